This design comes from an exercise in tuning for small area, a short achievable clock period and few clock cycles on the open sky130 flow, not from production work. Where RTL was checked, it was by simulation tests only, not by an equivalence proof against the original. The runs stand in the order in which they began. Some may have run side by side, so a run need not build on the results above it, and the first need not be the original design. Not every run is shown, and edits may drop behaviour that the tests do not exercise. Only the layout flow was run in runs 2 to 6, 10, 12 to 15, 18, 19, 27 and 28; the RTL was not checked for function there.

$ cat design.v
`timescale 1ns/1ns
module full_adder #(parameter n = 8)
					(input [n-1:0] a, b,
					input c,
					output reg carry,
					output reg [n-1:0] sum);
  always@(*)
	{carry, sum} = a+b+c;
endmodule
`timescale 1ns/1ns
module register #(parameter n = 8)
						(input clk, rst, enable,
						input [n-1:0] reg_in,
						output reg [n-1:0] reg_out);
	always @(posedge clk) begin
		if (rst)
			reg_out <= 0;
		else if (enable)
			reg_out <= reg_in;	
	end
endmodule
`timescale 1ns/1ns
module shift_register #(parameter n = 8)
						(input clk, rst, enable, load,
						input  ser_in,
						input [n-1:0] par_in,
						output reg [n-1:0] par_out);
	always @(posedge clk) begin
		if (rst)
			par_out <= 0;
		else if (load)
			par_out <= par_in;	
		else if (enable) begin
			par_out <= {ser_in, par_out[n-1:1]};
		end	
	end
endmodule
`timescale 1ns/1ns
module mux2to1 #(parameter width = 8) 
				(input [width-1:0] a,b,
				 input sel,
				 output reg [width-1:0] out);
	always @(*) begin
		case (sel)
			0: out = a;
			1: out = b;
			default: out = {width{1'b0}};
		endcase	
	end
endmodule
`timescale 1ns/1ns
module datapath #(parameter n = 8)
				(input rst, clk,
				input reg_b_enable, reg_a_enable, reg_p_enable, reg_a_load, sel_mux_reg_b_zero,
				input sel_p_reg,
				input [n-1:0] a, b,
				output a_lsb,
				output [2*n-1:0] mul_out);
	wire [n-1:0] b_to_mux, mux_to_adder, adder_sum, mux_to_p_out, reg_p_out;
	wire adder_cout;
	register #(n) reg_partial_out (.clk(clk), .enable(reg_p_enable), .rst (rst), .reg_in(mux_to_p_out), .reg_out(reg_p_out));
	shift_register #(n) reg_a (.clk(clk), .rst (rst), .enable(reg_a_enable), .load (reg_a_load), .ser_in (adder_sum[0]), .par_in (a), .par_out(mul_out[n-1:0]));
	register #(n) reg_b (.clk(clk), .rst (rst), .enable(reg_b_enable), .reg_in(b), .reg_out(b_to_mux));			
	full_adder #(n) fa (.a(reg_p_out), .b(mux_to_adder), .c(1'b0), .carry(adder_cout), .sum(adder_sum));
	mux2to1 #(n) mux_to_reg_p (.a({n{1'b0}}), .b({adder_cout,adder_sum[n-1:1]}), .sel(sel_p_reg), .out(mux_to_p_out));  
	mux2to1 #(n) mux_reg_b_zero (.a({n{1'b0}}), .b(b_to_mux), .sel(sel_mux_reg_b_zero), .out(mux_to_adder));  
	assign a_lsb = (mul_out[0] == 1);  
	assign mul_out[2*n-1:n] = reg_p_out;
endmodule				
`timescale 1ns/1ns
module controller #(parameter m = 3)  
					(input start, clk, rst, a_lsb,
					output reg reg_b_enable, reg_a_enable, reg_p_enable, sel_p_reg, reg_a_load, sel_mux_reg_b_zero,
					output reg valid);
	parameter [1:0] reset = 0, load = 1, addshift = 2, done = 3;
	reg [1:0] current_state, next_state;
	reg count_en;
	reg [m-1:0] count;
	always @(current_state, start, count) begin :combinational
		case (current_state) 
			reset: begin
				if (start == 1) next_state = load;
				else next_state = reset;
			end	
			load: begin
				if (start == 0) next_state = addshift;
				else next_state = load;
			end				
			addshift: begin
				if ( count == {m{1'b1}}) next_state = done;
				else next_state = addshift;
			end	
			done: begin
				next_state = reset;
			end	
			default: next_state = reset;
		endcase
	end
	always @(current_state, a_lsb) begin :combinational_controlling_signals
		count_en = 0;
		reg_b_enable = 0;
		reg_a_enable = 0;
		reg_p_enable = 0;
		sel_p_reg = 0;
		reg_a_load = 0;
		sel_mux_reg_b_zero = 0;
		valid = 0;
		case (current_state) 
			reset: begin
				count_en = 0;
				reg_b_enable = 0;
				reg_a_enable = 0;
				reg_p_enable = 1;
				sel_p_reg = 0;
				reg_a_load = 0;
				sel_mux_reg_b_zero = 0;
				valid = 0;
			end	
			load: begin
				reg_a_load = 1;
				reg_b_enable =1;
			end				
			addshift: begin
				if (a_lsb == 0) begin
					reg_a_enable = 1;
					sel_mux_reg_b_zero = 0;  
					reg_p_enable = 1;
				end	
				else begin
					reg_a_enable = 1;
					sel_mux_reg_b_zero = 1;  
					reg_p_enable = 1;
				end	
				count_en = 1;
				sel_p_reg = 1;
			end	
			done: begin
				valid = 1;
			end	
			default: begin
				count_en = 0;
				reg_b_enable = 0;
				reg_a_enable = 0;
				reg_p_enable = 0;
				sel_p_reg = 0;
				reg_a_load = 0;
				sel_mux_reg_b_zero = 0;
				valid = 0;
			end
		endcase
	end
	always @(posedge clk) begin :sequential
		if (rst)
			current_state <= reset;
		else
			current_state <= next_state;
	end	
	always @(posedge clk) begin :counter_seq
		if (rst) begin
			count <= 0;
		end	
		else if (count_en == 1)
			count <= count + 1;
	end
endmodule
`timescale 1ns/1ns
module seq_mult #(parameter n = 32)
				(input start, rst, clk,
				input [n-1:0] a, b,
				output valid,
				output [2*n-1:0] result);
	wire reg_b_enable, reg_a_enable, reg_p_enable, reg_a_load, sel_mux_reg_b_zero, sel_p_reg;
	datapath #(n) dpth (.rst (rst), .clk (clk),
					.reg_b_enable (reg_b_enable), .reg_a_enable (reg_a_enable), .reg_p_enable(reg_p_enable), .reg_a_load(reg_a_load),
					.sel_mux_reg_b_zero(sel_mux_reg_b_zero), .sel_p_reg(sel_p_reg),
					.a (a), .b (b),
					.a_lsb (a_lsb),
					.mul_out(result));
	controller #($clog2(n)) ctl (.start (start), .clk (clk), .rst (rst), .a_lsb (a_lsb),
				    .reg_b_enable (reg_b_enable), .reg_a_enable (reg_a_enable), .reg_p_enable(reg_p_enable), .sel_p_reg (sel_p_reg),
					.reg_a_load (reg_a_load), .sel_mux_reg_b_zero (sel_mux_reg_b_zero),
					.valid (valid));				
endmodule	
$ cat run.sh
#!/bin/bash
# synth_recipe.tcl (not shown) runs the flow's synth.tcl, then flattens the netlist and writes it again
# the make line also repeats each setting of config.mk as NAME=value (left out here)
make -C /OpenROAD-flow-scripts/flow DESIGN_CONFIG=/design/flow/config.mk WORK_HOME=/design/flow/orfs CLKGATE_MAP_FILE= SYNTH_SCRIPT=/design/flow/synth_recipe.tcl finish
$ cat config.mk
export PLATFORM = sky130hd
export DESIGN_NAME = seq_mult
export DESIGN_NICKNAME = seq_mult
export VERILOG_FILES = /design/flow/design.v
export SDC_FILE = /design/flow/constraint.sdc
export NUM_CORES = 4
export LEC_CHECK = 0
export CAP_MARGIN = 20
export CORE_MARGIN = 2
export CORE_UTILIZATION = 40
export SLEW_MARGIN = 20
$ cat constraint.sdc
create_clock -name core_clock -period 5.0 [get_ports {clk}]
set_input_delay 1.0000 -clock core_clock [delete_from_list [all_inputs] [get_ports {clk}]]
set_output_delay 1.0000 -clock core_clock [all_outputs]
set_load 0.01 [all_outputs]
==> results of run 1 <==
routing by layer:
metal,track usage,share of wire,up-vias
li1,-,-,2700
met1,0.2537,0.45,2515
met2,0.3375,0.49,122
met3,0.04639,0.051,14
met4,0.06076,0.013,0
met5,0,0,-
registers in the layout (all words and copies together), names as in the netlist, named ones only:
name / flops
ctl.current_state: 1
dpth.reg_partial_out.reg_out: 32
dpth.reg_b.reg_out: 32
dpth.reg_a.par_out: 32
ctl.count: 5
synthesized netlist by cell type (3+ instances only):
library cell / n / area (sq um)
and3_1: 37 / 231.5
a21oi_1: 37 / 185.2
nor2_1: 93 / 349.1
buf_2: 5 / 25.02
a31oi_1: 4 / 25.02
dfxtp_1: 103 / 2062
nand3_1: 12 / 60.06
a21o_1: 17 / 127.6
nor2b_1: 5 / 31.28
xnor2_1: 13 / 113.9
clkbuf_1: 39 / 146.4
a211oi_1: 36 / 270.3
xor2_1: 14 / 122.6
nand2_1: 44 / 165.2
o21ai_0: 34 / 170.2
buf_1: 7 / 26.28
o31ai_1: 4 / 30.03
nand4_1: 7 / 43.79
inv_1: 10 / 37.54
o21bai_1: 4 / 30.03
ha_1: 39 / 488.0
o21ai_1: 5 / 25.02
or3_1: 3 / 18.77
a22oi_1: 7 / 52.55
nor3_1: 3 / 15.01
mux2i_1: 68 / 680.7
nand2b_1: 12 / 75.07
nand3b_1: 3 / 22.52
kinds of logic after synthesis:
logic type	count (synthesis)
adder cells (fa/ha/maj)	40
multiplexers	68
AND/OR/NAND/NOR	227
AO/OA/AOI/OAI	175
buffers and inverters	63
flip-flops	103
XOR/XNOR	27
area by class of cell:
class	count	area, sq um	share of cell area
flip-flops and latches	103	2062	0.2683
clock inverters	6	73.82	0.009604
clock buffers	10	239.0	0.03109
well taps	184	230.2	0.02995
repair buffers	135	1340	0.1743
inverters	10	37.54	0.004884
multi-input cells	537	3704	0.4818
critical path: stages (launching register included):
cell       delay (ns)
dfxtp_1          0.37
inv_1            0.18
ha_1             0.69
and3_1           0.28
ha_1             0.16
inv_1            0.06
fa_1             0.40
nand2b_1         0.18
a21oi_1          0.28
o2111ai_2        0.22
o21ai_2          0.33
o211ai_2         0.13
a21oi_1          0.17
o21ai_0          0.09
a32o_1           0.27
worst max path at each step:
stage | startpoint | end | slack, ns | depth (start not counted)
finish | ctl.current_state[0] | dpth.reg_partial_out.reg_out[25] | 1.07 | 14
global route | ctl.current_state[0] | dpth.reg_partial_out.reg_out[31] | 0.71 | 14
CTS | ctl.current_state[0] | dpth.reg_partial_out.reg_out[25] | 1.14 | 14
detailed placement | ctl.current_state[0] | dpth.reg_partial_out.reg_out[25] | 1.18 | 14
global placement | ctl.current_state[0] | dpth.reg_partial_out.reg_out[25] | 1.32 | 14
floorplan | ctl.current_state[0] | dpth.reg_partial_out.reg_out[25] | 1.89 | 15
stage by stage:
stage	cell area, sq um	hold slack, ns
2_1_floorplan	5988	0.4516
3_3_place_gp	7360	0.4691
3_5_place_dp	7360	0.4795
4_1_cts	7672	0.4905
5_1_grt	7686	0.4975
6_report	7686	0.4848
==> results.tsv, run 1 <==
metric	value	unit
start_util	0.4105	
ys_ff_latch	103	
min_from	dpth.reg_partial_out.reg_out[14]	
clock_path_buffers	2	
maxCapViolations	0	
r2r_slack	1.07	ns
dp.cells	969	
viasPerCell	5.432	
r2r-end	dpth.reg_partial_out.reg_out[25]	
r2r-start	ctl.current_state[0]	
synth-edff-count	0	
dp_hpwl	11.43	mm
yosys.area_share.simple	0.1797	
status	no timing/DRC/antenna violations	
ios	132	
core_region_area	14590	sq um
route.detailed.wl_per_inst	16.17	microns
mostFrequentLayoutCells	clkdlybuf4s50_1 (130), dfxtp_1 (103), nor2_1 (92), mux2i_1 (68), nand2_1 (44)	
post-route-period-util	0.7859	
setup_viol_count_final	0	
rsz0062_at_grt	false	
reg2reg_depth	14	
root_buffer	clkbuf_16	
hold_end	dpth.reg_partial_out.reg_out[14]	
port_buffers	131	
synth_area_per_cell	8.518	sq um
area_growth	28.35	%
fmaxAchievable	254.5	MHz
cts_buffers	9	
cts.clk_slew.worst_paths	0.07	ns
place.gp.congestion	0.8813	
grt.overflow.total	0	
wirelength	15.93	mm
clk_latency	0.36	ns
endpoint_kind	flop	
drc	0	
grt_pass1_vias	5356	
drt_pass1_iterations	4	
chipWidth	126.4	microns
final_max_slew_viol_count	0	
fin_util	0.5268	
fin_tns_setup	0	ns
worstSetupStartpointType	flop	
place_ws	1.184	ns
cts_num_sinks	103	
grt_pass1_wl	26.28	mm
stdcell_count	985	
synth_xor_area_frac	0.03949	
antenna_cells	0	
netlist_area	5988	sq um
synthAdderAreaFrac	0.08483	
setup_ws	1.071	ns
dieArea	15970	sq um
synthMuxAreaShare	0.1137	
post_cts_buffers	0	
cts_tree	done	
ys_seq_area_frac	0.3443	
fp.dieH	126.4	microns
final_common_cell	clkdlybuf4s50_1	
vias	5351	
required	5.25	ns
ys_warn_count	6	
arrival	4.18	ns
antenna_found_initial	0	
grt_use_total	0.1997	
worst_hold_path_type	flop to flop	
fillers	1343	
hold_viol	0	
final_nets	903	
ctsResizeCount	0	
ctsHoldBuffers	0	
grt_max_degree	85	
drt-initial-drc-count	272	
dominantRegCellSynth	dfxtp_1	
fin_skew	0.007062	ns
synthArstFlopShare	0	
synth-compound-area-share	0.1962	
rows	44	
synth_top_family_by_area	compound AO/OA/AOI/OAI gates	
postRouteAntennaNets	0	
tightest_slew	1.086	ns
final_layout_size_suffix_gt1_frac	0.04869	
synth_cell_type_count	57	
min_path_cells	2	
path_max_fanout	26	
path_class	flop to flop	
slew_headroom	0.2751	
synthCells	703	
final.min_clock_period	3.929	ns
htreeDepth	3	
Testbench counts, summed over its fixed seeds: cycles 56,000.
Power of run 1 is not shown: the default activity estimate is doubtful for this run.
==> inputs of run 2 (changes only) <==
--- a/design.v
+++ b/design.v
@@ -171,13 +171,69 @@
 				output [2*n-1:0] result);
-	wire reg_b_enable, reg_a_enable, reg_p_enable, reg_a_load, sel_mux_reg_b_zero, sel_p_reg;
-	datapath #(n) dpth (.rst (rst), .clk (clk),
-					.reg_b_enable (reg_b_enable), .reg_a_enable (reg_a_enable), .reg_p_enable(reg_p_enable), .reg_a_load(reg_a_load),
-					.sel_mux_reg_b_zero(sel_mux_reg_b_zero), .sel_p_reg(sel_p_reg),
-					.a (a), .b (b),
-					.a_lsb (a_lsb),
-					.mul_out(result));
-	controller #($clog2(n)) ctl (.start (start), .clk (clk), .rst (rst), .a_lsb (a_lsb),
-				    .reg_b_enable (reg_b_enable), .reg_a_enable (reg_a_enable), .reg_p_enable(reg_p_enable), .sel_p_reg (sel_p_reg),
-					.reg_a_load (reg_a_load), .sel_mux_reg_b_zero (sel_mux_reg_b_zero),
-					.valid (valid));				
-endmodule	
+	localparam D  = 2;           
+	localparam SB = 2*D;         
+	localparam NS = 32/SB;       
+	localparam W  = 32 + SB;     
+	localparam CW = $clog2(NS);
+	reg [31:0] breg;
+	reg [31:0] h;                
+	reg [32:0] l;                
+	reg        pb;               
+	reg [CW-1:0] cnt;
+	reg        run, vld;
+	wire [W-1:0] rows [0:D-1];
+	wire [D-1:0] negs;
+	genvar j;
+	generate
+		for (j = 0; j < D; j = j + 1) begin : g_row
+			wire p  = (j == 0) ? pb : l[2*j-1];
+			wire x0 = l[2*j];
+			wire x1 = l[2*j+1];
+			wire one = x0 ^ p;
+			wire two = (x1 & ~x0 & ~p) | (~x1 & x0 & p);
+			wire [32:0] m = ({33{one}} & {1'b0, breg}) | ({33{two}} & {breg, 1'b0});
+			wire [W-1:0] me = {{(W-33){1'b0}}, m};
+			assign rows[j] = (me << (2*j)) ^ {W{x1}};
+			assign negs[j] = x1;
+		end
+	endgenerate
+	reg [W-1:0] v;
+	integer k;
+	always @(*) begin
+		v = {{(W-32){h[31]}}, h};
+		for (k = 0; k < D; k = k + 1)
+			v = v + rows[k] + {{(W-1){1'b0}}, negs[k]};
+	end
+	always @(posedge clk) begin
+		if (start) begin
+			breg <= b;
+			h    <= {1'b0, (b & {32{a[0]}}) >> 1};
+			l    <= {b[0] & a[0], 1'b0, a[31:1]};
+			pb   <= 1'b0;
+		end else begin
+			h    <= v[W-1:SB];
+			l    <= {v[SB-1:0], l[32:SB]};
+			pb   <= l[SB-1];
+		end
+	end
+	always @(posedge clk) begin
+		if (rst) begin
+			run <= 1'b0;
+			vld <= 1'b0;
+			cnt <= {CW{1'b0}};
+		end else begin
+			vld <= 1'b0;
+			if (start) begin
+				run <= 1'b1;
+				cnt <= {CW{1'b0}};
+			end else if (run) begin
+				cnt <= cnt + 1'b1;
+				if (cnt == NS-1) begin
+					run <= 1'b0;
+					vld <= 1'b1;
+				end
+			end
+		end
+	end
+	assign valid  = vld;
+	assign result = {h[30:0], l};
+endmodule
==> results.tsv, run 2 <==
metric	value	unit
grt_use_total	0.2291	
viasPerCell	5.877	
netlist_area	9199	sq um
wirelength	27.54	mm
cts.clk_slew.worst_paths	0.09	ns
r2r-start	l[0]	
synthTopCellsByCount	a21oi_1 (125), nand2_1 (114), clkbuf_1 (85)	
yosys.area.top_type	dfxtp_1	
start_util	0.4063	
met1_usage	0.3203	
synth_area_per_cell	8.272	sq um
mostFrequentLayoutCells	clkdlybuf4s50_1 (130), a21oi_1 (125), nand2_1 (113), nor2_1 (81), ha_1 (70)	
post-route-period-util	0.9248	
synthCells	1112	
endpoint_kind	flop	
ys_ff_latch	103	
path_class	flop to flop	
root_buffer	clkbuf_16	
place.gp.congestion	0.9801	
grt_use_met2	0.3563	
path_depth	16	
use_met3	0.04417	
yosysTopAreaCellShare	0.1545	
arrival	4.88	ns
core_region_area	22640	sq um
path_max_fanout	32	
grt_max_degree	94	
synth-edff-count	32	
largest_reg_flops	33	
worst-path-buf-inv	4	
critPathSlowestCell	fa_1	
ys_warn_count	1	
final.min_clock_period	4.624	ns
maxCapViolations	0	
clock_path_buffers	2	
fin_tns_setup	0	ns
r2r_slack	0.38	ns
ctsResizeCount	0	
ys_seq_area_frac	0.2590	
grt.overflow.total	0	
slew_headroom	0.3622	
hold_viol	0	
status	no timing/DRC/antenna violations	
rows	55	
drt-initial-drc-count	675	
drt_pass1_iterations	5	
min_path_cells	1	
final_common_cell	clkdlybuf4s50_1	
port_buffers	131	
route.detailed.wl_per_inst	19.32	microns
grt_pass1_vias	8068	
crit_family	compound AO/OA/AOI/OAI gates	
synthTopCellsByArea	dfxtp_1 (15%), edfxtp_1 (10%), ha_1 (9.5%)	
startpoint	l[0]	
worst_hold_path_type	flop to flop	
cts_tree	done	
regMostFlops	l	
fillers	2199	
dominantRegCellSynth	dfxtp_1	
grt_pass1_wl	44.02	mm
fmaxAchievable	216.3	MHz
tightest_slew	0.9568	ns
clk_latency	0.37	ns
rsz0062_at_grt	false	
cp_slowest_stage_delay	0.49	ns
crit_top_cell	buf_4	
final_layout_size_suffix_gt1_frac	0.07719	
cts_buffers	9	
reg2reg_depth	16	
dieArea	24230	sq um
setup_viol_count_final	0	
dp_hpwl	20.81	mm
ios	132	
synth_cell_type_count	69	
cts_num_sinks	103	
synthArstFlopShare	0	
required	5.26	ns
final_nets	1307	
largestRegisters	l (33), breg (32), h (32)	
busiest_layer	met2	
path_cells	buf_4 > nor2_2 > buf_4 > a221oi_1 > fa_1 > ha_1 > ha_1 > a21oi_1 > a32oi_1 > o31ai_1 > buf_4 > a221o_1 > a2111oi_0 > buf_4 > o21ai_0 > o311ai_0	
post_cts_buffers	0	
yosysMostFrequentCell	a21oi_1	
chipWidth	155.6	microns
area_growth	16.35	%
final_max_slew_viol_count	0	
antenna_found_initial	0	
vias	8375	
fin_skew	0.01201	ns
htreeDepth	3	
postRouteAntennaNets	0	
drc	0	
worstSetupStartpointType	flop	
fp.dieH	155.6	microns
min_from	l[20]	
antenna_cells	0	
ctsHoldBuffers	0	
-- run 2: cell count changes after synthesis, sizes merged, moves of 36 or more --
| cell | delta |
|---|---|
| clkbuf | +47 |
| o22ai | +50 |
| and3 | -37 |
| nand2 | +71 |
| buf | +42 |
| a211oi | -36 |
| a21oi | +87 |
| mux2i | -65 |
-- run 2: cell families after synthesis --
family                     share of synthesized area
AOI/OAI and AO/OA                             0.2497
muxes                                        0.04121
adders and majority gates                     0.2018
and+or+nand+nor                               0.1405
buffers and inverters                        0.08202
DFF                                           0.2590
xor gates and xnor gates                     0.02571
-- run 2: stage by stage --
stage,setup slack [ns],instance area (sq um),utilization,cells,hold WS (ns)
4_1_cts,0.2517,10700,0.4726,1425,0.4901
3_3_place_gp,0.2896,10390,0.4590,1409,0.4650
6_report,0.3759,10700,0.4727,1425,0.4848
3_5_place_dp,0.2628,10390,0.4590,1409,0.4748
2_1_floorplan,0.4165,9199,-,1112,0.4892
5_1_grt,0.02617,10700,0.4727,1425,0.5132
-- run 2: final timing paths --
check	end
setup reg to reg	h[27]
hold / removal	l[16]
setup / recovery	h[27]
hold reg to reg	l[16]
-- run 2: layout make-up --
cell class                 count  area (sq um)  share of cell area
timing repair buffer         154          1494              0.1396
multi-input combinational    844          6070              0.5671
clock buffer                   9         225.2             0.02104
clock inverter                 7         81.33            0.007599
tap                          285         356.6             0.03332
sequential                   103          2390              0.2233
inverter                      23         86.33            0.008066
-- run 2: worst reg2reg max path: stages (launching register included) --
cell and delay [ns]:
dfxtp_2 0.37, buf_4 0.36, nor2_2 0.10, buf_4 0.24, a221oi_1 0.48, fa_1 0.49
ha_1 0.31, ha_1 0.39, a21oi_1 0.14, a32oi_1 0.19, o31ai_1 0.10, buf_4 0.15
a221o_1 0.37, a2111oi_0 0.45, buf_4 0.19, o21ai_0 0.07, o311ai_0 0.11
-- run 2: per-layer routing --
metal	vias to the layer above	share of wire
met3	41	0.088
met5	-	0
met1	3921	0.44
met2	364	0.45
met4	0	0.026
li1	4049	-
Power of run 2 is not shown: the default activity estimate is doubtful for this run.
==> inputs of run 3 (changes only) <==
--- a/design.v
+++ b/design.v
@@ -171,3 +171,3 @@
 				output [2*n-1:0] result);
-	localparam D  = 2;           
+	localparam D  = 4;           
 	localparam SB = 2*D;         
==> results.tsv, run 3 <==
metric	value	unit
final_common_cell	nand2_1	
rows	69	
slew_headroom	0.4303	
fillers	3375	
port_buffers	131	
grt.overflow.total	0	
critPathSlowestCell	fa_1	
cts.clk_slew.worst_paths	0.09	ns
min_from	l[19]	
path_max_fanout	11	
crit_family	adder cells	
tightest_slew	0.8545	ns
hold_end	l[11]	
ys_ff_latch	102	
wirelength	47.31	mm
grt_use_total	0.2478	
synth-edff-count	32	
root_buffer	clkbuf_16	
cts_buffers	9	
required	5.32	ns
vias	14280	
worstSetupStartpointType	flop	
cts_tree	done	
synthTopCellsByCount	nand2_1 (207), a21oi_1 (185), inv_1 (179)	
arrival	5.23	ns
dominantRegCellSynth	dfxtp_1	
fin_util	0.5126	
startpoint	l[1]	
place_ws	-0.1552	ns
setup_viol_count_final	0	
cts_num_sinks	102	
largestRegisters	l (33), breg (32), h (32)	
mostFrequentLayoutCells	nand2_1 (205), buf_4 (190), inv_1 (175), nor2_1 (173), a21oi_1 (170)	
core_region_area	35310	sq um
place.gp.congestion	0.9306	
ys_warn_count	1	
viasPerCell	5.742	
drt_pass1_iterations	6	
fin_skew	0.01852	ns
dieArea	37050	sq um
yosysTopAreaCellShare	0.1479	
final_nets	2271	
hold_viol	0	
regMostFlops	l	
largest_reg_flops	33	
min_path_cells	1	
rsz0062_at_grt	true	
grt_max_degree	68	
area_growth	27.37	%
antenna_cells	0	
synthTopCellsByArea	fa_1 (15%), dfxtp_1 (9.9%), ha_1 (6.9%)	
chipWidth	192.5	microns
synth_area_per_cell	7.499	sq um
r2r-end	h[30]	
yosys.area.top_type	fa_1	
multiInputGateArea	10700	sq um
final_max_slew_viol_count	0	
worst_hold_path_type	flop to flop	
hold_ws	0.4890	ns
route.detailed.wl_per_inst	19.02	microns
r2r_slack	0.09	ns
ys_seq_area_frac	0.1662	
start_util	0.4024	
netlist_area	14210	sq um
post-route-period-util	0.9820	
final.min_clock_period	4.910	ns
final_layout_size_suffix_gt1_frac	0.1945	
postRouteAntennaNets	0	
clk_latency	0.40	ns
path_class	flop to flop	
drt-initial-drc-count	1280	
fmaxAchievable	203.7	MHz
clock_path_buffers	2	
grt_pass1_wl	72.51	mm
setup_ws	0.09000	ns
htreeDepth	3	
synth_cell_type_count	79	
cp_slowest_stage_delay	0.57	ns
ios	132	
drc	0	
synthCells	1895	
grt_pass1_vias	13330	
dp_hpwl	34.47	mm
r2r-start	l[1]	
yosysMostFrequentCell	nand2_1	
register_area	2385	sq um
reg2reg_depth	20	
worst-path-buf-inv	5	
path_cells	buf_12 > maj3_2 > o22ai_2 > a21oi_2 > fa_1 > inv_1 > fa_1 > inv_1 > fa_1 > ha_4 > buf_4 > o211ai_4 > o21ai_4 > o21ai_4 > nand4b_4 > a311oi_4 > buf_4 > o21ai_4 > mux2_4 > a211oi_2	
antenna_found_initial	0	
maxCapViolations	0	
fp.dieH	192.5	microns
synthArstFlopShare	0	
endpoint_kind	flop	
status	no timing/DRC/antenna violations	
-- run 3: final cells by class --
| cell class | instances | area share |
|---|---|---|
| clock buffers | 9 | 0.01244 |
| repair buffers | 359 | 0.1901 |
| flip-flops and latches | 102 | 0.1318 |
| inverters | 179 | 0.03712 |
| multi-input cells | 1370 | 0.5912 |
| clock inverters | 7 | 0.005461 |
| well taps | 461 | 0.03187 |
-- run 3: cell families (layout without fill, tap and decap cells) --
logic type / Yosys count / count (layout) / share of synthesized area
buf+inv: 423 / 554 / 0.1241
simple gates: 471 / 471 / 0.1393
mux: 33 / 33 / 0.02624
xor+xnor: 42 / 42 / 0.02589
flops: 102 / 102 / 0.1662
compound gates: 582 / 582 / 0.2601
fa+ha+maj: 242 / 242 / 0.2582
-- run 3: how the worst max path moves through the flow --
stage / to / slack [ns] / cells past startpoint
4_1_cts: h[31] / 0.002 / 20
3_5_place_dp: h[9] / -0.16 / 18
3_3_place_gp: h[9] / -0.09 / 18
6_report: h[30] / 0.09 / 20
2_1_floorplan: h[31] / -0.008 / 21
5_1_grt: h[20] / -0.08 / 23
-- run 3: metrics by stage --
| stage | instance area, sq um | TNS (ns) | instances |
|---|---|---|---|
| after floorplan | 14220 | -0.007998 | 1895 |
| after global placement | 16680 | -0.3066 | 2440 |
| after global routing | 18100 | -0.5348 | 2487 |
| after CTS | 17170 | 0 | 2460 |
| final | 18100 | 0 | 2487 |
| after detailed placement | 16680 | -0.5848 | 2440 |
-- run 3: metal layers --
layer,share of wire,GRT usage
met5,0,0
met4,0.018,0.05960
met3,0.069,0.03601
met2,0.47,0.4135
met1,0.44,0.3371
-- run 3: what timing repair did --
action / in CTS / in global routing
gates cloned: 0 / 6
hold buffers: 0 / 0
setup buffers: 4 / 21
endpoints found under the setup margin: 13 / 22
gates resized for setup: 16 / 122
hold endpoints to repair: 0 / 0
pin swaps: 8 / 38
Power of run 3 is left out: the tool's default activity adds up to more than one toggle a clock period on the data nets, which glitch-free logic cannot reach.
==> inputs of run 4 (changes only) <==
--- a/design.v
+++ b/design.v
@@ -171,36 +171,594 @@
 				output [2*n-1:0] result);
-	localparam D  = 4;           
-	localparam SB = 2*D;         
-	localparam NS = 32/SB;       
-	localparam W  = 32 + SB;     
-	localparam CW = $clog2(NS);
 	reg [31:0] breg;
-	reg [31:0] h;                
-	reg [32:0] l;                
-	reg        pb;               
-	reg [CW-1:0] cnt;
-	reg        run, vld;
-	wire [W-1:0] rows [0:D-1];
-	wire [D-1:0] negs;
-	genvar j;
-	generate
-		for (j = 0; j < D; j = j + 1) begin : g_row
-			wire p  = (j == 0) ? pb : l[2*j-1];
-			wire x0 = l[2*j];
-			wire x1 = l[2*j+1];
-			wire one = x0 ^ p;
-			wire two = (x1 & ~x0 & ~p) | (~x1 & x0 & p);
-			wire [32:0] m = ({33{one}} & {1'b0, breg}) | ({33{two}} & {breg, 1'b0});
-			wire [W-1:0] me = {{(W-33){1'b0}}, m};
-			assign rows[j] = (me << (2*j)) ^ {W{x1}};
-			assign negs[j] = x1;
-		end
-	endgenerate
-	reg [W-1:0] v;
-	integer k;
-	always @(*) begin
-		v = {{(W-32){h[31]}}, h};
-		for (k = 0; k < D; k = k + 1)
-			v = v + rows[k] + {{(W-1){1'b0}}, negs[k]};
-	end
+	reg [33:0] hs, hc;
+	reg [29:0] l;
+	reg        cy;
+	reg [2:0]  cnt;
+	reg        run, fin, vld;
+	wire [31:0] pp0 = breg & {32{l[0]}};
+	wire [31:0] pp1 = breg & {32{l[1]}};
+	wire [31:0] pp2 = breg & {32{l[2]}};
+	wire [31:0] pp3 = breg & {32{l[3]}};
+	wire [31:0] pp4 = breg & {32{l[4]}};
+	wire [31:0] pp5 = breg & {32{l[5]}};
+	wire s1, c2;
+	wire s3, c4;
+	wire s5, c6;
+	wire s7, c8;
+	wire s9, c10;
+	wire s11, c12;
+	wire s13, c14;
+	wire s15, c16;
+	wire s17, c18;
+	wire s19, c20;
+	wire s21, c22;
+	wire s23, c24;
+	wire s25, c26;
+	wire s27, c28;
+	wire s29, c30;
+	wire s31, c32;
+	wire s33, c34;
+	wire s35, c36;
+	wire s37, c38;
+	wire s39, c40;
+	wire s41, c42;
+	wire s43, c44;
+	wire s45, c46;
+	wire s47, c48;
+	wire s49, c50;
+	wire s51, c52;
+	wire s53, c54;
+	wire s55, c56;
+	wire s57, c58;
+	wire s59, c60;
+	wire s61, c62;
+	wire s63, c64;
+	wire s65, c66;
+	wire s67, c68;
+	wire s69, c70;
+	wire s71, c72;
+	wire s73, c74;
+	wire s75, c76;
+	wire s77, c78;
+	wire s79, c80;
+	wire s81, c82;
+	wire s83, c84;
+	wire s85, c86;
+	wire s87, c88;
+	wire s89, c90;
+	wire s91, c92;
+	wire s93, c94;
+	wire s95, c96;
+	wire s97, c98;
+	wire s99, c100;
+	wire s101, c102;
+	wire s103, c104;
+	wire s105, c106;
+	wire s107, c108;
+	wire s109, c110;
+	wire s111, c112;
+	wire s113, c114;
+	wire s115, c116;
+	wire s117, c118;
+	wire s119, c120;
+	wire s121, c122;
+	wire s123, c124;
+	wire s125, c126;
+	wire s127, c128;
+	wire s129, c130;
+	wire s131, c132;
+	wire s133, c134;
+	wire s135, c136;
+	wire s137, c138;
+	wire s139, c140;
+	wire s141, c142;
+	wire s143, c144;
+	wire s145, c146;
+	wire s147, c148;
+	wire s149, c150;
+	wire s151, c152;
+	wire s153, c154;
+	wire s155, c156;
+	wire s157, c158;
+	wire s159, c160;
+	wire s161, c162;
+	wire s163, c164;
+	wire s165, c166;
+	wire s167, c168;
+	wire s169, c170;
+	wire s171, c172;
+	wire s173, c174;
+	wire s175, c176;
+	wire s177, c178;
+	wire s179, c180;
+	wire s181, c182;
+	wire s183, c184;
+	wire s185, c186;
+	wire s187, c188;
+	wire s189, c190;
+	wire s191, c192;
+	wire s193, c194;
+	wire s195, c196;
+	wire s197, c198;
+	wire s199, c200;
+	wire s201, c202;
+	wire s203, c204;
+	wire s205, c206;
+	wire s207, c208;
+	wire s209, c210;
+	wire s211, c212;
+	wire s213, c214;
+	wire s215, c216;
+	wire s217, c218;
+	wire s219, c220;
+	wire s221, c222;
+	wire s223, c224;
+	wire s225, c226;
+	wire s227, c228;
+	wire s229, c230;
+	wire s231, c232;
+	wire s233, c234;
+	wire s235, c236;
+	wire s237, c238;
+	wire s239, c240;
+	wire s241, c242;
+	wire s243, c244;
+	wire s245, c246;
+	wire s247, c248;
+	wire s249, c250;
+	wire s251, c252;
+	wire s253, c254;
+	wire s255, c256;
+	wire s257, c258;
+	wire s259, c260;
+	wire s261, c262;
+	wire s263, c264;
+	wire s265, c266;
+	wire s267, c268;
+	wire s269, c270;
+	wire s271, c272;
+	wire s273, c274;
+	wire s275, c276;
+	wire s277, c278;
+	wire s279, c280;
+	wire s281, c282;
+	wire s283, c284;
+	wire s285, c286;
+	wire s287, c288;
+	wire s289, c290;
+	wire s291, c292;
+	wire s293, c294;
+	wire s295, c296;
+	wire s297, c298;
+	wire s299, c300;
+	wire s301, c302;
+	wire s303, c304;
+	wire s305, c306;
+	wire s307, c308;
+	wire s309, c310;
+	wire s311, c312;
+	wire s313, c314;
+	wire s315, c316;
+	wire s317, c318;
+	wire s319, c320;
+	wire s321, c322;
+	wire s323, c324;
+	wire s325, c326;
+	wire s327, c328;
+	wire s329, c330;
+	wire s331, c332;
+	wire s333, c334;
+	wire s335, c336;
+	wire s337, c338;
+	wire s339, c340;
+	wire s341, c342;
+	wire s343, c344;
+	wire s345, c346;
+	wire s347, c348;
+	wire s349, c350;
+	wire s351, c352;
+	wire s353, c354;
+	wire s355, c356;
+	wire s357, c358;
+	wire s359, c360;
+	wire s361, c362;
+	wire s363, c364;
+	wire s365, c366;
+	wire s367, c368;
+	wire s369, c370;
+	wire s371, c372;
+	wire s373, c374;
+	wire s375, c376;
+	wire s377, c378;
+	wire s379, c380;
+	wire s381, c382;
+	wire s383, c384;
+	assign s1 = hs[6] ^ hc[6];
+	assign c2 = hs[6] & hc[6];
+	assign s3 = hs[7] ^ hc[7] ^ pp0[5];
+	assign c4 = (hs[7] & hc[7]) | (hs[7] & pp0[5]) | (hc[7] & pp0[5]);
+	assign s5 = pp1[4] ^ pp2[3];
+	assign c6 = pp1[4] & pp2[3];
+	assign s7 = hs[8] ^ hc[8] ^ pp0[6];
+	assign c8 = (hs[8] & hc[8]) | (hs[8] & pp0[6]) | (hc[8] & pp0[6]);
+	assign s9 = pp1[5] ^ pp2[4] ^ pp3[3];
+	assign c10 = (pp1[5] & pp2[4]) | (pp1[5] & pp3[3]) | (pp2[4] & pp3[3]);
+	assign s11 = hs[9] ^ hc[9] ^ pp0[7];
+	assign c12 = (hs[9] & hc[9]) | (hs[9] & pp0[7]) | (hc[9] & pp0[7]);
+	assign s13 = pp1[6] ^ pp2[5] ^ pp3[4];
+	assign c14 = (pp1[6] & pp2[5]) | (pp1[6] & pp3[4]) | (pp2[5] & pp3[4]);
+	assign s15 = hs[10] ^ hc[10] ^ pp0[8];
+	assign c16 = (hs[10] & hc[10]) | (hs[10] & pp0[8]) | (hc[10] & pp0[8]);
+	assign s17 = pp1[7] ^ pp2[6] ^ pp3[5];
+	assign c18 = (pp1[7] & pp2[6]) | (pp1[7] & pp3[5]) | (pp2[6] & pp3[5]);
+	assign s19 = hs[11] ^ hc[11] ^ pp0[9];
+	assign c20 = (hs[11] & hc[11]) | (hs[11] & pp0[9]) | (hc[11] & pp0[9]);
+	assign s21 = pp1[8] ^ pp2[7] ^ pp3[6];
+	assign c22 = (pp1[8] & pp2[7]) | (pp1[8] & pp3[6]) | (pp2[7] & pp3[6]);
+	assign s23 = hs[12] ^ hc[12] ^ pp0[10];
+	assign c24 = (hs[12] & hc[12]) | (hs[12] & pp0[10]) | (hc[12] & pp0[10]);
+	assign s25 = pp1[9] ^ pp2[8] ^ pp3[7];
+	assign c26 = (pp1[9] & pp2[8]) | (pp1[9] & pp3[7]) | (pp2[8] & pp3[7]);
+	assign s27 = hs[13] ^ hc[13] ^ pp0[11];
+	assign c28 = (hs[13] & hc[13]) | (hs[13] & pp0[11]) | (hc[13] & pp0[11]);
+	assign s29 = pp1[10] ^ pp2[9] ^ pp3[8];
+	assign c30 = (pp1[10] & pp2[9]) | (pp1[10] & pp3[8]) | (pp2[9] & pp3[8]);
+	assign s31 = hs[14] ^ hc[14] ^ pp0[12];
+	assign c32 = (hs[14] & hc[14]) | (hs[14] & pp0[12]) | (hc[14] & pp0[12]);
+	assign s33 = pp1[11] ^ pp2[10] ^ pp3[9];
+	assign c34 = (pp1[11] & pp2[10]) | (pp1[11] & pp3[9]) | (pp2[10] & pp3[9]);
+	assign s35 = hs[15] ^ hc[15] ^ pp0[13];
+	assign c36 = (hs[15] & hc[15]) | (hs[15] & pp0[13]) | (hc[15] & pp0[13]);
+	assign s37 = pp1[12] ^ pp2[11] ^ pp3[10];
+	assign c38 = (pp1[12] & pp2[11]) | (pp1[12] & pp3[10]) | (pp2[11] & pp3[10]);
+	assign s39 = hs[16] ^ hc[16] ^ pp0[14];
+	assign c40 = (hs[16] & hc[16]) | (hs[16] & pp0[14]) | (hc[16] & pp0[14]);
+	assign s41 = pp1[13] ^ pp2[12] ^ pp3[11];
+	assign c42 = (pp1[13] & pp2[12]) | (pp1[13] & pp3[11]) | (pp2[12] & pp3[11]);
+	assign s43 = hs[17] ^ hc[17] ^ pp0[15];
+	assign c44 = (hs[17] & hc[17]) | (hs[17] & pp0[15]) | (hc[17] & pp0[15]);
+	assign s45 = pp1[14] ^ pp2[13] ^ pp3[12];
+	assign c46 = (pp1[14] & pp2[13]) | (pp1[14] & pp3[12]) | (pp2[13] & pp3[12]);
+	assign s47 = hs[18] ^ hc[18] ^ pp0[16];
+	assign c48 = (hs[18] & hc[18]) | (hs[18] & pp0[16]) | (hc[18] & pp0[16]);
+	assign s49 = pp1[15] ^ pp2[14] ^ pp3[13];
+	assign c50 = (pp1[15] & pp2[14]) | (pp1[15] & pp3[13]) | (pp2[14] & pp3[13]);
+	assign s51 = hs[19] ^ hc[19] ^ pp0[17];
+	assign c52 = (hs[19] & hc[19]) | (hs[19] & pp0[17]) | (hc[19] & pp0[17]);
+	assign s53 = pp1[16] ^ pp2[15] ^ pp3[14];
+	assign c54 = (pp1[16] & pp2[15]) | (pp1[16] & pp3[14]) | (pp2[15] & pp3[14]);
+	assign s55 = hs[20] ^ hc[20] ^ pp0[18];
+	assign c56 = (hs[20] & hc[20]) | (hs[20] & pp0[18]) | (hc[20] & pp0[18]);
+	assign s57 = pp1[17] ^ pp2[16] ^ pp3[15];
+	assign c58 = (pp1[17] & pp2[16]) | (pp1[17] & pp3[15]) | (pp2[16] & pp3[15]);
+	assign s59 = hs[21] ^ hc[21] ^ pp0[19];
+	assign c60 = (hs[21] & hc[21]) | (hs[21] & pp0[19]) | (hc[21] & pp0[19]);
+	assign s61 = pp1[18] ^ pp2[17] ^ pp3[16];
+	assign c62 = (pp1[18] & pp2[17]) | (pp1[18] & pp3[16]) | (pp2[17] & pp3[16]);
+	assign s63 = hs[22] ^ hc[22] ^ pp0[20];
+	assign c64 = (hs[22] & hc[22]) | (hs[22] & pp0[20]) | (hc[22] & pp0[20]);
+	assign s65 = pp1[19] ^ pp2[18] ^ pp3[17];
+	assign c66 = (pp1[19] & pp2[18]) | (pp1[19] & pp3[17]) | (pp2[18] & pp3[17]);
+	assign s67 = hs[23] ^ hc[23] ^ pp0[21];
+	assign c68 = (hs[23] & hc[23]) | (hs[23] & pp0[21]) | (hc[23] & pp0[21]);
+	assign s69 = pp1[20] ^ pp2[19] ^ pp3[18];
+	assign c70 = (pp1[20] & pp2[19]) | (pp1[20] & pp3[18]) | (pp2[19] & pp3[18]);
+	assign s71 = hs[24] ^ hc[24] ^ pp0[22];
+	assign c72 = (hs[24] & hc[24]) | (hs[24] & pp0[22]) | (hc[24] & pp0[22]);
+	assign s73 = pp1[21] ^ pp2[20] ^ pp3[19];
+	assign c74 = (pp1[21] & pp2[20]) | (pp1[21] & pp3[19]) | (pp2[20] & pp3[19]);
+	assign s75 = hs[25] ^ hc[25] ^ pp0[23];
+	assign c76 = (hs[25] & hc[25]) | (hs[25] & pp0[23]) | (hc[25] & pp0[23]);
+	assign s77 = pp1[22] ^ pp2[21] ^ pp3[20];
+	assign c78 = (pp1[22] & pp2[21]) | (pp1[22] & pp3[20]) | (pp2[21] & pp3[20]);
+	assign s79 = hs[26] ^ hc[26] ^ pp0[24];
+	assign c80 = (hs[26] & hc[26]) | (hs[26] & pp0[24]) | (hc[26] & pp0[24]);
+	assign s81 = pp1[23] ^ pp2[22] ^ pp3[21];
+	assign c82 = (pp1[23] & pp2[22]) | (pp1[23] & pp3[21]) | (pp2[22] & pp3[21]);
+	assign s83 = hs[27] ^ hc[27] ^ pp0[25];
+	assign c84 = (hs[27] & hc[27]) | (hs[27] & pp0[25]) | (hc[27] & pp0[25]);
+	assign s85 = pp1[24] ^ pp2[23] ^ pp3[22];
+	assign c86 = (pp1[24] & pp2[23]) | (pp1[24] & pp3[22]) | (pp2[23] & pp3[22]);
+	assign s87 = hs[28] ^ hc[28] ^ pp0[26];
+	assign c88 = (hs[28] & hc[28]) | (hs[28] & pp0[26]) | (hc[28] & pp0[26]);
+	assign s89 = pp1[25] ^ pp2[24] ^ pp3[23];
+	assign c90 = (pp1[25] & pp2[24]) | (pp1[25] & pp3[23]) | (pp2[24] & pp3[23]);
+	assign s91 = hs[29] ^ hc[29] ^ pp0[27];
+	assign c92 = (hs[29] & hc[29]) | (hs[29] & pp0[27]) | (hc[29] & pp0[27]);
+	assign s93 = pp1[26] ^ pp2[25] ^ pp3[24];
+	assign c94 = (pp1[26] & pp2[25]) | (pp1[26] & pp3[24]) | (pp2[25] & pp3[24]);
+	assign s95 = hs[30] ^ hc[30] ^ pp0[28];
+	assign c96 = (hs[30] & hc[30]) | (hs[30] & pp0[28]) | (hc[30] & pp0[28]);
+	assign s97 = pp1[27] ^ pp2[26] ^ pp3[25];
+	assign c98 = (pp1[27] & pp2[26]) | (pp1[27] & pp3[25]) | (pp2[26] & pp3[25]);
+	assign s99 = hs[31] ^ hc[31] ^ pp0[29];
+	assign c100 = (hs[31] & hc[31]) | (hs[31] & pp0[29]) | (hc[31] & pp0[29]);
+	assign s101 = pp1[28] ^ pp2[27] ^ pp3[26];
+	assign c102 = (pp1[28] & pp2[27]) | (pp1[28] & pp3[26]) | (pp2[27] & pp3[26]);
+	assign s103 = hs[32] ^ hc[32] ^ pp0[30];
+	assign c104 = (hs[32] & hc[32]) | (hs[32] & pp0[30]) | (hc[32] & pp0[30]);
+	assign s105 = pp1[29] ^ pp2[28] ^ pp3[27];
+	assign c106 = (pp1[29] & pp2[28]) | (pp1[29] & pp3[27]) | (pp2[28] & pp3[27]);
+	assign s107 = hs[33] ^ hc[33] ^ pp0[31];
+	assign c108 = (hs[33] & hc[33]) | (hs[33] & pp0[31]) | (hc[33] & pp0[31]);
+	assign s109 = pp1[30] ^ pp2[29] ^ pp3[28];
+	assign c110 = (pp1[30] & pp2[29]) | (pp1[30] & pp3[28]) | (pp2[29] & pp3[28]);
+	assign s111 = pp1[31] ^ pp2[30];
+	assign c112 = pp1[31] & pp2[30];
+	assign s113 = hs[4] ^ hc[4];
+	assign c114 = hs[4] & hc[4];
+	assign s115 = hs[5] ^ hc[5] ^ pp0[3];
+	assign c116 = (hs[5] & hc[5]) | (hs[5] & pp0[3]) | (hc[5] & pp0[3]);
+	assign s117 = pp1[2] ^ pp2[1];
+	assign c118 = pp1[2] & pp2[1];
+	assign s119 = pp0[4] ^ pp1[3] ^ pp2[2];
+	assign c120 = (pp0[4] & pp1[3]) | (pp0[4] & pp2[2]) | (pp1[3] & pp2[2]);
+	assign s121 = pp3[1] ^ pp4[0] ^ s1;
+	assign c122 = (pp3[1] & pp4[0]) | (pp3[1] & s1) | (pp4[0] & s1);
+	assign s123 = c2 ^ pp3[2] ^ pp4[1];
+	assign c124 = (c2 & pp3[2]) | (c2 & pp4[1]) | (pp3[2] & pp4[1]);
+	assign s125 = pp5[0] ^ s3 ^ s5;
+	assign c126 = (pp5[0] & s3) | (pp5[0] & s5) | (s3 & s5);
+	assign s127 = c4 ^ c6 ^ pp4[2];
+	assign c128 = (c4 & c6) | (c4 & pp4[2]) | (c6 & pp4[2]);
+	assign s129 = pp5[1] ^ s7 ^ s9;
+	assign c130 = (pp5[1] & s7) | (pp5[1] & s9) | (s7 & s9);
+	assign s131 = c8 ^ c10 ^ pp4[3];
+	assign c132 = (c8 & c10) | (c8 & pp4[3]) | (c10 & pp4[3]);
+	assign s133 = pp5[2] ^ s11 ^ s13;
+	assign c134 = (pp5[2] & s11) | (pp5[2] & s13) | (s11 & s13);
+	assign s135 = c12 ^ c14 ^ pp4[4];
+	assign c136 = (c12 & c14) | (c12 & pp4[4]) | (c14 & pp4[4]);
+	assign s137 = pp5[3] ^ s15 ^ s17;
+	assign c138 = (pp5[3] & s15) | (pp5[3] & s17) | (s15 & s17);
+	assign s139 = c16 ^ c18 ^ pp4[5];
+	assign c140 = (c16 & c18) | (c16 & pp4[5]) | (c18 & pp4[5]);
+	assign s141 = pp5[4] ^ s19 ^ s21;
+	assign c142 = (pp5[4] & s19) | (pp5[4] & s21) | (s19 & s21);
+	assign s143 = c20 ^ c22 ^ pp4[6];
+	assign c144 = (c20 & c22) | (c20 & pp4[6]) | (c22 & pp4[6]);
+	assign s145 = pp5[5] ^ s23 ^ s25;
+	assign c146 = (pp5[5] & s23) | (pp5[5] & s25) | (s23 & s25);
+	assign s147 = c24 ^ c26 ^ pp4[7];
+	assign c148 = (c24 & c26) | (c24 & pp4[7]) | (c26 & pp4[7]);
+	assign s149 = pp5[6] ^ s27 ^ s29;
+	assign c150 = (pp5[6] & s27) | (pp5[6] & s29) | (s27 & s29);
+	assign s151 = c28 ^ c30 ^ pp4[8];
+	assign c152 = (c28 & c30) | (c28 & pp4[8]) | (c30 & pp4[8]);
+	assign s153 = pp5[7] ^ s31 ^ s33;
+	assign c154 = (pp5[7] & s31) | (pp5[7] & s33) | (s31 & s33);
+	assign s155 = c32 ^ c34 ^ pp4[9];
+	assign c156 = (c32 & c34) | (c32 & pp4[9]) | (c34 & pp4[9]);
+	assign s157 = pp5[8] ^ s35 ^ s37;
+	assign c158 = (pp5[8] & s35) | (pp5[8] & s37) | (s35 & s37);
+	assign s159 = c36 ^ c38 ^ pp4[10];
+	assign c160 = (c36 & c38) | (c36 & pp4[10]) | (c38 & pp4[10]);
+	assign s161 = pp5[9] ^ s39 ^ s41;
+	assign c162 = (pp5[9] & s39) | (pp5[9] & s41) | (s39 & s41);
+	assign s163 = c40 ^ c42 ^ pp4[11];
+	assign c164 = (c40 & c42) | (c40 & pp4[11]) | (c42 & pp4[11]);
+	assign s165 = pp5[10] ^ s43 ^ s45;
+	assign c166 = (pp5[10] & s43) | (pp5[10] & s45) | (s43 & s45);
+	assign s167 = c44 ^ c46 ^ pp4[12];
+	assign c168 = (c44 & c46) | (c44 & pp4[12]) | (c46 & pp4[12]);
+	assign s169 = pp5[11] ^ s47 ^ s49;
+	assign c170 = (pp5[11] & s47) | (pp5[11] & s49) | (s47 & s49);
+	assign s171 = c48 ^ c50 ^ pp4[13];
+	assign c172 = (c48 & c50) | (c48 & pp4[13]) | (c50 & pp4[13]);
+	assign s173 = pp5[12] ^ s51 ^ s53;
+	assign c174 = (pp5[12] & s51) | (pp5[12] & s53) | (s51 & s53);
+	assign s175 = c52 ^ c54 ^ pp4[14];
+	assign c176 = (c52 & c54) | (c52 & pp4[14]) | (c54 & pp4[14]);
+	assign s177 = pp5[13] ^ s55 ^ s57;
+	assign c178 = (pp5[13] & s55) | (pp5[13] & s57) | (s55 & s57);
+	assign s179 = c56 ^ c58 ^ pp4[15];
+	assign c180 = (c56 & c58) | (c56 & pp4[15]) | (c58 & pp4[15]);
+	assign s181 = pp5[14] ^ s59 ^ s61;
+	assign c182 = (pp5[14] & s59) | (pp5[14] & s61) | (s59 & s61);
+	assign s183 = c60 ^ c62 ^ pp4[16];
+	assign c184 = (c60 & c62) | (c60 & pp4[16]) | (c62 & pp4[16]);
+	assign s185 = pp5[15] ^ s63 ^ s65;
+	assign c186 = (pp5[15] & s63) | (pp5[15] & s65) | (s63 & s65);
+	assign s187 = c64 ^ c66 ^ pp4[17];
+	assign c188 = (c64 & c66) | (c64 & pp4[17]) | (c66 & pp4[17]);
+	assign s189 = pp5[16] ^ s67 ^ s69;
+	assign c190 = (pp5[16] & s67) | (pp5[16] & s69) | (s67 & s69);
+	assign s191 = c68 ^ c70 ^ pp4[18];
+	assign c192 = (c68 & c70) | (c68 & pp4[18]) | (c70 & pp4[18]);
+	assign s193 = pp5[17] ^ s71 ^ s73;
+	assign c194 = (pp5[17] & s71) | (pp5[17] & s73) | (s71 & s73);
+	assign s195 = c72 ^ c74 ^ pp4[19];
+	assign c196 = (c72 & c74) | (c72 & pp4[19]) | (c74 & pp4[19]);
+	assign s197 = pp5[18] ^ s75 ^ s77;
+	assign c198 = (pp5[18] & s75) | (pp5[18] & s77) | (s75 & s77);
+	assign s199 = c76 ^ c78 ^ pp4[20];
+	assign c200 = (c76 & c78) | (c76 & pp4[20]) | (c78 & pp4[20]);
+	assign s201 = pp5[19] ^ s79 ^ s81;
+	assign c202 = (pp5[19] & s79) | (pp5[19] & s81) | (s79 & s81);
+	assign s203 = c80 ^ c82 ^ pp4[21];
+	assign c204 = (c80 & c82) | (c80 & pp4[21]) | (c82 & pp4[21]);
+	assign s205 = pp5[20] ^ s83 ^ s85;
+	assign c206 = (pp5[20] & s83) | (pp5[20] & s85) | (s83 & s85);
+	assign s207 = c84 ^ c86 ^ pp4[22];
+	assign c208 = (c84 & c86) | (c84 & pp4[22]) | (c86 & pp4[22]);
+	assign s209 = pp5[21] ^ s87 ^ s89;
+	assign c210 = (pp5[21] & s87) | (pp5[21] & s89) | (s87 & s89);
+	assign s211 = c88 ^ c90 ^ pp4[23];
+	assign c212 = (c88 & c90) | (c88 & pp4[23]) | (c90 & pp4[23]);
+	assign s213 = pp5[22] ^ s91 ^ s93;
+	assign c214 = (pp5[22] & s91) | (pp5[22] & s93) | (s91 & s93);
+	assign s215 = c92 ^ c94 ^ pp4[24];
+	assign c216 = (c92 & c94) | (c92 & pp4[24]) | (c94 & pp4[24]);
+	assign s217 = pp5[23] ^ s95 ^ s97;
+	assign c218 = (pp5[23] & s95) | (pp5[23] & s97) | (s95 & s97);
+	assign s219 = c96 ^ c98 ^ pp4[25];
+	assign c220 = (c96 & c98) | (c96 & pp4[25]) | (c98 & pp4[25]);
+	assign s221 = pp5[24] ^ s99 ^ s101;
+	assign c222 = (pp5[24] & s99) | (pp5[24] & s101) | (s99 & s101);
+	assign s223 = c100 ^ c102 ^ pp4[26];
+	assign c224 = (c100 & c102) | (c100 & pp4[26]) | (c102 & pp4[26]);
+	assign s225 = pp5[25] ^ s103 ^ s105;
+	assign c226 = (pp5[25] & s103) | (pp5[25] & s105) | (s103 & s105);
+	assign s227 = c104 ^ c106 ^ pp4[27];
+	assign c228 = (c104 & c106) | (c104 & pp4[27]) | (c106 & pp4[27]);
+	assign s229 = pp5[26] ^ s107 ^ s109;
+	assign c230 = (pp5[26] & s107) | (pp5[26] & s109) | (s107 & s109);
+	assign s231 = c108 ^ c110 ^ pp3[29];
+	assign c232 = (c108 & c110) | (c108 & pp3[29]) | (c110 & pp3[29]);
+	assign s233 = pp4[28] ^ pp5[27] ^ s111;
+	assign c234 = (pp4[28] & pp5[27]) | (pp4[28] & s111) | (pp5[27] & s111);
+	assign s235 = c112 ^ pp2[31] ^ pp3[30];
+	assign c236 = (c112 & pp2[31]) | (c112 & pp3[30]) | (pp2[31] & pp3[30]);
+	assign s237 = pp4[29] ^ pp5[28];
+	assign c238 = pp4[29] & pp5[28];
+	assign s239 = pp3[31] ^ pp4[30];
+	assign c240 = pp3[31] & pp4[30];
+	assign s241 = hs[3] ^ hc[3];
+	assign c242 = hs[3] & hc[3];
+	assign s243 = pp0[2] ^ pp1[1] ^ pp2[0];
+	assign c244 = (pp0[2] & pp1[1]) | (pp0[2] & pp2[0]) | (pp1[1] & pp2[0]);
+	assign s245 = c114 ^ pp3[0] ^ s115;
+	assign c246 = (c114 & pp3[0]) | (c114 & s115) | (pp3[0] & s115);
+	assign s247 = c116 ^ c118 ^ s119;
+	assign c248 = (c116 & c118) | (c116 & s119) | (c118 & s119);
+	assign s249 = c120 ^ c122 ^ s123;
+	assign c250 = (c120 & c122) | (c120 & s123) | (c122 & s123);
+	assign s251 = c124 ^ c126 ^ s127;
+	assign c252 = (c124 & c126) | (c124 & s127) | (c126 & s127);
+	assign s253 = c128 ^ c130 ^ s131;
+	assign c254 = (c128 & c130) | (c128 & s131) | (c130 & s131);
+	assign s255 = c132 ^ c134 ^ s135;
+	assign c256 = (c132 & c134) | (c132 & s135) | (c134 & s135);
+	assign s257 = c136 ^ c138 ^ s139;
+	assign c258 = (c136 & c138) | (c136 & s139) | (c138 & s139);
+	assign s259 = c140 ^ c142 ^ s143;
+	assign c260 = (c140 & c142) | (c140 & s143) | (c142 & s143);
+	assign s261 = c144 ^ c146 ^ s147;
+	assign c262 = (c144 & c146) | (c144 & s147) | (c146 & s147);
+	assign s263 = c148 ^ c150 ^ s151;
+	assign c264 = (c148 & c150) | (c148 & s151) | (c150 & s151);
+	assign s265 = c152 ^ c154 ^ s155;
+	assign c266 = (c152 & c154) | (c152 & s155) | (c154 & s155);
+	assign s267 = c156 ^ c158 ^ s159;
+	assign c268 = (c156 & c158) | (c156 & s159) | (c158 & s159);
+	assign s269 = c160 ^ c162 ^ s163;
+	assign c270 = (c160 & c162) | (c160 & s163) | (c162 & s163);
+	assign s271 = c164 ^ c166 ^ s167;
+	assign c272 = (c164 & c166) | (c164 & s167) | (c166 & s167);
+	assign s273 = c168 ^ c170 ^ s171;
+	assign c274 = (c168 & c170) | (c168 & s171) | (c170 & s171);
+	assign s275 = c172 ^ c174 ^ s175;
+	assign c276 = (c172 & c174) | (c172 & s175) | (c174 & s175);
+	assign s277 = c176 ^ c178 ^ s179;
+	assign c278 = (c176 & c178) | (c176 & s179) | (c178 & s179);
+	assign s279 = c180 ^ c182 ^ s183;
+	assign c280 = (c180 & c182) | (c180 & s183) | (c182 & s183);
+	assign s281 = c184 ^ c186 ^ s187;
+	assign c282 = (c184 & c186) | (c184 & s187) | (c186 & s187);
+	assign s283 = c188 ^ c190 ^ s191;
+	assign c284 = (c188 & c190) | (c188 & s191) | (c190 & s191);
+	assign s285 = c192 ^ c194 ^ s195;
+	assign c286 = (c192 & c194) | (c192 & s195) | (c194 & s195);
+	assign s287 = c196 ^ c198 ^ s199;
+	assign c288 = (c196 & c198) | (c196 & s199) | (c198 & s199);
+	assign s289 = c200 ^ c202 ^ s203;
+	assign c290 = (c200 & c202) | (c200 & s203) | (c202 & s203);
+	assign s291 = c204 ^ c206 ^ s207;
+	assign c292 = (c204 & c206) | (c204 & s207) | (c206 & s207);
+	assign s293 = c208 ^ c210 ^ s211;
+	assign c294 = (c208 & c210) | (c208 & s211) | (c210 & s211);
+	assign s295 = c212 ^ c214 ^ s215;
+	assign c296 = (c212 & c214) | (c212 & s215) | (c214 & s215);
+	assign s297 = c216 ^ c218 ^ s219;
+	assign c298 = (c216 & c218) | (c216 & s219) | (c218 & s219);
+	assign s299 = c220 ^ c222 ^ s223;
+	assign c300 = (c220 & c222) | (c220 & s223) | (c222 & s223);
+	assign s301 = c224 ^ c226 ^ s227;
+	assign c302 = (c224 & c226) | (c224 & s227) | (c226 & s227);
+	assign s303 = c228 ^ c230 ^ s231;
+	assign c304 = (c228 & c230) | (c228 & s231) | (c230 & s231);
+	assign s305 = c232 ^ c234 ^ s235;
+	assign c306 = (c232 & c234) | (c232 & s235) | (c234 & s235);
+	assign s307 = c236 ^ c238 ^ pp5[29];
+	assign c308 = (c236 & c238) | (c236 & pp5[29]) | (c238 & pp5[29]);
+	assign s309 = c240 ^ pp4[31];
+	assign c310 = c240 & pp4[31];
+	assign s311 = hs[2] ^ hc[2];
+	assign c312 = hs[2] & hc[2];
+	assign s313 = pp0[1] ^ pp1[0] ^ s241;
+	assign c314 = (pp0[1] & pp1[0]) | (pp0[1] & s241) | (pp1[0] & s241);
+	assign s315 = c242 ^ s113 ^ s243;
+	assign c316 = (c242 & s113) | (c242 & s243) | (s113 & s243);
+	assign s317 = c244 ^ s117 ^ s245;
+	assign c318 = (c244 & s117) | (c244 & s245) | (s117 & s245);
+	assign s319 = c246 ^ s121 ^ s247;
+	assign c320 = (c246 & s121) | (c246 & s247) | (s121 & s247);
+	assign s321 = c248 ^ s125 ^ s249;
+	assign c322 = (c248 & s125) | (c248 & s249) | (s125 & s249);
+	assign s323 = c250 ^ s129 ^ s251;
+	assign c324 = (c250 & s129) | (c250 & s251) | (s129 & s251);
+	assign s325 = c252 ^ s133 ^ s253;
+	assign c326 = (c252 & s133) | (c252 & s253) | (s133 & s253);
+	assign s327 = c254 ^ s137 ^ s255;
+	assign c328 = (c254 & s137) | (c254 & s255) | (s137 & s255);
+	assign s329 = c256 ^ s141 ^ s257;
+	assign c330 = (c256 & s141) | (c256 & s257) | (s141 & s257);
+	assign s331 = c258 ^ s145 ^ s259;
+	assign c332 = (c258 & s145) | (c258 & s259) | (s145 & s259);
+	assign s333 = c260 ^ s149 ^ s261;
+	assign c334 = (c260 & s149) | (c260 & s261) | (s149 & s261);
+	assign s335 = c262 ^ s153 ^ s263;
+	assign c336 = (c262 & s153) | (c262 & s263) | (s153 & s263);
+	assign s337 = c264 ^ s157 ^ s265;
+	assign c338 = (c264 & s157) | (c264 & s265) | (s157 & s265);
+	assign s339 = c266 ^ s161 ^ s267;
+	assign c340 = (c266 & s161) | (c266 & s267) | (s161 & s267);
+	assign s341 = c268 ^ s165 ^ s269;
+	assign c342 = (c268 & s165) | (c268 & s269) | (s165 & s269);
+	assign s343 = c270 ^ s169 ^ s271;
+	assign c344 = (c270 & s169) | (c270 & s271) | (s169 & s271);
+	assign s345 = c272 ^ s173 ^ s273;
+	assign c346 = (c272 & s173) | (c272 & s273) | (s173 & s273);
+	assign s347 = c274 ^ s177 ^ s275;
+	assign c348 = (c274 & s177) | (c274 & s275) | (s177 & s275);
+	assign s349 = c276 ^ s181 ^ s277;
+	assign c350 = (c276 & s181) | (c276 & s277) | (s181 & s277);
+	assign s351 = c278 ^ s185 ^ s279;
+	assign c352 = (c278 & s185) | (c278 & s279) | (s185 & s279);
+	assign s353 = c280 ^ s189 ^ s281;
+	assign c354 = (c280 & s189) | (c280 & s281) | (s189 & s281);
+	assign s355 = c282 ^ s193 ^ s283;
+	assign c356 = (c282 & s193) | (c282 & s283) | (s193 & s283);
+	assign s357 = c284 ^ s197 ^ s285;
+	assign c358 = (c284 & s197) | (c284 & s285) | (s197 & s285);
+	assign s359 = c286 ^ s201 ^ s287;
+	assign c360 = (c286 & s201) | (c286 & s287) | (s201 & s287);
+	assign s361 = c288 ^ s205 ^ s289;
+	assign c362 = (c288 & s205) | (c288 & s289) | (s205 & s289);
+	assign s363 = c290 ^ s209 ^ s291;
+	assign c364 = (c290 & s209) | (c290 & s291) | (s209 & s291);
+	assign s365 = c292 ^ s213 ^ s293;
+	assign c366 = (c292 & s213) | (c292 & s293) | (s213 & s293);
+	assign s367 = c294 ^ s217 ^ s295;
+	assign c368 = (c294 & s217) | (c294 & s295) | (s217 & s295);
+	assign s369 = c296 ^ s221 ^ s297;
+	assign c370 = (c296 & s221) | (c296 & s297) | (s221 & s297);
+	assign s371 = c298 ^ s225 ^ s299;
+	assign c372 = (c298 & s225) | (c298 & s299) | (s225 & s299);
+	assign s373 = c300 ^ s229 ^ s301;
+	assign c374 = (c300 & s229) | (c300 & s301) | (s229 & s301);
+	assign s375 = c302 ^ s233 ^ s303;
+	assign c376 = (c302 & s233) | (c302 & s303) | (s233 & s303);
+	assign s377 = c304 ^ s237 ^ s305;
+	assign c378 = (c304 & s237) | (c304 & s305) | (s237 & s305);
+	assign s379 = c306 ^ s239 ^ s307;
+	assign c380 = (c306 & s239) | (c306 & s307) | (s239 & s307);
+	assign s381 = c308 ^ pp5[30] ^ s309;
+	assign c382 = (c308 & pp5[30]) | (c308 & s309) | (pp5[30] & s309);
+	assign s383 = c310 ^ pp5[31];
+	assign c384 = c310 & pp5[31];
+	wire [39:0] sv = {c384, c382, c380, c378, c376, c374, c372, c370, c368, c366, c364, c362, c360, c358, c356, c354, c352, c350, c348, c346, c344, c342, c340, c338, c336, c334, c332, c330, c328, c326, c324, c322, c320, c318, c316, c314, c312, pp0[0], hs[1], hs[0]};
+	wire [39:0] cv = {1'b0, s383, s381, s379, s377, s375, s373, s371, s369, s367, s365, s363, s361, s359, s357, s355, s353, s351, s349, s347, s345, s343, s341, s339, s337, s335, s333, s331, s329, s327, s325, s323, s321, s319, s317, s315, s313, s311, hc[1], hc[0]};
+	wire [6:0] low = sv[5:0] + cv[5:0] + cy;
+	wire [33:0] hsum = hs + hc + cy;
 	always @(posedge clk) begin
@@ -208,9 +766,13 @@
 			breg <= b;
-			h    <= {1'b0, (b & {32{a[0]}}) >> 1};
-			l    <= {b[0] & a[0], 1'b0, a[31:1]};
-			pb   <= 1'b0;
+			hs   <= {2'b00, b & {32{a[0]}}};
+			hc   <= {1'b0, b & {32{a[1]}}, 1'b0};
+			l    <= a[31:2];
+			cy   <= 1'b0;
+		end else if (fin) begin
+			hs   <= hsum;
 		end else begin
-			h    <= v[W-1:SB];
-			l    <= {v[SB-1:0], l[32:SB]};
-			pb   <= l[SB-1];
+			hs   <= sv[39:6];
+			hc   <= cv[39:6];
+			l    <= {low[5:0], l[29:6]};
+			cy   <= low[6];
 		end
@@ -220,14 +782,15 @@
 			run <= 1'b0;
+			fin <= 1'b0;
 			vld <= 1'b0;
-			cnt <= {CW{1'b0}};
 		end else begin
-			vld <= 1'b0;
+			fin <= 1'b0;
+			vld <= fin;
 			if (start) begin
 				run <= 1'b1;
-				cnt <= {CW{1'b0}};
+				cnt <= 3'd0;
 			end else if (run) begin
 				cnt <= cnt + 1'b1;
-				if (cnt == NS-1) begin
+				if (cnt == 3'd4) begin
 					run <= 1'b0;
-					vld <= 1'b1;
+					fin <= 1'b1;
 				end
@@ -237,3 +800,3 @@
 	assign valid  = vld;
-	assign result = {h[30:0], l};
+	assign result = {hs, l};
 endmodule
==> results.tsv, run 4 <==
metric	value	unit
status	no timing/DRC/antenna violations	
cts_buffers	17	
vias	8959	
drc	0	
ys_warn_count	1	
dp_hpwl	25.90	mm
fin_tns_setup	0	ns
fin_skew	0.01788	ns
fmaxAchievable	271.5	MHz
fp.dieH	179.0	microns
cts.clk_slew.worst_paths	0.07	ns
ctsHoldBuffers	0	
postRouteAntennaNets	0	
grt_max_degree	57	
register_area	3694	sq um
cts_num_sinks	136	
synth_area_per_cell	10.37	sq um
regMostFlops	hs	
antenna_cells	0	
drt_pass1_iterations	5	
ios	132	
core_region_area	30350	sq um
grt.overflow.total	0	
area_growth	18.67	%
worst_hold_path_type	flop to flop	
root_buffer	clkbuf_16	
grt_use_total	0.2281	
fillers	2822	
final_common_cell	fa_1	
largest_reg_flops	34	
hold_viol	0	
wirelength	34.40	mm
setup_viol_count_final	0	
synthTopCellsByCount	fa_1 (183), nand2_1 (177), inv_1 (154)	
min_path_cells	1	
ys_ff_latch	136	
chipWidth	179.0	microns
worst-path-buf-inv	1	
grt_pass1_vias	9497	
final_layout_size_suffix_gt1_frac	0.06284	
arrival	3.85	ns
netlist_area	12250	sq um
mostFrequentLayoutCells	fa_1 (183), nand2_1 (177), inv_1 (153), clkdlybuf4s50_1 (130), and2_1 (105)	
viasPerCell	5.267	
grt_pass1_wl	54.29	mm
final_nets	1588	
htreeDepth	4	
dominantRegCellSynth	edfxtp_1	
critPathSlowestCell	edfxtp_1	
cts_tree	done	
endpoint_kind	flop	
path_class	flop to flop	
drt-initial-drc-count	579	
path_cells	and2_1 > fa_1 > inv_1 > fa_1 > fa_1 > fa_1 > o21ai_0	
tightest_slew	1.135	ns
dieArea	32040	sq um
slew_headroom	0.2435	
final.min_clock_period	3.683	ns
yosys.area.top_type	fa_1	
worstSetupStartpointType	flop	
rsz0062_at_grt	false	
ys_seq_area_frac	0.3015	
stdcell_count	1701	
yosysTopAreaCellShare	0.2991	
post-route-period-util	0.7367	
place.gp.congestion	0.8891	
crit_family	adder cells	
clock_path_buffers	2	
route.detailed.wl_per_inst	20.22	microns
multiInputGateArea	7754	sq um
synthArstFlopShare	0	
antenna_found_initial	0	
final_max_slew_viol_count	0	
synthTopCellsByArea	fa_1 (30%), edfxtp_1 (24%), dfxtp_1 (6.4%)	
synth-edff-count	97	
synthCells	1181	
largestRegisters	hs (34), breg (32), hc (31)	
synth_cell_type_count	51	
clk_latency	0.45	ns
required	5.16	ns
reg2reg_depth	7	
yosysMostFrequentCell	fa_1	
crit_top_cell	fa_1	
post_cts_buffers	0	
path_depth	7	
path_max_fanout	33	
port_buffers	131	
maxCapViolations	0	
rows	64	
dp.cells	1669	
start_util	0.4037	
cp_slowest_stage_delay	0.85	ns
ctsResizeCount	0	
[run 4: cell families after synthesis]
kind of cell             after synthesis  synth area share
adder cells (fa/ha/maj)              229            0.3460
AND/OR/NAND/NOR                      361            0.1407
flip-flops                           136            0.3015
XOR/XNOR                              34           0.02431
AO/OA/AOI/OAI                        187           0.09540
multiplexers                          29           0.02645
buffers and inverters                205           0.06557
[run 4: worst register-to-register path: stages (launching register included)]
cell,delay [ns]
edfxtp_1,0.85
and2_1,0.42
fa_1,0.50
inv_1,0.07
fa_1,0.45
fa_1,0.50
fa_1,0.54
o21ai_0,0.07
[run 4: cell type report]
class                      count  share of cell area
clock buffer                  17             0.02926
tap                          396             0.03408
timing repair buffer         143             0.09708
sequential                   136              0.2541
clock inverter                15             0.01231
inverter                     154             0.03985
multi-input combinational    840              0.5334
[run 4: through the flow]
step | util | setup slack [ns] | hold WS [ns] | area [sq um]
after floorplan | - | 1.363 | 0.4532 | 12250
after global placement | 0.4591 | 1.315 | 0.4720 | 13930
after detailed placement | 0.4591 | 1.327 | 0.4751 | 13930
after CTS | 0.4790 | 1.314 | 0.4827 | 14540
after global routing | 0.4790 | 1.196 | 0.5089 | 14540
final | 0.4790 | 1.317 | 0.4746 | 14540
[run 4: per-layer routing]
metal  wire length, microns  global-route usage
met1                  14530              0.2977
met2                  17080              0.3835
met3                   1740             0.03774
met4                   1048             0.08130
met5                      0                   0
[run 4: worst paths after layout]
path,start,to,slack (ns)
min,run,fin,0.47
min reg2reg,run,fin,0.47
max reg2reg,l[1],hc[24],1.32
max,l[1],hc[24],1.32
Power of run 4 is not shown: the default activity estimate is doubtful for this run.
==> inputs of run 5 (changes only) <==
==> design.v (replaced) <==
`timescale 1ns/1ns
module full_adder #(parameter n = 8)
					(input [n-1:0] a, b,
					input c,
					output reg carry,
					output reg [n-1:0] sum);
  always@(*)
	{carry, sum} = a+b+c;
endmodule
`timescale 1ns/1ns
module register #(parameter n = 8)
						(input clk, rst, enable,
						input [n-1:0] reg_in,
						output reg [n-1:0] reg_out);
	always @(posedge clk) begin
		if (rst)
			reg_out <= 0;
		else if (enable)
			reg_out <= reg_in;	
	end
endmodule
`timescale 1ns/1ns
module shift_register #(parameter n = 8)
						(input clk, rst, enable, load,
						input  ser_in,
						input [n-1:0] par_in,
						output reg [n-1:0] par_out);
	always @(posedge clk) begin
		if (rst)
			par_out <= 0;
		else if (load)
			par_out <= par_in;	
		else if (enable) begin
			par_out <= {ser_in, par_out[n-1:1]};
		end	
	end
endmodule
`timescale 1ns/1ns
module mux2to1 #(parameter width = 8) 
				(input [width-1:0] a,b,
				 input sel,
				 output reg [width-1:0] out);
	always @(*) begin
		case (sel)
			0: out = a;
			1: out = b;
			default: out = {width{1'b0}};
		endcase	
	end
endmodule
`timescale 1ns/1ns
module datapath #(parameter n = 8)
				(input rst, clk,
				input reg_b_enable, reg_a_enable, reg_p_enable, reg_a_load, sel_mux_reg_b_zero,
				input sel_p_reg,
				input [n-1:0] a, b,
				output a_lsb,
				output [2*n-1:0] mul_out);
	wire [n-1:0] b_to_mux, mux_to_adder, adder_sum, mux_to_p_out, reg_p_out;
	wire adder_cout;
	register #(n) reg_partial_out (.clk(clk), .enable(reg_p_enable), .rst (rst), .reg_in(mux_to_p_out), .reg_out(reg_p_out));
	shift_register #(n) reg_a (.clk(clk), .rst (rst), .enable(reg_a_enable), .load (reg_a_load), .ser_in (adder_sum[0]), .par_in (a), .par_out(mul_out[n-1:0]));
	register #(n) reg_b (.clk(clk), .rst (rst), .enable(reg_b_enable), .reg_in(b), .reg_out(b_to_mux));			
	full_adder #(n) fa (.a(reg_p_out), .b(mux_to_adder), .c(1'b0), .carry(adder_cout), .sum(adder_sum));
	mux2to1 #(n) mux_to_reg_p (.a({n{1'b0}}), .b({adder_cout,adder_sum[n-1:1]}), .sel(sel_p_reg), .out(mux_to_p_out));  
	mux2to1 #(n) mux_reg_b_zero (.a({n{1'b0}}), .b(b_to_mux), .sel(sel_mux_reg_b_zero), .out(mux_to_adder));  
	assign a_lsb = (mul_out[0] == 1);  
	assign mul_out[2*n-1:n] = reg_p_out;
endmodule				
`timescale 1ns/1ns
module controller #(parameter m = 3)  
					(input start, clk, rst, a_lsb,
					output reg reg_b_enable, reg_a_enable, reg_p_enable, sel_p_reg, reg_a_load, sel_mux_reg_b_zero,
					output reg valid);
	parameter [1:0] reset = 0, load = 1, addshift = 2, done = 3;
	reg [1:0] current_state, next_state;
	reg count_en;
	reg [m-1:0] count;
	always @(current_state, start, count) begin :combinational
		case (current_state) 
			reset: begin
				if (start == 1) next_state = load;
				else next_state = reset;
			end	
			load: begin
				if (start == 0) next_state = addshift;
				else next_state = load;
			end				
			addshift: begin
				if ( count == {m{1'b1}}) next_state = done;
				else next_state = addshift;
			end	
			done: begin
				next_state = reset;
			end	
			default: next_state = reset;
		endcase
	end
	always @(current_state, a_lsb) begin :combinational_controlling_signals
		count_en = 0;
		reg_b_enable = 0;
		reg_a_enable = 0;
		reg_p_enable = 0;
		sel_p_reg = 0;
		reg_a_load = 0;
		sel_mux_reg_b_zero = 0;
		valid = 0;
		case (current_state) 
			reset: begin
				count_en = 0;
				reg_b_enable = 0;
				reg_a_enable = 0;
				reg_p_enable = 1;
				sel_p_reg = 0;
				reg_a_load = 0;
				sel_mux_reg_b_zero = 0;
				valid = 0;
			end	
			load: begin
				reg_a_load = 1;
				reg_b_enable =1;
			end				
			addshift: begin
				if (a_lsb == 0) begin
					reg_a_enable = 1;
					sel_mux_reg_b_zero = 0;  
					reg_p_enable = 1;
				end	
				else begin
					reg_a_enable = 1;
					sel_mux_reg_b_zero = 1;  
					reg_p_enable = 1;
				end	
				count_en = 1;
				sel_p_reg = 1;
			end	
			done: begin
				valid = 1;
			end	
			default: begin
				count_en = 0;
				reg_b_enable = 0;
				reg_a_enable = 0;
				reg_p_enable = 0;
				sel_p_reg = 0;
				reg_a_load = 0;
				sel_mux_reg_b_zero = 0;
				valid = 0;
			end
		endcase
	end
	always @(posedge clk) begin :sequential
		if (rst)
			current_state <= reset;
		else
			current_state <= next_state;
	end	
	always @(posedge clk) begin :counter_seq
		if (rst) begin
			count <= 0;
		end	
		else if (count_en == 1)
			count <= count + 1;
	end
endmodule
`timescale 1ns/1ns
module seq_mult #(parameter n = 32)
				(input start, rst, clk,
				input [n-1:0] a, b,
				output valid,
				output [2*n-1:0] result);
	reg [31:0] breg;
	reg [34:0] hs, hc;
	reg [3:0] sl, cl;
	reg [27:0] l;
	reg        cy, lb;
	reg [1:0] p1, p2, n1, n2;    
	reg [2:0]  cnt;
	reg        run, vld;
	wire [1:0] ng = n1 | n2;
	wire [33:0] pp0 = {~ng[0], ({33{p1[0]}} & {1'b0, breg}) | ({33{p2[0]}} & {breg, 1'b0}) | ({33{n1[0]}} & ~{1'b0, breg}) | ({33{n2[0]}} & ~{breg, 1'b0})};
	wire [33:0] pp1 = {~ng[1], ({33{p1[1]}} & {1'b0, breg}) | ({33{p2[1]}} & {breg, 1'b0}) | ({33{n1[1]}} & ~{1'b0, breg}) | ({33{n2[1]}} & ~{breg, 1'b0})};
	wire s1, c2;
	wire s3, c4;
	wire s5, c6;
	wire s7, c8;
	wire s9, c10;
	wire s11, c12;
	wire s13, c14;
	wire s15, c16;
	wire s17, c18;
	wire s19, c20;
	wire s21, c22;
	wire s23, c24;
	wire s25, c26;
	wire s27, c28;
	wire s29, c30;
	wire s31, c32;
	wire s33, c34;
	wire s35, c36;
	wire s37, c38;
	wire s39, c40;
	wire s41, c42;
	wire s43, c44;
	wire s45, c46;
	wire s47, c48;
	wire s49, c50;
	wire s51, c52;
	wire s53, c54;
	wire s55, c56;
	wire s57, c58;
	wire s59, c60;
	wire s61, c62;
	wire s63, c64;
	wire s65, c66;
	wire s67, c68;
	wire s69, c70;
	wire s71, c72;
	wire s73, c74;
	wire s75, c76;
	wire s77, c78;
	wire s79, c80;
	wire s81, c82;
	wire s83, c84;
	wire s85, c86;
	wire s87, c88;
	wire s89, c90;
	wire s91, c92;
	wire s93, c94;
	wire s95, c96;
	wire s97, c98;
	wire s99, c100;
	wire s101, c102;
	wire s103, c104;
	wire s105, c106;
	wire s107, c108;
	wire s109, c110;
	wire s111, c112;
	wire s113, c114;
	wire s115, c116;
	wire s117, c118;
	wire s119, c120;
	wire s121, c122;
	wire s123, c124;
	wire s125, c126;
	wire s127, c128;
	wire s129, c130;
	wire s131, c132;
	wire s133, c134;
	wire s135, c136;
	wire s137, c138;
	wire s139, c140;
	wire s141, c142;
	wire s143, c144;
	wire s145, c146;
	wire s147, c148;
	wire s149, c150;
	wire s151, c152;
	wire s153, c154;
	wire s155, c156;
	wire s157, c158;
	wire s159, c160;
	wire s161, c162;
	wire s163, c164;
	wire s165, c166;
	wire s167, c168;
	wire s169, c170;
	wire s171, c172;
	wire s173, c174;
	wire s175, c176;
	wire s177, c178;
	wire s179, c180;
	wire s181, c182;
	wire s183, c184;
	wire s185, c186;
	wire s187, c188;
	wire s189, c190;
	wire s191, c192;
	wire s193, c194;
	wire s195, c196;
	wire s197, c198;
	wire s199, c200;
	assign s1 = hs[4] ^ hc[4];
	assign c2 = hs[4] & hc[4];
	assign s3 = hs[5] ^ hc[5];
	assign c4 = hs[5] & hc[5];
	assign s5 = hs[6] ^ hc[6];
	assign c6 = hs[6] & hc[6];
	assign s7 = hs[7] ^ hc[7];
	assign c8 = hs[7] & hc[7];
	assign s9 = hs[8] ^ hc[8];
	assign c10 = hs[8] & hc[8];
	assign s11 = hs[9] ^ hc[9];
	assign c12 = hs[9] & hc[9];
	assign s13 = hs[10] ^ hc[10];
	assign c14 = hs[10] & hc[10];
	assign s15 = hs[11] ^ hc[11];
	assign c16 = hs[11] & hc[11];
	assign s17 = hs[12] ^ hc[12];
	assign c18 = hs[12] & hc[12];
	assign s19 = hs[13] ^ hc[13];
	assign c20 = hs[13] & hc[13];
	assign s21 = hs[14] ^ hc[14];
	assign c22 = hs[14] & hc[14];
	assign s23 = hs[15] ^ hc[15];
	assign c24 = hs[15] & hc[15];
	assign s25 = hs[16] ^ hc[16];
	assign c26 = hs[16] & hc[16];
	assign s27 = hs[17] ^ hc[17];
	assign c28 = hs[17] & hc[17];
	assign s29 = hs[18] ^ hc[18];
	assign c30 = hs[18] & hc[18];
	assign s31 = hs[19] ^ hc[19];
	assign c32 = hs[19] & hc[19];
	assign s33 = hs[20] ^ hc[20];
	assign c34 = hs[20] & hc[20];
	assign s35 = hs[21] ^ hc[21];
	assign c36 = hs[21] & hc[21];
	assign s37 = hs[22] ^ hc[22];
	assign c38 = hs[22] & hc[22];
	assign s39 = hs[23] ^ hc[23];
	assign c40 = hs[23] & hc[23];
	assign s41 = hs[24] ^ hc[24];
	assign c42 = hs[24] & hc[24];
	assign s43 = hs[25] ^ hc[25];
	assign c44 = hs[25] & hc[25];
	assign s45 = hs[26] ^ hc[26];
	assign c46 = hs[26] & hc[26];
	assign s47 = hs[27] ^ hc[27];
	assign c48 = hs[27] & hc[27];
	assign s49 = hs[28] ^ hc[28];
	assign c50 = hs[28] & hc[28];
	assign s51 = hs[29] ^ hc[29];
	assign c52 = hs[29] & hc[29];
	assign s53 = hs[30] ^ hc[30];
	assign c54 = hs[30] & hc[30];
	assign s55 = hs[31] ^ hc[31];
	assign c56 = hs[31] & hc[31];
	assign s57 = hs[32] ^ hc[32];
	assign c58 = hs[32] & hc[32];
	assign s59 = hs[33] ^ hc[33];
	assign c60 = hs[33] & hc[33];
	assign s61 = hs[34] ^ hc[34] ^ pp0[32];
	assign c62 = (hs[34] & hc[34]) | (hs[34] & pp0[32]) | (hc[34] & pp0[32]);
	assign s63 = hs[2] ^ hc[2];
	assign c64 = hs[2] & hc[2];
	assign s65 = hs[3] ^ hc[3];
	assign c66 = hs[3] & hc[3];
	assign s67 = pp0[2] ^ pp1[0] ^ ng[1];
	assign c68 = (pp0[2] & pp1[0]) | (pp0[2] & ng[1]) | (pp1[0] & ng[1]);
	assign s69 = c2 ^ pp0[3] ^ pp1[1];
	assign c70 = (c2 & pp0[3]) | (c2 & pp1[1]) | (pp0[3] & pp1[1]);
	assign s71 = c4 ^ pp0[4] ^ pp1[2];
	assign c72 = (c4 & pp0[4]) | (c4 & pp1[2]) | (pp0[4] & pp1[2]);
	assign s73 = c6 ^ pp0[5] ^ pp1[3];
	assign c74 = (c6 & pp0[5]) | (c6 & pp1[3]) | (pp0[5] & pp1[3]);
	assign s75 = c8 ^ pp0[6] ^ pp1[4];
	assign c76 = (c8 & pp0[6]) | (c8 & pp1[4]) | (pp0[6] & pp1[4]);
	assign s77 = c10 ^ pp0[7] ^ pp1[5];
	assign c78 = (c10 & pp0[7]) | (c10 & pp1[5]) | (pp0[7] & pp1[5]);
	assign s79 = c12 ^ pp0[8] ^ pp1[6];
	assign c80 = (c12 & pp0[8]) | (c12 & pp1[6]) | (pp0[8] & pp1[6]);
	assign s81 = c14 ^ pp0[9] ^ pp1[7];
	assign c82 = (c14 & pp0[9]) | (c14 & pp1[7]) | (pp0[9] & pp1[7]);
	assign s83 = c16 ^ pp0[10] ^ pp1[8];
	assign c84 = (c16 & pp0[10]) | (c16 & pp1[8]) | (pp0[10] & pp1[8]);
	assign s85 = c18 ^ pp0[11] ^ pp1[9];
	assign c86 = (c18 & pp0[11]) | (c18 & pp1[9]) | (pp0[11] & pp1[9]);
	assign s87 = c20 ^ pp0[12] ^ pp1[10];
	assign c88 = (c20 & pp0[12]) | (c20 & pp1[10]) | (pp0[12] & pp1[10]);
	assign s89 = c22 ^ pp0[13] ^ pp1[11];
	assign c90 = (c22 & pp0[13]) | (c22 & pp1[11]) | (pp0[13] & pp1[11]);
	assign s91 = c24 ^ pp0[14] ^ pp1[12];
	assign c92 = (c24 & pp0[14]) | (c24 & pp1[12]) | (pp0[14] & pp1[12]);
	assign s93 = c26 ^ pp0[15] ^ pp1[13];
	assign c94 = (c26 & pp0[15]) | (c26 & pp1[13]) | (pp0[15] & pp1[13]);
	assign s95 = c28 ^ pp0[16] ^ pp1[14];
	assign c96 = (c28 & pp0[16]) | (c28 & pp1[14]) | (pp0[16] & pp1[14]);
	assign s97 = c30 ^ pp0[17] ^ pp1[15];
	assign c98 = (c30 & pp0[17]) | (c30 & pp1[15]) | (pp0[17] & pp1[15]);
	assign s99 = c32 ^ pp0[18] ^ pp1[16];
	assign c100 = (c32 & pp0[18]) | (c32 & pp1[16]) | (pp0[18] & pp1[16]);
	assign s101 = c34 ^ pp0[19] ^ pp1[17];
	assign c102 = (c34 & pp0[19]) | (c34 & pp1[17]) | (pp0[19] & pp1[17]);
	assign s103 = c36 ^ pp0[20] ^ pp1[18];
	assign c104 = (c36 & pp0[20]) | (c36 & pp1[18]) | (pp0[20] & pp1[18]);
	assign s105 = c38 ^ pp0[21] ^ pp1[19];
	assign c106 = (c38 & pp0[21]) | (c38 & pp1[19]) | (pp0[21] & pp1[19]);
	assign s107 = c40 ^ pp0[22] ^ pp1[20];
	assign c108 = (c40 & pp0[22]) | (c40 & pp1[20]) | (pp0[22] & pp1[20]);
	assign s109 = c42 ^ pp0[23] ^ pp1[21];
	assign c110 = (c42 & pp0[23]) | (c42 & pp1[21]) | (pp0[23] & pp1[21]);
	assign s111 = c44 ^ pp0[24] ^ pp1[22];
	assign c112 = (c44 & pp0[24]) | (c44 & pp1[22]) | (pp0[24] & pp1[22]);
	assign s113 = c46 ^ pp0[25] ^ pp1[23];
	assign c114 = (c46 & pp0[25]) | (c46 & pp1[23]) | (pp0[25] & pp1[23]);
	assign s115 = c48 ^ pp0[26] ^ pp1[24];
	assign c116 = (c48 & pp0[26]) | (c48 & pp1[24]) | (pp0[26] & pp1[24]);
	assign s117 = c50 ^ pp0[27] ^ pp1[25];
	assign c118 = (c50 & pp0[27]) | (c50 & pp1[25]) | (pp0[27] & pp1[25]);
	assign s119 = c52 ^ pp0[28] ^ pp1[26];
	assign c120 = (c52 & pp0[28]) | (c52 & pp1[26]) | (pp0[28] & pp1[26]);
	assign s121 = c54 ^ pp0[29] ^ pp1[27];
	assign c122 = (c54 & pp0[29]) | (c54 & pp1[27]) | (pp0[29] & pp1[27]);
	assign s123 = c56 ^ pp0[30] ^ pp1[28];
	assign c124 = (c56 & pp0[30]) | (c56 & pp1[28]) | (pp0[30] & pp1[28]);
	assign s125 = c58 ^ pp0[31] ^ pp1[29];
	assign c126 = (c58 & pp0[31]) | (c58 & pp1[29]) | (pp0[31] & pp1[29]);
	assign s127 = c60 ^ pp1[30] ^ 1'b1;
	assign c128 = (c60 & pp1[30]) | (c60 & 1'b1) | (pp1[30] & 1'b1);
	assign s129 = c62 ^ pp0[33];
	assign c130 = c62 & pp0[33];
	assign s131 = pp0[0] ^ ng[0];
	assign c132 = pp0[0] & ng[0];
	assign s133 = c64 ^ pp0[1] ^ s65;
	assign c134 = (c64 & pp0[1]) | (c64 & s65) | (pp0[1] & s65);
	assign s135 = c66 ^ s1 ^ s67;
	assign c136 = (c66 & s1) | (c66 & s67) | (s1 & s67);
	assign s137 = c68 ^ s3 ^ s69;
	assign c138 = (c68 & s3) | (c68 & s69) | (s3 & s69);
	assign s139 = c70 ^ s5 ^ s71;
	assign c140 = (c70 & s5) | (c70 & s71) | (s5 & s71);
	assign s141 = c72 ^ s7 ^ s73;
	assign c142 = (c72 & s7) | (c72 & s73) | (s7 & s73);
	assign s143 = c74 ^ s9 ^ s75;
	assign c144 = (c74 & s9) | (c74 & s75) | (s9 & s75);
	assign s145 = c76 ^ s11 ^ s77;
	assign c146 = (c76 & s11) | (c76 & s77) | (s11 & s77);
	assign s147 = c78 ^ s13 ^ s79;
	assign c148 = (c78 & s13) | (c78 & s79) | (s13 & s79);
	assign s149 = c80 ^ s15 ^ s81;
	assign c150 = (c80 & s15) | (c80 & s81) | (s15 & s81);
	assign s151 = c82 ^ s17 ^ s83;
	assign c152 = (c82 & s17) | (c82 & s83) | (s17 & s83);
	assign s153 = c84 ^ s19 ^ s85;
	assign c154 = (c84 & s19) | (c84 & s85) | (s19 & s85);
	assign s155 = c86 ^ s21 ^ s87;
	assign c156 = (c86 & s21) | (c86 & s87) | (s21 & s87);
	assign s157 = c88 ^ s23 ^ s89;
	assign c158 = (c88 & s23) | (c88 & s89) | (s23 & s89);
	assign s159 = c90 ^ s25 ^ s91;
	assign c160 = (c90 & s25) | (c90 & s91) | (s25 & s91);
	assign s161 = c92 ^ s27 ^ s93;
	assign c162 = (c92 & s27) | (c92 & s93) | (s27 & s93);
	assign s163 = c94 ^ s29 ^ s95;
	assign c164 = (c94 & s29) | (c94 & s95) | (s29 & s95);
	assign s165 = c96 ^ s31 ^ s97;
	assign c166 = (c96 & s31) | (c96 & s97) | (s31 & s97);
	assign s167 = c98 ^ s33 ^ s99;
	assign c168 = (c98 & s33) | (c98 & s99) | (s33 & s99);
	assign s169 = c100 ^ s35 ^ s101;
	assign c170 = (c100 & s35) | (c100 & s101) | (s35 & s101);
	assign s171 = c102 ^ s37 ^ s103;
	assign c172 = (c102 & s37) | (c102 & s103) | (s37 & s103);
	assign s173 = c104 ^ s39 ^ s105;
	assign c174 = (c104 & s39) | (c104 & s105) | (s39 & s105);
	assign s175 = c106 ^ s41 ^ s107;
	assign c176 = (c106 & s41) | (c106 & s107) | (s41 & s107);
	assign s177 = c108 ^ s43 ^ s109;
	assign c178 = (c108 & s43) | (c108 & s109) | (s43 & s109);
	assign s179 = c110 ^ s45 ^ s111;
	assign c180 = (c110 & s45) | (c110 & s111) | (s45 & s111);
	assign s181 = c112 ^ s47 ^ s113;
	assign c182 = (c112 & s47) | (c112 & s113) | (s47 & s113);
	assign s183 = c114 ^ s49 ^ s115;
	assign c184 = (c114 & s49) | (c114 & s115) | (s49 & s115);
	assign s185 = c116 ^ s51 ^ s117;
	assign c186 = (c116 & s51) | (c116 & s117) | (s51 & s117);
	assign s187 = c118 ^ s53 ^ s119;
	assign c188 = (c118 & s53) | (c118 & s119) | (s53 & s119);
	assign s189 = c120 ^ s55 ^ s121;
	assign c190 = (c120 & s55) | (c120 & s121) | (s55 & s121);
	assign s191 = c122 ^ s57 ^ s123;
	assign c192 = (c122 & s57) | (c122 & s123) | (s57 & s123);
	assign s193 = c124 ^ s59 ^ s125;
	assign c194 = (c124 & s59) | (c124 & s125) | (s59 & s125);
	assign s195 = c126 ^ s61 ^ s127;
	assign c196 = (c126 & s61) | (c126 & s127) | (s61 & s127);
	assign s197 = c128 ^ pp1[31] ^ s129;
	assign c198 = (c128 & pp1[31]) | (c128 & s129) | (pp1[31] & s129);
	assign s199 = c130 ^ pp1[32] ^ 1'b1;
	assign c200 = (c130 & pp1[32]) | (c130 & 1'b1) | (pp1[32] & 1'b1);
	wire [38:0] sv = {1'b0, c200, c198, c196, c194, c192, c190, c188, c186, c184, c182, c180, c178, c176, c174, c172, c170, c168, c166, c164, c162, c160, c158, c156, c154, c152, c150, c148, c146, c144, c142, c140, c138, c136, c134, c132, s63, hs[1], hs[0]};
	wire [38:0] cv = {1'b0, pp1[33], s199, s197, s195, s193, s191, s189, s187, s185, s183, s181, s179, s177, s175, s173, s171, s169, s167, s165, s163, s161, s159, s157, s155, s153, s151, s149, s147, s145, s143, s141, s139, s137, s135, s133, s131, hc[1], hc[0]};
	wire [4:0] low = sl + cl + cy;
	function [7:0] sel;
		input [3:0] x;
		input y;
		integer k;
		reg [4:0] xy;
		reg x1, x0, p;
		begin
			xy = {x, y};
			for (k = 0; k < 2; k = k + 1) begin
				x1 = xy[2*k+2];
				x0 = xy[2*k+1];
				p  = xy[2*k];
				sel[k]       = ~x1 & (x0 ^ p);
				sel[2+k]   = ~x1 & x0 & p;
				sel[4+k] = x1 & (x0 ^ p);
				sel[6+k] = x1 & ~x0 & ~p;
			end
		end
	endfunction
	always @(posedge clk) begin
		if (start) begin
			breg <= b;
			hs   <= {1'b1, 2'b00, b & {32{a[0]}}};
			hc   <= {2'b00, b & {32{a[1]}}, 1'b0};
			sl   <= 4'd0;
			cl   <= 4'd0;
			cy   <= 1'b0;
			{n2, n1, p2, p1} <= sel(a[5:2], 1'b0);
			lb   <= a[5];
			l    <= {6'd0, a[31:6]};
		end else begin
			hs   <= sv[38:4];
			hc   <= cv[38:4];
			sl   <= sv[3:0];
			cl   <= cv[3:0];
			cy   <= low[4];
			{n2, n1, p2, p1} <= sel(l[3:0], lb);
			lb   <= l[3];
			l    <= {low[3:0], l[27:4]};
		end
	end
	always @(posedge clk) begin
		if (rst) begin
			run <= 1'b0;
			vld <= 1'b0;
		end else begin
			vld <= 1'b0;
			if (start) begin
				run <= 1'b1;
				cnt <= 3'd0;
			end else if (run) begin
				cnt <= cnt + 1'b1;
				if (cnt == 3'd7) begin
					run <= 1'b0;
					vld <= 1'b1;
				end
			end
		end
	end
	wire [35:0] hsum = {hs[31:0], sl} + {hc[31:0], cl} + cy;
	assign valid  = vld;
	assign result = {hsum, l};
endmodule
==> results.tsv, run 5 <==
metric	value	unit
status	no timing/DRC/antenna violations	
postRouteAntennaNets	0	
worst-path-buf-inv	1	
synth_area_per_cell	9.459	sq um
cts.clk_slew.worst_paths	0.07	ns
tightest_slew	0.9147	ns
cts_buffers	17	
start_util	0.4083	
root_buffer	clkbuf_16	
critPathSlowestCell	clkdlybuf4s50_1	
largestRegisters	hs (35), hc (34), breg (32)	
maxCapViolations	0	
rsz0062_at_grt	false	
regMostFlops	hs	
final_max_slew_viol_count	0	
path_depth	11	
reg2reg_depth	8	
dominantRegCellSynth	dfxtp_1	
synth_cell_type_count	72	
min_path_cells	1	
synthCells	1087	
grt_pass1_vias	7963	
grt_max_degree	119	
fillers	2319	
yosysMostFrequentCell	inv_1	
slew_headroom	0.3902	
cp_slowest_stage_delay	0.55	ns
setup_viol_count_final	0	
wirelength	26.93	mm
dp.cells	1503	
grt_pass1_wl	43.37	mm
fmaxAchievable	206.0	MHz
path_max_fanout	4	
cts_num_sinks	152	
post-route-period-util	0.9711	
synthTopCellsByCount	inv_1 (167), dfxtp_1 (117), mux2_2 (86), o21ai_0 (86), nor2b_1 (80)	
ys_warn_count	1	
path_class	flop to primary output	
crit_family	compound AO/OA/AOI/OAI gates	
htreeDepth	4	
vias	7936	
hold_viol	0	
fp.dieH	164.3	microns
ys_seq_area_frac	0.3300	
rows	58	
port_buffers	131	
final.min_clock_period	4.855	ns
drt-initial-drc-count	444	
r2r_slack	2.24	ns
path_cells	fa_1 > fa_1 > a21oi_2 > o211ai_1 > nand4b_1 > nand4_1 > a41oi_2 > o211ai_1 > a31oi_1 > xnor2_1 > clkdlybuf4s50_1	
synthArstFlopShare	0	
grt.overflow.total	0	
worstSetupStartpointType	flop	
final_common_cell	inv_1	
route.detailed.wl_per_inst	17.53	microns
synth-edff-count	35	
drc	0	
synthTopCellsByArea	dfxtp_1 (23%), fa_1 (13%), edfxtp_1 (10%)	
antenna_found_initial	0	
ys_ff_latch	152	
antenna_cells	0	
clk_latency	0.44	ns
chipWidth	164.3	microns
fin_tns_setup	0	ns
viasPerCell	5.167	
endpoint_kind	primary output	
dp_hpwl	19.30	mm
final_layout_size_suffix_gt1_frac	0.1335	
mostFrequentLayoutCells	inv_1 (167), clkdlybuf4s50_1 (129), dfxtp_1 (115), o21ai_0 (86), mux2_2 (86)	
clock_path_buffers	2	
cts_tree	done	
ios	132	
yosysTopAreaCellShare	0.2278	
worst_hold_path_type	flop to flop	
arrival	3.86	ns
netlist_area	10280	sq um
fin_skew	0.01355	ns
core_region_area	25180	sq um
fin_util	0.4953	
drt_pass1_iterations	5	
hold_ws	0.4801	ns
yosys.area.top_type	dfxtp_1	
largest_reg_flops	35	
stdcell_count	1536	
area_growth	21.30	%
final_nets	1370	
required	4.00	ns
dieArea	27000	sq um
place.gp.congestion	0.8552	
grt_use_total	0.2078	
run 5: cell types whose count changed in the layout (fill, tap and decap cells not counted), sizes merged, moves of 16 or more:
cell / delta
edfxtp: -62
o21ai: +25
mux2: +59
a21oi: -30
nor2b: +75
inv: +16
o221ai: -19
nand2: -114
a211oi: +60
and2: -100
fa: -117
dfxtp: +78
nand3: +28
run 5: worst reg2reg max path, delay by kind of cell (launching register included):
| family | cells | cell delay (ns) |
|---|---|---|
| adders and majority gates | 2 | 1.07 |
| buffers and inverters | 3 | 0.44 |
| AOI/OAI and AO/OA | 2 | 0.18 |
| muxes | 1 | 0.19 |
| DFF | 1 | 0.81 |
run 5: area by class of cell:
type / instances / area [sq um] / share of cell area
inverters: 168 / 630.6 / 0.05056
multi-input cells: 712 / 6038 / 0.4841
flip-flops and latches: 152 / 3396 / 0.2723
clock inverters: 15 / 178.9 / 0.01435
well taps: 330 / 412.9 / 0.03311
clock buffers: 17 / 425.4 / 0.03411
repair buffers: 142 / 1390 / 0.1115
run 5: cells by family after synthesis:
| family | after synthesis | synth area share |
|---|---|---|
| simple gates | 243 | 0.1245 |
| buf+inv | 223 | 0.08323 |
| flops | 152 | 0.3300 |
| compound gates | 235 | 0.1525 |
| mux | 90 | 0.09808 |
| fa+ha+maj | 110 | 0.1820 |
| xor+xnor | 34 | 0.02969 |
run 5: worst paths after layout:
kind,startpoint,endpoint
hold reg to reg,hc[1],cl[1]
hold / removal,hc[1],cl[1]
setup reg to reg,p2[0],hc[19]
setup / recovery,sl[0],result[60]
run 5: timing repair:
| item | CTS | global route |
|---|---|---|
| buffers inserted | 0 | 1 |
| setup endpoints to repair | 0 | 4 |
| resized for setup | 0 | 1 |
| hold buffers | 0 | 0 |
run 5: metal layers:
| metal | track usage | share of wire | wire length (microns) | up-vias |
|---|---|---|---|---|
| li1 | - | - | - | 3881 |
| met1 | 0.2847 | 0.47 | 12560 | 3869 |
| met2 | 0.3450 | 0.48 | 13020 | 168 |
| met3 | 0.03485 | 0.041 | 1110 | 18 |
| met4 | 0.04466 | 0.0092 | 247 | 0 |
| met5 | 0 | 0 | 0 | - |
run 5: metrics by stage:
| stage | instance area, sq um | worst slack [ns] |
|---|---|---|
| 6_report | 12470 | 0.1445 |
| 5_1_grt | 12470 | 0.01440 |
| 4_1_cts | 12460 | 0.04405 |
| 3_5_place_dp | 11850 | 0.5144 |
| 3_3_place_gp | 11850 | 0.5724 |
| 2_1_floorplan | 10280 | 1.420 |
Power of run 5 is not shown: the default activity estimate is doubtful for this run.
==> inputs of run 6 (changes only) <==
==> design.v (replaced) <==
`timescale 1ns/1ns
module full_adder #(parameter n = 8)
					(input [n-1:0] a, b,
					input c,
					output reg carry,
					output reg [n-1:0] sum);
  always@(*)
	{carry, sum} = a+b+c;
endmodule
`timescale 1ns/1ns
module register #(parameter n = 8)
						(input clk, rst, enable,
						input [n-1:0] reg_in,
						output reg [n-1:0] reg_out);
	always @(posedge clk) begin
		if (rst)
			reg_out <= 0;
		else if (enable)
			reg_out <= reg_in;	
	end
endmodule
`timescale 1ns/1ns
module shift_register #(parameter n = 8)
						(input clk, rst, enable, load,
						input  ser_in,
						input [n-1:0] par_in,
						output reg [n-1:0] par_out);
	always @(posedge clk) begin
		if (rst)
			par_out <= 0;
		else if (load)
			par_out <= par_in;	
		else if (enable) begin
			par_out <= {ser_in, par_out[n-1:1]};
		end	
	end
endmodule
`timescale 1ns/1ns
module mux2to1 #(parameter width = 8) 
				(input [width-1:0] a,b,
				 input sel,
				 output reg [width-1:0] out);
	always @(*) begin
		case (sel)
			0: out = a;
			1: out = b;
			default: out = {width{1'b0}};
		endcase	
	end
endmodule
`timescale 1ns/1ns
module datapath #(parameter n = 8)
				(input rst, clk,
				input reg_b_enable, reg_a_enable, reg_p_enable, reg_a_load, sel_mux_reg_b_zero,
				input sel_p_reg,
				input [n-1:0] a, b,
				output a_lsb,
				output [2*n-1:0] mul_out);
	wire [n-1:0] b_to_mux, mux_to_adder, adder_sum, mux_to_p_out, reg_p_out;
	wire adder_cout;
	register #(n) reg_partial_out (.clk(clk), .enable(reg_p_enable), .rst (rst), .reg_in(mux_to_p_out), .reg_out(reg_p_out));
	shift_register #(n) reg_a (.clk(clk), .rst (rst), .enable(reg_a_enable), .load (reg_a_load), .ser_in (adder_sum[0]), .par_in (a), .par_out(mul_out[n-1:0]));
	register #(n) reg_b (.clk(clk), .rst (rst), .enable(reg_b_enable), .reg_in(b), .reg_out(b_to_mux));			
	full_adder #(n) fa (.a(reg_p_out), .b(mux_to_adder), .c(1'b0), .carry(adder_cout), .sum(adder_sum));
	mux2to1 #(n) mux_to_reg_p (.a({n{1'b0}}), .b({adder_cout,adder_sum[n-1:1]}), .sel(sel_p_reg), .out(mux_to_p_out));  
	mux2to1 #(n) mux_reg_b_zero (.a({n{1'b0}}), .b(b_to_mux), .sel(sel_mux_reg_b_zero), .out(mux_to_adder));  
	assign a_lsb = (mul_out[0] == 1);  
	assign mul_out[2*n-1:n] = reg_p_out;
endmodule				
`timescale 1ns/1ns
module controller #(parameter m = 3)  
					(input start, clk, rst, a_lsb,
					output reg reg_b_enable, reg_a_enable, reg_p_enable, sel_p_reg, reg_a_load, sel_mux_reg_b_zero,
					output reg valid);
	parameter [1:0] reset = 0, load = 1, addshift = 2, done = 3;
	reg [1:0] current_state, next_state;
	reg count_en;
	reg [m-1:0] count;
	always @(current_state, start, count) begin :combinational
		case (current_state) 
			reset: begin
				if (start == 1) next_state = load;
				else next_state = reset;
			end	
			load: begin
				if (start == 0) next_state = addshift;
				else next_state = load;
			end				
			addshift: begin
				if ( count == {m{1'b1}}) next_state = done;
				else next_state = addshift;
			end	
			done: begin
				next_state = reset;
			end	
			default: next_state = reset;
		endcase
	end
	always @(current_state, a_lsb) begin :combinational_controlling_signals
		count_en = 0;
		reg_b_enable = 0;
		reg_a_enable = 0;
		reg_p_enable = 0;
		sel_p_reg = 0;
		reg_a_load = 0;
		sel_mux_reg_b_zero = 0;
		valid = 0;
		case (current_state) 
			reset: begin
				count_en = 0;
				reg_b_enable = 0;
				reg_a_enable = 0;
				reg_p_enable = 1;
				sel_p_reg = 0;
				reg_a_load = 0;
				sel_mux_reg_b_zero = 0;
				valid = 0;
			end	
			load: begin
				reg_a_load = 1;
				reg_b_enable =1;
			end				
			addshift: begin
				if (a_lsb == 0) begin
					reg_a_enable = 1;
					sel_mux_reg_b_zero = 0;  
					reg_p_enable = 1;
				end	
				else begin
					reg_a_enable = 1;
					sel_mux_reg_b_zero = 1;  
					reg_p_enable = 1;
				end	
				count_en = 1;
				sel_p_reg = 1;
			end	
			done: begin
				valid = 1;
			end	
			default: begin
				count_en = 0;
				reg_b_enable = 0;
				reg_a_enable = 0;
				reg_p_enable = 0;
				sel_p_reg = 0;
				reg_a_load = 0;
				sel_mux_reg_b_zero = 0;
				valid = 0;
			end
		endcase
	end
	always @(posedge clk) begin :sequential
		if (rst)
			current_state <= reset;
		else
			current_state <= next_state;
	end	
	always @(posedge clk) begin :counter_seq
		if (rst) begin
			count <= 0;
		end	
		else if (count_en == 1)
			count <= count + 1;
	end
endmodule
`timescale 1ns/1ns
module seq_mult #(parameter n = 32)
				(input start, rst, clk,
				input [n-1:0] a, b,
				output valid,
				output [2*n-1:0] result);
	reg [31:0] breg;
	reg [34:0] hs, hc;
	reg [7:0] sl, cl;
	reg [23:0] l;
	reg        cy, lb;
	reg [3:0] p1, p2, n1, n2;    
	reg [1:0]  cnt;
	reg        run, vld;
	wire [3:0] ng = n1 | n2;
	wire [33:0] pp0 = {~ng[0], ({33{p1[0]}} & {1'b0, breg}) | ({33{p2[0]}} & {breg, 1'b0}) | ({33{n1[0]}} & ~{1'b0, breg}) | ({33{n2[0]}} & ~{breg, 1'b0})};
	wire [33:0] pp1 = {~ng[1], ({33{p1[1]}} & {1'b0, breg}) | ({33{p2[1]}} & {breg, 1'b0}) | ({33{n1[1]}} & ~{1'b0, breg}) | ({33{n2[1]}} & ~{breg, 1'b0})};
	wire [33:0] pp2 = {~ng[2], ({33{p1[2]}} & {1'b0, breg}) | ({33{p2[2]}} & {breg, 1'b0}) | ({33{n1[2]}} & ~{1'b0, breg}) | ({33{n2[2]}} & ~{breg, 1'b0})};
	wire [33:0] pp3 = {~ng[3], ({33{p1[3]}} & {1'b0, breg}) | ({33{p2[3]}} & {breg, 1'b0}) | ({33{n1[3]}} & ~{1'b0, breg}) | ({33{n2[3]}} & ~{breg, 1'b0})};
	wire s1, c2;
	wire s3, c4;
	wire s5, c6;
	wire s7, c8;
	wire s9, c10;
	wire s11, c12;
	wire s13, c14;
	wire s15, c16;
	wire s17, c18;
	wire s19, c20;
	wire s21, c22;
	wire s23, c24;
	wire s25, c26;
	wire s27, c28;
	wire s29, c30;
	wire s31, c32;
	wire s33, c34;
	wire s35, c36;
	wire s37, c38;
	wire s39, c40;
	wire s41, c42;
	wire s43, c44;
	wire s45, c46;
	wire s47, c48;
	wire s49, c50;
	wire s51, c52;
	wire s53, c54;
	wire s55, c56;
	wire s57, c58;
	wire s59, c60;
	wire s61, c62;
	wire s63, c64;
	wire s65, c66;
	wire s67, c68;
	wire s69, c70;
	wire s71, c72;
	wire s73, c74;
	wire s75, c76;
	wire s77, c78;
	wire s79, c80;
	wire s81, c82;
	wire s83, c84;
	wire s85, c86;
	wire s87, c88;
	wire s89, c90;
	wire s91, c92;
	wire s93, c94;
	wire s95, c96;
	wire s97, c98;
	wire s99, c100;
	wire s101, c102;
	wire s103, c104;
	wire s105, c106;
	wire s107, c108;
	wire s109, c110;
	wire s111, c112;
	wire s113, c114;
	wire s115, c116;
	wire s117, c118;
	wire s119, c120;
	wire s121, c122;
	wire s123, c124;
	wire s125, c126;
	wire s127, c128;
	wire s129, c130;
	wire s131, c132;
	wire s133, c134;
	wire s135, c136;
	wire s137, c138;
	wire s139, c140;
	wire s141, c142;
	wire s143, c144;
	wire s145, c146;
	wire s147, c148;
	wire s149, c150;
	wire s151, c152;
	wire s153, c154;
	wire s155, c156;
	wire s157, c158;
	wire s159, c160;
	wire s161, c162;
	wire s163, c164;
	wire s165, c166;
	wire s167, c168;
	wire s169, c170;
	wire s171, c172;
	wire s173, c174;
	wire s175, c176;
	wire s177, c178;
	wire s179, c180;
	wire s181, c182;
	wire s183, c184;
	wire s185, c186;
	wire s187, c188;
	wire s189, c190;
	wire s191, c192;
	wire s193, c194;
	wire s195, c196;
	wire s197, c198;
	wire s199, c200;
	wire s201, c202;
	wire s203, c204;
	wire s205, c206;
	wire s207, c208;
	wire s209, c210;
	wire s211, c212;
	wire s213, c214;
	wire s215, c216;
	wire s217, c218;
	wire s219, c220;
	wire s221, c222;
	wire s223, c224;
	wire s225, c226;
	wire s227, c228;
	wire s229, c230;
	wire s231, c232;
	wire s233, c234;
	wire s235, c236;
	wire s237, c238;
	wire s239, c240;
	wire s241, c242;
	wire s243, c244;
	wire s245, c246;
	wire s247, c248;
	wire s249, c250;
	wire s251, c252;
	wire s253, c254;
	wire s255, c256;
	wire s257, c258;
	wire s259, c260;
	wire s261, c262;
	wire s263, c264;
	wire s265, c266;
	wire s267, c268;
	wire s269, c270;
	wire s271, c272;
	wire s273, c274;
	wire s275, c276;
	wire s277, c278;
	wire s279, c280;
	wire s281, c282;
	wire s283, c284;
	wire s285, c286;
	wire s287, c288;
	wire s289, c290;
	wire s291, c292;
	wire s293, c294;
	wire s295, c296;
	wire s297, c298;
	wire s299, c300;
	wire s301, c302;
	wire s303, c304;
	wire s305, c306;
	wire s307, c308;
	wire s309, c310;
	wire s311, c312;
	wire s313, c314;
	wire s315, c316;
	wire s317, c318;
	wire s319, c320;
	wire s321, c322;
	wire s323, c324;
	wire s325, c326;
	wire s327, c328;
	wire s329, c330;
	wire s331, c332;
	assign s1 = hs[8] ^ hc[8];
	assign c2 = hs[8] & hc[8];
	assign s3 = hs[9] ^ hc[9];
	assign c4 = hs[9] & hc[9];
	assign s5 = hs[10] ^ hc[10];
	assign c6 = hs[10] & hc[10];
	assign s7 = hs[11] ^ hc[11];
	assign c8 = hs[11] & hc[11];
	assign s9 = hs[12] ^ hc[12];
	assign c10 = hs[12] & hc[12];
	assign s11 = hs[13] ^ hc[13];
	assign c12 = hs[13] & hc[13];
	assign s13 = hs[14] ^ hc[14];
	assign c14 = hs[14] & hc[14];
	assign s15 = hs[15] ^ hc[15];
	assign c16 = hs[15] & hc[15];
	assign s17 = hs[16] ^ hc[16];
	assign c18 = hs[16] & hc[16];
	assign s19 = hs[17] ^ hc[17];
	assign c20 = hs[17] & hc[17];
	assign s21 = hs[18] ^ hc[18];
	assign c22 = hs[18] & hc[18];
	assign s23 = hs[19] ^ hc[19];
	assign c24 = hs[19] & hc[19];
	assign s25 = hs[20] ^ hc[20];
	assign c26 = hs[20] & hc[20];
	assign s27 = hs[21] ^ hc[21];
	assign c28 = hs[21] & hc[21];
	assign s29 = hs[22] ^ hc[22];
	assign c30 = hs[22] & hc[22];
	assign s31 = hs[23] ^ hc[23];
	assign c32 = hs[23] & hc[23];
	assign s33 = hs[24] ^ hc[24];
	assign c34 = hs[24] & hc[24];
	assign s35 = hs[25] ^ hc[25];
	assign c36 = hs[25] & hc[25];
	assign s37 = hs[26] ^ hc[26];
	assign c38 = hs[26] & hc[26];
	assign s39 = hs[27] ^ hc[27];
	assign c40 = hs[27] & hc[27];
	assign s41 = hs[28] ^ hc[28];
	assign c42 = hs[28] & hc[28];
	assign s43 = hs[29] ^ hc[29];
	assign c44 = hs[29] & hc[29];
	assign s45 = hs[30] ^ hc[30];
	assign c46 = hs[30] & hc[30];
	assign s47 = hs[31] ^ hc[31];
	assign c48 = hs[31] & hc[31];
	assign s49 = hs[32] ^ hc[32];
	assign c50 = hs[32] & hc[32];
	assign s51 = hs[33] ^ hc[33];
	assign c52 = hs[33] & hc[33];
	assign s53 = hs[34] ^ hc[34] ^ pp0[32];
	assign c54 = (hs[34] & hc[34]) | (hs[34] & pp0[32]) | (hc[34] & pp0[32]);
	assign s55 = hs[4] ^ hc[4];
	assign c56 = hs[4] & hc[4];
	assign s57 = hs[5] ^ hc[5];
	assign c58 = hs[5] & hc[5];
	assign s59 = hs[6] ^ hc[6] ^ pp0[4];
	assign c60 = (hs[6] & hc[6]) | (hs[6] & pp0[4]) | (hc[6] & pp0[4]);
	assign s61 = pp1[2] ^ pp2[0];
	assign c62 = pp1[2] & pp2[0];
	assign s63 = hs[7] ^ hc[7] ^ pp0[5];
	assign c64 = (hs[7] & hc[7]) | (hs[7] & pp0[5]) | (hc[7] & pp0[5]);
	assign s65 = pp1[3] ^ pp2[1];
	assign c66 = pp1[3] & pp2[1];
	assign s67 = pp0[6] ^ pp1[4] ^ pp2[2];
	assign c68 = (pp0[6] & pp1[4]) | (pp0[6] & pp2[2]) | (pp1[4] & pp2[2]);
	assign s69 = pp3[0] ^ ng[3] ^ s1;
	assign c70 = (pp3[0] & ng[3]) | (pp3[0] & s1) | (ng[3] & s1);
	assign s71 = c2 ^ pp0[7] ^ pp1[5];
	assign c72 = (c2 & pp0[7]) | (c2 & pp1[5]) | (pp0[7] & pp1[5]);
	assign s73 = pp2[3] ^ pp3[1] ^ s3;
	assign c74 = (pp2[3] & pp3[1]) | (pp2[3] & s3) | (pp3[1] & s3);
	assign s75 = c4 ^ pp0[8] ^ pp1[6];
	assign c76 = (c4 & pp0[8]) | (c4 & pp1[6]) | (pp0[8] & pp1[6]);
	assign s77 = pp2[4] ^ pp3[2] ^ s5;
	assign c78 = (pp2[4] & pp3[2]) | (pp2[4] & s5) | (pp3[2] & s5);
	assign s79 = c6 ^ pp0[9] ^ pp1[7];
	assign c80 = (c6 & pp0[9]) | (c6 & pp1[7]) | (pp0[9] & pp1[7]);
	assign s81 = pp2[5] ^ pp3[3] ^ s7;
	assign c82 = (pp2[5] & pp3[3]) | (pp2[5] & s7) | (pp3[3] & s7);
	assign s83 = c8 ^ pp0[10] ^ pp1[8];
	assign c84 = (c8 & pp0[10]) | (c8 & pp1[8]) | (pp0[10] & pp1[8]);
	assign s85 = pp2[6] ^ pp3[4] ^ s9;
	assign c86 = (pp2[6] & pp3[4]) | (pp2[6] & s9) | (pp3[4] & s9);
	assign s87 = c10 ^ pp0[11] ^ pp1[9];
	assign c88 = (c10 & pp0[11]) | (c10 & pp1[9]) | (pp0[11] & pp1[9]);
	assign s89 = pp2[7] ^ pp3[5] ^ s11;
	assign c90 = (pp2[7] & pp3[5]) | (pp2[7] & s11) | (pp3[5] & s11);
	assign s91 = c12 ^ pp0[12] ^ pp1[10];
	assign c92 = (c12 & pp0[12]) | (c12 & pp1[10]) | (pp0[12] & pp1[10]);
	assign s93 = pp2[8] ^ pp3[6] ^ s13;
	assign c94 = (pp2[8] & pp3[6]) | (pp2[8] & s13) | (pp3[6] & s13);
	assign s95 = c14 ^ pp0[13] ^ pp1[11];
	assign c96 = (c14 & pp0[13]) | (c14 & pp1[11]) | (pp0[13] & pp1[11]);
	assign s97 = pp2[9] ^ pp3[7] ^ s15;
	assign c98 = (pp2[9] & pp3[7]) | (pp2[9] & s15) | (pp3[7] & s15);
	assign s99 = c16 ^ pp0[14] ^ pp1[12];
	assign c100 = (c16 & pp0[14]) | (c16 & pp1[12]) | (pp0[14] & pp1[12]);
	assign s101 = pp2[10] ^ pp3[8] ^ s17;
	assign c102 = (pp2[10] & pp3[8]) | (pp2[10] & s17) | (pp3[8] & s17);
	assign s103 = c18 ^ pp0[15] ^ pp1[13];
	assign c104 = (c18 & pp0[15]) | (c18 & pp1[13]) | (pp0[15] & pp1[13]);
	assign s105 = pp2[11] ^ pp3[9] ^ s19;
	assign c106 = (pp2[11] & pp3[9]) | (pp2[11] & s19) | (pp3[9] & s19);
	assign s107 = c20 ^ pp0[16] ^ pp1[14];
	assign c108 = (c20 & pp0[16]) | (c20 & pp1[14]) | (pp0[16] & pp1[14]);
	assign s109 = pp2[12] ^ pp3[10] ^ s21;
	assign c110 = (pp2[12] & pp3[10]) | (pp2[12] & s21) | (pp3[10] & s21);
	assign s111 = c22 ^ pp0[17] ^ pp1[15];
	assign c112 = (c22 & pp0[17]) | (c22 & pp1[15]) | (pp0[17] & pp1[15]);
	assign s113 = pp2[13] ^ pp3[11] ^ s23;
	assign c114 = (pp2[13] & pp3[11]) | (pp2[13] & s23) | (pp3[11] & s23);
	assign s115 = c24 ^ pp0[18] ^ pp1[16];
	assign c116 = (c24 & pp0[18]) | (c24 & pp1[16]) | (pp0[18] & pp1[16]);
	assign s117 = pp2[14] ^ pp3[12] ^ s25;
	assign c118 = (pp2[14] & pp3[12]) | (pp2[14] & s25) | (pp3[12] & s25);
	assign s119 = c26 ^ pp0[19] ^ pp1[17];
	assign c120 = (c26 & pp0[19]) | (c26 & pp1[17]) | (pp0[19] & pp1[17]);
	assign s121 = pp2[15] ^ pp3[13] ^ s27;
	assign c122 = (pp2[15] & pp3[13]) | (pp2[15] & s27) | (pp3[13] & s27);
	assign s123 = c28 ^ pp0[20] ^ pp1[18];
	assign c124 = (c28 & pp0[20]) | (c28 & pp1[18]) | (pp0[20] & pp1[18]);
	assign s125 = pp2[16] ^ pp3[14] ^ s29;
	assign c126 = (pp2[16] & pp3[14]) | (pp2[16] & s29) | (pp3[14] & s29);
	assign s127 = c30 ^ pp0[21] ^ pp1[19];
	assign c128 = (c30 & pp0[21]) | (c30 & pp1[19]) | (pp0[21] & pp1[19]);
	assign s129 = pp2[17] ^ pp3[15] ^ s31;
	assign c130 = (pp2[17] & pp3[15]) | (pp2[17] & s31) | (pp3[15] & s31);
	assign s131 = c32 ^ pp0[22] ^ pp1[20];
	assign c132 = (c32 & pp0[22]) | (c32 & pp1[20]) | (pp0[22] & pp1[20]);
	assign s133 = pp2[18] ^ pp3[16] ^ s33;
	assign c134 = (pp2[18] & pp3[16]) | (pp2[18] & s33) | (pp3[16] & s33);
	assign s135 = c34 ^ pp0[23] ^ pp1[21];
	assign c136 = (c34 & pp0[23]) | (c34 & pp1[21]) | (pp0[23] & pp1[21]);
	assign s137 = pp2[19] ^ pp3[17] ^ s35;
	assign c138 = (pp2[19] & pp3[17]) | (pp2[19] & s35) | (pp3[17] & s35);
	assign s139 = c36 ^ pp0[24] ^ pp1[22];
	assign c140 = (c36 & pp0[24]) | (c36 & pp1[22]) | (pp0[24] & pp1[22]);
	assign s141 = pp2[20] ^ pp3[18] ^ s37;
	assign c142 = (pp2[20] & pp3[18]) | (pp2[20] & s37) | (pp3[18] & s37);
	assign s143 = c38 ^ pp0[25] ^ pp1[23];
	assign c144 = (c38 & pp0[25]) | (c38 & pp1[23]) | (pp0[25] & pp1[23]);
	assign s145 = pp2[21] ^ pp3[19] ^ s39;
	assign c146 = (pp2[21] & pp3[19]) | (pp2[21] & s39) | (pp3[19] & s39);
	assign s147 = c40 ^ pp0[26] ^ pp1[24];
	assign c148 = (c40 & pp0[26]) | (c40 & pp1[24]) | (pp0[26] & pp1[24]);
	assign s149 = pp2[22] ^ pp3[20] ^ s41;
	assign c150 = (pp2[22] & pp3[20]) | (pp2[22] & s41) | (pp3[20] & s41);
	assign s151 = c42 ^ pp0[27] ^ pp1[25];
	assign c152 = (c42 & pp0[27]) | (c42 & pp1[25]) | (pp0[27] & pp1[25]);
	assign s153 = pp2[23] ^ pp3[21] ^ s43;
	assign c154 = (pp2[23] & pp3[21]) | (pp2[23] & s43) | (pp3[21] & s43);
	assign s155 = c44 ^ pp0[28] ^ pp1[26];
	assign c156 = (c44 & pp0[28]) | (c44 & pp1[26]) | (pp0[28] & pp1[26]);
	assign s157 = pp2[24] ^ pp3[22] ^ s45;
	assign c158 = (pp2[24] & pp3[22]) | (pp2[24] & s45) | (pp3[22] & s45);
	assign s159 = c46 ^ pp0[29] ^ pp1[27];
	assign c160 = (c46 & pp0[29]) | (c46 & pp1[27]) | (pp0[29] & pp1[27]);
	assign s161 = pp2[25] ^ pp3[23] ^ s47;
	assign c162 = (pp2[25] & pp3[23]) | (pp2[25] & s47) | (pp3[23] & s47);
	assign s163 = c48 ^ pp0[30] ^ pp1[28];
	assign c164 = (c48 & pp0[30]) | (c48 & pp1[28]) | (pp0[30] & pp1[28]);
	assign s165 = pp2[26] ^ pp3[24] ^ s49;
	assign c166 = (pp2[26] & pp3[24]) | (pp2[26] & s49) | (pp3[24] & s49);
	assign s167 = c50 ^ pp0[31] ^ pp1[29];
	assign c168 = (c50 & pp0[31]) | (c50 & pp1[29]) | (pp0[31] & pp1[29]);
	assign s169 = pp2[27] ^ pp3[25] ^ s51;
	assign c170 = (pp2[27] & pp3[25]) | (pp2[27] & s51) | (pp3[25] & s51);
	assign s171 = c52 ^ pp1[30] ^ pp2[28];
	assign c172 = (c52 & pp1[30]) | (c52 & pp2[28]) | (pp1[30] & pp2[28]);
	assign s173 = pp3[26] ^ 1'b1 ^ s53;
	assign c174 = (pp3[26] & 1'b1) | (pp3[26] & s53) | (1'b1 & s53);
	assign s175 = c54 ^ pp0[33] ^ pp1[31];
	assign c176 = (c54 & pp0[33]) | (c54 & pp1[31]) | (pp0[33] & pp1[31]);
	assign s177 = pp2[29] ^ pp3[27];
	assign c178 = pp2[29] & pp3[27];
	assign s179 = pp1[32] ^ pp2[30] ^ pp3[28];
	assign c180 = (pp1[32] & pp2[30]) | (pp1[32] & pp3[28]) | (pp2[30] & pp3[28]);
	assign s181 = hs[2] ^ hc[2];
	assign c182 = hs[2] & hc[2];
	assign s183 = hs[3] ^ hc[3];
	assign c184 = hs[3] & hc[3];
	assign s185 = pp0[2] ^ pp1[0] ^ ng[1];
	assign c186 = (pp0[2] & pp1[0]) | (pp0[2] & ng[1]) | (pp1[0] & ng[1]);
	assign s187 = c56 ^ pp0[3] ^ pp1[1];
	assign c188 = (c56 & pp0[3]) | (c56 & pp1[1]) | (pp0[3] & pp1[1]);
	assign s189 = c58 ^ ng[2] ^ s59;
	assign c190 = (c58 & ng[2]) | (c58 & s59) | (ng[2] & s59);
	assign s191 = c60 ^ c62 ^ s63;
	assign c192 = (c60 & c62) | (c60 & s63) | (c62 & s63);
	assign s193 = c64 ^ c66 ^ s67;
	assign c194 = (c64 & c66) | (c64 & s67) | (c66 & s67);
	assign s195 = c68 ^ c70 ^ s71;
	assign c196 = (c68 & c70) | (c68 & s71) | (c70 & s71);
	assign s197 = c72 ^ c74 ^ s75;
	assign c198 = (c72 & c74) | (c72 & s75) | (c74 & s75);
	assign s199 = c76 ^ c78 ^ s79;
	assign c200 = (c76 & c78) | (c76 & s79) | (c78 & s79);
	assign s201 = c80 ^ c82 ^ s83;
	assign c202 = (c80 & c82) | (c80 & s83) | (c82 & s83);
	assign s203 = c84 ^ c86 ^ s87;
	assign c204 = (c84 & c86) | (c84 & s87) | (c86 & s87);
	assign s205 = c88 ^ c90 ^ s91;
	assign c206 = (c88 & c90) | (c88 & s91) | (c90 & s91);
	assign s207 = c92 ^ c94 ^ s95;
	assign c208 = (c92 & c94) | (c92 & s95) | (c94 & s95);
	assign s209 = c96 ^ c98 ^ s99;
	assign c210 = (c96 & c98) | (c96 & s99) | (c98 & s99);
	assign s211 = c100 ^ c102 ^ s103;
	assign c212 = (c100 & c102) | (c100 & s103) | (c102 & s103);
	assign s213 = c104 ^ c106 ^ s107;
	assign c214 = (c104 & c106) | (c104 & s107) | (c106 & s107);
	assign s215 = c108 ^ c110 ^ s111;
	assign c216 = (c108 & c110) | (c108 & s111) | (c110 & s111);
	assign s217 = c112 ^ c114 ^ s115;
	assign c218 = (c112 & c114) | (c112 & s115) | (c114 & s115);
	assign s219 = c116 ^ c118 ^ s119;
	assign c220 = (c116 & c118) | (c116 & s119) | (c118 & s119);
	assign s221 = c120 ^ c122 ^ s123;
	assign c222 = (c120 & c122) | (c120 & s123) | (c122 & s123);
	assign s223 = c124 ^ c126 ^ s127;
	assign c224 = (c124 & c126) | (c124 & s127) | (c126 & s127);
	assign s225 = c128 ^ c130 ^ s131;
	assign c226 = (c128 & c130) | (c128 & s131) | (c130 & s131);
	assign s227 = c132 ^ c134 ^ s135;
	assign c228 = (c132 & c134) | (c132 & s135) | (c134 & s135);
	assign s229 = c136 ^ c138 ^ s139;
	assign c230 = (c136 & c138) | (c136 & s139) | (c138 & s139);
	assign s231 = c140 ^ c142 ^ s143;
	assign c232 = (c140 & c142) | (c140 & s143) | (c142 & s143);
	assign s233 = c144 ^ c146 ^ s147;
	assign c234 = (c144 & c146) | (c144 & s147) | (c146 & s147);
	assign s235 = c148 ^ c150 ^ s151;
	assign c236 = (c148 & c150) | (c148 & s151) | (c150 & s151);
	assign s237 = c152 ^ c154 ^ s155;
	assign c238 = (c152 & c154) | (c152 & s155) | (c154 & s155);
	assign s239 = c156 ^ c158 ^ s159;
	assign c240 = (c156 & c158) | (c156 & s159) | (c158 & s159);
	assign s241 = c160 ^ c162 ^ s163;
	assign c242 = (c160 & c162) | (c160 & s163) | (c162 & s163);
	assign s243 = c164 ^ c166 ^ s167;
	assign c244 = (c164 & c166) | (c164 & s167) | (c166 & s167);
	assign s245 = c168 ^ c170 ^ s171;
	assign c246 = (c168 & c170) | (c168 & s171) | (c170 & s171);
	assign s247 = c172 ^ c174 ^ s175;
	assign c248 = (c172 & c174) | (c172 & s175) | (c174 & s175);
	assign s249 = c176 ^ c178 ^ 1'b1;
	assign c250 = (c176 & c178) | (c176 & 1'b1) | (c178 & 1'b1);
	assign s251 = c180 ^ pp1[33] ^ pp2[31];
	assign c252 = (c180 & pp1[33]) | (c180 & pp2[31]) | (pp1[33] & pp2[31]);
	assign s253 = pp2[32] ^ pp3[30];
	assign c254 = pp2[32] & pp3[30];
	assign s255 = pp0[0] ^ ng[0];
	assign c256 = pp0[0] & ng[0];
	assign s257 = c182 ^ pp0[1] ^ s183;
	assign c258 = (c182 & pp0[1]) | (c182 & s183) | (pp0[1] & s183);
	assign s259 = c184 ^ s55 ^ s185;
	assign c260 = (c184 & s55) | (c184 & s185) | (s55 & s185);
	assign s261 = c186 ^ s57 ^ s187;
	assign c262 = (c186 & s57) | (c186 & s187) | (s57 & s187);
	assign s263 = c188 ^ s61 ^ s189;
	assign c264 = (c188 & s61) | (c188 & s189) | (s61 & s189);
	assign s265 = c190 ^ s65 ^ s191;
	assign c266 = (c190 & s65) | (c190 & s191) | (s65 & s191);
	assign s267 = c192 ^ s69 ^ s193;
	assign c268 = (c192 & s69) | (c192 & s193) | (s69 & s193);
	assign s269 = c194 ^ s73 ^ s195;
	assign c270 = (c194 & s73) | (c194 & s195) | (s73 & s195);
	assign s271 = c196 ^ s77 ^ s197;
	assign c272 = (c196 & s77) | (c196 & s197) | (s77 & s197);
	assign s273 = c198 ^ s81 ^ s199;
	assign c274 = (c198 & s81) | (c198 & s199) | (s81 & s199);
	assign s275 = c200 ^ s85 ^ s201;
	assign c276 = (c200 & s85) | (c200 & s201) | (s85 & s201);
	assign s277 = c202 ^ s89 ^ s203;
	assign c278 = (c202 & s89) | (c202 & s203) | (s89 & s203);
	assign s279 = c204 ^ s93 ^ s205;
	assign c280 = (c204 & s93) | (c204 & s205) | (s93 & s205);
	assign s281 = c206 ^ s97 ^ s207;
	assign c282 = (c206 & s97) | (c206 & s207) | (s97 & s207);
	assign s283 = c208 ^ s101 ^ s209;
	assign c284 = (c208 & s101) | (c208 & s209) | (s101 & s209);
	assign s285 = c210 ^ s105 ^ s211;
	assign c286 = (c210 & s105) | (c210 & s211) | (s105 & s211);
	assign s287 = c212 ^ s109 ^ s213;
	assign c288 = (c212 & s109) | (c212 & s213) | (s109 & s213);
	assign s289 = c214 ^ s113 ^ s215;
	assign c290 = (c214 & s113) | (c214 & s215) | (s113 & s215);
	assign s291 = c216 ^ s117 ^ s217;
	assign c292 = (c216 & s117) | (c216 & s217) | (s117 & s217);
	assign s293 = c218 ^ s121 ^ s219;
	assign c294 = (c218 & s121) | (c218 & s219) | (s121 & s219);
	assign s295 = c220 ^ s125 ^ s221;
	assign c296 = (c220 & s125) | (c220 & s221) | (s125 & s221);
	assign s297 = c222 ^ s129 ^ s223;
	assign c298 = (c222 & s129) | (c222 & s223) | (s129 & s223);
	assign s299 = c224 ^ s133 ^ s225;
	assign c300 = (c224 & s133) | (c224 & s225) | (s133 & s225);
	assign s301 = c226 ^ s137 ^ s227;
	assign c302 = (c226 & s137) | (c226 & s227) | (s137 & s227);
	assign s303 = c228 ^ s141 ^ s229;
	assign c304 = (c228 & s141) | (c228 & s229) | (s141 & s229);
	assign s305 = c230 ^ s145 ^ s231;
	assign c306 = (c230 & s145) | (c230 & s231) | (s145 & s231);
	assign s307 = c232 ^ s149 ^ s233;
	assign c308 = (c232 & s149) | (c232 & s233) | (s149 & s233);
	assign s309 = c234 ^ s153 ^ s235;
	assign c310 = (c234 & s153) | (c234 & s235) | (s153 & s235);
	assign s311 = c236 ^ s157 ^ s237;
	assign c312 = (c236 & s157) | (c236 & s237) | (s157 & s237);
	assign s313 = c238 ^ s161 ^ s239;
	assign c314 = (c238 & s161) | (c238 & s239) | (s161 & s239);
	assign s315 = c240 ^ s165 ^ s241;
	assign c316 = (c240 & s165) | (c240 & s241) | (s165 & s241);
	assign s317 = c242 ^ s169 ^ s243;
	assign c318 = (c242 & s169) | (c242 & s243) | (s169 & s243);
	assign s319 = c244 ^ s173 ^ s245;
	assign c320 = (c244 & s173) | (c244 & s245) | (s173 & s245);
	assign s321 = c246 ^ s177 ^ s247;
	assign c322 = (c246 & s177) | (c246 & s247) | (s177 & s247);
	assign s323 = c248 ^ s179 ^ s249;
	assign c324 = (c248 & s179) | (c248 & s249) | (s179 & s249);
	assign s325 = c250 ^ pp3[29] ^ s251;
	assign c326 = (c250 & pp3[29]) | (c250 & s251) | (pp3[29] & s251);
	assign s327 = c252 ^ 1'b1 ^ s253;
	assign c328 = (c252 & 1'b1) | (c252 & s253) | (1'b1 & s253);
	assign s329 = c254 ^ pp2[33] ^ pp3[31];
	assign c330 = (c254 & pp2[33]) | (c254 & pp3[31]) | (pp2[33] & pp3[31]);
	assign s331 = pp3[32] ^ 1'b1;
	assign c332 = pp3[32] & 1'b1;
	wire [42:0] sv = {1'b0, c332, c330, c328, c326, c324, c322, c320, c318, c316, c314, c312, c310, c308, c306, c304, c302, c300, c298, c296, c294, c292, c290, c288, c286, c284, c282, c280, c278, c276, c274, c272, c270, c268, c266, c264, c262, c260, c258, c256, s181, hs[1], hs[0]};
	wire [42:0] cv = {1'b0, pp3[33], s331, s329, s327, s325, s323, s321, s319, s317, s315, s313, s311, s309, s307, s305, s303, s301, s299, s297, s295, s293, s291, s289, s287, s285, s283, s281, s279, s277, s275, s273, s271, s269, s267, s265, s263, s261, s259, s257, s255, hc[1], hc[0]};
	wire [8:0] low = sl + cl + cy;
	function [15:0] sel;
		input [7:0] x;
		input y;
		integer k;
		reg [8:0] xy;
		reg x1, x0, p;
		begin
			xy = {x, y};
			for (k = 0; k < 4; k = k + 1) begin
				x1 = xy[2*k+2];
				x0 = xy[2*k+1];
				p  = xy[2*k];
				sel[k]       = ~x1 & (x0 ^ p);
				sel[4+k]   = ~x1 & x0 & p;
				sel[8+k] = x1 & (x0 ^ p);
				sel[12+k] = x1 & ~x0 & ~p;
			end
		end
	endfunction
	always @(posedge clk) begin
		if (start) begin
			breg <= b;
			hs   <= {1'b1, 2'b00, b & {32{a[0]}}};
			hc   <= {2'b00, b & {32{a[1]}}, 1'b0};
			sl   <= 8'd0;
			cl   <= 8'd0;
			cy   <= 1'b0;
			{n2, n1, p2, p1} <= sel(a[9:2], 1'b0);
			lb   <= a[9];
			l    <= {10'd0, a[31:10]};
		end else begin
			hs   <= sv[42:8];
			hc   <= cv[42:8];
			sl   <= sv[7:0];
			cl   <= cv[7:0];
			cy   <= low[8];
			{n2, n1, p2, p1} <= sel(l[7:0], lb);
			lb   <= l[7];
			l    <= {low[7:0], l[23:8]};
		end
	end
	always @(posedge clk) begin
		if (rst) begin
			run <= 1'b0;
			vld <= 1'b0;
		end else begin
			vld <= 1'b0;
			if (start) begin
				run <= 1'b1;
				cnt <= 2'd0;
			end else if (run) begin
				cnt <= cnt + 1'b1;
				if (cnt == 2'd3) begin
					run <= 1'b0;
					vld <= 1'b1;
				end
			end
		end
	end
	wire [39:0] hsum = {hs[31:0], sl} + {hc[31:0], cl} + cy;
	assign valid  = vld;
	assign result = {hsum, l};
endmodule
==> results.tsv, run 6 <==
metric	value	unit
yosysTopAreaCellShare	0.1829	
cp_slowest_stage_delay	0.55	ns
vias	11200	
antenna_found_initial	0	
final_layout_size_suffix_gt1_frac	0.1172	
r2r-end	hc[4]	
fp.dieH	191.9	microns
dieArea	36820	sq um
antenna_cells	0	
port_buffers	131	
grt.overflow.total	0	
fmaxAchievable	208.1	MHz
final.min_clock_period	4.805	ns
drt_pass1_iterations	6	
grt_pass1_vias	11140	
rsz0062_at_grt	false	
ys_warn_count	1	
maxCapViolations	0	
clk_latency	0.46	ns
yosysMostFrequentCell	inv_1	
post-route-period-util	0.9611	
worst_hold_path_type	flop to flop	
fin_skew	0.02045	ns
cts_num_sinks	163	
cts_tree	done	
reg2reg_depth	8	
ys_seq_area_frac	0.2552	
largest_reg_flops	35	
grt_max_degree	125	
tightest_slew	1.137	ns
final_common_cell	inv_1	
path_class	flop to primary output	
synthCells	1546	
place.gp.congestion	0.9602	
chipWidth	191.9	microns
synthTopCellsByCount	inv_1 (219), dfxtp_1 (129), fa_1 (129)	
start_util	0.4078	
core_region_area	34630	sq um
clock_path_buffers	2	
stdcell_count	2068	
root_buffer	clkbuf_16	
synth_area_per_cell	9.134	sq um
regMostFlops	hs	
netlist_area	14120	sq um
cts.clk_slew.worst_paths	0.08	ns
min_path_cells	1	
route.detailed.wl_per_inst	19.91	microns
required	4.00	ns
grt_pass1_wl	64.67	mm
setup_viol_count_final	0	
dp_hpwl	30.56	mm
arrival	3.81	ns
area_growth	15.91	%
slew_headroom	0.2408	
crit_top_cell	fa_1	
mostFrequentLayoutCells	inv_1 (219), fa_1 (129), clkdlybuf4s50_1 (128), dfxtp_1 (126), nor2b_1 (115)	
wirelength	41.17	mm
fin_tns_setup	0	ns
hold_viol	0	
r2r-start	p2[1]	
fin_util	0.4727	
yosys.area.top_type	dfxtp_1	
hold_ws	0.4927	ns
hold_end	l[4]	
min_from	l[12]	
drt-initial-drc-count	826	
endpoint_kind	primary output	
largestRegisters	hs (35), hc (34), breg (32)	
synth-edff-count	34	
htreeDepth	4	
final_max_slew_viol_count	0	
critPathSlowestCell	clkdlybuf4s50_1	
status	no timing/DRC/antenna violations	
drc	0	
ios	132	
synthTopCellsByArea	dfxtp_1 (18%), fa_1 (18%), mux2_2 (9.1%)	
rows	68	
synthArstFlopShare	0	
worstSetupStartpointType	flop	
path_cells	fa_1 > fa_1 > a21oi_2 > o21ai_1 > a221oi_2 > o311ai_1 > a21boi_2 > buf_4 > o21ai_4 > a41oi_2 > xnor2_1 > clkdlybuf4s50_1	
postRouteAntennaNets	0	
path_max_fanout	3	
r2r_slack	1.49	ns
synth_cell_type_count	57	
final_nets	1847	
ys_ff_latch	163	
dp.cells	2033	
cts_buffers	17	
grt_use_total	0.2320	
ctsHoldBuffers	0	
viasPerCell	5.415	
dominantRegCellSynth	dfxtp_1	
## run 6: changes by cell type after synthesis, moves of 20 or more
cell / change
fa_1: +63
a21oi_1: +20
nand2_1: +43
clkbuf_1: +60
mux2_2: +28
nor2b_1: +35
a211oi_1: +33
mux2i_1: +63
inv_1: +52
## run 6: worst max-delay path: cells and delay by family, from the launching register on
kind / cells / cell delay (ns)
AOI/OAI and AO/OA: 7 / 1.30
adders and majority gates: 2 / 0.89
buffers and inverters: 2 / 0.70
DFF: 1 / 0.32
xor gates and xnor gates: 1 / 0.14
## run 6: kinds of logic (layout without fill, tap and decap cells)
kind of cell / Yosys count / count (layout) / synth area share
xor gates and xnor gates: 44 / 44 / 0.02729
buffers and inverters: 340 / 407 / 0.09250
and+or+nand+nor: 334 / 334 / 0.1195
muxes: 181 / 181 / 0.1384
adders and majority gates: 180 / 180 / 0.2281
DFF: 163 / 163 / 0.2552
AOI/OAI and AO/OA: 304 / 304 / 0.1390
## run 6: layer usage
| layer | part of all wire | wire, microns | GRT usage | vias up |
|---|---|---|---|---|
| met1 | 0.46 | 18930 | 0.3261 | 5485 |
| met4 | 0.016 | 652 | 0.05976 | 2 |
| met3 | 0.068 | 2790 | 0.05079 | 54 |
| met2 | 0.46 | 18740 | 0.3600 | 395 |
| li1 | - | - | - | 5262 |
| met5 | 0.0014 | 59 | 0.01236 | - |
## run 6: through the flow
stage               setup WS (ns)  area (sq um)
finish                     0.1945         16370
detailed placement         0.3648         15700
global placement           0.4001         15700
floorplan                   1.300         14120
CTS                       0.04263         16330
global route              0.01653         16370
## run 6: area by class of cell
cell class | instances | area, sq um
clock buffer | 17 | 425.4
clock inverter | 15 | 185.2
fill | 3303 | 18260
inverter | 219 | 822.0
multi-input combinational | 1043 | 9241
sequential | 163 | 3607
tap | 455 | 569.3
timing repair buffer | 156 | 1518
## run 6: worst max-delay path by stage
stage	startpoint	endpoint	slack [ns]	depth (start not counted)
floorplan	sl[0]	result[60]	1.30	10
global placement	sl[0]	result[60]	0.40	11
detailed placement	sl[0]	result[60]	0.36	11
CTS	sl[0]	result[62]	0.04	13
global route	sl[0]	result[48]	0.02	12
finish	sl[0]	result[60]	0.19	12
## run 6: what timing repair did
action                                  in CTS  in global routing
endpoints found under the setup margin       2                  7
hold endpoints to repair                     0                  0
setup buffers                                1                  2
resized for setup                            2                  6
pin swaps                                    2                  2
Power of run 6 is not shown: the default activity estimate is doubtful for this run.
==> inputs of run 7 (changes only) <==
--- a/design.v
+++ b/design.v
@@ -175,3 +175,3 @@
 	reg [23:0] l;
-	reg        cy, lb;
+	reg        lb;
 	reg [3:0] p1, p2, n1, n2;    
@@ -350,2 +350,4 @@
 	wire s331, c332;
+	wire s333, c334;
+	wire s335, c336;
 	assign s1 = hs[8] ^ hc[8];
@@ -604,83 +606,88 @@
 	assign c254 = pp2[32] & pp3[30];
-	assign s255 = pp0[0] ^ ng[0];
-	assign c256 = pp0[0] & ng[0];
-	assign s257 = c182 ^ pp0[1] ^ s183;
-	assign c258 = (c182 & pp0[1]) | (c182 & s183) | (pp0[1] & s183);
-	assign s259 = c184 ^ s55 ^ s185;
-	assign c260 = (c184 & s55) | (c184 & s185) | (s55 & s185);
-	assign s261 = c186 ^ s57 ^ s187;
-	assign c262 = (c186 & s57) | (c186 & s187) | (s57 & s187);
-	assign s263 = c188 ^ s61 ^ s189;
-	assign c264 = (c188 & s61) | (c188 & s189) | (s61 & s189);
-	assign s265 = c190 ^ s65 ^ s191;
-	assign c266 = (c190 & s65) | (c190 & s191) | (s65 & s191);
-	assign s267 = c192 ^ s69 ^ s193;
-	assign c268 = (c192 & s69) | (c192 & s193) | (s69 & s193);
-	assign s269 = c194 ^ s73 ^ s195;
-	assign c270 = (c194 & s73) | (c194 & s195) | (s73 & s195);
-	assign s271 = c196 ^ s77 ^ s197;
-	assign c272 = (c196 & s77) | (c196 & s197) | (s77 & s197);
-	assign s273 = c198 ^ s81 ^ s199;
-	assign c274 = (c198 & s81) | (c198 & s199) | (s81 & s199);
-	assign s275 = c200 ^ s85 ^ s201;
-	assign c276 = (c200 & s85) | (c200 & s201) | (s85 & s201);
-	assign s277 = c202 ^ s89 ^ s203;
-	assign c278 = (c202 & s89) | (c202 & s203) | (s89 & s203);
-	assign s279 = c204 ^ s93 ^ s205;
-	assign c280 = (c204 & s93) | (c204 & s205) | (s93 & s205);
-	assign s281 = c206 ^ s97 ^ s207;
-	assign c282 = (c206 & s97) | (c206 & s207) | (s97 & s207);
-	assign s283 = c208 ^ s101 ^ s209;
-	assign c284 = (c208 & s101) | (c208 & s209) | (s101 & s209);
-	assign s285 = c210 ^ s105 ^ s211;
-	assign c286 = (c210 & s105) | (c210 & s211) | (s105 & s211);
-	assign s287 = c212 ^ s109 ^ s213;
-	assign c288 = (c212 & s109) | (c212 & s213) | (s109 & s213);
-	assign s289 = c214 ^ s113 ^ s215;
-	assign c290 = (c214 & s113) | (c214 & s215) | (s113 & s215);
-	assign s291 = c216 ^ s117 ^ s217;
-	assign c292 = (c216 & s117) | (c216 & s217) | (s117 & s217);
-	assign s293 = c218 ^ s121 ^ s219;
-	assign c294 = (c218 & s121) | (c218 & s219) | (s121 & s219);
-	assign s295 = c220 ^ s125 ^ s221;
-	assign c296 = (c220 & s125) | (c220 & s221) | (s125 & s221);
-	assign s297 = c222 ^ s129 ^ s223;
-	assign c298 = (c222 & s129) | (c222 & s223) | (s129 & s223);
-	assign s299 = c224 ^ s133 ^ s225;
-	assign c300 = (c224 & s133) | (c224 & s225) | (s133 & s225);
-	assign s301 = c226 ^ s137 ^ s227;
-	assign c302 = (c226 & s137) | (c226 & s227) | (s137 & s227);
-	assign s303 = c228 ^ s141 ^ s229;
-	assign c304 = (c228 & s141) | (c228 & s229) | (s141 & s229);
-	assign s305 = c230 ^ s145 ^ s231;
-	assign c306 = (c230 & s145) | (c230 & s231) | (s145 & s231);
-	assign s307 = c232 ^ s149 ^ s233;
-	assign c308 = (c232 & s149) | (c232 & s233) | (s149 & s233);
-	assign s309 = c234 ^ s153 ^ s235;
-	assign c310 = (c234 & s153) | (c234 & s235) | (s153 & s235);
-	assign s311 = c236 ^ s157 ^ s237;
-	assign c312 = (c236 & s157) | (c236 & s237) | (s157 & s237);
-	assign s313 = c238 ^ s161 ^ s239;
-	assign c314 = (c238 & s161) | (c238 & s239) | (s161 & s239);
-	assign s315 = c240 ^ s165 ^ s241;
-	assign c316 = (c240 & s165) | (c240 & s241) | (s165 & s241);
-	assign s317 = c242 ^ s169 ^ s243;
-	assign c318 = (c242 & s169) | (c242 & s243) | (s169 & s243);
-	assign s319 = c244 ^ s173 ^ s245;
-	assign c320 = (c244 & s173) | (c244 & s245) | (s173 & s245);
-	assign s321 = c246 ^ s177 ^ s247;
-	assign c322 = (c246 & s177) | (c246 & s247) | (s177 & s247);
-	assign s323 = c248 ^ s179 ^ s249;
-	assign c324 = (c248 & s179) | (c248 & s249) | (s179 & s249);
-	assign s325 = c250 ^ pp3[29] ^ s251;
-	assign c326 = (c250 & pp3[29]) | (c250 & s251) | (pp3[29] & s251);
-	assign s327 = c252 ^ 1'b1 ^ s253;
-	assign c328 = (c252 & 1'b1) | (c252 & s253) | (1'b1 & s253);
-	assign s329 = c254 ^ pp2[33] ^ pp3[31];
-	assign c330 = (c254 & pp2[33]) | (c254 & pp3[31]) | (pp2[33] & pp3[31]);
-	assign s331 = pp3[32] ^ 1'b1;
-	assign c332 = pp3[32] & 1'b1;
-	wire [42:0] sv = {1'b0, c332, c330, c328, c326, c324, c322, c320, c318, c316, c314, c312, c310, c308, c306, c304, c302, c300, c298, c296, c294, c292, c290, c288, c286, c284, c282, c280, c278, c276, c274, c272, c270, c268, c266, c264, c262, c260, c258, c256, s181, hs[1], hs[0]};
-	wire [42:0] cv = {1'b0, pp3[33], s331, s329, s327, s325, s323, s321, s319, s317, s315, s313, s311, s309, s307, s305, s303, s301, s299, s297, s295, s293, s291, s289, s287, s285, s283, s281, s279, s277, s275, s273, s271, s269, s267, s265, s263, s261, s259, s257, s255, hc[1], hc[0]};
-	wire [8:0] low = sl + cl + cy;
+	assign s255 = hs[0] ^ hc[0];
+	assign c256 = hs[0] & hc[0];
+	assign s257 = hs[1] ^ hc[1];
+	assign c258 = hs[1] & hc[1];
+	assign s259 = pp0[0] ^ ng[0] ^ s181;
+	assign c260 = (pp0[0] & ng[0]) | (pp0[0] & s181) | (ng[0] & s181);
+	assign s261 = c182 ^ pp0[1] ^ s183;
+	assign c262 = (c182 & pp0[1]) | (c182 & s183) | (pp0[1] & s183);
+	assign s263 = c184 ^ s55 ^ s185;
+	assign c264 = (c184 & s55) | (c184 & s185) | (s55 & s185);
+	assign s265 = c186 ^ s57 ^ s187;
+	assign c266 = (c186 & s57) | (c186 & s187) | (s57 & s187);
+	assign s267 = c188 ^ s61 ^ s189;
+	assign c268 = (c188 & s61) | (c188 & s189) | (s61 & s189);
+	assign s269 = c190 ^ s65 ^ s191;
+	assign c270 = (c190 & s65) | (c190 & s191) | (s65 & s191);
+	assign s271 = c192 ^ s69 ^ s193;
+	assign c272 = (c192 & s69) | (c192 & s193) | (s69 & s193);
+	assign s273 = c194 ^ s73 ^ s195;
+	assign c274 = (c194 & s73) | (c194 & s195) | (s73 & s195);
+	assign s275 = c196 ^ s77 ^ s197;
+	assign c276 = (c196 & s77) | (c196 & s197) | (s77 & s197);
+	assign s277 = c198 ^ s81 ^ s199;
+	assign c278 = (c198 & s81) | (c198 & s199) | (s81 & s199);
+	assign s279 = c200 ^ s85 ^ s201;
+	assign c280 = (c200 & s85) | (c200 & s201) | (s85 & s201);
+	assign s281 = c202 ^ s89 ^ s203;
+	assign c282 = (c202 & s89) | (c202 & s203) | (s89 & s203);
+	assign s283 = c204 ^ s93 ^ s205;
+	assign c284 = (c204 & s93) | (c204 & s205) | (s93 & s205);
+	assign s285 = c206 ^ s97 ^ s207;
+	assign c286 = (c206 & s97) | (c206 & s207) | (s97 & s207);
+	assign s287 = c208 ^ s101 ^ s209;
+	assign c288 = (c208 & s101) | (c208 & s209) | (s101 & s209);
+	assign s289 = c210 ^ s105 ^ s211;
+	assign c290 = (c210 & s105) | (c210 & s211) | (s105 & s211);
+	assign s291 = c212 ^ s109 ^ s213;
+	assign c292 = (c212 & s109) | (c212 & s213) | (s109 & s213);
+	assign s293 = c214 ^ s113 ^ s215;
+	assign c294 = (c214 & s113) | (c214 & s215) | (s113 & s215);
+	assign s295 = c216 ^ s117 ^ s217;
+	assign c296 = (c216 & s117) | (c216 & s217) | (s117 & s217);
+	assign s297 = c218 ^ s121 ^ s219;
+	assign c298 = (c218 & s121) | (c218 & s219) | (s121 & s219);
+	assign s299 = c220 ^ s125 ^ s221;
+	assign c300 = (c220 & s125) | (c220 & s221) | (s125 & s221);
+	assign s301 = c222 ^ s129 ^ s223;
+	assign c302 = (c222 & s129) | (c222 & s223) | (s129 & s223);
+	assign s303 = c224 ^ s133 ^ s225;
+	assign c304 = (c224 & s133) | (c224 & s225) | (s133 & s225);
+	assign s305 = c226 ^ s137 ^ s227;
+	assign c306 = (c226 & s137) | (c226 & s227) | (s137 & s227);
+	assign s307 = c228 ^ s141 ^ s229;
+	assign c308 = (c228 & s141) | (c228 & s229) | (s141 & s229);
+	assign s309 = c230 ^ s145 ^ s231;
+	assign c310 = (c230 & s145) | (c230 & s231) | (s145 & s231);
+	assign s311 = c232 ^ s149 ^ s233;
+	assign c312 = (c232 & s149) | (c232 & s233) | (s149 & s233);
+	assign s313 = c234 ^ s153 ^ s235;
+	assign c314 = (c234 & s153) | (c234 & s235) | (s153 & s235);
+	assign s315 = c236 ^ s157 ^ s237;
+	assign c316 = (c236 & s157) | (c236 & s237) | (s157 & s237);
+	assign s317 = c238 ^ s161 ^ s239;
+	assign c318 = (c238 & s161) | (c238 & s239) | (s161 & s239);
+	assign s319 = c240 ^ s165 ^ s241;
+	assign c320 = (c240 & s165) | (c240 & s241) | (s165 & s241);
+	assign s321 = c242 ^ s169 ^ s243;
+	assign c322 = (c242 & s169) | (c242 & s243) | (s169 & s243);
+	assign s323 = c244 ^ s173 ^ s245;
+	assign c324 = (c244 & s173) | (c244 & s245) | (s173 & s245);
+	assign s325 = c246 ^ s177 ^ s247;
+	assign c326 = (c246 & s177) | (c246 & s247) | (s177 & s247);
+	assign s327 = c248 ^ s179 ^ s249;
+	assign c328 = (c248 & s179) | (c248 & s249) | (s179 & s249);
+	assign s329 = c250 ^ pp3[29] ^ s251;
+	assign c330 = (c250 & pp3[29]) | (c250 & s251) | (pp3[29] & s251);
+	assign s331 = c252 ^ 1'b1 ^ s253;
+	assign c332 = (c252 & 1'b1) | (c252 & s253) | (1'b1 & s253);
+	assign s333 = c254 ^ pp2[33] ^ pp3[31];
+	assign c334 = (c254 & pp2[33]) | (c254 & pp3[31]) | (pp2[33] & pp3[31]);
+	assign s335 = pp3[32] ^ 1'b1;
+	assign c336 = pp3[32] & 1'b1;
+	wire [42:0] sv = {1'b0, c336, c334, c332, c330, c328, c326, c324, c322, c320, c318, c316, c314, c312, c310, c308, c306, c304, c302, c300, c298, c296, c294, c292, c290, c288, c286, c284, c282, c280, c278, c276, c274, c272, c270, c268, c266, c264, c262, c260, c258, c256, cyn};
+	wire [42:0] cv = {1'b0, pp3[33], s335, s333, s331, s329, s327, s325, s323, s321, s319, s317, s315, s313, s311, s309, s307, s305, s303, s301, s299, s297, s295, s293, s291, s289, s287, s285, s283, s281, s279, s277, s275, s273, s271, s269, s267, s265, s263, s261, s259, s257, s255};
+	wire [8:0] low = sl + cl;
+	wire       cyn = low[8];
 	function [15:0] sel;
@@ -711,3 +718,2 @@
 			cl   <= 8'd0;
-			cy   <= 1'b0;
 			{n2, n1, p2, p1} <= sel(a[9:2], 1'b0);
@@ -720,3 +726,2 @@
 			cl   <= cv[7:0];
-			cy   <= low[8];
 			{n2, n1, p2, p1} <= sel(l[7:0], lb);
@@ -744,3 +749,3 @@
 	end
-	wire [39:0] hsum = {hs[31:0], sl} + {hc[31:0], cl} + cy;
+	wire [39:0] hsum = {hs[31:0], sl} + {hc[31:0], cl};
 	assign valid  = vld;
==> flow/run.sh (new file) <==
#!/bin/bash
# The standard layout, with the port buffers made of buf_1 cells
# instead of the default clkdlybuf4s50_1. The make output goes to make.log.
set -euo pipefail
bash standard.sh "BUFFER_PORTS_ARGS=-buffer_cell sky130_fd_sc_hd__buf_1" finish > make.log 2>&1
==> standard.sh (new file) <==
#!/bin/bash
# synth_recipe.tcl (not shown) runs the flow's synth.tcl, then flattens the netlist and writes it again
# the make line also repeats each setting of config.mk as NAME=value (left out here)
make -C /OpenROAD-flow-scripts/flow DESIGN_CONFIG=/design/flow/config.mk WORK_HOME=/design/flow/orfs CLKGATE_MAP_FILE= SYNTH_SCRIPT=/design/flow/synth_recipe.tcl "${@:-finish}"
removed: run.sh
==> results.tsv, run 7 <==
metric	value	unit
antenna_found_initial	0	
drt_pass1_iterations	5	
yosysTopAreaCellShare	0.1840	
synthCells	1545	
clock_path_buffers	2	
area_growth	9.966	%
core_region_area	34540	sq um
rows	68	
yosys.area.top_type	fa_1	
dp.cells	2035	
cts_num_sinks	162	
critPathSlowestCell	o31ai_1	
vias	11150	
grt_use_met2	0.3742	
postRouteAntennaNets	0	
place.gp.congestion	0.8786	
largestRegisters	hs (35), hc (34), breg (32)	
grt_use_total	0.2304	
crit_family	compound AO/OA/AOI/OAI gates	
largest_reg_flops	35	
post_cts_buffers	0	
final.min_clock_period	4.461	ns
wirelength	41.09	mm
grt_pass1_vias	11180	
antenna_cells	0	
ys_ff_latch	162	
busiest_layer	met2	
rsz0062_at_grt	false	
met1_usage	0.3160	
drc	0	
route.detailed.wl_per_inst	19.88	microns
final_layout_size_suffix_gt1_frac	0.09491	
dp_hpwl	30.90	mm
synth-edff-count	34	
path_max_fanout	4	
cp_slowest_stage_delay	0.40	ns
post-route-period-util	0.8923	
maxCapViolations	0	
status	no timing/DRC/antenna violations	
worstSetupStartpointType	flop	
endpoint_kind	primary output	
chipWidth	191.3	microns
ctsHoldBuffers	0	
synthArstFlopShare	0	
root_buffer	clkbuf_16	
htreeDepth	4	
hold_ws	0.4900	ns
fin_tns_setup	0	ns
tightest_slew	0.9564	ns
path_cells	ha_1 > inv_1 > fa_1 > nor2b_1 > o21ai_0 > a21oi_1 > o31ai_1 > nand3_2 > a21oi_2 > nor2_1 > o311ai_0 > buf_1	
arrival	3.46	ns
synth_area_per_cell	9.085	sq um
fp.dieH	191.3	microns
start_util	0.4063	
synth_cell_type_count	59	
regMostFlops	hs	
drt-initial-drc-count	869	
ys_warn_count	1	
final_nets	1846	
clk_latency	0.47	ns
synthTopCellsByCount	inv_1 (213), nand2_1 (137), mux2i_1 (131)	
fin_skew	0.02404	ns
grt.overflow.total	0	
place_area	14830	sq um
viasPerCell	5.394	
register_area	3583	sq um
use_met3	0.03617	
slew_headroom	0.3624	
final_common_cell	inv_1	
netlist_area	14040	sq um
hold_viol	0	
final_cell_area	15430	sq um
worst-path-buf-inv	2	
ys_seq_area_frac	0.2553	
ctsResizeCount	0	
cts.clk_slew.worst_paths	0.08	ns
dieArea	36600	sq um
path_class	flop to primary output	
final_max_slew_viol_count	0	
dominantRegCellSynth	dfxtp_1	
fillers	3473	
ios	132	
synthTopCellsByArea	fa_1 (18%), dfxtp_1 (18%), mux2i_1 (9.3%)	
worst_hold_path_type	flop to flop	
grt_pass1_wl	64.25	mm
yosysMostFrequentCell	inv_1	
mostFrequentLayoutCells	inv_1 (213), nand2_1 (137), mux2i_1 (131), fa_1 (129), buf_1 (129)	
cts_tree	done	
required	4.00	ns
cts_buffers	17	
multiInputGateArea	9216	sq um
stdcell_count	2067	
grt_max_degree	125	
fmaxAchievable	224.1	MHz
setup_viol_count_final	0	
port_buffers	131	
==> run 7: changes by cell type after synthesis, moves of 13 or more <==
cell	previous run	this run
mux2_2	114	81
nor2_1	35	48
a211oi_1	96	67
nand2_1	104	137
mux2i_1	67	131
nor2b_1	115	81
==> run 7: tightest hold or removal path, stage by stage (launching register included) <==
cell	delay, ns
dfxtp_1	0.34
nand2_1	0.07
nor3_1	0.04
==> run 7: layout make-up <==
class,count,share of cell area
repair buffers,151,0.04272
inverters,213,0.05180
clock buffers,17,0.02756
flip-flops and latches,162,0.2322
well taps,455,0.03688
clock inverters,15,0.01175
multi-input cells,1054,0.5971
==> run 7: final timing paths <==
| path | from | end | slack (ns) | cells after the start |
|---|---|---|---|---|
| max reg2reg | n2[0] | hc[5] | 1.48 | 9 |
| max | hs[3] | result[61] | 0.54 | 12 |
| min reg2reg | lb | p2[0] | 0.49 | 2 |
| min | lb | p2[0] | 0.49 | 2 |
==> run 7: kinds of logic after synthesis <==
kind of cell / Yosys count / share of synthesized area
fa+ha+maj: 180 / 0.2295
xor+xnor: 38 / 0.02371
flops: 162 / 0.2553
mux: 212 / 0.1584
buf+inv: 329 / 0.08807
compound gates: 262 / 0.1195
simple gates: 362 / 0.1256
==> run 7: through the flow <==
stage | setup slack (ns) | util
2_1_floorplan | 1.617 | -
3_3_place_gp | 1.126 | 0.4293
3_5_place_dp | 1.056 | 0.4293
4_1_cts | 0.5440 | 0.4468
5_1_grt | 0.3556 | 0.4468
6_report | 0.5385 | 0.4468
==> run 7: routing by layer <==
| layer | share of wire | routed length (microns) |
|---|---|---|
| met5 | 0 | 0 |
| met4 | 0.018 | 741 |
| met3 | 0.048 | 1965 |
| met2 | 0.48 | 19550 |
| met1 | 0.46 | 18830 |
Testbench counts for the RTL of run 7, summed over its fixed seeds: cycles 9,600.
Power of run 7 is not shown: the default activity estimate is doubtful for this run.
==> inputs of run 8 (changes only) <==
--- a/config.mk
+++ b/config.mk
@@ -10,2 +10,3 @@
 export CORE_UTILIZATION = 40
+export SETUP_SLACK_MARGIN = 1.5
 export SLEW_MARGIN = 20
==> results.tsv, run 8 <==
metric	value	unit
synth_area_per_cell	9.085	sq um
cts.clk_slew.worst_paths	0.07	ns
core_region_area	34540	sq um
place_area	14830	sq um
grt_use_total	0.2400	
synth_xor_area_frac	0.02371	
yosysMostFrequentCell	inv_1	
final.min_clock_period	4.170	ns
slew_headroom	0.3615	
postRouteAntennaNets	0	
rsz0062_at_grt	true	
grt_max_degree	125	
cts_num_sinks	162	
wirelength	43.64	mm
ctsHoldBuffers	0	
reg2reg_depth	8	
path_depth	11	
synthCells	1545	
synthMuxAreaShare	0.1584	
cts_buffers	17	
place.gp.congestion	0.8786	
place_ws	1.056	ns
dominantRegCellSynth	dfxtp_1	
worst-path-buf-inv	1	
ios	132	
cts_tree	done	
area_growth	21.50	%
synthTopCellsByCount	inv_1 (213), nand2_1 (137), mux2i_1 (131)	
fin_tns_setup	0	ns
dp_hpwl	30.90	mm
antenna_found_initial	0	
worstSetupStartpointType	flop	
grt.overflow.total	0	
viasPerCell	5.405	
required	4.00	ns
critPathSlowestCell	fa_2	
path_max_fanout	3	
crit_family	compound AO/OA/AOI/OAI gates	
netlist_area	14040	sq um
rows	68	
r2r_slack	1.63	ns
setup_viol_count_final	0	
yosys.area_share.simple	0.1256	
path_class	flop to primary output	
final_layout_size_suffix_gt1_frac	0.2258	
route.detailed.wl_per_inst	20.41	microns
r2r-start	breg[11]	
drt-met1-wl	19.55	mm
hold_viol	0	
route.met2.wl	20.94	mm
synth_cell_type_count	59	
clock_path_buffers	2	
setup_ws	0.8295	ns
root_buffer	clkbuf_16	
vias	11560	
synth-compound-area-share	0.1195	
drt_pass1_iterations	5	
yosys.area.top_type	fa_1	
port_buffers	131	
crit_path_end	result[62]	
yosysTopAreaCellShare	0.1840	
ys_warn_count	1	
tightest_slew	0.9577	ns
grt_pass1_vias	11640	
chipWidth	191.3	microns
r2r-end	hc[8]	
regMostFlops	hs	
post-route-period-util	0.8341	
synth-edff-count	34	
arrival	3.17	ns
synth_top_family_by_area	adder cells	
final_common_cell	inv_1	
fp.dieH	191.3	microns
mostFrequentLayoutCells	inv_1 (210), nand2_1 (132), mux2i_1 (131), fa_1 (127), dfxtp_1 (102)	
dieArea	36600	sq um
dr.max_layer_used	met4	
fmaxAchievable	239.8	MHz
largestRegisters	hs (35), hc (34), breg (32)	
fin_skew	0.02306	ns
antenna_cells	0	
htreeDepth	4	
maxCapViolations	0	
grt_pass1_wl	66.96	mm
worst_hold_path_type	flop to flop	
fillers	3292	
routed-wl-met3	2.048	mm
ys_seq_area_frac	0.2553	
drc	0	
clk_latency	0.47	ns
synthTopCellsByArea	fa_1 (18%), dfxtp_1 (18%), mux2i_1 (9.3%)	
synthAdderAreaFrac	0.2295	
final_max_slew_viol_count	0	
path_cells	ha_4 > fa_2 > a211oi_4 > nor4_4 > o21ai_2 > a2111o_1 > a22oi_2 > a31o_4 > a31oi_4 > xnor2_1 > buf_2	
startpoint	sl[0]	
synthArstFlopShare	0	
final_nets	1917	
endpoint_kind	primary output	
cp_slowest_stage_delay	0.39	ns
largest_reg_flops	35	
drt-initial-drc-count	893	
status	no timing/DRC/antenna violations	
ys_ff_latch	162	
final_cell_area	17050	sq um
start_util	0.4063	
## run 8: logic make-up (layout without fill, tap and decap cells)
logic type	Yosys count	count (layout)
multiplexers	212	212
flip-flops	162	162
XOR/XNOR	38	38
adder cells (fa/ha/maj)	180	180
AO/OA/AOI/OAI	262	262
AND/OR/NAND/NOR	362	362
buffers and inverters	329	467
## run 8: final cells by class
class                   instances  area, sq um  area share
inverters                     213        804.5     0.04718
clock inverters                15        181.4     0.01064
clock buffers                  17        425.4     0.02494
repair buffers                222         1320     0.07740
multi-input cells            1054        10140      0.5944
well taps                     455        569.3     0.03338
flip-flops and latches        162         3616      0.2120
## run 8: worst min-delay path by stage
stage          start     to  slack (ns)  depth (start not counted)
6_report          lb  p2[0]        0.48                          2
3_3_place_gp   l[19]  l[11]        0.47                          1
3_5_place_dp    l[8]   l[0]        0.47                          1
4_1_cts           lb  p2[0]        0.49                          2
2_1_floorplan     lb  p2[0]        0.45                          2
5_1_grt         l[8]   l[0]        0.51                          1
## run 8: layer usage
layer | global-route usage | vias to the layer above
met5 | 0 | -
li1 | - | 5394
met1 | 0.3249 | 5774
met3 | 0.03562 | 58
met2 | 0.3911 | 329
met4 | 0.08254 | 0
## run 8: per-stage QoR
stage               hold slack, ns    util  cells
finish                      0.4826  0.4937   2138
detailed placement          0.4718  0.4293   2035
global placement            0.4670  0.4293   2035
floorplan                   0.4503       -   1545
CTS                         0.4912  0.4764   2098
global route                0.5051  0.4937   2138
## run 8: worst reg2reg max path: cells and delay by family (launching register included)
family          cells  cell delay [ns]
compound gates      2             0.53
fa+ha+maj           3             1.60
buf+inv             2             0.09
flops               1             0.66
mux                 1             0.40
## run 8: repair_timing
item,4_1_cts,5_1_grt
pin swaps,56,55
setup endpoints to repair,32,46
resized for setup,173,73
buffers inserted,31,40
endpoints found under the hold margin,0,0
Power of run 8 is not shown: the default activity estimate is doubtful for this run.
==> inputs of run 9 (changes only) <==
--- a/config.mk
+++ b/config.mk
@@ -9,4 +9,3 @@
 export CORE_MARGIN = 2
-export CORE_UTILIZATION = 40
-export SETUP_SLACK_MARGIN = 1.5
+export CORE_UTILIZATION = 65
 export SLEW_MARGIN = 20
==> results.tsv, run 9 <==
metric	value	unit
status	no timing/DRC/antenna violations	
wirelength	39.09	mm
hold_viol	0	
final.min_clock_period	4.560	ns
synthTopCellsByCount	inv_1 (213), nand2_1 (137), mux2i_1 (131)	
worstSetupStartpointType	flop	
path_max_fanout	4	
yosysMostFrequentCell	inv_1	
mostFrequentLayoutCells	inv_1 (213), nand2_1 (137), mux2i_1 (131), fa_1 (129), buf_1 (129)	
rsz0062_at_grt	false	
dominantRegCellSynth	dfxtp_1	
drt_pass1_iterations	6	
tightest_slew	1.140	ns
endpoint_kind	primary output	
grt_use_total	0.3556	
antenna_cells	0	
synth_area_per_cell	9.085	sq um
cts_tree	done	
route.detailed.wl_per_inst	20.69	microns
start_util	0.6656	
viasPerCell	6.005	
grt_pass1_wl	61.40	mm
ys_seq_area_frac	0.2553	
final_common_cell	inv_1	
ys_ff_latch	162	
cts_buffers	17	
synthCells	1545	
clock_path_buffers	2	
ctsHoldBuffers	0	
yosys.area.top_type	fa_1	
hold_ws	0.4857	ns
rows	53	
chipWidth	151.0	microns
final_max_slew_viol_count	0	
ctsResizeCount	0	
htreeDepth	4	
synth-edff-count	34	
regMostFlops	hs	
antenna_found_initial	0	
setup_viol_count_final	0	
cts.clk_slew.worst_paths	0.09	ns
reg2reg_depth	9	
core_region_area	21090	sq um
ys_warn_count	1	
area_growth	8.736	%
slew_headroom	0.2386	
root_buffer	clkbuf_16	
netlist_area	14040	sq um
yosysTopAreaCellShare	0.1840	
fin_tns_setup	0	ns
worst_hold_path_type	flop to flop	
final_nets	1848	
cts_num_sinks	162	
post_cts_buffers	0	
ios	132	
dieArea	22790	sq um
path_class	flop to primary output	
dp.cells	1857	
fp.dieH	151.0	microns
required	4.00	ns
dp_hpwl	28.46	mm
largestRegisters	hs (35), hc (34), breg (32)	
drc	0	
stdcell_count	1889	
place.gp.congestion	0.9185	
fin_skew	0.01879	ns
largest_reg_flops	35	
min_path_cells	1	
arrival	3.56	ns
synth_cell_type_count	59	
port_buffers	131	
synthArstFlopShare	0	
grt_max_degree	81	
maxCapViolations	0	
postRouteAntennaNets	0	
drt-initial-drc-count	1016	
synthTopCellsByArea	fa_1 (18%), dfxtp_1 (18%), mux2i_1 (9.3%)	
vias	11340	
grt_pass1_vias	11250	
final_layout_size_suffix_gt1_frac	0.09727	
fmaxAchievable	219.3	MHz
clk_latency	0.46	ns
post-route-period-util	0.9120	
grt.overflow.total	0	
==> run 9: cell types whose count changed in the layout (fill, tap and decap cells not counted), moves of 8 or more <==
cell	change
buf_2	-30
ha_4	-23
ha_1	+27
buf_1	+32
dfxtp_2	-24
buf_6	-22
a21oi_1	+10
o21ai_0	+10
buf_4	-49
xnor2_1	+13
xnor2_2	-8
dfxtp_1	+24
==> run 9: logic make-up after synthesis <==
group / count (synthesis) / share of synthesized area
AND/OR/NAND/NOR: 362 / 0.1256
buffers and inverters: 329 / 0.08807
AO/OA/AOI/OAI: 262 / 0.1195
adder cells (fa/ha/maj): 180 / 0.2295
XOR/XNOR: 38 / 0.02371
flip-flops: 162 / 0.2553
multiplexers: 212 / 0.1584
==> run 9: path summary, 6_finish.rpt <==
kind         start         end  slack [ns]
max reg2reg  n2[0]       hc[6]        1.30
min reg2reg   l[8]        l[0]        0.49
max          hs[3]  result[61]        0.44
min           l[8]        l[0]        0.49
==> run 9: worst max-delay path, stage by stage (launching register included) <==
cell,delay (ns)
dfxtp_1,0.31
ha_1,0.22
inv_1,0.12
fa_1,0.22
nor2b_1,0.05
o21ai_0,0.24
a21oi_1,0.16
o31ai_1,0.56
nand3_2,0.22
a21oi_2,0.36
nor2_1,0.13
o311ai_0,0.33
buf_1,0.19
==> run 9: area by class of cell <==
class | count | area [sq um]
multi-input cells | 1054 | 9216
fillers | 1673 | 5826
flip-flops and latches | 162 | 3586
inverters | 213 | 799.5
repair buffers | 153 | 674.4
clock buffers | 17 | 425.4
well taps | 275 | 344.1
clock inverters | 15 | 216.5
==> run 9: routing by layer <==
metal / share of wire / track usage / wire (microns) / vias to the layer above
li1: - / - / - / 5270
met1: 0.42 / 0.4820 / 16480 / 5516
met2: 0.47 / 0.5759 / 18400 / 476
met3: 0.077 / 0.06657 / 3025 / 81
met4: 0.030 / 0.1224 / 1182 / 0
met5: 0 / 0 / 0 / -
==> run 9: stage by stage <==
step	util	cell area (sq um)	setup WS, ns
finish	0.7237	15260	0.4400
global route	0.7237	15260	0.2570
CTS	0.7236	15260	0.5504
detailed placement	0.6932	14620	1.044
global placement	0.6932	14620	1.074
floorplan	-	14040	1.617
Power of run 9 is not shown: the default activity estimate is doubtful for this run.
==> inputs of run 10 (changes only) <==
==> design.v (replaced) <==
`timescale 1ns/1ns
module full_adder #(parameter n = 8)
					(input [n-1:0] a, b,
					input c,
					output reg carry,
					output reg [n-1:0] sum);
  always@(*)
	{carry, sum} = a+b+c;
endmodule
`timescale 1ns/1ns
module register #(parameter n = 8)
						(input clk, rst, enable,
						input [n-1:0] reg_in,
						output reg [n-1:0] reg_out);
	always @(posedge clk) begin
		if (rst)
			reg_out <= 0;
		else if (enable)
			reg_out <= reg_in;	
	end
endmodule
`timescale 1ns/1ns
module shift_register #(parameter n = 8)
						(input clk, rst, enable, load,
						input  ser_in,
						input [n-1:0] par_in,
						output reg [n-1:0] par_out);
	always @(posedge clk) begin
		if (rst)
			par_out <= 0;
		else if (load)
			par_out <= par_in;	
		else if (enable) begin
			par_out <= {ser_in, par_out[n-1:1]};
		end	
	end
endmodule
`timescale 1ns/1ns
module mux2to1 #(parameter width = 8) 
				(input [width-1:0] a,b,
				 input sel,
				 output reg [width-1:0] out);
	always @(*) begin
		case (sel)
			0: out = a;
			1: out = b;
			default: out = {width{1'b0}};
		endcase	
	end
endmodule
`timescale 1ns/1ns
module datapath #(parameter n = 8)
				(input rst, clk,
				input reg_b_enable, reg_a_enable, reg_p_enable, reg_a_load, sel_mux_reg_b_zero,
				input sel_p_reg,
				input [n-1:0] a, b,
				output a_lsb,
				output [2*n-1:0] mul_out);
	wire [n-1:0] b_to_mux, mux_to_adder, adder_sum, mux_to_p_out, reg_p_out;
	wire adder_cout;
	register #(n) reg_partial_out (.clk(clk), .enable(reg_p_enable), .rst (rst), .reg_in(mux_to_p_out), .reg_out(reg_p_out));
	shift_register #(n) reg_a (.clk(clk), .rst (rst), .enable(reg_a_enable), .load (reg_a_load), .ser_in (adder_sum[0]), .par_in (a), .par_out(mul_out[n-1:0]));
	register #(n) reg_b (.clk(clk), .rst (rst), .enable(reg_b_enable), .reg_in(b), .reg_out(b_to_mux));			
	full_adder #(n) fa (.a(reg_p_out), .b(mux_to_adder), .c(1'b0), .carry(adder_cout), .sum(adder_sum));
	mux2to1 #(n) mux_to_reg_p (.a({n{1'b0}}), .b({adder_cout,adder_sum[n-1:1]}), .sel(sel_p_reg), .out(mux_to_p_out));  
	mux2to1 #(n) mux_reg_b_zero (.a({n{1'b0}}), .b(b_to_mux), .sel(sel_mux_reg_b_zero), .out(mux_to_adder));  
	assign a_lsb = (mul_out[0] == 1);  
	assign mul_out[2*n-1:n] = reg_p_out;
endmodule				
`timescale 1ns/1ns
module controller #(parameter m = 3)  
					(input start, clk, rst, a_lsb,
					output reg reg_b_enable, reg_a_enable, reg_p_enable, sel_p_reg, reg_a_load, sel_mux_reg_b_zero,
					output reg valid);
	parameter [1:0] reset = 0, load = 1, addshift = 2, done = 3;
	reg [1:0] current_state, next_state;
	reg count_en;
	reg [m-1:0] count;
	always @(current_state, start, count) begin :combinational
		case (current_state) 
			reset: begin
				if (start == 1) next_state = load;
				else next_state = reset;
			end	
			load: begin
				if (start == 0) next_state = addshift;
				else next_state = load;
			end				
			addshift: begin
				if ( count == {m{1'b1}}) next_state = done;
				else next_state = addshift;
			end	
			done: begin
				next_state = reset;
			end	
			default: next_state = reset;
		endcase
	end
	always @(current_state, a_lsb) begin :combinational_controlling_signals
		count_en = 0;
		reg_b_enable = 0;
		reg_a_enable = 0;
		reg_p_enable = 0;
		sel_p_reg = 0;
		reg_a_load = 0;
		sel_mux_reg_b_zero = 0;
		valid = 0;
		case (current_state) 
			reset: begin
				count_en = 0;
				reg_b_enable = 0;
				reg_a_enable = 0;
				reg_p_enable = 1;
				sel_p_reg = 0;
				reg_a_load = 0;
				sel_mux_reg_b_zero = 0;
				valid = 0;
			end	
			load: begin
				reg_a_load = 1;
				reg_b_enable =1;
			end				
			addshift: begin
				if (a_lsb == 0) begin
					reg_a_enable = 1;
					sel_mux_reg_b_zero = 0;  
					reg_p_enable = 1;
				end	
				else begin
					reg_a_enable = 1;
					sel_mux_reg_b_zero = 1;  
					reg_p_enable = 1;
				end	
				count_en = 1;
				sel_p_reg = 1;
			end	
			done: begin
				valid = 1;
			end	
			default: begin
				count_en = 0;
				reg_b_enable = 0;
				reg_a_enable = 0;
				reg_p_enable = 0;
				sel_p_reg = 0;
				reg_a_load = 0;
				sel_mux_reg_b_zero = 0;
				valid = 0;
			end
		endcase
	end
	always @(posedge clk) begin :sequential
		if (rst)
			current_state <= reset;
		else
			current_state <= next_state;
	end	
	always @(posedge clk) begin :counter_seq
		if (rst) begin
			count <= 0;
		end	
		else if (count_en == 1)
			count <= count + 1;
	end
endmodule
`timescale 1ns/1ns
module seq_mult #(parameter n = 32)
				(input start, rst, clk,
				input [n-1:0] a, b,
				output valid,
				output [2*n-1:0] result);
	reg [31:0] breg;
	reg [34:0] hs, hc;
	reg [7:0] sl, cl;
	reg [23:0] l;
	reg        lb, ngd;
	reg [3:0] p1, p2, n1, n2;    
	reg [1:0]  cnt;
	reg        run, vld;
	wire [3:0] ng = n1 | n2;
	wire [33:0] pp0 = {~ng[0], ({33{p1[0]}} & {1'b0, breg}) | ({33{p2[0]}} & {breg, 1'b0}) | ({33{n1[0]}} & ~{1'b0, breg}) | ({33{n2[0]}} & ~{breg, 1'b0})};
	wire [33:0] pp1 = {~ng[1], ({33{p1[1]}} & {1'b0, breg}) | ({33{p2[1]}} & {breg, 1'b0}) | ({33{n1[1]}} & ~{1'b0, breg}) | ({33{n2[1]}} & ~{breg, 1'b0})};
	wire [33:0] pp2 = {~ng[2], ({33{p1[2]}} & {1'b0, breg}) | ({33{p2[2]}} & {breg, 1'b0}) | ({33{n1[2]}} & ~{1'b0, breg}) | ({33{n2[2]}} & ~{breg, 1'b0})};
	wire [33:0] pp3 = {~ng[3], ({33{p1[3]}} & {1'b0, breg}) | ({33{p2[3]}} & {breg, 1'b0}) | ({33{n1[3]}} & ~{1'b0, breg}) | ({33{n2[3]}} & ~{breg, 1'b0})};
	wire s1, c2;
	wire s3, c4;
	wire s5, c6;
	wire s7, c8;
	wire s9, c10;
	wire s11, c12;
	wire s13, c14;
	wire s15, c16;
	wire s17, c18;
	wire s19, c20;
	wire s21, c22;
	wire s23, c24;
	wire s25, c26;
	wire s27, c28;
	wire s29, c30;
	wire s31, c32;
	wire s33, c34;
	wire s35, c36;
	wire s37, c38;
	wire s39, c40;
	wire s41, c42;
	wire s43, c44;
	wire s45, c46;
	wire s47, c48;
	wire s49, c50;
	wire s51, c52;
	wire s53, c54;
	wire s55, c56;
	wire s57, c58;
	wire s59, c60;
	wire s61, c62;
	wire s63, c64;
	wire s65, c66;
	wire s67, c68;
	wire s69, c70;
	wire s71, c72;
	wire s73, c74;
	wire s75, c76;
	wire s77, c78;
	wire s79, c80;
	wire s81, c82;
	wire s83, c84;
	wire s85, c86;
	wire s87, c88;
	wire s89, c90;
	wire s91, c92;
	wire s93, c94;
	wire s95, c96;
	wire s97, c98;
	wire s99, c100;
	wire s101, c102;
	wire s103, c104;
	wire s105, c106;
	wire s107, c108;
	wire s109, c110;
	wire s111, c112;
	wire s113, c114;
	wire s115, c116;
	wire s117, c118;
	wire s119, c120;
	wire s121, c122;
	wire s123, c124;
	wire s125, c126;
	wire s127, c128;
	wire s129, c130;
	wire s131, c132;
	wire s133, c134;
	wire s135, c136;
	wire s137, c138;
	wire s139, c140;
	wire s141, c142;
	wire s143, c144;
	wire s145, c146;
	wire s147, c148;
	wire s149, c150;
	wire s151, c152;
	wire s153, c154;
	wire s155, c156;
	wire s157, c158;
	wire s159, c160;
	wire s161, c162;
	wire s163, c164;
	wire s165, c166;
	wire s167, c168;
	wire s169, c170;
	wire s171, c172;
	wire s173, c174;
	wire s175, c176;
	wire s177, c178;
	wire s179, c180;
	wire s181, c182;
	wire s183, c184;
	wire s185, c186;
	wire s187, c188;
	wire s189, c190;
	wire s191, c192;
	wire s193, c194;
	wire s195, c196;
	wire s197, c198;
	wire s199, c200;
	wire s201, c202;
	wire s203, c204;
	wire s205, c206;
	wire s207, c208;
	wire s209, c210;
	wire s211, c212;
	wire s213, c214;
	wire s215, c216;
	wire s217, c218;
	wire s219, c220;
	wire s221, c222;
	wire s223, c224;
	wire s225, c226;
	wire s227, c228;
	wire s229, c230;
	wire s231, c232;
	wire s233, c234;
	wire s235, c236;
	wire s237, c238;
	wire s239, c240;
	wire s241, c242;
	wire s243, c244;
	wire s245, c246;
	wire s247, c248;
	wire s249, c250;
	wire s251, c252;
	wire s253, c254;
	wire s255, c256;
	wire s257, c258;
	wire s259, c260;
	wire s261, c262;
	wire s263, c264;
	wire s265, c266;
	wire s267, c268;
	wire s269, c270;
	wire s271, c272;
	wire s273, c274;
	wire s275, c276;
	wire s277, c278;
	wire s279, c280;
	wire s281, c282;
	wire s283, c284;
	assign s1 = hs[4] ^ hc[4];
	assign c2 = hs[4] & hc[4];
	assign s3 = hs[5] ^ hc[5];
	assign c4 = hs[5] & hc[5];
	assign s5 = hs[6] ^ hc[6] ^ pp0[4];
	assign c6 = (hs[6] & hc[6]) | (hs[6] & pp0[4]) | (hc[6] & pp0[4]);
	assign s7 = pp1[2] ^ pp2[0];
	assign c8 = pp1[2] & pp2[0];
	assign s9 = hs[7] ^ hc[7] ^ pp0[5];
	assign c10 = (hs[7] & hc[7]) | (hs[7] & pp0[5]) | (hc[7] & pp0[5]);
	assign s11 = pp1[3] ^ pp2[1];
	assign c12 = pp1[3] & pp2[1];
	assign s13 = hs[8] ^ hc[8] ^ pp0[6];
	assign c14 = (hs[8] & hc[8]) | (hs[8] & pp0[6]) | (hc[8] & pp0[6]);
	assign s15 = pp1[4] ^ pp2[2] ^ pp3[0];
	assign c16 = (pp1[4] & pp2[2]) | (pp1[4] & pp3[0]) | (pp2[2] & pp3[0]);
	assign s17 = hs[9] ^ hc[9] ^ pp0[7];
	assign c18 = (hs[9] & hc[9]) | (hs[9] & pp0[7]) | (hc[9] & pp0[7]);
	assign s19 = pp1[5] ^ pp2[3] ^ pp3[1];
	assign c20 = (pp1[5] & pp2[3]) | (pp1[5] & pp3[1]) | (pp2[3] & pp3[1]);
	assign s21 = hs[10] ^ hc[10] ^ pp0[8];
	assign c22 = (hs[10] & hc[10]) | (hs[10] & pp0[8]) | (hc[10] & pp0[8]);
	assign s23 = pp1[6] ^ pp2[4] ^ pp3[2];
	assign c24 = (pp1[6] & pp2[4]) | (pp1[6] & pp3[2]) | (pp2[4] & pp3[2]);
	assign s25 = hs[11] ^ hc[11] ^ pp0[9];
	assign c26 = (hs[11] & hc[11]) | (hs[11] & pp0[9]) | (hc[11] & pp0[9]);
	assign s27 = pp1[7] ^ pp2[5] ^ pp3[3];
	assign c28 = (pp1[7] & pp2[5]) | (pp1[7] & pp3[3]) | (pp2[5] & pp3[3]);
	assign s29 = hs[12] ^ hc[12] ^ pp0[10];
	assign c30 = (hs[12] & hc[12]) | (hs[12] & pp0[10]) | (hc[12] & pp0[10]);
	assign s31 = pp1[8] ^ pp2[6] ^ pp3[4];
	assign c32 = (pp1[8] & pp2[6]) | (pp1[8] & pp3[4]) | (pp2[6] & pp3[4]);
	assign s33 = hs[13] ^ hc[13] ^ pp0[11];
	assign c34 = (hs[13] & hc[13]) | (hs[13] & pp0[11]) | (hc[13] & pp0[11]);
	assign s35 = pp1[9] ^ pp2[7] ^ pp3[5];
	assign c36 = (pp1[9] & pp2[7]) | (pp1[9] & pp3[5]) | (pp2[7] & pp3[5]);
	assign s37 = hs[14] ^ hc[14] ^ pp0[12];
	assign c38 = (hs[14] & hc[14]) | (hs[14] & pp0[12]) | (hc[14] & pp0[12]);
	assign s39 = pp1[10] ^ pp2[8] ^ pp3[6];
	assign c40 = (pp1[10] & pp2[8]) | (pp1[10] & pp3[6]) | (pp2[8] & pp3[6]);
	assign s41 = hs[15] ^ hc[15] ^ pp0[13];
	assign c42 = (hs[15] & hc[15]) | (hs[15] & pp0[13]) | (hc[15] & pp0[13]);
	assign s43 = pp1[11] ^ pp2[9] ^ pp3[7];
	assign c44 = (pp1[11] & pp2[9]) | (pp1[11] & pp3[7]) | (pp2[9] & pp3[7]);
	assign s45 = hs[16] ^ hc[16] ^ pp0[14];
	assign c46 = (hs[16] & hc[16]) | (hs[16] & pp0[14]) | (hc[16] & pp0[14]);
	assign s47 = pp1[12] ^ pp2[10] ^ pp3[8];
	assign c48 = (pp1[12] & pp2[10]) | (pp1[12] & pp3[8]) | (pp2[10] & pp3[8]);
	assign s49 = hs[17] ^ hc[17] ^ pp0[15];
	assign c50 = (hs[17] & hc[17]) | (hs[17] & pp0[15]) | (hc[17] & pp0[15]);
	assign s51 = pp1[13] ^ pp2[11] ^ pp3[9];
	assign c52 = (pp1[13] & pp2[11]) | (pp1[13] & pp3[9]) | (pp2[11] & pp3[9]);
	assign s53 = hs[18] ^ hc[18] ^ pp0[16];
	assign c54 = (hs[18] & hc[18]) | (hs[18] & pp0[16]) | (hc[18] & pp0[16]);
	assign s55 = pp1[14] ^ pp2[12] ^ pp3[10];
	assign c56 = (pp1[14] & pp2[12]) | (pp1[14] & pp3[10]) | (pp2[12] & pp3[10]);
	assign s57 = hs[19] ^ hc[19] ^ pp0[17];
	assign c58 = (hs[19] & hc[19]) | (hs[19] & pp0[17]) | (hc[19] & pp0[17]);
	assign s59 = pp1[15] ^ pp2[13] ^ pp3[11];
	assign c60 = (pp1[15] & pp2[13]) | (pp1[15] & pp3[11]) | (pp2[13] & pp3[11]);
	assign s61 = hs[20] ^ hc[20] ^ pp0[18];
	assign c62 = (hs[20] & hc[20]) | (hs[20] & pp0[18]) | (hc[20] & pp0[18]);
	assign s63 = pp1[16] ^ pp2[14] ^ pp3[12];
	assign c64 = (pp1[16] & pp2[14]) | (pp1[16] & pp3[12]) | (pp2[14] & pp3[12]);
	assign s65 = hs[21] ^ hc[21] ^ pp0[19];
	assign c66 = (hs[21] & hc[21]) | (hs[21] & pp0[19]) | (hc[21] & pp0[19]);
	assign s67 = pp1[17] ^ pp2[15] ^ pp3[13];
	assign c68 = (pp1[17] & pp2[15]) | (pp1[17] & pp3[13]) | (pp2[15] & pp3[13]);
	assign s69 = hs[22] ^ hc[22] ^ pp0[20];
	assign c70 = (hs[22] & hc[22]) | (hs[22] & pp0[20]) | (hc[22] & pp0[20]);
	assign s71 = pp1[18] ^ pp2[16] ^ pp3[14];
	assign c72 = (pp1[18] & pp2[16]) | (pp1[18] & pp3[14]) | (pp2[16] & pp3[14]);
	assign s73 = hs[23] ^ hc[23] ^ pp0[21];
	assign c74 = (hs[23] & hc[23]) | (hs[23] & pp0[21]) | (hc[23] & pp0[21]);
	assign s75 = pp1[19] ^ pp2[17] ^ pp3[15];
	assign c76 = (pp1[19] & pp2[17]) | (pp1[19] & pp3[15]) | (pp2[17] & pp3[15]);
	assign s77 = hs[24] ^ hc[24] ^ pp0[22];
	assign c78 = (hs[24] & hc[24]) | (hs[24] & pp0[22]) | (hc[24] & pp0[22]);
	assign s79 = pp1[20] ^ pp2[18] ^ pp3[16];
	assign c80 = (pp1[20] & pp2[18]) | (pp1[20] & pp3[16]) | (pp2[18] & pp3[16]);
	assign s81 = hs[25] ^ hc[25] ^ pp0[23];
	assign c82 = (hs[25] & hc[25]) | (hs[25] & pp0[23]) | (hc[25] & pp0[23]);
	assign s83 = pp1[21] ^ pp2[19] ^ pp3[17];
	assign c84 = (pp1[21] & pp2[19]) | (pp1[21] & pp3[17]) | (pp2[19] & pp3[17]);
	assign s85 = hs[26] ^ hc[26] ^ pp0[24];
	assign c86 = (hs[26] & hc[26]) | (hs[26] & pp0[24]) | (hc[26] & pp0[24]);
	assign s87 = pp1[22] ^ pp2[20] ^ pp3[18];
	assign c88 = (pp1[22] & pp2[20]) | (pp1[22] & pp3[18]) | (pp2[20] & pp3[18]);
	assign s89 = hs[27] ^ hc[27] ^ pp0[25];
	assign c90 = (hs[27] & hc[27]) | (hs[27] & pp0[25]) | (hc[27] & pp0[25]);
	assign s91 = pp1[23] ^ pp2[21] ^ pp3[19];
	assign c92 = (pp1[23] & pp2[21]) | (pp1[23] & pp3[19]) | (pp2[21] & pp3[19]);
	assign s93 = hs[28] ^ hc[28] ^ pp0[26];
	assign c94 = (hs[28] & hc[28]) | (hs[28] & pp0[26]) | (hc[28] & pp0[26]);
	assign s95 = pp1[24] ^ pp2[22] ^ pp3[20];
	assign c96 = (pp1[24] & pp2[22]) | (pp1[24] & pp3[20]) | (pp2[22] & pp3[20]);
	assign s97 = hs[29] ^ hc[29] ^ pp0[27];
	assign c98 = (hs[29] & hc[29]) | (hs[29] & pp0[27]) | (hc[29] & pp0[27]);
	assign s99 = pp1[25] ^ pp2[23] ^ pp3[21];
	assign c100 = (pp1[25] & pp2[23]) | (pp1[25] & pp3[21]) | (pp2[23] & pp3[21]);
	assign s101 = hs[30] ^ hc[30] ^ pp0[28];
	assign c102 = (hs[30] & hc[30]) | (hs[30] & pp0[28]) | (hc[30] & pp0[28]);
	assign s103 = pp1[26] ^ pp2[24] ^ pp3[22];
	assign c104 = (pp1[26] & pp2[24]) | (pp1[26] & pp3[22]) | (pp2[24] & pp3[22]);
	assign s105 = hs[31] ^ hc[31] ^ pp0[29];
	assign c106 = (hs[31] & hc[31]) | (hs[31] & pp0[29]) | (hc[31] & pp0[29]);
	assign s107 = pp1[27] ^ pp2[25] ^ pp3[23];
	assign c108 = (pp1[27] & pp2[25]) | (pp1[27] & pp3[23]) | (pp2[25] & pp3[23]);
	assign s109 = hs[32] ^ hc[32] ^ pp0[30];
	assign c110 = (hs[32] & hc[32]) | (hs[32] & pp0[30]) | (hc[32] & pp0[30]);
	assign s111 = pp1[28] ^ pp2[26] ^ pp3[24];
	assign c112 = (pp1[28] & pp2[26]) | (pp1[28] & pp3[24]) | (pp2[26] & pp3[24]);
	assign s113 = hs[33] ^ hc[33] ^ pp0[31];
	assign c114 = (hs[33] & hc[33]) | (hs[33] & pp0[31]) | (hc[33] & pp0[31]);
	assign s115 = pp1[29] ^ pp2[27] ^ pp3[25];
	assign c116 = (pp1[29] & pp2[27]) | (pp1[29] & pp3[25]) | (pp2[27] & pp3[25]);
	assign s117 = ~hs[34] ^ hc[34] ^ pp0[32];
	assign c118 = (~hs[34] & hc[34]) | (~hs[34] & pp0[32]) | (hc[34] & pp0[32]);
	assign s119 = pp1[30] ^ pp2[28] ^ pp3[26];
	assign c120 = (pp1[30] & pp2[28]) | (pp1[30] & pp3[26]) | (pp2[28] & pp3[26]);
	assign s121 = hs[34] ^ pp0[33] ^ pp1[31];
	assign c122 = (hs[34] & pp0[33]) | (hs[34] & pp1[31]) | (pp0[33] & pp1[31]);
	assign s123 = pp2[29] ^ pp3[27];
	assign c124 = pp2[29] & pp3[27];
	assign s125 = pp1[32] ^ pp2[30] ^ pp3[28];
	assign c126 = (pp1[32] & pp2[30]) | (pp1[32] & pp3[28]) | (pp2[30] & pp3[28]);
	assign s127 = hs[0] ^ hc[0];
	assign c128 = hs[0] & hc[0];
	assign s129 = hs[2] ^ hc[2];
	assign c130 = hs[2] & hc[2];
	assign s131 = hs[3] ^ hc[3];
	assign c132 = hs[3] & hc[3];
	assign s133 = pp0[2] ^ pp1[0] ^ ng[1];
	assign c134 = (pp0[2] & pp1[0]) | (pp0[2] & ng[1]) | (pp1[0] & ng[1]);
	assign s135 = c2 ^ pp0[3] ^ pp1[1];
	assign c136 = (c2 & pp0[3]) | (c2 & pp1[1]) | (pp0[3] & pp1[1]);
	assign s137 = c4 ^ ng[2] ^ s5;
	assign c138 = (c4 & ng[2]) | (c4 & s5) | (ng[2] & s5);
	assign s139 = c6 ^ c8 ^ s9;
	assign c140 = (c6 & c8) | (c6 & s9) | (c8 & s9);
	assign s141 = c10 ^ c12 ^ s13;
	assign c142 = (c10 & c12) | (c10 & s13) | (c12 & s13);
	assign s143 = c14 ^ c16 ^ s17;
	assign c144 = (c14 & c16) | (c14 & s17) | (c16 & s17);
	assign s145 = c18 ^ c20 ^ s21;
	assign c146 = (c18 & c20) | (c18 & s21) | (c20 & s21);
	assign s147 = c22 ^ c24 ^ s25;
	assign c148 = (c22 & c24) | (c22 & s25) | (c24 & s25);
	assign s149 = c26 ^ c28 ^ s29;
	assign c150 = (c26 & c28) | (c26 & s29) | (c28 & s29);
	assign s151 = c30 ^ c32 ^ s33;
	assign c152 = (c30 & c32) | (c30 & s33) | (c32 & s33);
	assign s153 = c34 ^ c36 ^ s37;
	assign c154 = (c34 & c36) | (c34 & s37) | (c36 & s37);
	assign s155 = c38 ^ c40 ^ s41;
	assign c156 = (c38 & c40) | (c38 & s41) | (c40 & s41);
	assign s157 = c42 ^ c44 ^ s45;
	assign c158 = (c42 & c44) | (c42 & s45) | (c44 & s45);
	assign s159 = c46 ^ c48 ^ s49;
	assign c160 = (c46 & c48) | (c46 & s49) | (c48 & s49);
	assign s161 = c50 ^ c52 ^ s53;
	assign c162 = (c50 & c52) | (c50 & s53) | (c52 & s53);
	assign s163 = c54 ^ c56 ^ s57;
	assign c164 = (c54 & c56) | (c54 & s57) | (c56 & s57);
	assign s165 = c58 ^ c60 ^ s61;
	assign c166 = (c58 & c60) | (c58 & s61) | (c60 & s61);
	assign s167 = c62 ^ c64 ^ s65;
	assign c168 = (c62 & c64) | (c62 & s65) | (c64 & s65);
	assign s169 = c66 ^ c68 ^ s69;
	assign c170 = (c66 & c68) | (c66 & s69) | (c68 & s69);
	assign s171 = c70 ^ c72 ^ s73;
	assign c172 = (c70 & c72) | (c70 & s73) | (c72 & s73);
	assign s173 = c74 ^ c76 ^ s77;
	assign c174 = (c74 & c76) | (c74 & s77) | (c76 & s77);
	assign s175 = c78 ^ c80 ^ s81;
	assign c176 = (c78 & c80) | (c78 & s81) | (c80 & s81);
	assign s177 = c82 ^ c84 ^ s85;
	assign c178 = (c82 & c84) | (c82 & s85) | (c84 & s85);
	assign s179 = c86 ^ c88 ^ s89;
	assign c180 = (c86 & c88) | (c86 & s89) | (c88 & s89);
	assign s181 = c90 ^ c92 ^ s93;
	assign c182 = (c90 & c92) | (c90 & s93) | (c92 & s93);
	assign s183 = c94 ^ c96 ^ s97;
	assign c184 = (c94 & c96) | (c94 & s97) | (c96 & s97);
	assign s185 = c98 ^ c100 ^ s101;
	assign c186 = (c98 & c100) | (c98 & s101) | (c100 & s101);
	assign s187 = c102 ^ c104 ^ s105;
	assign c188 = (c102 & c104) | (c102 & s105) | (c104 & s105);
	assign s189 = c106 ^ c108 ^ s109;
	assign c190 = (c106 & c108) | (c106 & s109) | (c108 & s109);
	assign s191 = c110 ^ c112 ^ s113;
	assign c192 = (c110 & c112) | (c110 & s113) | (c112 & s113);
	assign s193 = c114 ^ c116 ^ s117;
	assign c194 = (c114 & c116) | (c114 & s117) | (c116 & s117);
	assign s195 = c118 ^ c120 ^ s121;
	assign c196 = (c118 & c120) | (c118 & s121) | (c120 & s121);
	assign s197 = c122 ^ c124 ^ 1'b1;
	assign c198 = (c122 & c124) | (c122 & 1'b1) | (c124 & 1'b1);
	assign s199 = c126 ^ pp1[33] ^ pp2[31];
	assign c200 = (c126 & pp1[33]) | (c126 & pp2[31]) | (pp1[33] & pp2[31]);
	assign s201 = pp2[32] ^ pp3[30];
	assign c202 = pp2[32] & pp3[30];
	assign s203 = ngd ^ cyn;
	assign c204 = ngd & cyn;
	assign s205 = c128 ^ hs[1] ^ hc[1];
	assign c206 = (c128 & hs[1]) | (c128 & hc[1]) | (hs[1] & hc[1]);
	assign s207 = pp0[0] ^ ng[0] ^ s129;
	assign c208 = (pp0[0] & ng[0]) | (pp0[0] & s129) | (ng[0] & s129);
	assign s209 = c130 ^ pp0[1] ^ s131;
	assign c210 = (c130 & pp0[1]) | (c130 & s131) | (pp0[1] & s131);
	assign s211 = c132 ^ s1 ^ s133;
	assign c212 = (c132 & s1) | (c132 & s133) | (s1 & s133);
	assign s213 = c134 ^ s3 ^ s135;
	assign c214 = (c134 & s3) | (c134 & s135) | (s3 & s135);
	assign s215 = c136 ^ s7 ^ s137;
	assign c216 = (c136 & s7) | (c136 & s137) | (s7 & s137);
	assign s217 = c138 ^ s11 ^ s139;
	assign c218 = (c138 & s11) | (c138 & s139) | (s11 & s139);
	assign s219 = c140 ^ s15 ^ s141;
	assign c220 = (c140 & s15) | (c140 & s141) | (s15 & s141);
	assign s221 = c142 ^ s19 ^ s143;
	assign c222 = (c142 & s19) | (c142 & s143) | (s19 & s143);
	assign s223 = c144 ^ s23 ^ s145;
	assign c224 = (c144 & s23) | (c144 & s145) | (s23 & s145);
	assign s225 = c146 ^ s27 ^ s147;
	assign c226 = (c146 & s27) | (c146 & s147) | (s27 & s147);
	assign s227 = c148 ^ s31 ^ s149;
	assign c228 = (c148 & s31) | (c148 & s149) | (s31 & s149);
	assign s229 = c150 ^ s35 ^ s151;
	assign c230 = (c150 & s35) | (c150 & s151) | (s35 & s151);
	assign s231 = c152 ^ s39 ^ s153;
	assign c232 = (c152 & s39) | (c152 & s153) | (s39 & s153);
	assign s233 = c154 ^ s43 ^ s155;
	assign c234 = (c154 & s43) | (c154 & s155) | (s43 & s155);
	assign s235 = c156 ^ s47 ^ s157;
	assign c236 = (c156 & s47) | (c156 & s157) | (s47 & s157);
	assign s237 = c158 ^ s51 ^ s159;
	assign c238 = (c158 & s51) | (c158 & s159) | (s51 & s159);
	assign s239 = c160 ^ s55 ^ s161;
	assign c240 = (c160 & s55) | (c160 & s161) | (s55 & s161);
	assign s241 = c162 ^ s59 ^ s163;
	assign c242 = (c162 & s59) | (c162 & s163) | (s59 & s163);
	assign s243 = c164 ^ s63 ^ s165;
	assign c244 = (c164 & s63) | (c164 & s165) | (s63 & s165);
	assign s245 = c166 ^ s67 ^ s167;
	assign c246 = (c166 & s67) | (c166 & s167) | (s67 & s167);
	assign s247 = c168 ^ s71 ^ s169;
	assign c248 = (c168 & s71) | (c168 & s169) | (s71 & s169);
	assign s249 = c170 ^ s75 ^ s171;
	assign c250 = (c170 & s75) | (c170 & s171) | (s75 & s171);
	assign s251 = c172 ^ s79 ^ s173;
	assign c252 = (c172 & s79) | (c172 & s173) | (s79 & s173);
	assign s253 = c174 ^ s83 ^ s175;
	assign c254 = (c174 & s83) | (c174 & s175) | (s83 & s175);
	assign s255 = c176 ^ s87 ^ s177;
	assign c256 = (c176 & s87) | (c176 & s177) | (s87 & s177);
	assign s257 = c178 ^ s91 ^ s179;
	assign c258 = (c178 & s91) | (c178 & s179) | (s91 & s179);
	assign s259 = c180 ^ s95 ^ s181;
	assign c260 = (c180 & s95) | (c180 & s181) | (s95 & s181);
	assign s261 = c182 ^ s99 ^ s183;
	assign c262 = (c182 & s99) | (c182 & s183) | (s99 & s183);
	assign s263 = c184 ^ s103 ^ s185;
	assign c264 = (c184 & s103) | (c184 & s185) | (s103 & s185);
	assign s265 = c186 ^ s107 ^ s187;
	assign c266 = (c186 & s107) | (c186 & s187) | (s107 & s187);
	assign s267 = c188 ^ s111 ^ s189;
	assign c268 = (c188 & s111) | (c188 & s189) | (s111 & s189);
	assign s269 = c190 ^ s115 ^ s191;
	assign c270 = (c190 & s115) | (c190 & s191) | (s115 & s191);
	assign s271 = c192 ^ s119 ^ s193;
	assign c272 = (c192 & s119) | (c192 & s193) | (s119 & s193);
	assign s273 = c194 ^ s123 ^ s195;
	assign c274 = (c194 & s123) | (c194 & s195) | (s123 & s195);
	assign s275 = c196 ^ s125 ^ s197;
	assign c276 = (c196 & s125) | (c196 & s197) | (s125 & s197);
	assign s277 = c198 ^ pp3[29] ^ s199;
	assign c278 = (c198 & pp3[29]) | (c198 & s199) | (pp3[29] & s199);
	assign s279 = c200 ^ 1'b1 ^ s201;
	assign c280 = (c200 & 1'b1) | (c200 & s201) | (1'b1 & s201);
	assign s281 = c202 ^ pp2[33] ^ pp3[31];
	assign c282 = (c202 & pp2[33]) | (c202 & pp3[31]) | (pp2[33] & pp3[31]);
	assign s283 = pp3[32] ^ 1'b1;
	assign c284 = pp3[32] & 1'b1;
	wire [42:0] sv = {1'b0, c284, c282, c280, c278, c276, c274, c272, c270, c268, c266, c264, c262, c260, c258, c256, c254, c252, c250, c248, c246, c244, c242, c240, c238, c236, c234, c232, c230, c228, c226, c224, c222, c220, c218, c216, c214, c212, c210, c208, c206, c204, s127};
	wire [42:0] cv = {1'b0, pp3[33], s283, s281, s279, s277, s275, s273, s271, s269, s267, s265, s263, s261, s259, s257, s255, s253, s251, s249, s247, s245, s243, s241, s239, s237, s235, s233, s231, s229, s227, s225, s223, s221, s219, s217, s215, s213, s211, s209, s207, s205, s203};
	wire [8:0] low = sl + cl;
	wire       cyn = low[8];
	function [15:0] sel;
		input [7:0] x;
		input y;
		integer k;
		reg [8:0] xy;
		reg x1, x0, p;
		begin
			xy = {x, y};
			for (k = 0; k < 4; k = k + 1) begin
				x1 = xy[2*k+2];
				x0 = xy[2*k+1];
				p  = xy[2*k];
				sel[k]       = ~x1 & (x0 ^ p);
				sel[4+k]   = ~x1 & x0 & p;
				sel[8+k] = x1 & (x0 ^ p);
				sel[12+k] = x1 & ~x0 & ~p;
			end
		end
	endfunction
	always @(posedge clk) begin
		if (start) begin
			breg <= b;
			hs   <= {1'b1, 2'b00, b & {32{a[0]}}};
			hc   <= {2'b00, b & {32{a[1]}}, 1'b0};
			sl   <= 8'd0;
			ngd  <= 1'b0;
			cl   <= 8'd0;
			{n2, n1, p2, p1} <= sel(a[9:2], 1'b0);
			lb   <= a[9];
			l    <= {10'd0, a[31:10]};
		end else begin
			hs   <= sv[42:8];
			hc   <= cv[42:8];
			sl   <= sv[7:0];
			ngd  <= ng[3];
			cl   <= cv[7:0];
			{n2, n1, p2, p1} <= sel(l[7:0], lb);
			lb   <= l[7];
			l    <= {low[7:0], l[23:8]};
		end
	end
	always @(posedge clk) begin
		if (rst) begin
			run <= 1'b0;
			vld <= 1'b0;
		end else begin
			vld <= 1'b0;
			if (start) begin
				run <= 1'b1;
				cnt <= 2'd0;
			end else if (run) begin
				cnt <= cnt + 1'b1;
				if (cnt == 2'd3) begin
					run <= 1'b0;
					vld <= 1'b1;
				end
			end
		end
	end
	wire [39:0] hsum = {hs[31:0], sl} + {hc[31:0], cl};
	assign valid  = vld;
	assign result = {hsum, l};
endmodule
--- a/config.mk
+++ b/config.mk
@@ -9,3 +9,3 @@
 export CORE_MARGIN = 2
-export CORE_UTILIZATION = 65
+export CORE_UTILIZATION = 40
 export SLEW_MARGIN = 20
==> results.tsv, run 10 <==
metric	value	unit
dieArea	37240	sq um
mostFrequentLayoutCells	inv_1 (235), mux2i_1 (232), nand2_1 (190), fa_1 (130), buf_1 (130)	
clk_latency	0.45	ns
worstSetupStartpointType	flop	
path_class	flop to primary output	
ctsResizeCount	0	
grt_max_degree	102	
fillers	3559	
use_met3	0.03439	
crit_top_cell	a31oi_1	
post-route-period-util	0.9014	
wirelength	40.51	mm
route.detailed.wl_per_inst	19.26	microns
final_nets	1875	
synth_cell_type_count	69	
cts_tree	done	
grt.overflow.total	0	
final_common_cell	inv_1	
area_growth	9.407	%
drt_pass1_iterations	5	
cts.clk_slew.worst_paths	0.07	ns
busiest_layer	met2	
start_util	0.4036	
path_max_fanout	3	
yosys.area.top_type	fa_1	
fmaxAchievable	221.9	MHz
core_region_area	35400	sq um
largestRegisters	hs (35), hc (34), breg (32)	
fin_tns_setup	0	ns
grt_use_total	0.2221	
drc	0	
critPathSlowestCell	a31oi_1	
final_max_slew_viol_count	0	
rsz0062_at_grt	false	
path_cells	ha_1 > fa_1 > a21o_2 > a221oi_2 > o211ai_1 > a31oi_1 > nand2_1 > a31oi_1 > xnor2_1 > buf_1	
r2r_slack	1.59	ns
hold_end	l[5]	
met1_usage	0.2961	
post_cts_buffers	0	
drt-initial-drc-count	689	
port_buffers	131	
place.gp.congestion	0.8964	
synthCells	1585	
dominantRegCellSynth	dfxtp_1	
ys_warn_count	1	
netlist_area	14280	sq um
status	no timing/DRC/antenna violations	
clock_path_buffers	2	
fin_skew	0.01033	ns
worst_hold_path_type	flop to flop	
synthTopCellsByCount	inv_1 (235), mux2i_1 (232), nand2_1 (190)	
antenna_found_initial	0	
antenna_cells	0	
fp.dieH	193.0	microns
arrival	3.51	ns
root_buffer	clkbuf_16	
grt_pass1_wl	63.03	mm
rows	69	
min_path_cells	1	
final.min_clock_period	4.507	ns
yosysTopAreaCellShare	0.1822	
setup_viol_count_final	0	
dp_hpwl	30.94	mm
synthTopCellsByArea	fa_1 (18%), dfxtp_1 (18%), mux2i_1 (16%)	
cts_num_sinks	163	
min_from	l[13]	
viasPerCell	5.280	
grt_use_met2	0.3668	
tightest_slew	1.025	ns
postRouteAntennaNets	0	
r2r-end	hc[21]	
ys_ff_latch	163	
final_layout_size_suffix_gt1_frac	0.06273	
vias	11100	
endpoint_kind	primary output	
cts_buffers	17	
synthArstFlopShare	0	
chipWidth	193.0	microns
reg2reg_depth	10	
htreeDepth	4	
cp_slowest_stage_delay	0.51	ns
slew_headroom	0.3154	
ys_seq_area_frac	0.2523	
grt_pass1_vias	11210	
yosysMostFrequentCell	inv_1	
synth-edff-count	34	
synth_area_per_cell	9.013	sq um
ctsHoldBuffers	0	
hold_viol	0	
ios	132	
maxCapViolations	0	
regMostFlops	hs	
r2r-start	p2[0]	
largest_reg_flops	35	
required	4.00	ns
[run 10: cell types whose count changed after synthesis, sizes merged, moves of 6 or more]
cell    previous run  this run
clkbuf           100       113
a211oi            69        16
nor2b             81        29
mux2              81        31
inv              213       235
o21bai             3        10
mux2i            131       232
nand2            137       190
nand3             51        44
a21oi             40        46
nor2              48        36
[run 10: logic make-up after synthesis]
logic type                 count (synthesis)  share of synthesized area
muxes                                    263                     0.1870
xor gates and xnor gates                  42                    0.02575
buffers and inverters                    359                    0.09468
adders and majority gates                179                     0.2251
AOI/OAI and AO/OA                        233                     0.1059
DFF                                      163                     0.2523
and+or+nand+nor                          346                     0.1093
[run 10: critical path, delay by kind of cell (launching register included)]
kind / cells / cell delay [ns]
xor gates and xnor gates: 1 / 0.14
buffers and inverters: 1 / 0.17
and+or+nand+nor: 1 / 0.21
adders and majority gates: 2 / 0.65
AOI/OAI and AO/OA: 5 / 1.57
DFF: 1 / 0.31
[run 10: area by class of cell]
class / count / area, sq um / share of cell area
clock buffers: 19 / 454.2 / 0.02906
multi-input cells: 1063 / 9329 / 0.5969
repair buffers: 149 / 643.1 / 0.04115
clock inverters: 13 / 137.6 / 0.008806
well taps: 461 / 576.8 / 0.03691
inverters: 235 / 882.1 / 0.05644
flip-flops and latches: 163 / 3606 / 0.2307
[run 10: how the worst max path moves through the flow]
stage	from	end	slack, ns
finish	sl[0]	result[46]	0.49
global route	sl[0]	result[46]	0.29
CTS	sl[0]	result[46]	0.50
detailed placement	sl[0]	result[46]	1.02
global placement	sl[0]	result[46]	1.08
floorplan	sl[0]	result[46]	1.77
[run 10: through the flow]
step                      instances  worst slack, ns  hold slack (ns)  instance area, sq um  utilization
after floorplan                1585            1.774           0.4503                 14290            -
final                          2103           0.4928           0.4868                 15630       0.4415
after global routing           2103           0.2925           0.5027                 15630       0.4415
after detailed placement       2071            1.017           0.4688                 15040       0.4248
after global placement         2071            1.080           0.4636                 15040       0.4248
after CTS                      2103           0.4954           0.4868                 15630       0.4415
[run 10: metal layers]
metal / up-vias / part of all wire
li1: 5289 / -
met1: 5453 / 0.45
met2: 308 / 0.48
met3: 54 / 0.047
met4: 0 / 0.028
met5: - / 0
Power of run 10 is not shown: the default activity estimate is doubtful for this run.
==> inputs of run 11 (changes only) <==
==> design.v: back to that of run 7 <==
--- a/config.mk
+++ b/config.mk
@@ -10,2 +10,3 @@
 export CORE_UTILIZATION = 40
+export SETUP_SLACK_MARGIN = 1.0
 export SLEW_MARGIN = 20
==> results.tsv, run 11 <==
metric	value	unit
min_path_cells	2	
yosys.area.top_type	fa_1	
dp_hpwl	30.90	mm
largest_reg_flops	35	
grt_use_total	0.2369	
antenna_found_initial	0	
port_buffers	131	
ys_warn_count	1	
required	4.00	ns
cts.clk_slew.worst_paths	0.08	ns
final_layout_size_suffix_gt1_frac	0.1654	
ys_ff_latch	162	
final_max_slew_viol_count	0	
r2r-start	n2[0]	
drt-initial-drc-count	828	
place.gp.congestion	0.8786	
wirelength	42.40	mm
ios	132	
grt_max_degree	125	
arrival	3.04	ns
dieArea	36600	sq um
hold_viol	0	
cts_buffers	17	
worstSetupStartpointType	flop	
start_util	0.4063	
yosysMostFrequentCell	inv_1	
ys_seq_area_frac	0.2553	
reg2reg_depth	9	
clk_latency	0.47	ns
path_max_fanout	4	
path_class	flop to primary output	
drc	0	
post-route-period-util	0.8076	
grt_pass1_vias	11490	
largestRegisters	hs (35), hc (34), breg (32)	
min_from	lb	
drt_pass1_iterations	7	
synth-edff-count	34	
postRouteAntennaNets	0	
rows	68	
vias	11290	
final.min_clock_period	4.038	ns
synthTopCellsByArea	fa_1 (18%), dfxtp_1 (18%), mux2i_1 (9.3%)	
chipWidth	191.3	microns
fp.dieH	191.3	microns
slew_headroom	0.3675	
route.detailed.wl_per_inst	20.26	microns
endpoint_kind	primary output	
viasPerCell	5.396	
netlist_area	14040	sq um
ctsHoldBuffers	0	
grt_pass1_wl	66.05	mm
final_nets	1872	
mostFrequentLayoutCells	inv_1 (211), nand2_1 (133), mux2i_1 (131), fa_1 (127), buf_1 (116)	
fin_tns_setup	0	ns
root_buffer	clkbuf_16	
dominantRegCellSynth	dfxtp_1	
hold_end	p2[0]	
worst_hold_path_type	flop to flop	
clock_path_buffers	2	
fmaxAchievable	247.7	MHz
core_region_area	34540	sq um
grt.overflow.total	0	
cts_num_sinks	162	
regMostFlops	hs	
synthArstFlopShare	0	
tightest_slew	0.9488	ns
r2r-end	hc[5]	
area_growth	15.62	%
yosysTopAreaCellShare	0.1840	
maxCapViolations	0	
status	no timing/DRC/antenna violations	
setup_viol_count_final	0	
rsz0062_at_grt	true	
synthTopCellsByCount	inv_1 (213), nand2_1 (137), mux2i_1 (131)	
synthCells	1545	
r2r_slack	1.49	ns
antenna_cells	0	
htreeDepth	4	
final_common_cell	inv_1	
synth_area_per_cell	9.085	sq um
fin_skew	0.02359	ns
cts_tree	done	
synth_cell_type_count	59	
## run 11: changes by cell type in the layout (fill, tap and decap cells not counted), sizes merged, moves of 21 or more
cell | previous run | this run
mux2 | 31 | 81
mux2i | 232 | 131
nor2b | 29 | 81
a211oi | 16 | 69
nand2 | 190 | 137
buf | 148 | 172
inv | 243 | 222
## run 11: through the flow
step / util / hold WS [ns] / instance area [sq um] / worst slack (ns) / cells
after floorplan: - / 0.4503 / 14040 / 1.617 / 1545
after global placement: 0.4293 / 0.4670 / 14830 / 1.126 / 2035
after detailed placement: 0.4293 / 0.4718 / 14830 / 1.056 / 2035
final: 0.4698 / 0.4895 / 16230 / 0.9621 / 2093
after global routing: 0.4698 / 0.5050 / 16230 / 0.8112 / 2093
after CTS: 0.4656 / 0.4912 / 16080 / 0.8657 / 2086
## run 11: routing by layer
metal,global-route usage,vias up,part of all wire
met5,0,-,0
met4,0.08047,0,0.023
met3,0.03470,62,0.045
met2,0.3850,305,0.48
met1,0.3222,5622,0.45
li1,-,5305,-
## run 11: worst max-delay path: stages, from the launching register on
cell and delay [ns]:
dfxtp_1 0.34, ha_4 0.29, inv_1 0.12, nor3_2 0.24
o21ai_2 0.11, a2111o_1 0.54, a22oi_2 0.25, a31o_4 0.25
a31oi_4 0.10, xnor2_1 0.18, buf_2 0.15
## run 11: final cells by class
type                       count  area (sq um)
sequential                   162          3600
clock buffer                  17         425.4
multi-input combinational   1054          9772
fill                        3396         18320
tap                          455         569.3
inverter                     213         802.0
clock inverter                15         181.4
timing repair buffer         177         878.3
## run 11: worst max path at each step
| stage | startpoint | endpoint | slack, ns | cells past startpoint |
|---|---|---|---|---|
| CTS | sl[0] | result[62] | 0.87 | 11 |
| global placement | sl[0] | result[62] | 1.13 | 11 |
| detailed placement | sl[0] | result[62] | 1.06 | 11 |
| finish | hs[2] | result[62] | 0.96 | 10 |
| global route | hs[2] | result[62] | 0.81 | 10 |
| floorplan | hs[16] | result[61] | 1.62 | 9 |
## run 11: timing repair
item,in CTS,in global routing
pin swaps,33,19
setup buffers,19,7
resized for setup,103,29
endpoints found under the setup margin,20,18
## run 11: logic make-up after synthesis
logic type,count (synthesis),synth area share
flops,162,0.2553
simple gates,362,0.1256
mux,212,0.1584
xor+xnor,38,0.02371
compound gates,262,0.1195
fa+ha+maj,180,0.2295
buf+inv,329,0.08807
Testbench counts for the RTL of run 11, summed over its fixed seeds: cycles 9,600.
Power of run 11 is not shown: the default activity estimate is doubtful for this run.
==> inputs of run 12 (changes only) <==
==> design.v (replaced) <==
`timescale 1ns/1ns
module full_adder #(parameter n = 8)
					(input [n-1:0] a, b,
					input c,
					output reg carry,
					output reg [n-1:0] sum);
  always@(*)
	{carry, sum} = a+b+c;
endmodule
`timescale 1ns/1ns
module register #(parameter n = 8)
						(input clk, rst, enable,
						input [n-1:0] reg_in,
						output reg [n-1:0] reg_out);
	always @(posedge clk) begin
		if (rst)
			reg_out <= 0;
		else if (enable)
			reg_out <= reg_in;	
	end
endmodule
`timescale 1ns/1ns
module shift_register #(parameter n = 8)
						(input clk, rst, enable, load,
						input  ser_in,
						input [n-1:0] par_in,
						output reg [n-1:0] par_out);
	always @(posedge clk) begin
		if (rst)
			par_out <= 0;
		else if (load)
			par_out <= par_in;	
		else if (enable) begin
			par_out <= {ser_in, par_out[n-1:1]};
		end	
	end
endmodule
`timescale 1ns/1ns
module mux2to1 #(parameter width = 8) 
				(input [width-1:0] a,b,
				 input sel,
				 output reg [width-1:0] out);
	always @(*) begin
		case (sel)
			0: out = a;
			1: out = b;
			default: out = {width{1'b0}};
		endcase	
	end
endmodule
`timescale 1ns/1ns
module datapath #(parameter n = 8)
				(input rst, clk,
				input reg_b_enable, reg_a_enable, reg_p_enable, reg_a_load, sel_mux_reg_b_zero,
				input sel_p_reg,
				input [n-1:0] a, b,
				output a_lsb,
				output [2*n-1:0] mul_out);
	wire [n-1:0] b_to_mux, mux_to_adder, adder_sum, mux_to_p_out, reg_p_out;
	wire adder_cout;
	register #(n) reg_partial_out (.clk(clk), .enable(reg_p_enable), .rst (rst), .reg_in(mux_to_p_out), .reg_out(reg_p_out));
	shift_register #(n) reg_a (.clk(clk), .rst (rst), .enable(reg_a_enable), .load (reg_a_load), .ser_in (adder_sum[0]), .par_in (a), .par_out(mul_out[n-1:0]));
	register #(n) reg_b (.clk(clk), .rst (rst), .enable(reg_b_enable), .reg_in(b), .reg_out(b_to_mux));			
	full_adder #(n) fa (.a(reg_p_out), .b(mux_to_adder), .c(1'b0), .carry(adder_cout), .sum(adder_sum));
	mux2to1 #(n) mux_to_reg_p (.a({n{1'b0}}), .b({adder_cout,adder_sum[n-1:1]}), .sel(sel_p_reg), .out(mux_to_p_out));  
	mux2to1 #(n) mux_reg_b_zero (.a({n{1'b0}}), .b(b_to_mux), .sel(sel_mux_reg_b_zero), .out(mux_to_adder));  
	assign a_lsb = (mul_out[0] == 1);  
	assign mul_out[2*n-1:n] = reg_p_out;
endmodule				
`timescale 1ns/1ns
module controller #(parameter m = 3)  
					(input start, clk, rst, a_lsb,
					output reg reg_b_enable, reg_a_enable, reg_p_enable, sel_p_reg, reg_a_load, sel_mux_reg_b_zero,
					output reg valid);
	parameter [1:0] reset = 0, load = 1, addshift = 2, done = 3;
	reg [1:0] current_state, next_state;
	reg count_en;
	reg [m-1:0] count;
	always @(current_state, start, count) begin :combinational
		case (current_state) 
			reset: begin
				if (start == 1) next_state = load;
				else next_state = reset;
			end	
			load: begin
				if (start == 0) next_state = addshift;
				else next_state = load;
			end				
			addshift: begin
				if ( count == {m{1'b1}}) next_state = done;
				else next_state = addshift;
			end	
			done: begin
				next_state = reset;
			end	
			default: next_state = reset;
		endcase
	end
	always @(current_state, a_lsb) begin :combinational_controlling_signals
		count_en = 0;
		reg_b_enable = 0;
		reg_a_enable = 0;
		reg_p_enable = 0;
		sel_p_reg = 0;
		reg_a_load = 0;
		sel_mux_reg_b_zero = 0;
		valid = 0;
		case (current_state) 
			reset: begin
				count_en = 0;
				reg_b_enable = 0;
				reg_a_enable = 0;
				reg_p_enable = 1;
				sel_p_reg = 0;
				reg_a_load = 0;
				sel_mux_reg_b_zero = 0;
				valid = 0;
			end	
			load: begin
				reg_a_load = 1;
				reg_b_enable =1;
			end				
			addshift: begin
				if (a_lsb == 0) begin
					reg_a_enable = 1;
					sel_mux_reg_b_zero = 0;  
					reg_p_enable = 1;
				end	
				else begin
					reg_a_enable = 1;
					sel_mux_reg_b_zero = 1;  
					reg_p_enable = 1;
				end	
				count_en = 1;
				sel_p_reg = 1;
			end	
			done: begin
				valid = 1;
			end	
			default: begin
				count_en = 0;
				reg_b_enable = 0;
				reg_a_enable = 0;
				reg_p_enable = 0;
				sel_p_reg = 0;
				reg_a_load = 0;
				sel_mux_reg_b_zero = 0;
				valid = 0;
			end
		endcase
	end
	always @(posedge clk) begin :sequential
		if (rst)
			current_state <= reset;
		else
			current_state <= next_state;
	end	
	always @(posedge clk) begin :counter_seq
		if (rst) begin
			count <= 0;
		end	
		else if (count_en == 1)
			count <= count + 1;
	end
endmodule
`timescale 1ns/1ns
module seq_mult #(parameter n = 32)
				(input start, rst, clk,
				input [n-1:0] a, b,
				output valid,
				output [2*n-1:0] result);
	reg [31:0] breg;
	reg [34:0] hs, hc;
	reg [7:0] sl, cl;
	reg [23:0] l;
	reg        lb, ngd;
	reg [15:0] selr;            
	reg [1:0]  cnt;
	reg        run, vld;
	function [15:0] sel;
		input [7:0] x;
		input y;
		integer k;
		reg [8:0] xy;
		reg x1, x0, p;
		begin
			xy = {x, y};
			for (k = 0; k < 4; k = k + 1) begin
				x1 = xy[2*k+2];
				x0 = xy[2*k+1];
				p  = xy[2*k];
				sel[k]       = ~x1 & (x0 ^ p);
				sel[4+k]   = ~x1 & x0 & p;
				sel[8+k] = x1 & (x0 ^ p);
				sel[12+k] = x1 & ~x0 & ~p;
			end
		end
	endfunction
	wire [31:0] bm = start ? b : breg;
	wire [15:0] seli = start ? sel(a[9:2], 1'b0) : selr;
	wire [34:0] hsi = start ? {1'b1, 2'b00, b & {32{a[0]}}} : hs;
	wire [34:0] hci = start ? {2'b00, b & {32{a[1]}}, 1'b0} : hc;
	wire [7:0] sli = sl & {8{~start}};
	wire [7:0] cli = cl & {8{~start}};
	wire       ngdi = ngd & ~start;
	wire [3:0] p1 = seli[3:0];
	wire [3:0] p2 = seli[7:4];
	wire [3:0] n1 = seli[11:8];
	wire [3:0] n2 = seli[15:12];
	wire [3:0] ng = n1 | n2;
	wire [33:0] pp0 = {~ng[0], ({33{p1[0]}} & {1'b0, bm}) | ({33{p2[0]}} & {bm, 1'b0}) | ({33{n1[0]}} & ~{1'b0, bm}) | ({33{n2[0]}} & ~{bm, 1'b0})};
	wire [33:0] pp1 = {~ng[1], ({33{p1[1]}} & {1'b0, bm}) | ({33{p2[1]}} & {bm, 1'b0}) | ({33{n1[1]}} & ~{1'b0, bm}) | ({33{n2[1]}} & ~{bm, 1'b0})};
	wire [33:0] pp2 = {~ng[2], ({33{p1[2]}} & {1'b0, bm}) | ({33{p2[2]}} & {bm, 1'b0}) | ({33{n1[2]}} & ~{1'b0, bm}) | ({33{n2[2]}} & ~{bm, 1'b0})};
	wire [33:0] pp3 = {~ng[3], ({33{p1[3]}} & {1'b0, bm}) | ({33{p2[3]}} & {bm, 1'b0}) | ({33{n1[3]}} & ~{1'b0, bm}) | ({33{n2[3]}} & ~{bm, 1'b0})};
	wire s1, c2;
	wire s3, c4;
	wire s5, c6;
	wire s7, c8;
	wire s9, c10;
	wire s11, c12;
	wire s13, c14;
	wire s15, c16;
	wire s17, c18;
	wire s19, c20;
	wire s21, c22;
	wire s23, c24;
	wire s25, c26;
	wire s27, c28;
	wire s29, c30;
	wire s31, c32;
	wire s33, c34;
	wire s35, c36;
	wire s37, c38;
	wire s39, c40;
	wire s41, c42;
	wire s43, c44;
	wire s45, c46;
	wire s47, c48;
	wire s49, c50;
	wire s51, c52;
	wire s53, c54;
	wire s55, c56;
	wire s57, c58;
	wire s59, c60;
	wire s61, c62;
	wire s63, c64;
	wire s65, c66;
	wire s67, c68;
	wire s69, c70;
	wire s71, c72;
	wire s73, c74;
	wire s75, c76;
	wire s77, c78;
	wire s79, c80;
	wire s81, c82;
	wire s83, c84;
	wire s85, c86;
	wire s87, c88;
	wire s89, c90;
	wire s91, c92;
	wire s93, c94;
	wire s95, c96;
	wire s97, c98;
	wire s99, c100;
	wire s101, c102;
	wire s103, c104;
	wire s105, c106;
	wire s107, c108;
	wire s109, c110;
	wire s111, c112;
	wire s113, c114;
	wire s115, c116;
	wire s117, c118;
	wire s119, c120;
	wire s121, c122;
	wire s123, c124;
	wire s125, c126;
	wire s127, c128;
	wire s129, c130;
	wire s131, c132;
	wire s133, c134;
	wire s135, c136;
	wire s137, c138;
	wire s139, c140;
	wire s141, c142;
	wire s143, c144;
	wire s145, c146;
	wire s147, c148;
	wire s149, c150;
	wire s151, c152;
	wire s153, c154;
	wire s155, c156;
	wire s157, c158;
	wire s159, c160;
	wire s161, c162;
	wire s163, c164;
	wire s165, c166;
	wire s167, c168;
	wire s169, c170;
	wire s171, c172;
	wire s173, c174;
	wire s175, c176;
	wire s177, c178;
	wire s179, c180;
	wire s181, c182;
	wire s183, c184;
	wire s185, c186;
	wire s187, c188;
	wire s189, c190;
	wire s191, c192;
	wire s193, c194;
	wire s195, c196;
	wire s197, c198;
	wire s199, c200;
	wire s201, c202;
	wire s203, c204;
	wire s205, c206;
	wire s207, c208;
	wire s209, c210;
	wire s211, c212;
	wire s213, c214;
	wire s215, c216;
	wire s217, c218;
	wire s219, c220;
	wire s221, c222;
	wire s223, c224;
	wire s225, c226;
	wire s227, c228;
	wire s229, c230;
	wire s231, c232;
	wire s233, c234;
	wire s235, c236;
	wire s237, c238;
	wire s239, c240;
	wire s241, c242;
	wire s243, c244;
	wire s245, c246;
	wire s247, c248;
	wire s249, c250;
	wire s251, c252;
	wire s253, c254;
	wire s255, c256;
	wire s257, c258;
	wire s259, c260;
	wire s261, c262;
	wire s263, c264;
	wire s265, c266;
	wire s267, c268;
	wire s269, c270;
	wire s271, c272;
	wire s273, c274;
	wire s275, c276;
	wire s277, c278;
	wire s279, c280;
	wire s281, c282;
	wire s283, c284;
	assign s1 = hsi[4] ^ hci[4];
	assign c2 = hsi[4] & hci[4];
	assign s3 = hsi[5] ^ hci[5];
	assign c4 = hsi[5] & hci[5];
	assign s5 = hsi[6] ^ hci[6] ^ pp0[4];
	assign c6 = (hsi[6] & hci[6]) | (hsi[6] & pp0[4]) | (hci[6] & pp0[4]);
	assign s7 = pp1[2] ^ pp2[0];
	assign c8 = pp1[2] & pp2[0];
	assign s9 = hsi[7] ^ hci[7] ^ pp0[5];
	assign c10 = (hsi[7] & hci[7]) | (hsi[7] & pp0[5]) | (hci[7] & pp0[5]);
	assign s11 = pp1[3] ^ pp2[1];
	assign c12 = pp1[3] & pp2[1];
	assign s13 = hsi[8] ^ hci[8] ^ pp0[6];
	assign c14 = (hsi[8] & hci[8]) | (hsi[8] & pp0[6]) | (hci[8] & pp0[6]);
	assign s15 = pp1[4] ^ pp2[2] ^ pp3[0];
	assign c16 = (pp1[4] & pp2[2]) | (pp1[4] & pp3[0]) | (pp2[2] & pp3[0]);
	assign s17 = hsi[9] ^ hci[9] ^ pp0[7];
	assign c18 = (hsi[9] & hci[9]) | (hsi[9] & pp0[7]) | (hci[9] & pp0[7]);
	assign s19 = pp1[5] ^ pp2[3] ^ pp3[1];
	assign c20 = (pp1[5] & pp2[3]) | (pp1[5] & pp3[1]) | (pp2[3] & pp3[1]);
	assign s21 = hsi[10] ^ hci[10] ^ pp0[8];
	assign c22 = (hsi[10] & hci[10]) | (hsi[10] & pp0[8]) | (hci[10] & pp0[8]);
	assign s23 = pp1[6] ^ pp2[4] ^ pp3[2];
	assign c24 = (pp1[6] & pp2[4]) | (pp1[6] & pp3[2]) | (pp2[4] & pp3[2]);
	assign s25 = hsi[11] ^ hci[11] ^ pp0[9];
	assign c26 = (hsi[11] & hci[11]) | (hsi[11] & pp0[9]) | (hci[11] & pp0[9]);
	assign s27 = pp1[7] ^ pp2[5] ^ pp3[3];
	assign c28 = (pp1[7] & pp2[5]) | (pp1[7] & pp3[3]) | (pp2[5] & pp3[3]);
	assign s29 = hsi[12] ^ hci[12] ^ pp0[10];
	assign c30 = (hsi[12] & hci[12]) | (hsi[12] & pp0[10]) | (hci[12] & pp0[10]);
	assign s31 = pp1[8] ^ pp2[6] ^ pp3[4];
	assign c32 = (pp1[8] & pp2[6]) | (pp1[8] & pp3[4]) | (pp2[6] & pp3[4]);
	assign s33 = hsi[13] ^ hci[13] ^ pp0[11];
	assign c34 = (hsi[13] & hci[13]) | (hsi[13] & pp0[11]) | (hci[13] & pp0[11]);
	assign s35 = pp1[9] ^ pp2[7] ^ pp3[5];
	assign c36 = (pp1[9] & pp2[7]) | (pp1[9] & pp3[5]) | (pp2[7] & pp3[5]);
	assign s37 = hsi[14] ^ hci[14] ^ pp0[12];
	assign c38 = (hsi[14] & hci[14]) | (hsi[14] & pp0[12]) | (hci[14] & pp0[12]);
	assign s39 = pp1[10] ^ pp2[8] ^ pp3[6];
	assign c40 = (pp1[10] & pp2[8]) | (pp1[10] & pp3[6]) | (pp2[8] & pp3[6]);
	assign s41 = hsi[15] ^ hci[15] ^ pp0[13];
	assign c42 = (hsi[15] & hci[15]) | (hsi[15] & pp0[13]) | (hci[15] & pp0[13]);
	assign s43 = pp1[11] ^ pp2[9] ^ pp3[7];
	assign c44 = (pp1[11] & pp2[9]) | (pp1[11] & pp3[7]) | (pp2[9] & pp3[7]);
	assign s45 = hsi[16] ^ hci[16] ^ pp0[14];
	assign c46 = (hsi[16] & hci[16]) | (hsi[16] & pp0[14]) | (hci[16] & pp0[14]);
	assign s47 = pp1[12] ^ pp2[10] ^ pp3[8];
	assign c48 = (pp1[12] & pp2[10]) | (pp1[12] & pp3[8]) | (pp2[10] & pp3[8]);
	assign s49 = hsi[17] ^ hci[17] ^ pp0[15];
	assign c50 = (hsi[17] & hci[17]) | (hsi[17] & pp0[15]) | (hci[17] & pp0[15]);
	assign s51 = pp1[13] ^ pp2[11] ^ pp3[9];
	assign c52 = (pp1[13] & pp2[11]) | (pp1[13] & pp3[9]) | (pp2[11] & pp3[9]);
	assign s53 = hsi[18] ^ hci[18] ^ pp0[16];
	assign c54 = (hsi[18] & hci[18]) | (hsi[18] & pp0[16]) | (hci[18] & pp0[16]);
	assign s55 = pp1[14] ^ pp2[12] ^ pp3[10];
	assign c56 = (pp1[14] & pp2[12]) | (pp1[14] & pp3[10]) | (pp2[12] & pp3[10]);
	assign s57 = hsi[19] ^ hci[19] ^ pp0[17];
	assign c58 = (hsi[19] & hci[19]) | (hsi[19] & pp0[17]) | (hci[19] & pp0[17]);
	assign s59 = pp1[15] ^ pp2[13] ^ pp3[11];
	assign c60 = (pp1[15] & pp2[13]) | (pp1[15] & pp3[11]) | (pp2[13] & pp3[11]);
	assign s61 = hsi[20] ^ hci[20] ^ pp0[18];
	assign c62 = (hsi[20] & hci[20]) | (hsi[20] & pp0[18]) | (hci[20] & pp0[18]);
	assign s63 = pp1[16] ^ pp2[14] ^ pp3[12];
	assign c64 = (pp1[16] & pp2[14]) | (pp1[16] & pp3[12]) | (pp2[14] & pp3[12]);
	assign s65 = hsi[21] ^ hci[21] ^ pp0[19];
	assign c66 = (hsi[21] & hci[21]) | (hsi[21] & pp0[19]) | (hci[21] & pp0[19]);
	assign s67 = pp1[17] ^ pp2[15] ^ pp3[13];
	assign c68 = (pp1[17] & pp2[15]) | (pp1[17] & pp3[13]) | (pp2[15] & pp3[13]);
	assign s69 = hsi[22] ^ hci[22] ^ pp0[20];
	assign c70 = (hsi[22] & hci[22]) | (hsi[22] & pp0[20]) | (hci[22] & pp0[20]);
	assign s71 = pp1[18] ^ pp2[16] ^ pp3[14];
	assign c72 = (pp1[18] & pp2[16]) | (pp1[18] & pp3[14]) | (pp2[16] & pp3[14]);
	assign s73 = hsi[23] ^ hci[23] ^ pp0[21];
	assign c74 = (hsi[23] & hci[23]) | (hsi[23] & pp0[21]) | (hci[23] & pp0[21]);
	assign s75 = pp1[19] ^ pp2[17] ^ pp3[15];
	assign c76 = (pp1[19] & pp2[17]) | (pp1[19] & pp3[15]) | (pp2[17] & pp3[15]);
	assign s77 = hsi[24] ^ hci[24] ^ pp0[22];
	assign c78 = (hsi[24] & hci[24]) | (hsi[24] & pp0[22]) | (hci[24] & pp0[22]);
	assign s79 = pp1[20] ^ pp2[18] ^ pp3[16];
	assign c80 = (pp1[20] & pp2[18]) | (pp1[20] & pp3[16]) | (pp2[18] & pp3[16]);
	assign s81 = hsi[25] ^ hci[25] ^ pp0[23];
	assign c82 = (hsi[25] & hci[25]) | (hsi[25] & pp0[23]) | (hci[25] & pp0[23]);
	assign s83 = pp1[21] ^ pp2[19] ^ pp3[17];
	assign c84 = (pp1[21] & pp2[19]) | (pp1[21] & pp3[17]) | (pp2[19] & pp3[17]);
	assign s85 = hsi[26] ^ hci[26] ^ pp0[24];
	assign c86 = (hsi[26] & hci[26]) | (hsi[26] & pp0[24]) | (hci[26] & pp0[24]);
	assign s87 = pp1[22] ^ pp2[20] ^ pp3[18];
	assign c88 = (pp1[22] & pp2[20]) | (pp1[22] & pp3[18]) | (pp2[20] & pp3[18]);
	assign s89 = hsi[27] ^ hci[27] ^ pp0[25];
	assign c90 = (hsi[27] & hci[27]) | (hsi[27] & pp0[25]) | (hci[27] & pp0[25]);
	assign s91 = pp1[23] ^ pp2[21] ^ pp3[19];
	assign c92 = (pp1[23] & pp2[21]) | (pp1[23] & pp3[19]) | (pp2[21] & pp3[19]);
	assign s93 = hsi[28] ^ hci[28] ^ pp0[26];
	assign c94 = (hsi[28] & hci[28]) | (hsi[28] & pp0[26]) | (hci[28] & pp0[26]);
	assign s95 = pp1[24] ^ pp2[22] ^ pp3[20];
	assign c96 = (pp1[24] & pp2[22]) | (pp1[24] & pp3[20]) | (pp2[22] & pp3[20]);
	assign s97 = hsi[29] ^ hci[29] ^ pp0[27];
	assign c98 = (hsi[29] & hci[29]) | (hsi[29] & pp0[27]) | (hci[29] & pp0[27]);
	assign s99 = pp1[25] ^ pp2[23] ^ pp3[21];
	assign c100 = (pp1[25] & pp2[23]) | (pp1[25] & pp3[21]) | (pp2[23] & pp3[21]);
	assign s101 = hsi[30] ^ hci[30] ^ pp0[28];
	assign c102 = (hsi[30] & hci[30]) | (hsi[30] & pp0[28]) | (hci[30] & pp0[28]);
	assign s103 = pp1[26] ^ pp2[24] ^ pp3[22];
	assign c104 = (pp1[26] & pp2[24]) | (pp1[26] & pp3[22]) | (pp2[24] & pp3[22]);
	assign s105 = hsi[31] ^ hci[31] ^ pp0[29];
	assign c106 = (hsi[31] & hci[31]) | (hsi[31] & pp0[29]) | (hci[31] & pp0[29]);
	assign s107 = pp1[27] ^ pp2[25] ^ pp3[23];
	assign c108 = (pp1[27] & pp2[25]) | (pp1[27] & pp3[23]) | (pp2[25] & pp3[23]);
	assign s109 = hsi[32] ^ hci[32] ^ pp0[30];
	assign c110 = (hsi[32] & hci[32]) | (hsi[32] & pp0[30]) | (hci[32] & pp0[30]);
	assign s111 = pp1[28] ^ pp2[26] ^ pp3[24];
	assign c112 = (pp1[28] & pp2[26]) | (pp1[28] & pp3[24]) | (pp2[26] & pp3[24]);
	assign s113 = hsi[33] ^ hci[33] ^ pp0[31];
	assign c114 = (hsi[33] & hci[33]) | (hsi[33] & pp0[31]) | (hci[33] & pp0[31]);
	assign s115 = pp1[29] ^ pp2[27] ^ pp3[25];
	assign c116 = (pp1[29] & pp2[27]) | (pp1[29] & pp3[25]) | (pp2[27] & pp3[25]);
	assign s117 = ~hsi[34] ^ hci[34] ^ pp0[32];
	assign c118 = (~hsi[34] & hci[34]) | (~hsi[34] & pp0[32]) | (hci[34] & pp0[32]);
	assign s119 = pp1[30] ^ pp2[28] ^ pp3[26];
	assign c120 = (pp1[30] & pp2[28]) | (pp1[30] & pp3[26]) | (pp2[28] & pp3[26]);
	assign s121 = hsi[34] ^ pp0[33] ^ pp1[31];
	assign c122 = (hsi[34] & pp0[33]) | (hsi[34] & pp1[31]) | (pp0[33] & pp1[31]);
	assign s123 = pp2[29] ^ pp3[27];
	assign c124 = pp2[29] & pp3[27];
	assign s125 = pp1[32] ^ pp2[30] ^ pp3[28];
	assign c126 = (pp1[32] & pp2[30]) | (pp1[32] & pp3[28]) | (pp2[30] & pp3[28]);
	assign s127 = hsi[0] ^ hci[0];
	assign c128 = hsi[0] & hci[0];
	assign s129 = hsi[2] ^ hci[2];
	assign c130 = hsi[2] & hci[2];
	assign s131 = hsi[3] ^ hci[3];
	assign c132 = hsi[3] & hci[3];
	assign s133 = pp0[2] ^ pp1[0] ^ ng[1];
	assign c134 = (pp0[2] & pp1[0]) | (pp0[2] & ng[1]) | (pp1[0] & ng[1]);
	assign s135 = c2 ^ pp0[3] ^ pp1[1];
	assign c136 = (c2 & pp0[3]) | (c2 & pp1[1]) | (pp0[3] & pp1[1]);
	assign s137 = c4 ^ ng[2] ^ s5;
	assign c138 = (c4 & ng[2]) | (c4 & s5) | (ng[2] & s5);
	assign s139 = c6 ^ c8 ^ s9;
	assign c140 = (c6 & c8) | (c6 & s9) | (c8 & s9);
	assign s141 = c10 ^ c12 ^ s13;
	assign c142 = (c10 & c12) | (c10 & s13) | (c12 & s13);
	assign s143 = c14 ^ c16 ^ s17;
	assign c144 = (c14 & c16) | (c14 & s17) | (c16 & s17);
	assign s145 = c18 ^ c20 ^ s21;
	assign c146 = (c18 & c20) | (c18 & s21) | (c20 & s21);
	assign s147 = c22 ^ c24 ^ s25;
	assign c148 = (c22 & c24) | (c22 & s25) | (c24 & s25);
	assign s149 = c26 ^ c28 ^ s29;
	assign c150 = (c26 & c28) | (c26 & s29) | (c28 & s29);
	assign s151 = c30 ^ c32 ^ s33;
	assign c152 = (c30 & c32) | (c30 & s33) | (c32 & s33);
	assign s153 = c34 ^ c36 ^ s37;
	assign c154 = (c34 & c36) | (c34 & s37) | (c36 & s37);
	assign s155 = c38 ^ c40 ^ s41;
	assign c156 = (c38 & c40) | (c38 & s41) | (c40 & s41);
	assign s157 = c42 ^ c44 ^ s45;
	assign c158 = (c42 & c44) | (c42 & s45) | (c44 & s45);
	assign s159 = c46 ^ c48 ^ s49;
	assign c160 = (c46 & c48) | (c46 & s49) | (c48 & s49);
	assign s161 = c50 ^ c52 ^ s53;
	assign c162 = (c50 & c52) | (c50 & s53) | (c52 & s53);
	assign s163 = c54 ^ c56 ^ s57;
	assign c164 = (c54 & c56) | (c54 & s57) | (c56 & s57);
	assign s165 = c58 ^ c60 ^ s61;
	assign c166 = (c58 & c60) | (c58 & s61) | (c60 & s61);
	assign s167 = c62 ^ c64 ^ s65;
	assign c168 = (c62 & c64) | (c62 & s65) | (c64 & s65);
	assign s169 = c66 ^ c68 ^ s69;
	assign c170 = (c66 & c68) | (c66 & s69) | (c68 & s69);
	assign s171 = c70 ^ c72 ^ s73;
	assign c172 = (c70 & c72) | (c70 & s73) | (c72 & s73);
	assign s173 = c74 ^ c76 ^ s77;
	assign c174 = (c74 & c76) | (c74 & s77) | (c76 & s77);
	assign s175 = c78 ^ c80 ^ s81;
	assign c176 = (c78 & c80) | (c78 & s81) | (c80 & s81);
	assign s177 = c82 ^ c84 ^ s85;
	assign c178 = (c82 & c84) | (c82 & s85) | (c84 & s85);
	assign s179 = c86 ^ c88 ^ s89;
	assign c180 = (c86 & c88) | (c86 & s89) | (c88 & s89);
	assign s181 = c90 ^ c92 ^ s93;
	assign c182 = (c90 & c92) | (c90 & s93) | (c92 & s93);
	assign s183 = c94 ^ c96 ^ s97;
	assign c184 = (c94 & c96) | (c94 & s97) | (c96 & s97);
	assign s185 = c98 ^ c100 ^ s101;
	assign c186 = (c98 & c100) | (c98 & s101) | (c100 & s101);
	assign s187 = c102 ^ c104 ^ s105;
	assign c188 = (c102 & c104) | (c102 & s105) | (c104 & s105);
	assign s189 = c106 ^ c108 ^ s109;
	assign c190 = (c106 & c108) | (c106 & s109) | (c108 & s109);
	assign s191 = c110 ^ c112 ^ s113;
	assign c192 = (c110 & c112) | (c110 & s113) | (c112 & s113);
	assign s193 = c114 ^ c116 ^ s117;
	assign c194 = (c114 & c116) | (c114 & s117) | (c116 & s117);
	assign s195 = c118 ^ c120 ^ s121;
	assign c196 = (c118 & c120) | (c118 & s121) | (c120 & s121);
	assign s197 = c122 ^ c124 ^ 1'b1;
	assign c198 = (c122 & c124) | (c122 & 1'b1) | (c124 & 1'b1);
	assign s199 = c126 ^ pp1[33] ^ pp2[31];
	assign c200 = (c126 & pp1[33]) | (c126 & pp2[31]) | (pp1[33] & pp2[31]);
	assign s201 = pp2[32] ^ pp3[30];
	assign c202 = pp2[32] & pp3[30];
	assign s203 = ngdi ^ cyn;
	assign c204 = ngdi & cyn;
	assign s205 = c128 ^ hsi[1] ^ hci[1];
	assign c206 = (c128 & hsi[1]) | (c128 & hci[1]) | (hsi[1] & hci[1]);
	assign s207 = pp0[0] ^ ng[0] ^ s129;
	assign c208 = (pp0[0] & ng[0]) | (pp0[0] & s129) | (ng[0] & s129);
	assign s209 = c130 ^ pp0[1] ^ s131;
	assign c210 = (c130 & pp0[1]) | (c130 & s131) | (pp0[1] & s131);
	assign s211 = c132 ^ s1 ^ s133;
	assign c212 = (c132 & s1) | (c132 & s133) | (s1 & s133);
	assign s213 = c134 ^ s3 ^ s135;
	assign c214 = (c134 & s3) | (c134 & s135) | (s3 & s135);
	assign s215 = c136 ^ s7 ^ s137;
	assign c216 = (c136 & s7) | (c136 & s137) | (s7 & s137);
	assign s217 = c138 ^ s11 ^ s139;
	assign c218 = (c138 & s11) | (c138 & s139) | (s11 & s139);
	assign s219 = c140 ^ s15 ^ s141;
	assign c220 = (c140 & s15) | (c140 & s141) | (s15 & s141);
	assign s221 = c142 ^ s19 ^ s143;
	assign c222 = (c142 & s19) | (c142 & s143) | (s19 & s143);
	assign s223 = c144 ^ s23 ^ s145;
	assign c224 = (c144 & s23) | (c144 & s145) | (s23 & s145);
	assign s225 = c146 ^ s27 ^ s147;
	assign c226 = (c146 & s27) | (c146 & s147) | (s27 & s147);
	assign s227 = c148 ^ s31 ^ s149;
	assign c228 = (c148 & s31) | (c148 & s149) | (s31 & s149);
	assign s229 = c150 ^ s35 ^ s151;
	assign c230 = (c150 & s35) | (c150 & s151) | (s35 & s151);
	assign s231 = c152 ^ s39 ^ s153;
	assign c232 = (c152 & s39) | (c152 & s153) | (s39 & s153);
	assign s233 = c154 ^ s43 ^ s155;
	assign c234 = (c154 & s43) | (c154 & s155) | (s43 & s155);
	assign s235 = c156 ^ s47 ^ s157;
	assign c236 = (c156 & s47) | (c156 & s157) | (s47 & s157);
	assign s237 = c158 ^ s51 ^ s159;
	assign c238 = (c158 & s51) | (c158 & s159) | (s51 & s159);
	assign s239 = c160 ^ s55 ^ s161;
	assign c240 = (c160 & s55) | (c160 & s161) | (s55 & s161);
	assign s241 = c162 ^ s59 ^ s163;
	assign c242 = (c162 & s59) | (c162 & s163) | (s59 & s163);
	assign s243 = c164 ^ s63 ^ s165;
	assign c244 = (c164 & s63) | (c164 & s165) | (s63 & s165);
	assign s245 = c166 ^ s67 ^ s167;
	assign c246 = (c166 & s67) | (c166 & s167) | (s67 & s167);
	assign s247 = c168 ^ s71 ^ s169;
	assign c248 = (c168 & s71) | (c168 & s169) | (s71 & s169);
	assign s249 = c170 ^ s75 ^ s171;
	assign c250 = (c170 & s75) | (c170 & s171) | (s75 & s171);
	assign s251 = c172 ^ s79 ^ s173;
	assign c252 = (c172 & s79) | (c172 & s173) | (s79 & s173);
	assign s253 = c174 ^ s83 ^ s175;
	assign c254 = (c174 & s83) | (c174 & s175) | (s83 & s175);
	assign s255 = c176 ^ s87 ^ s177;
	assign c256 = (c176 & s87) | (c176 & s177) | (s87 & s177);
	assign s257 = c178 ^ s91 ^ s179;
	assign c258 = (c178 & s91) | (c178 & s179) | (s91 & s179);
	assign s259 = c180 ^ s95 ^ s181;
	assign c260 = (c180 & s95) | (c180 & s181) | (s95 & s181);
	assign s261 = c182 ^ s99 ^ s183;
	assign c262 = (c182 & s99) | (c182 & s183) | (s99 & s183);
	assign s263 = c184 ^ s103 ^ s185;
	assign c264 = (c184 & s103) | (c184 & s185) | (s103 & s185);
	assign s265 = c186 ^ s107 ^ s187;
	assign c266 = (c186 & s107) | (c186 & s187) | (s107 & s187);
	assign s267 = c188 ^ s111 ^ s189;
	assign c268 = (c188 & s111) | (c188 & s189) | (s111 & s189);
	assign s269 = c190 ^ s115 ^ s191;
	assign c270 = (c190 & s115) | (c190 & s191) | (s115 & s191);
	assign s271 = c192 ^ s119 ^ s193;
	assign c272 = (c192 & s119) | (c192 & s193) | (s119 & s193);
	assign s273 = c194 ^ s123 ^ s195;
	assign c274 = (c194 & s123) | (c194 & s195) | (s123 & s195);
	assign s275 = c196 ^ s125 ^ s197;
	assign c276 = (c196 & s125) | (c196 & s197) | (s125 & s197);
	assign s277 = c198 ^ pp3[29] ^ s199;
	assign c278 = (c198 & pp3[29]) | (c198 & s199) | (pp3[29] & s199);
	assign s279 = c200 ^ 1'b1 ^ s201;
	assign c280 = (c200 & 1'b1) | (c200 & s201) | (1'b1 & s201);
	assign s281 = c202 ^ pp2[33] ^ pp3[31];
	assign c282 = (c202 & pp2[33]) | (c202 & pp3[31]) | (pp2[33] & pp3[31]);
	assign s283 = pp3[32] ^ 1'b1;
	assign c284 = pp3[32] & 1'b1;
	wire [42:0] sv = {1'b0, c284, c282, c280, c278, c276, c274, c272, c270, c268, c266, c264, c262, c260, c258, c256, c254, c252, c250, c248, c246, c244, c242, c240, c238, c236, c234, c232, c230, c228, c226, c224, c222, c220, c218, c216, c214, c212, c210, c208, c206, c204, s127};
	wire [42:0] cv = {1'b0, pp3[33], s283, s281, s279, s277, s275, s273, s271, s269, s267, s265, s263, s261, s259, s257, s255, s253, s251, s249, s247, s245, s243, s241, s239, s237, s235, s233, s231, s229, s227, s225, s223, s221, s219, s217, s215, s213, s211, s209, s207, s205, s203};
	wire [8:0] low = sli + cli;
	wire       cyn = low[8];
	always @(posedge clk) begin
		breg <= bm;
		hs   <= sv[42:8];
		hc   <= cv[42:8];
		sl   <= sv[7:0];
		cl   <= cv[7:0];
		ngd  <= ng[3];
		if (start) begin
			selr <= sel(a[17:10], a[9]);
			lb   <= a[17];
			l    <= {18'd0, a[31:18]};
		end else begin
			selr <= sel(l[7:0], lb);
			lb   <= l[7];
			l    <= {low[7:0], l[23:8]};
		end
	end
	always @(posedge clk) begin
		if (rst) begin
			run <= 1'b0;
			vld <= 1'b0;
		end else begin
			vld <= 1'b0;
			if (start) begin
				run <= 1'b1;
				cnt <= 2'd0;
			end else if (run) begin
				cnt <= cnt + 1'b1;
				if (cnt == 2'd2) begin
					run <= 1'b0;
					vld <= 1'b1;
				end
			end
		end
	end
	wire [39:0] hsum = {hs[31:0], sl} + {hc[31:0], cl};
	assign valid  = vld;
	assign result = {hsum, l};
endmodule
==> results.tsv, run 12 <==
metric	value	unit
final_nets	2143	
rows	69	
largestRegisters	hc (34), hs (34), breg (32)	
root_buffer	clkbuf_16	
setup_viol_count_final	0	
core_region_area	35480	sq um
cts.clk_slew.worst_paths	0.08	ns
tightest_slew	1.127	ns
worstSetupStartpointType	flop	
dp_hpwl	32.53	mm
dieArea	37460	sq um
vias	12780	
required	4.00	ns
start_util	0.4050	
critPathSlowestCell	or4_4	
yosysMostFrequentCell	inv_1	
ys_ff_latch	162	
drc	0	
hold_end	vld	
dominantRegCellSynth	dfxtp_1	
yosysTopAreaCellShare	0.2229	
path_max_fanout	4	
r2r_slack	1.74	ns
antenna_found_initial	1	
chipWidth	193.5	microns
rsz0062_at_grt	true	
min_from	run	
synth_cell_type_count	66	
mostFrequentLayoutCells	inv_1 (276), dfxtp_1 (150), nor2_1 (141), nand2_1 (136), fa_1 (129)	
wirelength	44.59	mm
ctsHoldBuffers	0	
endpoint_kind	primary output	
worst_hold_path_type	flop to flop	
place.gp.congestion	0.8713	
synthTopCellsByCount	inv_1 (277), dfxtp_1 (160), nor2_1 (145)	
final_common_cell	inv_1	
cts_buffers	17	
ios	132	
cts_tree	done	
postRouteAntennaNets	0	
drt_pass1_iterations	6	
fin_util	0.4713	
antenna_cells	0	
r2r-start	selr[8]	
htreeDepth	4	
path_class	flop to primary output	
fmaxAchievable	248.8	MHz
netlist_area	14370	sq um
min_path_cells	1	
cts_num_sinks	162	
final_max_slew_viol_count	0	
synthTopCellsByArea	dfxtp_1 (22%), fa_1 (18%), inv_1 (7.2%)	
fin_skew	0.009074	ns
clk_latency	0.45	ns
cp_slowest_stage_delay	0.46	ns
ys_warn_count	1	
fp.dieH	193.5	microns
reg2reg_depth	8	
synthArstFlopShare	0	
synthCells	1806	
status	no timing/DRC/antenna violations	
clock_path_buffers	2	
grt.overflow.total	0	
synth-edff-count	2	
final_layout_size_suffix_gt1_frac	0.1064	
port_buffers	131	
route.detailed.wl_per_inst	18.90	microns
grt_pass1_vias	12500	
grt_max_degree	117	
fin_tns_setup	0	ns
arrival	3.02	ns
place_ws	0.4942	ns
area_growth	16.38	%
slew_headroom	0.2457	
grt_pass1_wl	69.40	mm
hold_viol	0	
ys_seq_area_frac	0.2271	
grt_use_total	0.2318	
synth_area_per_cell	7.957	sq um
viasPerCell	5.419	
final.min_clock_period	4.020	ns
yosys.area.top_type	dfxtp_1	
path_cells	ha_4 > nand2_1 > nor3_2 > o21ai_4 > a21oi_2 > nor4_2 > buf_4 > or4_4 > a211o_1 > o311ai_1 > buf_2	
maxCapViolations	0	
drt-initial-drc-count	841	
post-route-period-util	0.8039	
setup_ws	0.9805	ns
r2r-end	hc[0]	
[run 12: cell types whose count changed after synthesis, sizes merged, moves of 41 or more]
cell | previous run | this run
a211oi | 69 | 11
a21oi | 40 | 123
inv | 213 | 278
mux2 | 81 | 15
mux2i | 131 | 25
nor2 | 48 | 145
o211ai | 5 | 53
o21ai | 94 | 135
[run 12: cell families after synthesis]
logic type	after synthesis	synth area share
AOI/OAI and AO/OA	491	0.2244
and+or+nand+nor	472	0.1498
buffers and inverters	400	0.1048
adders and majority gates	191	0.2342
DFF	162	0.2271
xor gates and xnor gates	50	0.03047
muxes	40	0.02917
[run 12: worst max path at each step]
stage / cells past startpoint / slack [ns] / start / endpoint
6_report: 11 / 0.98 / cl[6] / result[60]
5_1_grt: 10 / 0.84 / cl[2] / result[61]
4_1_cts: 10 / 0.91 / sl[1] / result[61]
3_5_place_dp: 13 / 0.49 / start / hc[24]
3_3_place_gp: 13 / 0.53 / start / hc[24]
2_1_floorplan: 12 / 1.01 / start / hc[23]
[run 12: worst max-delay path: cells and delay by family (launching register included)]
family	cells	cell delay (ns)
and+or+nand+nor	4	0.88
DFF	1	0.36
AOI/OAI and AO/OA	4	0.68
buffers and inverters	2	0.34
adders and majority gates	1	0.31
[run 12: timing repair]
action / CTS / global route
pin swaps: 19 / 15
buffers inserted: 3 / 8
setup endpoints to repair: 21 / 58
cloned: 0 / 3
resized for setup: 79 / 33
[run 12: metal layers]
layer  track usage  wire [microns]  vias up
met5             0              13        -
met4       0.09330            1651        2
met3       0.02842            2159       81
met2        0.3819           21150      414
met1        0.3093           19610     6079
li1              -               -     6208
[run 12: area by class of cell]
cell class,instances,area (sq um)
clock buffer,17,425.4
clock inverter,15,230.2
fill,3422,18760
inverter,279,1051
multi-input combinational,1244,10150
sequential,162,3281
tap,461,576.8
timing repair buffer,181,1011
[run 12: stage by stage]
| step | area, sq um | hold slack (ns) | cells |
|---|---|---|---|
| after floorplan | 14400 | 0.4442 | 1806 |
| after global placement | 15380 | 0.4520 | 2313 |
| after detailed placement | 15380 | 0.4659 | 2313 |
| after CTS | 16410 | 0.4779 | 2348 |
| after global routing | 16720 | 0.4951 | 2359 |
| final | 16720 | 0.4762 | 2359 |
Power of run 12 is not shown: the default activity estimate is doubtful for this run.
==> inputs of run 13 (changes only) <==
--- a/config.mk
+++ b/config.mk
@@ -10,2 +10,3 @@
 export CORE_UTILIZATION = 40
+export CTS_BUF_LIST = sky130_fd_sc_hd__clkbuf_8
 export SETUP_SLACK_MARGIN = 1.0
==> results.tsv, run 13 <==
metric	value	unit
status	no timing/DRC/antenna violations	
r2r-start	selr[8]	
cts_tree	done	
worst_hold_path_type	flop to flop	
endpoint_kind	primary output	
area_growth	16.40	%
grt_pass1_wl	69.39	mm
dieArea	37460	sq um
cts_buffers	17	
ios	132	
drc	0	
fillers	3424	
final_layout_size_suffix_gt1_frac	0.1226	
hold_viol	0	
mostFrequentLayoutCells	inv_1 (276), dfxtp_1 (145), nor2_1 (141), nand2_1 (136), fa_1 (129)	
final_common_cell	inv_1	
chipWidth	193.5	microns
rsz0062_at_grt	true	
cts.clk_slew.worst_paths	0.11	ns
largestRegisters	hc (34), hs (34), breg (32)	
worstSetupStartpointType	flop	
hold_end	vld	
yosys.area.top_type	dfxtp_1	
grt_pass1_vias	12450	
synth_cell_type_count	66	
synthTopCellsByCount	inv_1 (277), dfxtp_1 (160), nor2_1 (145)	
vias	12850	
antenna_cells	0	
r2r_slack	1.69	ns
path_class	flop to primary output	
min_from	run	
clock_path_buffers	2	
final.min_clock_period	4.058	ns
port_buffers	131	
yosysTopAreaCellShare	0.2229	
synthCells	1806	
ctsHoldBuffers	0	
grt.overflow.total	0	
dominantRegCellSynth	dfxtp_1	
path_max_fanout	5	
core_region_area	35480	sq um
final_nets	2154	
start_util	0.4050	
synthTopCellsByArea	dfxtp_1 (22%), fa_1 (18%), inv_1 (7.2%)	
wirelength	45.19	mm
dp_hpwl	32.53	mm
route.detailed.wl_per_inst	19.07	microns
grt_max_degree	117	
postRouteAntennaNets	0	
htreeDepth	4	
tightest_slew	1.028	ns
ys_seq_area_frac	0.2271	
fmaxAchievable	246.4	MHz
synth_area_per_cell	7.957	sq um
antenna_found_initial	1	
cts_num_sinks	162	
viasPerCell	5.422	
synth-edff-count	2	
ys_ff_latch	162	
clk_latency	0.49	ns
drt_pass1_iterations	5	
maxCapViolations	0	
drt-initial-drc-count	872	
netlist_area	14370	sq um
slew_headroom	0.3146	
setup_viol_count_final	0	
required	4.00	ns
synthArstFlopShare	0	
arrival	3.06	ns
ys_warn_count	1	
final_max_slew_viol_count	0	
rows	69	
fin_tns_setup	0	ns
min_path_cells	1	
place.gp.congestion	0.8713	
fin_skew	0.01349	ns
post-route-period-util	0.8117	
yosysMostFrequentCell	inv_1	
r2r-end	hc[0]	
grt_use_total	0.2315	
reg2reg_depth	8	
root_buffer	clkbuf_8	
fp.dieH	193.5	microns
run 13: cell counts after synthesis:
Identical to the previous run, type by type.
run 13: routing by layer:
layer / vias up / GRT usage / share of wire
met2: 371 / 0.3884 / 0.48
met1: 6176 / 0.3097 / 0.45
met5: - / 0 / 0.00029
met4: 2 / 0.07520 / 0.033
li1: 6229 / - / -
met3: 71 / 0.02894 / 0.043
run 13: timing repair:
item | 4_1_cts | 5_1_grt
setup endpoints to repair | 23 | 38
resized for setup | 83 | 63
cloned | 0 | 6
buffers inserted | 7 | 12
pin swaps | 21 | 17
run 13: through the flow:
step	hold WS, ns	area [sq um]	cells	util	setup slack, ns
final	0.4820	16730	2370	0.4714	0.9417
after global routing	0.5004	16730	2370	0.4714	0.8080
after CTS	0.4831	16260	2352	0.4583	0.8647
after detailed placement	0.4659	15380	2313	0.4335	0.4942
after global placement	0.4520	15380	2313	0.4335	0.5281
after floorplan	0.4442	14400	1806	-	1.008
run 13: critical path, cell delays in order, from the launching register on:
cell and delay [ns]:
dfxtp_4 0.37, ha_4 0.25, a211oi_4 0.23, o21ai_2 0.09
a311oi_2 0.30, o21ai_2 0.15, a41o_4 0.28, a211o_4 0.40
and3_4 0.19, a211oi_2 0.15, buf_2 0.16
run 13: final cells by class:
type | instances | area (sq um) | share of cell area
Clock inverter | 15 | 230.2 | 0.01376
Sequential cell | 162 | 3289 | 0.1967
Inverter | 279 | 1051 | 0.06284
Clock buffer | 17 | 234.0 | 0.01399
Multi-Input combinational cell | 1246 | 10270 | 0.6143
Timing Repair inverter | 1 | 5.005 | 0.0002992
Timing Repair Buffer | 189 | 1065 | 0.06366
Tap cell | 461 | 576.8 | 0.03449
run 13: kinds of logic (layout without fill, tap and decap cells):
family	after synthesis	count (layout)	share of synthesized area
AO/OA/AOI/OAI	491	493	0.2244
multiplexers	40	40	0.02917
XOR/XNOR	50	50	0.03047
flip-flops	162	162	0.2271
adder cells (fa/ha/maj)	191	191	0.2342
AND/OR/NAND/NOR	472	472	0.1498
buffers and inverters	400	501	0.1048
run 13: worst max-delay path by stage:
stage                     start         end  slack (ns)  cells past startpoint
after global placement    start      hc[24]        0.53                     13
after floorplan           start      hc[23]        1.01                     12
after global routing      hs[2]  result[60]        0.81                     11
after CTS                 sl[1]  result[61]        0.86                     10
final                     sl[1]  result[61]        0.94                     10
after detailed placement  start      hc[24]        0.49                     13
Power of run 13 is not shown: the default activity estimate is doubtful for this run.
==> inputs of run 14 (changes only) <==
--- a/config.mk
+++ b/config.mk
@@ -7,2 +7,3 @@
 export LEC_CHECK = 0
+export ABC_AREA = 1
 export CAP_MARGIN = 20
@@ -10,3 +11,2 @@
 export CORE_UTILIZATION = 40
-export CTS_BUF_LIST = sky130_fd_sc_hd__clkbuf_8
 export SETUP_SLACK_MARGIN = 1.0
==> results.tsv, run 14 <==
metric	value	unit
dr.max_layer_used	met4	
synth_top_family_by_area	adder cells	
cts.clk_slew.worst_paths	0.08	ns
clock_path_buffers	2	
largestRegisters	hc (34), hs (34), breg (32)	
r2r-start	breg[11]	
min_from	l[22]	
post-route-period-util	0.7620	
rsz0062_at_grt	false	
rows	71	
final_max_slew_viol_count	0	
area_growth	9.489	%
postRouteAntennaNets	0	
drc	0	
start_util	0.4041	
path_cells	buf_6 > buf_4 > nand2_1 > o22ai_2 > inv_1 > buf_4 > o21ai_0 > fa_1 > inv_1 > fa_1 > inv_1 > fa_1	
cts_tree	done	
hold_viol	0	
port_buffers	131	
fmaxAchievable	262.5	MHz
hold_end	l[14]	
required	5.33	ns
synth-compound-area-share	0.1819	
synth_area_per_cell	6.906	sq um
startpoint	start	
synthTopCellsByCount	nand2_1 (675), inv_1 (391), o21ai_0 (167)	
path_class	primary input to flop	
stdcell_count	2802	
ys_warn_count	1	
final.min_clock_period	3.810	ns
grt.overflow.total	0	
synthMuxAreaShare	0	
mostFrequentLayoutCells	nand2_1 (674), inv_1 (391), o21ai_0 (167), dfxtp_1 (160)	
grt_pass1_wl	77.40	mm
htreeDepth	4	
cts_buffers	17	
synth_xor_area_frac	0.01387	
cts_num_sinks	162	
clk_latency	0.45	ns
route.detailed.wl_per_inst	17.76	microns
routed-wl-met3	3.887	mm
yosys.area_share.simple	0.2219	
status	no timing/DRC/antenna violations	
r2r_slack	1.82	ns
tightest_slew	0.8017	ns
drt-initial-drc-count	1365	
dp_hpwl	39.05	mm
wirelength	49.77	mm
synth-edff-count	2	
arrival	4.14	ns
final_layout_size_suffix_gt1_frac	0.06067	
yosysMostFrequentCell	nand2_1	
register_area	3263	sq um
antenna_cells	0	
viasPerCell	5.234	
setup_viol_count_final	0	
final_common_cell	nand2_1	
fp.dieH	198.6	microns
synthAdderAreaFrac	0.2221	
ctsHoldBuffers	0	
grt_use_total	0.2554	
synthCells	2194	
place.gp.congestion	0.8764	
slew_headroom	0.4655	
fin_skew	0.01548	ns
multiInputGateArea	9714	sq um
root_buffer	clkbuf_16	
grt_pass1_vias	13990	
synthArstFlopShare	0	
r2r-end	hc[5]	
synth_cell_type_count	54	
route.met2.wl	22.47	mm
chipWidth	198.6	microns
ys_ff_latch	162	
fillers	3966	
final_cell_area	16590	sq um
dp.cells	2770	
grt_max_degree	59	
worst_hold_path_type	flop to flop	
drt-met1-wl	22.06	mm
dominantRegCellSynth	dfxtp_1	
synthTopCellsByArea	dfxtp_1 (21%), fa_1 (17%), nand2_1 (17%)	
ys_seq_area_frac	0.2154	
path_max_fanout	20	
vias	14670	
maxCapViolations	0	
final_nets	2536	
ios	132	
min_path_cells	2	
dieArea	39450	sq um
fin_tns_setup	0	ns
place_area	15970	sq um
critPathSlowestCell	fa_1	
yosysTopAreaCellShare	0.2114	
core_region_area	37490	sq um
worstSetupStartpointType	primary input	
fin_util	0.4425	
cp_slowest_stage_delay	0.50	ns
netlist_area	15150	sq um
endpoint_kind	flop	
yosys.area.top_type	dfxtp_1	
reg2reg_depth	10	
drt_pass1_iterations	5	
antenna_found_initial	0	
==> run 14: cell count changes in the layout (fill, tap and decap cells not counted), moves of 41 or more <==
cell      change
o21ai_0      +43
nand2_1     +538
o211ai_1     -52
a21o_1       -41
nor2b_1      -62
inv_1       +115
==> run 14: cells by family after synthesis <==
family | after synthesis
and+or+nand+nor | 858
buffers and inverters | 511
AOI/OAI and AO/OA | 448
adders and majority gates | 191
DFF | 162
xor gates and xnor gates | 24
==> run 14: area by class of cell <==
| class | instances | share of cell area |
|---|---|---|
| clock buffers | 17 | 0.02564 |
| clock inverters | 15 | 0.01003 |
| repair buffers | 170 | 0.05099 |
| flip-flops and latches | 162 | 0.1967 |
| well taps | 511 | 0.03854 |
| multi-input cells | 1521 | 0.5856 |
| inverters | 406 | 0.09247 |
==> run 14: per-layer routing <==
layer / track usage / up-vias
li1: - / 7060
met1: 0.3493 / 6884
met2: 0.4079 / 639
met3: 0.04323 / 84
met4: 0.08817 / 0
met5: 0 / -
==> run 14: how the worst max path moves through the flow <==
stage / to / slack, ns / cells after the start
3_3_place_gp: hc[4] / 0.59 / 12
4_1_cts: hc[1] / 1.02 / 13
2_1_floorplan: hc[3] / 1.32 / 13
3_5_place_dp: hc[4] / 0.52 / 12
6_report: hc[8] / 1.19 / 12
5_1_grt: hc[5] / 1.04 / 12
==> run 14: critical path, delay by kind of cell <==
family | cells | cell delay, ns
adders and majority gates | 3 | 1.26
buffers and inverters | 6 | 1.18
AOI/OAI and AO/OA | 2 | 0.57
and+or+nand+nor | 1 | 0.10
==> run 14: what timing repair did <==
item	in CTS	in global routing
setup endpoints to repair	1	34
gates resized for setup	1	7
setup buffers	0	0
==> run 14: through the flow <==
stage          setup WS (ns)  hold WS, ns
3_3_place_gp          0.5874       0.4261
6_report               1.190       0.4464
4_1_cts                1.021       0.4545
3_5_place_dp          0.5166       0.4441
2_1_floorplan          1.318       0.4210
5_1_grt                1.037       0.4739
Power of run 14 is not shown: the default activity estimate is doubtful for this run.
==> inputs of run 15 (changes only) <==
==> design.v (replaced) <==
`timescale 1ns/1ns
module full_adder #(parameter n = 8)
					(input [n-1:0] a, b,
					input c,
					output reg carry,
					output reg [n-1:0] sum);
  always@(*)
	{carry, sum} = a+b+c;
endmodule
`timescale 1ns/1ns
module register #(parameter n = 8)
						(input clk, rst, enable,
						input [n-1:0] reg_in,
						output reg [n-1:0] reg_out);
	always @(posedge clk) begin
		if (rst)
			reg_out <= 0;
		else if (enable)
			reg_out <= reg_in;	
	end
endmodule
`timescale 1ns/1ns
module shift_register #(parameter n = 8)
						(input clk, rst, enable, load,
						input  ser_in,
						input [n-1:0] par_in,
						output reg [n-1:0] par_out);
	always @(posedge clk) begin
		if (rst)
			par_out <= 0;
		else if (load)
			par_out <= par_in;	
		else if (enable) begin
			par_out <= {ser_in, par_out[n-1:1]};
		end	
	end
endmodule
`timescale 1ns/1ns
module mux2to1 #(parameter width = 8) 
				(input [width-1:0] a,b,
				 input sel,
				 output reg [width-1:0] out);
	always @(*) begin
		case (sel)
			0: out = a;
			1: out = b;
			default: out = {width{1'b0}};
		endcase	
	end
endmodule
`timescale 1ns/1ns
module datapath #(parameter n = 8)
				(input rst, clk,
				input reg_b_enable, reg_a_enable, reg_p_enable, reg_a_load, sel_mux_reg_b_zero,
				input sel_p_reg,
				input [n-1:0] a, b,
				output a_lsb,
				output [2*n-1:0] mul_out);
	wire [n-1:0] b_to_mux, mux_to_adder, adder_sum, mux_to_p_out, reg_p_out;
	wire adder_cout;
	register #(n) reg_partial_out (.clk(clk), .enable(reg_p_enable), .rst (rst), .reg_in(mux_to_p_out), .reg_out(reg_p_out));
	shift_register #(n) reg_a (.clk(clk), .rst (rst), .enable(reg_a_enable), .load (reg_a_load), .ser_in (adder_sum[0]), .par_in (a), .par_out(mul_out[n-1:0]));
	register #(n) reg_b (.clk(clk), .rst (rst), .enable(reg_b_enable), .reg_in(b), .reg_out(b_to_mux));			
	full_adder #(n) fa (.a(reg_p_out), .b(mux_to_adder), .c(1'b0), .carry(adder_cout), .sum(adder_sum));
	mux2to1 #(n) mux_to_reg_p (.a({n{1'b0}}), .b({adder_cout,adder_sum[n-1:1]}), .sel(sel_p_reg), .out(mux_to_p_out));  
	mux2to1 #(n) mux_reg_b_zero (.a({n{1'b0}}), .b(b_to_mux), .sel(sel_mux_reg_b_zero), .out(mux_to_adder));  
	assign a_lsb = (mul_out[0] == 1);  
	assign mul_out[2*n-1:n] = reg_p_out;
endmodule				
`timescale 1ns/1ns
module controller #(parameter m = 3)  
					(input start, clk, rst, a_lsb,
					output reg reg_b_enable, reg_a_enable, reg_p_enable, sel_p_reg, reg_a_load, sel_mux_reg_b_zero,
					output reg valid);
	parameter [1:0] reset = 0, load = 1, addshift = 2, done = 3;
	reg [1:0] current_state, next_state;
	reg count_en;
	reg [m-1:0] count;
	always @(current_state, start, count) begin :combinational
		case (current_state) 
			reset: begin
				if (start == 1) next_state = load;
				else next_state = reset;
			end	
			load: begin
				if (start == 0) next_state = addshift;
				else next_state = load;
			end				
			addshift: begin
				if ( count == {m{1'b1}}) next_state = done;
				else next_state = addshift;
			end	
			done: begin
				next_state = reset;
			end	
			default: next_state = reset;
		endcase
	end
	always @(current_state, a_lsb) begin :combinational_controlling_signals
		count_en = 0;
		reg_b_enable = 0;
		reg_a_enable = 0;
		reg_p_enable = 0;
		sel_p_reg = 0;
		reg_a_load = 0;
		sel_mux_reg_b_zero = 0;
		valid = 0;
		case (current_state) 
			reset: begin
				count_en = 0;
				reg_b_enable = 0;
				reg_a_enable = 0;
				reg_p_enable = 1;
				sel_p_reg = 0;
				reg_a_load = 0;
				sel_mux_reg_b_zero = 0;
				valid = 0;
			end	
			load: begin
				reg_a_load = 1;
				reg_b_enable =1;
			end				
			addshift: begin
				if (a_lsb == 0) begin
					reg_a_enable = 1;
					sel_mux_reg_b_zero = 0;  
					reg_p_enable = 1;
				end	
				else begin
					reg_a_enable = 1;
					sel_mux_reg_b_zero = 1;  
					reg_p_enable = 1;
				end	
				count_en = 1;
				sel_p_reg = 1;
			end	
			done: begin
				valid = 1;
			end	
			default: begin
				count_en = 0;
				reg_b_enable = 0;
				reg_a_enable = 0;
				reg_p_enable = 0;
				sel_p_reg = 0;
				reg_a_load = 0;
				sel_mux_reg_b_zero = 0;
				valid = 0;
			end
		endcase
	end
	always @(posedge clk) begin :sequential
		if (rst)
			current_state <= reset;
		else
			current_state <= next_state;
	end	
	always @(posedge clk) begin :counter_seq
		if (rst) begin
			count <= 0;
		end	
		else if (count_en == 1)
			count <= count + 1;
	end
endmodule
`timescale 1ns/1ns
module seq_mult #(parameter n = 32)
				(input start, rst, clk,
				input [n-1:0] a, b,
				output valid,
				output [2*n-1:0] result);
	reg [31:0] breg;
	reg [34:0] hs, hc;
	reg [7:0] sl, cl;
	reg [23:0] l;
	reg        lb, ngd;
	reg [15:0] selr;            
	reg [1:0]  cnt;
	reg        run, pend, vld;
	function [15:0] sel;
		input [7:0] x;
		input y;
		integer k;
		reg [8:0] xy;
		reg x1, x0, p;
		begin
			xy = {x, y};
			for (k = 0; k < 4; k = k + 1) begin
				x1 = xy[2*k+2];
				x0 = xy[2*k+1];
				p  = xy[2*k];
				sel[k]       = ~x1 & (x0 ^ p);
				sel[4+k]   = ~x1 & x0 & p;
				sel[8+k] = x1 & (x0 ^ p);
				sel[12+k] = x1 & ~x0 & ~p;
			end
		end
	endfunction
	wire       ld = ~run;
	wire [31:0] bm = ld ? b : breg;
	wire [15:0] seli = ld ? sel(a[9:2], 1'b0) : selr;
	wire [34:0] hsi = ld ? {1'b1, 2'b00, b & {32{a[0]}}} : hs;
	wire [34:0] hci = ld ? {2'b00, b & {32{a[1]}}, 1'b0} : hc;
	wire [7:0] sli = sl & {8{run}};
	wire [7:0] cli = cl & {8{run}};
	wire       ngdi = ngd & run;
	wire [3:0] p1 = seli[3:0];
	wire [3:0] p2 = seli[7:4];
	wire [3:0] n1 = seli[11:8];
	wire [3:0] n2 = seli[15:12];
	wire [3:0] ng = n1 | n2;
	wire [33:0] pp0 = {~ng[0], ({33{p1[0]}} & {1'b0, bm}) | ({33{p2[0]}} & {bm, 1'b0}) | ({33{n1[0]}} & ~{1'b0, bm}) | ({33{n2[0]}} & ~{bm, 1'b0})};
	wire [33:0] pp1 = {~ng[1], ({33{p1[1]}} & {1'b0, bm}) | ({33{p2[1]}} & {bm, 1'b0}) | ({33{n1[1]}} & ~{1'b0, bm}) | ({33{n2[1]}} & ~{bm, 1'b0})};
	wire [33:0] pp2 = {~ng[2], ({33{p1[2]}} & {1'b0, bm}) | ({33{p2[2]}} & {bm, 1'b0}) | ({33{n1[2]}} & ~{1'b0, bm}) | ({33{n2[2]}} & ~{bm, 1'b0})};
	wire [33:0] pp3 = {~ng[3], ({33{p1[3]}} & {1'b0, bm}) | ({33{p2[3]}} & {bm, 1'b0}) | ({33{n1[3]}} & ~{1'b0, bm}) | ({33{n2[3]}} & ~{bm, 1'b0})};
	wire s1, c2;
	wire s3, c4;
	wire s5, c6;
	wire s7, c8;
	wire s9, c10;
	wire s11, c12;
	wire s13, c14;
	wire s15, c16;
	wire s17, c18;
	wire s19, c20;
	wire s21, c22;
	wire s23, c24;
	wire s25, c26;
	wire s27, c28;
	wire s29, c30;
	wire s31, c32;
	wire s33, c34;
	wire s35, c36;
	wire s37, c38;
	wire s39, c40;
	wire s41, c42;
	wire s43, c44;
	wire s45, c46;
	wire s47, c48;
	wire s49, c50;
	wire s51, c52;
	wire s53, c54;
	wire s55, c56;
	wire s57, c58;
	wire s59, c60;
	wire s61, c62;
	wire s63, c64;
	wire s65, c66;
	wire s67, c68;
	wire s69, c70;
	wire s71, c72;
	wire s73, c74;
	wire s75, c76;
	wire s77, c78;
	wire s79, c80;
	wire s81, c82;
	wire s83, c84;
	wire s85, c86;
	wire s87, c88;
	wire s89, c90;
	wire s91, c92;
	wire s93, c94;
	wire s95, c96;
	wire s97, c98;
	wire s99, c100;
	wire s101, c102;
	wire s103, c104;
	wire s105, c106;
	wire s107, c108;
	wire s109, c110;
	wire s111, c112;
	wire s113, c114;
	wire s115, c116;
	wire s117, c118;
	wire s119, c120;
	wire s121, c122;
	wire s123, c124;
	wire s125, c126;
	wire s127, c128;
	wire s129, c130;
	wire s131, c132;
	wire s133, c134;
	wire s135, c136;
	wire s137, c138;
	wire s139, c140;
	wire s141, c142;
	wire s143, c144;
	wire s145, c146;
	wire s147, c148;
	wire s149, c150;
	wire s151, c152;
	wire s153, c154;
	wire s155, c156;
	wire s157, c158;
	wire s159, c160;
	wire s161, c162;
	wire s163, c164;
	wire s165, c166;
	wire s167, c168;
	wire s169, c170;
	wire s171, c172;
	wire s173, c174;
	wire s175, c176;
	wire s177, c178;
	wire s179, c180;
	wire s181, c182;
	wire s183, c184;
	wire s185, c186;
	wire s187, c188;
	wire s189, c190;
	wire s191, c192;
	wire s193, c194;
	wire s195, c196;
	wire s197, c198;
	wire s199, c200;
	wire s201, c202;
	wire s203, c204;
	wire s205, c206;
	wire s207, c208;
	wire s209, c210;
	wire s211, c212;
	wire s213, c214;
	wire s215, c216;
	wire s217, c218;
	wire s219, c220;
	wire s221, c222;
	wire s223, c224;
	wire s225, c226;
	wire s227, c228;
	wire s229, c230;
	wire s231, c232;
	wire s233, c234;
	wire s235, c236;
	wire s237, c238;
	wire s239, c240;
	wire s241, c242;
	wire s243, c244;
	wire s245, c246;
	wire s247, c248;
	wire s249, c250;
	wire s251, c252;
	wire s253, c254;
	wire s255, c256;
	wire s257, c258;
	wire s259, c260;
	wire s261, c262;
	wire s263, c264;
	wire s265, c266;
	wire s267, c268;
	wire s269, c270;
	wire s271, c272;
	wire s273, c274;
	wire s275, c276;
	wire s277, c278;
	wire s279, c280;
	wire s281, c282;
	wire s283, c284;
	csa_ha u_s1 (.a(hsi[4]), .b(hci[4]), .s(s1), .co(c2));
	csa_ha u_s3 (.a(hsi[5]), .b(hci[5]), .s(s3), .co(c4));
	csa_fa u_s5 (.a(hsi[6]), .b(hci[6]), .c(pp0[4]), .s(s5), .co(c6));
	csa_ha u_s7 (.a(pp1[2]), .b(pp2[0]), .s(s7), .co(c8));
	csa_fa u_s9 (.a(hsi[7]), .b(hci[7]), .c(pp0[5]), .s(s9), .co(c10));
	csa_ha u_s11 (.a(pp1[3]), .b(pp2[1]), .s(s11), .co(c12));
	csa_fa u_s13 (.a(hsi[8]), .b(hci[8]), .c(pp0[6]), .s(s13), .co(c14));
	csa_fa u_s15 (.a(pp1[4]), .b(pp2[2]), .c(pp3[0]), .s(s15), .co(c16));
	csa_fa u_s17 (.a(hsi[9]), .b(hci[9]), .c(pp0[7]), .s(s17), .co(c18));
	csa_fa u_s19 (.a(pp1[5]), .b(pp2[3]), .c(pp3[1]), .s(s19), .co(c20));
	csa_fa u_s21 (.a(hsi[10]), .b(hci[10]), .c(pp0[8]), .s(s21), .co(c22));
	csa_fa u_s23 (.a(pp1[6]), .b(pp2[4]), .c(pp3[2]), .s(s23), .co(c24));
	csa_fa u_s25 (.a(hsi[11]), .b(hci[11]), .c(pp0[9]), .s(s25), .co(c26));
	csa_fa u_s27 (.a(pp1[7]), .b(pp2[5]), .c(pp3[3]), .s(s27), .co(c28));
	csa_fa u_s29 (.a(hsi[12]), .b(hci[12]), .c(pp0[10]), .s(s29), .co(c30));
	csa_fa u_s31 (.a(pp1[8]), .b(pp2[6]), .c(pp3[4]), .s(s31), .co(c32));
	csa_fa u_s33 (.a(hsi[13]), .b(hci[13]), .c(pp0[11]), .s(s33), .co(c34));
	csa_fa u_s35 (.a(pp1[9]), .b(pp2[7]), .c(pp3[5]), .s(s35), .co(c36));
	csa_fa u_s37 (.a(hsi[14]), .b(hci[14]), .c(pp0[12]), .s(s37), .co(c38));
	csa_fa u_s39 (.a(pp1[10]), .b(pp2[8]), .c(pp3[6]), .s(s39), .co(c40));
	csa_fa u_s41 (.a(hsi[15]), .b(hci[15]), .c(pp0[13]), .s(s41), .co(c42));
	csa_fa u_s43 (.a(pp1[11]), .b(pp2[9]), .c(pp3[7]), .s(s43), .co(c44));
	csa_fa u_s45 (.a(hsi[16]), .b(hci[16]), .c(pp0[14]), .s(s45), .co(c46));
	csa_fa u_s47 (.a(pp1[12]), .b(pp2[10]), .c(pp3[8]), .s(s47), .co(c48));
	csa_fa u_s49 (.a(hsi[17]), .b(hci[17]), .c(pp0[15]), .s(s49), .co(c50));
	csa_fa u_s51 (.a(pp1[13]), .b(pp2[11]), .c(pp3[9]), .s(s51), .co(c52));
	csa_fa u_s53 (.a(hsi[18]), .b(hci[18]), .c(pp0[16]), .s(s53), .co(c54));
	csa_fa u_s55 (.a(pp1[14]), .b(pp2[12]), .c(pp3[10]), .s(s55), .co(c56));
	csa_fa u_s57 (.a(hsi[19]), .b(hci[19]), .c(pp0[17]), .s(s57), .co(c58));
	csa_fa u_s59 (.a(pp1[15]), .b(pp2[13]), .c(pp3[11]), .s(s59), .co(c60));
	csa_fa u_s61 (.a(hsi[20]), .b(hci[20]), .c(pp0[18]), .s(s61), .co(c62));
	csa_fa u_s63 (.a(pp1[16]), .b(pp2[14]), .c(pp3[12]), .s(s63), .co(c64));
	csa_fa u_s65 (.a(hsi[21]), .b(hci[21]), .c(pp0[19]), .s(s65), .co(c66));
	csa_fa u_s67 (.a(pp1[17]), .b(pp2[15]), .c(pp3[13]), .s(s67), .co(c68));
	csa_fa u_s69 (.a(hsi[22]), .b(hci[22]), .c(pp0[20]), .s(s69), .co(c70));
	csa_fa u_s71 (.a(pp1[18]), .b(pp2[16]), .c(pp3[14]), .s(s71), .co(c72));
	csa_fa u_s73 (.a(hsi[23]), .b(hci[23]), .c(pp0[21]), .s(s73), .co(c74));
	csa_fa u_s75 (.a(pp1[19]), .b(pp2[17]), .c(pp3[15]), .s(s75), .co(c76));
	csa_fa u_s77 (.a(hsi[24]), .b(hci[24]), .c(pp0[22]), .s(s77), .co(c78));
	csa_fa u_s79 (.a(pp1[20]), .b(pp2[18]), .c(pp3[16]), .s(s79), .co(c80));
	csa_fa u_s81 (.a(hsi[25]), .b(hci[25]), .c(pp0[23]), .s(s81), .co(c82));
	csa_fa u_s83 (.a(pp1[21]), .b(pp2[19]), .c(pp3[17]), .s(s83), .co(c84));
	csa_fa u_s85 (.a(hsi[26]), .b(hci[26]), .c(pp0[24]), .s(s85), .co(c86));
	csa_fa u_s87 (.a(pp1[22]), .b(pp2[20]), .c(pp3[18]), .s(s87), .co(c88));
	csa_fa u_s89 (.a(hsi[27]), .b(hci[27]), .c(pp0[25]), .s(s89), .co(c90));
	csa_fa u_s91 (.a(pp1[23]), .b(pp2[21]), .c(pp3[19]), .s(s91), .co(c92));
	csa_fa u_s93 (.a(hsi[28]), .b(hci[28]), .c(pp0[26]), .s(s93), .co(c94));
	csa_fa u_s95 (.a(pp1[24]), .b(pp2[22]), .c(pp3[20]), .s(s95), .co(c96));
	csa_fa u_s97 (.a(hsi[29]), .b(hci[29]), .c(pp0[27]), .s(s97), .co(c98));
	csa_fa u_s99 (.a(pp1[25]), .b(pp2[23]), .c(pp3[21]), .s(s99), .co(c100));
	csa_fa u_s101 (.a(hsi[30]), .b(hci[30]), .c(pp0[28]), .s(s101), .co(c102));
	csa_fa u_s103 (.a(pp1[26]), .b(pp2[24]), .c(pp3[22]), .s(s103), .co(c104));
	csa_fa u_s105 (.a(hsi[31]), .b(hci[31]), .c(pp0[29]), .s(s105), .co(c106));
	csa_fa u_s107 (.a(pp1[27]), .b(pp2[25]), .c(pp3[23]), .s(s107), .co(c108));
	csa_fa u_s109 (.a(hsi[32]), .b(hci[32]), .c(pp0[30]), .s(s109), .co(c110));
	csa_fa u_s111 (.a(pp1[28]), .b(pp2[26]), .c(pp3[24]), .s(s111), .co(c112));
	csa_fa u_s113 (.a(hsi[33]), .b(hci[33]), .c(pp0[31]), .s(s113), .co(c114));
	csa_fa u_s115 (.a(pp1[29]), .b(pp2[27]), .c(pp3[25]), .s(s115), .co(c116));
	csa_fa u_s117 (.a(~hsi[34]), .b(hci[34]), .c(pp0[32]), .s(s117), .co(c118));
	csa_fa u_s119 (.a(pp1[30]), .b(pp2[28]), .c(pp3[26]), .s(s119), .co(c120));
	csa_fa u_s121 (.a(hsi[34]), .b(pp0[33]), .c(pp1[31]), .s(s121), .co(c122));
	csa_ha u_s123 (.a(pp2[29]), .b(pp3[27]), .s(s123), .co(c124));
	csa_fa u_s125 (.a(pp1[32]), .b(pp2[30]), .c(pp3[28]), .s(s125), .co(c126));
	csa_ha u_s127 (.a(hsi[0]), .b(hci[0]), .s(s127), .co(c128));
	csa_ha u_s129 (.a(hsi[2]), .b(hci[2]), .s(s129), .co(c130));
	csa_ha u_s131 (.a(hsi[3]), .b(hci[3]), .s(s131), .co(c132));
	csa_fa u_s133 (.a(pp0[2]), .b(pp1[0]), .c(ng[1]), .s(s133), .co(c134));
	csa_fa u_s135 (.a(c2), .b(pp0[3]), .c(pp1[1]), .s(s135), .co(c136));
	csa_fa u_s137 (.a(c4), .b(ng[2]), .c(s5), .s(s137), .co(c138));
	csa_fa u_s139 (.a(c6), .b(c8), .c(s9), .s(s139), .co(c140));
	csa_fa u_s141 (.a(c10), .b(c12), .c(s13), .s(s141), .co(c142));
	csa_fa u_s143 (.a(c14), .b(c16), .c(s17), .s(s143), .co(c144));
	csa_fa u_s145 (.a(c18), .b(c20), .c(s21), .s(s145), .co(c146));
	csa_fa u_s147 (.a(c22), .b(c24), .c(s25), .s(s147), .co(c148));
	csa_fa u_s149 (.a(c26), .b(c28), .c(s29), .s(s149), .co(c150));
	csa_fa u_s151 (.a(c30), .b(c32), .c(s33), .s(s151), .co(c152));
	csa_fa u_s153 (.a(c34), .b(c36), .c(s37), .s(s153), .co(c154));
	csa_fa u_s155 (.a(c38), .b(c40), .c(s41), .s(s155), .co(c156));
	csa_fa u_s157 (.a(c42), .b(c44), .c(s45), .s(s157), .co(c158));
	csa_fa u_s159 (.a(c46), .b(c48), .c(s49), .s(s159), .co(c160));
	csa_fa u_s161 (.a(c50), .b(c52), .c(s53), .s(s161), .co(c162));
	csa_fa u_s163 (.a(c54), .b(c56), .c(s57), .s(s163), .co(c164));
	csa_fa u_s165 (.a(c58), .b(c60), .c(s61), .s(s165), .co(c166));
	csa_fa u_s167 (.a(c62), .b(c64), .c(s65), .s(s167), .co(c168));
	csa_fa u_s169 (.a(c66), .b(c68), .c(s69), .s(s169), .co(c170));
	csa_fa u_s171 (.a(c70), .b(c72), .c(s73), .s(s171), .co(c172));
	csa_fa u_s173 (.a(c74), .b(c76), .c(s77), .s(s173), .co(c174));
	csa_fa u_s175 (.a(c78), .b(c80), .c(s81), .s(s175), .co(c176));
	csa_fa u_s177 (.a(c82), .b(c84), .c(s85), .s(s177), .co(c178));
	csa_fa u_s179 (.a(c86), .b(c88), .c(s89), .s(s179), .co(c180));
	csa_fa u_s181 (.a(c90), .b(c92), .c(s93), .s(s181), .co(c182));
	csa_fa u_s183 (.a(c94), .b(c96), .c(s97), .s(s183), .co(c184));
	csa_fa u_s185 (.a(c98), .b(c100), .c(s101), .s(s185), .co(c186));
	csa_fa u_s187 (.a(c102), .b(c104), .c(s105), .s(s187), .co(c188));
	csa_fa u_s189 (.a(c106), .b(c108), .c(s109), .s(s189), .co(c190));
	csa_fa u_s191 (.a(c110), .b(c112), .c(s113), .s(s191), .co(c192));
	csa_fa u_s193 (.a(c114), .b(c116), .c(s117), .s(s193), .co(c194));
	csa_fa u_s195 (.a(c118), .b(c120), .c(s121), .s(s195), .co(c196));
	csa_fa u_s197 (.a(c122), .b(c124), .c(1'b1), .s(s197), .co(c198));
	csa_fa u_s199 (.a(c126), .b(pp1[33]), .c(pp2[31]), .s(s199), .co(c200));
	csa_ha u_s201 (.a(pp2[32]), .b(pp3[30]), .s(s201), .co(c202));
	csa_ha u_s203 (.a(ngdi), .b(cyn), .s(s203), .co(c204));
	csa_fa u_s205 (.a(c128), .b(hsi[1]), .c(hci[1]), .s(s205), .co(c206));
	csa_fa u_s207 (.a(pp0[0]), .b(ng[0]), .c(s129), .s(s207), .co(c208));
	csa_fa u_s209 (.a(c130), .b(pp0[1]), .c(s131), .s(s209), .co(c210));
	csa_fa u_s211 (.a(c132), .b(s1), .c(s133), .s(s211), .co(c212));
	csa_fa u_s213 (.a(c134), .b(s3), .c(s135), .s(s213), .co(c214));
	csa_fa u_s215 (.a(c136), .b(s7), .c(s137), .s(s215), .co(c216));
	csa_fa u_s217 (.a(c138), .b(s11), .c(s139), .s(s217), .co(c218));
	csa_fa u_s219 (.a(c140), .b(s15), .c(s141), .s(s219), .co(c220));
	csa_fa u_s221 (.a(c142), .b(s19), .c(s143), .s(s221), .co(c222));
	csa_fa u_s223 (.a(c144), .b(s23), .c(s145), .s(s223), .co(c224));
	csa_fa u_s225 (.a(c146), .b(s27), .c(s147), .s(s225), .co(c226));
	csa_fa u_s227 (.a(c148), .b(s31), .c(s149), .s(s227), .co(c228));
	csa_fa u_s229 (.a(c150), .b(s35), .c(s151), .s(s229), .co(c230));
	csa_fa u_s231 (.a(c152), .b(s39), .c(s153), .s(s231), .co(c232));
	csa_fa u_s233 (.a(c154), .b(s43), .c(s155), .s(s233), .co(c234));
	csa_fa u_s235 (.a(c156), .b(s47), .c(s157), .s(s235), .co(c236));
	csa_fa u_s237 (.a(c158), .b(s51), .c(s159), .s(s237), .co(c238));
	csa_fa u_s239 (.a(c160), .b(s55), .c(s161), .s(s239), .co(c240));
	csa_fa u_s241 (.a(c162), .b(s59), .c(s163), .s(s241), .co(c242));
	csa_fa u_s243 (.a(c164), .b(s63), .c(s165), .s(s243), .co(c244));
	csa_fa u_s245 (.a(c166), .b(s67), .c(s167), .s(s245), .co(c246));
	csa_fa u_s247 (.a(c168), .b(s71), .c(s169), .s(s247), .co(c248));
	csa_fa u_s249 (.a(c170), .b(s75), .c(s171), .s(s249), .co(c250));
	csa_fa u_s251 (.a(c172), .b(s79), .c(s173), .s(s251), .co(c252));
	csa_fa u_s253 (.a(c174), .b(s83), .c(s175), .s(s253), .co(c254));
	csa_fa u_s255 (.a(c176), .b(s87), .c(s177), .s(s255), .co(c256));
	csa_fa u_s257 (.a(c178), .b(s91), .c(s179), .s(s257), .co(c258));
	csa_fa u_s259 (.a(c180), .b(s95), .c(s181), .s(s259), .co(c260));
	csa_fa u_s261 (.a(c182), .b(s99), .c(s183), .s(s261), .co(c262));
	csa_fa u_s263 (.a(c184), .b(s103), .c(s185), .s(s263), .co(c264));
	csa_fa u_s265 (.a(c186), .b(s107), .c(s187), .s(s265), .co(c266));
	csa_fa u_s267 (.a(c188), .b(s111), .c(s189), .s(s267), .co(c268));
	csa_fa u_s269 (.a(c190), .b(s115), .c(s191), .s(s269), .co(c270));
	csa_fa u_s271 (.a(c192), .b(s119), .c(s193), .s(s271), .co(c272));
	csa_fa u_s273 (.a(c194), .b(s123), .c(s195), .s(s273), .co(c274));
	csa_fa u_s275 (.a(c196), .b(s125), .c(s197), .s(s275), .co(c276));
	csa_fa u_s277 (.a(c198), .b(pp3[29]), .c(s199), .s(s277), .co(c278));
	csa_fa u_s279 (.a(c200), .b(1'b1), .c(s201), .s(s279), .co(c280));
	csa_fa u_s281 (.a(c202), .b(pp2[33]), .c(pp3[31]), .s(s281), .co(c282));
	csa_ha u_s283 (.a(pp3[32]), .b(1'b1), .s(s283), .co(c284));
	wire [42:0] sv = {1'b0, c284, c282, c280, c278, c276, c274, c272, c270, c268, c266, c264, c262, c260, c258, c256, c254, c252, c250, c248, c246, c244, c242, c240, c238, c236, c234, c232, c230, c228, c226, c224, c222, c220, c218, c216, c214, c212, c210, c208, c206, c204, s127};
	wire [42:0] cv = {1'b0, pp3[33], s283, s281, s279, s277, s275, s273, s271, s269, s267, s265, s263, s261, s259, s257, s255, s253, s251, s249, s247, s245, s243, s241, s239, s237, s235, s233, s231, s229, s227, s225, s223, s221, s219, s217, s215, s213, s211, s209, s207, s205, s203};
	wire [8:0] low = sli + cli;
	wire       cyn = low[8];
	always @(posedge clk) begin
		breg <= bm;
		hs   <= sv[42:8];
		hc   <= cv[42:8];
		sl   <= sv[7:0];
		cl   <= cv[7:0];
		ngd  <= ng[3];
		if (ld) begin
			selr <= sel(a[17:10], a[9]);
			lb   <= a[17];
			l    <= {18'd0, a[31:18]};
		end else begin
			selr <= sel(l[7:0], lb);
			lb   <= l[7];
			l    <= {low[7:0], l[23:8]};
		end
	end
	always @(posedge clk) begin
		if (rst) begin
			run  <= 1'b0;
			pend <= 1'b0;
			vld  <= 1'b0;
		end else begin
			vld <= 1'b0;
			if (!run) begin
				if (start | pend) begin
					run  <= 1'b1;
					pend <= 1'b0;
					cnt  <= 2'd0;
				end
			end else begin
				cnt <= cnt + 1'b1;
				if (cnt == 2'd2) begin
					run  <= 1'b0;
					pend <= start;
					vld  <= ~start;
				end
			end
		end
	end
	wire [39:0] hsum = {hs[31:0], sl} + {hc[31:0], cl};
	assign valid  = vld;
	assign result = {hsum, l};
endmodule
module csa_fa (input a, b, c, output s, co);
	assign s  = a ^ b ^ c;
	assign co = (a & b) | (a & c) | (b & c);
endmodule
module csa_ha (input a, b, output s, co);
	assign s  = a ^ b;
	assign co = a & b;
endmodule
--- a/config.mk
+++ b/config.mk
@@ -7,3 +7,2 @@
 export LEC_CHECK = 0
-export ABC_AREA = 1
 export CAP_MARGIN = 20
@@ -13 +12,2 @@
 export SLEW_MARGIN = 20
+export SYNTH_HIERARCHICAL = 1
==> results.tsv, run 15 <==
metric	value	unit
final_nets	1987	
status	no timing/DRC/antenna violations	
dieArea	36030	sq um
worst_hold_path_type	flop to flop	
synthCells	1632	
drt_pass1_iterations	6	
synth_cell_type_count	70	
route.detailed.wl_per_inst	20.81	microns
ios	132	
path_max_fanout	3	
chipWidth	189.8	microns
place.gp.congestion	0.9339	
required	4.00	ns
rows	68	
yosysMostFrequentCell	a21oi_1	
grt_pass1_wl	71.55	mm
arrival	2.99	ns
mostFrequentLayoutCells	a21oi_1 (195), nand2_1 (185), dfxtp_1 (156), nor2_1 (140), fa_1 (132)	
cts_num_sinks	163	
synth-edff-count	2	
grt.overflow.total	0	
synthTopCellsByCount	a21oi_1 (210), nand2_1 (187), dfxtp_1 (161)	
grt_max_degree	97	
fmaxAchievable	250.9	MHz
root_buffer	clkbuf_16	
dp.cells	2149	
dominantRegCellSynth	dfxtp_1	
dp_hpwl	33.99	mm
slew_headroom	0.3977	
final_layout_size_suffix_gt1_frac	0.1183	
area_growth	14.59	%
setup_viol_count_final	0	
antenna_cells	0	
grt_pass1_vias	12420	
clock_path_buffers	2	
fin_skew	0.008973	ns
tightest_slew	0.9034	ns
hold_viol	0	
fp.dieH	189.8	microns
place_ws	0.9002	ns
ys_seq_area_frac	0.2377	
cts_buffers	17	
synth_area_per_cell	8.463	sq um
fin_tns_setup	0	ns
drt-initial-drc-count	1388	
drc	0	
largestRegisters	hc (34), hs (34), breg (32)	
core_region_area	34290	sq um
ys_warn_count	7	
vias	12560	
wirelength	45.70	mm
yosysTopAreaCellShare	0.2334	
clk_latency	0.45	ns
maxCapViolations	0	
viasPerCell	5.719	
final_max_slew_viol_count	0	
rsz0062_at_grt	true	
grt_use_total	0.2560	
worstSetupStartpointType	flop	
synthArstFlopShare	0	
postRouteAntennaNets	0	
netlist_area	13810	sq um
ys_ff_latch	163	
final.min_clock_period	3.986	ns
endpoint_kind	primary output	
start_util	0.4028	
post-route-period-util	0.7972	
path_class	flop to primary output	
setup_ws	1.014	ns
final_common_cell	a21oi_1	
cts_tree	done	
synthTopCellsByArea	dfxtp_1 (23%), fa_1 (19%), a21oi_1 (7.6%)	
yosys.area.top_type	dfxtp_1	
htreeDepth	4	
port_buffers	131	
fillers	3331	
hold_ws	0.4730	ns
stdcell_count	2196	
cts.clk_slew.worst_paths	0.07	ns
antenna_found_initial	0	
## run 15: cell count changes after synthesis, moves of 67 or more
cell / delta
clkbuf_1: +68
inv_1: -335
nand2_1: -488
a21oi_1: +105
o211ai_1: +67
o21ai_0: -71
a22o_1: +69
## run 15: per-module statistics from Yosys (local to each module, per instance)
module	flops+latches	cell area, sq um	copies in the design
csa_ha	0	12.51	11
seq_mult	163	11050	1
csa_fa	0	20.02	131
## run 15: layout make-up
type	count	area [sq um]	area share
repair buffers	203	1075	0.06791
inverters	57	214.0	0.01352
clock inverters	14	123.9	0.007826
flip-flops and latches	163	3294	0.2081
multi-input cells	1286	10120	0.6395
clock buffers	18	429.2	0.02711
well taps	455	569.3	0.03597
## run 15: what timing repair did
| item | CTS | global route |
|---|---|---|
| endpoints found under the setup margin | 12 | 64 |
| setup buffers | 9 | 6 |
| pin swaps | 17 | 17 |
| resized for setup | 38 | 45 |
| hold buffers | 0 | 0 |
## run 15: worst max-delay path: stages, from the launching register on
cell	delay, ns
dfxtp_2	0.34
ha_4	0.17
fa_2	0.37
a21oi_4	0.17
o21ai_4	0.09
a221oi_4	0.33
a31oi_4	0.16
a211o_4	0.40
a21oi_4	0.16
xnor2_2	0.16
buf_2	0.18
## run 15: worst paths after layout
kind	from	endpoint	slack (ns)	depth (start not counted)
worst min-delay path	l[22]	l[14]	0.47	1
worst min register to register	l[22]	l[14]	0.47	1
worst max-delay path	sl[0]	result[62]	1.01	10
worst max register to register	run	hc[29]	1.34	10
## run 15: cells by family (layout without fill, tap and decap cells)
kind of cell / Yosys count / in the layout / share of synthesized area
xor+xnor: 52 / 52 / 0.03297
simple gates: 455 / 455 / 0.1478
other cells: 2 / 4 / 0.0005437
fa+ha+maj: 192 / 192 / 0.2462
buf+inv: 185 / 292 / 0.05381
compound gates: 568 / 568 / 0.2688
mux: 15 / 15 / 0.01214
flops: 163 / 163 / 0.2377
## run 15: per-stage QoR
step / util / area (sq um)
final: 0.4616 / 15830
after global routing: 0.4616 / 15830
after CTS: 0.4547 / 15590
after detailed placement: 0.4326 / 14830
after global placement: 0.4326 / 14830
after floorplan: - / 13820
## run 15: metal layers
layer / up-vias / wire length (microns) / GRT usage
li1: 5928 / - / -
met1: 6050 / 20450 / 0.3547
met2: 499 / 20910 / 0.4106
met3: 83 / 3190 / 0.04243
met4: 0 / 1151 / 0.07633
met5: - / 0 / 0
Power of run 15 is not shown: the default activity estimate is doubtful for this run.
==> inputs of run 16 (changes only) <==
--- a/design.v
+++ b/design.v
@@ -176,3 +176,2 @@
 	reg        lb, ngd;
-	reg [15:0] selr;            
 	reg [1:0]  cnt;
@@ -200,3 +199,3 @@
 	wire [31:0] bm = ld ? b : breg;
-	wire [15:0] seli = ld ? sel(a[9:2], 1'b0) : selr;
+	wire [15:0] seli = ld ? sel(a[9:2], 1'b0) : sel(l[7:0], lb);
 	wire [34:0] hsi = ld ? {1'b1, 2'b00, b & {32{a[0]}}} : hs;
@@ -511,7 +510,5 @@
 		if (ld) begin
-			selr <= sel(a[17:10], a[9]);
-			lb   <= a[17];
-			l    <= {18'd0, a[31:18]};
+			lb   <= a[9];
+			l    <= {10'd0, a[31:10]};
 		end else begin
-			selr <= sel(l[7:0], lb);
 			lb   <= l[7];
--- a/config.mk
+++ b/config.mk
@@ -7,2 +7,3 @@
 export LEC_CHECK = 0
+export ABC_AREA = 1
 export CAP_MARGIN = 20
@@ -10,3 +11,3 @@
 export CORE_UTILIZATION = 40
-export SETUP_SLACK_MARGIN = 1.0
+export SETUP_SLACK_MARGIN = 1.3
 export SLEW_MARGIN = 20
==> results.tsv, run 16 <==
metric	value	unit
status	no timing/DRC/antenna violations	
path_max_fanout	21	
final_layout_size_suffix_gt1_frac	0.05595	
synth_area_per_cell	7.016	sq um
worst-path-buf-inv	2	
maxCapViolations	0	
start_util	0.4034	
final_common_cell	nand2_1	
arrival	3.90	ns
route.met2.wl	20.27	mm
critPathSlowestCell	o31ai_4	
endpoint_kind	flop	
clk_latency	0.44	ns
cts_tree	done	
largestRegisters	hc (34), hs (34), breg (32)	
fmaxAchievable	278.8	MHz
cts_buffers	17	
crit_family	adder cells	
post-route-period-util	0.7173	
hold_viol	0	
required	5.31	ns
rows	69	
antenna_cells	0	
place.gp.congestion	0.8893	
grt_pass1_wl	72.46	mm
synthTopCellsByCount	nand2_1 (737), inv_1 (205), dfxtp_1 (145)	
dp_hpwl	35.66	mm
wirelength	46.14	mm
yosys.area.top_type	dfxtp_1	
synthCells	2030	
multiInputGateArea	9903	sq um
synth-edff-count	2	
ys_seq_area_frac	0.2080	
worst_hold_path_type	flop to flop	
cts.clk_slew.worst_paths	0.07	ns
grt_pass1_vias	12900	
synth_cell_type_count	47	
dr.max_layer_used	met4	
setup_viol_count_final	0	
path_cells	buf_1 > o31ai_4 > buf_4 > nand2_1 > o221ai_1 > fa_1 > fa_1 > fa_1	
final.min_clock_period	3.587	ns
route.detailed.wl_per_inst	17.95	microns
ys_warn_count	7	
drt-initial-drc-count	1064	
tightest_slew	0.7659	ns
cts_num_sinks	147	
drt_pass1_iterations	5	
rsz0062_at_grt	true	
fillers	3679	
drc	0	
grt_use_total	0.2560	
grt_max_degree	87	
synthTopCellsByArea	dfxtp_1 (20%), nand2_1 (19%), fa_1 (19%)	
routed-wl-met3	3.422	mm
fp.dieH	192.7	microns
register_area	2967	sq um
postRouteAntennaNets	0	
ys_ff_latch	147	
place_area	14880	sq um
netlist_area	14240	sq um
ios	132	
fin_skew	0.01452	ns
slew_headroom	0.4857	
chipWidth	192.7	microns
synthArstFlopShare	0	
viasPerCell	5.248	
core_region_area	35310	sq um
worstSetupStartpointType	primary input	
antenna_found_initial	0	
root_buffer	clkbuf_16	
grt.overflow.total	0	
fin_util	0.4404	
vias	13490	
yosysMostFrequentCell	nand2_1	
cp_slowest_stage_delay	0.62	ns
crit_top_cell	fa_1	
fin_tns_setup	0	ns
dominantRegCellSynth	dfxtp_1	
yosysTopAreaCellShare	0.2038	
port_buffers	131	
final_max_slew_viol_count	0	
final_cell_area	15550	sq um
drt-met1-wl	21.35	mm
path_class	primary input to flop	
dieArea	37130	sq um
area_growth	9.189	%
clock_path_buffers	2	
final_nets	2355	
mostFrequentLayoutCells	nand2_1 (733), inv_1 (205), dfxtp_1 (144), o21ai_0 (140), nor2_1 (136)	
htreeDepth	4	
[run 16: cell count changes after synthesis, moves of 37 or more]
cell,before,now
inv_1,56,205
a22o_1,70,0
a21oi_1,210,70
clkbuf_1,84,14
nand3_1,7,44
nand2_1,187,737
nor2b_1,41,0
o21ai_0,96,140
o21ai_1,3,50
[run 16: layer usage]
metal | vias to the layer above | track usage
met5 | - | 0
met1 | 6309 | 0.3600
li1 | 6637 | -
met4 | 0 | 0.07634
met3 | 63 | 0.05001
met2 | 479 | 0.3963
[run 16: per-module statistics from Yosys, one instance, submodules excluded]
module    flops+latches  cell area [sq um]
csa_ha                0              12.51
seq_mult            147              11480
csa_fa                0              20.02
[run 16: path summary, 6_finish.rpt]
check           start        to  slack [ns]  cells past startpoint
max              a[3]    hc[11]        1.41                      8
min reg2reg  breg[19]  breg[19]        0.45                      2
min          breg[19]  breg[19]        0.45                      2
max reg2reg       run    hc[11]        1.46                     11
[run 16: what timing repair did]
action,CTS,global route
hold buffers,0,0
endpoints found under the setup margin,23,69
resized for setup,4,20
pin swaps,0,1
gates cloned,0,0
buffers inserted,0,2
[run 16: metrics by stage]
step	std cells	setup slack, ns	hold WS, ns
finish	2570	1.413	0.4517
global route	2570	1.297	0.4809
CTS	2568	1.292	0.4533
detailed placement	2536	0.8193	0.4402
global placement	2536	0.8764	0.4391
floorplan	2032	1.652	0.4745
[run 16: kinds of logic after synthesis]
group / count (synthesis) / synth area share
buffers and inverters: 323 / 0.1022
DFF: 147 / 0.2080
other: 2 / 0.0005273
xor gates and xnor gates: 26 / 0.01599
adders and majority gates: 192 / 0.2388
AOI/OAI and AO/OA: 381 / 0.1710
and+or+nand+nor: 959 / 0.2636
[run 16: worst min-delay path: cells and delay by family (launching register included)]
kind             cells  cell delay [ns]
DFF                  1             0.30
and+or+nand+nor      2             0.11
[run 16: area by class of cell]
type | count | area share
Multi-Input combinational cell | 1562 | 0.6368
Sequential cell | 147 | 0.1908
Inverter | 213 | 0.05238
Timing Repair Buffer | 155 | 0.04514
Tap cell | 461 | 0.03709
Clock buffer | 19 | 0.02848
Clock inverter | 13 | 0.009333
Testbench counts for the RTL of run 16, summed over its fixed seeds: cycles 8,000.
Power of run 16 is not shown: the default activity estimate is doubtful for this run.
==> inputs of run 17 (changes only) <==
--- a/config.mk
+++ b/config.mk
@@ -11,3 +11,3 @@
 export CORE_UTILIZATION = 40
-export SETUP_SLACK_MARGIN = 1.3
+export SETUP_SLACK_MARGIN = 1.0
 export SLEW_MARGIN = 20
==> results.tsv, run 17 <==
metric	value	unit
yosysMostFrequentCell	nand2_1	
grt_use_total	0.2560	
synthTopCellsByCount	nand2_1 (737), inv_1 (205), dfxtp_1 (145)	
drc	0	
grt_pass1_vias	12900	
yosysTopAreaCellShare	0.2038	
cts_num_sinks	147	
hold_end	breg[19]	
r2r-start	run	
final_layout_size_suffix_gt1_frac	0.04983	
rsz0062_at_grt	false	
netlist_area	14240	sq um
drt-initial-drc-count	1180	
synthArstFlopShare	0	
grt_pass1_wl	72.46	mm
crit_top_cell	fa_1	
path_class	flop to flop	
ctsHoldBuffers	0	
synth_cell_type_count	47	
r2r_slack	1.25	ns
cp_slowest_stage_delay	0.59	ns
worst-path-buf-inv	2	
maxCapViolations	0	
slew_headroom	0.3541	
path_max_fanout	56	
fin_tns_setup	0	ns
start_util	0.4034	
core_region_area	35310	sq um
fp.dieH	192.7	microns
place.gp.congestion	0.8893	
synthTopCellsByArea	dfxtp_1 (20%), nand2_1 (19%), fa_1 (19%)	
critPathSlowestCell	fa_1	
cts.clk_slew.worst_paths	0.06	ns
min_from	breg[19]	
dieArea	37130	sq um
clk_latency	0.44	ns
grt_max_degree	87	
hold_viol	0	
ys_seq_area_frac	0.2080	
min_path_cells	2	
cts_buffers	17	
rows	69	
worst_hold_path_type	flop to flop	
port_buffers	131	
vias	13560	
largestRegisters	hc (34), hs (34), breg (32)	
root_buffer	clkbuf_16	
post_cts_buffers	0	
wirelength	46.14	mm
synth_area_per_cell	7.016	sq um
ctsResizeCount	0	
final.min_clock_period	3.755	ns
dp_hpwl	35.66	mm
grt.overflow.total	0	
final_nets	2353	
status	no timing/DRC/antenna violations	
cts_tree	done	
fmaxAchievable	266.3	MHz
endpoint_kind	flop	
drt_pass1_iterations	5	
post-route-period-util	0.7509	
area_growth	8.680	%
worstSetupStartpointType	flop	
path_cells	inv_4 > nand2_1 > nand2_1 > inv_1 > nor2_1 > o221ai_1 > fa_1 > fa_1 > fa_1	
synth-edff-count	2	
reg2reg_depth	9	
htreeDepth	4	
dominantRegCellSynth	dfxtp_1	
tightest_slew	0.9674	ns
ios	132	
antenna_cells	0	
yosys.area.top_type	dfxtp_1	
ys_ff_latch	147	
viasPerCell	5.280	
crit_family	adder cells	
arrival	4.06	ns
ys_warn_count	7	
final_max_slew_viol_count	0	
postRouteAntennaNets	0	
antenna_found_initial	0	
chipWidth	192.7	microns
required	5.31	ns
fin_skew	0.01572	ns
r2r-end	hc[13]	
route.detailed.wl_per_inst	17.97	microns
setup_viol_count_final	0	
mostFrequentLayoutCells	nand2_1 (736), inv_1 (205), dfxtp_1 (144), o21ai_0 (140), nor2_1 (139)	
clock_path_buffers	2	
final_common_cell	nand2_1	
synthCells	2030	
==> run 17: worst max path at each step <==
stage,startpoint,to,slack (ns),depth (start not counted)
4_1_cts,sl[0],result[62],1.11,12
3_3_place_gp,a[5],hc[25],0.88,12
2_1_floorplan,a[2],hc[19],1.65,9
5_1_grt,run,hc[11],1.02,9
6_report,run,hc[13],1.25,9
3_5_place_dp,a[5],hc[26],0.82,12
==> run 17: area by class of cell <==
class / count / area, sq um
inverters: 213 / 802.0
multi-input cells: 1562 / 9863
fillers: 3671 / 19830
clock buffers: 19 / 442.9
repair buffers: 153 / 681.9
well taps: 461 / 576.8
clock inverters: 13 / 145.1
flip-flops and latches: 147 / 2967
==> run 17: kinds of logic (layout without fill, tap and decap cells) <==
logic type / after synthesis / in the layout / share of synthesized area
DFF: 147 / 147 / 0.2080
xor gates and xnor gates: 26 / 26 / 0.01599
buffers and inverters: 323 / 398 / 0.1022
and+or+nand+nor: 959 / 959 / 0.2636
other: 2 / 4 / 0.0005273
adders and majority gates: 192 / 192 / 0.2388
AOI/OAI and AO/OA: 381 / 381 / 0.1710
==> run 17: metal layers <==
metal / vias up / routed length [microns] / global-route usage / share of wire
li1: 6628 / - / - / -
met1: 6348 / 21360 / 0.3600 / 0.46
met2: 520 / 20130 / 0.3963 / 0.44
met3: 62 / 3538 / 0.05001 / 0.077
met4: 0 / 1115 / 0.07634 / 0.024
met5: - / 0 / 0 / 0
==> run 17: through the flow <==
stage / std cells / setup WS [ns] / hold WS, ns / util / area [sq um]
finish: 2568 / 1.245 / 0.4509 / 0.4384 / 15480
detailed placement: 2536 / 0.8193 / 0.4402 / 0.4215 / 14880
global placement: 2536 / 0.8764 / 0.4391 / 0.4215 / 14880
CTS: 2568 / 1.112 / 0.4533 / 0.4381 / 15470
global route: 2568 / 1.018 / 0.4809 / 0.4384 / 15480
floorplan: 2032 / 1.652 / 0.4745 / - / 14250
==> run 17: worst register-to-register path: cells and delay by family, from the launching register on <==
kind,cells,cell delay [ns]
flip-flops,1,0.36
AO/OA/AOI/OAI,1,0.18
adder cells (fa/ha/maj),3,1.49
buffers and inverters,2,0.75
AND/OR/NAND/NOR,3,0.85
==> run 17: modules after synthesis, one instance, submodules excluded <==
module	flops+latches	cells inside	cell area, sq um	copies in the design
csa_fa	0	1	20.02	131
csa_ha	0	1	12.51	11
seq_mult	147	1888	11480	1
Power of run 17 is not shown: the default activity estimate is doubtful for this run.
==> inputs of run 18 (changes only) <==
==> design.v (replaced) <==
`timescale 1ns/1ns
module full_adder #(parameter n = 8)
					(input [n-1:0] a, b,
					input c,
					output reg carry,
					output reg [n-1:0] sum);
  always@(*)
	{carry, sum} = a+b+c;
endmodule
`timescale 1ns/1ns
module register #(parameter n = 8)
						(input clk, rst, enable,
						input [n-1:0] reg_in,
						output reg [n-1:0] reg_out);
	always @(posedge clk) begin
		if (rst)
			reg_out <= 0;
		else if (enable)
			reg_out <= reg_in;	
	end
endmodule
`timescale 1ns/1ns
module shift_register #(parameter n = 8)
						(input clk, rst, enable, load,
						input  ser_in,
						input [n-1:0] par_in,
						output reg [n-1:0] par_out);
	always @(posedge clk) begin
		if (rst)
			par_out <= 0;
		else if (load)
			par_out <= par_in;	
		else if (enable) begin
			par_out <= {ser_in, par_out[n-1:1]};
		end	
	end
endmodule
`timescale 1ns/1ns
module mux2to1 #(parameter width = 8) 
				(input [width-1:0] a,b,
				 input sel,
				 output reg [width-1:0] out);
	always @(*) begin
		case (sel)
			0: out = a;
			1: out = b;
			default: out = {width{1'b0}};
		endcase	
	end
endmodule
`timescale 1ns/1ns
module datapath #(parameter n = 8)
				(input rst, clk,
				input reg_b_enable, reg_a_enable, reg_p_enable, reg_a_load, sel_mux_reg_b_zero,
				input sel_p_reg,
				input [n-1:0] a, b,
				output a_lsb,
				output [2*n-1:0] mul_out);
	wire [n-1:0] b_to_mux, mux_to_adder, adder_sum, mux_to_p_out, reg_p_out;
	wire adder_cout;
	register #(n) reg_partial_out (.clk(clk), .enable(reg_p_enable), .rst (rst), .reg_in(mux_to_p_out), .reg_out(reg_p_out));
	shift_register #(n) reg_a (.clk(clk), .rst (rst), .enable(reg_a_enable), .load (reg_a_load), .ser_in (adder_sum[0]), .par_in (a), .par_out(mul_out[n-1:0]));
	register #(n) reg_b (.clk(clk), .rst (rst), .enable(reg_b_enable), .reg_in(b), .reg_out(b_to_mux));			
	full_adder #(n) fa (.a(reg_p_out), .b(mux_to_adder), .c(1'b0), .carry(adder_cout), .sum(adder_sum));
	mux2to1 #(n) mux_to_reg_p (.a({n{1'b0}}), .b({adder_cout,adder_sum[n-1:1]}), .sel(sel_p_reg), .out(mux_to_p_out));  
	mux2to1 #(n) mux_reg_b_zero (.a({n{1'b0}}), .b(b_to_mux), .sel(sel_mux_reg_b_zero), .out(mux_to_adder));  
	assign a_lsb = (mul_out[0] == 1);  
	assign mul_out[2*n-1:n] = reg_p_out;
endmodule				
`timescale 1ns/1ns
module controller #(parameter m = 3)  
					(input start, clk, rst, a_lsb,
					output reg reg_b_enable, reg_a_enable, reg_p_enable, sel_p_reg, reg_a_load, sel_mux_reg_b_zero,
					output reg valid);
	parameter [1:0] reset = 0, load = 1, addshift = 2, done = 3;
	reg [1:0] current_state, next_state;
	reg count_en;
	reg [m-1:0] count;
	always @(current_state, start, count) begin :combinational
		case (current_state) 
			reset: begin
				if (start == 1) next_state = load;
				else next_state = reset;
			end	
			load: begin
				if (start == 0) next_state = addshift;
				else next_state = load;
			end				
			addshift: begin
				if ( count == {m{1'b1}}) next_state = done;
				else next_state = addshift;
			end	
			done: begin
				next_state = reset;
			end	
			default: next_state = reset;
		endcase
	end
	always @(current_state, a_lsb) begin :combinational_controlling_signals
		count_en = 0;
		reg_b_enable = 0;
		reg_a_enable = 0;
		reg_p_enable = 0;
		sel_p_reg = 0;
		reg_a_load = 0;
		sel_mux_reg_b_zero = 0;
		valid = 0;
		case (current_state) 
			reset: begin
				count_en = 0;
				reg_b_enable = 0;
				reg_a_enable = 0;
				reg_p_enable = 1;
				sel_p_reg = 0;
				reg_a_load = 0;
				sel_mux_reg_b_zero = 0;
				valid = 0;
			end	
			load: begin
				reg_a_load = 1;
				reg_b_enable =1;
			end				
			addshift: begin
				if (a_lsb == 0) begin
					reg_a_enable = 1;
					sel_mux_reg_b_zero = 0;  
					reg_p_enable = 1;
				end	
				else begin
					reg_a_enable = 1;
					sel_mux_reg_b_zero = 1;  
					reg_p_enable = 1;
				end	
				count_en = 1;
				sel_p_reg = 1;
			end	
			done: begin
				valid = 1;
			end	
			default: begin
				count_en = 0;
				reg_b_enable = 0;
				reg_a_enable = 0;
				reg_p_enable = 0;
				sel_p_reg = 0;
				reg_a_load = 0;
				sel_mux_reg_b_zero = 0;
				valid = 0;
			end
		endcase
	end
	always @(posedge clk) begin :sequential
		if (rst)
			current_state <= reset;
		else
			current_state <= next_state;
	end	
	always @(posedge clk) begin :counter_seq
		if (rst) begin
			count <= 0;
		end	
		else if (count_en == 1)
			count <= count + 1;
	end
endmodule
`timescale 1ns/1ns
module seq_mult #(parameter n = 32)
				(input start, rst, clk,
				input [n-1:0] a, b,
				output valid,
				output [2*n-1:0] result);
	reg [31:0] breg;
	reg [32:0] hs, hc;
	reg [7:0] sl, cl;
	reg [23:0] l;
	reg        lb, ngd;
	reg [1:0]  p01;
	reg [1:0]  cnt;
	reg        run, pend, vld;
	function [15:0] sel;
		input [7:0] x;
		input y;
		integer k;
		reg [8:0] xy;
		reg x1, x0, p;
		begin
			xy = {x, y};
			for (k = 0; k < 4; k = k + 1) begin
				x1 = xy[2*k+2];
				x0 = xy[2*k+1];
				p  = xy[2*k];
				sel[k]       = ~x1 & (x0 ^ p);
				sel[4+k]   = ~x1 & x0 & p;
				sel[8+k] = x1 & (x0 ^ p);
				sel[12+k] = x1 & ~x0 & ~p;
			end
		end
	endfunction
	wire       ld = ~run;
	wire [31:0] bm = ld ? b : breg;
	wire [15:0] seli = ld ? sel(a[9:2], 1'b0) : sel(l[7:0], lb);
	wire [32:0] hsi = ld ? {1'b1, 2'b00, b[31:2] & {30{a[0]}}} : hs;
	wire [32:0] hci = ld ? {2'b00, b[31:1] & {31{a[1]}}} : hc;
	wire       c2i = ld & a[0] & a[1] & b[0] & b[1];
	wire [7:0] sli = sl & {8{run}};
	wire [7:0] cli = cl & {8{run}};
	wire       ngdi = ngd & run;
	wire [3:0] p1 = seli[3:0];
	wire [3:0] p2 = seli[7:4];
	wire [3:0] n1 = seli[11:8];
	wire [3:0] n2 = seli[15:12];
	wire [3:0] ng = n1 | n2;
	wire [33:0] pp0 = {~ng[0], ({33{p1[0]}} & {1'b0, bm}) | ({33{p2[0]}} & {bm, 1'b0}) | ({33{n1[0]}} & ~{1'b0, bm}) | ({33{n2[0]}} & ~{bm, 1'b0})};
	wire [33:0] pp1 = {~ng[1], ({33{p1[1]}} & {1'b0, bm}) | ({33{p2[1]}} & {bm, 1'b0}) | ({33{n1[1]}} & ~{1'b0, bm}) | ({33{n2[1]}} & ~{bm, 1'b0})};
	wire [33:0] pp2 = {~ng[2], ({33{p1[2]}} & {1'b0, bm}) | ({33{p2[2]}} & {bm, 1'b0}) | ({33{n1[2]}} & ~{1'b0, bm}) | ({33{n2[2]}} & ~{bm, 1'b0})};
	wire [33:0] pp3 = {~ng[3], ({33{p1[3]}} & {1'b0, bm}) | ({33{p2[3]}} & {bm, 1'b0}) | ({33{n1[3]}} & ~{1'b0, bm}) | ({33{n2[3]}} & ~{bm, 1'b0})};
	wire s1, c2;
	wire s3, c4;
	wire s5, c6;
	wire s7, c8;
	wire s9, c10;
	wire s11, c12;
	wire s13, c14;
	wire s15, c16;
	wire s17, c18;
	wire s19, c20;
	wire s21, c22;
	wire s23, c24;
	wire s25, c26;
	wire s27, c28;
	wire s29, c30;
	wire s31, c32;
	wire s33, c34;
	wire s35, c36;
	wire s37, c38;
	wire s39, c40;
	wire s41, c42;
	wire s43, c44;
	wire s45, c46;
	wire s47, c48;
	wire s49, c50;
	wire s51, c52;
	wire s53, c54;
	wire s55, c56;
	wire s57, c58;
	wire s59, c60;
	wire s61, c62;
	wire s63, c64;
	wire s65, c66;
	wire s67, c68;
	wire s69, c70;
	wire s71, c72;
	wire s73, c74;
	wire s75, c76;
	wire s77, c78;
	wire s79, c80;
	wire s81, c82;
	wire s83, c84;
	wire s85, c86;
	wire s87, c88;
	wire s89, c90;
	wire s91, c92;
	wire s93, c94;
	wire s95, c96;
	wire s97, c98;
	wire s99, c100;
	wire s101, c102;
	wire s103, c104;
	wire s105, c106;
	wire s107, c108;
	wire s109, c110;
	wire s111, c112;
	wire s113, c114;
	wire s115, c116;
	wire s117, c118;
	wire s119, c120;
	wire s121, c122;
	wire s123, c124;
	wire s125, c126;
	wire s127, c128;
	wire s129, c130;
	wire s131, c132;
	wire s133, c134;
	wire s135, c136;
	wire s137, c138;
	wire s139, c140;
	wire s141, c142;
	wire s143, c144;
	wire s145, c146;
	wire s147, c148;
	wire s149, c150;
	wire s151, c152;
	wire s153, c154;
	wire s155, c156;
	wire s157, c158;
	wire s159, c160;
	wire s161, c162;
	wire s163, c164;
	wire s165, c166;
	wire s167, c168;
	wire s169, c170;
	wire s171, c172;
	wire s173, c174;
	wire s175, c176;
	wire s177, c178;
	wire s179, c180;
	wire s181, c182;
	wire s183, c184;
	wire s185, c186;
	wire s187, c188;
	wire s189, c190;
	wire s191, c192;
	wire s193, c194;
	wire s195, c196;
	wire s197, c198;
	wire s199, c200;
	wire s201, c202;
	wire s203, c204;
	wire s205, c206;
	wire s207, c208;
	wire s209, c210;
	wire s211, c212;
	wire s213, c214;
	wire s215, c216;
	wire s217, c218;
	wire s219, c220;
	wire s221, c222;
	wire s223, c224;
	wire s225, c226;
	wire s227, c228;
	wire s229, c230;
	wire s231, c232;
	wire s233, c234;
	wire s235, c236;
	wire s237, c238;
	wire s239, c240;
	wire s241, c242;
	wire s243, c244;
	wire s245, c246;
	wire s247, c248;
	wire s249, c250;
	wire s251, c252;
	wire s253, c254;
	wire s255, c256;
	wire s257, c258;
	wire s259, c260;
	wire s261, c262;
	wire s263, c264;
	wire s265, c266;
	wire s267, c268;
	wire s269, c270;
	wire s271, c272;
	wire s273, c274;
	wire s275, c276;
	wire s277, c278;
	wire s279, c280;
	csa_fa u_s1 (.a(hsi[0]), .b(hci[0]), .c(pp0[0]), .s(s1), .co(c2));
	csa_ha u_s3 (.a(hsi[2]), .b(hci[2]), .s(s3), .co(c4));
	csa_ha u_s5 (.a(hsi[3]), .b(hci[3]), .s(s5), .co(c6));
	csa_fa u_s7 (.a(hsi[4]), .b(hci[4]), .c(pp0[4]), .s(s7), .co(c8));
	csa_ha u_s9 (.a(pp1[2]), .b(pp2[0]), .s(s9), .co(c10));
	csa_fa u_s11 (.a(hsi[5]), .b(hci[5]), .c(pp0[5]), .s(s11), .co(c12));
	csa_ha u_s13 (.a(pp1[3]), .b(pp2[1]), .s(s13), .co(c14));
	csa_fa u_s15 (.a(hsi[6]), .b(hci[6]), .c(pp0[6]), .s(s15), .co(c16));
	csa_fa u_s17 (.a(pp1[4]), .b(pp2[2]), .c(pp3[0]), .s(s17), .co(c18));
	csa_fa u_s19 (.a(hsi[7]), .b(hci[7]), .c(pp0[7]), .s(s19), .co(c20));
	csa_fa u_s21 (.a(pp1[5]), .b(pp2[3]), .c(pp3[1]), .s(s21), .co(c22));
	csa_fa u_s23 (.a(hsi[8]), .b(hci[8]), .c(pp0[8]), .s(s23), .co(c24));
	csa_fa u_s25 (.a(pp1[6]), .b(pp2[4]), .c(pp3[2]), .s(s25), .co(c26));
	csa_fa u_s27 (.a(hsi[9]), .b(hci[9]), .c(pp0[9]), .s(s27), .co(c28));
	csa_fa u_s29 (.a(pp1[7]), .b(pp2[5]), .c(pp3[3]), .s(s29), .co(c30));
	csa_fa u_s31 (.a(hsi[10]), .b(hci[10]), .c(pp0[10]), .s(s31), .co(c32));
	csa_fa u_s33 (.a(pp1[8]), .b(pp2[6]), .c(pp3[4]), .s(s33), .co(c34));
	csa_fa u_s35 (.a(hsi[11]), .b(hci[11]), .c(pp0[11]), .s(s35), .co(c36));
	csa_fa u_s37 (.a(pp1[9]), .b(pp2[7]), .c(pp3[5]), .s(s37), .co(c38));
	csa_fa u_s39 (.a(hsi[12]), .b(hci[12]), .c(pp0[12]), .s(s39), .co(c40));
	csa_fa u_s41 (.a(pp1[10]), .b(pp2[8]), .c(pp3[6]), .s(s41), .co(c42));
	csa_fa u_s43 (.a(hsi[13]), .b(hci[13]), .c(pp0[13]), .s(s43), .co(c44));
	csa_fa u_s45 (.a(pp1[11]), .b(pp2[9]), .c(pp3[7]), .s(s45), .co(c46));
	csa_fa u_s47 (.a(hsi[14]), .b(hci[14]), .c(pp0[14]), .s(s47), .co(c48));
	csa_fa u_s49 (.a(pp1[12]), .b(pp2[10]), .c(pp3[8]), .s(s49), .co(c50));
	csa_fa u_s51 (.a(hsi[15]), .b(hci[15]), .c(pp0[15]), .s(s51), .co(c52));
	csa_fa u_s53 (.a(pp1[13]), .b(pp2[11]), .c(pp3[9]), .s(s53), .co(c54));
	csa_fa u_s55 (.a(hsi[16]), .b(hci[16]), .c(pp0[16]), .s(s55), .co(c56));
	csa_fa u_s57 (.a(pp1[14]), .b(pp2[12]), .c(pp3[10]), .s(s57), .co(c58));
	csa_fa u_s59 (.a(hsi[17]), .b(hci[17]), .c(pp0[17]), .s(s59), .co(c60));
	csa_fa u_s61 (.a(pp1[15]), .b(pp2[13]), .c(pp3[11]), .s(s61), .co(c62));
	csa_fa u_s63 (.a(hsi[18]), .b(hci[18]), .c(pp0[18]), .s(s63), .co(c64));
	csa_fa u_s65 (.a(pp1[16]), .b(pp2[14]), .c(pp3[12]), .s(s65), .co(c66));
	csa_fa u_s67 (.a(hsi[19]), .b(hci[19]), .c(pp0[19]), .s(s67), .co(c68));
	csa_fa u_s69 (.a(pp1[17]), .b(pp2[15]), .c(pp3[13]), .s(s69), .co(c70));
	csa_fa u_s71 (.a(hsi[20]), .b(hci[20]), .c(pp0[20]), .s(s71), .co(c72));
	csa_fa u_s73 (.a(pp1[18]), .b(pp2[16]), .c(pp3[14]), .s(s73), .co(c74));
	csa_fa u_s75 (.a(hsi[21]), .b(hci[21]), .c(pp0[21]), .s(s75), .co(c76));
	csa_fa u_s77 (.a(pp1[19]), .b(pp2[17]), .c(pp3[15]), .s(s77), .co(c78));
	csa_fa u_s79 (.a(hsi[22]), .b(hci[22]), .c(pp0[22]), .s(s79), .co(c80));
	csa_fa u_s81 (.a(pp1[20]), .b(pp2[18]), .c(pp3[16]), .s(s81), .co(c82));
	csa_fa u_s83 (.a(hsi[23]), .b(hci[23]), .c(pp0[23]), .s(s83), .co(c84));
	csa_fa u_s85 (.a(pp1[21]), .b(pp2[19]), .c(pp3[17]), .s(s85), .co(c86));
	csa_fa u_s87 (.a(hsi[24]), .b(hci[24]), .c(pp0[24]), .s(s87), .co(c88));
	csa_fa u_s89 (.a(pp1[22]), .b(pp2[20]), .c(pp3[18]), .s(s89), .co(c90));
	csa_fa u_s91 (.a(hsi[25]), .b(hci[25]), .c(pp0[25]), .s(s91), .co(c92));
	csa_fa u_s93 (.a(pp1[23]), .b(pp2[21]), .c(pp3[19]), .s(s93), .co(c94));
	csa_fa u_s95 (.a(hsi[26]), .b(hci[26]), .c(pp0[26]), .s(s95), .co(c96));
	csa_fa u_s97 (.a(pp1[24]), .b(pp2[22]), .c(pp3[20]), .s(s97), .co(c98));
	csa_fa u_s99 (.a(hsi[27]), .b(hci[27]), .c(pp0[27]), .s(s99), .co(c100));
	csa_fa u_s101 (.a(pp1[25]), .b(pp2[23]), .c(pp3[21]), .s(s101), .co(c102));
	csa_fa u_s103 (.a(hsi[28]), .b(hci[28]), .c(pp0[28]), .s(s103), .co(c104));
	csa_fa u_s105 (.a(pp1[26]), .b(pp2[24]), .c(pp3[22]), .s(s105), .co(c106));
	csa_fa u_s107 (.a(hsi[29]), .b(hci[29]), .c(pp0[29]), .s(s107), .co(c108));
	csa_fa u_s109 (.a(pp1[27]), .b(pp2[25]), .c(pp3[23]), .s(s109), .co(c110));
	csa_fa u_s111 (.a(hsi[30]), .b(hci[30]), .c(pp0[30]), .s(s111), .co(c112));
	csa_fa u_s113 (.a(pp1[28]), .b(pp2[26]), .c(pp3[24]), .s(s113), .co(c114));
	csa_fa u_s115 (.a(hsi[31]), .b(hci[31]), .c(pp0[31]), .s(s115), .co(c116));
	csa_fa u_s117 (.a(pp1[29]), .b(pp2[27]), .c(pp3[25]), .s(s117), .co(c118));
	csa_fa u_s119 (.a(~hsi[32]), .b(hci[32]), .c(pp0[32]), .s(s119), .co(c120));
	csa_fa u_s121 (.a(pp1[30]), .b(pp2[28]), .c(pp3[26]), .s(s121), .co(c122));
	csa_fa u_s123 (.a(hsi[32]), .b(pp0[33]), .c(pp1[31]), .s(s123), .co(c124));
	csa_ha u_s125 (.a(pp2[29]), .b(pp3[27]), .s(s125), .co(c126));
	csa_fa u_s127 (.a(pp1[32]), .b(pp2[30]), .c(pp3[28]), .s(s127), .co(c128));
	csa_ha u_s129 (.a(ng[0]), .b(c2i), .s(s129), .co(c130));
	csa_fa u_s131 (.a(c2), .b(hsi[1]), .c(hci[1]), .s(s131), .co(c132));
	csa_fa u_s133 (.a(pp0[2]), .b(pp1[0]), .c(ng[1]), .s(s133), .co(c134));
	csa_fa u_s135 (.a(c4), .b(pp0[3]), .c(pp1[1]), .s(s135), .co(c136));
	csa_fa u_s137 (.a(c6), .b(ng[2]), .c(s7), .s(s137), .co(c138));
	csa_fa u_s139 (.a(c8), .b(c10), .c(s11), .s(s139), .co(c140));
	csa_fa u_s141 (.a(c12), .b(c14), .c(s15), .s(s141), .co(c142));
	csa_fa u_s143 (.a(c16), .b(c18), .c(s19), .s(s143), .co(c144));
	csa_fa u_s145 (.a(c20), .b(c22), .c(s23), .s(s145), .co(c146));
	csa_fa u_s147 (.a(c24), .b(c26), .c(s27), .s(s147), .co(c148));
	csa_fa u_s149 (.a(c28), .b(c30), .c(s31), .s(s149), .co(c150));
	csa_fa u_s151 (.a(c32), .b(c34), .c(s35), .s(s151), .co(c152));
	csa_fa u_s153 (.a(c36), .b(c38), .c(s39), .s(s153), .co(c154));
	csa_fa u_s155 (.a(c40), .b(c42), .c(s43), .s(s155), .co(c156));
	csa_fa u_s157 (.a(c44), .b(c46), .c(s47), .s(s157), .co(c158));
	csa_fa u_s159 (.a(c48), .b(c50), .c(s51), .s(s159), .co(c160));
	csa_fa u_s161 (.a(c52), .b(c54), .c(s55), .s(s161), .co(c162));
	csa_fa u_s163 (.a(c56), .b(c58), .c(s59), .s(s163), .co(c164));
	csa_fa u_s165 (.a(c60), .b(c62), .c(s63), .s(s165), .co(c166));
	csa_fa u_s167 (.a(c64), .b(c66), .c(s67), .s(s167), .co(c168));
	csa_fa u_s169 (.a(c68), .b(c70), .c(s71), .s(s169), .co(c170));
	csa_fa u_s171 (.a(c72), .b(c74), .c(s75), .s(s171), .co(c172));
	csa_fa u_s173 (.a(c76), .b(c78), .c(s79), .s(s173), .co(c174));
	csa_fa u_s175 (.a(c80), .b(c82), .c(s83), .s(s175), .co(c176));
	csa_fa u_s177 (.a(c84), .b(c86), .c(s87), .s(s177), .co(c178));
	csa_fa u_s179 (.a(c88), .b(c90), .c(s91), .s(s179), .co(c180));
	csa_fa u_s181 (.a(c92), .b(c94), .c(s95), .s(s181), .co(c182));
	csa_fa u_s183 (.a(c96), .b(c98), .c(s99), .s(s183), .co(c184));
	csa_fa u_s185 (.a(c100), .b(c102), .c(s103), .s(s185), .co(c186));
	csa_fa u_s187 (.a(c104), .b(c106), .c(s107), .s(s187), .co(c188));
	csa_fa u_s189 (.a(c108), .b(c110), .c(s111), .s(s189), .co(c190));
	csa_fa u_s191 (.a(c112), .b(c114), .c(s115), .s(s191), .co(c192));
	csa_fa u_s193 (.a(c116), .b(c118), .c(s119), .s(s193), .co(c194));
	csa_fa u_s195 (.a(c120), .b(c122), .c(s123), .s(s195), .co(c196));
	csa_fa u_s197 (.a(c124), .b(c126), .c(1'b1), .s(s197), .co(c198));
	csa_fa u_s199 (.a(c128), .b(pp1[33]), .c(pp2[31]), .s(s199), .co(c200));
	csa_ha u_s201 (.a(pp2[32]), .b(pp3[30]), .s(s201), .co(c202));
	csa_ha u_s203 (.a(cyn), .b(s1), .s(s203), .co(c204));
	csa_fa u_s205 (.a(c130), .b(pp0[1]), .c(s131), .s(s205), .co(c206));
	csa_fa u_s207 (.a(c132), .b(s3), .c(s133), .s(s207), .co(c208));
	csa_fa u_s209 (.a(c134), .b(s5), .c(s135), .s(s209), .co(c210));
	csa_fa u_s211 (.a(c136), .b(s9), .c(s137), .s(s211), .co(c212));
	csa_fa u_s213 (.a(c138), .b(s13), .c(s139), .s(s213), .co(c214));
	csa_fa u_s215 (.a(c140), .b(s17), .c(s141), .s(s215), .co(c216));
	csa_fa u_s217 (.a(c142), .b(s21), .c(s143), .s(s217), .co(c218));
	csa_fa u_s219 (.a(c144), .b(s25), .c(s145), .s(s219), .co(c220));
	csa_fa u_s221 (.a(c146), .b(s29), .c(s147), .s(s221), .co(c222));
	csa_fa u_s223 (.a(c148), .b(s33), .c(s149), .s(s223), .co(c224));
	csa_fa u_s225 (.a(c150), .b(s37), .c(s151), .s(s225), .co(c226));
	csa_fa u_s227 (.a(c152), .b(s41), .c(s153), .s(s227), .co(c228));
	csa_fa u_s229 (.a(c154), .b(s45), .c(s155), .s(s229), .co(c230));
	csa_fa u_s231 (.a(c156), .b(s49), .c(s157), .s(s231), .co(c232));
	csa_fa u_s233 (.a(c158), .b(s53), .c(s159), .s(s233), .co(c234));
	csa_fa u_s235 (.a(c160), .b(s57), .c(s161), .s(s235), .co(c236));
	csa_fa u_s237 (.a(c162), .b(s61), .c(s163), .s(s237), .co(c238));
	csa_fa u_s239 (.a(c164), .b(s65), .c(s165), .s(s239), .co(c240));
	csa_fa u_s241 (.a(c166), .b(s69), .c(s167), .s(s241), .co(c242));
	csa_fa u_s243 (.a(c168), .b(s73), .c(s169), .s(s243), .co(c244));
	csa_fa u_s245 (.a(c170), .b(s77), .c(s171), .s(s245), .co(c246));
	csa_fa u_s247 (.a(c172), .b(s81), .c(s173), .s(s247), .co(c248));
	csa_fa u_s249 (.a(c174), .b(s85), .c(s175), .s(s249), .co(c250));
	csa_fa u_s251 (.a(c176), .b(s89), .c(s177), .s(s251), .co(c252));
	csa_fa u_s253 (.a(c178), .b(s93), .c(s179), .s(s253), .co(c254));
	csa_fa u_s255 (.a(c180), .b(s97), .c(s181), .s(s255), .co(c256));
	csa_fa u_s257 (.a(c182), .b(s101), .c(s183), .s(s257), .co(c258));
	csa_fa u_s259 (.a(c184), .b(s105), .c(s185), .s(s259), .co(c260));
	csa_fa u_s261 (.a(c186), .b(s109), .c(s187), .s(s261), .co(c262));
	csa_fa u_s263 (.a(c188), .b(s113), .c(s189), .s(s263), .co(c264));
	csa_fa u_s265 (.a(c190), .b(s117), .c(s191), .s(s265), .co(c266));
	csa_fa u_s267 (.a(c192), .b(s121), .c(s193), .s(s267), .co(c268));
	csa_fa u_s269 (.a(c194), .b(s125), .c(s195), .s(s269), .co(c270));
	csa_fa u_s271 (.a(c196), .b(s127), .c(s197), .s(s271), .co(c272));
	csa_fa u_s273 (.a(c198), .b(pp3[29]), .c(s199), .s(s273), .co(c274));
	csa_fa u_s275 (.a(c200), .b(1'b1), .c(s201), .s(s275), .co(c276));
	csa_fa u_s277 (.a(c202), .b(pp2[33]), .c(pp3[31]), .s(s277), .co(c278));
	csa_ha u_s279 (.a(pp3[32]), .b(1'b1), .s(s279), .co(c280));
	wire [40:0] sv = {1'b0, c280, c278, c276, c274, c272, c270, c268, c266, c264, c262, c260, c258, c256, c254, c252, c250, c248, c246, c244, c242, c240, c238, c236, c234, c232, c230, c228, c226, c224, c222, c220, c218, c216, c214, c212, c210, c208, c206, c204, s129};
	wire [40:0] cv = {1'b0, pp3[33], s279, s277, s275, s273, s271, s269, s267, s265, s263, s261, s259, s257, s255, s253, s251, s249, s247, s245, s243, s241, s239, s237, s235, s233, s231, s229, s227, s225, s223, s221, s219, s217, s215, s213, s211, s209, s207, s205, s203};
	wire [8:0] low = sli + cli + {ngdi, 6'd0};
	wire       cyn = low[8];
	always @(posedge clk) begin
		breg <= bm;
		hs   <= sv[40:8];
		hc   <= cv[40:8];
		sl   <= sv[7:0];
		cl   <= cv[7:0];
		ngd  <= ng[3];
		if (ld) begin
			p01  <= {(a[0] & b[1]) ^ (a[1] & b[0]), a[0] & b[0]};
			lb   <= a[9];
			l    <= {10'd0, a[31:10]};
		end else begin
			lb   <= l[7];
			l    <= {low[7:0], l[23:8]};
		end
	end
	always @(posedge clk) begin
		if (rst) begin
			run  <= 1'b0;
			pend <= 1'b0;
			vld  <= 1'b0;
		end else begin
			vld <= 1'b0;
			if (!run) begin
				if (start | pend) begin
					run  <= 1'b1;
					pend <= 1'b0;
					cnt  <= 2'd0;
				end
			end else begin
				cnt <= cnt + 1'b1;
				if (cnt == 2'd2) begin
					run  <= 1'b0;
					pend <= start;
					vld  <= ~start;
				end
			end
		end
	end
	wire [37:0] hsum = {hs[29:0], sl} + {hc[29:0], cl};
	assign valid  = vld;
	assign result = {hsum, l, p01};
endmodule
module csa_fa (input a, b, c, output s, co);
	assign s  = a ^ b ^ c;
	assign co = (a & b) | (a & c) | (b & c);
endmodule
module csa_ha (input a, b, output s, co);
	assign s  = a ^ b;
	assign co = a & b;
endmodule
--- a/config.mk
+++ b/config.mk
@@ -11,3 +11,3 @@
 export CORE_UTILIZATION = 40
-export SETUP_SLACK_MARGIN = 1.0
+export SETUP_SLACK_MARGIN = 1.3
 export SLEW_MARGIN = 20
==> results.tsv, run 18 <==
metric	value	unit
netlist_area	14020	sq um
final_common_cell	nand2_1	
place.gp.congestion	0.9256	
postRouteAntennaNets	0	
hold_viol	0	
final.min_clock_period	3.540	ns
post-route-period-util	0.7080	
grt_pass1_vias	12790	
synth_area_per_cell	7.200	sq um
rows	68	
dp.cells	2440	
core_region_area	34540	sq um
fillers	3647	
endpoint_kind	flop	
cts_buffers	17	
stdcell_count	2473	
maxCapViolations	0	
clock_path_buffers	2	
root_buffer	clkbuf_16	
worstSetupStartpointType	flop	
fp.dieH	191.2	microns
ctsHoldBuffers	0	
dieArea	36560	sq um
viasPerCell	5.402	
dp_hpwl	35.10	mm
drt-initial-drc-count	1354	
cts_tree	done	
final_max_slew_viol_count	0	
yosys.area.top_type	dfxtp_1	
setup_viol_count_final	0	
fin_skew	0.02119	ns
yosysTopAreaCellShare	0.2014	
grt_pass1_wl	71.93	mm
dominantRegCellSynth	dfxtp_1	
fin_util	0.4413	
hold_ws	0.4646	ns
synthTopCellsByArea	dfxtp_1 (20%), fa_1 (19%), nand2_1 (18%)	
arrival	3.87	ns
worst_hold_path_type	flop to flop	
final_layout_size_suffix_gt1_frac	0.06987	
start_util	0.4058	
ys_ff_latch	145	
largestRegisters	breg (32), hc (32), hs (32)	
fin_tns_setup	0	ns
synth-edff-count	4	
clk_latency	0.45	ns
chipWidth	191.2	microns
ys_warn_count	7	
wirelength	46.56	mm
path_max_fanout	48	
ios	132	
status	no timing/DRC/antenna violations	
ys_seq_area_frac	0.2099	
synthArstFlopShare	0	
synth_cell_type_count	43	
drt_pass1_iterations	6	
required	5.33	ns
antenna_cells	0	
fmaxAchievable	282.5	MHz
rsz0062_at_grt	false	
path_class	flop to flop	
htreeDepth	4	
grt_max_degree	90	
synthCells	1947	
slew_headroom	0.4721	
area_growth	8.738	%
vias	13360	
grt.overflow.total	0	
synthTopCellsByCount	nand2_1 (678), inv_1 (183), dfxtp_1 (141)	
drc	0	
yosysMostFrequentCell	nand2_1	
route.detailed.wl_per_inst	18.83	microns
cts_num_sinks	145	
cts.clk_slew.worst_paths	0.07	ns
antenna_found_initial	0	
port_buffers	131	
tightest_slew	0.7907	ns
final_nets	2267	
mostFrequentLayoutCells	nand2_1 (671), inv_1 (183), dfxtp_1 (137), fa_1 (133), buf_1 (130)	
grt_use_total	0.2538	
run 18: final timing paths:
path	startpoint	slack, ns	depth (start not counted)	end
worst max-delay path	run	1.46	11	hc[0]
worst min-delay path	l[15]	0.46	2	l[7]
worst max register to register	run	1.46	11	hc[0]
worst min register to register	l[15]	0.46	2	l[7]
run 18: logic make-up (layout without fill, tap and decap cells):
family / count (synthesis) / after routing / share of synthesized area
AND/OR/NAND/NOR: 867 / 867 / 0.2487
AO/OA/AOI/OAI: 406 / 407 / 0.1790
buffers and inverters: 308 / 376 / 0.1010
adder cells (fa/ha/maj): 195 / 195 / 0.2458
flip-flops: 145 / 145 / 0.2099
XOR/XNOR: 24 / 24 / 0.01499
other: 2 / 4 / 0.0005357
run 18: area by class of cell:
type / count / area [sq um] / area share
multi-input cells: 1497 / 9778 / 0.6415
flip-flops and latches: 145 / 2950 / 0.1935
clock inverters: 13 / 136.4 / 0.008947
clock buffers: 19 / 432.9 / 0.02840
repair buffers: 145 / 621.8 / 0.04079
well taps: 455 / 569.3 / 0.03735
inverters: 199 / 754.5 / 0.04950
run 18: layer usage:
layer,global-route usage,routed length [microns],part of all wire,vias to the layer above
li1,-,-,-,6423
met1,0.3650,21540,0.46,6316
met2,0.3928,20400,0.44,554
met3,0.04369,3614,0.078,67
met4,0.06538,998,0.021,0
met5,0,0,0,-
run 18: worst max-delay path, stage by stage (launching register included):
cell and delay [ns]:
dfxtp_4 0.40, inv_4 0.27, buf_12 0.32, a21oi_1 0.10
nand2_1 0.08, buf_4 0.37, nand2_1 0.09, o21ai_1 0.09
o211ai_1 0.14, fa_1 0.50, fa_1 0.60, fa_1 0.43
run 18: per-stage QoR:
stage / instance area (sq um) / worst slack [ns]
after floorplan: 14030 / 1.670
after global placement: 14550 / 1.002
after detailed placement: 14550 / 0.8780
after CTS: 15140 / 1.330
after global routing: 15240 / 1.302
final: 15240 / 1.460
run 18: Yosys stat by module (local to each module, per instance):
| module | times used | flops+latches | cells inside | area [sq um] |
|---|---|---|---|---|
| csa_ha | 9 | 0 | 1 | 12.51 |
| seq_mult | 1 | 145 | 1807 | 11280 |
| csa_fa | 131 | 0 | 1 | 20.02 |
run 18: repair_timing:
item,4_1_cts,5_1_grt
pin swaps,0,2
resized for setup,7,25
gates cloned,0,1
endpoints found under the setup margin,25,44
buffers inserted,0,0
Power of run 18 is not shown: the default activity estimate is doubtful for this run.
==> inputs of run 19 (changes only) <==
--- a/config.mk
+++ b/config.mk
@@ -11,3 +11,3 @@
 export CORE_UTILIZATION = 40
-export SETUP_SLACK_MARGIN = 1.3
+export SETUP_SLACK_MARGIN = 1.6
 export SLEW_MARGIN = 20
==> results.tsv, run 19 <==
metric	value	unit
grt_use_total	0.2582	
fin_tns_setup	0	ns
rows	68	
route.detailed.wl_per_inst	19.15	microns
grt_pass1_vias	12900	
mostFrequentLayoutCells	nand2_1 (647), inv_1 (180), fa_1 (131), dfxtp_1 (129), buf_1 (120)	
reg2reg_depth	9	
yosys.area.top_type	dfxtp_1	
synthTopCellsByCount	nand2_1 (678), inv_1 (183), dfxtp_1 (141)	
final_nets	2293	
worst_hold_path_type	flop to flop	
chipWidth	191.2	microns
crit_top_cell	fa_1	
slew_headroom	0.5470	
core_region_area	34540	sq um
cts_tree	done	
path_depth	11	
status	no timing/DRC/antenna violations	
place.gp.congestion	0.9256	
final_layout_size_suffix_gt1_frac	0.1311	
htreeDepth	4	
setup_ws	1.637	ns
critPathSlowestCell	fa_1	
r2r-start	run	
wirelength	47.85	mm
worstSetupStartpointType	primary input	
synthArstFlopShare	0	
cts.clk_slew.worst_paths	0.06	ns
ios	132	
vias	13490	
dominantRegCellSynth	dfxtp_1	
largestRegisters	breg (32), hc (32), hs (32)	
antenna_found_initial	0	
synth-edff-count	4	
postRouteAntennaNets	0	
viasPerCell	5.399	
startpoint	a[3]	
synthCells	1947	
clock_path_buffers	2	
place_ws	0.8780	ns
post-route-period-util	0.6727	
required	5.31	ns
antenna_cells	0	
path_class	primary input to flop	
worst-path-buf-inv	2	
drc	0	
yosysMostFrequentCell	nand2_1	
final_common_cell	nand2_1	
drt-initial-drc-count	1307	
fin_skew	0.01804	ns
path_max_fanout	11	
cp_slowest_stage_delay	0.54	ns
ys_ff_latch	145	
synth_cell_type_count	43	
rsz0062_at_grt	true	
grt_max_degree	90	
hold_viol	0	
synth_area_per_cell	7.200	sq um
r2r_slack	1.71	ns
hold_ws	0.4625	ns
yosysTopAreaCellShare	0.2014	
arrival	3.67	ns
ys_seq_area_frac	0.2099	
synthTopCellsByArea	dfxtp_1 (20%), fa_1 (19%), nand2_1 (18%)	
crit_family	adder cells	
ys_warn_count	7	
grt.overflow.total	0	
fp.dieH	191.2	microns
dp_hpwl	35.10	mm
setup_viol_count_final	0	
cts_num_sinks	145	
path_cells	clkbuf_2 > or2_1 > nand4_1 > nand2_2 > inv_4 > o22ai_1 > a21oi_1 > nand2_1 > fa_1 > fa_1 > fa_1	
final.min_clock_period	3.364	ns
netlist_area	14020	sq um
grt_pass1_wl	73.08	mm
start_util	0.4058	
endpoint_kind	flop	
fmaxAchievable	297.3	MHz
crit_path_end	hc[23]	
dieArea	36560	sq um
clk_latency	0.45	ns
r2r-end	hc[14]	
final_max_slew_viol_count	0	
area_growth	14.83	%
maxCapViolations	0	
cts_buffers	17	
drt_pass1_iterations	6	
root_buffer	clkbuf_16	
ctsHoldBuffers	0	
tightest_slew	0.6788	ns
port_buffers	131	
==> run 19: cell families (layout without fill, tap and decap cells) <==
group           after synthesis  after routing  share of synthesized area
compound gates              406            407                     0.1790
xor+xnor                     24             24                    0.01499
fa+ha+maj                   195            195                     0.2458
buf+inv                     308            401                     0.1010
flops                       145            145                     0.2099
other cells                   2              4                  0.0005357
simple gates                867            868                     0.2487
==> run 19: Yosys stat by module (local to each module, per instance) <==
| module | cells | copies in the design |
|---|---|---|
| csa_fa | 1 | 131 |
| seq_mult | 1807 | 1 |
| csa_ha | 1 | 9 |
==> run 19: stage by stage <==
| step | instances | cell area (sq um) | util |
|---|---|---|---|
| global route | 2499 | 16100 | 0.4660 |
| detailed placement | 2440 | 14550 | 0.4211 |
| finish | 2499 | 16100 | 0.4660 |
| global placement | 2440 | 14550 | 0.4211 |
| CTS | 2476 | 15400 | 0.4459 |
| floorplan | 1949 | 14030 | - |
==> run 19: worst min path at each step <==
stage | end | start | slack (ns) | cells after the start
after floorplan | pend | pend | 0.47 | 2
after global placement | l[8] | l[16] | 0.45 | 2
after detailed placement | l[12] | l[20] | 0.45 | 2
after CTS | l[12] | l[20] | 0.46 | 2
after global routing | l[8] | l[16] | 0.48 | 2
final | l[12] | l[20] | 0.46 | 2
==> run 19: layout make-up <==
cell class | count | area, sq um
tap | 455 | 569.3
clock buffer | 19 | 432.9
clock inverter | 13 | 136.4
timing repair buffer | 170 | 948.4
multi-input combinational | 1498 | 10270
inverter | 199 | 783.3
fill | 3569 | 18450
sequential | 145 | 2960
==> run 19: tightest hold or removal path, delay by kind of cell, from the launching register on <==
| kind | cells | cell delay, ns |
|---|---|---|
| simple gates | 2 | 0.10 |
| flops | 1 | 0.32 |
==> run 19: layer usage <==
metal / vias up / GRT usage / share of wire
met3: 70 / 0.04424 / 0.080
met1: 6373 / 0.3719 / 0.45
met2: 572 / 0.3991 / 0.44
met5: - / 0 / 0
li1: 6476 / - / -
met4: 0 / 0.06657 / 0.023
==> run 19: repair_timing <==
item | in CTS | in global routing
pin swaps | 4 | 13
gates resized for setup | 57 | 120
setup endpoints to repair | 93 | 81
gates cloned | 2 | 2
buffers inserted | 2 | 21
Power of run 19 is not shown: the default activity estimate is doubtful for this run.
==> inputs of run 20 (changes only) <==
==> design.v (replaced) <==
`timescale 1ns/1ns
module full_adder #(parameter n = 8)
					(input [n-1:0] a, b,
					input c,
					output reg carry,
					output reg [n-1:0] sum);
  always@(*)
	{carry, sum} = a+b+c;
endmodule
`timescale 1ns/1ns
module register #(parameter n = 8)
						(input clk, rst, enable,
						input [n-1:0] reg_in,
						output reg [n-1:0] reg_out);
	always @(posedge clk) begin
		if (rst)
			reg_out <= 0;
		else if (enable)
			reg_out <= reg_in;	
	end
endmodule
`timescale 1ns/1ns
module shift_register #(parameter n = 8)
						(input clk, rst, enable, load,
						input  ser_in,
						input [n-1:0] par_in,
						output reg [n-1:0] par_out);
	always @(posedge clk) begin
		if (rst)
			par_out <= 0;
		else if (load)
			par_out <= par_in;	
		else if (enable) begin
			par_out <= {ser_in, par_out[n-1:1]};
		end	
	end
endmodule
`timescale 1ns/1ns
module mux2to1 #(parameter width = 8) 
				(input [width-1:0] a,b,
				 input sel,
				 output reg [width-1:0] out);
	always @(*) begin
		case (sel)
			0: out = a;
			1: out = b;
			default: out = {width{1'b0}};
		endcase	
	end
endmodule
`timescale 1ns/1ns
module datapath #(parameter n = 8)
				(input rst, clk,
				input reg_b_enable, reg_a_enable, reg_p_enable, reg_a_load, sel_mux_reg_b_zero,
				input sel_p_reg,
				input [n-1:0] a, b,
				output a_lsb,
				output [2*n-1:0] mul_out);
	wire [n-1:0] b_to_mux, mux_to_adder, adder_sum, mux_to_p_out, reg_p_out;
	wire adder_cout;
	register #(n) reg_partial_out (.clk(clk), .enable(reg_p_enable), .rst (rst), .reg_in(mux_to_p_out), .reg_out(reg_p_out));
	shift_register #(n) reg_a (.clk(clk), .rst (rst), .enable(reg_a_enable), .load (reg_a_load), .ser_in (adder_sum[0]), .par_in (a), .par_out(mul_out[n-1:0]));
	register #(n) reg_b (.clk(clk), .rst (rst), .enable(reg_b_enable), .reg_in(b), .reg_out(b_to_mux));			
	full_adder #(n) fa (.a(reg_p_out), .b(mux_to_adder), .c(1'b0), .carry(adder_cout), .sum(adder_sum));
	mux2to1 #(n) mux_to_reg_p (.a({n{1'b0}}), .b({adder_cout,adder_sum[n-1:1]}), .sel(sel_p_reg), .out(mux_to_p_out));  
	mux2to1 #(n) mux_reg_b_zero (.a({n{1'b0}}), .b(b_to_mux), .sel(sel_mux_reg_b_zero), .out(mux_to_adder));  
	assign a_lsb = (mul_out[0] == 1);  
	assign mul_out[2*n-1:n] = reg_p_out;
endmodule				
`timescale 1ns/1ns
module controller #(parameter m = 3)  
					(input start, clk, rst, a_lsb,
					output reg reg_b_enable, reg_a_enable, reg_p_enable, sel_p_reg, reg_a_load, sel_mux_reg_b_zero,
					output reg valid);
	parameter [1:0] reset = 0, load = 1, addshift = 2, done = 3;
	reg [1:0] current_state, next_state;
	reg count_en;
	reg [m-1:0] count;
	always @(current_state, start, count) begin :combinational
		case (current_state) 
			reset: begin
				if (start == 1) next_state = load;
				else next_state = reset;
			end	
			load: begin
				if (start == 0) next_state = addshift;
				else next_state = load;
			end				
			addshift: begin
				if ( count == {m{1'b1}}) next_state = done;
				else next_state = addshift;
			end	
			done: begin
				next_state = reset;
			end	
			default: next_state = reset;
		endcase
	end
	always @(current_state, a_lsb) begin :combinational_controlling_signals
		count_en = 0;
		reg_b_enable = 0;
		reg_a_enable = 0;
		reg_p_enable = 0;
		sel_p_reg = 0;
		reg_a_load = 0;
		sel_mux_reg_b_zero = 0;
		valid = 0;
		case (current_state) 
			reset: begin
				count_en = 0;
				reg_b_enable = 0;
				reg_a_enable = 0;
				reg_p_enable = 1;
				sel_p_reg = 0;
				reg_a_load = 0;
				sel_mux_reg_b_zero = 0;
				valid = 0;
			end	
			load: begin
				reg_a_load = 1;
				reg_b_enable =1;
			end				
			addshift: begin
				if (a_lsb == 0) begin
					reg_a_enable = 1;
					sel_mux_reg_b_zero = 0;  
					reg_p_enable = 1;
				end	
				else begin
					reg_a_enable = 1;
					sel_mux_reg_b_zero = 1;  
					reg_p_enable = 1;
				end	
				count_en = 1;
				sel_p_reg = 1;
			end	
			done: begin
				valid = 1;
			end	
			default: begin
				count_en = 0;
				reg_b_enable = 0;
				reg_a_enable = 0;
				reg_p_enable = 0;
				sel_p_reg = 0;
				reg_a_load = 0;
				sel_mux_reg_b_zero = 0;
				valid = 0;
			end
		endcase
	end
	always @(posedge clk) begin :sequential
		if (rst)
			current_state <= reset;
		else
			current_state <= next_state;
	end	
	always @(posedge clk) begin :counter_seq
		if (rst) begin
			count <= 0;
		end	
		else if (count_en == 1)
			count <= count + 1;
	end
endmodule
`timescale 1ns/1ns
module seq_mult #(parameter n = 32)
				(input start, rst, clk,
				input [n-1:0] a, b,
				output valid,
				output [2*n-1:0] result);
	reg [31:0] breg;
	reg [32:0] hs, hc;
	reg [7:0] sl, cl;
	reg [23:0] l;
	reg        lb, ngd;
	reg [1:0]  p01;
	reg [1:0]  cnt;
	reg        run, pend, vld;
	function [15:0] sel;
		input [7:0] x;
		input y;
		integer k;
		reg [8:0] xy;
		reg x1, x0, p;
		begin
			xy = {x, y};
			for (k = 0; k < 4; k = k + 1) begin
				x1 = xy[2*k+2];
				x0 = xy[2*k+1];
				p  = xy[2*k];
				sel[k]       = ~x1 & (x0 ^ p);
				sel[4+k]   = ~x1 & x0 & p;
				sel[8+k] = x1 & (x0 ^ p);
				sel[12+k] = x1 & ~x0 & ~p;
			end
		end
	endfunction
	wire       ld = ~run;
	wire [31:0] bm = ld ? b : breg;
	wire [15:0] seli = sel(ld ? a[9:2] : l[7:0], lb & ~ld);
	wire [32:0] hsi = ld ? {1'b1, 2'b00, b[31:2] & {30{a[0]}}} : hs;
	wire [32:0] hci = ld ? {2'b00, b[31:1] & {31{a[1]}}} : hc;
	wire       c2i = ld & a[0] & a[1] & b[0] & b[1];
	wire [7:0] sli = sl & {8{run}};
	wire [7:0] cli = cl & {8{run}};
	wire       ngdi = ngd & run;
	wire [3:0] p1 = seli[3:0];
	wire [3:0] p2 = seli[7:4];
	wire [3:0] n1 = seli[11:8];
	wire [3:0] n2 = seli[15:12];
	wire [3:0] ng = n1 | n2;
	wire [33:0] pp0 = {~ng[0], ({33{p1[0]}} & {1'b0, bm}) | ({33{p2[0]}} & {bm, 1'b0}) | ({33{n1[0]}} & ~{1'b0, bm}) | ({33{n2[0]}} & ~{bm, 1'b0})};
	wire [33:0] pp1 = {~ng[1], ({33{p1[1]}} & {1'b0, bm}) | ({33{p2[1]}} & {bm, 1'b0}) | ({33{n1[1]}} & ~{1'b0, bm}) | ({33{n2[1]}} & ~{bm, 1'b0})};
	wire [33:0] pp2 = {~ng[2], ({33{p1[2]}} & {1'b0, bm}) | ({33{p2[2]}} & {bm, 1'b0}) | ({33{n1[2]}} & ~{1'b0, bm}) | ({33{n2[2]}} & ~{bm, 1'b0})};
	wire [33:0] pp3 = {~ng[3], ({33{p1[3]}} & {1'b0, bm}) | ({33{p2[3]}} & {bm, 1'b0}) | ({33{n1[3]}} & ~{1'b0, bm}) | ({33{n2[3]}} & ~{bm, 1'b0})};
	wire s1, c2;
	wire s3, c4;
	wire s5, c6;
	wire s7, c8;
	wire s9, c10;
	wire s11, c12;
	wire s13, c14;
	wire s15, c16;
	wire s17, c18;
	wire s19, c20;
	wire s21, c22;
	wire s23, c24;
	wire s25, c26;
	wire s27, c28;
	wire s29, c30;
	wire s31, c32;
	wire s33, c34;
	wire s35, c36;
	wire s37, c38;
	wire s39, c40;
	wire s41, c42;
	wire s43, c44;
	wire s45, c46;
	wire s47, c48;
	wire s49, c50;
	wire s51, c52;
	wire s53, c54;
	wire s55, c56;
	wire s57, c58;
	wire s59, c60;
	wire s61, c62;
	wire s63, c64;
	wire s65, c66;
	wire s67, c68;
	wire s69, c70;
	wire s71, c72;
	wire s73, c74;
	wire s75, c76;
	wire s77, c78;
	wire s79, c80;
	wire s81, c82;
	wire s83, c84;
	wire s85, c86;
	wire s87, c88;
	wire s89, c90;
	wire s91, c92;
	wire s93, c94;
	wire s95, c96;
	wire s97, c98;
	wire s99, c100;
	wire s101, c102;
	wire s103, c104;
	wire s105, c106;
	wire s107, c108;
	wire s109, c110;
	wire s111, c112;
	wire s113, c114;
	wire s115, c116;
	wire s117, c118;
	wire s119, c120;
	wire s121, c122;
	wire s123, c124;
	wire s125, c126;
	wire s127, c128;
	wire s129, c130;
	wire s131, c132;
	wire s133, c134;
	wire s135, c136;
	wire s137, c138;
	wire s139, c140;
	wire s141, c142;
	wire s143, c144;
	wire s145, c146;
	wire s147, c148;
	wire s149, c150;
	wire s151, c152;
	wire s153, c154;
	wire s155, c156;
	wire s157, c158;
	wire s159, c160;
	wire s161, c162;
	wire s163, c164;
	wire s165, c166;
	wire s167, c168;
	wire s169, c170;
	wire s171, c172;
	wire s173, c174;
	wire s175, c176;
	wire s177, c178;
	wire s179, c180;
	wire s181, c182;
	wire s183, c184;
	wire s185, c186;
	wire s187, c188;
	wire s189, c190;
	wire s191, c192;
	wire s193, c194;
	wire s195, c196;
	wire s197, c198;
	wire s199, c200;
	wire s201, c202;
	wire s203, c204;
	wire s205, c206;
	wire s207, c208;
	wire s209, c210;
	wire s211, c212;
	wire s213, c214;
	wire s215, c216;
	wire s217, c218;
	wire s219, c220;
	wire s221, c222;
	wire s223, c224;
	wire s225, c226;
	wire s227, c228;
	wire s229, c230;
	wire s231, c232;
	wire s233, c234;
	wire s235, c236;
	wire s237, c238;
	wire s239, c240;
	wire s241, c242;
	wire s243, c244;
	wire s245, c246;
	wire s247, c248;
	wire s249, c250;
	wire s251, c252;
	wire s253, c254;
	wire s255, c256;
	wire s257, c258;
	wire s259, c260;
	wire s261, c262;
	wire s263, c264;
	wire s265, c266;
	wire s267, c268;
	wire s269, c270;
	wire s271, c272;
	wire s273, c274;
	wire s275, c276;
	wire s277, c278;
	wire s279, c280;
	wire s281, c282;
	csa_fa u_s1 (.a(hsi[0]), .b(hci[0]), .c(pp0[0]), .s(s1), .co(c2));
	csa_ha u_s3 (.a(hsi[1]), .b(hci[1]), .s(s3), .co(c4));
	csa_fa u_s5 (.a(hsi[2]), .b(hci[2]), .c(pp0[2]), .s(s5), .co(c6));
	csa_ha u_s7 (.a(hsi[3]), .b(hci[3]), .s(s7), .co(c8));
	csa_fa u_s9 (.a(hsi[4]), .b(hci[4]), .c(pp0[4]), .s(s9), .co(c10));
	csa_ha u_s11 (.a(pp1[2]), .b(pp2[0]), .s(s11), .co(c12));
	csa_fa u_s13 (.a(hsi[5]), .b(hci[5]), .c(pp0[5]), .s(s13), .co(c14));
	csa_ha u_s15 (.a(pp1[3]), .b(pp2[1]), .s(s15), .co(c16));
	csa_fa u_s17 (.a(hsi[6]), .b(hci[6]), .c(pp0[6]), .s(s17), .co(c18));
	csa_fa u_s19 (.a(pp1[4]), .b(pp2[2]), .c(pp3[0]), .s(s19), .co(c20));
	csa_fa u_s21 (.a(hsi[7]), .b(hci[7]), .c(pp0[7]), .s(s21), .co(c22));
	csa_fa u_s23 (.a(pp1[5]), .b(pp2[3]), .c(pp3[1]), .s(s23), .co(c24));
	csa_fa u_s25 (.a(hsi[8]), .b(hci[8]), .c(pp0[8]), .s(s25), .co(c26));
	csa_fa u_s27 (.a(pp1[6]), .b(pp2[4]), .c(pp3[2]), .s(s27), .co(c28));
	csa_fa u_s29 (.a(hsi[9]), .b(hci[9]), .c(pp0[9]), .s(s29), .co(c30));
	csa_fa u_s31 (.a(pp1[7]), .b(pp2[5]), .c(pp3[3]), .s(s31), .co(c32));
	csa_fa u_s33 (.a(hsi[10]), .b(hci[10]), .c(pp0[10]), .s(s33), .co(c34));
	csa_fa u_s35 (.a(pp1[8]), .b(pp2[6]), .c(pp3[4]), .s(s35), .co(c36));
	csa_fa u_s37 (.a(hsi[11]), .b(hci[11]), .c(pp0[11]), .s(s37), .co(c38));
	csa_fa u_s39 (.a(pp1[9]), .b(pp2[7]), .c(pp3[5]), .s(s39), .co(c40));
	csa_fa u_s41 (.a(hsi[12]), .b(hci[12]), .c(pp0[12]), .s(s41), .co(c42));
	csa_fa u_s43 (.a(pp1[10]), .b(pp2[8]), .c(pp3[6]), .s(s43), .co(c44));
	csa_fa u_s45 (.a(hsi[13]), .b(hci[13]), .c(pp0[13]), .s(s45), .co(c46));
	csa_fa u_s47 (.a(pp1[11]), .b(pp2[9]), .c(pp3[7]), .s(s47), .co(c48));
	csa_fa u_s49 (.a(hsi[14]), .b(hci[14]), .c(pp0[14]), .s(s49), .co(c50));
	csa_fa u_s51 (.a(pp1[12]), .b(pp2[10]), .c(pp3[8]), .s(s51), .co(c52));
	csa_fa u_s53 (.a(hsi[15]), .b(hci[15]), .c(pp0[15]), .s(s53), .co(c54));
	csa_fa u_s55 (.a(pp1[13]), .b(pp2[11]), .c(pp3[9]), .s(s55), .co(c56));
	csa_fa u_s57 (.a(hsi[16]), .b(hci[16]), .c(pp0[16]), .s(s57), .co(c58));
	csa_fa u_s59 (.a(pp1[14]), .b(pp2[12]), .c(pp3[10]), .s(s59), .co(c60));
	csa_fa u_s61 (.a(hsi[17]), .b(hci[17]), .c(pp0[17]), .s(s61), .co(c62));
	csa_fa u_s63 (.a(pp1[15]), .b(pp2[13]), .c(pp3[11]), .s(s63), .co(c64));
	csa_fa u_s65 (.a(hsi[18]), .b(hci[18]), .c(pp0[18]), .s(s65), .co(c66));
	csa_fa u_s67 (.a(pp1[16]), .b(pp2[14]), .c(pp3[12]), .s(s67), .co(c68));
	csa_fa u_s69 (.a(hsi[19]), .b(hci[19]), .c(pp0[19]), .s(s69), .co(c70));
	csa_fa u_s71 (.a(pp1[17]), .b(pp2[15]), .c(pp3[13]), .s(s71), .co(c72));
	csa_fa u_s73 (.a(hsi[20]), .b(hci[20]), .c(pp0[20]), .s(s73), .co(c74));
	csa_fa u_s75 (.a(pp1[18]), .b(pp2[16]), .c(pp3[14]), .s(s75), .co(c76));
	csa_fa u_s77 (.a(hsi[21]), .b(hci[21]), .c(pp0[21]), .s(s77), .co(c78));
	csa_fa u_s79 (.a(pp1[19]), .b(pp2[17]), .c(pp3[15]), .s(s79), .co(c80));
	csa_fa u_s81 (.a(hsi[22]), .b(hci[22]), .c(pp0[22]), .s(s81), .co(c82));
	csa_fa u_s83 (.a(pp1[20]), .b(pp2[18]), .c(pp3[16]), .s(s83), .co(c84));
	csa_fa u_s85 (.a(hsi[23]), .b(hci[23]), .c(pp0[23]), .s(s85), .co(c86));
	csa_fa u_s87 (.a(pp1[21]), .b(pp2[19]), .c(pp3[17]), .s(s87), .co(c88));
	csa_fa u_s89 (.a(hsi[24]), .b(hci[24]), .c(pp0[24]), .s(s89), .co(c90));
	csa_fa u_s91 (.a(pp1[22]), .b(pp2[20]), .c(pp3[18]), .s(s91), .co(c92));
	csa_fa u_s93 (.a(hsi[25]), .b(hci[25]), .c(pp0[25]), .s(s93), .co(c94));
	csa_fa u_s95 (.a(pp1[23]), .b(pp2[21]), .c(pp3[19]), .s(s95), .co(c96));
	csa_fa u_s97 (.a(hsi[26]), .b(hci[26]), .c(pp0[26]), .s(s97), .co(c98));
	csa_fa u_s99 (.a(pp1[24]), .b(pp2[22]), .c(pp3[20]), .s(s99), .co(c100));
	csa_fa u_s101 (.a(hsi[27]), .b(hci[27]), .c(pp0[27]), .s(s101), .co(c102));
	csa_fa u_s103 (.a(pp1[25]), .b(pp2[23]), .c(pp3[21]), .s(s103), .co(c104));
	csa_fa u_s105 (.a(hsi[28]), .b(hci[28]), .c(pp0[28]), .s(s105), .co(c106));
	csa_fa u_s107 (.a(pp1[26]), .b(pp2[24]), .c(pp3[22]), .s(s107), .co(c108));
	csa_fa u_s109 (.a(hsi[29]), .b(hci[29]), .c(pp0[29]), .s(s109), .co(c110));
	csa_fa u_s111 (.a(pp1[27]), .b(pp2[25]), .c(pp3[23]), .s(s111), .co(c112));
	csa_fa u_s113 (.a(hsi[30]), .b(hci[30]), .c(pp0[30]), .s(s113), .co(c114));
	csa_fa u_s115 (.a(pp1[28]), .b(pp2[26]), .c(pp3[24]), .s(s115), .co(c116));
	csa_fa u_s117 (.a(hsi[31]), .b(hci[31]), .c(pp0[31]), .s(s117), .co(c118));
	csa_fa u_s119 (.a(pp1[29]), .b(pp2[27]), .c(pp3[25]), .s(s119), .co(c120));
	csa_fa u_s121 (.a(~hsi[32]), .b(hci[32]), .c(pp0[32]), .s(s121), .co(c122));
	csa_fa u_s123 (.a(pp1[30]), .b(pp2[28]), .c(pp3[26]), .s(s123), .co(c124));
	csa_fa u_s125 (.a(hsi[32]), .b(pp0[33]), .c(pp1[31]), .s(s125), .co(c126));
	csa_ha u_s127 (.a(pp2[29]), .b(pp3[27]), .s(s127), .co(c128));
	csa_fa u_s129 (.a(pp1[32]), .b(pp2[30]), .c(pp3[28]), .s(s129), .co(c130));
	csa_ha u_s131 (.a(ng[0]), .b(c2i), .s(s131), .co(c132));
	csa_fa u_s133 (.a(c2), .b(pp0[1]), .c(cyn[1]), .s(s133), .co(c134));
	csa_fa u_s135 (.a(c4), .b(pp1[0]), .c(ng[1]), .s(s135), .co(c136));
	csa_fa u_s137 (.a(c6), .b(pp0[3]), .c(pp1[1]), .s(s137), .co(c138));
	csa_fa u_s139 (.a(c8), .b(ng[2]), .c(s9), .s(s139), .co(c140));
	csa_fa u_s141 (.a(c10), .b(c12), .c(s13), .s(s141), .co(c142));
	csa_fa u_s143 (.a(c14), .b(c16), .c(s17), .s(s143), .co(c144));
	csa_fa u_s145 (.a(c18), .b(c20), .c(s21), .s(s145), .co(c146));
	csa_fa u_s147 (.a(c22), .b(c24), .c(s25), .s(s147), .co(c148));
	csa_fa u_s149 (.a(c26), .b(c28), .c(s29), .s(s149), .co(c150));
	csa_fa u_s151 (.a(c30), .b(c32), .c(s33), .s(s151), .co(c152));
	csa_fa u_s153 (.a(c34), .b(c36), .c(s37), .s(s153), .co(c154));
	csa_fa u_s155 (.a(c38), .b(c40), .c(s41), .s(s155), .co(c156));
	csa_fa u_s157 (.a(c42), .b(c44), .c(s45), .s(s157), .co(c158));
	csa_fa u_s159 (.a(c46), .b(c48), .c(s49), .s(s159), .co(c160));
	csa_fa u_s161 (.a(c50), .b(c52), .c(s53), .s(s161), .co(c162));
	csa_fa u_s163 (.a(c54), .b(c56), .c(s57), .s(s163), .co(c164));
	csa_fa u_s165 (.a(c58), .b(c60), .c(s61), .s(s165), .co(c166));
	csa_fa u_s167 (.a(c62), .b(c64), .c(s65), .s(s167), .co(c168));
	csa_fa u_s169 (.a(c66), .b(c68), .c(s69), .s(s169), .co(c170));
	csa_fa u_s171 (.a(c70), .b(c72), .c(s73), .s(s171), .co(c172));
	csa_fa u_s173 (.a(c74), .b(c76), .c(s77), .s(s173), .co(c174));
	csa_fa u_s175 (.a(c78), .b(c80), .c(s81), .s(s175), .co(c176));
	csa_fa u_s177 (.a(c82), .b(c84), .c(s85), .s(s177), .co(c178));
	csa_fa u_s179 (.a(c86), .b(c88), .c(s89), .s(s179), .co(c180));
	csa_fa u_s181 (.a(c90), .b(c92), .c(s93), .s(s181), .co(c182));
	csa_fa u_s183 (.a(c94), .b(c96), .c(s97), .s(s183), .co(c184));
	csa_fa u_s185 (.a(c98), .b(c100), .c(s101), .s(s185), .co(c186));
	csa_fa u_s187 (.a(c102), .b(c104), .c(s105), .s(s187), .co(c188));
	csa_fa u_s189 (.a(c106), .b(c108), .c(s109), .s(s189), .co(c190));
	csa_fa u_s191 (.a(c110), .b(c112), .c(s113), .s(s191), .co(c192));
	csa_fa u_s193 (.a(c114), .b(c116), .c(s117), .s(s193), .co(c194));
	csa_fa u_s195 (.a(c118), .b(c120), .c(s121), .s(s195), .co(c196));
	csa_fa u_s197 (.a(c122), .b(c124), .c(s125), .s(s197), .co(c198));
	csa_fa u_s199 (.a(c126), .b(c128), .c(1'b1), .s(s199), .co(c200));
	csa_fa u_s201 (.a(c130), .b(pp1[33]), .c(pp2[31]), .s(s201), .co(c202));
	csa_ha u_s203 (.a(pp2[32]), .b(pp3[30]), .s(s203), .co(c204));
	csa_ha u_s205 (.a(cyn[0]), .b(s1), .s(s205), .co(c206));
	csa_fa u_s207 (.a(c132), .b(s3), .c(s133), .s(s207), .co(c208));
	csa_fa u_s209 (.a(c134), .b(s5), .c(s135), .s(s209), .co(c210));
	csa_fa u_s211 (.a(c136), .b(s7), .c(s137), .s(s211), .co(c212));
	csa_fa u_s213 (.a(c138), .b(s11), .c(s139), .s(s213), .co(c214));
	csa_fa u_s215 (.a(c140), .b(s15), .c(s141), .s(s215), .co(c216));
	csa_fa u_s217 (.a(c142), .b(s19), .c(s143), .s(s217), .co(c218));
	csa_fa u_s219 (.a(c144), .b(s23), .c(s145), .s(s219), .co(c220));
	csa_fa u_s221 (.a(c146), .b(s27), .c(s147), .s(s221), .co(c222));
	csa_fa u_s223 (.a(c148), .b(s31), .c(s149), .s(s223), .co(c224));
	csa_fa u_s225 (.a(c150), .b(s35), .c(s151), .s(s225), .co(c226));
	csa_fa u_s227 (.a(c152), .b(s39), .c(s153), .s(s227), .co(c228));
	csa_fa u_s229 (.a(c154), .b(s43), .c(s155), .s(s229), .co(c230));
	csa_fa u_s231 (.a(c156), .b(s47), .c(s157), .s(s231), .co(c232));
	csa_fa u_s233 (.a(c158), .b(s51), .c(s159), .s(s233), .co(c234));
	csa_fa u_s235 (.a(c160), .b(s55), .c(s161), .s(s235), .co(c236));
	csa_fa u_s237 (.a(c162), .b(s59), .c(s163), .s(s237), .co(c238));
	csa_fa u_s239 (.a(c164), .b(s63), .c(s165), .s(s239), .co(c240));
	csa_fa u_s241 (.a(c166), .b(s67), .c(s167), .s(s241), .co(c242));
	csa_fa u_s243 (.a(c168), .b(s71), .c(s169), .s(s243), .co(c244));
	csa_fa u_s245 (.a(c170), .b(s75), .c(s171), .s(s245), .co(c246));
	csa_fa u_s247 (.a(c172), .b(s79), .c(s173), .s(s247), .co(c248));
	csa_fa u_s249 (.a(c174), .b(s83), .c(s175), .s(s249), .co(c250));
	csa_fa u_s251 (.a(c176), .b(s87), .c(s177), .s(s251), .co(c252));
	csa_fa u_s253 (.a(c178), .b(s91), .c(s179), .s(s253), .co(c254));
	csa_fa u_s255 (.a(c180), .b(s95), .c(s181), .s(s255), .co(c256));
	csa_fa u_s257 (.a(c182), .b(s99), .c(s183), .s(s257), .co(c258));
	csa_fa u_s259 (.a(c184), .b(s103), .c(s185), .s(s259), .co(c260));
	csa_fa u_s261 (.a(c186), .b(s107), .c(s187), .s(s261), .co(c262));
	csa_fa u_s263 (.a(c188), .b(s111), .c(s189), .s(s263), .co(c264));
	csa_fa u_s265 (.a(c190), .b(s115), .c(s191), .s(s265), .co(c266));
	csa_fa u_s267 (.a(c192), .b(s119), .c(s193), .s(s267), .co(c268));
	csa_fa u_s269 (.a(c194), .b(s123), .c(s195), .s(s269), .co(c270));
	csa_fa u_s271 (.a(c196), .b(s127), .c(s197), .s(s271), .co(c272));
	csa_fa u_s273 (.a(c198), .b(s129), .c(s199), .s(s273), .co(c274));
	csa_fa u_s275 (.a(c200), .b(pp3[29]), .c(s201), .s(s275), .co(c276));
	csa_fa u_s277 (.a(c202), .b(1'b1), .c(s203), .s(s277), .co(c278));
	csa_fa u_s279 (.a(c204), .b(pp2[33]), .c(pp3[31]), .s(s279), .co(c280));
	csa_ha u_s281 (.a(pp3[32]), .b(1'b1), .s(s281), .co(c282));
	wire [40:0] sv = {1'b0, c282, c280, c278, c276, c274, c272, c270, c268, c266, c264, c262, c260, c258, c256, c254, c252, c250, c248, c246, c244, c242, c240, c238, c236, c234, c232, c230, c228, c226, c224, c222, c220, c218, c216, c214, c212, c210, c208, c206, s131};
	wire [40:0] cv = {1'b0, pp3[33], s281, s279, s277, s275, s273, s271, s269, s267, s265, s263, s261, s259, s257, s255, s253, s251, s249, s247, s245, s243, s241, s239, s237, s235, s233, s231, s229, s227, s225, s223, s221, s219, s217, s215, s213, s211, s209, s207, s205};
	wire [9:0] low = sli + cli + {ngdi, 6'd0};
	wire [1:0] cyn = low[9:8];
	always @(posedge clk) begin
		breg <= bm;
		hs   <= sv[40:8];
		hc   <= cv[40:8];
		sl   <= sv[7:0];
		cl   <= cv[7:0];
		ngd  <= ng[3];
		if (ld) begin
			p01  <= {(a[0] & b[1]) ^ (a[1] & b[0]), a[0] & b[0]};
			lb   <= a[9];
			l    <= {10'd0, a[31:10]};
		end else begin
			lb   <= l[7];
			l    <= {low[7:0], l[23:8]};
		end
	end
	always @(posedge clk) begin
		if (rst) begin
			run  <= 1'b0;
			pend <= 1'b0;
			vld  <= 1'b0;
		end else begin
			vld <= 1'b0;
			if (!run) begin
				if (start | pend) begin
					run  <= 1'b1;
					pend <= 1'b0;
					cnt  <= 2'd0;
				end
			end else begin
				cnt <= cnt + 1'b1;
				if (cnt == 2'd2) begin
					run  <= 1'b0;
					pend <= start;
					vld  <= ~start;
				end
			end
		end
	end
	wire [37:0] hsum = {hs[29:0], sl} + {hc[29:0], cl};
	assign valid  = vld;
	assign result = {hsum, l, p01};
endmodule
module csa_fa (input a, b, c, output s, co);
	assign s  = a ^ b ^ c;
	assign co = (a & b) | (a & c) | (b & c);
endmodule
module csa_ha (input a, b, output s, co);
	assign s  = a ^ b;
	assign co = a & b;
endmodule
--- a/config.mk
+++ b/config.mk
@@ -11,3 +11,5 @@
 export CORE_UTILIZATION = 40
-export SETUP_SLACK_MARGIN = 1.6
+export CTS_CLUSTER_DIAMETER = 150
+export CTS_CLUSTER_SIZE = 40
+export SETUP_SLACK_MARGIN = 1.3
 export SLEW_MARGIN = 20
==> results.tsv, run 20 <==
metric	value	unit
status	no timing/DRC/antenna violations	
setup_viol_count_final	0	
final_nets	2362	
route.detailed.wl_per_inst	18.66	microns
synthCells	2005	
path_cells	inv_8 > or2_1 > o21ai_4 > nand2_2 > nand3_4 > inv_2 > nand2_1 > nand4_1 > fa_1 > fa_1 > fa_1	
wirelength	47.77	mm
maxCapViolations	0	
root_buffer	clkbuf_16	
fp.dieH	189.3	microns
cts_num_sinks	145	
cts_tree	done	
antenna_cells	0	
ctsHoldBuffers	0	
yosysMostFrequentCell	nand2_1	
chipWidth	189.3	microns
clk_latency	0.45	ns
dp_hpwl	35.73	mm
tightest_slew	0.8326	ns
final_layout_size_suffix_gt1_frac	0.06392	
dieArea	35840	sq um
grt.overflow.total	0	
place.gp.congestion	0.8878	
synthTopCellsByArea	nand2_1 (23%), dfxtp_1 (21%), fa_1 (20%)	
rows	67	
ys_ff_latch	145	
start_util	0.4077	
hold_end	l[10]	
path_max_fanout	47	
required	5.32	ns
port_buffers	131	
drt-initial-drc-count	1227	
met1_usage	0.3661	
postRouteAntennaNets	0	
rsz0062_at_grt	true	
place_ws	0.8527	ns
stdcell_count	2560	
worst_hold_path_type	flop to flop	
worst-path-buf-inv	2	
busiest_layer	met2	
netlist_area	13740	sq um
synthArstFlopShare	0	
fin_skew	0.01150	ns
arrival	3.89	ns
final_common_cell	nand2_1	
crit_top_cell	fa_1	
fillers	3508	
yosys.area.top_type	nand2_1	
critPathSlowestCell	fa_1	
mostFrequentLayoutCells	nand2_1 (831), inv_1 (179), dfxtp_1 (137), fa_1 (133), buf_1 (130)	
synth-edff-count	4	
grt_pass1_wl	74.47	mm
yosysTopAreaCellShare	0.2298	
final.min_clock_period	3.574	ns
grt_use_total	0.2682	
drc	0	
grt_pass1_vias	13180	
setup_ws	1.426	ns
final_max_slew_viol_count	0	
synthTopCellsByCount	nand2_1 (841), inv_1 (179), dfxtp_1 (141)	
r2r-start	run	
multiInputGateArea	9787	sq um
dominantRegCellSynth	dfxtp_1	
hold_viol	0	
min_from	l[18]	
largestRegisters	breg (32), hc (32), hs (32)	
htreeDepth	4	
reg2reg_depth	11	
min_path_cells	2	
register_area	2950	sq um
viasPerCell	5.293	
grt_max_degree	62	
endpoint_kind	flop	
synth_cell_type_count	42	
cp_slowest_stage_delay	0.62	ns
ys_warn_count	7	
synth_area_per_cell	6.852	sq um
r2r-end	hc[22]	
vias	13550	
grt_use_met2	0.4332	
cts_buffers	17	
fmaxAchievable	279.8	MHz
cts.clk_slew.worst_paths	0.07	ns
r2r_slack	1.43	ns
dp.cells	2519	
core_region_area	33700	sq um
fin_tns_setup	0	ns
path_class	flop to flop	
ios	132	
crit_family	adder cells	
drt_pass1_iterations	6	
antenna_found_initial	0	
worstSetupStartpointType	flop	
clock_path_buffers	2	
post-route-period-util	0.7148	
ys_seq_area_frac	0.2142	
use_met3	0.04449	
slew_headroom	0.4444	
area_growth	12.14	%
run 20: cell count changes after synthesis, moves of 24 or more:
cell | previous run | this run
a22oi_1 | 24 | 0
buf_2 | 70 | 46
nand2_1 | 678 | 841
nand2_2 | 45 | 16
nand4_1 | 5 | 68
o21ai_1 | 68 | 23
run 20: worst max path at each step:
stage                      from          to  slack, ns  cells after the start
after global routing      hc[0]  result[59]       1.25                     12
final                       run      hc[22]       1.43                     11
after detailed placement   a[3]      hc[15]       0.85                     10
after global placement     a[2]      hc[12]       0.96                     11
after CTS                 hc[0]  result[59]       1.30                     12
after floorplan             run       cl[1]       1.31                     19
run 20: what timing repair did:
item / CTS / global route
resized for setup: 11 / 32
setup endpoints to repair: 76 / 71
cloned: 3 / 1
pin swaps: 3 / 2
buffers inserted: 4 / 1
run 20: per-stage QoR:
stage                       util  hold WS [ns]  cell area (sq um)
after floorplan                -        0.4745              13770
after global placement    0.4321        0.4330              14560
after detailed placement  0.4321        0.4361              14560
after CTS                 0.4531        0.4607              15270
after global routing      0.4572        0.4858              15410
final                     0.4572        0.4545              15410
run 20: logic make-up (layout without fill, tap and decap cells):
group	Yosys count	in the layout	share of synthesized area
simple gates	1080	1082	0.3212
buf+inv	283	386	0.08443
compound gates	275	275	0.1120
fa+ha+maj	196	196	0.2523
flops	145	145	0.2142
xor+xnor	24	24	0.01530
other cells	2	4	0.0005467
run 20: routing by layer:
| metal | part of all wire | vias to the layer above |
|---|---|---|
| met2 | 0.45 | 581 |
| met4 | 0.033 | 0 |
| li1 | - | 6562 |
| met3 | 0.069 | 87 |
| met5 | 0 | - |
| met1 | 0.45 | 6321 |
run 20: worst register-to-register path, delay by kind of cell (launching register included):
kind            cells  cell delay (ns)
simple gates        5             0.99
flops               1             0.40
compound gates      1             0.14
buf+inv             2             0.37
fa+ha+maj           3             1.56
run 20: per-module statistics from Yosys (local to each module, per instance):
module	cells	flops+latches
csa_fa	1	0
seq_mult	1864	145
csa_ha	1	0
run 20: layout make-up:
cell class / count / area share
well taps: 448 / 0.03638
multi-input cells: 1581 / 0.6353
flip-flops and latches: 145 / 0.1915
clock inverters: 15 / 0.009177
repair buffers: 155 / 0.04987
inverters: 199 / 0.05019
clock buffers: 17 / 0.02761
Testbench counts for the RTL of run 20, summed over its fixed seeds: cycles 8,000.
Power of run 20 is not shown: the default activity estimate is doubtful for this run.
==> inputs of run 21 (changes only) <==
--- a/config.mk
+++ b/config.mk
@@ -11,4 +11,2 @@
 export CORE_UTILIZATION = 40
-export CTS_CLUSTER_DIAMETER = 150
-export CTS_CLUSTER_SIZE = 40
 export SETUP_SLACK_MARGIN = 1.3
==> results.tsv, run 21 <==
metric	value	unit
rsz0062_at_grt	true	
arrival	3.89	ns
path_class	flop to flop	
fillers	3508	
dp_hpwl	35.73	mm
tightest_slew	0.8326	ns
drt-initial-drc-count	1227	
vias	13550	
slew_headroom	0.4444	
hold_ws	0.4545	ns
dp.cells	2519	
yosys.area.top_type	nand2_1	
clk_latency	0.45	ns
grt.overflow.total	0	
fmaxAchievable	279.8	MHz
start_util	0.4077	
endpoint_kind	flop	
required	5.32	ns
synth_area_per_cell	6.852	sq um
path_cells	inv_8 > or2_1 > o21ai_4 > nand2_2 > nand3_4 > inv_2 > nand2_1 > nand4_1 > fa_1 > fa_1 > fa_1	
dominantRegCellSynth	dfxtp_1	
cts.clk_slew.worst_paths	0.07	ns
grt_use_total	0.2682	
clock_path_buffers	2	
place.gp.congestion	0.8878	
fin_skew	0.01150	ns
fp.dieH	189.3	microns
final_nets	2362	
mostFrequentLayoutCells	nand2_1 (831), inv_1 (179), dfxtp_1 (137), fa_1 (133), buf_1 (130)	
yosysMostFrequentCell	nand2_1	
rows	67	
cts_buffers	17	
viasPerCell	5.293	
route.detailed.wl_per_inst	18.66	microns
antenna_cells	0	
final_layout_size_suffix_gt1_frac	0.06392	
fin_tns_setup	0	ns
synthTopCellsByArea	nand2_1 (23%), dfxtp_1 (21%), fa_1 (20%)	
area_growth	12.14	%
synth-edff-count	4	
final_common_cell	nand2_1	
port_buffers	131	
chipWidth	189.3	microns
ys_ff_latch	145	
synthCells	2005	
netlist_area	13740	sq um
final.min_clock_period	3.574	ns
fin_util	0.4572	
antenna_found_initial	0	
synthTopCellsByCount	nand2_1 (841), inv_1 (179), dfxtp_1 (141)	
largestRegisters	breg (32), hc (32), hs (32)	
crit_top_cell	fa_1	
yosysTopAreaCellShare	0.2298	
hold_viol	0	
worst_hold_path_type	flop to flop	
status	no timing/DRC/antenna violations	
critPathSlowestCell	fa_1	
cts_tree	done	
grt_pass1_vias	13180	
synthArstFlopShare	0	
cp_slowest_stage_delay	0.62	ns
root_buffer	clkbuf_16	
core_region_area	33700	sq um
path_max_fanout	47	
stdcell_count	2560	
ios	132	
htreeDepth	4	
grt_max_degree	62	
grt_pass1_wl	74.47	mm
final_max_slew_viol_count	0	
cts_num_sinks	145	
drt_pass1_iterations	6	
dieArea	35840	sq um
drc	0	
post-route-period-util	0.7148	
ys_seq_area_frac	0.2142	
ys_warn_count	7	
worstSetupStartpointType	flop	
postRouteAntennaNets	0	
maxCapViolations	0	
synth_cell_type_count	42	
setup_viol_count_final	0	
wirelength	47.77	mm
[run 21: per-module statistics from Yosys, one instance, submodules excluded]
module / area, sq um / flip-flops and latches / times used
seq_mult: 10980 / 145 / 1
csa_ha: 12.51 / 0 / 9
csa_fa: 20.02 / 0 / 132
[run 21: cell type report]
| type | instances | area [sq um] | area share |
|---|---|---|---|
| multi-input combinational | 1581 | 9787 | 0.6353 |
| sequential | 145 | 2950 | 0.1915 |
| inverter | 199 | 773.2 | 0.05019 |
| timing repair buffer | 155 | 768.2 | 0.04987 |
| tap | 448 | 560.5 | 0.03638 |
| clock buffer | 17 | 425.4 | 0.02761 |
| clock inverter | 15 | 141.4 | 0.009177 |
[run 21: cells by family (layout without fill, tap and decap cells)]
kind of cell,count (synthesis),in the layout,synth area share
flops,145,145,0.2142
xor+xnor,24,24,0.01530
other cells,2,4,0.0005467
fa+ha+maj,196,196,0.2523
compound gates,275,275,0.1120
simple gates,1080,1082,0.3212
buf+inv,283,386,0.08443
[run 21: worst paths after layout]
| check | startpoint | to | slack (ns) | cells after the start |
|---|---|---|---|---|
| worst min register to register | l[18] | l[10] | 0.45 | 2 |
| worst max-delay path | run | hc[22] | 1.43 | 11 |
| worst max register to register | run | hc[22] | 1.43 | 11 |
| worst min-delay path | l[18] | l[10] | 0.45 | 2 |
[run 21: repair_timing]
item,in CTS,in global routing
hold buffers,0,0
endpoints found under the setup margin,76,71
cloned,3,1
setup buffers,4,1
gates resized for setup,11,32
pin swaps,3,2
hold endpoints to repair,0,0
[run 21: worst max-delay path, delay by kind of cell (launching register included)]
kind	cells	cell delay [ns]
AOI/OAI and AO/OA	1	0.14
adders and majority gates	3	1.56
buffers and inverters	2	0.37
DFF	1	0.40
and+or+nand+nor	5	0.95
[run 21: layer usage]
metal  up-vias  wire (microns)  global-route usage
li1       6562               -                   -
met1      6321           21520              0.3661
met2       581           21380              0.4332
met3        87            3272             0.04449
met4         0            1600             0.08706
met5         -               0                   0
[run 21: stage by stage]
step                setup slack, ns  area, sq um
detailed placement           0.8527        14560
CTS                           1.303        15270
floorplan                     1.314        13770
global route                  1.245        15410
finish                        1.426        15410
global placement             0.9628        14560
Power of run 21 is not shown: the default activity estimate is doubtful for this run.
==> inputs of run 22 (changes only) <==
--- a/config.mk
+++ b/config.mk
@@ -11,3 +11,3 @@
 export CORE_UTILIZATION = 40
-export SETUP_SLACK_MARGIN = 1.3
+export SETUP_SLACK_MARGIN = 1.45
 export SLEW_MARGIN = 20
==> results.tsv, run 22 <==
metric	value	unit
start_util	0.4077	
status	no timing/DRC/antenna violations	
drt-initial-drc-count	1382	
grt_pass1_vias	13010	
cts_tree	done	
drt-met1-wl	21.51	mm
area_growth	14.43	%
fin_tns_setup	0	ns
required	5.30	ns
core_region_area	33700	sq um
netlist_area	13740	sq um
path_class	flop to flop	
viasPerCell	5.379	
ios	132	
route.detailed.wl_per_inst	18.83	microns
final.min_clock_period	3.488	ns
hold_viol	0	
cts_buffers	17	
vias	13820	
fp.dieH	189.3	microns
yosysMostFrequentCell	nand2_1	
routed-wl-met3	3.857	mm
dr.max_layer_used	met4	
arrival	3.79	ns
fin_skew	0.01642	ns
final_cell_area	15720	sq um
slew_headroom	0.3798	
grt_use_total	0.2657	
route.met2.wl	21.70	mm
drt_pass1_iterations	7	
worst_hold_path_type	flop to flop	
chipWidth	189.3	microns
final_max_slew_viol_count	0	
fillers	3481	
ys_seq_area_frac	0.2142	
clk_latency	0.45	ns
min_path_cells	2	
grt_max_degree	60	
synthTopCellsByCount	nand2_1 (841), inv_1 (179), dfxtp_1 (141)	
final_layout_size_suffix_gt1_frac	0.08765	
worstSetupStartpointType	flop	
dp_hpwl	35.54	mm
place_area	14570	sq um
maxCapViolations	0	
yosysTopAreaCellShare	0.2298	
postRouteAntennaNets	0	
mostFrequentLayoutCells	nand2_1 (819), inv_1 (177), dfxtp_1 (132), fa_1 (131), buf_1 (128)	
grt.overflow.total	0	
synth_area_per_cell	6.852	sq um
largestRegisters	breg (32), hc (32), hs (32)	
crit_top_cell	fa_1	
tightest_slew	0.9292	ns
synthCells	2005	
cp_slowest_stage_delay	0.55	ns
path_depth	12	
worst-path-buf-inv	3	
fmaxAchievable	286.7	MHz
multiInputGateArea	9940	sq um
crit_family	adder cells	
drc	0	
synth_cell_type_count	42	
synthTopCellsByArea	nand2_1 (23%), dfxtp_1 (21%), fa_1 (20%)	
htreeDepth	4	
fin_util	0.4665	
antenna_found_initial	0	
cts.clk_slew.worst_paths	0.07	ns
critPathSlowestCell	fa_1	
place.gp.congestion	0.8886	
reg2reg_depth	12	
final_nets	2372	
rsz0062_at_grt	true	
dieArea	35840	sq um
yosys.area.top_type	nand2_1	
synth-edff-count	4	
ys_warn_count	7	
cts_num_sinks	145	
synthArstFlopShare	0	
rows	67	
grt_pass1_wl	74.10	mm
endpoint_kind	flop	
ys_ff_latch	145	
port_buffers	131	
antenna_cells	0	
dominantRegCellSynth	dfxtp_1	
path_max_fanout	18	
path_cells	clkinv_8 > or2_1 > o21ai_2 > inv_2 > nand2_1 > nor2_4 > buf_4 > nand2_1 > nand4_1 > fa_1 > fa_1 > fa_1	
post-route-period-util	0.6975	
register_area	2957	sq um
root_buffer	clkbuf_16	
final_common_cell	nand2_1	
wirelength	48.40	mm
setup_viol_count_final	0	
clock_path_buffers	2	
==> run 22: cell counts after synthesis <==
No cell type changed its count.
==> run 22: timing repair <==
item | CTS | global route
hold buffers | 0 | 0
resized for setup | 31 | 68
gates cloned | 2 | 4
buffers inserted | 5 | 6
setup endpoints to repair | 91 | 90
pin swaps | 4 | 7
==> run 22: per-stage QoR <==
stage | cells | hold slack, ns | setup slack (ns)
after floorplan | 2007 | 0.4745 | 1.454
after global placement | 2521 | 0.4334 | 0.9739
after detailed placement | 2521 | 0.4365 | 0.9513
after CTS | 2560 | 0.4592 | 1.461
after global routing | 2570 | 0.4754 | 1.394
final | 2570 | 0.4578 | 1.512
==> run 22: kinds of logic (layout without fill, tap and decap cells) <==
| family | Yosys count | in the layout | synth area share |
|---|---|---|---|
| AOI/OAI and AO/OA | 275 | 275 | 0.1120 |
| xor gates and xnor gates | 24 | 24 | 0.01530 |
| buffers and inverters | 283 | 396 | 0.08443 |
| and+or+nand+nor | 1080 | 1082 | 0.3212 |
| DFF | 145 | 145 | 0.2142 |
| other | 2 | 4 | 0.0005467 |
| adders and majority gates | 196 | 196 | 0.2523 |
==> run 22: metal layers <==
metal  track usage  vias to the layer above
li1              -                     6590
met1        0.3680                     6514
met2        0.4252                      633
met3       0.04727                       86
met4       0.07603                        0
met5             0                        -
==> run 22: worst paths after layout <==
check | startpoint | end | slack [ns]
setup / recovery | run | hc[13] | 1.51
hold / removal | l[8] | l[0] | 0.46
hold reg to reg | l[8] | l[0] | 0.46
setup reg to reg | run | hc[13] | 1.51
==> run 22: area by class of cell <==
type	instances	area share
Clock buffer	18	0.02730
Clock inverter	14	0.01130
Inverter	199	0.05022
Multi-Input combinational cell	1581	0.6323
Sequential cell	145	0.1881
Tap cell	448	0.03566
Timing Repair Buffer	164	0.05460
Timing Repair inverter	1	0.0005571
==> run 22: Yosys stat by module, one instance, submodules excluded <==
module | cell area, sq um | cells | times used
csa_fa | 20.02 | 1 | 132
csa_ha | 12.51 | 1 | 9
seq_mult | 10980 | 1864 | 1
==> run 22: tightest hold or removal path, delay by kind of cell (launching register included) <==
kind             cells  cell delay [ns]
and+or+nand+nor      2             0.10
DFF                  1             0.31
Power of run 22 is not shown: the default activity estimate is doubtful for this run.
==> inputs of run 23 (changes only) <==
--- a/config.mk
+++ b/config.mk
@@ -11,3 +11,4 @@
 export CORE_UTILIZATION = 40
-export SETUP_SLACK_MARGIN = 1.45
+export PLACE_DENSITY = 0.75
+export SETUP_SLACK_MARGIN = 1.3
 export SLEW_MARGIN = 20
==> results.tsv, run 23 <==
metric	value	unit
fp.dieH	189.3	microns
cts_tree	done	
synth-edff-count	4	
worst_hold_path_type	flop to flop	
synth_xor_area_frac	0.01530	
grt.overflow.total	0	
yosys.area_share.simple	0.3212	
tightest_slew	0.6047	ns
r2r-end	hc[18]	
fin_skew	0.01140	ns
status	no timing/DRC/antenna violations	
crit_top_cell	fa_1	
vias	14050	
place.gp.congestion	0.9532	
ys_warn_count	7	
core_region_area	33700	sq um
htreeDepth	4	
port_buffers	131	
path_cells	buf_16 > nand2_1 > o211ai_1 > nand2_1 > nor2_2 > buf_4 > a21oi_1 > o21ai_1 > fa_1 > fa_1 > fa_1	
grt_use_total	0.2555	
synth_area_per_cell	6.852	sq um
dominantRegCellSynth	dfxtp_1	
r2r_slack	1.38	ns
final_nets	2365	
post-route-period-util	0.7246	
cts.clk_slew.worst_paths	0.07	ns
final_cell_area	15410	sq um
cts_buffers	17	
worstSetupStartpointType	flop	
postRouteAntennaNets	0	
clk_latency	0.45	ns
synthArstFlopShare	0	
antenna_found_initial	1	
ctsHoldBuffers	0	
synthAdderAreaFrac	0.2523	
synthMuxAreaShare	0	
required	5.29	ns
rows	67	
cts_num_sinks	145	
wirelength	47.23	mm
clock_path_buffers	2	
ios	132	
final_max_slew_viol_count	0	
antenna_cells	0	
yosysMostFrequentCell	nand2_1	
fmaxAchievable	276.0	MHz
dp_hpwl	34.66	mm
slew_headroom	0.5940	
yosysTopAreaCellShare	0.2298	
final_common_cell	nand2_1	
synthTopCellsByArea	nand2_1 (23%), dfxtp_1 (21%), fa_1 (20%)	
cp_slowest_stage_delay	0.56	ns
hold_viol	0	
maxCapViolations	0	
startpoint	run	
route.detailed.wl_per_inst	18.43	microns
path_max_fanout	37	
drt-initial-drc-count	1727	
netlist_area	13740	sq um
drc	0	
start_util	0.4077	
reg2reg_depth	11	
crit_path_end	hc[18]	
synthCells	2005	
ys_ff_latch	145	
final.min_clock_period	3.623	ns
grt_pass1_vias	13600	
grt_pass1_wl	72.11	mm
grt_max_degree	146	
dieArea	35840	sq um
mostFrequentLayoutCells	nand2_1 (834), inv_1 (179), dfxtp_1 (139), fa_1 (134), buf_1 (129)	
final_layout_size_suffix_gt1_frac	0.06147	
area_growth	12.16	%
multiInputGateArea	9761	sq um
register_area	2948	sq um
fillers	3420	
fin_tns_setup	0	ns
yosys.area.top_type	nand2_1	
endpoint_kind	flop	
root_buffer	clkbuf_16	
synth_cell_type_count	42	
synth-compound-area-share	0.1120	
r2r-start	run	
place_area	14560	sq um
ys_seq_area_frac	0.2142	
largestRegisters	breg (32), hc (32), hs (32)	
drt_pass1_iterations	6	
viasPerCell	5.481	
setup_viol_count_final	0	
rsz0062_at_grt	false	
arrival	3.92	ns
min_path_cells	2	
critPathSlowestCell	fa_1	
synthTopCellsByCount	nand2_1 (841), inv_1 (179), dfxtp_1 (141)	
synth_top_family_by_area	simple AND/OR/NAND/NOR gates	
chipWidth	189.3	microns
path_class	flop to flop	
run 23: cell types whose count changed in the layout (fill, tap and decap cells not counted), moves of 7 or more:
cell	change
nand2_1	+15
dfxtp_1	+7
dfxtp_2	-7
nand2_2	-9
ha_1	+9
run 23: repair_timing:
item | 4_1_cts | 5_1_grt
gates resized for setup | 10 | 27
pin swaps | 0 | 4
endpoints found under the setup margin | 49 | 79
gates cloned | 0 | 4
setup buffers | 0 | 7
endpoints found under the hold margin | 0 | 0
run 23: layout make-up:
class,count,area share
clock inverter,12,0.008526
timing repair buffer,159,0.05002
sequential,145,0.1913
inverter,199,0.05059
clock buffer,20,0.02972
tap,448,0.03638
multi-input combinational,1580,0.6335
run 23: how the worst min path moves through the flow:
stage / startpoint / end
finish: l[11] / l[3]
global route: l[11] / l[3]
CTS: l[11] / l[3]
detailed placement: l[16] / l[8]
global placement: l[11] / l[3]
floorplan: l[8] / l[0]
run 23: kinds of logic after synthesis:
| logic type | Yosys count |
|---|---|
| AO/OA/AOI/OAI | 275 |
| flip-flops | 145 |
| XOR/XNOR | 24 |
| AND/OR/NAND/NOR | 1080 |
| adder cells (fa/ha/maj) | 196 |
| other | 2 |
| buffers and inverters | 283 |
run 23: stage by stage:
step | utilization | hold slack, ns | instances | worst slack [ns]
3_5_place_dp | 0.4320 | 0.4437 | 2520 | 0.9609
3_3_place_gp | 0.4320 | 0.4412 | 2520 | 1.047
6_report | 0.4572 | 0.4556 | 2563 | 1.377
4_1_cts | 0.4505 | 0.4586 | 2552 | 1.206
5_1_grt | 0.4572 | 0.4657 | 2563 | 1.287
2_1_floorplan | - | 0.4745 | 2007 | 1.314
run 23: critical path, delay by kind of cell, from the launching register on:
kind	cells	cell delay (ns)
flip-flops	1	0.45
AO/OA/AOI/OAI	3	0.47
AND/OR/NAND/NOR	3	0.36
buffers and inverters	2	0.63
adder cells (fa/ha/maj)	3	1.53
run 23: routing by layer:
layer / GRT usage / up-vias / routed length, microns
met3: 0.04838 / 145 / 4640
met2: 0.4211 / 836 / 22010
met4: 0.1279 / 2 / 2067
li1: - / 6560 / -
met1: 0.3206 / 6505 / 18490
met5: 0 / - / 14
run 23: Yosys stat by module, one instance, submodules excluded:
module | cells | flip-flops and latches | cell area (sq um) | times used
seq_mult | 1864 | 145 | 10980 | 1
csa_fa | 1 | 0 | 20.02 | 132
csa_ha | 1 | 0 | 12.51 | 9
Power of run 23 is not shown: the default activity estimate is doubtful for this run.
==> inputs of run 24 (changes only) <==
--- a/config.mk
+++ b/config.mk
@@ -11,3 +11,3 @@
 export CORE_UTILIZATION = 40
-export PLACE_DENSITY = 0.75
+export CTS_BUF_LIST = sky130_fd_sc_hd__clkbuf_8
 export SETUP_SLACK_MARGIN = 1.3
==> results.tsv, run 24 <==
metric	value	unit
grt_use_total	0.2676	
dieArea	35840	sq um
fin_skew	0.02219	ns
dp_hpwl	35.73	mm
ios	132	
postRouteAntennaNets	0	
port_buffers	131	
core_region_area	33700	sq um
endpoint_kind	flop	
synthMuxAreaShare	0	
yosysTopAreaCellShare	0.2298	
netlist_area	13740	sq um
post-route-period-util	0.7235	
antenna_cells	0	
ys_warn_count	7	
worst_hold_path_type	flop to flop	
yosysMostFrequentCell	nand2_1	
ys_seq_area_frac	0.2142	
synth-edff-count	4	
synthArstFlopShare	0	
final_nets	2365	
grt_pass1_wl	74.25	mm
chipWidth	189.3	microns
cts_num_sinks	145	
hold_end	l[10]	
setup_viol_count_final	0	
yosys.area.top_type	nand2_1	
fin_tns_setup	0	ns
dominantRegCellSynth	dfxtp_1	
route.detailed.wl_per_inst	18.66	microns
cts.clk_slew.worst_paths	0.10	ns
final_common_cell	nand2_1	
clock_path_buffers	2	
met1_usage	0.3630	
startpoint	run	
viasPerCell	5.290	
reg2reg_depth	10	
tightest_slew	0.8668	ns
slew_headroom	0.4215	
rsz0062_at_grt	true	
final_layout_size_suffix_gt1_frac	0.06903	
ctsHoldBuffers	0	
r2r-end	hc[22]	
ys_ff_latch	145	
vias	13560	
crit_top_cell	fa_1	
status	no timing/DRC/antenna violations	
start_util	0.4077	
grt_max_degree	62	
htreeDepth	4	
r2r_slack	1.38	ns
min_from	l[18]	
clk_latency	0.50	ns
area_growth	11.05	%
synthCells	2005	
cts_buffers	17	
r2r-start	run	
synth-compound-area-share	0.1120	
final.min_clock_period	3.617	ns
largestRegisters	breg (32), hc (32), hs (32)	
fmaxAchievable	276.4	MHz
fp.dieH	189.3	microns
root_buffer	clkbuf_8	
final_max_slew_viol_count	0	
synth_top_family_by_area	simple AND/OR/NAND/NOR gates	
maxCapViolations	0	
hold_viol	0	
worstSetupStartpointType	flop	
path_max_fanout	16	
grt_pass1_vias	13140	
synth_cell_type_count	42	
use_met3	0.04745	
wirelength	47.84	mm
cp_slowest_stage_delay	0.62	ns
path_cells	buf_4 > o21ai_2 > nand2_2 > nand2_1 > nor2_4 > nand2_1 > nand4_1 > fa_1 > fa_1 > fa_1	
yosys.area_share.simple	0.3212	
fillers	3546	
drc	0	
drt_pass1_iterations	6	
arrival	3.98	ns
mostFrequentLayoutCells	nand2_1 (829), inv_1 (179), dfxtp_1 (135), fa_1 (133), buf_1 (129)	
cts_tree	done	
rows	67	
critPathSlowestCell	fa_1	
synthTopCellsByArea	nand2_1 (23%), dfxtp_1 (21%), fa_1 (20%)	
place.gp.congestion	0.8878	
antenna_found_initial	0	
synth_xor_area_frac	0.01530	
required	5.36	ns
synthTopCellsByCount	nand2_1 (841), inv_1 (179), dfxtp_1 (141)	
drt-initial-drc-count	1322	
path_class	flop to flop	
grt.overflow.total	0	
grt_use_met2	0.4310	
min_path_cells	2	
busiest_layer	met2	
synth_area_per_cell	6.852	sq um
synthAdderAreaFrac	0.2523	
-- run 24: changes by cell type in the layout (fill, tap and decap cells not counted), sizes merged --
cell	delta
bufinv	-2
clkinv	-6
bufbuf	+1
buf	-1
nor2	+1
clkbuf	-4
clkinvlp	+3
inv	+8
-- run 24: layout make-up --
class                   instances  area (sq um)  area share
clock inverters                15         141.4    0.009268
clock buffers                  17         234.0     0.01534
repair buffers                158         792.0     0.05191
well taps                     448         560.5     0.03674
multi-input cells            1581          9797      0.6422
inverters                     199         778.2     0.05101
flip-flops and latches        145          2953      0.1936
-- run 24: worst max path at each step --
stage | end | slack (ns) | cells after the start
after floorplan | cl[1] | 1.31 | 19
after global placement | hc[12] | 0.96 | 11
after detailed placement | hc[15] | 0.85 | 10
after CTS | result[61] | 1.30 | 9
after global routing | result[59] | 1.21 | 12
final | hc[22] | 1.38 | 10
-- run 24: what timing repair did --
item	CTS	global route
gates resized for setup	19	33
pin swaps	3	3
endpoints found under the setup margin	80	65
endpoints found under the hold margin	0	0
gates cloned	3	1
buffers inserted	5	3
-- run 24: through the flow --
step                      area [sq um]  utilization  std cells  setup WS, ns  hold slack [ns]
final                            15260       0.4527       2563         1.383           0.4614
after global routing             15260       0.4527       2563         1.206           0.4852
after CTS                        15110       0.4484       2559         1.301           0.4650
after detailed placement         14560       0.4321       2519        0.8527           0.4361
after global placement           14560       0.4321       2519        0.9628           0.4330
after floorplan                  13770            -       2007         1.314           0.4745
-- run 24: modules after synthesis, one instance, submodules excluded --
module	cells inside	flops+latches	area, sq um
csa_fa	1	0	20.02
csa_ha	1	0	12.51
seq_mult	1864	145	10980
-- run 24: logic make-up (layout without fill, tap and decap cells) --
logic type / count (synthesis) / count (layout)
and+or+nand+nor: 1080 / 1082
DFF: 145 / 145
adders and majority gates: 196 / 196
AOI/OAI and AO/OA: 275 / 275
xor gates and xnor gates: 24 / 24
other: 2 / 4
buffers and inverters: 283 / 389
-- run 24: worst max-delay path, delay by kind of cell (launching register included) --
| kind | cells | cell delay, ns |
|---|---|---|
| fa+ha+maj | 3 | 1.56 |
| simple gates | 5 | 0.95 |
| flops | 1 | 0.39 |
| compound gates | 1 | 0.39 |
| buf+inv | 1 | 0.20 |
-- run 24: layer usage --
layer / up-vias / routed length [microns]
li1: 6565 / -
met1: 6357 / 21490
met2: 549 / 21350
met3: 86 / 3450
met4: 0 / 1546
met5: - / 0
Power of run 24 is not shown: the default activity estimate is doubtful for this run.
==> inputs of run 25 (changes only) <==
--- a/config.mk
+++ b/config.mk
@@ -7,3 +7,2 @@
 export LEC_CHECK = 0
-export ABC_AREA = 1
 export CAP_MARGIN = 20
@@ -11,3 +10,2 @@
 export CORE_UTILIZATION = 40
-export CTS_BUF_LIST = sky130_fd_sc_hd__clkbuf_8
 export SETUP_SLACK_MARGIN = 1.3
==> results.tsv, run 25 <==
metric	value	unit
yosysMostFrequentCell	dfxtp_1	
maxCapViolations	0	
dieArea	34400	sq um
setup_viol_count_final	0	
chipWidth	185.5	microns
grt_use_total	0.2383	
worst_hold_path_type	flop to flop	
cp_slowest_stage_delay	0.38	ns
dp_hpwl	29.58	mm
area_growth	20.35	%
slew_headroom	0.3676	
htreeDepth	4	
place.gp.congestion	0.9092	
clock_path_buffers	2	
tightest_slew	0.9486	ns
route.detailed.wl_per_inst	20.76	microns
ys_warn_count	7	
status	no timing/DRC/antenna violations	
root_buffer	clkbuf_16	
required	4.00	ns
setup_ws	0.8501	ns
rows	66	
path_class	flop to primary output	
endpoint_kind	primary output	
vias	11010	
antenna_found_initial	0	
worstSetupStartpointType	flop	
cts.clk_slew.worst_paths	0.08	ns
arrival	3.15	ns
fin_skew	0.02141	ns
hold_viol	0	
final_nets	1750	
grt.overflow.total	0	
final_max_slew_viol_count	0	
antenna_cells	0	
yosysTopAreaCellShare	0.2143	
grt_pass1_vias	10960	
synthTopCellsByArea	dfxtp_1 (21%), fa_1 (21%), xor2_1 (7.6%)	
path_cells	ha_4 > inv_2 > fa_2 > nor2b_4 > o31a_4 > o41ai_4 > o31a_2 > a21boi_4 > a211oi_4 > buf_12 > o211ai_4 > xor2_1 > buf_2	
ios	132	
synthTopCellsByCount	dfxtp_1 (141), fa_1 (135), xor2_1 (114)	
synthCells	1378	
final_layout_size_suffix_gt1_frac	0.1940	
dominantRegCellSynth	dfxtp_1	
rsz0062_at_grt	true	
cts_buffers	17	
synth_area_per_cell	9.559	sq um
start_util	0.4059	
synthArstFlopShare	0	
fin_tns_setup	0	ns
fmaxAchievable	241.0	MHz
yosys.area.top_type	dfxtp_1	
drt-initial-drc-count	889	
wirelength	40.31	mm
drc	0	
grt_pass1_wl	62.72	mm
critPathSlowestCell	o41ai_4	
mostFrequentLayoutCells	fa_1 (133), buf_1 (116), dfxtp_1 (111), xor2_1 (110), o21ai_0 (100)	
place_ws	0.6973	ns
fp.dieH	185.5	microns
largestRegisters	breg (32), hc (32), hs (32)	
cts_tree	done	
synth_cell_type_count	62	
drt_pass1_iterations	5	
clk_latency	0.44	ns
postRouteAntennaNets	0	
post-route-period-util	0.8300	
port_buffers	131	
grt_max_degree	85	
cts_num_sinks	145	
synth-edff-count	4	
final_common_cell	fa_1	
final.min_clock_period	4.150	ns
viasPerCell	5.670	
path_max_fanout	3	
core_region_area	32450	sq um
ys_ff_latch	145	
netlist_area	13170	sq um
ys_seq_area_frac	0.2234	
==> run 25: critical path, delay by kind of cell (launching register included) <==
kind                     cells  cell delay (ns)
AO/OA/AOI/OAI                6             1.35
AND/OR/NAND/NOR              1             0.06
XOR/XNOR                     1             0.18
flip-flops                   1             0.34
adder cells (fa/ha/maj)      2             0.40
buffers and inverters        3             0.38
==> run 25: per-stage QoR <==
stage | hold WS (ns) | std cells | instance area, sq um | util
6_report | 0.4621 | 1942 | 15850 | 0.4885
3_3_place_gp | 0.4354 | 1884 | 14170 | 0.4367
2_1_floorplan | 0.4943 | 1380 | 13230 | -
5_1_grt | 0.5033 | 1942 | 15850 | 0.4885
4_1_cts | 0.4654 | 1934 | 15500 | 0.4775
3_5_place_dp | 0.4467 | 1884 | 14170 | 0.4367
==> run 25: kinds of logic after synthesis <==
| kind of cell | Yosys count | share of synthesized area |
|---|---|---|
| multiplexers | 30 | 0.02479 |
| adder cells (fa/ha/maj) | 196 | 0.2631 |
| buffers and inverters | 174 | 0.05671 |
| AO/OA/AOI/OAI | 457 | 0.2417 |
| other | 2 | 0.0005701 |
| AND/OR/NAND/NOR | 200 | 0.07399 |
| flip-flops | 145 | 0.2234 |
| XOR/XNOR | 174 | 0.1157 |
==> run 25: layer usage <==
| layer | vias to the layer above | global-route usage | part of all wire |
|---|---|---|---|
| met1 | 5451 | 0.3341 | 0.45 |
| met3 | 50 | 0.03894 | 0.064 |
| met5 | - | 0 | 0 |
| met4 | 0 | 0.06762 | 0.020 |
| met2 | 420 | 0.3793 | 0.46 |
| li1 | 5091 | - | - |
==> run 25: timing repair <==
| item | CTS | global route |
|---|---|---|
| setup buffers | 18 | 8 |
| gates resized for setup | 109 | 76 |
| cloned | 0 | 0 |
| hold endpoints to repair | 0 | 0 |
| hold buffers | 0 | 0 |
| endpoints found under the setup margin | 92 | 81 |
| pin swaps | 20 | 31 |
==> run 25: final cells by class <==
cell class / instances / area, sq um
Clock inverter: 15 / 178.9
Tap cell: 442 / 553.0
Sequential cell: 145 / 2985
Inverter: 51 / 192.7
Clock buffer: 17 / 425.4
Multi-Input combinational cell: 1061 / 10310
Timing Repair Buffer: 211 / 1211
Fill cell: 3062 / 16600
==> run 25: worst paths after layout <==
check	start	to	slack, ns	depth (start not counted)
setup / recovery	cl[0]	result[62]	0.85	13
hold / removal	breg[22]	breg[22]	0.46	2
setup reg to reg	run	hc[12]	1.45	11
hold reg to reg	breg[22]	breg[22]	0.46	2
==> run 25: Yosys stat by module (local to each module, per instance) <==
| module | cell area (sq um) | cells inside | times used | flops+latches |
|---|---|---|---|---|
| csa_fa | 20.02 | 1 | 132 | 0 |
| seq_mult | 10420 | 1237 | 1 | 145 |
| csa_ha | 12.51 | 1 | 9 | 0 |
Power of run 25 is not shown: the default activity estimate is doubtful for this run.
==> inputs of run 26 (changes only) <==
--- a/config.mk
+++ b/config.mk
@@ -7,5 +7,6 @@
 export LEC_CHECK = 0
+export ABC_AREA = 1
 export CAP_MARGIN = 20
 export CORE_MARGIN = 2
-export CORE_UTILIZATION = 40
+export CORE_UTILIZATION = 55
 export SETUP_SLACK_MARGIN = 1.3
==> results.tsv, run 26 <==
metric	value	unit
mostFrequentLayoutCells	nand2_1 (836), inv_1 (179), dfxtp_1 (135), fa_1 (133), buf_1 (130)	
postRouteAntennaNets	0	
synth_area_per_cell	6.852	sq um
antenna_cells	0	
fin_skew	0.01149	ns
ios	132	
r2r_slack	1.41	ns
clk_latency	0.44	ns
fillers	2276	
clock_path_buffers	2	
dominantRegCellSynth	dfxtp_1	
fin_util	0.6275	
hold_ws	0.4574	ns
chipWidth	162.0	microns
grt_pass1_vias	13250	
root_buffer	clkbuf_16	
yosysTopAreaCellShare	0.2298	
drt-initial-drc-count	1473	
synthTopCellsByCount	nand2_1 (841), inv_1 (179), dfxtp_1 (141)	
netlist_area	13740	sq um
ys_warn_count	7	
final_cell_area	15300	sq um
ys_seq_area_frac	0.2142	
synthArstFlopShare	0	
post-route-period-util	0.7186	
fmaxAchievable	278.3	MHz
multiInputGateArea	9764	sq um
dp_hpwl	34.39	mm
final_layout_size_suffix_gt1_frac	0.06767	
final_common_cell	nand2_1	
grt_use_total	0.3514	
synth-compound-area-share	0.1120	
startpoint	run	
cts_buffers	17	
r2r-end	hc[16]	
htreeDepth	4	
fin_tns_setup	0	ns
maxCapViolations	0	
grt_pass1_wl	71.99	mm
area_growth	11.40	%
fp.dieH	162.0	microns
antenna_found_initial	0	
final_nets	2378	
route.detailed.wl_per_inst	18.36	microns
final_max_slew_viol_count	0	
register_area	2953	sq um
synth_xor_area_frac	0.01530	
yosysMostFrequentCell	nand2_1	
worst_hold_path_type	flop to flop	
dieArea	26260	sq um
drc	0	
endpoint_kind	flop	
min_from	l[11]	
path_max_fanout	55	
ys_ff_latch	145	
grt_max_degree	70	
synth_top_family_by_area	simple AND/OR/NAND/NOR gates	
cts_num_sinks	145	
cts_tree	done	
synthCells	2005	
tightest_slew	0.9027	ns
drt_pass1_iterations	8	
wirelength	45.02	mm
final.min_clock_period	3.593	ns
largestRegisters	breg (32), hc (32), hs (32)	
grt.overflow.total	0	
synthAdderAreaFrac	0.2523	
arrival	3.90	ns
synthTopCellsByArea	nand2_1 (23%), dfxtp_1 (21%), fa_1 (20%)	
slew_headroom	0.3975	
synthMuxAreaShare	0	
yosys.area_share.simple	0.3212	
rows	57	
place_area	14460	sq um
vias	13680	
viasPerCell	5.581	
required	5.31	ns
crit_path_end	hc[16]	
place.gp.congestion	0.9191	
setup_viol_count_final	0	
ctsHoldBuffers	0	
status	no timing/DRC/antenna violations	
r2r-start	run	
yosys.area.top_type	nand2_1	
reg2reg_depth	10	
hold_viol	0	
port_buffers	131	
start_util	0.5633	
cts.clk_slew.worst_paths	0.07	ns
rsz0062_at_grt	true	
synth_cell_type_count	42	
worstSetupStartpointType	flop	
core_region_area	24390	sq um
synth-edff-count	4	
path_class	flop to flop	
-- run 26: changes by cell type after synthesis, moves of 34 or more --
cell,before,now
nand2_1,32,841
a22o_1,61,0
nor2b_1,38,0
a221o_1,34,0
xor2_1,114,18
nand4_1,8,68
inv_1,49,179
xnor2_1,60,6
a22oi_1,92,0
o211ai_1,1,48
-- run 26: logic make-up after synthesis --
kind of cell	Yosys count
other	2
DFF	145
adders and majority gates	196
AOI/OAI and AO/OA	275
xor gates and xnor gates	24
and+or+nand+nor	1080
buffers and inverters	283
-- run 26: layout make-up --
class / count / area share
Clock buffer: 18 / 0.02943
Inverter: 199 / 0.05069
Sequential cell: 145 / 0.1929
Tap cell: 324 / 0.02649
Timing Repair Buffer: 171 / 0.05477
Multi-Input combinational cell: 1581 / 0.6380
Clock inverter: 14 / 0.007685
-- run 26: metrics by stage --
| stage | cells | setup WS, ns |
|---|---|---|
| final | 2452 | 1.407 |
| after global routing | 2452 | 1.277 |
| after global placement | 2405 | 0.9749 |
| after detailed placement | 2405 | 0.9179 |
| after floorplan | 2007 | 1.314 |
| after CTS | 2440 | 1.309 |
-- run 26: what timing repair did --
| action | CTS | global route |
|---|---|---|
| gates resized for setup | 16 | 30 |
| setup endpoints to repair | 76 | 82 |
| buffers inserted | 1 | 12 |
| cloned | 2 | 0 |
| pin swaps | 2 | 6 |
-- run 26: how the worst min path moves through the flow --
stage	cells past startpoint	endpoint	slack [ns]
2_1_floorplan	2	l[0]	0.47
3_3_place_gp	2	l[6]	0.44
3_5_place_dp	2	l[3]	0.45
4_1_cts	2	l[0]	0.46
5_1_grt	2	l[6]	0.48
6_report	2	l[3]	0.46
-- run 26: critical path: stages, from the launching register on --
cell and delay, ns:
dfxtp_4 0.48, inv_16 0.12, o211ai_1 0.42, nand2_1 0.17, nor2_1 0.18, inv_1 0.09, buf_4 0.20, o211ai_1 0.30
fa_1 0.52, fa_1 0.54, fa_1 0.42
-- run 26: routing by layer --
metal | part of all wire | vias up | GRT usage | wire (microns)
met2 | 0.44 | 702 | 0.5427 | 19880
met5 | 0 | - | 0 | 0
li1 | - | 6596 | - | -
met3 | 0.091 | 79 | 0.06027 | 4076
met4 | 0.028 | 0 | 0.1114 | 1274
met1 | 0.44 | 6307 | 0.5049 | 19780
-- run 26: Yosys stat by module, one instance, submodules excluded --
module	copies in the design	cell area (sq um)	flip-flops and latches	cells
seq_mult	1	10980	145	1864
csa_ha	9	12.51	0	1
csa_fa	132	20.02	0	1
Power of run 26 is not shown: the default activity estimate is doubtful for this run.
==> inputs of run 27 (changes only) <==
--- a/design.v
+++ b/design.v
@@ -179,2 +179,3 @@
 	reg        run, pend, vld;
+	reg        ldr;                 
 	function [15:0] sel;
@@ -198,3 +199,3 @@
 	endfunction
-	wire       ld = ~run;
+	wire       ld = ldr;
 	wire [31:0] bm = ld ? b : breg;
@@ -521,2 +522,3 @@
 			run  <= 1'b0;
+			ldr  <= 1'b1;
 			pend <= 1'b0;
@@ -528,2 +530,3 @@
 					run  <= 1'b1;
+					ldr  <= 1'b0;
 					pend <= 1'b0;
@@ -535,2 +538,3 @@
 					run  <= 1'b0;
+					ldr  <= 1'b1;
 					pend <= start;
--- a/config.mk
+++ b/config.mk
@@ -10,3 +10,3 @@
 export CORE_MARGIN = 2
-export CORE_UTILIZATION = 55
+export CORE_UTILIZATION = 40
 export SETUP_SLACK_MARGIN = 1.3
==> results.tsv, run 27 <==
metric	value	unit
status	no timing/DRC/antenna violations	
place_ws	0.8534	ns
rsz0062_at_grt	true	
post-route-period-util	0.7164	
required	4.00	ns
cts_buffers	17	
multiInputGateArea	9817	sq um
grt_use_total	0.2619	
synth_cell_type_count	41	
endpoint_kind	primary output	
netlist_area	13860	sq um
port_buffers	131	
place.gp.congestion	0.8924	
final_common_cell	nand2_1	
min_path_cells	2	
r2r-end	hc[9]	
setup_ws	1.418	ns
tightest_slew	1.003	ns
final_max_slew_viol_count	0	
chipWidth	190.2	microns
grt_max_degree	53	
antenna_found_initial	0	
clk_latency	0.45	ns
ys_seq_area_frac	0.2138	
dieArea	36160	sq um
place_area	14680	sq um
maxCapViolations	0	
drt-initial-drc-count	1359	
fmaxAchievable	279.2	MHz
htreeDepth	4	
synthArstFlopShare	0	
arrival	2.58	ns
ys_ff_latch	146	
vias	13780	
fillers	3563	
register_area	2972	sq um
ys_warn_count	7	
hold_viol	0	
cts_tree	done	
start_util	0.4032	
yosysMostFrequentCell	nand2_1	
clock_path_buffers	2	
area_growth	12.14	%
final_cell_area	15540	sq um
fin_tns_setup	0	ns
dominantRegCellSynth	dfxtp_1	
synthCells	2027	
cts_num_sinks	146	
fp.dieH	190.2	microns
ios	132	
grt.overflow.total	0	
drc	0	
reg2reg_depth	12	
synthTopCellsByCount	nand2_1 (844), inv_1 (185), dfxtp_1 (142)	
fin_skew	0.02043	ns
setup_viol_count_final	0	
wirelength	46.75	mm
viasPerCell	5.323	
final_nets	2383	
antenna_cells	0	
synthTopCellsByArea	nand2_1 (23%), dfxtp_1 (21%), fa_1 (19%)	
root_buffer	clkbuf_16	
yosys.area.top_type	nand2_1	
worstSetupStartpointType	flop	
core_region_area	34370	sq um
route.detailed.wl_per_inst	18.06	microns
slew_headroom	0.3310	
rows	68	
cts.clk_slew.worst_paths	0.07	ns
path_max_fanout	6	
dp_hpwl	35.76	mm
postRouteAntennaNets	0	
r2r_slack	1.45	ns
drt_pass1_iterations	6	
final_layout_size_suffix_gt1_frac	0.06376	
synth_area_per_cell	6.838	sq um
yosysTopAreaCellShare	0.2286	
r2r-start	ldr	
ctsHoldBuffers	0	
path_class	flop to primary output	
largestRegisters	breg (32), hc (32), hs (32)	
mostFrequentLayoutCells	nand2_1 (837), inv_1 (182), dfxtp_1 (137), fa_1 (134), buf_1 (128)	
final.min_clock_period	3.582	ns
hold_end	l[11]	
min_from	l[19]	
worst_hold_path_type	flop to flop	
grt_pass1_vias	13310	
grt_pass1_wl	73.02	mm
synth-edff-count	4	
## run 27: cell types whose count changed after synthesis, sizes merged, moves of 6 or more
cell,before,now
o211ai,48,69
nand3,32,65
inv,188,194
clkbuf,24,35
o21ai,144,163
nand4,68,43
a21oi,73,61
nor2,94,74
clkinv,11,4
nand2,857,850
## run 27: final cells by class
| cell class | instances | share of cell area |
|---|---|---|
| repair buffers | 168 | 0.05248 |
| multi-input cells | 1588 | 0.6316 |
| inverters | 198 | 0.04975 |
| repair inverters | 1 | 0.0004830 |
| clock buffers | 18 | 0.02825 |
| flip-flops and latches | 146 | 0.1912 |
| well taps | 455 | 0.03663 |
| clock inverters | 14 | 0.009659 |
## run 27: how the worst max path moves through the flow
stage | slack [ns] | end | startpoint | cells after the start
floorplan | 1.50 | hc[24] | a[4] | 11
CTS | 1.26 | result[58] | sl[0] | 15
finish | 1.42 | result[55] | sl[2] | 10
global route | 1.30 | hc[9] | ldr | 12
detailed placement | 0.85 | hc[6] | a[2] | 11
global placement | 0.90 | cl[6] | a[2] | 11
## run 27: timing repair
item,4_1_cts,5_1_grt
gates cloned,0,1
pin swaps,0,3
setup endpoints to repair,58,80
resized for setup,10,48
setup buffers,1,10
## run 27: per-stage QoR
| stage | instances | hold WS, ns | utilization |
|---|---|---|---|
| 2_1_floorplan | 2029 | 0.4699 | - |
| 3_3_place_gp | 2544 | 0.4319 | 0.4270 |
| 3_5_place_dp | 2544 | 0.4289 | 0.4270 |
| 4_1_cts | 2577 | 0.4464 | 0.4455 |
| 5_1_grt | 2588 | 0.4699 | 0.4522 |
| 6_report | 2588 | 0.4474 | 0.4522 |
## run 27: per-module statistics from Yosys, one instance, submodules excluded
module	flops+latches	copies in the design	cells	area, sq um
seq_mult	146	1	1886	11110
csa_fa	0	132	1	20.02
csa_ha	0	9	1	12.51
## run 27: critical path, stage by stage, from the launching register on
cell,delay [ns]
dfxtp_1,0.36
ha_1,0.41
or2_2,0.33
nand3_1,0.09
nand2_1,0.13
nand2_1,0.10
nand3_1,0.24
nand2_1,0.17
nand3_1,0.08
nand2_1,0.09
buf_1,0.15
## run 27: layer usage
metal | vias to the layer above | global-route usage | wire [microns]
met5 | - | 0 | 0
met4 | 0 | 0.1097 | 1796
met3 | 102 | 0.05054 | 3723
met2 | 569 | 0.4109 | 20770
met1 | 6469 | 0.3533 | 20460
li1 | 6637 | - | -
## run 27: cells by family (layout without fill, tap and decap cells)
| family | after synthesis | count (layout) | share of synthesized area |
|---|---|---|---|
| AO/OA/AOI/OAI | 303 | 303 | 0.1246 |
| XOR/XNOR | 23 | 23 | 0.01453 |
| adder cells (fa/ha/maj) | 196 | 196 | 0.2500 |
| buffers and inverters | 295 | 399 | 0.08720 |
| flip-flops | 146 | 146 | 0.2138 |
| other | 2 | 4 | 0.0005418 |
| AND/OR/NAND/NOR | 1062 | 1062 | 0.3094 |
Power of run 27 is not shown: the default activity estimate is doubtful for this run.
==> inputs of run 28 (changes only) <==
--- a/design.v
+++ b/design.v
@@ -180,24 +180,5 @@
 	reg        ldr;                 
-	function [15:0] sel;
-		input [7:0] x;
-		input y;
-		integer k;
-		reg [8:0] xy;
-		reg x1, x0, p;
-		begin
-			xy = {x, y};
-			for (k = 0; k < 4; k = k + 1) begin
-				x1 = xy[2*k+2];
-				x0 = xy[2*k+1];
-				p  = xy[2*k];
-				sel[k]       = ~x1 & (x0 ^ p);
-				sel[4+k]   = ~x1 & x0 & p;
-				sel[8+k] = x1 & (x0 ^ p);
-				sel[12+k] = x1 & ~x0 & ~p;
-			end
-		end
-	endfunction
 	wire       ld = ldr;
 	wire [31:0] bm = ld ? b : breg;
-	wire [15:0] seli = sel(ld ? a[9:2] : l[7:0], lb & ~ld);
+	wire [8:0] xsel = {ld ? a[9:2] : l[7:0], lb & ~ld};
 	wire [32:0] hsi = ld ? {1'b1, 2'b00, b[31:2] & {30{a[0]}}} : hs;
@@ -208,11 +189,38 @@
 	wire       ngdi = ngd & run;
-	wire [3:0] p1 = seli[3:0];
-	wire [3:0] p2 = seli[7:4];
-	wire [3:0] n1 = seli[11:8];
-	wire [3:0] n2 = seli[15:12];
-	wire [3:0] ng = n1 | n2;
-	wire [33:0] pp0 = {~ng[0], ({33{p1[0]}} & {1'b0, bm}) | ({33{p2[0]}} & {bm, 1'b0}) | ({33{n1[0]}} & ~{1'b0, bm}) | ({33{n2[0]}} & ~{bm, 1'b0})};
-	wire [33:0] pp1 = {~ng[1], ({33{p1[1]}} & {1'b0, bm}) | ({33{p2[1]}} & {bm, 1'b0}) | ({33{n1[1]}} & ~{1'b0, bm}) | ({33{n2[1]}} & ~{bm, 1'b0})};
-	wire [33:0] pp2 = {~ng[2], ({33{p1[2]}} & {1'b0, bm}) | ({33{p2[2]}} & {bm, 1'b0}) | ({33{n1[2]}} & ~{1'b0, bm}) | ({33{n2[2]}} & ~{bm, 1'b0})};
-	wire [33:0] pp3 = {~ng[3], ({33{p1[3]}} & {1'b0, bm}) | ({33{p2[3]}} & {bm, 1'b0}) | ({33{n1[3]}} & ~{1'b0, bm}) | ({33{n2[3]}} & ~{bm, 1'b0})};
+	wire [32:0] pb1 = {1'b0, bm};
+	wire [32:0] pb2 = {bm, 1'b0};
+	wire [3:0] p1l, p2l, n1l, n2l, p1h, p2h, n1h, n2h;
+	wire [3:0] ng = n1l | n2l;
+	booth_enc u_enc0l (.x1(xsel[2]), .x0(xsel[1]), .p(xsel[0]),
+		.p1(p1l[0]), .p2(p2l[0]), .n1(n1l[0]), .n2(n2l[0]));
+	booth_enc u_enc0h (.x1(xsel[2]), .x0(xsel[1]), .p(xsel[0]),
+		.p1(p1h[0]), .p2(p2h[0]), .n1(n1h[0]), .n2(n2h[0]));
+	wire [33:0] pp0;
+	assign pp0[33] = ~ng[0];
+	assign pp0[16:0] = ({17{p1l[0]}} & pb1[16:0]) | ({17{p2l[0]}} & pb2[16:0]) | ({17{n1l[0]}} & ~pb1[16:0]) | ({17{n2l[0]}} & ~pb2[16:0]);
+	assign pp0[32:17] = ({16{p1h[0]}} & pb1[32:17]) | ({16{p2h[0]}} & pb2[32:17]) | ({16{n1h[0]}} & ~pb1[32:17]) | ({16{n2h[0]}} & ~pb2[32:17]);
+	booth_enc u_enc1l (.x1(xsel[4]), .x0(xsel[3]), .p(xsel[2]),
+		.p1(p1l[1]), .p2(p2l[1]), .n1(n1l[1]), .n2(n2l[1]));
+	booth_enc u_enc1h (.x1(xsel[4]), .x0(xsel[3]), .p(xsel[2]),
+		.p1(p1h[1]), .p2(p2h[1]), .n1(n1h[1]), .n2(n2h[1]));
+	wire [33:0] pp1;
+	assign pp1[33] = ~ng[1];
+	assign pp1[16:0] = ({17{p1l[1]}} & pb1[16:0]) | ({17{p2l[1]}} & pb2[16:0]) | ({17{n1l[1]}} & ~pb1[16:0]) | ({17{n2l[1]}} & ~pb2[16:0]);
+	assign pp1[32:17] = ({16{p1h[1]}} & pb1[32:17]) | ({16{p2h[1]}} & pb2[32:17]) | ({16{n1h[1]}} & ~pb1[32:17]) | ({16{n2h[1]}} & ~pb2[32:17]);
+	booth_enc u_enc2l (.x1(xsel[6]), .x0(xsel[5]), .p(xsel[4]),
+		.p1(p1l[2]), .p2(p2l[2]), .n1(n1l[2]), .n2(n2l[2]));
+	booth_enc u_enc2h (.x1(xsel[6]), .x0(xsel[5]), .p(xsel[4]),
+		.p1(p1h[2]), .p2(p2h[2]), .n1(n1h[2]), .n2(n2h[2]));
+	wire [33:0] pp2;
+	assign pp2[33] = ~ng[2];
+	assign pp2[16:0] = ({17{p1l[2]}} & pb1[16:0]) | ({17{p2l[2]}} & pb2[16:0]) | ({17{n1l[2]}} & ~pb1[16:0]) | ({17{n2l[2]}} & ~pb2[16:0]);
+	assign pp2[32:17] = ({16{p1h[2]}} & pb1[32:17]) | ({16{p2h[2]}} & pb2[32:17]) | ({16{n1h[2]}} & ~pb1[32:17]) | ({16{n2h[2]}} & ~pb2[32:17]);
+	booth_enc u_enc3l (.x1(xsel[8]), .x0(xsel[7]), .p(xsel[6]),
+		.p1(p1l[3]), .p2(p2l[3]), .n1(n1l[3]), .n2(n2l[3]));
+	booth_enc u_enc3h (.x1(xsel[8]), .x0(xsel[7]), .p(xsel[6]),
+		.p1(p1h[3]), .p2(p2h[3]), .n1(n1h[3]), .n2(n2h[3]));
+	wire [33:0] pp3;
+	assign pp3[33] = ~ng[3];
+	assign pp3[16:0] = ({17{p1l[3]}} & pb1[16:0]) | ({17{p2l[3]}} & pb2[16:0]) | ({17{n1l[3]}} & ~pb1[16:0]) | ({17{n2l[3]}} & ~pb2[16:0]);
+	assign pp3[32:17] = ({16{p1h[3]}} & pb1[32:17]) | ({16{p2h[3]}} & pb2[32:17]) | ({16{n1h[3]}} & ~pb1[32:17]) | ({16{n2h[3]}} & ~pb2[32:17]);
 	wire s1, c2;
@@ -557 +565,7 @@
 endmodule
+module booth_enc (input x1, x0, p, output p1, p2, n1, n2);
+	assign p1 = ~x1 & (x0 ^ p);
+	assign p2 = ~x1 & x0 & p;
+	assign n1 = x1 & (x0 ^ p);
+	assign n2 = x1 & ~x0 & ~p;
+endmodule
==> results.tsv, run 28 <==
metric	value	unit
synth-edff-count	4	
drt-initial-drc-count	1196	
viasPerCell	5.334	
worstSetupStartpointType	primary input	
setup_ws	1.423	ns
startpoint	a[3]	
cts_num_sinks	146	
synth_cell_type_count	36	
clk_latency	0.45	ns
place_ws	0.6223	ns
crit_top_cell	fa_1	
grt_use_total	0.2653	
synthTopCellsByCount	nand2_1 (915), inv_1 (215), dfxtp_1 (142)	
area_growth	11.98	%
final_layout_size_suffix_gt1_frac	0.07193	
dominantRegCellSynth	dfxtp_1	
slew_headroom	0.5266	
critPathSlowestCell	fa_1	
final_max_slew_viol_count	0	
cts_tree	done	
route.detailed.wl_per_inst	18.45	microns
worst-path-buf-inv	4	
fp.dieH	192.0	microns
arrival	3.91	ns
cts_buffers	17	
yosys.area.top_type	nand2_1	
rows	68	
fin_tns_setup	0	ns
postRouteAntennaNets	0	
stdcell_count	2610	
grt_pass1_wl	74.87	mm
crit_family	adder cells	
ys_seq_area_frac	0.2095	
fillers	3603	
start_util	0.4073	
post-route-period-util	0.7154	
worst_hold_path_type	flop to flop	
cts.clk_slew.worst_paths	0.08	ns
rsz0062_at_grt	true	
drt_pass1_iterations	5	
netlist_area	14140	sq um
port_buffers	131	
status	no timing/DRC/antenna violations	
required	5.33	ns
grt_pass1_vias	13540	
clock_path_buffers	2	
vias	13920	
fmaxAchievable	279.6	MHz
antenna_cells	0	
antenna_found_initial	1	
path_max_fanout	10	
htreeDepth	4	
setup_viol_count_final	0	
r2r-start	ldr	
path_class	primary input to flop	
final_common_cell	nand2_1	
grt_max_degree	114	
endpoint_kind	flop	
maxCapViolations	0	
synthCells	2060	
ys_ff_latch	146	
wirelength	48.15	mm
core_region_area	34710	sq um
synthArstFlopShare	0	
dieArea	36870	sq um
yosysMostFrequentCell	nand2_1	
root_buffer	clkbuf_16	
tightest_slew	0.7093	ns
min_from	l[14]	
cp_slowest_stage_delay	0.52	ns
synth_area_per_cell	6.864	sq um
yosysTopAreaCellShare	0.2429	
mostFrequentLayoutCells	nand2_1 (898), inv_1 (208), dfxtp_1 (136), fa_1 (134), buf_1 (130)	
drc	0	
dp.cells	2567	
hold_viol	0	
chipWidth	192.0	microns
fin_skew	0.02484	ns
dp_hpwl	36.89	mm
ios	132	
place.gp.congestion	0.9032	
ctsHoldBuffers	0	
grt.overflow.total	0	
final_nets	2406	
synthTopCellsByArea	nand2_1 (24%), dfxtp_1 (20%), fa_1 (19%)	
final.min_clock_period	3.577	ns
ys_warn_count	7	
path_cells	buf_1 > nand2_1 > nand2_1 > inv_1 > nor2_1 > buf_4 > clkinv_2 > o2111ai_2 > fa_1 > fa_1 > fa_1	
largestRegisters	breg (32), hc (32), hs (32)	
==> run 28: cell types whose count changed after synthesis, moves of 19 or more <==
cell       change
clkbuf_1      +19
buf_2         -27
o21ai_0       -65
nor2_1        +30
nand2_1       +71
o21ai_1       -38
nand2_2       +20
o2111ai_1    +124
buf_4         +23
inv_1         +30
nand4_1       -43
a21oi_1       -19
o211ai_1      -68
==> run 28: repair_timing <==
action                                 in CTS  in global routing
endpoints found under the hold margin       0                  0
setup endpoints to repair                  49                 73
pin swaps                                   0                  3
cloned                                      0                  1
buffers inserted                            0                 11
gates resized for setup                    10                 43
==> run 28: worst reg2reg max path: cells and delay by family (launching register included) <==
| kind | cells | cell delay, ns |
|---|---|---|
| flip-flops | 1 | 0.40 |
| buffers and inverters | 4 | 0.80 |
| AO/OA/AOI/OAI | 1 | 0.37 |
| adder cells (fa/ha/maj) | 3 | 1.44 |
| AND/OR/NAND/NOR | 3 | 0.43 |
==> run 28: final timing paths <==
path              cells past startpoint  slack (ns)     to
setup reg to reg                     11        1.44  hc[8]
setup / recovery                     11        1.42  hc[8]
hold / removal                        2        0.46   l[6]
hold reg to reg                       2        0.46   l[6]
==> run 28: final cells by class <==
type | instances | area, sq um | share of cell area
clock buffers | 19 | 442.9 | 0.02797
clock inverters | 12 | 153.9 | 0.009720
inverters | 219 | 848.3 | 0.05358
multi-input cells | 1585 | 9932 | 0.6273
flip-flops and latches | 146 | 2973 | 0.1878
well taps | 455 | 569.3 | 0.03595
repair buffers | 174 | 914.6 | 0.05776
==> run 28: per-stage QoR <==
stage          hold slack [ns]    util  cell area, sq um
5_1_grt                 0.4823  0.4561             15830
3_3_place_gp            0.4424  0.4294             14910
6_report                0.4583  0.4561             15830
2_1_floorplan           0.4700       -             14160
3_5_place_dp            0.4446  0.4294             14910
4_1_cts                 0.4597  0.4476             15540
==> run 28: modules after synthesis, one instance, submodules excluded <==
module / cells inside / flops+latches / times used / area, sq um
csa_fa: 1 / 0 / 132 / 20.02
booth_enc: 10 / 0 / 8 / 42.54
csa_ha: 1 / 0 / 9 / 12.51
seq_mult: 1839 / 146 / 1 / 11040
==> run 28: cells by family (layout without fill, tap and decap cells) <==
family	Yosys count	in the layout	synth area share
simple gates	1126	1126	0.3144
xor+xnor	24	24	0.01487
flops	146	146	0.2095
fa+ha+maj	196	196	0.2451
other cells	2	4	0.0005311
buf+inv	331	424	0.09742
compound gates	235	235	0.1181
==> run 28: per-layer routing <==
layer | vias to the layer above | wire length, microns | part of all wire | global-route usage
met3 | 73 | 4015 | 0.083 | 0.06559
met5 | - | 9 | 0.00019 | 0
met2 | 528 | 21640 | 0.45 | 0.4232
met1 | 6610 | 21260 | 0.44 | 0.3552
met4 | 2 | 1229 | 0.026 | 0.07898
li1 | 6710 | - | - | -
Power of run 28 is not shown: the default activity estimate is doubtful for this run.

-- re-timing with driven ports --
Ports are ideal in the flow. The routed layouts listed here were re-timed in OpenROAD.
Step 1, drivers: a clkbuf_16 drives clk and a buf_2 each remaining input, both assumed.
Step 2 times the ports against the registers' clock, not the clock port: input delays grow and output delays shrink by t, the midpoint of the rising clock arrivals with the driver on.
Slacks: no drivers / after step 1 / after step 2; pairs: no drivers / after step 1.
run | t, ns | setup WS [ns] | worst register clock-pin slew, ns | pins driven straight from the clock port
run 1 | 0.402 | 1.071 / 1.071 / 1.071 | 0.08 / 0.08 | 1
run 2 | 0.410 | 0.376 / 0.376 / 0.376 | 0.09 / 0.09 | 1
run 3 | 0.448 | 0.090 / 0.090 / 0.090 | 0.10 / 0.10 | 1
run 4 | 0.490 | 1.317 / 1.317 / 1.317 | 0.08 / 0.08 | 1
run 5 | 0.478 | 0.145 / 0.095 / 0.573 | 0.08 / 0.08 | 1
run 6 | 0.502 | 0.195 / 0.143 / 0.644 | 0.08 / 0.08 | 1
run 7 | 0.508 | 0.539 / 0.489 / 0.998 | 0.09 / 0.09 | 1
run 8 | 0.508 | 0.830 / 0.780 / 1.288 | 0.09 / 0.09 | 1
run 9 | 0.500 | 0.440 / 0.389 / 0.889 | 0.09 / 0.09 | 1
run 10 | 0.495 | 0.493 / 0.443 / 0.938 | 0.07 / 0.07 | 1
run 11 | 0.511 | 0.962 / 0.910 / 1.421 | 0.09 / 0.09 | 1
run 12 | 0.499 | 0.980 / 0.928 / 0.669 | 0.08 / 0.08 | 1
run 13 | 0.536 | 0.942 / 0.893 / 0.631 | 0.12 / 0.12 | 1
run 14 | 0.497 | 1.190 / 1.206 / 0.708 | 0.08 / 0.08 | 1
run 15 | 0.495 | 1.014 / 0.960 / 0.897 | 0.07 / 0.07 | 1
run 16 | 0.481 | 1.413 / 1.417 / 0.951 | 0.07 / 0.07 | 1
run 17 | 0.482 | 1.245 / 1.212 / 0.818 | 0.07 / 0.07 | 1
run 18 | 0.488 | 1.460 / 1.425 / 1.027 | 0.07 / 0.07 | 1
run 19 | 0.484 | 1.636 / 1.633 / 1.173 | 0.07 / 0.07 | 1
run 20 | 0.494 | 1.426 / 1.401 / 0.973 | 0.07 / 0.07 | 1
run 21 | 0.494 | 1.426 / 1.401 / 0.973 | 0.07 / 0.07 | 1
run 22 | 0.490 | 1.512 / 1.486 / 1.068 | 0.07 / 0.07 | 1
run 23 | 0.490 | 1.377 / 1.377 / 0.975 | 0.07 / 0.07 | 1
run 24 | 0.532 | 1.383 / 1.365 / 0.910 | 0.11 / 0.11 | 1
run 25 | 0.481 | 0.850 / 0.799 / 0.960 | 0.08 / 0.08 | 1
run 26 | 0.481 | 1.407 / 1.395 / 1.025 | 0.07 / 0.07 | 1
run 27 | 0.489 | 1.418 / 1.369 / 0.983 | 0.08 / 0.08 | 1
run 28 | 0.490 | 1.423 / 1.436 / 0.955 | 0.08 / 0.08 | 1
After both steps setup and hold are still met in every run listed. For run 14, which loses most, drivers alone change the setup slack by +0.016 ns; drivers and shift together by -0.482 ns.
